From an optimization exercise on the open Yosys and OpenROAD flow, aimed at small area and a short achievable clock period; shortcuts taken in it are not production practice. At most, simulation tests tie the RTL to the original design; equivalence was not proved. Order is by start time. A run may have started before the one above it ended, and the first run may already hold edits. The series may have gaps, and a smaller design here may also do less where the tests do not look. Function not checked in runs 2 to 4, 9, 15, 16 and 27 to 32: the RTL went through the layout flow alone. Power and IR drop assume default switching activity.

==> design/flow/design.v <==
module adder_1 #(parameter DSIZE = 64)
            (
                in_a,
                in_b,
                in_c,
                in_d,
                sum,
                clk, 
                rst_n
            );
input   [DSIZE-1:0]     in_a;
input   [DSIZE-1:0]     in_b;
input   [DSIZE-1:0]     in_c;
input   [DSIZE-1:0]     in_d;
output  [DSIZE-1:0]     sum ;
input                   clk;
input                   rst_n;
wire   [DSIZE-1:0]      sum_ab;
wire   [DSIZE-1:0]      sum_cd;
wire   [DSIZE-1:0]      sum_abcd;
reg    [DSIZE-1:0]      sum_ab_l;
reg    [DSIZE-1:0]      sum_cd_l;
reg    [DSIZE-1:0]      sum_abcd_l;
assign sum_ab[DSIZE-1:0]    = in_a + in_b;
assign sum_cd[DSIZE-1:0]    = in_c + in_d;
assign sum_abcd[DSIZE-1:0]  = sum_ab_l + sum_cd_l;
always @(posedge clk or negedge rst_n)
begin
    if(~rst_n)
    begin
        sum_ab_l    <= 0;
        sum_cd_l    <= 0;
        sum_abcd_l  <= 0;
    end
    else
    begin
        sum_ab_l    <= sum_ab;
        sum_cd_l    <= sum_cd;
        sum_abcd_l  <= sum_abcd;
    end
end
assign sum = sum_abcd_l;
endmodule
==> design/flow/run.sh <==
#!/bin/bash
# synth_recipe.tcl (not shown) runs the flow's synth.tcl, then flattens the netlist and writes it again
# the make line also repeats each setting of config.mk as NAME=value (left out here)
make -C /OpenROAD-flow-scripts/flow DESIGN_CONFIG=/design/flow/config.mk WORK_HOME=/design/flow/orfs CLKGATE_MAP_FILE= SYNTH_SCRIPT=/design/flow/synth_recipe.tcl finish
==> design/flow/config.mk <==
export PLATFORM = sky130hd
export DESIGN_NAME = adder_1
export DESIGN_NICKNAME = adder_1
export VERILOG_FILES = /design/flow/design.v
export SDC_FILE = /design/flow/constraint.sdc
export NUM_CORES = 4
export LEC_CHECK = 0
export CAP_MARGIN = 20
export CORE_MARGIN = 2
export CORE_UTILIZATION = 40
export SLEW_MARGIN = 20
==> design/flow/constraint.sdc <==
create_clock -name core_clock -period 4.0 [get_ports {clk}]
set_input_delay 0.8000 -clock core_clock [delete_from_list [all_inputs] [get_ports {clk}]]
set_output_delay 0.8000 -clock core_clock [all_outputs]
set_load 0.01 [all_outputs]
==> results of run 1 <==
layout by cell type, fill, tap and decap left out, types with 21 or more instances in the layout:
master and count:
a21o_1 94, clkdlybuf4s50_1 320, nand2_1 138, xor2_1 73, a21oi_1 225, buf_4 67
nand3_1 40, o21ai_0 81, inv_1 56, o21a_1 25, dfrtp_1 192, ha_1 189
nand4_1 71, o21bai_1 51, nor2_1 110, xnor2_1 113, a31oi_1 21, o21ai_1 28
metal layers:
layer / share of wire (%) / wire, µm / up-vias
li1: - / - / 7365
met1: 51 / 27000 / 7127
met2: 43 / 22700 / 525
met3: 5.3 / 2840 / 38
met4: 1.4 / 722 / 0
met5: 0 / 0 / -
how the worst max path moves through the flow:
stage	startpoint	end	slack (ps)
2_1_floorplan	in_c[0]	sum_cd_l[46]	560
3_3_place_gp	in_c[0]	sum_cd_l[58]	-150
3_5_place_dp	in_a[0]	sum_ab_l[50]	-180
4_1_cts	in_a[0]	sum_ab_l[50]	240
5_1_grt	in_b[0]	sum_ab_l[50]	50
6_report	in_a[0]	sum_ab_l[50]	230
what timing repair did:
item / in CTS / in global routing
setup endpoints to repair: 0 / 1
endpoints found under the hold margin: 0 / 0
buffers inserted: 0 / 0
gates resized for setup: 0 / 1
logic make-up after synthesis:
family	count (synthesis)	synth area share [%]
adder cells (fa/ha/maj)	192	15.2
buffers and inverters	141	3.33
XOR/XNOR	186	10.2
AND/OR/NAND/NOR	471	14.3
flip-flops	192	30.0
AO/OA/AOI/OAI	654	27.0
cell type report:
class                           instances  area, µm²
Sequential cell                       192       4800
Multi-Input combinational cell       1503      10700
Clock inverter                         13        158
Timing Repair Buffer                  389       3740
Antenna cell                            1       2.50
Tap cell                              525        657
Clock buffer                           19        443
Inverter                               56        210
Fill cell                            3788      19000
power groups by stage:
stage	registers (µW)	logic, µW	clock network, µW
after floorplan	2950	3290	0
after global placement	2940	5480	0
after detailed placement	2940	5500	0
after CTS	2910	5520	1780
after global routing	2960	6100	1850
final	2920	5560	1730
metrics by stage:
step / worst slack (ps) / total power, µW / instances / cell area (µm²) / utilization, %
CTS: 244 / 10200 / 2697 / 20700 / 52.2
detailed placement: -180 / 8440 / 2665 / 20100 / 50.6
global placement: -152 / 8430 / 2665 / 20100 / 50.6
finish: 233 / 10200 / 2698 / 20700 / 52.2
global route: 47.5 / 10900 / 2698 / 20700 / 52.2
floorplan: 564 / 6250 / 1836 / 16000 / -
flip-flops by register name, indices dropped and copies added, names as in the netlist:
signal / cells
sum_ab_l: 64
sum_cd_l: 64
sum_abcd_l: 64
==> results.yml, run 1 <==
synthesis:
  syn_area_mm2: 0.0160
  synth_warnings: 1
  synth_area_leader_cell: "dfrtp_1"
  post_synth_most_frequent_cells: "225 x a21oi_1, 192 x dfrtp_1, 189 x ha_1"
  synth_cell_type_count: 83
  post_synth_main_area_contributors: "dfrtp_1 30%, ha_1 15%, a21oi_1 7.0%"
  number_of_flops_mapped_to_enable_cells_by_yosys: 0
  ys_dominant_reg_cell: "dfrtp_1"
  post_synth_arst_share_pct: 100
  synthesized_instance_count: 1836
  post_synth.cell_area_avg_um2: 8.72
  ys_seq_area_share_pct: 30.0
  synth_largest_type_area_fraction_pct: 30.0
  synth_seq_cells: 192
  post-synth-top-count-cell: "a21oi_1"
detailed_routing:
  wirelength_um: 53300
  drc_errors: 0
  drt_first_pass_iters: 5
  num_vias: 15100
  drt-initial-drc-count: 943
  route.antenna.remaining_nets: 0
  route.detailed.vias_per_inst: 5.58
  routedWlPerCell_um: 19.7
setup_path:
  critical_path.top_delay_family: "compound AO/OA/AOI/OAI gates"
  critical_path_cell_count: 14
  timing.reg2reg.setup_slack_ps: 580
  r2r_end: "sum_abcd_l[62]"
  worst_setup_path_class: "input pin to flip-flop"
  timing.critical_path.mode_cell: "a31oi_1"
  cp_max_fo: 3
  r2r.worst_path.cells: 12
  timing.critical_path.buf_inv: 2
  cp_slowest_stage_delay_ps: 400
  timing.critical_path.cells: "clkdlybuf4s50_1 -> ha_1 -> fa_1 -> a211oi_1 -> o21ai_1 -> a31oi_1 -> buf_4 -> a31oi_1 -> o211ai_1 -> a31oi_1 -> o21ai_1 -> a21oi_1 -> nor3b_1 -> xnor2_1"
  crit_path_start_kind: "input pin"
  worst_r2r_startpoint: "sum_ab_l[0]"
  crit_required_ps: 4350
  type_of_destination_of_the_critical_path: "flip-flop"
  worst-endpoint-arrival_ps: 4120
  critical-path-slowest-cell: "clkdlybuf4s50_1"
sta:
  timing_worst_slew_pin_value_ps: 601
  rsz0062_at_grt: "no"
  worst_clock_skew_ps: 18.6
  whs_ps: 277
  hold_viol: 0
  finalSetupTns_ps: 0
  final_critical_period_ps: 3770
  final_min_period_over_clock_period_pct: 94.2
  worst_rel_slew_slack_pct: 59.4
  timing_max_transition_violations_final: 0
  finalSetupViolCount: 0
  fmax_mhz: 265
global_route:
  global_route.overflow_total: 0
  gr-usage-met1_pct: 39.0
  wire_length_of_the_first_global_routing_pass_um: 82400
  grt_usage_pct: 25.5
  number_of_global_route_vias_before_repair: 14800
  top_usage_layer: "met1"
  grt_max_degree: 103
  use_met3_pct: 3.28
  grt_antenna_before_repair: 1
  met2_use_gr_pct: 38.2
clocking:
  clockRootBuffer: "clkbuf_16"
  clock_sink_count: 192
  max-clock-path-buffers: 2
  worst_setup_hold_path_clk_slew_ps: 70
  cts_hold_repair.buffers: 0
  clk_latency_ps: 450
  numCtsBuffers: 17
  clock_tree_from_tritoncts: "done"
  htree_levels: 4
place:
  port_buffers: 321
  dpl.hpwl_um: 45200
  place.gp.congestion: 0.940
die:
  fp.dieW_um: 204
  design.die.area_mm2: 0.0416
  floorplan.rows: 73
  die_h_um: 204
  fp.coreArea_mm2: 0.0396
  initial_utilization_pct: 40.4
  total_i_o_pin_count: 322
power:
  swShare_pct: 40.3
  irDropWorstVdd_uv: 340
  power.share.clock_pct: 17.0
  design_internal_power_uw: 6090
  static-leakage-power_uw: 0.00901
  power.density_cell_area_mw_per_mm2: 493
  pwr-share-comb_pct: 54.4
  total_switching_power_uw: 4110
  share_of_power_burned_in_registers_pct: 28.6
finish:
  final_layout_size_suffix_gt1_share_pct: 6.58
  area_delta_synth_final_pct: 29.2
  design.final.nets: 2609
worst_hold_path:
  worst_hold_path_type: "input pin to asynchronous set/reset pin"
outcome:
  status: "no timing/DRC/antenna violations"
job:
  max_cap_viol_count: 0
==> inputs of run 2 (changes only) <==
==> design/flow/design.v (replaced) <==
module adder_1 #(parameter DSIZE = 64)
            (
                in_a,
                in_b,
                in_c,
                in_d,
                sum,
                clk,
                rst_n
            );
input   [DSIZE-1:0]     in_a;
input   [DSIZE-1:0]     in_b;
input   [DSIZE-1:0]     in_c;
input   [DSIZE-1:0]     in_d;
output  [DSIZE-1:0]     sum ;
input                   clk;
input                   rst_n;
wire   [DSIZE-1:0]      s1 = in_a ^ in_b ^ in_c;
wire   [DSIZE-1:0]      c1 = (in_a & in_b) | (in_a & in_c) | (in_b & in_c);
wire   [DSIZE-1:0]      c1s = {c1[DSIZE-2:0], 1'b0};
wire   [DSIZE-1:0]      s2 = s1 ^ c1s ^ in_d;
wire   [DSIZE-1:0]      c2 = (s1 & c1s) | (s1 & in_d) | (c1s & in_d);
reg    [DSIZE-1:0]      sv_l;
reg    [DSIZE-1:1]      cv_l;
reg    [DSIZE-1:0]      sum_l;
always @(posedge clk or negedge rst_n)
begin
    if(~rst_n)
    begin
        sv_l    <= 0;
        cv_l    <= 0;
        sum_l   <= 0;
    end
    else
    begin
        sv_l    <= s2;
        cv_l    <= c2[DSIZE-2:0];
        sum_l   <= sv_l + {cv_l, 1'b0};
    end
end
assign sum = sum_l;
endmodule
==> run 2 against run 1 <==
  * Critical path type is now flip-flop to flip-flop
  * Combinational power fell by 23%
  * Register-to-register slack better by 260 ps
  * Wire length fell by 52%
  * Via count shrank 50%
  * Synthesized cell count down 55%
  * Fmax up 19%
  * First-iteration DRC count fell by 55%
  * Die area decreased by 31%
  * Cell area fell by 27%
  * Power decreased by 15%
  * Sequential power down 6%
  * Worst setup slack improved by 610 ps
==> results.yml, run 2 <==
synthesis:
  synth_seq_cells: 191
  synthesized_instance_count: 828
  post_synth.cell_area_avg_um2: 13.2
  synth_largest_type_area_fraction_pct: 43.7
  number_of_flops_mapped_to_enable_cells_by_yosys: 0
  post_synth_arst_share_pct: 100
  synth_warnings: 1
  ys_dominant_reg_cell: "dfrtp_1"
  ys_seq_area_share_pct: 43.7
  post_synth_and_or_nand_nor_area_fraction_pct: 6.27
  combinational_family_with_the_most_area_after_synthesis: "adder cells"
  syn_area_mm2: 0.0109
  synthMuxAreaShare_pct: 0
  synth_area_leader_cell: "dfrtp_1"
  post_synth_main_area_contributors: "dfrtp_1 44%, fa_1 23%, ha_1 7.2%"
  post_synth_most_frequent_cells: "191 x dfrtp_1, 126 x fa_1, 63 x a21oi_1, 63 x ha_1, 49 x a21o_1"
  post_synthesis_adder_cell_area_fraction_pct: 30.3
  parity_gate_share_of_the_synthesized_area_counting_xor_and_xnor_cells_pct: 5.29
  post-synth-top-count-cell: "dfrtp_1"
  synth_compound_area_share_pct: 13.1
  synth_cell_type_count: 59
die:
  die_h_um: 169
  fp.coreArea_mm2: 0.0269
  fp.dieW_um: 169
  initial_utilization_pct: 40.7
  floorplan.rows: 60
  total_i_o_pin_count: 322
  design.die.area_mm2: 0.0287
clocking:
  clk_latency_ps: 430
  clockRootBuffer: "clkbuf_16"
  cts_hold_repair.buffers: 0
  worst_setup_hold_path_clk_slew_ps: 70
  clock_tree_from_tritoncts: "done"
  numCtsBuffers: 17
  htree_levels: 4
  cts.repair.resized: 0
  clock_sink_count: 191
  cts.repair_timing.setup_buffer_count: 0
  max-clock-path-buffers: 2
finish:
  design.final.nets: 1597
  final_cell_count_no_fill: 1505
  layout.cells.most_common: "clkdlybuf4s50_1"
  area_delta_synth_final_pct: 38.2
  fillCellCount: 2297
  postLayoutCoreUtil_pct: 56.2
  reg.largest.list: "sum_l (64), sv_l (64), cv_l (63)"
  mostFrequentLayoutCells: "320 x clkdlybuf4s50_1, 191 x dfrtp_1, 126 x fa_1"
  final_layout_size_suffix_gt1_share_pct: 4.90
setup_path:
  crit_required_ps: 4300
  setup.worst_path.start: "sv_l[1]"
  r2r_end: "sum_l[41]"
  crit_end: "sum_l[41]"
  critical-path-slowest-cell: "fa_1"
  timing.critical_path.buf_inv: 0
  cp_max_fo: 3
  crit_path_start_kind: "flip-flop"
  critical_path_cell_count: 12
  cp_slowest_stage_delay_ps: 400
  worst_setup_path_class: "flip-flop to flip-flop"
  type_of_destination_of_the_critical_path: "flip-flop"
  worst-endpoint-arrival_ps: 3460
  critical_path.top_delay_family: "compound AO/OA/AOI/OAI gates"
  r2r.worst_path.cells: 12
  timing.critical_path.cells: "ha_1 -> fa_1 -> a21o_1 -> a221oi_2 -> nor3_2 -> o21ba_2 -> o21bai_4 -> nand3_1 -> nor3_1 -> o21a_1 -> o22ai_1 -> xor2_1"
  timing.reg2reg.setup_slack_ps: 840
  worst_r2r_startpoint: "sv_l[1]"
detailed_routing:
  route.detailed.vias_per_inst: 5.00
  drt_first_pass_iters: 5
  wirelength_um: 25600
  routedWlPerCell_um: 17.0
  drc_errors: 0
  route.antenna.remaining_nets: 0
  num_vias: 7520
  drt-initial-drc-count: 422
power:
  irDropWorstVdd_uv: 326
  design_internal_power_uw: 5510
  static-leakage-power_uw: 0.00643
  total_switching_power_uw: 3180
  pwr-share-comb_pct: 49.0
  share_of_power_burned_in_registers_pct: 31.5
  swShare_pct: 36.6
  power.share.clock_pct: 19.5
  power.density_cell_area_mw_per_mm2: 575
place:
  placedCellCount: 1472
  dpl.hpwl_um: 21400
  place.gp.congestion: 0.845
  port_buffers: 321
  detailedPlace.worstSlack_ps: 838
global_route:
  grt_max_degree: 101
  number_of_global_route_vias_before_repair: 8090
  grt_antenna_before_repair: 2
  grt_usage_pct: 18.5
  wire_length_of_the_first_global_routing_pass_um: 41200
  global_route.overflow_total: 0
sta:
  worst_rel_slew_slack_pct: 44.6
  finalSetupTns_ps: 0
  finalSetupViolCount: 0
  rsz0062_at_grt: "no"
  timing_worst_slew_pin_value_ps: 831
  hold_viol: 0
  fmax_mhz: 317
  timing_max_transition_violations_final: 0
  final_min_period_over_clock_period_pct: 79.0
  final_critical_period_ps: 3160
  final_critical_path_setup_slack_ps: 841
  worst_clock_skew_ps: 11.4
worst_hold_path:
  worst_hold_path_type: "flip-flop to flip-flop"
outcome:
  status: "no timing/DRC/antenna violations"
job:
  max_cap_viol_count: 0
[run 2: cell count changes after synthesis, moves of 39 or more]
| cell | delta |
|---|---|
| a21o_1 | -45 |
| a21oi_1 | -162 |
| clkbuf_1 | -68 |
| fa_1 | +123 |
| ha_1 | -126 |
| inv_1 | -41 |
| nand2_1 | -100 |
| nand4_1 | -55 |
| nor2_1 | -78 |
| o21ai_0 | -57 |
| o21bai_1 | -39 |
| xnor2_1 | -70 |
| xor2_1 | -50 |
[run 2: how the worst min path moves through the flow]
| stage | endpoint | slack, ps | cells past startpoint | from |
|---|---|---|---|---|
| after global routing | sum_l[0] | 370 | 0 | sv_l[0] |
| after floorplan | sum_l[0] | 330 | 0 | sv_l[0] |
| final | sum_l[0] | 360 | 0 | sv_l[0] |
| after detailed placement | sum_l[0] | 340 | 0 | sv_l[0] |
| after CTS | sum_l[0] | 360 | 0 | sv_l[0] |
| after global placement | sum_l[0] | 340 | 0 | sv_l[0] |
[run 2: stage by stage]
step | hold slack, ps | power [µW] | cell area, µm²
2_1_floorplan | 331 | 5260 | 10900
3_3_place_gp | 335 | 7040 | 14500
3_5_place_dp | 336 | 7050 | 14500
4_1_cts | 363 | 8800 | 15100
5_1_grt | 372 | 9320 | 15100
6_report | 357 | 8690 | 15100
[run 2: area by class of cell]
class,instances,area (µm²),share of cell area [%]
Sequential cell,191,4780,31.6
Clock buffer,19,453,3.00
Tap cell,341,427,2.82
Clock inverter,13,143,0.944
Multi-Input combinational cell,600,6000,39.7
Antenna cell,1,2.50,0.0166
Inverter,15,56.3,0.373
Timing Repair Buffer,325,3250,21.5
[run 2: routing by layer]
metal	part of all wire (%)	wire (µm)	vias up	track usage [%]
met3	5.8	1490	24	4.41
met5	0.062	16	-	0
met1	44	11300	3729	25.4
met4	1.6	399	2	4.83
met2	49	12400	236	29.9
li1	-	-	3529	-
[run 2: kinds of logic after synthesis]
group | after synthesis
buffers and inverters | 37
adder cells (fa/ha/maj) | 189
XOR/XNOR | 66
AND/OR/NAND/NOR | 137
AO/OA/AOI/OAI | 208
flip-flops | 191
[run 2: power groups by stage]
stage	clock [µW]	combinational [µW]	sequential (µW)
CTS	1750	4300	2750
global placement	0	4270	2770
floorplan	0	2340	2920
finish	1700	4260	2740
global route	1830	4690	2800
detailed placement	0	4270	2780
==> inputs of run 3 (changes only) <==
--- a/design/flow/design.v
+++ b/design/flow/design.v
@@ -1,3 +1,407 @@
+module pfx_nnp (input gi, input pi, input gj, input pj, output go, output po);
+assign go = ((~gi) | ((~pi) & (~gj)));
+assign po = ((~pi) & (~pj));
+endmodule
+module pfx_nnp_g (input gi, input pi, input gj, output go);
+assign go = ((~gi) | ((~pi) & (~gj)));
+endmodule
+module pfx_npp_g (input gi, input pi, input gj, output go);
+assign go = ((~gi) | ((~pi) & (gj)));
+endmodule
+module pfx_pnn_g (input gi, input pi, input gj, output go);
+assign go = ~((gi) | ((pi) & (~gj)));
+endmodule
+module pfx_ppn (input gi, input pi, input gj, input pj, output go, output po);
+assign go = ~((gi) | ((pi) & (gj)));
+assign po = ~((pi) & (pj));
+endmodule
+module pfx_ppn_g (input gi, input pi, input gj, output go);
+assign go = ~((gi) | ((pi) & (gj)));
+endmodule
+module cpa (input [63:0] x, input [63:0] y, output [63:0] s);
+wire [63:0] g0 = x & y;
+wire [63:0] p0 = x ^ y;
+wire g1_1, g1_2, p1_2, g1_3, p1_3, g1_4, p1_4, g1_5, p1_5, g1_6, p1_6, g1_7, p1_7, g1_8, p1_8, g1_9, p1_9, g1_10, p1_10, g1_11, p1_11, g1_12, p1_12, g1_13, p1_13, g1_14, p1_14, g1_15, p1_15, g1_16, p1_16, g1_17, p1_17, g1_18, p1_18, g1_19, p1_19, g1_20, p1_20, g1_21, p1_21, g1_22, p1_22, g1_23, p1_23, g1_24, p1_24, g1_25, p1_25, g1_26, p1_26, g1_27, p1_27, g1_28, p1_28, g1_29, p1_29, g1_30, p1_30, g1_31, p1_31, g1_32, p1_32, g1_33, p1_33, g1_34, p1_34, g1_35, p1_35, g1_36, p1_36, g1_37, p1_37, g1_38, p1_38, g1_39, p1_39, g1_40, p1_40, g1_41, p1_41, g1_42, p1_42, g1_43, p1_43, g1_44, p1_44, g1_45, p1_45, g1_46, p1_46, g1_47, p1_47, g1_48, p1_48, g1_49, p1_49, g1_50, p1_50, g1_51, p1_51, g1_52, p1_52, g1_53, p1_53, g1_54, p1_54, g1_55, p1_55, g1_56, p1_56, g1_57, p1_57, g1_58, p1_58, g1_59, p1_59, g1_60, p1_60, g1_61, p1_61, g1_62, p1_62, g2_2, g2_3, g2_4, p2_4, g2_5, p2_5, g2_6, p2_6, g2_7, p2_7, g2_8, p2_8, g2_9, p2_9, g2_10, p2_10, g2_11, p2_11, g2_12, p2_12, g2_13, p2_13, g2_14, p2_14, g2_15, p2_15, g2_16, p2_16, g2_17, p2_17, g2_18, p2_18, g2_19, p2_19, g2_20, p2_20, g2_21, p2_21, g2_22, p2_22, g2_23, p2_23, g2_24, p2_24, g2_25, p2_25, g2_26, p2_26, g2_27, p2_27, g2_28, p2_28, g2_29, p2_29, g2_30, p2_30, g2_31, p2_31, g2_32, p2_32, g2_33, p2_33, g2_34, p2_34, g2_35, p2_35, g2_36, p2_36, g2_37, p2_37, g2_38, p2_38, g2_39, p2_39, g2_40, p2_40, g2_41, p2_41, g2_42, p2_42, g2_43, p2_43, g2_44, p2_44, g2_45, p2_45, g2_46, p2_46, g2_47, p2_47, g2_48, p2_48, g2_49, p2_49, g2_50, p2_50, g2_51, p2_51, g2_52, p2_52, g2_53, p2_53, g2_54, p2_54, g2_55, p2_55, g2_56, p2_56, g2_57, p2_57, g2_58, p2_58, g2_59, p2_59, g2_60, p2_60, g2_61, p2_61, g2_62, p2_62, g3_4, g3_5, g3_6, g3_7, g3_8, p3_8, g3_9, p3_9, g3_10, p3_10, g3_11, p3_11, g3_12, p3_12, g3_13, p3_13, g3_14, p3_14, g3_15, p3_15, g3_16, p3_16, g3_17, p3_17, g3_18, p3_18, g3_19, p3_19, g3_20, p3_20, g3_21, p3_21, g3_22, p3_22, g3_23, p3_23, g3_24, p3_24, g3_25, p3_25, g3_26, p3_26, g3_27, p3_27, g3_28, p3_28, g3_29, p3_29, g3_30, p3_30, g3_31, p3_31, g3_32, p3_32, g3_33, p3_33, g3_34, p3_34, g3_35, p3_35, g3_36, p3_36, g3_37, p3_37, g3_38, p3_38, g3_39, p3_39, g3_40, p3_40, g3_41, p3_41, g3_42, p3_42, g3_43, p3_43, g3_44, p3_44, g3_45, p3_45, g3_46, p3_46, g3_47, p3_47, g3_48, p3_48, g3_49, p3_49, g3_50, p3_50, g3_51, p3_51, g3_52, p3_52, g3_53, p3_53, g3_54, p3_54, g3_55, p3_55, g3_56, p3_56, g3_57, p3_57, g3_58, p3_58, g3_59, p3_59, g3_60, p3_60, g3_61, p3_61, g3_62, p3_62, g4_8, g4_9, g4_10, g4_11, g4_12, g4_13, g4_14, g4_15, g4_16, p4_16, g4_17, p4_17, g4_18, p4_18, g4_19, p4_19, g4_20, p4_20, g4_21, p4_21, g4_22, p4_22, g4_23, p4_23, g4_24, p4_24, g4_25, p4_25, g4_26, p4_26, g4_27, p4_27, g4_28, p4_28, g4_29, p4_29, g4_30, p4_30, g4_31, p4_31, g4_32, p4_32, g4_33, p4_33, g4_34, p4_34, g4_35, p4_35, g4_36, p4_36, g4_37, p4_37, g4_38, p4_38, g4_39, p4_39, g4_40, p4_40, g4_41, p4_41, g4_42, p4_42, g4_43, p4_43, g4_44, p4_44, g4_45, p4_45, g4_46, p4_46, g4_47, p4_47, g4_48, p4_48, g4_49, p4_49, g4_50, p4_50, g4_51, p4_51, g4_52, p4_52, g4_53, p4_53, g4_54, p4_54, g4_55, p4_55, g4_56, p4_56, g4_57, p4_57, g4_58, p4_58, g4_59, p4_59, g4_60, p4_60, g4_61, p4_61, g4_62, p4_62, g5_16, g5_17, g5_18, g5_19, g5_20, g5_21, g5_22, g5_23, g5_24, g5_25, g5_26, g5_27, g5_28, g5_29, g5_30, g5_31, g5_32, p5_32, g5_33, p5_33, g5_34, p5_34, g5_35, p5_35, g5_36, p5_36, g5_37, p5_37, g5_38, p5_38, g5_39, p5_39, g5_40, p5_40, g5_41, p5_41, g5_42, p5_42, g5_43, p5_43, g5_44, p5_44, g5_45, p5_45, g5_46, p5_46, g5_47, p5_47, g5_48, p5_48, g5_49, p5_49, g5_50, p5_50, g5_51, p5_51, g5_52, p5_52, g5_53, p5_53, g5_54, p5_54, g5_55, p5_55, g5_56, p5_56, g5_57, p5_57, g5_58, p5_58, g5_59, p5_59, g5_60, p5_60, g5_61, p5_61, g5_62, p5_62, g6_32, g6_33, g6_34, g6_35, g6_36, g6_37, g6_38, g6_39, g6_40, g6_41, g6_42, g6_43, g6_44, g6_45, g6_46, g6_47, g6_48, g6_49, g6_50, g6_51, g6_52, g6_53, g6_54, g6_55, g6_56, g6_57, g6_58, g6_59, g6_60, g6_61, g6_62;
+pfx_ppn_g u_1_1 (.gi(g0[1]), .pi(p0[1]), .gj(g0[0]), .go(g1_1));
+pfx_ppn u_1_2 (.gi(g0[2]), .pi(p0[2]), .gj(g0[1]), .pj(p0[1]), .po(p1_2), .go(g1_2));
+pfx_ppn u_1_3 (.gi(g0[3]), .pi(p0[3]), .gj(g0[2]), .pj(p0[2]), .po(p1_3), .go(g1_3));
+pfx_ppn u_1_4 (.gi(g0[4]), .pi(p0[4]), .gj(g0[3]), .pj(p0[3]), .po(p1_4), .go(g1_4));
+pfx_ppn u_1_5 (.gi(g0[5]), .pi(p0[5]), .gj(g0[4]), .pj(p0[4]), .po(p1_5), .go(g1_5));
+pfx_ppn u_1_6 (.gi(g0[6]), .pi(p0[6]), .gj(g0[5]), .pj(p0[5]), .po(p1_6), .go(g1_6));
+pfx_ppn u_1_7 (.gi(g0[7]), .pi(p0[7]), .gj(g0[6]), .pj(p0[6]), .po(p1_7), .go(g1_7));
+pfx_ppn u_1_8 (.gi(g0[8]), .pi(p0[8]), .gj(g0[7]), .pj(p0[7]), .po(p1_8), .go(g1_8));
+pfx_ppn u_1_9 (.gi(g0[9]), .pi(p0[9]), .gj(g0[8]), .pj(p0[8]), .po(p1_9), .go(g1_9));
+pfx_ppn u_1_10 (.gi(g0[10]), .pi(p0[10]), .gj(g0[9]), .pj(p0[9]), .po(p1_10), .go(g1_10));
+pfx_ppn u_1_11 (.gi(g0[11]), .pi(p0[11]), .gj(g0[10]), .pj(p0[10]), .po(p1_11), .go(g1_11));
+pfx_ppn u_1_12 (.gi(g0[12]), .pi(p0[12]), .gj(g0[11]), .pj(p0[11]), .po(p1_12), .go(g1_12));
+pfx_ppn u_1_13 (.gi(g0[13]), .pi(p0[13]), .gj(g0[12]), .pj(p0[12]), .po(p1_13), .go(g1_13));
+pfx_ppn u_1_14 (.gi(g0[14]), .pi(p0[14]), .gj(g0[13]), .pj(p0[13]), .po(p1_14), .go(g1_14));
+pfx_ppn u_1_15 (.gi(g0[15]), .pi(p0[15]), .gj(g0[14]), .pj(p0[14]), .po(p1_15), .go(g1_15));
+pfx_ppn u_1_16 (.gi(g0[16]), .pi(p0[16]), .gj(g0[15]), .pj(p0[15]), .po(p1_16), .go(g1_16));
+pfx_ppn u_1_17 (.gi(g0[17]), .pi(p0[17]), .gj(g0[16]), .pj(p0[16]), .po(p1_17), .go(g1_17));
+pfx_ppn u_1_18 (.gi(g0[18]), .pi(p0[18]), .gj(g0[17]), .pj(p0[17]), .po(p1_18), .go(g1_18));
+pfx_ppn u_1_19 (.gi(g0[19]), .pi(p0[19]), .gj(g0[18]), .pj(p0[18]), .po(p1_19), .go(g1_19));
+pfx_ppn u_1_20 (.gi(g0[20]), .pi(p0[20]), .gj(g0[19]), .pj(p0[19]), .po(p1_20), .go(g1_20));
+pfx_ppn u_1_21 (.gi(g0[21]), .pi(p0[21]), .gj(g0[20]), .pj(p0[20]), .po(p1_21), .go(g1_21));
+pfx_ppn u_1_22 (.gi(g0[22]), .pi(p0[22]), .gj(g0[21]), .pj(p0[21]), .po(p1_22), .go(g1_22));
+pfx_ppn u_1_23 (.gi(g0[23]), .pi(p0[23]), .gj(g0[22]), .pj(p0[22]), .po(p1_23), .go(g1_23));
+pfx_ppn u_1_24 (.gi(g0[24]), .pi(p0[24]), .gj(g0[23]), .pj(p0[23]), .po(p1_24), .go(g1_24));
+pfx_ppn u_1_25 (.gi(g0[25]), .pi(p0[25]), .gj(g0[24]), .pj(p0[24]), .po(p1_25), .go(g1_25));
+pfx_ppn u_1_26 (.gi(g0[26]), .pi(p0[26]), .gj(g0[25]), .pj(p0[25]), .po(p1_26), .go(g1_26));
+pfx_ppn u_1_27 (.gi(g0[27]), .pi(p0[27]), .gj(g0[26]), .pj(p0[26]), .po(p1_27), .go(g1_27));
+pfx_ppn u_1_28 (.gi(g0[28]), .pi(p0[28]), .gj(g0[27]), .pj(p0[27]), .po(p1_28), .go(g1_28));
+pfx_ppn u_1_29 (.gi(g0[29]), .pi(p0[29]), .gj(g0[28]), .pj(p0[28]), .po(p1_29), .go(g1_29));
+pfx_ppn u_1_30 (.gi(g0[30]), .pi(p0[30]), .gj(g0[29]), .pj(p0[29]), .po(p1_30), .go(g1_30));
+pfx_ppn u_1_31 (.gi(g0[31]), .pi(p0[31]), .gj(g0[30]), .pj(p0[30]), .po(p1_31), .go(g1_31));
+pfx_ppn u_1_32 (.gi(g0[32]), .pi(p0[32]), .gj(g0[31]), .pj(p0[31]), .po(p1_32), .go(g1_32));
+pfx_ppn u_1_33 (.gi(g0[33]), .pi(p0[33]), .gj(g0[32]), .pj(p0[32]), .po(p1_33), .go(g1_33));
+pfx_ppn u_1_34 (.gi(g0[34]), .pi(p0[34]), .gj(g0[33]), .pj(p0[33]), .po(p1_34), .go(g1_34));
+pfx_ppn u_1_35 (.gi(g0[35]), .pi(p0[35]), .gj(g0[34]), .pj(p0[34]), .po(p1_35), .go(g1_35));
+pfx_ppn u_1_36 (.gi(g0[36]), .pi(p0[36]), .gj(g0[35]), .pj(p0[35]), .po(p1_36), .go(g1_36));
+pfx_ppn u_1_37 (.gi(g0[37]), .pi(p0[37]), .gj(g0[36]), .pj(p0[36]), .po(p1_37), .go(g1_37));
+pfx_ppn u_1_38 (.gi(g0[38]), .pi(p0[38]), .gj(g0[37]), .pj(p0[37]), .po(p1_38), .go(g1_38));
+pfx_ppn u_1_39 (.gi(g0[39]), .pi(p0[39]), .gj(g0[38]), .pj(p0[38]), .po(p1_39), .go(g1_39));
+pfx_ppn u_1_40 (.gi(g0[40]), .pi(p0[40]), .gj(g0[39]), .pj(p0[39]), .po(p1_40), .go(g1_40));
+pfx_ppn u_1_41 (.gi(g0[41]), .pi(p0[41]), .gj(g0[40]), .pj(p0[40]), .po(p1_41), .go(g1_41));
+pfx_ppn u_1_42 (.gi(g0[42]), .pi(p0[42]), .gj(g0[41]), .pj(p0[41]), .po(p1_42), .go(g1_42));
+pfx_ppn u_1_43 (.gi(g0[43]), .pi(p0[43]), .gj(g0[42]), .pj(p0[42]), .po(p1_43), .go(g1_43));
+pfx_ppn u_1_44 (.gi(g0[44]), .pi(p0[44]), .gj(g0[43]), .pj(p0[43]), .po(p1_44), .go(g1_44));
+pfx_ppn u_1_45 (.gi(g0[45]), .pi(p0[45]), .gj(g0[44]), .pj(p0[44]), .po(p1_45), .go(g1_45));
+pfx_ppn u_1_46 (.gi(g0[46]), .pi(p0[46]), .gj(g0[45]), .pj(p0[45]), .po(p1_46), .go(g1_46));
+pfx_ppn u_1_47 (.gi(g0[47]), .pi(p0[47]), .gj(g0[46]), .pj(p0[46]), .po(p1_47), .go(g1_47));
+pfx_ppn u_1_48 (.gi(g0[48]), .pi(p0[48]), .gj(g0[47]), .pj(p0[47]), .po(p1_48), .go(g1_48));
+pfx_ppn u_1_49 (.gi(g0[49]), .pi(p0[49]), .gj(g0[48]), .pj(p0[48]), .po(p1_49), .go(g1_49));
+pfx_ppn u_1_50 (.gi(g0[50]), .pi(p0[50]), .gj(g0[49]), .pj(p0[49]), .po(p1_50), .go(g1_50));
+pfx_ppn u_1_51 (.gi(g0[51]), .pi(p0[51]), .gj(g0[50]), .pj(p0[50]), .po(p1_51), .go(g1_51));
+pfx_ppn u_1_52 (.gi(g0[52]), .pi(p0[52]), .gj(g0[51]), .pj(p0[51]), .po(p1_52), .go(g1_52));
+pfx_ppn u_1_53 (.gi(g0[53]), .pi(p0[53]), .gj(g0[52]), .pj(p0[52]), .po(p1_53), .go(g1_53));
+pfx_ppn u_1_54 (.gi(g0[54]), .pi(p0[54]), .gj(g0[53]), .pj(p0[53]), .po(p1_54), .go(g1_54));
+pfx_ppn u_1_55 (.gi(g0[55]), .pi(p0[55]), .gj(g0[54]), .pj(p0[54]), .po(p1_55), .go(g1_55));
+pfx_ppn u_1_56 (.gi(g0[56]), .pi(p0[56]), .gj(g0[55]), .pj(p0[55]), .po(p1_56), .go(g1_56));
+pfx_ppn u_1_57 (.gi(g0[57]), .pi(p0[57]), .gj(g0[56]), .pj(p0[56]), .po(p1_57), .go(g1_57));
+pfx_ppn u_1_58 (.gi(g0[58]), .pi(p0[58]), .gj(g0[57]), .pj(p0[57]), .po(p1_58), .go(g1_58));
+pfx_ppn u_1_59 (.gi(g0[59]), .pi(p0[59]), .gj(g0[58]), .pj(p0[58]), .po(p1_59), .go(g1_59));
+pfx_ppn u_1_60 (.gi(g0[60]), .pi(p0[60]), .gj(g0[59]), .pj(p0[59]), .po(p1_60), .go(g1_60));
+pfx_ppn u_1_61 (.gi(g0[61]), .pi(p0[61]), .gj(g0[60]), .pj(p0[60]), .po(p1_61), .go(g1_61));
+pfx_ppn u_1_62 (.gi(g0[62]), .pi(p0[62]), .gj(g0[61]), .pj(p0[61]), .po(p1_62), .go(g1_62));
+pfx_npp_g u_2_2 (.gi(g1_2), .pi(p1_2), .gj(g0[0]), .go(g2_2));
+pfx_nnp_g u_2_3 (.gi(g1_3), .pi(p1_3), .gj(g1_1), .go(g2_3));
+pfx_nnp u_2_4 (.gi(g1_4), .pi(p1_4), .gj(g1_2), .pj(p1_2), .po(p2_4), .go(g2_4));
+pfx_nnp u_2_5 (.gi(g1_5), .pi(p1_5), .gj(g1_3), .pj(p1_3), .po(p2_5), .go(g2_5));
+pfx_nnp u_2_6 (.gi(g1_6), .pi(p1_6), .gj(g1_4), .pj(p1_4), .po(p2_6), .go(g2_6));
+pfx_nnp u_2_7 (.gi(g1_7), .pi(p1_7), .gj(g1_5), .pj(p1_5), .po(p2_7), .go(g2_7));
+pfx_nnp u_2_8 (.gi(g1_8), .pi(p1_8), .gj(g1_6), .pj(p1_6), .po(p2_8), .go(g2_8));
+pfx_nnp u_2_9 (.gi(g1_9), .pi(p1_9), .gj(g1_7), .pj(p1_7), .po(p2_9), .go(g2_9));
+pfx_nnp u_2_10 (.gi(g1_10), .pi(p1_10), .gj(g1_8), .pj(p1_8), .po(p2_10), .go(g2_10));
+pfx_nnp u_2_11 (.gi(g1_11), .pi(p1_11), .gj(g1_9), .pj(p1_9), .po(p2_11), .go(g2_11));
+pfx_nnp u_2_12 (.gi(g1_12), .pi(p1_12), .gj(g1_10), .pj(p1_10), .po(p2_12), .go(g2_12));
+pfx_nnp u_2_13 (.gi(g1_13), .pi(p1_13), .gj(g1_11), .pj(p1_11), .po(p2_13), .go(g2_13));
+pfx_nnp u_2_14 (.gi(g1_14), .pi(p1_14), .gj(g1_12), .pj(p1_12), .po(p2_14), .go(g2_14));
+pfx_nnp u_2_15 (.gi(g1_15), .pi(p1_15), .gj(g1_13), .pj(p1_13), .po(p2_15), .go(g2_15));
+pfx_nnp u_2_16 (.gi(g1_16), .pi(p1_16), .gj(g1_14), .pj(p1_14), .po(p2_16), .go(g2_16));
+pfx_nnp u_2_17 (.gi(g1_17), .pi(p1_17), .gj(g1_15), .pj(p1_15), .po(p2_17), .go(g2_17));
+pfx_nnp u_2_18 (.gi(g1_18), .pi(p1_18), .gj(g1_16), .pj(p1_16), .po(p2_18), .go(g2_18));
+pfx_nnp u_2_19 (.gi(g1_19), .pi(p1_19), .gj(g1_17), .pj(p1_17), .po(p2_19), .go(g2_19));
+pfx_nnp u_2_20 (.gi(g1_20), .pi(p1_20), .gj(g1_18), .pj(p1_18), .po(p2_20), .go(g2_20));
+pfx_nnp u_2_21 (.gi(g1_21), .pi(p1_21), .gj(g1_19), .pj(p1_19), .po(p2_21), .go(g2_21));
+pfx_nnp u_2_22 (.gi(g1_22), .pi(p1_22), .gj(g1_20), .pj(p1_20), .po(p2_22), .go(g2_22));
+pfx_nnp u_2_23 (.gi(g1_23), .pi(p1_23), .gj(g1_21), .pj(p1_21), .po(p2_23), .go(g2_23));
+pfx_nnp u_2_24 (.gi(g1_24), .pi(p1_24), .gj(g1_22), .pj(p1_22), .po(p2_24), .go(g2_24));
+pfx_nnp u_2_25 (.gi(g1_25), .pi(p1_25), .gj(g1_23), .pj(p1_23), .po(p2_25), .go(g2_25));
+pfx_nnp u_2_26 (.gi(g1_26), .pi(p1_26), .gj(g1_24), .pj(p1_24), .po(p2_26), .go(g2_26));
+pfx_nnp u_2_27 (.gi(g1_27), .pi(p1_27), .gj(g1_25), .pj(p1_25), .po(p2_27), .go(g2_27));
+pfx_nnp u_2_28 (.gi(g1_28), .pi(p1_28), .gj(g1_26), .pj(p1_26), .po(p2_28), .go(g2_28));
+pfx_nnp u_2_29 (.gi(g1_29), .pi(p1_29), .gj(g1_27), .pj(p1_27), .po(p2_29), .go(g2_29));
+pfx_nnp u_2_30 (.gi(g1_30), .pi(p1_30), .gj(g1_28), .pj(p1_28), .po(p2_30), .go(g2_30));
+pfx_nnp u_2_31 (.gi(g1_31), .pi(p1_31), .gj(g1_29), .pj(p1_29), .po(p2_31), .go(g2_31));
+pfx_nnp u_2_32 (.gi(g1_32), .pi(p1_32), .gj(g1_30), .pj(p1_30), .po(p2_32), .go(g2_32));
+pfx_nnp u_2_33 (.gi(g1_33), .pi(p1_33), .gj(g1_31), .pj(p1_31), .po(p2_33), .go(g2_33));
+pfx_nnp u_2_34 (.gi(g1_34), .pi(p1_34), .gj(g1_32), .pj(p1_32), .po(p2_34), .go(g2_34));
+pfx_nnp u_2_35 (.gi(g1_35), .pi(p1_35), .gj(g1_33), .pj(p1_33), .po(p2_35), .go(g2_35));
+pfx_nnp u_2_36 (.gi(g1_36), .pi(p1_36), .gj(g1_34), .pj(p1_34), .po(p2_36), .go(g2_36));
+pfx_nnp u_2_37 (.gi(g1_37), .pi(p1_37), .gj(g1_35), .pj(p1_35), .po(p2_37), .go(g2_37));
+pfx_nnp u_2_38 (.gi(g1_38), .pi(p1_38), .gj(g1_36), .pj(p1_36), .po(p2_38), .go(g2_38));
+pfx_nnp u_2_39 (.gi(g1_39), .pi(p1_39), .gj(g1_37), .pj(p1_37), .po(p2_39), .go(g2_39));
+pfx_nnp u_2_40 (.gi(g1_40), .pi(p1_40), .gj(g1_38), .pj(p1_38), .po(p2_40), .go(g2_40));
+pfx_nnp u_2_41 (.gi(g1_41), .pi(p1_41), .gj(g1_39), .pj(p1_39), .po(p2_41), .go(g2_41));
+pfx_nnp u_2_42 (.gi(g1_42), .pi(p1_42), .gj(g1_40), .pj(p1_40), .po(p2_42), .go(g2_42));
+pfx_nnp u_2_43 (.gi(g1_43), .pi(p1_43), .gj(g1_41), .pj(p1_41), .po(p2_43), .go(g2_43));
+pfx_nnp u_2_44 (.gi(g1_44), .pi(p1_44), .gj(g1_42), .pj(p1_42), .po(p2_44), .go(g2_44));
+pfx_nnp u_2_45 (.gi(g1_45), .pi(p1_45), .gj(g1_43), .pj(p1_43), .po(p2_45), .go(g2_45));
+pfx_nnp u_2_46 (.gi(g1_46), .pi(p1_46), .gj(g1_44), .pj(p1_44), .po(p2_46), .go(g2_46));
+pfx_nnp u_2_47 (.gi(g1_47), .pi(p1_47), .gj(g1_45), .pj(p1_45), .po(p2_47), .go(g2_47));
+pfx_nnp u_2_48 (.gi(g1_48), .pi(p1_48), .gj(g1_46), .pj(p1_46), .po(p2_48), .go(g2_48));
+pfx_nnp u_2_49 (.gi(g1_49), .pi(p1_49), .gj(g1_47), .pj(p1_47), .po(p2_49), .go(g2_49));
+pfx_nnp u_2_50 (.gi(g1_50), .pi(p1_50), .gj(g1_48), .pj(p1_48), .po(p2_50), .go(g2_50));
+pfx_nnp u_2_51 (.gi(g1_51), .pi(p1_51), .gj(g1_49), .pj(p1_49), .po(p2_51), .go(g2_51));
+pfx_nnp u_2_52 (.gi(g1_52), .pi(p1_52), .gj(g1_50), .pj(p1_50), .po(p2_52), .go(g2_52));
+pfx_nnp u_2_53 (.gi(g1_53), .pi(p1_53), .gj(g1_51), .pj(p1_51), .po(p2_53), .go(g2_53));
+pfx_nnp u_2_54 (.gi(g1_54), .pi(p1_54), .gj(g1_52), .pj(p1_52), .po(p2_54), .go(g2_54));
+pfx_nnp u_2_55 (.gi(g1_55), .pi(p1_55), .gj(g1_53), .pj(p1_53), .po(p2_55), .go(g2_55));
+pfx_nnp u_2_56 (.gi(g1_56), .pi(p1_56), .gj(g1_54), .pj(p1_54), .po(p2_56), .go(g2_56));
+pfx_nnp u_2_57 (.gi(g1_57), .pi(p1_57), .gj(g1_55), .pj(p1_55), .po(p2_57), .go(g2_57));
+pfx_nnp u_2_58 (.gi(g1_58), .pi(p1_58), .gj(g1_56), .pj(p1_56), .po(p2_58), .go(g2_58));
+pfx_nnp u_2_59 (.gi(g1_59), .pi(p1_59), .gj(g1_57), .pj(p1_57), .po(p2_59), .go(g2_59));
+pfx_nnp u_2_60 (.gi(g1_60), .pi(p1_60), .gj(g1_58), .pj(p1_58), .po(p2_60), .go(g2_60));
+pfx_nnp u_2_61 (.gi(g1_61), .pi(p1_61), .gj(g1_59), .pj(p1_59), .po(p2_61), .go(g2_61));
+pfx_nnp u_2_62 (.gi(g1_62), .pi(p1_62), .gj(g1_60), .pj(p1_60), .po(p2_62), .go(g2_62));
+pfx_ppn_g u_3_4 (.gi(g2_4), .pi(p2_4), .gj(g0[0]), .go(g3_4));
+pfx_pnn_g u_3_5 (.gi(g2_5), .pi(p2_5), .gj(g1_1), .go(g3_5));
+pfx_ppn_g u_3_6 (.gi(g2_6), .pi(p2_6), .gj(g2_2), .go(g3_6));
+pfx_ppn_g u_3_7 (.gi(g2_7), .pi(p2_7), .gj(g2_3), .go(g3_7));
+pfx_ppn u_3_8 (.gi(g2_8), .pi(p2_8), .gj(g2_4), .pj(p2_4), .po(p3_8), .go(g3_8));
+pfx_ppn u_3_9 (.gi(g2_9), .pi(p2_9), .gj(g2_5), .pj(p2_5), .po(p3_9), .go(g3_9));
+pfx_ppn u_3_10 (.gi(g2_10), .pi(p2_10), .gj(g2_6), .pj(p2_6), .po(p3_10), .go(g3_10));
+pfx_ppn u_3_11 (.gi(g2_11), .pi(p2_11), .gj(g2_7), .pj(p2_7), .po(p3_11), .go(g3_11));
+pfx_ppn u_3_12 (.gi(g2_12), .pi(p2_12), .gj(g2_8), .pj(p2_8), .po(p3_12), .go(g3_12));
+pfx_ppn u_3_13 (.gi(g2_13), .pi(p2_13), .gj(g2_9), .pj(p2_9), .po(p3_13), .go(g3_13));
+pfx_ppn u_3_14 (.gi(g2_14), .pi(p2_14), .gj(g2_10), .pj(p2_10), .po(p3_14), .go(g3_14));
+pfx_ppn u_3_15 (.gi(g2_15), .pi(p2_15), .gj(g2_11), .pj(p2_11), .po(p3_15), .go(g3_15));
+pfx_ppn u_3_16 (.gi(g2_16), .pi(p2_16), .gj(g2_12), .pj(p2_12), .po(p3_16), .go(g3_16));
+pfx_ppn u_3_17 (.gi(g2_17), .pi(p2_17), .gj(g2_13), .pj(p2_13), .po(p3_17), .go(g3_17));
+pfx_ppn u_3_18 (.gi(g2_18), .pi(p2_18), .gj(g2_14), .pj(p2_14), .po(p3_18), .go(g3_18));
+pfx_ppn u_3_19 (.gi(g2_19), .pi(p2_19), .gj(g2_15), .pj(p2_15), .po(p3_19), .go(g3_19));
+pfx_ppn u_3_20 (.gi(g2_20), .pi(p2_20), .gj(g2_16), .pj(p2_16), .po(p3_20), .go(g3_20));
+pfx_ppn u_3_21 (.gi(g2_21), .pi(p2_21), .gj(g2_17), .pj(p2_17), .po(p3_21), .go(g3_21));
+pfx_ppn u_3_22 (.gi(g2_22), .pi(p2_22), .gj(g2_18), .pj(p2_18), .po(p3_22), .go(g3_22));
+pfx_ppn u_3_23 (.gi(g2_23), .pi(p2_23), .gj(g2_19), .pj(p2_19), .po(p3_23), .go(g3_23));
+pfx_ppn u_3_24 (.gi(g2_24), .pi(p2_24), .gj(g2_20), .pj(p2_20), .po(p3_24), .go(g3_24));
+pfx_ppn u_3_25 (.gi(g2_25), .pi(p2_25), .gj(g2_21), .pj(p2_21), .po(p3_25), .go(g3_25));
+pfx_ppn u_3_26 (.gi(g2_26), .pi(p2_26), .gj(g2_22), .pj(p2_22), .po(p3_26), .go(g3_26));
+pfx_ppn u_3_27 (.gi(g2_27), .pi(p2_27), .gj(g2_23), .pj(p2_23), .po(p3_27), .go(g3_27));
+pfx_ppn u_3_28 (.gi(g2_28), .pi(p2_28), .gj(g2_24), .pj(p2_24), .po(p3_28), .go(g3_28));
+pfx_ppn u_3_29 (.gi(g2_29), .pi(p2_29), .gj(g2_25), .pj(p2_25), .po(p3_29), .go(g3_29));
+pfx_ppn u_3_30 (.gi(g2_30), .pi(p2_30), .gj(g2_26), .pj(p2_26), .po(p3_30), .go(g3_30));
+pfx_ppn u_3_31 (.gi(g2_31), .pi(p2_31), .gj(g2_27), .pj(p2_27), .po(p3_31), .go(g3_31));
+pfx_ppn u_3_32 (.gi(g2_32), .pi(p2_32), .gj(g2_28), .pj(p2_28), .po(p3_32), .go(g3_32));
+pfx_ppn u_3_33 (.gi(g2_33), .pi(p2_33), .gj(g2_29), .pj(p2_29), .po(p3_33), .go(g3_33));
+pfx_ppn u_3_34 (.gi(g2_34), .pi(p2_34), .gj(g2_30), .pj(p2_30), .po(p3_34), .go(g3_34));
+pfx_ppn u_3_35 (.gi(g2_35), .pi(p2_35), .gj(g2_31), .pj(p2_31), .po(p3_35), .go(g3_35));
+pfx_ppn u_3_36 (.gi(g2_36), .pi(p2_36), .gj(g2_32), .pj(p2_32), .po(p3_36), .go(g3_36));
+pfx_ppn u_3_37 (.gi(g2_37), .pi(p2_37), .gj(g2_33), .pj(p2_33), .po(p3_37), .go(g3_37));
+pfx_ppn u_3_38 (.gi(g2_38), .pi(p2_38), .gj(g2_34), .pj(p2_34), .po(p3_38), .go(g3_38));
+pfx_ppn u_3_39 (.gi(g2_39), .pi(p2_39), .gj(g2_35), .pj(p2_35), .po(p3_39), .go(g3_39));
+pfx_ppn u_3_40 (.gi(g2_40), .pi(p2_40), .gj(g2_36), .pj(p2_36), .po(p3_40), .go(g3_40));
+pfx_ppn u_3_41 (.gi(g2_41), .pi(p2_41), .gj(g2_37), .pj(p2_37), .po(p3_41), .go(g3_41));
+pfx_ppn u_3_42 (.gi(g2_42), .pi(p2_42), .gj(g2_38), .pj(p2_38), .po(p3_42), .go(g3_42));
+pfx_ppn u_3_43 (.gi(g2_43), .pi(p2_43), .gj(g2_39), .pj(p2_39), .po(p3_43), .go(g3_43));
+pfx_ppn u_3_44 (.gi(g2_44), .pi(p2_44), .gj(g2_40), .pj(p2_40), .po(p3_44), .go(g3_44));
+pfx_ppn u_3_45 (.gi(g2_45), .pi(p2_45), .gj(g2_41), .pj(p2_41), .po(p3_45), .go(g3_45));
+pfx_ppn u_3_46 (.gi(g2_46), .pi(p2_46), .gj(g2_42), .pj(p2_42), .po(p3_46), .go(g3_46));
+pfx_ppn u_3_47 (.gi(g2_47), .pi(p2_47), .gj(g2_43), .pj(p2_43), .po(p3_47), .go(g3_47));
+pfx_ppn u_3_48 (.gi(g2_48), .pi(p2_48), .gj(g2_44), .pj(p2_44), .po(p3_48), .go(g3_48));
+pfx_ppn u_3_49 (.gi(g2_49), .pi(p2_49), .gj(g2_45), .pj(p2_45), .po(p3_49), .go(g3_49));
+pfx_ppn u_3_50 (.gi(g2_50), .pi(p2_50), .gj(g2_46), .pj(p2_46), .po(p3_50), .go(g3_50));
+pfx_ppn u_3_51 (.gi(g2_51), .pi(p2_51), .gj(g2_47), .pj(p2_47), .po(p3_51), .go(g3_51));
+pfx_ppn u_3_52 (.gi(g2_52), .pi(p2_52), .gj(g2_48), .pj(p2_48), .po(p3_52), .go(g3_52));
+pfx_ppn u_3_53 (.gi(g2_53), .pi(p2_53), .gj(g2_49), .pj(p2_49), .po(p3_53), .go(g3_53));
+pfx_ppn u_3_54 (.gi(g2_54), .pi(p2_54), .gj(g2_50), .pj(p2_50), .po(p3_54), .go(g3_54));
+pfx_ppn u_3_55 (.gi(g2_55), .pi(p2_55), .gj(g2_51), .pj(p2_51), .po(p3_55), .go(g3_55));
+pfx_ppn u_3_56 (.gi(g2_56), .pi(p2_56), .gj(g2_52), .pj(p2_52), .po(p3_56), .go(g3_56));
+pfx_ppn u_3_57 (.gi(g2_57), .pi(p2_57), .gj(g2_53), .pj(p2_53), .po(p3_57), .go(g3_57));
+pfx_ppn u_3_58 (.gi(g2_58), .pi(p2_58), .gj(g2_54), .pj(p2_54), .po(p3_58), .go(g3_58));
+pfx_ppn u_3_59 (.gi(g2_59), .pi(p2_59), .gj(g2_55), .pj(p2_55), .po(p3_59), .go(g3_59));
+pfx_ppn u_3_60 (.gi(g2_60), .pi(p2_60), .gj(g2_56), .pj(p2_56), .po(p3_60), .go(g3_60));
+pfx_ppn u_3_61 (.gi(g2_61), .pi(p2_61), .gj(g2_57), .pj(p2_57), .po(p3_61), .go(g3_61));
+pfx_ppn u_3_62 (.gi(g2_62), .pi(p2_62), .gj(g2_58), .pj(p2_58), .po(p3_62), .go(g3_62));
+pfx_npp_g u_4_8 (.gi(g3_8), .pi(p3_8), .gj(g0[0]), .go(g4_8));
+pfx_nnp_g u_4_9 (.gi(g3_9), .pi(p3_9), .gj(g1_1), .go(g4_9));
+pfx_npp_g u_4_10 (.gi(g3_10), .pi(p3_10), .gj(g2_2), .go(g4_10));
+pfx_npp_g u_4_11 (.gi(g3_11), .pi(p3_11), .gj(g2_3), .go(g4_11));
+pfx_nnp_g u_4_12 (.gi(g3_12), .pi(p3_12), .gj(g3_4), .go(g4_12));
+pfx_nnp_g u_4_13 (.gi(g3_13), .pi(p3_13), .gj(g3_5), .go(g4_13));
+pfx_nnp_g u_4_14 (.gi(g3_14), .pi(p3_14), .gj(g3_6), .go(g4_14));
+pfx_nnp_g u_4_15 (.gi(g3_15), .pi(p3_15), .gj(g3_7), .go(g4_15));
+pfx_nnp u_4_16 (.gi(g3_16), .pi(p3_16), .gj(g3_8), .pj(p3_8), .po(p4_16), .go(g4_16));
+pfx_nnp u_4_17 (.gi(g3_17), .pi(p3_17), .gj(g3_9), .pj(p3_9), .po(p4_17), .go(g4_17));
+pfx_nnp u_4_18 (.gi(g3_18), .pi(p3_18), .gj(g3_10), .pj(p3_10), .po(p4_18), .go(g4_18));
+pfx_nnp u_4_19 (.gi(g3_19), .pi(p3_19), .gj(g3_11), .pj(p3_11), .po(p4_19), .go(g4_19));
+pfx_nnp u_4_20 (.gi(g3_20), .pi(p3_20), .gj(g3_12), .pj(p3_12), .po(p4_20), .go(g4_20));
+pfx_nnp u_4_21 (.gi(g3_21), .pi(p3_21), .gj(g3_13), .pj(p3_13), .po(p4_21), .go(g4_21));
+pfx_nnp u_4_22 (.gi(g3_22), .pi(p3_22), .gj(g3_14), .pj(p3_14), .po(p4_22), .go(g4_22));
+pfx_nnp u_4_23 (.gi(g3_23), .pi(p3_23), .gj(g3_15), .pj(p3_15), .po(p4_23), .go(g4_23));
+pfx_nnp u_4_24 (.gi(g3_24), .pi(p3_24), .gj(g3_16), .pj(p3_16), .po(p4_24), .go(g4_24));
+pfx_nnp u_4_25 (.gi(g3_25), .pi(p3_25), .gj(g3_17), .pj(p3_17), .po(p4_25), .go(g4_25));
+pfx_nnp u_4_26 (.gi(g3_26), .pi(p3_26), .gj(g3_18), .pj(p3_18), .po(p4_26), .go(g4_26));
+pfx_nnp u_4_27 (.gi(g3_27), .pi(p3_27), .gj(g3_19), .pj(p3_19), .po(p4_27), .go(g4_27));
+pfx_nnp u_4_28 (.gi(g3_28), .pi(p3_28), .gj(g3_20), .pj(p3_20), .po(p4_28), .go(g4_28));
+pfx_nnp u_4_29 (.gi(g3_29), .pi(p3_29), .gj(g3_21), .pj(p3_21), .po(p4_29), .go(g4_29));
+pfx_nnp u_4_30 (.gi(g3_30), .pi(p3_30), .gj(g3_22), .pj(p3_22), .po(p4_30), .go(g4_30));
+pfx_nnp u_4_31 (.gi(g3_31), .pi(p3_31), .gj(g3_23), .pj(p3_23), .po(p4_31), .go(g4_31));
+pfx_nnp u_4_32 (.gi(g3_32), .pi(p3_32), .gj(g3_24), .pj(p3_24), .po(p4_32), .go(g4_32));
+pfx_nnp u_4_33 (.gi(g3_33), .pi(p3_33), .gj(g3_25), .pj(p3_25), .po(p4_33), .go(g4_33));
+pfx_nnp u_4_34 (.gi(g3_34), .pi(p3_34), .gj(g3_26), .pj(p3_26), .po(p4_34), .go(g4_34));
+pfx_nnp u_4_35 (.gi(g3_35), .pi(p3_35), .gj(g3_27), .pj(p3_27), .po(p4_35), .go(g4_35));
+pfx_nnp u_4_36 (.gi(g3_36), .pi(p3_36), .gj(g3_28), .pj(p3_28), .po(p4_36), .go(g4_36));
+pfx_nnp u_4_37 (.gi(g3_37), .pi(p3_37), .gj(g3_29), .pj(p3_29), .po(p4_37), .go(g4_37));
+pfx_nnp u_4_38 (.gi(g3_38), .pi(p3_38), .gj(g3_30), .pj(p3_30), .po(p4_38), .go(g4_38));
+pfx_nnp u_4_39 (.gi(g3_39), .pi(p3_39), .gj(g3_31), .pj(p3_31), .po(p4_39), .go(g4_39));
+pfx_nnp u_4_40 (.gi(g3_40), .pi(p3_40), .gj(g3_32), .pj(p3_32), .po(p4_40), .go(g4_40));
+pfx_nnp u_4_41 (.gi(g3_41), .pi(p3_41), .gj(g3_33), .pj(p3_33), .po(p4_41), .go(g4_41));
+pfx_nnp u_4_42 (.gi(g3_42), .pi(p3_42), .gj(g3_34), .pj(p3_34), .po(p4_42), .go(g4_42));
+pfx_nnp u_4_43 (.gi(g3_43), .pi(p3_43), .gj(g3_35), .pj(p3_35), .po(p4_43), .go(g4_43));
+pfx_nnp u_4_44 (.gi(g3_44), .pi(p3_44), .gj(g3_36), .pj(p3_36), .po(p4_44), .go(g4_44));
+pfx_nnp u_4_45 (.gi(g3_45), .pi(p3_45), .gj(g3_37), .pj(p3_37), .po(p4_45), .go(g4_45));
+pfx_nnp u_4_46 (.gi(g3_46), .pi(p3_46), .gj(g3_38), .pj(p3_38), .po(p4_46), .go(g4_46));
+pfx_nnp u_4_47 (.gi(g3_47), .pi(p3_47), .gj(g3_39), .pj(p3_39), .po(p4_47), .go(g4_47));
+pfx_nnp u_4_48 (.gi(g3_48), .pi(p3_48), .gj(g3_40), .pj(p3_40), .po(p4_48), .go(g4_48));
+pfx_nnp u_4_49 (.gi(g3_49), .pi(p3_49), .gj(g3_41), .pj(p3_41), .po(p4_49), .go(g4_49));
+pfx_nnp u_4_50 (.gi(g3_50), .pi(p3_50), .gj(g3_42), .pj(p3_42), .po(p4_50), .go(g4_50));
+pfx_nnp u_4_51 (.gi(g3_51), .pi(p3_51), .gj(g3_43), .pj(p3_43), .po(p4_51), .go(g4_51));
+pfx_nnp u_4_52 (.gi(g3_52), .pi(p3_52), .gj(g3_44), .pj(p3_44), .po(p4_52), .go(g4_52));
+pfx_nnp u_4_53 (.gi(g3_53), .pi(p3_53), .gj(g3_45), .pj(p3_45), .po(p4_53), .go(g4_53));
+pfx_nnp u_4_54 (.gi(g3_54), .pi(p3_54), .gj(g3_46), .pj(p3_46), .po(p4_54), .go(g4_54));
+pfx_nnp u_4_55 (.gi(g3_55), .pi(p3_55), .gj(g3_47), .pj(p3_47), .po(p4_55), .go(g4_55));
+pfx_nnp u_4_56 (.gi(g3_56), .pi(p3_56), .gj(g3_48), .pj(p3_48), .po(p4_56), .go(g4_56));
+pfx_nnp u_4_57 (.gi(g3_57), .pi(p3_57), .gj(g3_49), .pj(p3_49), .po(p4_57), .go(g4_57));
+pfx_nnp u_4_58 (.gi(g3_58), .pi(p3_58), .gj(g3_50), .pj(p3_50), .po(p4_58), .go(g4_58));
+pfx_nnp u_4_59 (.gi(g3_59), .pi(p3_59), .gj(g3_51), .pj(p3_51), .po(p4_59), .go(g4_59));
+pfx_nnp u_4_60 (.gi(g3_60), .pi(p3_60), .gj(g3_52), .pj(p3_52), .po(p4_60), .go(g4_60));
+pfx_nnp u_4_61 (.gi(g3_61), .pi(p3_61), .gj(g3_53), .pj(p3_53), .po(p4_61), .go(g4_61));
+pfx_nnp u_4_62 (.gi(g3_62), .pi(p3_62), .gj(g3_54), .pj(p3_54), .po(p4_62), .go(g4_62));
+pfx_ppn_g u_5_16 (.gi(g4_16), .pi(p4_16), .gj(g0[0]), .go(g5_16));
+pfx_pnn_g u_5_17 (.gi(g4_17), .pi(p4_17), .gj(g1_1), .go(g5_17));
+pfx_ppn_g u_5_18 (.gi(g4_18), .pi(p4_18), .gj(g2_2), .go(g5_18));
+pfx_ppn_g u_5_19 (.gi(g4_19), .pi(p4_19), .gj(g2_3), .go(g5_19));
+pfx_pnn_g u_5_20 (.gi(g4_20), .pi(p4_20), .gj(g3_4), .go(g5_20));
+pfx_pnn_g u_5_21 (.gi(g4_21), .pi(p4_21), .gj(g3_5), .go(g5_21));
+pfx_pnn_g u_5_22 (.gi(g4_22), .pi(p4_22), .gj(g3_6), .go(g5_22));
+pfx_pnn_g u_5_23 (.gi(g4_23), .pi(p4_23), .gj(g3_7), .go(g5_23));
+pfx_ppn_g u_5_24 (.gi(g4_24), .pi(p4_24), .gj(g4_8), .go(g5_24));
+pfx_ppn_g u_5_25 (.gi(g4_25), .pi(p4_25), .gj(g4_9), .go(g5_25));
+pfx_ppn_g u_5_26 (.gi(g4_26), .pi(p4_26), .gj(g4_10), .go(g5_26));
+pfx_ppn_g u_5_27 (.gi(g4_27), .pi(p4_27), .gj(g4_11), .go(g5_27));
+pfx_ppn_g u_5_28 (.gi(g4_28), .pi(p4_28), .gj(g4_12), .go(g5_28));
+pfx_ppn_g u_5_29 (.gi(g4_29), .pi(p4_29), .gj(g4_13), .go(g5_29));
+pfx_ppn_g u_5_30 (.gi(g4_30), .pi(p4_30), .gj(g4_14), .go(g5_30));
+pfx_ppn_g u_5_31 (.gi(g4_31), .pi(p4_31), .gj(g4_15), .go(g5_31));
+pfx_ppn u_5_32 (.gi(g4_32), .pi(p4_32), .gj(g4_16), .pj(p4_16), .po(p5_32), .go(g5_32));
+pfx_ppn u_5_33 (.gi(g4_33), .pi(p4_33), .gj(g4_17), .pj(p4_17), .po(p5_33), .go(g5_33));
+pfx_ppn u_5_34 (.gi(g4_34), .pi(p4_34), .gj(g4_18), .pj(p4_18), .po(p5_34), .go(g5_34));
+pfx_ppn u_5_35 (.gi(g4_35), .pi(p4_35), .gj(g4_19), .pj(p4_19), .po(p5_35), .go(g5_35));
+pfx_ppn u_5_36 (.gi(g4_36), .pi(p4_36), .gj(g4_20), .pj(p4_20), .po(p5_36), .go(g5_36));
+pfx_ppn u_5_37 (.gi(g4_37), .pi(p4_37), .gj(g4_21), .pj(p4_21), .po(p5_37), .go(g5_37));
+pfx_ppn u_5_38 (.gi(g4_38), .pi(p4_38), .gj(g4_22), .pj(p4_22), .po(p5_38), .go(g5_38));
+pfx_ppn u_5_39 (.gi(g4_39), .pi(p4_39), .gj(g4_23), .pj(p4_23), .po(p5_39), .go(g5_39));
+pfx_ppn u_5_40 (.gi(g4_40), .pi(p4_40), .gj(g4_24), .pj(p4_24), .po(p5_40), .go(g5_40));
+pfx_ppn u_5_41 (.gi(g4_41), .pi(p4_41), .gj(g4_25), .pj(p4_25), .po(p5_41), .go(g5_41));
+pfx_ppn u_5_42 (.gi(g4_42), .pi(p4_42), .gj(g4_26), .pj(p4_26), .po(p5_42), .go(g5_42));
+pfx_ppn u_5_43 (.gi(g4_43), .pi(p4_43), .gj(g4_27), .pj(p4_27), .po(p5_43), .go(g5_43));
+pfx_ppn u_5_44 (.gi(g4_44), .pi(p4_44), .gj(g4_28), .pj(p4_28), .po(p5_44), .go(g5_44));
+pfx_ppn u_5_45 (.gi(g4_45), .pi(p4_45), .gj(g4_29), .pj(p4_29), .po(p5_45), .go(g5_45));
+pfx_ppn u_5_46 (.gi(g4_46), .pi(p4_46), .gj(g4_30), .pj(p4_30), .po(p5_46), .go(g5_46));
+pfx_ppn u_5_47 (.gi(g4_47), .pi(p4_47), .gj(g4_31), .pj(p4_31), .po(p5_47), .go(g5_47));
+pfx_ppn u_5_48 (.gi(g4_48), .pi(p4_48), .gj(g4_32), .pj(p4_32), .po(p5_48), .go(g5_48));
+pfx_ppn u_5_49 (.gi(g4_49), .pi(p4_49), .gj(g4_33), .pj(p4_33), .po(p5_49), .go(g5_49));
+pfx_ppn u_5_50 (.gi(g4_50), .pi(p4_50), .gj(g4_34), .pj(p4_34), .po(p5_50), .go(g5_50));
+pfx_ppn u_5_51 (.gi(g4_51), .pi(p4_51), .gj(g4_35), .pj(p4_35), .po(p5_51), .go(g5_51));
+pfx_ppn u_5_52 (.gi(g4_52), .pi(p4_52), .gj(g4_36), .pj(p4_36), .po(p5_52), .go(g5_52));
+pfx_ppn u_5_53 (.gi(g4_53), .pi(p4_53), .gj(g4_37), .pj(p4_37), .po(p5_53), .go(g5_53));
+pfx_ppn u_5_54 (.gi(g4_54), .pi(p4_54), .gj(g4_38), .pj(p4_38), .po(p5_54), .go(g5_54));
+pfx_ppn u_5_55 (.gi(g4_55), .pi(p4_55), .gj(g4_39), .pj(p4_39), .po(p5_55), .go(g5_55));
+pfx_ppn u_5_56 (.gi(g4_56), .pi(p4_56), .gj(g4_40), .pj(p4_40), .po(p5_56), .go(g5_56));
+pfx_ppn u_5_57 (.gi(g4_57), .pi(p4_57), .gj(g4_41), .pj(p4_41), .po(p5_57), .go(g5_57));
+pfx_ppn u_5_58 (.gi(g4_58), .pi(p4_58), .gj(g4_42), .pj(p4_42), .po(p5_58), .go(g5_58));
+pfx_ppn u_5_59 (.gi(g4_59), .pi(p4_59), .gj(g4_43), .pj(p4_43), .po(p5_59), .go(g5_59));
+pfx_ppn u_5_60 (.gi(g4_60), .pi(p4_60), .gj(g4_44), .pj(p4_44), .po(p5_60), .go(g5_60));
+pfx_ppn u_5_61 (.gi(g4_61), .pi(p4_61), .gj(g4_45), .pj(p4_45), .po(p5_61), .go(g5_61));
+pfx_ppn u_5_62 (.gi(g4_62), .pi(p4_62), .gj(g4_46), .pj(p4_46), .po(p5_62), .go(g5_62));
+pfx_npp_g u_6_32 (.gi(g5_32), .pi(p5_32), .gj(g0[0]), .go(g6_32));
+pfx_nnp_g u_6_33 (.gi(g5_33), .pi(p5_33), .gj(g1_1), .go(g6_33));
+pfx_npp_g u_6_34 (.gi(g5_34), .pi(p5_34), .gj(g2_2), .go(g6_34));
+pfx_npp_g u_6_35 (.gi(g5_35), .pi(p5_35), .gj(g2_3), .go(g6_35));
+pfx_nnp_g u_6_36 (.gi(g5_36), .pi(p5_36), .gj(g3_4), .go(g6_36));
+pfx_nnp_g u_6_37 (.gi(g5_37), .pi(p5_37), .gj(g3_5), .go(g6_37));
+pfx_nnp_g u_6_38 (.gi(g5_38), .pi(p5_38), .gj(g3_6), .go(g6_38));
+pfx_nnp_g u_6_39 (.gi(g5_39), .pi(p5_39), .gj(g3_7), .go(g6_39));
+pfx_npp_g u_6_40 (.gi(g5_40), .pi(p5_40), .gj(g4_8), .go(g6_40));
+pfx_npp_g u_6_41 (.gi(g5_41), .pi(p5_41), .gj(g4_9), .go(g6_41));
+pfx_npp_g u_6_42 (.gi(g5_42), .pi(p5_42), .gj(g4_10), .go(g6_42));
+pfx_npp_g u_6_43 (.gi(g5_43), .pi(p5_43), .gj(g4_11), .go(g6_43));
+pfx_npp_g u_6_44 (.gi(g5_44), .pi(p5_44), .gj(g4_12), .go(g6_44));
+pfx_npp_g u_6_45 (.gi(g5_45), .pi(p5_45), .gj(g4_13), .go(g6_45));
+pfx_npp_g u_6_46 (.gi(g5_46), .pi(p5_46), .gj(g4_14), .go(g6_46));
+pfx_npp_g u_6_47 (.gi(g5_47), .pi(p5_47), .gj(g4_15), .go(g6_47));
+pfx_nnp_g u_6_48 (.gi(g5_48), .pi(p5_48), .gj(g5_16), .go(g6_48));
+pfx_nnp_g u_6_49 (.gi(g5_49), .pi(p5_49), .gj(g5_17), .go(g6_49));
+pfx_nnp_g u_6_50 (.gi(g5_50), .pi(p5_50), .gj(g5_18), .go(g6_50));
+pfx_nnp_g u_6_51 (.gi(g5_51), .pi(p5_51), .gj(g5_19), .go(g6_51));
+pfx_nnp_g u_6_52 (.gi(g5_52), .pi(p5_52), .gj(g5_20), .go(g6_52));
+pfx_nnp_g u_6_53 (.gi(g5_53), .pi(p5_53), .gj(g5_21), .go(g6_53));
+pfx_nnp_g u_6_54 (.gi(g5_54), .pi(p5_54), .gj(g5_22), .go(g6_54));
+pfx_nnp_g u_6_55 (.gi(g5_55), .pi(p5_55), .gj(g5_23), .go(g6_55));
+pfx_nnp_g u_6_56 (.gi(g5_56), .pi(p5_56), .gj(g5_24), .go(g6_56));
+pfx_nnp_g u_6_57 (.gi(g5_57), .pi(p5_57), .gj(g5_25), .go(g6_57));
+pfx_nnp_g u_6_58 (.gi(g5_58), .pi(p5_58), .gj(g5_26), .go(g6_58));
+pfx_nnp_g u_6_59 (.gi(g5_59), .pi(p5_59), .gj(g5_27), .go(g6_59));
+pfx_nnp_g u_6_60 (.gi(g5_60), .pi(p5_60), .gj(g5_28), .go(g6_60));
+pfx_nnp_g u_6_61 (.gi(g5_61), .pi(p5_61), .gj(g5_29), .go(g6_61));
+pfx_nnp_g u_6_62 (.gi(g5_62), .pi(p5_62), .gj(g5_30), .go(g6_62));
+assign s[0] = p0[0];
+assign s[1] = p0[1] ^ g0[0];
+assign s[2] = ~(p0[2] ^ g1_1);
+assign s[3] = p0[3] ^ g2_2;
+assign s[4] = p0[4] ^ g2_3;
+assign s[5] = ~(p0[5] ^ g3_4);
+assign s[6] = ~(p0[6] ^ g3_5);
+assign s[7] = ~(p0[7] ^ g3_6);
+assign s[8] = ~(p0[8] ^ g3_7);
+assign s[9] = p0[9] ^ g4_8;
+assign s[10] = p0[10] ^ g4_9;
+assign s[11] = p0[11] ^ g4_10;
+assign s[12] = p0[12] ^ g4_11;
+assign s[13] = p0[13] ^ g4_12;
+assign s[14] = p0[14] ^ g4_13;
+assign s[15] = p0[15] ^ g4_14;
+assign s[16] = p0[16] ^ g4_15;
+assign s[17] = ~(p0[17] ^ g5_16);
+assign s[18] = ~(p0[18] ^ g5_17);
+assign s[19] = ~(p0[19] ^ g5_18);
+assign s[20] = ~(p0[20] ^ g5_19);
+assign s[21] = ~(p0[21] ^ g5_20);
+assign s[22] = ~(p0[22] ^ g5_21);
+assign s[23] = ~(p0[23] ^ g5_22);
+assign s[24] = ~(p0[24] ^ g5_23);
+assign s[25] = ~(p0[25] ^ g5_24);
+assign s[26] = ~(p0[26] ^ g5_25);
+assign s[27] = ~(p0[27] ^ g5_26);
+assign s[28] = ~(p0[28] ^ g5_27);
+assign s[29] = ~(p0[29] ^ g5_28);
+assign s[30] = ~(p0[30] ^ g5_29);
+assign s[31] = ~(p0[31] ^ g5_30);
+assign s[32] = ~(p0[32] ^ g5_31);
+assign s[33] = p0[33] ^ g6_32;
+assign s[34] = p0[34] ^ g6_33;
+assign s[35] = p0[35] ^ g6_34;
+assign s[36] = p0[36] ^ g6_35;
+assign s[37] = p0[37] ^ g6_36;
+assign s[38] = p0[38] ^ g6_37;
+assign s[39] = p0[39] ^ g6_38;
+assign s[40] = p0[40] ^ g6_39;
+assign s[41] = p0[41] ^ g6_40;
+assign s[42] = p0[42] ^ g6_41;
+assign s[43] = p0[43] ^ g6_42;
+assign s[44] = p0[44] ^ g6_43;
+assign s[45] = p0[45] ^ g6_44;
+assign s[46] = p0[46] ^ g6_45;
+assign s[47] = p0[47] ^ g6_46;
+assign s[48] = p0[48] ^ g6_47;
+assign s[49] = p0[49] ^ g6_48;
+assign s[50] = p0[50] ^ g6_49;
+assign s[51] = p0[51] ^ g6_50;
+assign s[52] = p0[52] ^ g6_51;
+assign s[53] = p0[53] ^ g6_52;
+assign s[54] = p0[54] ^ g6_53;
+assign s[55] = p0[55] ^ g6_54;
+assign s[56] = p0[56] ^ g6_55;
+assign s[57] = p0[57] ^ g6_56;
+assign s[58] = p0[58] ^ g6_57;
+assign s[59] = p0[59] ^ g6_58;
+assign s[60] = p0[60] ^ g6_59;
+assign s[61] = p0[61] ^ g6_60;
+assign s[62] = p0[62] ^ g6_61;
+assign s[63] = p0[63] ^ g6_62;
+endmodule
 module adder_1 #(parameter DSIZE = 64)
             (
                 in_a,
@@ -23,6 +427,8 @@
 reg    [DSIZE-1:0]      sv_l;
 reg    [DSIZE-1:1]      cv_l;
 reg    [DSIZE-1:0]      sum_l;
+wire   [DSIZE-1:0]      sum_n;
+cpa u_cpa (.x(sv_l), .y({cv_l, 1'b0}), .s(sum_n));
 always @(posedge clk or negedge rst_n)
 begin
     if(~rst_n)
@@ -35,7 +441,7 @@
     begin
         sv_l    <= s2;
         cv_l    <= c2[DSIZE-2:0];
-        sum_l   <= sv_l + {cv_l, 1'b0};
+        sum_l   <= sum_n;
     end
 end
 assign sum = sum_l;
==> design/flow/flow/run.sh (new file) <==
#!/bin/bash
export BUFFER_PORTS_ARGS="-buffer_cell sky130_fd_sc_hd__buf_1"
bash standard.sh > standard.log 2>&1
==> design/flow/standard.sh (new file) <==
#!/bin/bash
# synth_recipe.tcl (not shown) runs the flow's synth.tcl, then flattens the netlist and writes it again
# the make line also repeats each setting of config.mk as NAME=value (left out here)
make -C /OpenROAD-flow-scripts/flow DESIGN_CONFIG=/design/flow/config.mk WORK_HOME=/design/flow/orfs CLKGATE_MAP_FILE= SYNTH_SCRIPT=/design/flow/synth_recipe.tcl "${@:-finish}"
--- a/design/flow/config.mk
+++ b/design/flow/config.mk
@@ -8,4 +8,7 @@
 export CAP_MARGIN = 20
 export CORE_MARGIN = 2
 export CORE_UTILIZATION = 40
+export SETUP_SLACK_MARGIN = 2.1
 export SLEW_MARGIN = 20
+export SYNTH_HIERARCHICAL = 1
+export SYNTH_MINIMUM_KEEP_SIZE = 0
removed: design/flow/run.sh
==> run 3 against run 2 <==
  * Still clean on timing, DRC and antenna
  * Non-clock buffer count grew 76
  * Combinational power grew 77%
  * Critical path depth down 4
  * Cell area is 19% higher
  * Critical endpoint is now sum_l[52]
==> results.yml, run 3 <==
outcome:
  status: "no timing/DRC/antenna violations"
worst_hold_path:
  worst_hold_path_type: "input pin to asynchronous set/reset pin"
synthesis:
  post_synth.cell_area_avg_um2: 11.6
  synth_area_leader_cell: "dfrtp_1"
  synth_warnings: 7
  post_synth_arst_share_pct: 100
  syn_area_mm2: 0.0120
  synth_cell_type_count: 15
  post_synth_most_frequent_cells: "191 x dfrtp_1, 168 x a21oi_2, 147 x nand2_1"
  number_of_flops_mapped_to_enable_cells_by_yosys: 0
  ys_seq_area_share_pct: 39.9
  ys_dominant_reg_cell: "dfrtp_1"
  synth_seq_cells: 191
  synth_largest_type_area_fraction_pct: 39.9
  synthesized_instance_count: 1037
  post_synth_main_area_contributors: "dfrtp_1 40%, fa_1 21%, a21oi_2 12%"
  post-synth-top-count-cell: "dfrtp_1"
setup_path:
  cp_slowest_stage_delay_ps: 410
  crit_path_start_kind: "flip-flop"
  timing.critical_path.cells: "ha_4 -> nand2_4 -> nor2_4 -> nand2_2 -> nor2_2 -> a21oi_4 -> o21ai_2 -> xor2_1"
  type_of_destination_of_the_critical_path: "flip-flop"
  cp_max_fo: 4
  worst_setup_path_class: "flip-flop to flip-flop"
  worst-endpoint-arrival_ps: 2420
  r2r.worst_path.cells: 8
  crit_required_ps: 4360
  critical-path-slowest-cell: "dfrtp_1"
finish:
  postLayoutCoreUtil_pct: 60.7
  layout.cells.most_common: "buf_1"
  mostFrequentLayoutCells: "319 x buf_1, 191 x dfrtp_1, 125 x fa_1"
  reg.largest.list: "sum_l (64), sv_l (64), cv_l (63)"
  fillCellCount: 2385
  area_delta_synth_final_pct: 49.5
  design.final.nets: 1903
  antenna-diode-count: 0
  final_layout_size_suffix_gt1_share_pct: 43.5
place:
  detailedPlace.worstSlack_ps: 1410
  port_buffers: 321
  dpl.hpwl_um: 29800
  place.gp.congestion: 0.936
clocking:
  htree_levels: 4
  worst_setup_hold_path_clk_slew_ps: 80
  clk_latency_ps: 450
  max-clock-path-buffers: 2
  cts_hold_repair.buffers: 0
  clock_tree_from_tritoncts: "done"
  numCtsBuffers: 17
  clock_sink_count: 191
  clockRootBuffer: "clkbuf_16"
die:
  design.die.area_mm2: 0.0314
  fp.dieW_um: 177
  fp.coreArea_mm2: 0.0296
  die_h_um: 177
  total_i_o_pin_count: 322
  initial_utilization_pct: 40.6
  floorplan.rows: 63
detailed_routing:
  route.detailed.vias_per_inst: 5.15
  route.antenna.remaining_nets: 0
  drt_first_pass_iters: 5
  wirelength_um: 38100
  routedWlPerCell_um: 20.5
  drc_errors: 0
  drt-initial-drc-count: 531
  num_vias: 9563
global_route:
  global_route.overflow_total: 0
  wire_length_of_the_first_global_routing_pass_um: 57800
  grt_usage_pct: 24.6
  grt_antenna_before_repair: 0
  number_of_global_route_vias_before_repair: 10200
  grt_max_degree: 63
power:
  pwr-share-comb_pct: 62.1
  total_switching_power_uw: 5670
  swShare_pct: 46.8
  power.density_cell_area_mw_per_mm2: 676
  static-leakage-power_uw: 0.00652
  power.share.clock_pct: 13.7
  irDropWorstVdd_uv: 375
  share_of_power_burned_in_registers_pct: 24.2
  total_design_power_uw: 12100
  design_internal_power_uw: 6450
sta:
  timing_worst_slew_pin_value_ps: 810
  final_critical_period_ps: 2070
  timing_max_transition_violations_final: 0
  hold_viol: 0
  finalSetupTns_ps: 0
  fmax_mhz: 484
  finalSetupViolCount: 0
  rsz0062_at_grt: "yes"
  final_critical_path_setup_slack_ps: 1930
  final_min_period_over_clock_period_pct: 51.6
  worst_clock_skew_ps: 13.8
  worst_rel_slew_slack_pct: 46.0
job:
  max_cap_viol_count: 0
[run 3: cell count changes after synthesis, moves of 49 or more]
cell,previous run,this run
a21o_1,49,0
a21oi_1,63,0
a21oi_2,0,168
nand2_1,38,147
nor2_1,32,106
o21ai_1,4,132
[run 3: through the flow]
stage               instances  cell area [µm²]  hold WS (ps)
finish                   1858            17900           476
global route             1858            17900           532
CTS                      1839            17100           496
detailed placement       1750            13700           494
global placement         1750            13700           501
floorplan                1037            12000           504
[run 3: cells by family after synthesis]
kind of cell	synth area share, %
buffers and inverters	0.720
XOR/XNOR	5.06
AND/OR/NAND/NOR	7.92
adder cells (fa/ha/maj)	27.5
AO/OA/AOI/OAI	18.9
flip-flops	39.9
other	0.0313
[run 3: cell type report]
class	count	area [µm²]	share of cell area, %
multi-input cells	824	10100	56.5
flip-flops and latches	191	4780	26.7
repair buffers	401	1890	10.6
well taps	390	488	2.72
clock buffers	18	439	2.45
clock inverters	13	124	0.691
inverters	21	78.8	0.440
[run 3: routing by layer]
| metal | share of wire [%] | vias up | track usage (%) |
|---|---|---|---|
| met3 | 5.4 | 41 | 3.37 |
| met5 | 0 | - | 0 |
| met4 | 1.5 | 0 | 5.51 |
| li1 | - | 4356 | - |
| met2 | 49 | 333 | 40.4 |
| met1 | 44 | 4833 | 34.9 |
[run 3: worst max-delay path, delay by kind of cell, from the launching register on]
kind	cells	cell delay, ps
AOI/OAI and AO/OA	2	320
xor gates and xnor gates	1	190
adders and majority gates	1	340
DFF	1	410
and+or+nand+nor	4	700
[run 3: final timing paths]
check | start | endpoint | slack (ps)
min in group core_clock | sv_l[0] | sum_l[0] | 500
worst min-delay path | rst_n | sv_l[0] | 480
worst max register to register | cv_l[12] | sum_l[52] | 1930
worst max-delay path | cv_l[12] | sum_l[52] | 1930
worst min register to register | sv_l[0] | sum_l[0] | 500
max in group asynchronous | rst_n | sv_l[57] | 2720
[run 3: power by group through the flow]
stage / registers, µW / logic [µW] / clock network [µW]
after global routing: 2990 / 8010 / 1770
final: 2930 / 7530 / 1660
after detailed placement: 2840 / 4730 / 0
after CTS: 2920 / 6790 / 1700
after global placement: 2850 / 4770 / 0
after floorplan: 2920 / 2920 / 0
[run 3: Yosys stat by module (local to each module, per instance)]
| module | copies in the design | flops+latches | cells inside |
|---|---|---|---|
| pfx_ppn | 147 | 0 | 2 |
| adder_1 | 1 | 191 | 321 |
| pfx_npp_g | 15 | 0 | 2 |
| pfx_pnn_g | 6 | 0 | 2 |
| pfx_nnp | 106 | 0 | 2 |
| pfx_nnp_g | 26 | 0 | 1 |
| cpa | 1 | 0 | 127 |
| pfx_ppn_g | 15 | 0 | 1 |
[run 3: repair_timing]
| action | CTS | global route |
|---|---|---|
| resized for setup | 489 | 126 |
| pin swaps | 108 | 66 |
| setup buffers | 58 | 19 |
| setup endpoints to repair | 52 | 50 |
==> run 4: too many edits to list; what changed since run 3 <==
design/flow/design.v: 448 -> 319 lines; modules unchanged: 7
  cpa: edited, 384 -> 255 lines, shown in part
==> module cpa as of run 4, first 3 of 255 lines <==
module cpa (input [63:0] x, input [63:0] y, output [63:0] s);
wire [63:0] g0 = x & y;
wire [63:0] p0 = x ^ y;
==> run 4 against run 3 <==
  * Largest cell class unchanged
  * Cell area decreased by 16%
  * Core utilization shrank 2.6 points
  * Clock-buffer cell count rose by 2
  * Non-clock buffer count down 32
==> results.yml, run 4 <==
place:
  dpl.hpwl_um: 20400
  place.gp.congestion: 0.896
  detailedPlace.worstSlack_ps: 1600
  port_buffers: 321
sta:
  timing_max_transition_violations_final: 0
  fmax_mhz: 477
  hold_viol: 0
  worst_clock_skew_ps: 10.9
  rsz0062_at_grt: "yes"
  final_critical_path_setup_slack_ps: 1900
  final_critical_period_ps: 2100
  final_min_period_over_clock_period_pct: 52.4
  finalSetupTns_ps: 0
  worst_rel_slew_slack_pct: 41.9
  finalSetupViolCount: 0
  timing_worst_slew_pin_value_ps: 871
synthesis:
  post-synth-top-count-cell: "dfrtp_1"
  number_of_flops_mapped_to_enable_cells_by_yosys: 0
  post_synth_most_frequent_cells: "191 x dfrtp_1, 125 x fa_1, 114 x a21oi_2"
  ys_dominant_reg_cell: "dfrtp_1"
  synth_cell_type_count: 14
  synthesized_instance_count: 779
  synth_largest_type_area_fraction_pct: 45.0
  post_synth_main_area_contributors: "dfrtp_1 45%, fa_1 24%, a21oi_2 9.4%"
  post_synth_arst_share_pct: 100
  syn_area_mm2: 0.0106
  synth_warnings: 7
  ys_seq_area_share_pct: 45.0
  synth_area_leader_cell: "dfrtp_1"
  post_synth.cell_area_avg_um2: 13.6
  synth_seq_cells: 191
die:
  design.die.area_mm2: 0.0279
  initial_utilization_pct: 40.8
  die_h_um: 167
  total_i_o_pin_count: 322
  floorplan.rows: 59
  fp.dieW_um: 167
  fp.coreArea_mm2: 0.0261
power:
  design_internal_power_uw: 5820
  pwr-share-comb_pct: 53.0
  total_switching_power_uw: 3910
  static-leakage-power_uw: 0.00572
  share_of_power_burned_in_registers_pct: 29.4
  power.density_cell_area_mw_per_mm2: 644
  irDropWorstVdd_uv: 302
  power.share.clock_pct: 17.6
  swShare_pct: 40.2
finish:
  mostFrequentLayoutCells: "320 x buf_1, 191 x dfrtp_1, 125 x fa_1"
  final_layout_size_suffix_gt1_share_pct: 34.8
  layout.cells.most_common: "buf_1"
  reg.largest.list: "sum_l (64), sv_l (64), cv_l (63)"
  area_delta_synth_final_pct: 42.3
  design.final.nets: 1613
clocking:
  max-clock-path-buffers: 2
  clockRootBuffer: "clkbuf_16"
  clock_sink_count: 191
  clock_tree_from_tritoncts: "done"
  numCtsBuffers: 17
  worst_setup_hold_path_clk_slew_ps: 70
  htree_levels: 4
  clk_latency_ps: 440
detailed_routing:
  route.detailed.vias_per_inst: 4.79
  drt_first_pass_iters: 4
  drc_errors: 0
  routedWlPerCell_um: 17.0
  drt-initial-drc-count: 249
  num_vias: 7253
  route.antenna.remaining_nets: 0
  wirelength_um: 25800
setup_path:
  cp_max_fo: 4
  type_of_destination_of_the_critical_path: "flip-flop"
  worst_setup_path_class: "flip-flop to flip-flop"
  crit_path_start_kind: "flip-flop"
  crit_required_ps: 4320
  worst-endpoint-arrival_ps: 2410
  timing.reg2reg.setup_slack_ps: 1900
global_route:
  grt_antenna_before_repair: 0
  wire_length_of_the_first_global_routing_pass_um: 42300
  grt_usage_pct: 19.5
  number_of_global_route_vias_before_repair: 8236
  grt_max_degree: 59
  global_route.overflow_total: 0
worst_hold_path:
  worst_hold_path_type: "input pin to asynchronous set/reset pin"
outcome:
  status: "no timing/DRC/antenna violations"
job:
  max_cap_viol_count: 0
-- run 4: changes by cell type after synthesis, moves of 9 or more --
cell | before | now
nand2_1 | 147 | 72
xnor2_1 | 22 | 42
xor2_1 | 42 | 22
a21oi_2 | 168 | 114
nor2_1 | 106 | 52
o21ai_2 | 15 | 6
o21ai_1 | 132 | 66
-- run 4: cells by family (layout without fill, tap and decap cells) --
| logic type | Yosys count | after routing | synth area share (%) |
|---|---|---|---|
| flip-flops | 191 | 191 | 45.0 |
| adder cells (fa/ha/maj) | 189 | 189 | 31.1 |
| AO/OA/AOI/OAI | 186 | 186 | 13.0 |
| AND/OR/NAND/NOR | 124 | 124 | 4.38 |
| XOR/XNOR | 66 | 66 | 5.70 |
| buffers and inverters | 22 | 422 | 0.813 |
| other | 1 | 2 | 0.0353 |
-- run 4: metrics by stage --
stage               util (%)  power, µW  hold WS, ps  area [µm²]  instances
floorplan                  -       5260          504       10800        779
global placement        48.0       6430          449       12500       1438
detailed placement      48.0       6440          466       12500       1438
CTS                     57.0       9530          484       14800       1504
global route            58.0      10400          500       15100       1514
finish                  58.0       9730          477       15100       1515
-- run 4: area by class of cell --
type / instances / area (µm²)
fill: 2139 / 10900
inverter: 21 / 78.8
multi-input combinational: 566 / 7560
clock buffer: 20 / 467
antenna: 1 / 2.50
timing repair buffer: 369 / 1680
tap: 335 / 419
sequential: 191 / 4780
clock inverter: 12 / 131
-- run 4: power groups by stage --
stage          registers [µW]  logic (µW)  clock network, µW
3_3_place_gp             2820        3610                  0
6_report                 2860        5160               1710
2_1_floorplan            2930        2320                  0
5_1_grt                  2910        5610               1840
3_5_place_dp             2820        3630                  0
4_1_cts                  2860        4910               1760
-- run 4: Yosys stat by module (local to each module, per instance) --
| module | cells | copies in the design | area, µm² |
|---|---|---|---|
| pfx_ppn_g | 1 | 27 | 8.76 |
| pfx_nnp | 2 | 52 | 8.76 |
| adder_1 | 321 | 1 | 7340 |
| cpa | 127 | 1 | 1360 |
| pfx_pnn_g | 2 | 15 | 12.5 |
| pfx_npp_g | 2 | 6 | 12.5 |
| pfx_ppn | 2 | 72 | 12.5 |
| pfx_nnp_g | 1 | 14 | 5.00 |
-- run 4: worst paths after layout --
check,end,depth (start not counted),from
setup / recovery,sum_l[63],9,sv_l[5]
hold / removal,sum_l[0],1,rst_n
setup reg to reg,sum_l[63],9,sv_l[5]
hold reg to reg,sum_l[0],1,sv_l[0]
max in group asynchronous,sum_l[30],2,rst_n
min in group core_clock,sum_l[0],1,sv_l[0]
-- run 4: layer usage --
metal	track usage (%)	wire length, µm	vias to the layer above
met1	25.4	10900	3657
met3	5.01	1420	17
li1	-	-	3376
met2	33.4	13200	203
met5	0	0	-
met4	3.60	288	0
-- run 4: worst max-delay path, cell delays in order, from the launching register on --
cell,delay (ps)
dfrtp_1,400
ha_4,270
a21oi_4,230
o21ai_4,110
a21oi_4,210
o21ai_4,110
a21oi_2,190
o21ai_2,100
a21oi_2,130
xnor3_1,220
-- run 4: what timing repair did --
action	in CTS	in global routing
hold buffers	0	0
resized for setup	280	41
buffers inserted	34	10
pin swaps	73	39
setup endpoints to repair	48	50
==> inputs of run 5 (changes only) <==
--- a/design/flow/design.v
+++ b/design/flow/design.v
@@ -18,9 +18,7 @@
 module pfx_ppn_g (input gi, input pi, input gj, output go);
 assign go = ~((gi) | ((pi) & (gj)));
 endmodule
-module cpa (input [63:0] x, input [63:0] y, output [63:0] s);
-wire [63:0] g0 = x & y;
-wire [63:0] p0 = x ^ y;
+module cpa (input [63:0] p0, input [63:0] g0, output [63:0] s);
 wire g1_1, g1_3, p1_3, g1_5, p1_5, g1_7, p1_7, g1_9, p1_9, g1_11, p1_11, g1_13, p1_13, g1_15, p1_15, g1_17, p1_17, g1_19, p1_19, g1_21, p1_21, g1_23, p1_23, g1_25, p1_25, g1_27, p1_27, g1_29, p1_29, g1_31, p1_31, g1_33, p1_33, g1_35, p1_35, g1_37, p1_37, g1_39, p1_39, g1_41, p1_41, g1_43, p1_43, g1_45, p1_45, g1_47, p1_47, g1_49, p1_49, g1_51, p1_51, g1_53, p1_53, g1_55, p1_55, g1_57, p1_57, g1_59, p1_59, g1_61, p1_61, g2_3, g2_5, p2_5, g2_7, p2_7, g2_9, p2_9, g2_11, p2_11, g2_13, p2_13, g2_15, p2_15, g2_17, p2_17, g2_19, p2_19, g2_21, p2_21, g2_23, p2_23, g2_25, p2_25, g2_27, p2_27, g2_29, p2_29, g2_31, p2_31, g2_33, p2_33, g2_35, p2_35, g2_37, p2_37, g2_39, p2_39, g2_41, p2_41, g2_43, p2_43, g2_45, p2_45, g2_47, p2_47, g2_49, p2_49, g2_51, p2_51, g2_53, p2_53, g2_55, p2_55, g2_57, p2_57, g2_59, p2_59, g2_61, p2_61, g3_5, g3_7, g3_9, p3_9, g3_11, p3_11, g3_13, p3_13, g3_15, p3_15, g3_17, p3_17, g3_19, p3_19, g3_21, p3_21, g3_23, p3_23, g3_25, p3_25, g3_27, p3_27, g3_29, p3_29, g3_31, p3_31, g3_33, p3_33, g3_35, p3_35, g3_37, p3_37, g3_39, p3_39, g3_41, p3_41, g3_43, p3_43, g3_45, p3_45, g3_47, p3_47, g3_49, p3_49, g3_51, p3_51, g3_53, p3_53, g3_55, p3_55, g3_57, p3_57, g3_59, p3_59, g3_61, p3_61, g4_9, g4_11, g4_13, g4_15, g4_17, p4_17, g4_19, p4_19, g4_21, p4_21, g4_23, p4_23, g4_25, p4_25, g4_27, p4_27, g4_29, p4_29, g4_31, p4_31, g4_33, p4_33, g4_35, p4_35, g4_37, p4_37, g4_39, p4_39, g4_41, p4_41, g4_43, p4_43, g4_45, p4_45, g4_47, p4_47, g4_49, p4_49, g4_51, p4_51, g4_53, p4_53, g4_55, p4_55, g4_57, p4_57, g4_59, p4_59, g4_61, p4_61, g5_17, g5_19, g5_21, g5_23, g5_25, g5_27, g5_29, g5_31, g5_33, p5_33, g5_35, p5_35, g5_37, p5_37, g5_39, p5_39, g5_41, p5_41, g5_43, p5_43, g5_45, p5_45, g5_47, p5_47, g5_49, p5_49, g5_51, p5_51, g5_53, p5_53, g5_55, p5_55, g5_57, p5_57, g5_59, p5_59, g5_61, p5_61, g6_33, g6_35, g6_37, g6_39, g6_41, g6_43, g6_45, g6_47, g6_49, g6_51, g6_53, g6_55, g6_57, g6_59, g6_61, g7_2, g7_4, g7_6, g7_8, g7_10, g7_12, g7_14, g7_16, g7_18, g7_20, g7_22, g7_24, g7_26, g7_28, g7_30, g7_32, g7_34, g7_36, g7_38, g7_40, g7_42, g7_44, g7_46, g7_48, g7_50, g7_52, g7_54, g7_56, g7_58, g7_60, g7_62;
 pfx_ppn_g u_1_1 (.gi(g0[1]), .pi(p0[1]), .gj(g0[0]), .go(g1_1));
 pfx_ppn u_1_3 (.gi(g0[3]), .pi(p0[3]), .gj(g0[2]), .pj(p0[2]), .po(p1_3), .go(g1_3));
@@ -273,6 +271,14 @@
 assign s[62] = p0[62] ^ g6_61;
 assign s[63] = ~(p0[63] ^ g7_62);
 endmodule
+module fa_m (input a, input b, input c, output s, output co);
+assign s = a ^ b ^ c;
+assign co = (a & b) | (a & c) | (b & c);
+endmodule
+module ha_m (input a, input b, output s, output co);
+assign s = a ^ b;
+assign co = a & b;
+endmodule
 module adder_1 #(parameter DSIZE = 64)
             (
                 in_a,
@@ -290,28 +296,220 @@
 output  [DSIZE-1:0]     sum ;
 input                   clk;
 input                   rst_n;
-wire   [DSIZE-1:0]      s1 = in_a ^ in_b ^ in_c;
-wire   [DSIZE-1:0]      c1 = (in_a & in_b) | (in_a & in_c) | (in_b & in_c);
-wire   [DSIZE-1:0]      c1s = {c1[DSIZE-2:0], 1'b0};
-wire   [DSIZE-1:0]      s2 = s1 ^ c1s ^ in_d;
-wire   [DSIZE-1:0]      c2 = (s1 & c1s) | (s1 & in_d) | (c1s & in_d);
-reg    [DSIZE-1:0]      sv_l;
-reg    [DSIZE-1:1]      cv_l;
+wire   [DSIZE-1:0]      s1, c1, s2, c2, pv, gv;
+fa_m u_fa1_0 (.a(in_a[0]), .b(in_b[0]), .c(in_c[0]), .s(s1[0]), .co(c1[0]));
+fa_m u_fa1_1 (.a(in_a[1]), .b(in_b[1]), .c(in_c[1]), .s(s1[1]), .co(c1[1]));
+fa_m u_fa1_2 (.a(in_a[2]), .b(in_b[2]), .c(in_c[2]), .s(s1[2]), .co(c1[2]));
+fa_m u_fa1_3 (.a(in_a[3]), .b(in_b[3]), .c(in_c[3]), .s(s1[3]), .co(c1[3]));
+fa_m u_fa1_4 (.a(in_a[4]), .b(in_b[4]), .c(in_c[4]), .s(s1[4]), .co(c1[4]));
+fa_m u_fa1_5 (.a(in_a[5]), .b(in_b[5]), .c(in_c[5]), .s(s1[5]), .co(c1[5]));
+fa_m u_fa1_6 (.a(in_a[6]), .b(in_b[6]), .c(in_c[6]), .s(s1[6]), .co(c1[6]));
+fa_m u_fa1_7 (.a(in_a[7]), .b(in_b[7]), .c(in_c[7]), .s(s1[7]), .co(c1[7]));
+fa_m u_fa1_8 (.a(in_a[8]), .b(in_b[8]), .c(in_c[8]), .s(s1[8]), .co(c1[8]));
+fa_m u_fa1_9 (.a(in_a[9]), .b(in_b[9]), .c(in_c[9]), .s(s1[9]), .co(c1[9]));
+fa_m u_fa1_10 (.a(in_a[10]), .b(in_b[10]), .c(in_c[10]), .s(s1[10]), .co(c1[10]));
+fa_m u_fa1_11 (.a(in_a[11]), .b(in_b[11]), .c(in_c[11]), .s(s1[11]), .co(c1[11]));
+fa_m u_fa1_12 (.a(in_a[12]), .b(in_b[12]), .c(in_c[12]), .s(s1[12]), .co(c1[12]));
+fa_m u_fa1_13 (.a(in_a[13]), .b(in_b[13]), .c(in_c[13]), .s(s1[13]), .co(c1[13]));
+fa_m u_fa1_14 (.a(in_a[14]), .b(in_b[14]), .c(in_c[14]), .s(s1[14]), .co(c1[14]));
+fa_m u_fa1_15 (.a(in_a[15]), .b(in_b[15]), .c(in_c[15]), .s(s1[15]), .co(c1[15]));
+fa_m u_fa1_16 (.a(in_a[16]), .b(in_b[16]), .c(in_c[16]), .s(s1[16]), .co(c1[16]));
+fa_m u_fa1_17 (.a(in_a[17]), .b(in_b[17]), .c(in_c[17]), .s(s1[17]), .co(c1[17]));
+fa_m u_fa1_18 (.a(in_a[18]), .b(in_b[18]), .c(in_c[18]), .s(s1[18]), .co(c1[18]));
+fa_m u_fa1_19 (.a(in_a[19]), .b(in_b[19]), .c(in_c[19]), .s(s1[19]), .co(c1[19]));
+fa_m u_fa1_20 (.a(in_a[20]), .b(in_b[20]), .c(in_c[20]), .s(s1[20]), .co(c1[20]));
+fa_m u_fa1_21 (.a(in_a[21]), .b(in_b[21]), .c(in_c[21]), .s(s1[21]), .co(c1[21]));
+fa_m u_fa1_22 (.a(in_a[22]), .b(in_b[22]), .c(in_c[22]), .s(s1[22]), .co(c1[22]));
+fa_m u_fa1_23 (.a(in_a[23]), .b(in_b[23]), .c(in_c[23]), .s(s1[23]), .co(c1[23]));
+fa_m u_fa1_24 (.a(in_a[24]), .b(in_b[24]), .c(in_c[24]), .s(s1[24]), .co(c1[24]));
+fa_m u_fa1_25 (.a(in_a[25]), .b(in_b[25]), .c(in_c[25]), .s(s1[25]), .co(c1[25]));
+fa_m u_fa1_26 (.a(in_a[26]), .b(in_b[26]), .c(in_c[26]), .s(s1[26]), .co(c1[26]));
+fa_m u_fa1_27 (.a(in_a[27]), .b(in_b[27]), .c(in_c[27]), .s(s1[27]), .co(c1[27]));
+fa_m u_fa1_28 (.a(in_a[28]), .b(in_b[28]), .c(in_c[28]), .s(s1[28]), .co(c1[28]));
+fa_m u_fa1_29 (.a(in_a[29]), .b(in_b[29]), .c(in_c[29]), .s(s1[29]), .co(c1[29]));
+fa_m u_fa1_30 (.a(in_a[30]), .b(in_b[30]), .c(in_c[30]), .s(s1[30]), .co(c1[30]));
+fa_m u_fa1_31 (.a(in_a[31]), .b(in_b[31]), .c(in_c[31]), .s(s1[31]), .co(c1[31]));
+fa_m u_fa1_32 (.a(in_a[32]), .b(in_b[32]), .c(in_c[32]), .s(s1[32]), .co(c1[32]));
+fa_m u_fa1_33 (.a(in_a[33]), .b(in_b[33]), .c(in_c[33]), .s(s1[33]), .co(c1[33]));
+fa_m u_fa1_34 (.a(in_a[34]), .b(in_b[34]), .c(in_c[34]), .s(s1[34]), .co(c1[34]));
+fa_m u_fa1_35 (.a(in_a[35]), .b(in_b[35]), .c(in_c[35]), .s(s1[35]), .co(c1[35]));
+fa_m u_fa1_36 (.a(in_a[36]), .b(in_b[36]), .c(in_c[36]), .s(s1[36]), .co(c1[36]));
+fa_m u_fa1_37 (.a(in_a[37]), .b(in_b[37]), .c(in_c[37]), .s(s1[37]), .co(c1[37]));
+fa_m u_fa1_38 (.a(in_a[38]), .b(in_b[38]), .c(in_c[38]), .s(s1[38]), .co(c1[38]));
+fa_m u_fa1_39 (.a(in_a[39]), .b(in_b[39]), .c(in_c[39]), .s(s1[39]), .co(c1[39]));
+fa_m u_fa1_40 (.a(in_a[40]), .b(in_b[40]), .c(in_c[40]), .s(s1[40]), .co(c1[40]));
+fa_m u_fa1_41 (.a(in_a[41]), .b(in_b[41]), .c(in_c[41]), .s(s1[41]), .co(c1[41]));
+fa_m u_fa1_42 (.a(in_a[42]), .b(in_b[42]), .c(in_c[42]), .s(s1[42]), .co(c1[42]));
+fa_m u_fa1_43 (.a(in_a[43]), .b(in_b[43]), .c(in_c[43]), .s(s1[43]), .co(c1[43]));
+fa_m u_fa1_44 (.a(in_a[44]), .b(in_b[44]), .c(in_c[44]), .s(s1[44]), .co(c1[44]));
+fa_m u_fa1_45 (.a(in_a[45]), .b(in_b[45]), .c(in_c[45]), .s(s1[45]), .co(c1[45]));
+fa_m u_fa1_46 (.a(in_a[46]), .b(in_b[46]), .c(in_c[46]), .s(s1[46]), .co(c1[46]));
+fa_m u_fa1_47 (.a(in_a[47]), .b(in_b[47]), .c(in_c[47]), .s(s1[47]), .co(c1[47]));
+fa_m u_fa1_48 (.a(in_a[48]), .b(in_b[48]), .c(in_c[48]), .s(s1[48]), .co(c1[48]));
+fa_m u_fa1_49 (.a(in_a[49]), .b(in_b[49]), .c(in_c[49]), .s(s1[49]), .co(c1[49]));
+fa_m u_fa1_50 (.a(in_a[50]), .b(in_b[50]), .c(in_c[50]), .s(s1[50]), .co(c1[50]));
+fa_m u_fa1_51 (.a(in_a[51]), .b(in_b[51]), .c(in_c[51]), .s(s1[51]), .co(c1[51]));
+fa_m u_fa1_52 (.a(in_a[52]), .b(in_b[52]), .c(in_c[52]), .s(s1[52]), .co(c1[52]));
+fa_m u_fa1_53 (.a(in_a[53]), .b(in_b[53]), .c(in_c[53]), .s(s1[53]), .co(c1[53]));
+fa_m u_fa1_54 (.a(in_a[54]), .b(in_b[54]), .c(in_c[54]), .s(s1[54]), .co(c1[54]));
+fa_m u_fa1_55 (.a(in_a[55]), .b(in_b[55]), .c(in_c[55]), .s(s1[55]), .co(c1[55]));
+fa_m u_fa1_56 (.a(in_a[56]), .b(in_b[56]), .c(in_c[56]), .s(s1[56]), .co(c1[56]));
+fa_m u_fa1_57 (.a(in_a[57]), .b(in_b[57]), .c(in_c[57]), .s(s1[57]), .co(c1[57]));
+fa_m u_fa1_58 (.a(in_a[58]), .b(in_b[58]), .c(in_c[58]), .s(s1[58]), .co(c1[58]));
+fa_m u_fa1_59 (.a(in_a[59]), .b(in_b[59]), .c(in_c[59]), .s(s1[59]), .co(c1[59]));
+fa_m u_fa1_60 (.a(in_a[60]), .b(in_b[60]), .c(in_c[60]), .s(s1[60]), .co(c1[60]));
+fa_m u_fa1_61 (.a(in_a[61]), .b(in_b[61]), .c(in_c[61]), .s(s1[61]), .co(c1[61]));
+fa_m u_fa1_62 (.a(in_a[62]), .b(in_b[62]), .c(in_c[62]), .s(s1[62]), .co(c1[62]));
+assign s1[63] = in_a[63] ^ in_b[63] ^ in_c[63];
+assign c1[63] = 1'b0;
+ha_m u_fa2_0 (.a(s1[0]), .b(in_d[0]), .s(s2[0]), .co(c2[0]));
+fa_m u_fa2_1 (.a(s1[1]), .b(c1[0]), .c(in_d[1]), .s(s2[1]), .co(c2[1]));
+fa_m u_fa2_2 (.a(s1[2]), .b(c1[1]), .c(in_d[2]), .s(s2[2]), .co(c2[2]));
+fa_m u_fa2_3 (.a(s1[3]), .b(c1[2]), .c(in_d[3]), .s(s2[3]), .co(c2[3]));
+fa_m u_fa2_4 (.a(s1[4]), .b(c1[3]), .c(in_d[4]), .s(s2[4]), .co(c2[4]));
+fa_m u_fa2_5 (.a(s1[5]), .b(c1[4]), .c(in_d[5]), .s(s2[5]), .co(c2[5]));
+fa_m u_fa2_6 (.a(s1[6]), .b(c1[5]), .c(in_d[6]), .s(s2[6]), .co(c2[6]));
+fa_m u_fa2_7 (.a(s1[7]), .b(c1[6]), .c(in_d[7]), .s(s2[7]), .co(c2[7]));
+fa_m u_fa2_8 (.a(s1[8]), .b(c1[7]), .c(in_d[8]), .s(s2[8]), .co(c2[8]));
+fa_m u_fa2_9 (.a(s1[9]), .b(c1[8]), .c(in_d[9]), .s(s2[9]), .co(c2[9]));
+fa_m u_fa2_10 (.a(s1[10]), .b(c1[9]), .c(in_d[10]), .s(s2[10]), .co(c2[10]));
+fa_m u_fa2_11 (.a(s1[11]), .b(c1[10]), .c(in_d[11]), .s(s2[11]), .co(c2[11]));
+fa_m u_fa2_12 (.a(s1[12]), .b(c1[11]), .c(in_d[12]), .s(s2[12]), .co(c2[12]));
+fa_m u_fa2_13 (.a(s1[13]), .b(c1[12]), .c(in_d[13]), .s(s2[13]), .co(c2[13]));
+fa_m u_fa2_14 (.a(s1[14]), .b(c1[13]), .c(in_d[14]), .s(s2[14]), .co(c2[14]));
+fa_m u_fa2_15 (.a(s1[15]), .b(c1[14]), .c(in_d[15]), .s(s2[15]), .co(c2[15]));
+fa_m u_fa2_16 (.a(s1[16]), .b(c1[15]), .c(in_d[16]), .s(s2[16]), .co(c2[16]));
+fa_m u_fa2_17 (.a(s1[17]), .b(c1[16]), .c(in_d[17]), .s(s2[17]), .co(c2[17]));
+fa_m u_fa2_18 (.a(s1[18]), .b(c1[17]), .c(in_d[18]), .s(s2[18]), .co(c2[18]));
+fa_m u_fa2_19 (.a(s1[19]), .b(c1[18]), .c(in_d[19]), .s(s2[19]), .co(c2[19]));
+fa_m u_fa2_20 (.a(s1[20]), .b(c1[19]), .c(in_d[20]), .s(s2[20]), .co(c2[20]));
+fa_m u_fa2_21 (.a(s1[21]), .b(c1[20]), .c(in_d[21]), .s(s2[21]), .co(c2[21]));
+fa_m u_fa2_22 (.a(s1[22]), .b(c1[21]), .c(in_d[22]), .s(s2[22]), .co(c2[22]));
+fa_m u_fa2_23 (.a(s1[23]), .b(c1[22]), .c(in_d[23]), .s(s2[23]), .co(c2[23]));
+fa_m u_fa2_24 (.a(s1[24]), .b(c1[23]), .c(in_d[24]), .s(s2[24]), .co(c2[24]));
+fa_m u_fa2_25 (.a(s1[25]), .b(c1[24]), .c(in_d[25]), .s(s2[25]), .co(c2[25]));
+fa_m u_fa2_26 (.a(s1[26]), .b(c1[25]), .c(in_d[26]), .s(s2[26]), .co(c2[26]));
+fa_m u_fa2_27 (.a(s1[27]), .b(c1[26]), .c(in_d[27]), .s(s2[27]), .co(c2[27]));
+fa_m u_fa2_28 (.a(s1[28]), .b(c1[27]), .c(in_d[28]), .s(s2[28]), .co(c2[28]));
+fa_m u_fa2_29 (.a(s1[29]), .b(c1[28]), .c(in_d[29]), .s(s2[29]), .co(c2[29]));
+fa_m u_fa2_30 (.a(s1[30]), .b(c1[29]), .c(in_d[30]), .s(s2[30]), .co(c2[30]));
+fa_m u_fa2_31 (.a(s1[31]), .b(c1[30]), .c(in_d[31]), .s(s2[31]), .co(c2[31]));
+fa_m u_fa2_32 (.a(s1[32]), .b(c1[31]), .c(in_d[32]), .s(s2[32]), .co(c2[32]));
+fa_m u_fa2_33 (.a(s1[33]), .b(c1[32]), .c(in_d[33]), .s(s2[33]), .co(c2[33]));
+fa_m u_fa2_34 (.a(s1[34]), .b(c1[33]), .c(in_d[34]), .s(s2[34]), .co(c2[34]));
+fa_m u_fa2_35 (.a(s1[35]), .b(c1[34]), .c(in_d[35]), .s(s2[35]), .co(c2[35]));
+fa_m u_fa2_36 (.a(s1[36]), .b(c1[35]), .c(in_d[36]), .s(s2[36]), .co(c2[36]));
+fa_m u_fa2_37 (.a(s1[37]), .b(c1[36]), .c(in_d[37]), .s(s2[37]), .co(c2[37]));
+fa_m u_fa2_38 (.a(s1[38]), .b(c1[37]), .c(in_d[38]), .s(s2[38]), .co(c2[38]));
+fa_m u_fa2_39 (.a(s1[39]), .b(c1[38]), .c(in_d[39]), .s(s2[39]), .co(c2[39]));
+fa_m u_fa2_40 (.a(s1[40]), .b(c1[39]), .c(in_d[40]), .s(s2[40]), .co(c2[40]));
+fa_m u_fa2_41 (.a(s1[41]), .b(c1[40]), .c(in_d[41]), .s(s2[41]), .co(c2[41]));
+fa_m u_fa2_42 (.a(s1[42]), .b(c1[41]), .c(in_d[42]), .s(s2[42]), .co(c2[42]));
+fa_m u_fa2_43 (.a(s1[43]), .b(c1[42]), .c(in_d[43]), .s(s2[43]), .co(c2[43]));
+fa_m u_fa2_44 (.a(s1[44]), .b(c1[43]), .c(in_d[44]), .s(s2[44]), .co(c2[44]));
+fa_m u_fa2_45 (.a(s1[45]), .b(c1[44]), .c(in_d[45]), .s(s2[45]), .co(c2[45]));
+fa_m u_fa2_46 (.a(s1[46]), .b(c1[45]), .c(in_d[46]), .s(s2[46]), .co(c2[46]));
+fa_m u_fa2_47 (.a(s1[47]), .b(c1[46]), .c(in_d[47]), .s(s2[47]), .co(c2[47]));
+fa_m u_fa2_48 (.a(s1[48]), .b(c1[47]), .c(in_d[48]), .s(s2[48]), .co(c2[48]));
+fa_m u_fa2_49 (.a(s1[49]), .b(c1[48]), .c(in_d[49]), .s(s2[49]), .co(c2[49]));
+fa_m u_fa2_50 (.a(s1[50]), .b(c1[49]), .c(in_d[50]), .s(s2[50]), .co(c2[50]));
+fa_m u_fa2_51 (.a(s1[51]), .b(c1[50]), .c(in_d[51]), .s(s2[51]), .co(c2[51]));
+fa_m u_fa2_52 (.a(s1[52]), .b(c1[51]), .c(in_d[52]), .s(s2[52]), .co(c2[52]));
+fa_m u_fa2_53 (.a(s1[53]), .b(c1[52]), .c(in_d[53]), .s(s2[53]), .co(c2[53]));
+fa_m u_fa2_54 (.a(s1[54]), .b(c1[53]), .c(in_d[54]), .s(s2[54]), .co(c2[54]));
+fa_m u_fa2_55 (.a(s1[55]), .b(c1[54]), .c(in_d[55]), .s(s2[55]), .co(c2[55]));
+fa_m u_fa2_56 (.a(s1[56]), .b(c1[55]), .c(in_d[56]), .s(s2[56]), .co(c2[56]));
+fa_m u_fa2_57 (.a(s1[57]), .b(c1[56]), .c(in_d[57]), .s(s2[57]), .co(c2[57]));
+fa_m u_fa2_58 (.a(s1[58]), .b(c1[57]), .c(in_d[58]), .s(s2[58]), .co(c2[58]));
+fa_m u_fa2_59 (.a(s1[59]), .b(c1[58]), .c(in_d[59]), .s(s2[59]), .co(c2[59]));
+fa_m u_fa2_60 (.a(s1[60]), .b(c1[59]), .c(in_d[60]), .s(s2[60]), .co(c2[60]));
+fa_m u_fa2_61 (.a(s1[61]), .b(c1[60]), .c(in_d[61]), .s(s2[61]), .co(c2[61]));
+fa_m u_fa2_62 (.a(s1[62]), .b(c1[61]), .c(in_d[62]), .s(s2[62]), .co(c2[62]));
+assign s2[63] = s1[63] ^ c1[62] ^ in_d[63];
+assign c2[63] = 1'b0;
+assign pv[0] = s2[0];
+assign gv[0] = 1'b0;
+ha_m u_ha3_1 (.a(s2[1]), .b(c2[0]), .s(pv[1]), .co(gv[1]));
+ha_m u_ha3_2 (.a(s2[2]), .b(c2[1]), .s(pv[2]), .co(gv[2]));
+ha_m u_ha3_3 (.a(s2[3]), .b(c2[2]), .s(pv[3]), .co(gv[3]));
+ha_m u_ha3_4 (.a(s2[4]), .b(c2[3]), .s(pv[4]), .co(gv[4]));
+ha_m u_ha3_5 (.a(s2[5]), .b(c2[4]), .s(pv[5]), .co(gv[5]));
+ha_m u_ha3_6 (.a(s2[6]), .b(c2[5]), .s(pv[6]), .co(gv[6]));
+ha_m u_ha3_7 (.a(s2[7]), .b(c2[6]), .s(pv[7]), .co(gv[7]));
+ha_m u_ha3_8 (.a(s2[8]), .b(c2[7]), .s(pv[8]), .co(gv[8]));
+ha_m u_ha3_9 (.a(s2[9]), .b(c2[8]), .s(pv[9]), .co(gv[9]));
+ha_m u_ha3_10 (.a(s2[10]), .b(c2[9]), .s(pv[10]), .co(gv[10]));
+ha_m u_ha3_11 (.a(s2[11]), .b(c2[10]), .s(pv[11]), .co(gv[11]));
+ha_m u_ha3_12 (.a(s2[12]), .b(c2[11]), .s(pv[12]), .co(gv[12]));
+ha_m u_ha3_13 (.a(s2[13]), .b(c2[12]), .s(pv[13]), .co(gv[13]));
+ha_m u_ha3_14 (.a(s2[14]), .b(c2[13]), .s(pv[14]), .co(gv[14]));
+ha_m u_ha3_15 (.a(s2[15]), .b(c2[14]), .s(pv[15]), .co(gv[15]));
+ha_m u_ha3_16 (.a(s2[16]), .b(c2[15]), .s(pv[16]), .co(gv[16]));
+ha_m u_ha3_17 (.a(s2[17]), .b(c2[16]), .s(pv[17]), .co(gv[17]));
+ha_m u_ha3_18 (.a(s2[18]), .b(c2[17]), .s(pv[18]), .co(gv[18]));
+ha_m u_ha3_19 (.a(s2[19]), .b(c2[18]), .s(pv[19]), .co(gv[19]));
+ha_m u_ha3_20 (.a(s2[20]), .b(c2[19]), .s(pv[20]), .co(gv[20]));
+ha_m u_ha3_21 (.a(s2[21]), .b(c2[20]), .s(pv[21]), .co(gv[21]));
+ha_m u_ha3_22 (.a(s2[22]), .b(c2[21]), .s(pv[22]), .co(gv[22]));
+ha_m u_ha3_23 (.a(s2[23]), .b(c2[22]), .s(pv[23]), .co(gv[23]));
+ha_m u_ha3_24 (.a(s2[24]), .b(c2[23]), .s(pv[24]), .co(gv[24]));
+ha_m u_ha3_25 (.a(s2[25]), .b(c2[24]), .s(pv[25]), .co(gv[25]));
+ha_m u_ha3_26 (.a(s2[26]), .b(c2[25]), .s(pv[26]), .co(gv[26]));
+ha_m u_ha3_27 (.a(s2[27]), .b(c2[26]), .s(pv[27]), .co(gv[27]));
+ha_m u_ha3_28 (.a(s2[28]), .b(c2[27]), .s(pv[28]), .co(gv[28]));
+ha_m u_ha3_29 (.a(s2[29]), .b(c2[28]), .s(pv[29]), .co(gv[29]));
+ha_m u_ha3_30 (.a(s2[30]), .b(c2[29]), .s(pv[30]), .co(gv[30]));
+ha_m u_ha3_31 (.a(s2[31]), .b(c2[30]), .s(pv[31]), .co(gv[31]));
+ha_m u_ha3_32 (.a(s2[32]), .b(c2[31]), .s(pv[32]), .co(gv[32]));
+ha_m u_ha3_33 (.a(s2[33]), .b(c2[32]), .s(pv[33]), .co(gv[33]));
+ha_m u_ha3_34 (.a(s2[34]), .b(c2[33]), .s(pv[34]), .co(gv[34]));
+ha_m u_ha3_35 (.a(s2[35]), .b(c2[34]), .s(pv[35]), .co(gv[35]));
+ha_m u_ha3_36 (.a(s2[36]), .b(c2[35]), .s(pv[36]), .co(gv[36]));
+ha_m u_ha3_37 (.a(s2[37]), .b(c2[36]), .s(pv[37]), .co(gv[37]));
+ha_m u_ha3_38 (.a(s2[38]), .b(c2[37]), .s(pv[38]), .co(gv[38]));
+ha_m u_ha3_39 (.a(s2[39]), .b(c2[38]), .s(pv[39]), .co(gv[39]));
+ha_m u_ha3_40 (.a(s2[40]), .b(c2[39]), .s(pv[40]), .co(gv[40]));
+ha_m u_ha3_41 (.a(s2[41]), .b(c2[40]), .s(pv[41]), .co(gv[41]));
+ha_m u_ha3_42 (.a(s2[42]), .b(c2[41]), .s(pv[42]), .co(gv[42]));
+ha_m u_ha3_43 (.a(s2[43]), .b(c2[42]), .s(pv[43]), .co(gv[43]));
+ha_m u_ha3_44 (.a(s2[44]), .b(c2[43]), .s(pv[44]), .co(gv[44]));
+ha_m u_ha3_45 (.a(s2[45]), .b(c2[44]), .s(pv[45]), .co(gv[45]));
+ha_m u_ha3_46 (.a(s2[46]), .b(c2[45]), .s(pv[46]), .co(gv[46]));
+ha_m u_ha3_47 (.a(s2[47]), .b(c2[46]), .s(pv[47]), .co(gv[47]));
+ha_m u_ha3_48 (.a(s2[48]), .b(c2[47]), .s(pv[48]), .co(gv[48]));
+ha_m u_ha3_49 (.a(s2[49]), .b(c2[48]), .s(pv[49]), .co(gv[49]));
+ha_m u_ha3_50 (.a(s2[50]), .b(c2[49]), .s(pv[50]), .co(gv[50]));
+ha_m u_ha3_51 (.a(s2[51]), .b(c2[50]), .s(pv[51]), .co(gv[51]));
+ha_m u_ha3_52 (.a(s2[52]), .b(c2[51]), .s(pv[52]), .co(gv[52]));
+ha_m u_ha3_53 (.a(s2[53]), .b(c2[52]), .s(pv[53]), .co(gv[53]));
+ha_m u_ha3_54 (.a(s2[54]), .b(c2[53]), .s(pv[54]), .co(gv[54]));
+ha_m u_ha3_55 (.a(s2[55]), .b(c2[54]), .s(pv[55]), .co(gv[55]));
+ha_m u_ha3_56 (.a(s2[56]), .b(c2[55]), .s(pv[56]), .co(gv[56]));
+ha_m u_ha3_57 (.a(s2[57]), .b(c2[56]), .s(pv[57]), .co(gv[57]));
+ha_m u_ha3_58 (.a(s2[58]), .b(c2[57]), .s(pv[58]), .co(gv[58]));
+ha_m u_ha3_59 (.a(s2[59]), .b(c2[58]), .s(pv[59]), .co(gv[59]));
+ha_m u_ha3_60 (.a(s2[60]), .b(c2[59]), .s(pv[60]), .co(gv[60]));
+ha_m u_ha3_61 (.a(s2[61]), .b(c2[60]), .s(pv[61]), .co(gv[61]));
+ha_m u_ha3_62 (.a(s2[62]), .b(c2[61]), .s(pv[62]), .co(gv[62]));
+assign pv[63] = s2[63] ^ c2[62];
+assign gv[63] = 1'b0;
+reg    [DSIZE-1:0]      pv_l;
+reg    [DSIZE-2:1]      gv_l;
 reg    [DSIZE-1:0]      sum_l;
 wire   [DSIZE-1:0]      sum_n;
-cpa u_cpa (.x(sv_l), .y({cv_l, 1'b0}), .s(sum_n));
+cpa u_cpa (.p0(pv_l), .g0({1'b0, gv_l, 1'b0}), .s(sum_n));
 always @(posedge clk or negedge rst_n)
 begin
     if(~rst_n)
     begin
-        sv_l    <= 0;
-        cv_l    <= 0;
+        pv_l    <= 0;
+        gv_l    <= 0;
         sum_l   <= 0;
     end
     else
     begin
-        sv_l    <= s2;
-        cv_l    <= c2[DSIZE-2:0];
+        pv_l    <= pv;
+        gv_l    <= gv[DSIZE-2:1];
         sum_l   <= sum_n;
     end
 end
--- a/design/flow/config.mk
+++ b/design/flow/config.mk
@@ -7,8 +7,9 @@
 export LEC_CHECK = 0
 export CAP_MARGIN = 20
 export CORE_MARGIN = 2
-export CORE_UTILIZATION = 40
-export SETUP_SLACK_MARGIN = 2.1
+export CORE_UTILIZATION = 70
+export PLACE_DENSITY = 0.8
+export SETUP_SLACK_MARGIN = 2.2
 export SLEW_MARGIN = 20
 export SYNTH_HIERARCHICAL = 1
 export SYNTH_MINIMUM_KEEP_SIZE = 0
==> run 5 against run 4 <==
  * The run now fails in global routing (5_1_grt)
  * Area after synthesis shrank 0.33%
  * Synthesized cell count down 0.13%
==> results.yml, run 5 <==
synthesis:
  syn_area_mm2: 0.0106
  synth_largest_type_area_fraction_pct: 44.9
  post_synth_arst_share_pct: 100
  post_synth_most_frequent_cells: "190 x dfrtp_1, 125 x fa_1, 114 x a21oi_2"
  synthesized_instance_count: 778
  synth_seq_cells: 190
  post_synth.cell_area_avg_um2: 13.6
  synthMuxAreaShare_pct: 0
  combinational_family_with_the_most_area_after_synthesis: "adder cells"
  post-synth-top-count-cell: "dfrtp_1"
  synth_cell_type_count: 15
  post_synth_and_or_nand_nor_area_fraction_pct: 4.40
  synth_compound_area_share_pct: 13.0
  ys_dominant_reg_cell: "dfrtp_1"
  parity_gate_share_of_the_synthesized_area_counting_xor_and_xnor_cells_pct: 5.74
  synth_warnings: 7
  ys_seq_area_share_pct: 44.9
  number_of_flops_mapped_to_enable_cells_by_yosys: 0
  post_synth_main_area_contributors: "dfrtp_1 45%, fa_1 24%, a21oi_2 9.4%"
  post_synthesis_adder_cell_area_fraction_pct: 31.1
  synth_area_leader_cell: "dfrtp_1"
clocking:
  max-clock-path-buffers: 2
  htree_levels: 4
  numCtsBuffers: 17
  clockRootBuffer: "clkbuf_16"
  clock_sink_count: 190
sta:
  timing.grt.repair.worst_endpoint: "sum_l[57]$_DFF_PN0_/D"
  worst_endpoint_kind: "register input"
die:
  die_h_um: 127
  fp.dieW_um: 127
  initial_utilization_pct: 72.3
  floorplan.rows: 44
  total_i_o_pin_count: 322
place:
  place.gp.congestion: 0.859
  dpl.hpwl_um: 21300
  port_buffers: 321
outcome:
  flow.first_error: "[ERROR DPL-0038] Utilization greater than 100%, impossible to legalize"
  outcome.stop_stage: "global routing (5_1_grt)"
  status: "did not finish"
global_route:
  grt_max_degree: 72
## run 5: cell count changes after synthesis
cell / before / now
xnor2_1: 42 / 44
xnor2_2: 0 / 1
xnor3_1: 2 / 1
ha_1: 64 / 63
dfrtp_1: 191 / 190
xor2_1: 22 / 21
## run 5: through the flow
step                hold WS (ps)  area, µm²  worst slack [ps]  std cells  total power, µW
floorplan                    416      10700              1830        779             5210
global placement             338      12200              1670       1287             6210
detailed placement           338      12200              1570       1287             6420
CTS                          363      13500              2050       1334             8630
## run 5: power groups by stage
stage	registers [µW]	clock network, µW	logic, µW
4_1_cts	3260	1720	3640
3_5_place_dp	3260	0	3160
3_3_place_gp	3220	0	2990
2_1_floorplan	3300	0	1900
## run 5: worst min-delay path by stage
| stage | endpoint | depth (start not counted) | from |
|---|---|---|---|
| global placement | sum_l[0] | 0 | pv_l[0] |
| floorplan | sum_l[63] | 1 | pv_l[63] |
| detailed placement | sum_l[0] | 0 | pv_l[0] |
| CTS | sum_l[0] | 0 | pv_l[0] |
## run 5: cells by family after synthesis
family | Yosys count
buffers and inverters | 22
other | 1
XOR/XNOR | 67
flip-flops | 190
adder cells (fa/ha/maj) | 188
AO/OA/AOI/OAI | 186
AND/OR/NAND/NOR | 124
## run 5: per-module statistics from Yosys, one instance, submodules excluded, a selection
module | area, µm² | copies in the design | cells
adder_1 | 4810 | 1 | 195
cpa | 559 | 1 | 64
fa_m | 20.0 | 125 | 1
pfx_npp_g | 12.5 | 6 | 2
pfx_pnn_g | 12.5 | 15 | 2
pfx_ppn | 12.5 | 72 | 2
ha_m | 12.5 | 63 | 1
pfx_nnp | 8.76 | 52 | 2
pfx_nnp_g | 5.00 | 14 | 1
## run 5: what timing repair did
item                       in CTS
hold buffers                    0
pin swaps                     104
resized for setup             108
setup buffers                  16
setup endpoints to repair     114
==> inputs of run 6 (changes only) <==
--- a/design/flow/config.mk
+++ b/design/flow/config.mk
@@ -7,8 +7,7 @@
 export LEC_CHECK = 0
 export CAP_MARGIN = 20
 export CORE_MARGIN = 2
-export CORE_UTILIZATION = 70
-export PLACE_DENSITY = 0.8
+export CORE_UTILIZATION = 40
 export SETUP_SLACK_MARGIN = 2.2
 export SLEW_MARGIN = 20
 export SYNTH_HIERARCHICAL = 1
==> run 6 against run 5 <==
  * The run now finishes clean
  * Synthesized cell count did not move
  * Area after synthesis did not move
==> results.yml, run 6 <==
synthesis:
  post_synth.cell_area_avg_um2: 13.6
  synthesized_instance_count: 778
  synth_area_leader_cell: "dfrtp_1"
  synth_warnings: 7
  synth_largest_type_area_fraction_pct: 44.9
  synth_seq_cells: 190
  ys_dominant_reg_cell: "dfrtp_1"
  synth_cell_type_count: 15
  post-synth-top-count-cell: "dfrtp_1"
  post_synth_arst_share_pct: 100
  syn_area_mm2: 0.0106
  number_of_flops_mapped_to_enable_cells_by_yosys: 0
  post_synth_most_frequent_cells: "190 x dfrtp_1, 125 x fa_1, 114 x a21oi_2"
  ys_seq_area_share_pct: 44.9
  post_synth_main_area_contributors: "dfrtp_1 45%, fa_1 24%, a21oi_2 9.4%"
finish:
  finish.instance_area_mm2: 0.0143
  antenna-diode-count: 0
  mostFrequentLayoutCells: "302 x buf_1, 186 x dfrtp_1, 114 x fa_1"
  final_layout_size_suffix_gt1_share_pct: 31.2
  design.final.nets: 1604
  reg.largest.list: "pv_l (64), sum_l (64), gv_l (62)"
  area_delta_synth_final_pct: 35.2
  layout.cells.most_common: "buf_1"
setup_path:
  crit_required_ps: 4320
  worst_setup_path_class: "input pin to flip-flop"
  worst-endpoint-arrival_ps: 2250
  crit_path_start_kind: "input pin"
  type_of_destination_of_the_critical_path: "flip-flop"
  r2r.worst_path.cells: 8
  cp_max_fo: 1
detailed_routing:
  route.antenna.remaining_nets: 0
  num_vias: 7111
  routedWlPerCell_um: 16.5
  route.detailed.vias_per_inst: 4.72
  drc_errors: 0
  wirelength_um: 24800
  drt-initial-drc-count: 247
  drt_first_pass_iters: 4
die:
  total_i_o_pin_count: 322
  fp.coreArea_mm2: 0.0261
  fp.dieW_um: 167
  floorplan.rows: 59
  initial_utilization_pct: 40.6
  die_h_um: 167
  design.die.area_mm2: 0.0278
global_route:
  grt_antenna_before_repair: 0
  grt_max_degree: 75
  number_of_global_route_vias_before_repair: 7900
  global_route.overflow_total: 0
  wire_length_of_the_first_global_routing_pass_um: 39700
  grt_usage_pct: 18.5
sta:
  timing_worst_slew_pin_value_ps: 670
  finalSetupTns_ps: 0
  rsz0062_at_grt: "yes"
  worst_rel_slew_slack_pct: 55.4
  worst_clock_skew_ps: 10.5
  timing_max_transition_violations_final: 0
  hold_viol: 0
  fmax_mhz: 518
  final_critical_period_ps: 1930
  finalSetupViolCount: 0
  final_min_period_over_clock_period_pct: 48.3
clocking:
  clockRootBuffer: "clkbuf_16"
  htree_levels: 4
  clock_sink_count: 190
  clock_tree_from_tritoncts: "done"
  worst_setup_hold_path_clk_slew_ps: 70
  clk_latency_ps: 430
  numCtsBuffers: 17
  max-clock-path-buffers: 2
  cts_hold_repair.buffers: 0
power:
  pwr-share-comb_pct: 44.3
  power.density_cell_area_mw_per_mm2: 634
  design_internal_power_uw: 5490
  share_of_power_burned_in_registers_pct: 35.7
  power.share.clock_pct: 19.9
  total_switching_power_uw: 3590
  static-leakage-power_uw: 0.00549
  swShare_pct: 39.5
  irDropWorstVdd_uv: 364
place:
  place.gp.congestion: 0.824
  port_buffers: 321
  place_area_mm2: 0.0124
  dpl.hpwl_um: 19900
job:
  max_cap_viol_count: 0
worst_hold_path:
  worst_hold_path_type: "flip-flop to flip-flop"
  worst_hold_path.num_cells: 0
outcome:
  status: "no timing/DRC/antenna violations"
[run 6: per-stage QoR]
stage	power (µW)	std cells	utilization, %	hold slack [ps]	setup WS (ps)
2_1_floorplan	5210	779	-	416	1830
3_3_place_gp	6350	1436	47.4	332	1640
3_5_place_dp	6400	1436	47.4	354	1650
4_1_cts	8890	1495	53.1	370	2130
5_1_grt	9730	1506	54.9	375	2040
6_report	9070	1506	54.9	362	2070
[run 6: final timing paths]
check / from / end / slack (ps)
setup / recovery: in_a[36] / pv_l[36] / 2070
hold / removal: pv_l[0] / sum_l[0] / 360
setup reg to reg: pv_l[21] / sum_l[59] / 2120
hold reg to reg: pv_l[0] / sum_l[0] / 360
max in group asynchronous: rst_n / pv_l[34] / 2730
min in group asynchronous: rst_n / sum_l[0] / 430
[run 6: critical path, cell delays in order]
cell,delay [ps]
buf_1,90
fa_1,530
fa_1,610
ha_4,220
[run 6: timing repair]
item / in CTS / in global routing
gates resized for setup: 133 / 87
setup buffers: 27 / 11
pin swaps: 102 / 58
setup endpoints to repair: 103 / 118
[run 6: layout make-up]
cell class              count  area (µm²)
fillers                  2221       11700
clock buffers              19         443
repair buffers            361        1620
well taps                 335         419
clock inverters            13         184
flip-flops and latches    190        4760
multi-input cells         567        6810
inverters                  21        81.3
[run 6: cells by family (layout without fill, tap and decap cells)]
group | after synthesis | count (layout) | synth area share [%]
adder cells (fa/ha/maj) | 188 | 188 | 31.1
AND/OR/NAND/NOR | 124 | 124 | 4.40
other | 1 | 2 | 0.0354
AO/OA/AOI/OAI | 186 | 186 | 13.0
buffers and inverters | 22 | 414 | 0.815
flip-flops | 190 | 190 | 44.9
XOR/XNOR | 67 | 67 | 5.74
[run 6: power groups by stage]
| stage | Combinational, µW | Clock, µW | Sequential [µW] |
|---|---|---|---|
| final | 4020 | 1810 | 3240 |
| after global routing | 4450 | 1950 | 3330 |
| after CTS | 3780 | 1870 | 3230 |
| after detailed placement | 3160 | 0 | 3240 |
| after global placement | 3110 | 0 | 3240 |
| after floorplan | 1900 | 0 | 3300 |
[run 6: modules after synthesis (local to each module, per instance), a selection]
| module | cells inside | area [µm²] |
|---|---|---|
| adder_1 | 195 | 4810 |
| fa_m | 1 | 20.0 |
| pfx_npp_g | 2 | 12.5 |
| pfx_ppn | 2 | 12.5 |
| ha_m | 1 | 12.5 |
| pfx_pnn_g | 2 | 12.5 |
| pfx_ppn_g | 1 | 8.76 |
| pfx_nnp | 2 | 8.76 |
| pfx_nnp_g | 1 | 5.00 |
[run 6: per-layer routing]
layer  up-vias  share of wire, %  global-route usage, %
li1       3357                 -                      -
met1      3514                42                   23.7
met2       219                51                   31.8
met3        21               5.4                   3.94
met4         0               1.6                   5.17
met5         -                 0                      0
==> inputs of run 7 (changes only) <==
--- a/design/flow/config.mk
+++ b/design/flow/config.mk
@@ -7,8 +7,9 @@
 export LEC_CHECK = 0
 export CAP_MARGIN = 20
 export CORE_MARGIN = 2
-export CORE_UTILIZATION = 40
-export SETUP_SLACK_MARGIN = 2.2
+export CORE_UTILIZATION = 50
+export PLACE_DENSITY = 0.7
+export SETUP_SLACK_MARGIN = 2.3
 export SLEW_MARGIN = 20
 export SYNTH_HIERARCHICAL = 1
 export SYNTH_MINIMUM_KEEP_SIZE = 0
==> run 7 against run 6 <==
  * Still clean on timing, DRC and antenna
  * First-iteration DRC count down 4.0%
  * Wire length grew 9.0%
  * Clock-buffer cell count grew 1
  * Critical path type unchanged
  * Largest cell class unchanged
==> results.yml, run 7 <==
clocking:
  numCtsBuffers: 17
  cts_hold_repair.buffers: 0
  clock_tree_from_tritoncts: "done"
  htree_levels: 4
  clk_latency_ps: 420
  clockRootBuffer: "clkbuf_16"
  clock_sink_count: 190
  max-clock-path-buffers: 2
  worst_setup_hold_path_clk_slew_ps: 70
sta:
  fmax_mhz: 508
  rsz0062_at_grt: "yes"
  final_min_period_over_clock_period_pct: 49.2
  finalSetupTns_ps: 0
  final_critical_period_ps: 1970
  timing_worst_slew_pin_value_ps: 534
  hold_viol: 0
  worst_rel_slew_slack_pct: 64.4
  worst_clock_skew_ps: 11.6
  timing_max_transition_violations_final: 0
  finalSetupViolCount: 0
setup_path:
  worst-endpoint-arrival_ps: 2280
  worst_setup_path_class: "input pin to flip-flop"
  timing.reg2reg.setup_slack_ps: 2100
  type_of_destination_of_the_critical_path: "flip-flop"
  timing.critical_path.cells: "buf_6 -> fa_2 -> fa_2 -> ha_4"
  crit_path_start_kind: "input pin"
  critical-path-slowest-cell: "fa_2"
  cp_max_fo: 1
  crit_required_ps: 4310
  cp_slowest_stage_delay_ps: 630
  timing.critical_path.mode_cell: "fa_2"
synthesis:
  number_of_flops_mapped_to_enable_cells_by_yosys: 0
  post_synth_most_frequent_cells: "190 x dfrtp_1, 125 x fa_1, 114 x a21oi_2"
  ys_dominant_reg_cell: "dfrtp_1"
  synth_largest_type_area_fraction_pct: 44.9
  synth_cell_type_count: 15
  post-synth-top-count-cell: "dfrtp_1"
  post_synth_arst_share_pct: 100
  post_synth_main_area_contributors: "dfrtp_1 45%, fa_1 24%, a21oi_2 9.4%"
  syn_area_mm2: 0.0106
  synth_warnings: 7
  synth_area_leader_cell: "dfrtp_1"
  synth_seq_cells: 190
  synthesized_instance_count: 778
  post_synth.cell_area_avg_um2: 13.6
  ys_seq_area_share_pct: 44.9
finish:
  final_layout_size_suffix_gt1_share_pct: 49.2
  multiInputGateArea_mm2: 0.00736
  area_delta_synth_final_pct: 46.7
  mostFrequentLayoutCells: "189 x buf_1, 175 x dfrtp_1, 105 x fa_1"
  antenna-diode-count: 0
  fillCellCount: 1345
  reg.largest.list: "pv_l (64), sum_l (64), gv_l (62)"
  finish.instance_area_mm2: 0.0155
  design.final.nets: 1630
  seq_area_mm2: 0.00477
  layout.cells.most_common: "buf_1"
detailed_routing:
  drt_first_pass_iters: 4
  drt-initial-drc-count: 237
  routedWlPerCell_um: 18.4
  route.detailed.vias_per_inst: 5.10
  wirelength_um: 27000
  route.antenna.remaining_nets: 0
  drc_errors: 0
  num_vias: 7503
power:
  design_internal_power_uw: 5810
  pwr-share-comb_pct: 49.4
  power.share.clock_pct: 16.4
  power.density_cell_area_mw_per_mm2: 626
  share_of_power_burned_in_registers_pct: 34.2
  static-leakage-power_uw: 0.00616
  irDropWorstVdd_uv: 307
  swShare_pct: 40.3
  total_switching_power_uw: 3920
global_route:
  grt_usage_pct: 23.2
  grt_max_degree: 191
  number_of_global_route_vias_before_repair: 8074
  global_route.overflow_total: 0
  wire_length_of_the_first_global_routing_pass_um: 39000
  grt_antenna_before_repair: 0
die:
  die_h_um: 150
  initial_utilization_pct: 50.7
  design.die.area_mm2: 0.0224
  fp.dieW_um: 150
  total_i_o_pin_count: 322
  fp.coreArea_mm2: 0.0209
  floorplan.rows: 53
place:
  dpl.hpwl_um: 19800
  place.gp.congestion: 0.819
  port_buffers: 321
  place_area_mm2: 0.0123
worst_hold_path:
  worst_hold_path_type: "flip-flop to flip-flop"
outcome:
  status: "no timing/DRC/antenna violations"
job:
  max_cap_viol_count: 0
## run 7: cell types whose count changed in the layout (fill, tap and decap cells not counted), moves of 12 or more
| cell | change |
|---|---|
| buf_6 | +81 |
| buf_1 | -113 |
| nor2_4 | +13 |
| ha_1 | -20 |
| nand2_1 | -20 |
| clkbuf_2 | +42 |
| buf_4 | +13 |
| ha_2 | +12 |
## run 7: cell type report
type                       instances  area share, %
tap                              275           2.21
clock buffer                      20           2.88
inverter                          21          0.507
clock inverter                    11          0.677
sequential                       190           30.7
timing repair buffer             387           15.6
multi-input combinational        567           47.4
## run 7: metal layers
metal | GRT usage, % | wire length [µm] | up-vias
li1 | - | - | 3416
met1 | 28.7 | 10400 | 3790
met2 | 42.0 | 14600 | 250
met3 | 4.09 | 1400 | 47
met4 | 6.14 | 595 | 0
met5 | 0 | 0 | -
## run 7: stage by stage
stage | hold slack, ps | worst slack, ps | util [%] | cells | total power (µW)
6_report | 357 | 2030 | 74.4 | 1471 | 9730
5_1_grt | 366 | 2040 | 74.4 | 1471 | 10300
4_1_cts | 361 | 2080 | 67.9 | 1438 | 8920
3_5_place_dp | 348 | 1590 | 58.7 | 1375 | 6400
3_3_place_gp | 332 | 1610 | 58.7 | 1375 | 6310
2_1_floorplan | 416 | 1830 | - | 779 | 5220
## run 7: worst max-delay path, delay by kind of cell
family	cells	cell delay (ps)
adder cells (fa/ha/maj)	3	1380
buffers and inverters	1	100
## run 7: logic make-up (layout without fill, tap and decap cells)
group                      Yosys count  after routing  share of synthesized area, %
DFF                                190            190                          44.9
adders and majority gates          188            188                          31.1
AOI/OAI and AO/OA                  186            186                          13.0
and+or+nand+nor                    124            124                          4.40
xor gates and xnor gates            67             67                          5.74
buffers and inverters               22            439                         0.815
other                                1              2                        0.0354
## run 7: per-module statistics from Yosys (local to each module, per instance), excerpt
| module | cells | copies in the design | cell area (µm²) |
|---|---|---|---|
| pfx_ppn | 2 | 72 | 12.5 |
| pfx_pnn_g | 2 | 15 | 12.5 |
| pfx_npp_g | 2 | 6 | 12.5 |
| pfx_ppn_g | 1 | 27 | 8.76 |
| pfx_nnp_g | 1 | 14 | 5.00 |
| adder_1 | 195 | 1 | 4810 |
| cpa | 64 | 1 | 559 |
| ha_m | 1 | 63 | 12.5 |
| fa_m | 1 | 125 | 20.0 |
## run 7: final timing paths
kind,start,to,cells after the start
min reg2reg,pv_l[0],sum_l[0],0
max,in_b[36],pv_l[36],4
min in group asynchronous,rst_n,pv_l[0],2
min,pv_l[0],sum_l[0],0
max reg2reg,pv_l[7],sum_l[63],8
max in group asynchronous,rst_n,pv_l[28],3
## run 7: power groups by stage
stage          combinational (µW)  sequential [µW]  clock, µW
3_5_place_dp                 3160             3240          0
4_1_cts                      4020             3260       1630
3_3_place_gp                 3060             3250          0
6_report                     4800             3330       1590
5_1_grt                      5210             3400       1730
2_1_floorplan                1910             3310          0
## run 7: repair_timing
action	CTS	global route
pin swaps	117	125
endpoints found under the setup margin	230	239
setup buffers	32	32
gates resized for setup	264	289
==> inputs of run 8 (changes only) <==
==> design/flow/flow/run.sh (replaced) <==
#!/bin/bash
export BUFFER_PORTS_ARGS="-buffer_cell sky130_fd_sc_hd__buf_1"
bash standard.sh ABC_LOAD_IN_FF=3 finish > standard.log 2>&1
--- a/design/flow/config.mk
+++ b/design/flow/config.mk
@@ -7,9 +7,8 @@
 export LEC_CHECK = 0
 export CAP_MARGIN = 20
 export CORE_MARGIN = 2
-export CORE_UTILIZATION = 50
-export PLACE_DENSITY = 0.7
-export SETUP_SLACK_MARGIN = 2.3
+export CORE_UTILIZATION = 40
+export SETUP_SLACK_MARGIN = 2.2
 export SLEW_MARGIN = 20
 export SYNTH_HIERARCHICAL = 1
 export SYNTH_MINIMUM_KEEP_SIZE = 0
==> run 8 against run 7 <==
  * Highest routed layer unchanged
  * Largest cell class unchanged
  * Clock-buffer cell count grew 2
  * Cell count rose by 1.6%
  * Worst setup slack improved by 47 ps
  * Clock skew up 1.1 ps
  * Largest power group unchanged
  * Area after synthesis fell by 4.3%
  * Via count is 3.8% lower
  * Combinational power down 19%
  * Power shrank 10%
==> results.yml, run 8 <==
setup_path:
  cp_max_fo: 1
  setup.worst_path.start: "in_a[33]"
  worst-endpoint-arrival_ps: 2230
  r2r_end: "sum_l[55]"
  timing.reg2reg.setup_slack_ps: 2140
  worst_setup_path_class: "input pin to flip-flop"
  r2r.worst_path.cells: 9
  timing.critical_path.cells: "clkbuf_2 -> fa_2 -> fa_1 -> ha_1"
  cp_slowest_stage_delay_ps: 530
  worst_r2r_startpoint: "pv_l[3]"
  type_of_destination_of_the_critical_path: "flip-flop"
  crit_path_start_kind: "input pin"
  critical-path-slowest-cell: "fa_1"
  crit_required_ps: 4310
sta:
  rsz0062_at_grt: "yes"
  hold_viol: 0
  timing_worst_slew_pin_value_ps: 1120
  worst_clock_skew_ps: 12.7
  whs_ps: 351
  final_min_period_over_clock_period_pct: 48.0
  finalSetupTns_ps: 0
  worst_rel_slew_slack_pct: 25.4
  final_critical_period_ps: 1920
  timing_max_transition_violations_final: 0
  fmax_mhz: 520
  finalSetupViolCount: 0
outcome:
  status: "no timing/DRC/antenna violations"
die:
  fp.dieW_um: 163
  floorplan.rows: 58
  design.die.area_mm2: 0.0266
  total_i_o_pin_count: 322
  fp.coreArea_mm2: 0.0250
  initial_utilization_pct: 40.5
  die_h_um: 163
worst_hold_path:
  worst_hold_path.num_cells: 0
  timing.hold.worst.start: "pv_l[0]"
  worst_hold_path_type: "flip-flop to flip-flop"
  min_delay_worst_endpoint: "sum_l[0]"
global_route:
  grt_max_degree: 191
  gr-usage-met1_pct: 25.1
  grt_antenna_before_repair: 0
  met2_use_gr_pct: 32.9
  number_of_global_route_vias_before_repair: 7740
  wire_length_of_the_first_global_routing_pass_um: 38900
  global_route.overflow_total: 0
  use_met3_pct: 4.90
  grt_usage_pct: 19.4
  top_usage_layer: "met2"
clocking:
  worst_setup_hold_path_clk_slew_ps: 70
  clock_sink_count: 190
  clock_tree_from_tritoncts: "done"
  htree_levels: 4
  max-clock-path-buffers: 2
  clk_latency_ps: 430
  numCtsBuffers: 17
  clockRootBuffer: "clkbuf_16"
power:
  irDropWorstVdd_uv: 279
  power.density_cell_area_mw_per_mm2: 622
  static-leakage-power_uw: 0.00543
detailed_routing:
  num_vias: 7215
  route.detailed.vias_per_inst: 4.83
  route.antenna.remaining_nets: 0
  drt_first_pass_iters: 4
  wirelength_um: 24900
  drt-initial-drc-count: 275
  drc_errors: 0
  routedWlPerCell_um: 16.7
job:
  max_cap_viol_count: 0
finish:
  reg.largest.list: "pv_l (64), sum_l (64), gv_l (62)"
  multiInputGateArea_mm2: 0.00665
  final_layout_size_suffix_gt1_share_pct: 28.7
  fillCellCount: 2092
  area_delta_synth_final_pct: 38.6
  design.final.nets: 1599
  antenna-diode-count: 0
  final_cell_count_no_fill: 1495
  layout.cells.most_common: "buf_1"
  finish.instance_area_mm2: 0.0141
  seq_area_mm2: 0.00476
  mostFrequentLayoutCells: "293 x buf_1, 187 x dfrtp_1, 108 x fa_1"
place:
  place_area_mm2: 0.0119
  port_buffers: 321
  placedCellCount: 1430
  place.gp.congestion: 0.876
  dpl.hpwl_um: 20100
synthesis:
  synth_seq_cells: 190
  post_synth_arst_share_pct: 100
  post_synth.cell_area_avg_um2: 13.0
  post-synth-top-count-cell: "dfrtp_1"
  ys_dominant_reg_cell: "dfrtp_1"
  synthesized_instance_count: 778
  post_synth_most_frequent_cells: "190 x dfrtp_1, 125 x fa_1, 114 x a21oi_1"
  synth_largest_type_area_fraction_pct: 46.9
  synth_area_leader_cell: "dfrtp_1"
  ys_seq_area_share_pct: 46.9
  syn_area_mm2: 0.0101
  number_of_flops_mapped_to_enable_cells_by_yosys: 0
  post_synth_main_area_contributors: "dfrtp_1 47%, fa_1 25%, ha_1 7.8%"
  synth_warnings: 7
  synth_cell_type_count: 14
## run 8: metal layers
layer	share of wire, %	routed length [µm]	vias to the layer above
li1	-	-	3347
met1	41	10300	3634
met2	51	12700	214
met3	6.3	1580	20
met4	1.2	303	0
met5	0	0	-
## run 8: area by class of cell
| class | instances | area share, % |
|---|---|---|
| tap | 330 | 2.94 |
| inverter | 21 | 0.579 |
| sequential | 190 | 33.8 |
| clock inverter | 9 | 0.783 |
| timing repair buffer | 356 | 11.2 |
| multi-input combinational | 567 | 47.3 |
| clock buffer | 22 | 3.37 |
## run 8: power breakdown
group          total [µW]  internal (µW)  switching (µW)
sequential           3180           2680             495
clock                1670            968             702
combinational        3900           1660            2230
total                8740           5310            3430
## run 8: stage by stage
stage	worst slack [ps]	util [%]	power [µW]
detailed placement	1580	47.5	6030
global placement	1580	47.5	5990
finish	2080	56.1	8740
global route	2040	56.1	9410
floorplan	1830	-	4850
CTS	2080	53.6	8420
## run 8: how the worst max path moves through the flow
stage                            to  slack (ps)  cells past startpoint
final                      pv_l[33]        2080                      4
after global routing      sum_l[63]        2040                      8
after CTS                  pv_l[33]        2080                      4
after detailed placement   pv_l[33]        1580                      4
after global placement     pv_l[33]        1580                      4
after floorplan            pv_l[11]        1830                      3
## run 8: logic make-up after synthesis
family	Yosys count	synth area share (%)
AO/OA/AOI/OAI	186	9.18
other	1	0.0370
AND/OR/NAND/NOR	124	4.59
buffers and inverters	22	0.852
XOR/XNOR	67	6.00
adder cells (fa/ha/maj)	188	32.5
flip-flops	190	46.9
## run 8: timing repair
item / CTS / global route
buffers inserted: 26 / 8
resized for setup: 166 / 151
pin swaps: 102 / 87
endpoints found under the setup margin: 116 / 123
hold buffers: 0 / 0
## run 8: per-module statistics from Yosys, one instance, submodules excluded
| module | area [µm²] | cells | flops+latches | times used |
|---|---|---|---|---|
| cpa | 559 | 64 | 0 | 1 |
| adder_1 | 4810 | 195 | 190 | 1 |
| pfx_pnn_g | 8.76 | 2 | 0 | 15 |
| ha_m | 12.5 | 1 | 0 | 63 |
| fa_m | 20.0 | 1 | 0 | 125 |
| pfx_nnp_g | 5.00 | 1 | 0 | 14 |
| pfx_npp_g | 8.76 | 2 | 0 | 6 |
| pfx_nnp | 8.76 | 2 | 0 | 52 |
| pfx_ppn_g | 5.00 | 1 | 0 | 27 |
| pfx_ppn | 8.76 | 2 | 0 | 72 |
## run 8: critical path, delay by kind of cell
kind / cells / cell delay, ps
fa+ha+maj: 3 / 1320
buf+inv: 1 / 110
==> inputs of run 9 (changes only) <==
--- a/design/flow/design.v
+++ b/design/flow/design.v
@@ -275,6 +275,13 @@
 assign s = a ^ b ^ c;
 assign co = (a & b) | (a & c) | (b & c);
 endmodule
+module c42_m (input a, input b, input c, input d, input ci, output s, output cy, output co);
+wire x1 = a ^ b;
+wire x = x1 ^ c ^ d;
+assign co = x1 ? c : a;
+assign s = x ^ ci;
+assign cy = x ? ci : d;
+endmodule
 module ha_m (input a, input b, output s, output co);
 assign s = a ^ b;
 assign co = a & b;
@@ -297,136 +304,71 @@
 input                   clk;
 input                   rst_n;
 wire   [DSIZE-1:0]      s1, c1, s2, c2, pv, gv;
-fa_m u_fa1_0 (.a(in_a[0]), .b(in_b[0]), .c(in_c[0]), .s(s1[0]), .co(c1[0]));
-fa_m u_fa1_1 (.a(in_a[1]), .b(in_b[1]), .c(in_c[1]), .s(s1[1]), .co(c1[1]));
-fa_m u_fa1_2 (.a(in_a[2]), .b(in_b[2]), .c(in_c[2]), .s(s1[2]), .co(c1[2]));
-fa_m u_fa1_3 (.a(in_a[3]), .b(in_b[3]), .c(in_c[3]), .s(s1[3]), .co(c1[3]));
-fa_m u_fa1_4 (.a(in_a[4]), .b(in_b[4]), .c(in_c[4]), .s(s1[4]), .co(c1[4]));
-fa_m u_fa1_5 (.a(in_a[5]), .b(in_b[5]), .c(in_c[5]), .s(s1[5]), .co(c1[5]));
-fa_m u_fa1_6 (.a(in_a[6]), .b(in_b[6]), .c(in_c[6]), .s(s1[6]), .co(c1[6]));
-fa_m u_fa1_7 (.a(in_a[7]), .b(in_b[7]), .c(in_c[7]), .s(s1[7]), .co(c1[7]));
-fa_m u_fa1_8 (.a(in_a[8]), .b(in_b[8]), .c(in_c[8]), .s(s1[8]), .co(c1[8]));
-fa_m u_fa1_9 (.a(in_a[9]), .b(in_b[9]), .c(in_c[9]), .s(s1[9]), .co(c1[9]));
-fa_m u_fa1_10 (.a(in_a[10]), .b(in_b[10]), .c(in_c[10]), .s(s1[10]), .co(c1[10]));
-fa_m u_fa1_11 (.a(in_a[11]), .b(in_b[11]), .c(in_c[11]), .s(s1[11]), .co(c1[11]));
-fa_m u_fa1_12 (.a(in_a[12]), .b(in_b[12]), .c(in_c[12]), .s(s1[12]), .co(c1[12]));
-fa_m u_fa1_13 (.a(in_a[13]), .b(in_b[13]), .c(in_c[13]), .s(s1[13]), .co(c1[13]));
-fa_m u_fa1_14 (.a(in_a[14]), .b(in_b[14]), .c(in_c[14]), .s(s1[14]), .co(c1[14]));
-fa_m u_fa1_15 (.a(in_a[15]), .b(in_b[15]), .c(in_c[15]), .s(s1[15]), .co(c1[15]));
-fa_m u_fa1_16 (.a(in_a[16]), .b(in_b[16]), .c(in_c[16]), .s(s1[16]), .co(c1[16]));
-fa_m u_fa1_17 (.a(in_a[17]), .b(in_b[17]), .c(in_c[17]), .s(s1[17]), .co(c1[17]));
-fa_m u_fa1_18 (.a(in_a[18]), .b(in_b[18]), .c(in_c[18]), .s(s1[18]), .co(c1[18]));
-fa_m u_fa1_19 (.a(in_a[19]), .b(in_b[19]), .c(in_c[19]), .s(s1[19]), .co(c1[19]));
-fa_m u_fa1_20 (.a(in_a[20]), .b(in_b[20]), .c(in_c[20]), .s(s1[20]), .co(c1[20]));
-fa_m u_fa1_21 (.a(in_a[21]), .b(in_b[21]), .c(in_c[21]), .s(s1[21]), .co(c1[21]));
-fa_m u_fa1_22 (.a(in_a[22]), .b(in_b[22]), .c(in_c[22]), .s(s1[22]), .co(c1[22]));
-fa_m u_fa1_23 (.a(in_a[23]), .b(in_b[23]), .c(in_c[23]), .s(s1[23]), .co(c1[23]));
-fa_m u_fa1_24 (.a(in_a[24]), .b(in_b[24]), .c(in_c[24]), .s(s1[24]), .co(c1[24]));
-fa_m u_fa1_25 (.a(in_a[25]), .b(in_b[25]), .c(in_c[25]), .s(s1[25]), .co(c1[25]));
-fa_m u_fa1_26 (.a(in_a[26]), .b(in_b[26]), .c(in_c[26]), .s(s1[26]), .co(c1[26]));
-fa_m u_fa1_27 (.a(in_a[27]), .b(in_b[27]), .c(in_c[27]), .s(s1[27]), .co(c1[27]));
-fa_m u_fa1_28 (.a(in_a[28]), .b(in_b[28]), .c(in_c[28]), .s(s1[28]), .co(c1[28]));
-fa_m u_fa1_29 (.a(in_a[29]), .b(in_b[29]), .c(in_c[29]), .s(s1[29]), .co(c1[29]));
-fa_m u_fa1_30 (.a(in_a[30]), .b(in_b[30]), .c(in_c[30]), .s(s1[30]), .co(c1[30]));
-fa_m u_fa1_31 (.a(in_a[31]), .b(in_b[31]), .c(in_c[31]), .s(s1[31]), .co(c1[31]));
-fa_m u_fa1_32 (.a(in_a[32]), .b(in_b[32]), .c(in_c[32]), .s(s1[32]), .co(c1[32]));
-fa_m u_fa1_33 (.a(in_a[33]), .b(in_b[33]), .c(in_c[33]), .s(s1[33]), .co(c1[33]));
-fa_m u_fa1_34 (.a(in_a[34]), .b(in_b[34]), .c(in_c[34]), .s(s1[34]), .co(c1[34]));
-fa_m u_fa1_35 (.a(in_a[35]), .b(in_b[35]), .c(in_c[35]), .s(s1[35]), .co(c1[35]));
-fa_m u_fa1_36 (.a(in_a[36]), .b(in_b[36]), .c(in_c[36]), .s(s1[36]), .co(c1[36]));
-fa_m u_fa1_37 (.a(in_a[37]), .b(in_b[37]), .c(in_c[37]), .s(s1[37]), .co(c1[37]));
-fa_m u_fa1_38 (.a(in_a[38]), .b(in_b[38]), .c(in_c[38]), .s(s1[38]), .co(c1[38]));
-fa_m u_fa1_39 (.a(in_a[39]), .b(in_b[39]), .c(in_c[39]), .s(s1[39]), .co(c1[39]));
-fa_m u_fa1_40 (.a(in_a[40]), .b(in_b[40]), .c(in_c[40]), .s(s1[40]), .co(c1[40]));
-fa_m u_fa1_41 (.a(in_a[41]), .b(in_b[41]), .c(in_c[41]), .s(s1[41]), .co(c1[41]));
-fa_m u_fa1_42 (.a(in_a[42]), .b(in_b[42]), .c(in_c[42]), .s(s1[42]), .co(c1[42]));
-fa_m u_fa1_43 (.a(in_a[43]), .b(in_b[43]), .c(in_c[43]), .s(s1[43]), .co(c1[43]));
-fa_m u_fa1_44 (.a(in_a[44]), .b(in_b[44]), .c(in_c[44]), .s(s1[44]), .co(c1[44]));
-fa_m u_fa1_45 (.a(in_a[45]), .b(in_b[45]), .c(in_c[45]), .s(s1[45]), .co(c1[45]));
-fa_m u_fa1_46 (.a(in_a[46]), .b(in_b[46]), .c(in_c[46]), .s(s1[46]), .co(c1[46]));
-fa_m u_fa1_47 (.a(in_a[47]), .b(in_b[47]), .c(in_c[47]), .s(s1[47]), .co(c1[47]));
-fa_m u_fa1_48 (.a(in_a[48]), .b(in_b[48]), .c(in_c[48]), .s(s1[48]), .co(c1[48]));
-fa_m u_fa1_49 (.a(in_a[49]), .b(in_b[49]), .c(in_c[49]), .s(s1[49]), .co(c1[49]));
-fa_m u_fa1_50 (.a(in_a[50]), .b(in_b[50]), .c(in_c[50]), .s(s1[50]), .co(c1[50]));
-fa_m u_fa1_51 (.a(in_a[51]), .b(in_b[51]), .c(in_c[51]), .s(s1[51]), .co(c1[51]));
-fa_m u_fa1_52 (.a(in_a[52]), .b(in_b[52]), .c(in_c[52]), .s(s1[52]), .co(c1[52]));
-fa_m u_fa1_53 (.a(in_a[53]), .b(in_b[53]), .c(in_c[53]), .s(s1[53]), .co(c1[53]));
-fa_m u_fa1_54 (.a(in_a[54]), .b(in_b[54]), .c(in_c[54]), .s(s1[54]), .co(c1[54]));
-fa_m u_fa1_55 (.a(in_a[55]), .b(in_b[55]), .c(in_c[55]), .s(s1[55]), .co(c1[55]));
-fa_m u_fa1_56 (.a(in_a[56]), .b(in_b[56]), .c(in_c[56]), .s(s1[56]), .co(c1[56]));
-fa_m u_fa1_57 (.a(in_a[57]), .b(in_b[57]), .c(in_c[57]), .s(s1[57]), .co(c1[57]));
-fa_m u_fa1_58 (.a(in_a[58]), .b(in_b[58]), .c(in_c[58]), .s(s1[58]), .co(c1[58]));
-fa_m u_fa1_59 (.a(in_a[59]), .b(in_b[59]), .c(in_c[59]), .s(s1[59]), .co(c1[59]));
-fa_m u_fa1_60 (.a(in_a[60]), .b(in_b[60]), .c(in_c[60]), .s(s1[60]), .co(c1[60]));
-fa_m u_fa1_61 (.a(in_a[61]), .b(in_b[61]), .c(in_c[61]), .s(s1[61]), .co(c1[61]));
-fa_m u_fa1_62 (.a(in_a[62]), .b(in_b[62]), .c(in_c[62]), .s(s1[62]), .co(c1[62]));
-assign s1[63] = in_a[63] ^ in_b[63] ^ in_c[63];
-assign c1[63] = 1'b0;
-ha_m u_fa2_0 (.a(s1[0]), .b(in_d[0]), .s(s2[0]), .co(c2[0]));
-fa_m u_fa2_1 (.a(s1[1]), .b(c1[0]), .c(in_d[1]), .s(s2[1]), .co(c2[1]));
-fa_m u_fa2_2 (.a(s1[2]), .b(c1[1]), .c(in_d[2]), .s(s2[2]), .co(c2[2]));
-fa_m u_fa2_3 (.a(s1[3]), .b(c1[2]), .c(in_d[3]), .s(s2[3]), .co(c2[3]));
-fa_m u_fa2_4 (.a(s1[4]), .b(c1[3]), .c(in_d[4]), .s(s2[4]), .co(c2[4]));
-fa_m u_fa2_5 (.a(s1[5]), .b(c1[4]), .c(in_d[5]), .s(s2[5]), .co(c2[5]));
-fa_m u_fa2_6 (.a(s1[6]), .b(c1[5]), .c(in_d[6]), .s(s2[6]), .co(c2[6]));
-fa_m u_fa2_7 (.a(s1[7]), .b(c1[6]), .c(in_d[7]), .s(s2[7]), .co(c2[7]));
-fa_m u_fa2_8 (.a(s1[8]), .b(c1[7]), .c(in_d[8]), .s(s2[8]), .co(c2[8]));
-fa_m u_fa2_9 (.a(s1[9]), .b(c1[8]), .c(in_d[9]), .s(s2[9]), .co(c2[9]));
-fa_m u_fa2_10 (.a(s1[10]), .b(c1[9]), .c(in_d[10]), .s(s2[10]), .co(c2[10]));
-fa_m u_fa2_11 (.a(s1[11]), .b(c1[10]), .c(in_d[11]), .s(s2[11]), .co(c2[11]));
-fa_m u_fa2_12 (.a(s1[12]), .b(c1[11]), .c(in_d[12]), .s(s2[12]), .co(c2[12]));
-fa_m u_fa2_13 (.a(s1[13]), .b(c1[12]), .c(in_d[13]), .s(s2[13]), .co(c2[13]));
-fa_m u_fa2_14 (.a(s1[14]), .b(c1[13]), .c(in_d[14]), .s(s2[14]), .co(c2[14]));
-fa_m u_fa2_15 (.a(s1[15]), .b(c1[14]), .c(in_d[15]), .s(s2[15]), .co(c2[15]));
-fa_m u_fa2_16 (.a(s1[16]), .b(c1[15]), .c(in_d[16]), .s(s2[16]), .co(c2[16]));
-fa_m u_fa2_17 (.a(s1[17]), .b(c1[16]), .c(in_d[17]), .s(s2[17]), .co(c2[17]));
-fa_m u_fa2_18 (.a(s1[18]), .b(c1[17]), .c(in_d[18]), .s(s2[18]), .co(c2[18]));
-fa_m u_fa2_19 (.a(s1[19]), .b(c1[18]), .c(in_d[19]), .s(s2[19]), .co(c2[19]));
-fa_m u_fa2_20 (.a(s1[20]), .b(c1[19]), .c(in_d[20]), .s(s2[20]), .co(c2[20]));
-fa_m u_fa2_21 (.a(s1[21]), .b(c1[20]), .c(in_d[21]), .s(s2[21]), .co(c2[21]));
-fa_m u_fa2_22 (.a(s1[22]), .b(c1[21]), .c(in_d[22]), .s(s2[22]), .co(c2[22]));
-fa_m u_fa2_23 (.a(s1[23]), .b(c1[22]), .c(in_d[23]), .s(s2[23]), .co(c2[23]));
-fa_m u_fa2_24 (.a(s1[24]), .b(c1[23]), .c(in_d[24]), .s(s2[24]), .co(c2[24]));
-fa_m u_fa2_25 (.a(s1[25]), .b(c1[24]), .c(in_d[25]), .s(s2[25]), .co(c2[25]));
-fa_m u_fa2_26 (.a(s1[26]), .b(c1[25]), .c(in_d[26]), .s(s2[26]), .co(c2[26]));
-fa_m u_fa2_27 (.a(s1[27]), .b(c1[26]), .c(in_d[27]), .s(s2[27]), .co(c2[27]));
-fa_m u_fa2_28 (.a(s1[28]), .b(c1[27]), .c(in_d[28]), .s(s2[28]), .co(c2[28]));
-fa_m u_fa2_29 (.a(s1[29]), .b(c1[28]), .c(in_d[29]), .s(s2[29]), .co(c2[29]));
-fa_m u_fa2_30 (.a(s1[30]), .b(c1[29]), .c(in_d[30]), .s(s2[30]), .co(c2[30]));
-fa_m u_fa2_31 (.a(s1[31]), .b(c1[30]), .c(in_d[31]), .s(s2[31]), .co(c2[31]));
-fa_m u_fa2_32 (.a(s1[32]), .b(c1[31]), .c(in_d[32]), .s(s2[32]), .co(c2[32]));
-fa_m u_fa2_33 (.a(s1[33]), .b(c1[32]), .c(in_d[33]), .s(s2[33]), .co(c2[33]));
-fa_m u_fa2_34 (.a(s1[34]), .b(c1[33]), .c(in_d[34]), .s(s2[34]), .co(c2[34]));
-fa_m u_fa2_35 (.a(s1[35]), .b(c1[34]), .c(in_d[35]), .s(s2[35]), .co(c2[35]));
-fa_m u_fa2_36 (.a(s1[36]), .b(c1[35]), .c(in_d[36]), .s(s2[36]), .co(c2[36]));
-fa_m u_fa2_37 (.a(s1[37]), .b(c1[36]), .c(in_d[37]), .s(s2[37]), .co(c2[37]));
-fa_m u_fa2_38 (.a(s1[38]), .b(c1[37]), .c(in_d[38]), .s(s2[38]), .co(c2[38]));
-fa_m u_fa2_39 (.a(s1[39]), .b(c1[38]), .c(in_d[39]), .s(s2[39]), .co(c2[39]));
-fa_m u_fa2_40 (.a(s1[40]), .b(c1[39]), .c(in_d[40]), .s(s2[40]), .co(c2[40]));
-fa_m u_fa2_41 (.a(s1[41]), .b(c1[40]), .c(in_d[41]), .s(s2[41]), .co(c2[41]));
-fa_m u_fa2_42 (.a(s1[42]), .b(c1[41]), .c(in_d[42]), .s(s2[42]), .co(c2[42]));
-fa_m u_fa2_43 (.a(s1[43]), .b(c1[42]), .c(in_d[43]), .s(s2[43]), .co(c2[43]));
-fa_m u_fa2_44 (.a(s1[44]), .b(c1[43]), .c(in_d[44]), .s(s2[44]), .co(c2[44]));
-fa_m u_fa2_45 (.a(s1[45]), .b(c1[44]), .c(in_d[45]), .s(s2[45]), .co(c2[45]));
-fa_m u_fa2_46 (.a(s1[46]), .b(c1[45]), .c(in_d[46]), .s(s2[46]), .co(c2[46]));
-fa_m u_fa2_47 (.a(s1[47]), .b(c1[46]), .c(in_d[47]), .s(s2[47]), .co(c2[47]));
-fa_m u_fa2_48 (.a(s1[48]), .b(c1[47]), .c(in_d[48]), .s(s2[48]), .co(c2[48]));
-fa_m u_fa2_49 (.a(s1[49]), .b(c1[48]), .c(in_d[49]), .s(s2[49]), .co(c2[49]));
-fa_m u_fa2_50 (.a(s1[50]), .b(c1[49]), .c(in_d[50]), .s(s2[50]), .co(c2[50]));
-fa_m u_fa2_51 (.a(s1[51]), .b(c1[50]), .c(in_d[51]), .s(s2[51]), .co(c2[51]));
-fa_m u_fa2_52 (.a(s1[52]), .b(c1[51]), .c(in_d[52]), .s(s2[52]), .co(c2[52]));
-fa_m u_fa2_53 (.a(s1[53]), .b(c1[52]), .c(in_d[53]), .s(s2[53]), .co(c2[53]));
-fa_m u_fa2_54 (.a(s1[54]), .b(c1[53]), .c(in_d[54]), .s(s2[54]), .co(c2[54]));
-fa_m u_fa2_55 (.a(s1[55]), .b(c1[54]), .c(in_d[55]), .s(s2[55]), .co(c2[55]));
-fa_m u_fa2_56 (.a(s1[56]), .b(c1[55]), .c(in_d[56]), .s(s2[56]), .co(c2[56]));
-fa_m u_fa2_57 (.a(s1[57]), .b(c1[56]), .c(in_d[57]), .s(s2[57]), .co(c2[57]));
-fa_m u_fa2_58 (.a(s1[58]), .b(c1[57]), .c(in_d[58]), .s(s2[58]), .co(c2[58]));
-fa_m u_fa2_59 (.a(s1[59]), .b(c1[58]), .c(in_d[59]), .s(s2[59]), .co(c2[59]));
-fa_m u_fa2_60 (.a(s1[60]), .b(c1[59]), .c(in_d[60]), .s(s2[60]), .co(c2[60]));
-fa_m u_fa2_61 (.a(s1[61]), .b(c1[60]), .c(in_d[61]), .s(s2[61]), .co(c2[61]));
-fa_m u_fa2_62 (.a(s1[62]), .b(c1[61]), .c(in_d[62]), .s(s2[62]), .co(c2[62]));
-assign s2[63] = s1[63] ^ c1[62] ^ in_d[63];
-assign c2[63] = 1'b0;
+c42_m u_c42_0 (.a(in_a[0]), .b(in_b[0]), .c(in_c[0]), .d(in_d[0]), .ci(1'b0), .s(s2[0]), .cy(c2[0]), .co(c1[0]));
+c42_m u_c42_1 (.a(in_a[1]), .b(in_b[1]), .c(in_c[1]), .d(in_d[1]), .ci(c1[0]), .s(s2[1]), .cy(c2[1]), .co(c1[1]));
+c42_m u_c42_2 (.a(in_a[2]), .b(in_b[2]), .c(in_c[2]), .d(in_d[2]), .ci(c1[1]), .s(s2[2]), .cy(c2[2]), .co(c1[2]));
+c42_m u_c42_3 (.a(in_a[3]), .b(in_b[3]), .c(in_c[3]), .d(in_d[3]), .ci(c1[2]), .s(s2[3]), .cy(c2[3]), .co(c1[3]));
+c42_m u_c42_4 (.a(in_a[4]), .b(in_b[4]), .c(in_c[4]), .d(in_d[4]), .ci(c1[3]), .s(s2[4]), .cy(c2[4]), .co(c1[4]));
+c42_m u_c42_5 (.a(in_a[5]), .b(in_b[5]), .c(in_c[5]), .d(in_d[5]), .ci(c1[4]), .s(s2[5]), .cy(c2[5]), .co(c1[5]));
+c42_m u_c42_6 (.a(in_a[6]), .b(in_b[6]), .c(in_c[6]), .d(in_d[6]), .ci(c1[5]), .s(s2[6]), .cy(c2[6]), .co(c1[6]));
+c42_m u_c42_7 (.a(in_a[7]), .b(in_b[7]), .c(in_c[7]), .d(in_d[7]), .ci(c1[6]), .s(s2[7]), .cy(c2[7]), .co(c1[7]));
+c42_m u_c42_8 (.a(in_a[8]), .b(in_b[8]), .c(in_c[8]), .d(in_d[8]), .ci(c1[7]), .s(s2[8]), .cy(c2[8]), .co(c1[8]));
+c42_m u_c42_9 (.a(in_a[9]), .b(in_b[9]), .c(in_c[9]), .d(in_d[9]), .ci(c1[8]), .s(s2[9]), .cy(c2[9]), .co(c1[9]));
+c42_m u_c42_10 (.a(in_a[10]), .b(in_b[10]), .c(in_c[10]), .d(in_d[10]), .ci(c1[9]), .s(s2[10]), .cy(c2[10]), .co(c1[10]));
+c42_m u_c42_11 (.a(in_a[11]), .b(in_b[11]), .c(in_c[11]), .d(in_d[11]), .ci(c1[10]), .s(s2[11]), .cy(c2[11]), .co(c1[11]));
+c42_m u_c42_12 (.a(in_a[12]), .b(in_b[12]), .c(in_c[12]), .d(in_d[12]), .ci(c1[11]), .s(s2[12]), .cy(c2[12]), .co(c1[12]));
+c42_m u_c42_13 (.a(in_a[13]), .b(in_b[13]), .c(in_c[13]), .d(in_d[13]), .ci(c1[12]), .s(s2[13]), .cy(c2[13]), .co(c1[13]));
+c42_m u_c42_14 (.a(in_a[14]), .b(in_b[14]), .c(in_c[14]), .d(in_d[14]), .ci(c1[13]), .s(s2[14]), .cy(c2[14]), .co(c1[14]));
+c42_m u_c42_15 (.a(in_a[15]), .b(in_b[15]), .c(in_c[15]), .d(in_d[15]), .ci(c1[14]), .s(s2[15]), .cy(c2[15]), .co(c1[15]));
+c42_m u_c42_16 (.a(in_a[16]), .b(in_b[16]), .c(in_c[16]), .d(in_d[16]), .ci(c1[15]), .s(s2[16]), .cy(c2[16]), .co(c1[16]));
+c42_m u_c42_17 (.a(in_a[17]), .b(in_b[17]), .c(in_c[17]), .d(in_d[17]), .ci(c1[16]), .s(s2[17]), .cy(c2[17]), .co(c1[17]));
+c42_m u_c42_18 (.a(in_a[18]), .b(in_b[18]), .c(in_c[18]), .d(in_d[18]), .ci(c1[17]), .s(s2[18]), .cy(c2[18]), .co(c1[18]));
+c42_m u_c42_19 (.a(in_a[19]), .b(in_b[19]), .c(in_c[19]), .d(in_d[19]), .ci(c1[18]), .s(s2[19]), .cy(c2[19]), .co(c1[19]));
+c42_m u_c42_20 (.a(in_a[20]), .b(in_b[20]), .c(in_c[20]), .d(in_d[20]), .ci(c1[19]), .s(s2[20]), .cy(c2[20]), .co(c1[20]));
+c42_m u_c42_21 (.a(in_a[21]), .b(in_b[21]), .c(in_c[21]), .d(in_d[21]), .ci(c1[20]), .s(s2[21]), .cy(c2[21]), .co(c1[21]));
+c42_m u_c42_22 (.a(in_a[22]), .b(in_b[22]), .c(in_c[22]), .d(in_d[22]), .ci(c1[21]), .s(s2[22]), .cy(c2[22]), .co(c1[22]));
+c42_m u_c42_23 (.a(in_a[23]), .b(in_b[23]), .c(in_c[23]), .d(in_d[23]), .ci(c1[22]), .s(s2[23]), .cy(c2[23]), .co(c1[23]));
+c42_m u_c42_24 (.a(in_a[24]), .b(in_b[24]), .c(in_c[24]), .d(in_d[24]), .ci(c1[23]), .s(s2[24]), .cy(c2[24]), .co(c1[24]));
+c42_m u_c42_25 (.a(in_a[25]), .b(in_b[25]), .c(in_c[25]), .d(in_d[25]), .ci(c1[24]), .s(s2[25]), .cy(c2[25]), .co(c1[25]));
+c42_m u_c42_26 (.a(in_a[26]), .b(in_b[26]), .c(in_c[26]), .d(in_d[26]), .ci(c1[25]), .s(s2[26]), .cy(c2[26]), .co(c1[26]));
+c42_m u_c42_27 (.a(in_a[27]), .b(in_b[27]), .c(in_c[27]), .d(in_d[27]), .ci(c1[26]), .s(s2[27]), .cy(c2[27]), .co(c1[27]));
+c42_m u_c42_28 (.a(in_a[28]), .b(in_b[28]), .c(in_c[28]), .d(in_d[28]), .ci(c1[27]), .s(s2[28]), .cy(c2[28]), .co(c1[28]));
+c42_m u_c42_29 (.a(in_a[29]), .b(in_b[29]), .c(in_c[29]), .d(in_d[29]), .ci(c1[28]), .s(s2[29]), .cy(c2[29]), .co(c1[29]));
+c42_m u_c42_30 (.a(in_a[30]), .b(in_b[30]), .c(in_c[30]), .d(in_d[30]), .ci(c1[29]), .s(s2[30]), .cy(c2[30]), .co(c1[30]));
+c42_m u_c42_31 (.a(in_a[31]), .b(in_b[31]), .c(in_c[31]), .d(in_d[31]), .ci(c1[30]), .s(s2[31]), .cy(c2[31]), .co(c1[31]));
+c42_m u_c42_32 (.a(in_a[32]), .b(in_b[32]), .c(in_c[32]), .d(in_d[32]), .ci(c1[31]), .s(s2[32]), .cy(c2[32]), .co(c1[32]));
+c42_m u_c42_33 (.a(in_a[33]), .b(in_b[33]), .c(in_c[33]), .d(in_d[33]), .ci(c1[32]), .s(s2[33]), .cy(c2[33]), .co(c1[33]));
+c42_m u_c42_34 (.a(in_a[34]), .b(in_b[34]), .c(in_c[34]), .d(in_d[34]), .ci(c1[33]), .s(s2[34]), .cy(c2[34]), .co(c1[34]));
+c42_m u_c42_35 (.a(in_a[35]), .b(in_b[35]), .c(in_c[35]), .d(in_d[35]), .ci(c1[34]), .s(s2[35]), .cy(c2[35]), .co(c1[35]));
+c42_m u_c42_36 (.a(in_a[36]), .b(in_b[36]), .c(in_c[36]), .d(in_d[36]), .ci(c1[35]), .s(s2[36]), .cy(c2[36]), .co(c1[36]));
+c42_m u_c42_37 (.a(in_a[37]), .b(in_b[37]), .c(in_c[37]), .d(in_d[37]), .ci(c1[36]), .s(s2[37]), .cy(c2[37]), .co(c1[37]));
+c42_m u_c42_38 (.a(in_a[38]), .b(in_b[38]), .c(in_c[38]), .d(in_d[38]), .ci(c1[37]), .s(s2[38]), .cy(c2[38]), .co(c1[38]));
+c42_m u_c42_39 (.a(in_a[39]), .b(in_b[39]), .c(in_c[39]), .d(in_d[39]), .ci(c1[38]), .s(s2[39]), .cy(c2[39]), .co(c1[39]));
+c42_m u_c42_40 (.a(in_a[40]), .b(in_b[40]), .c(in_c[40]), .d(in_d[40]), .ci(c1[39]), .s(s2[40]), .cy(c2[40]), .co(c1[40]));
+c42_m u_c42_41 (.a(in_a[41]), .b(in_b[41]), .c(in_c[41]), .d(in_d[41]), .ci(c1[40]), .s(s2[41]), .cy(c2[41]), .co(c1[41]));
+c42_m u_c42_42 (.a(in_a[42]), .b(in_b[42]), .c(in_c[42]), .d(in_d[42]), .ci(c1[41]), .s(s2[42]), .cy(c2[42]), .co(c1[42]));
+c42_m u_c42_43 (.a(in_a[43]), .b(in_b[43]), .c(in_c[43]), .d(in_d[43]), .ci(c1[42]), .s(s2[43]), .cy(c2[43]), .co(c1[43]));
+c42_m u_c42_44 (.a(in_a[44]), .b(in_b[44]), .c(in_c[44]), .d(in_d[44]), .ci(c1[43]), .s(s2[44]), .cy(c2[44]), .co(c1[44]));
+c42_m u_c42_45 (.a(in_a[45]), .b(in_b[45]), .c(in_c[45]), .d(in_d[45]), .ci(c1[44]), .s(s2[45]), .cy(c2[45]), .co(c1[45]));
+c42_m u_c42_46 (.a(in_a[46]), .b(in_b[46]), .c(in_c[46]), .d(in_d[46]), .ci(c1[45]), .s(s2[46]), .cy(c2[46]), .co(c1[46]));
+c42_m u_c42_47 (.a(in_a[47]), .b(in_b[47]), .c(in_c[47]), .d(in_d[47]), .ci(c1[46]), .s(s2[47]), .cy(c2[47]), .co(c1[47]));
+c42_m u_c42_48 (.a(in_a[48]), .b(in_b[48]), .c(in_c[48]), .d(in_d[48]), .ci(c1[47]), .s(s2[48]), .cy(c2[48]), .co(c1[48]));
+c42_m u_c42_49 (.a(in_a[49]), .b(in_b[49]), .c(in_c[49]), .d(in_d[49]), .ci(c1[48]), .s(s2[49]), .cy(c2[49]), .co(c1[49]));
+c42_m u_c42_50 (.a(in_a[50]), .b(in_b[50]), .c(in_c[50]), .d(in_d[50]), .ci(c1[49]), .s(s2[50]), .cy(c2[50]), .co(c1[50]));
+c42_m u_c42_51 (.a(in_a[51]), .b(in_b[51]), .c(in_c[51]), .d(in_d[51]), .ci(c1[50]), .s(s2[51]), .cy(c2[51]), .co(c1[51]));
+c42_m u_c42_52 (.a(in_a[52]), .b(in_b[52]), .c(in_c[52]), .d(in_d[52]), .ci(c1[51]), .s(s2[52]), .cy(c2[52]), .co(c1[52]));
+c42_m u_c42_53 (.a(in_a[53]), .b(in_b[53]), .c(in_c[53]), .d(in_d[53]), .ci(c1[52]), .s(s2[53]), .cy(c2[53]), .co(c1[53]));
+c42_m u_c42_54 (.a(in_a[54]), .b(in_b[54]), .c(in_c[54]), .d(in_d[54]), .ci(c1[53]), .s(s2[54]), .cy(c2[54]), .co(c1[54]));
+c42_m u_c42_55 (.a(in_a[55]), .b(in_b[55]), .c(in_c[55]), .d(in_d[55]), .ci(c1[54]), .s(s2[55]), .cy(c2[55]), .co(c1[55]));
+c42_m u_c42_56 (.a(in_a[56]), .b(in_b[56]), .c(in_c[56]), .d(in_d[56]), .ci(c1[55]), .s(s2[56]), .cy(c2[56]), .co(c1[56]));
+c42_m u_c42_57 (.a(in_a[57]), .b(in_b[57]), .c(in_c[57]), .d(in_d[57]), .ci(c1[56]), .s(s2[57]), .cy(c2[57]), .co(c1[57]));
+c42_m u_c42_58 (.a(in_a[58]), .b(in_b[58]), .c(in_c[58]), .d(in_d[58]), .ci(c1[57]), .s(s2[58]), .cy(c2[58]), .co(c1[58]));
+c42_m u_c42_59 (.a(in_a[59]), .b(in_b[59]), .c(in_c[59]), .d(in_d[59]), .ci(c1[58]), .s(s2[59]), .cy(c2[59]), .co(c1[59]));
+c42_m u_c42_60 (.a(in_a[60]), .b(in_b[60]), .c(in_c[60]), .d(in_d[60]), .ci(c1[59]), .s(s2[60]), .cy(c2[60]), .co(c1[60]));
+c42_m u_c42_61 (.a(in_a[61]), .b(in_b[61]), .c(in_c[61]), .d(in_d[61]), .ci(c1[60]), .s(s2[61]), .cy(c2[61]), .co(c1[61]));
+c42_m u_c42_62 (.a(in_a[62]), .b(in_b[62]), .c(in_c[62]), .d(in_d[62]), .ci(c1[61]), .s(s2[62]), .cy(c2[62]), .co(c1[62]));
+c42_m u_c42_63 (.a(in_a[63]), .b(in_b[63]), .c(in_c[63]), .d(in_d[63]), .ci(c1[62]), .s(s2[63]), .cy(c2[63]), .co(c1[63]));
+assign s1 = 0;
 assign pv[0] = s2[0];
 assign gv[0] = 1'b0;
 ha_m u_ha3_1 (.a(s2[1]), .b(c2[0]), .s(pv[1]), .co(gv[1]));
==> design/flow/flow/run.sh (replaced) <==
#!/bin/bash
export BUFFER_PORTS_ARGS="-buffer_cell sky130_fd_sc_hd__buf_1"
bash standard.sh ADDER_MAP_FILE= ABC_LOAD_IN_FF=3 finish > standard.log 2>&1
--- a/design/flow/config.mk
+++ b/design/flow/config.mk
@@ -8,7 +8,7 @@
 export CAP_MARGIN = 20
 export CORE_MARGIN = 2
 export CORE_UTILIZATION = 40
-export SETUP_SLACK_MARGIN = 2.2
+export SETUP_SLACK_MARGIN = 2.3
 export SLEW_MARGIN = 20
 export SYNTH_HIERARCHICAL = 1
 export SYNTH_MINIMUM_KEEP_SIZE = 0
==> run 9 against run 8 <==
  * Non-clock buffer count rose by 14
  * Highest routed layer unchanged
  * Combinational power grew 27%
  * Cell count grew 30%
  * Power increased by 12%
  * Sequential share of layout area is 4.1 points lower
  * Cell area rose by 14%
==> results.yml, run 9 <==
detailed_routing:
  num_vias: 9301
  drt_first_pass_iters: 6
  route.antenna.remaining_nets: 0
  route.detailed.vias_per_inst: 4.78
  drc_errors: 0
  routedWlPerCell_um: 14.9
  drt-initial-drc-count: 441
  wirelength_um: 29000
setup_path:
  worst_setup_path_class: "flip-flop to flip-flop"
  crit_required_ps: 4350
  critical_path_cell_count: 9
  crit_path_start_kind: "flip-flop"
  timing.critical_path.cells: "a21oi_4 -> o21ai_4 -> a21oi_4 -> buf_6 -> o21ai_4 -> a21oi_4 -> o21ai_4 -> a21oi_2 -> xnor2_1"
  critical_path.top_delay_family: "compound AO/OA/AOI/OAI gates"
  cp_slowest_stage_delay_ps: 430
  type_of_destination_of_the_critical_path: "flip-flop"
  critical-path-slowest-cell: "dfrtp_1"
  timing.critical_path.buf_inv: 1
  worst-endpoint-arrival_ps: 2250
  r2r.worst_path.cells: 9
  cp_max_fo: 3
power:
  total_switching_power_uw: 3930
  irDropWorstVdd_uv: 318
  pwr-share-comb_pct: 50.3
  swShare_pct: 40.1
  design_internal_power_uw: 5880
  power.density_cell_area_mw_per_mm2: 613
  power.share.clock_pct: 15.8
  share_of_power_burned_in_registers_pct: 33.9
  static-leakage-power_uw: 0.00673
sta:
  worst_rel_slew_slack_pct: 66.4
  rsz0062_at_grt: "yes"
  fmax_mhz: 527
  timing_max_transition_violations_final: 0
  final_min_period_over_clock_period_pct: 47.4
  final_critical_period_ps: 1900
  worst_clock_skew_ps: 9.06
  whs_ps: 249
  finalSetupTns_ps: 0
  finalSetupViolCount: 0
  timing_worst_slew_pin_value_ps: 504
  hold_viol: 0
clocking:
  clk_latency_ps: 430
  clock_tree_from_tritoncts: "done"
  numCtsBuffers: 17
  clock_sink_count: 190
  max-clock-path-buffers: 2
  worst_setup_hold_path_clk_slew_ps: 70
  clockRootBuffer: "clkbuf_16"
  htree_levels: 4
die:
  design.die.area_mm2: 0.0309
  fp.coreArea_mm2: 0.0289
  fp.dieW_um: 176
  die_h_um: 176
  floorplan.rows: 62
  total_i_o_pin_count: 322
  initial_utilization_pct: 40.9
global_route:
  global_route.overflow_total: 0
  grt_max_degree: 95
  grt_usage_pct: 18.6
  grt_antenna_before_repair: 0
  number_of_global_route_vias_before_repair: 9131
  wire_length_of_the_first_global_routing_pass_um: 45100
worst_hold_path:
  worst_hold_path_type: "input pin to asynchronous set/reset pin"
finish:
  mostFrequentLayoutCells: "256 x buf_1, 184 x dfrtp_1, 148 x xor2_1"
  design.final.nets: 1805
  reg.largest.list: "pv_l (64), sum_l (64), gv_l (62)"
  final_layout_size_suffix_gt1_share_pct: 31.5
  antenna-diode-count: 0
  fillCellCount: 2536
  area_delta_synth_final_pct: 35.9
  layout.cells.most_common: "buf_1"
job:
  max_cap_viol_count: 0
synthesis:
  synthesized_instance_count: 1155
  post_synth.cell_area_avg_um2: 10.2
  syn_area_mm2: 0.0118
  synth_warnings: 7
place:
  port_buffers: 321
  place.gp.congestion: 0.854
  dpl.hpwl_um: 23100
outcome:
  status: "no timing/DRC/antenna violations"
-- run 9: metal layers --
layer / track usage [%] / share of wire [%]
met2: 31.6 / 49
met4: 4.72 / 1.7
met5: 0 / 0
met1: 24.1 / 43
met3: 4.24 / 5.9
-- run 9: layout make-up --
class                      count  area, µm²  area share (%)
multi-input combinational    947       8240            51.4
sequential                   190       4760            29.7
timing repair buffer         370       1910            11.9
tap                          384        480            3.00
clock buffer                  23        478            2.98
inverter                      21       83.8           0.523
clock inverter                 9       62.6           0.391
-- run 9: power groups by stage --
stage	clock [µW]	sequential, µW	combinational (µW)
2_1_floorplan	0	3250	2170
3_3_place_gp	0	3190	3430
3_5_place_dp	0	3190	3440
4_1_cts	1600	3260	4370
5_1_grt	1680	3420	5340
6_report	1550	3330	4940
-- run 9: worst paths after layout --
kind	start	end	slack (ps)
worst max-delay path	pv_l[5]	sum_l[63]	2100
worst min-delay path	rst_n	sum_l[13]	250
worst max register to register	pv_l[5]	sum_l[63]	2100
worst min register to register	pv_l[0]	sum_l[0]	360
max in group asynchronous	rst_n	pv_l[21]	3000
min in group core_clock	pv_l[0]	sum_l[0]	360
-- run 9: repair_timing --
item                       4_1_cts  5_1_grt
pin swaps                       29       54
hold buffers                     0        0
gates cloned                     0        0
gates resized for setup        240      169
buffers inserted                30       17
setup endpoints to repair      115      114
-- run 9: worst reg2reg max path: stages, from the launching register on --
cell     delay (ps)
dfrtp_1         430
a21oi_4         240
o21ai_4         120
a21oi_4         210
buf_6           140
o21ai_4          70
a21oi_4         240
o21ai_4         100
a21oi_2         160
xnor2_1         120
-- run 9: stage by stage --
| step | cells | total power (µW) | area, µm² | setup slack (ps) | util (%) |
|---|---|---|---|---|---|
| 2_1_floorplan | 1159 | 5410 | 11900 | 2280 | - |
| 3_3_place_gp | 1865 | 6620 | 13600 | 1580 | 47.3 |
| 3_5_place_dp | 1865 | 6630 | 13600 | 1560 | 47.3 |
| 4_1_cts | 1927 | 9230 | 15300 | 2150 | 53.0 |
| 5_1_grt | 1944 | 10400 | 16000 | 2050 | 55.5 |
| 6_report | 1944 | 9820 | 16000 | 2100 | 55.5 |
==> inputs of run 10 (changes only) <==
==> design/flow/design.v: back to that of run 5 <==
==> design/flow/flow/run.sh (replaced) <==
#!/bin/bash
export BUFFER_PORTS_ARGS="-buffer_cell sky130_fd_sc_hd__buf_1"
bash standard.sh ABC_LOAD_IN_FF=3 finish > standard.log 2>&1
--- a/design/flow/config.mk
+++ b/design/flow/config.mk
@@ -8,7 +8,7 @@
 export CAP_MARGIN = 20
 export CORE_MARGIN = 2
 export CORE_UTILIZATION = 40
-export SETUP_SLACK_MARGIN = 2.3
+export SETUP_SLACK_MARGIN = 2.1
 export SLEW_MARGIN = 20
 export SYNTH_HIERARCHICAL = 1
 export SYNTH_MINIMUM_KEEP_SIZE = 0
==> run 10 against run 9 <==
  * Worst setup slack worse by 46 ps
  * Wire length down 15%
  * Clock power rose by 6%
  * Clock-buffer cell count is 6 lower
  * Non-clock buffer count is 23 lower
  * Power shrank 13%
  * Area after synthesis shrank 14%
  * Flip-flop and latch count unchanged
==> results.yml, run 10 <==
sta:
  finalSetupTns_ps: 0
  finalSetupViolCount: 0
  hold_viol: 0
  final_critical_path_setup_slack_ps: 2060
  worst_clock_skew_ps: 10.3
  timing_worst_slew_pin_value_ps: 911
  final_min_period_over_clock_period_pct: 48.6
  worst_rel_slew_slack_pct: 39.2
  timing_max_transition_violations_final: 0
  final_critical_period_ps: 1940
  fmax_mhz: 515
  rsz0062_at_grt: "yes"
power:
  design_internal_power_uw: 5130
  swShare_pct: 39.9
  irDropWorstVdd_uv: 258
  pwr-share-comb_pct: 43.4
  total_switching_power_uw: 3410
  static-leakage-power_uw: 0.00529
  power.share.clock_pct: 19.2
  power.density_cell_area_mw_per_mm2: 626
  share_of_power_burned_in_registers_pct: 37.4
setup_path:
  crit_path_start_kind: "flip-flop"
  worst_setup_path_class: "flip-flop to flip-flop"
  type_of_destination_of_the_critical_path: "flip-flop"
  worst-endpoint-arrival_ps: 2290
  cp_max_fo: 3
  crit_required_ps: 4350
  timing.reg2reg.setup_slack_ps: 2060
job:
  max_cap_viol_count: 0
detailed_routing:
  drt_first_pass_iters: 4
  route.detailed.vias_per_inst: 4.83
  route.antenna.remaining_nets: 0
  drt-initial-drc-count: 213
  num_vias: 7173
  routedWlPerCell_um: 16.7
  drc_errors: 0
  wirelength_um: 24700
synthesis:
  synth_largest_type_area_fraction_pct: 46.9
  synthesized_instance_count: 778
  synth_warnings: 7
  ys_seq_area_share_pct: 46.9
  synth_cell_type_count: 14
  post-synth-top-count-cell: "dfrtp_1"
  post_synth_most_frequent_cells: "190 x dfrtp_1, 125 x fa_1, 114 x a21oi_1"
  synth_seq_cells: 190
  number_of_flops_mapped_to_enable_cells_by_yosys: 0
  syn_area_mm2: 0.0101
  ys_dominant_reg_cell: "dfrtp_1"
  synth_area_leader_cell: "dfrtp_1"
  post_synth_arst_share_pct: 100
  post_synth.cell_area_avg_um2: 13.0
  post_synth_main_area_contributors: "dfrtp_1 47%, fa_1 25%, ha_1 7.8%"
finish:
  reg.largest.list: "pv_l (64), sum_l (64), gv_l (62)"
  area_delta_synth_final_pct: 34.6
  finish.instance_area_mm2: 0.0136
  multiInputGateArea_mm2: 0.00636
  mostFrequentLayoutCells: "314 x buf_1, 186 x dfrtp_1, 118 x fa_1"
  seq_area_mm2: 0.00476
  fillCellCount: 2197
  layout.cells.most_common: "buf_1"
  final_layout_size_suffix_gt1_share_pct: 23.7
  antenna-diode-count: 0
  design.final.nets: 1590
clocking:
  cts_hold_repair.buffers: 0
  clk_latency_ps: 430
  htree_levels: 4
  clockRootBuffer: "clkbuf_16"
  clock_sink_count: 190
  numCtsBuffers: 17
  worst_setup_hold_path_clk_slew_ps: 70
  clock_tree_from_tritoncts: "done"
  max-clock-path-buffers: 2
place:
  dpl.hpwl_um: 20100
  detailedPlace.worstSlack_ps: 1430
  place.gp.congestion: 0.864
  port_buffers: 321
  place_area_mm2: 0.0119
die:
  floorplan.rows: 58
  fp.dieW_um: 163
  initial_utilization_pct: 40.5
  fp.coreArea_mm2: 0.0250
  total_i_o_pin_count: 322
  design.die.area_mm2: 0.0266
  die_h_um: 163
global_route:
  wire_length_of_the_first_global_routing_pass_um: 37800
  grt_max_degree: 65
  grt_antenna_before_repair: 0
  grt_usage_pct: 18.8
  number_of_global_route_vias_before_repair: 7609
  global_route.overflow_total: 0
worst_hold_path:
  worst_hold_path_type: "flip-flop to flip-flop"
outcome:
  status: "no timing/DRC/antenna violations"
[run 10: what timing repair did]
action	4_1_cts	5_1_grt
pin swaps	9	61
setup endpoints to repair	48	58
resized for setup	55	185
buffers inserted	12	11
cloned	0	0
[run 10: kinds of logic after synthesis]
kind of cell / count (synthesis) / share of synthesized area [%]
AOI/OAI and AO/OA: 186 / 9.18
adders and majority gates: 188 / 32.5
buffers and inverters: 22 / 0.852
xor gates and xnor gates: 67 / 6.00
DFF: 190 / 46.9
other: 1 / 0.0370
and+or+nand+nor: 124 / 4.59
[run 10: per-stage QoR]
stage / instances / hold WS [ps] / total power (µW) / util, %
6_report: 1486 / 363 / 8540 / 54.5
5_1_grt: 1486 / 378 / 9160 / 54.5
4_1_cts: 1475 / 364 / 7980 / 51.1
3_5_place_dp: 1432 / 347 / 6040 / 47.5
3_3_place_gp: 1432 / 332 / 6000 / 47.5
2_1_floorplan: 779 / 416 / 4850 / -
[run 10: area by class of cell]
type / instances / area share, %
flip-flops and latches: 190 / 34.9
clock inverters: 14 / 1.05
well taps: 330 / 3.03
clock buffers: 17 / 3.12
repair buffers: 347 / 10.7
inverters: 21 / 0.596
multi-input cells: 567 / 46.6
[run 10: per-module statistics from Yosys, one instance, submodules excluded, excerpt]
module	area (µm²)	flops+latches
adder_1	4810	190
cpa	559	0
fa_m	20.0	0
pfx_nnp_g	5.00	0
pfx_npp_g	8.76	0
pfx_pnn_g	8.76	0
pfx_ppn_g	5.00	0
[run 10: routing by layer]
| layer | share of wire (%) | wire [µm] | up-vias | track usage, % |
|---|---|---|---|---|
| li1 | - | - | 3325 | - |
| met1 | 42 | 10400 | 3590 | 24.8 |
| met3 | 6.6 | 1640 | 22 | 4.60 |
| met4 | 1.4 | 335 | 0 | 4.30 |
| met5 | 0 | 0 | - | 0 |
| met2 | 50 | 12400 | 236 | 31.5 |
[run 10: final timing paths]
check / from / to / cells past startpoint
setup / recovery: pv_l[3] / sum_l[23] / 10
hold / removal: pv_l[0] / sum_l[0] / 0
setup reg to reg: pv_l[3] / sum_l[23] / 10
min in group asynchronous: rst_n / pv_l[0] / 1
max in group asynchronous: rst_n / gv_l[50] / 2
hold reg to reg: pv_l[0] / sum_l[0] / 0
[run 10: critical path, stage by stage (launching register included)]
cell     delay, ps
dfrtp_2        440
a21oi_4        240
o21ai_4        120
a21oi_4        230
buf_6          140
inv_4           30
a21oi_4        180
buf_6          140
inv_2           40
a21oi_2        160
xnor2_1        140
[run 10: power groups by stage]
stage	clock (µW)	combinational (µW)	sequential [µW]
after CTS	1680	3180	3110
after detailed placement	0	2910	3130
after global placement	0	2880	3120
after floorplan	0	1630	3220
after global routing	1770	4110	3280
final	1640	3710	3200
==> inputs of run 11 (changes only) <==
--- a/design/flow/config.mk
+++ b/design/flow/config.mk
@@ -8,7 +8,7 @@
 export CAP_MARGIN = 20
 export CORE_MARGIN = 2
 export CORE_UTILIZATION = 40
-export SETUP_SLACK_MARGIN = 2.1
+export SETUP_SLACK_MARGIN = 1.8
 export SLEW_MARGIN = 20
 export SYNTH_HIERARCHICAL = 1
 export SYNTH_MINIMUM_KEEP_SIZE = 0
==> run 11 against run 10 <==
  * Still clean on timing, DRC and antenna
  * Cell area decreased by 8.8%
  * Sequential share of layout area increased by 3.3 points
  * Sequential power fell by 3%
  * Core utilization is 4.8 points lower
  * Clock-buffer cell count up 5
  * Worst hold slack worse by 12 ps
  * Wire length fell by 5.2%
  * Area after synthesis stayed put
  * Combinational power fell by about 20%
  * Critical endpoint is now sum_l[41]
==> results.yml, run 11 <==
outcome:
  status: "no timing/DRC/antenna violations"
power:
  swShare_pct: 38.4
  power.share.clock_pct: 20.0
  static-leakage-power_uw: 0.00509
  total_switching_power_uw: 2920
  irDropWorstVdd_uv: 236
  design_internal_power_uw: 4670
  share_of_power_burned_in_registers_pct: 40.8
  power.density_cell_area_mw_per_mm2: 610
  pwr-share-comb_pct: 39.2
finish:
  layout.cells.most_common: "buf_1"
  final_cell_count_no_fill: 1467
  mostFrequentLayoutCells: "320 x buf_1, 190 x dfrtp_1, 124 x fa_1"
  final_layout_size_suffix_gt1_share_pct: 5.10
  antenna-diode-count: 0
  design.final.nets: 1571
  area_delta_synth_final_pct: 22.7
  fillCellCount: 2307
  reg.largest.list: "pv_l (64), sum_l (64), gv_l (62)"
synthesis:
  post_synth_main_area_contributors: "dfrtp_1 47%, fa_1 25%, ha_1 7.8%"
  post_synth.cell_area_avg_um2: 13.0
  post-synth-top-count-cell: "dfrtp_1"
  synth_seq_cells: 190
  synth_area_leader_cell: "dfrtp_1"
  ys_seq_area_share_pct: 46.9
  post_synth_most_frequent_cells: "190 x dfrtp_1, 125 x fa_1, 114 x a21oi_1"
  synthesized_instance_count: 778
  synth_largest_type_area_fraction_pct: 46.9
  number_of_flops_mapped_to_enable_cells_by_yosys: 0
  synth_cell_type_count: 14
  ys_dominant_reg_cell: "dfrtp_1"
  synth_warnings: 7
  syn_area_mm2: 0.0101
  post_synth_arst_share_pct: 100
die:
  floorplan.rows: 58
  fp.dieW_um: 163
  fp.coreArea_mm2: 0.0250
  design.die.area_mm2: 0.0266
  total_i_o_pin_count: 322
  initial_utilization_pct: 40.5
  die_h_um: 163
place:
  placedCellCount: 1430
  port_buffers: 321
  dpl.hpwl_um: 19800
  place.gp.congestion: 0.838
global_route:
  grt_usage_pct: 18.5
  grt_max_degree: 191
  wire_length_of_the_first_global_routing_pass_um: 37100
  grt_antenna_before_repair: 0
  global_route.overflow_total: 0
  number_of_global_route_vias_before_repair: 7537
worst_hold_path:
  timing.hold.worst.start: "pv_l[0]"
  worst_hold_path.num_cells: 0
  worst_hold_path_type: "flip-flop to flip-flop"
clocking:
  clk_latency_ps: 420
  worst_setup_hold_path_clk_slew_ps: 70
  max-clock-path-buffers: 2
  numCtsBuffers: 17
  cts_hold_repair.buffers: 0
  htree_levels: 4
  clock_tree_from_tritoncts: "done"
  clockRootBuffer: "clkbuf_16"
  clock_sink_count: 190
job:
  max_cap_viol_count: 0
detailed_routing:
  routedWlPerCell_um: 16.0
  wirelength_um: 23500
  drc_errors: 0
  drt-initial-drc-count: 315
  num_vias: 6927
  route.antenna.remaining_nets: 0
  drt_first_pass_iters: 5
  route.detailed.vias_per_inst: 4.72
sta:
  final_min_period_over_clock_period_pct: 53.1
  timing_worst_slew_pin_value_ps: 1020
  worst_clock_skew_ps: 10.5
  finalSetupTns_ps: 0
  worst_rel_slew_slack_pct: 32.1
  final_critical_period_ps: 2120
  finalSetupViolCount: 0
  rsz0062_at_grt: "yes"
  fmax_mhz: 471
  timing_max_transition_violations_final: 0
  hold_viol: 0
setup_path:
  setup.worst_path.start: "pv_l[26]"
  critical-path-slowest-cell: "o21ai_1"
  crit_path_start_kind: "flip-flop"
  cp_slowest_stage_delay_ps: 440
  worst-endpoint-arrival_ps: 2420
  cp_max_fo: 3
  type_of_destination_of_the_critical_path: "flip-flop"
  crit_required_ps: 4300
  r2r.worst_path.cells: 8
  timing.critical_path.cells: "nand2_1 -> nor2_1 -> nand2_1 -> nor2_1 -> nand2_1 -> o21ai_1 -> a21oi_1 -> xnor2_1"
  worst_r2r_startpoint: "pv_l[26]"
  worst_setup_path_class: "flip-flop to flip-flop"
  timing.critical_path.mode_cell: "nand2_1"
[run 11: layout make-up]
type                       instances  area [µm²]  area share, %
multi-input combinational        567        5400           43.4
sequential                       190        4750           38.2
timing repair buffer             328        1270           10.2
clock buffer                      22         464           3.73
tap                              330         413           3.32
inverter                          21        78.8          0.634
clock inverter                     9        62.6          0.503
[run 11: critical path: cells and delay by family, from the launching register on]
family | cells | cell delay, ps
flops | 1 | 380
simple gates | 5 | 860
compound gates | 2 | 600
xor+xnor | 1 | 170
[run 11: kinds of logic (layout without fill, tap and decap cells)]
logic type | count (synthesis) | after routing | synth area share, %
buf+inv | 22 | 380 | 0.852
flops | 190 | 190 | 46.9
xor+xnor | 67 | 67 | 6.00
other cells | 1 | 2 | 0.0370
fa+ha+maj | 188 | 188 | 32.5
compound gates | 186 | 186 | 9.18
simple gates | 124 | 124 | 4.59
[run 11: power by group through the flow]
stage          clock (µW)  combinational, µW  sequential, µW
2_1_floorplan           0               1630            3210
3_3_place_gp            0               2860            3140
3_5_place_dp            0               2890            3130
4_1_cts              1580               2960            3110
5_1_grt              1650               3370            3190
6_report             1520               2970            3100
[run 11: stage by stage]
stage	power, µW	area (µm²)	utilization [%]	worst slack (ps)	hold WS, ps
floorplan	4850	10100	-	1790	416
global placement	6000	11800	47.1	1520	336
detailed placement	6030	11800	47.1	1390	336
CTS	7640	12400	49.3	1780	354
global route	8210	12400	49.7	1740	369
finish	7590	12400	49.7	1880	351
[run 11: timing repair]
action / CTS / global route
endpoints found under the setup margin: 27 / 21
resized for setup: 8 / 14
pin swaps: 0 / 2
buffers inserted: 2 / 4
[run 11: worst paths after layout]
| path | to | slack, ps |
|---|---|---|
| max in group asynchronous | pv_l[46] | 2670 |
| max | sum_l[41] | 1880 |
| min in group asynchronous | sum_l[9] | 560 |
| min reg2reg | sum_l[0] | 350 |
| max reg2reg | sum_l[41] | 1880 |
| min | sum_l[0] | 350 |
[run 11: per-module statistics from Yosys, one instance, submodules excluded, a selection]
| module | times used | area (µm²) | flops+latches | cells |
|---|---|---|---|---|
| pfx_nnp | 52 | 8.76 | 0 | 2 |
| pfx_ppn | 72 | 8.76 | 0 | 2 |
| pfx_ppn_g | 27 | 5.00 | 0 | 1 |
| fa_m | 125 | 20.0 | 0 | 1 |
| adder_1 | 1 | 4810 | 190 | 195 |
| ha_m | 63 | 12.5 | 0 | 1 |
| pfx_npp_g | 6 | 8.76 | 0 | 2 |
[run 11: routing by layer]
layer | track usage [%] | up-vias | wire, µm
li1 | - | 3280 | -
met1 | 23.6 | 3435 | 10100
met2 | 32.1 | 196 | 11900
met3 | 4.32 | 16 | 1230
met4 | 4.02 | 0 | 233
met5 | 0 | - | 0
==> inputs of run 12 (changes only) <==
--- a/design/flow/config.mk
+++ b/design/flow/config.mk
@@ -8,7 +8,7 @@
 export CAP_MARGIN = 20
 export CORE_MARGIN = 2
 export CORE_UTILIZATION = 40
-export SETUP_SLACK_MARGIN = 1.8
+export SETUP_SLACK_MARGIN = 1.9
 export SLEW_MARGIN = 20
 export SYNTH_HIERARCHICAL = 1
 export SYNTH_MINIMUM_KEEP_SIZE = 0
==> run 12 against run 11 <==
  * Worst setup slack better by 60 ps
  * Die area stayed put
  * Power is 3.1% higher
  * Clock-buffer cell count is 1 higher
  * Area after synthesis stayed put
  * Clock skew is 1.7 ps lower
  * Sequential power hardly changed
  * Critical endpoint is now sum_l[57]
  * Largest power group unchanged
  * Highest routed layer unchanged
==> results.yml, run 12 <==
outcome:
  status: "no timing/DRC/antenna violations"
synthesis:
  number_of_flops_mapped_to_enable_cells_by_yosys: 0
  post_synthesis_adder_cell_area_fraction_pct: 32.5
  combinational_family_with_the_most_area_after_synthesis: "adder cells"
  synth_cell_type_count: 14
  synth_area_leader_cell: "dfrtp_1"
  post_synth_arst_share_pct: 100
  post_synth.cell_area_avg_um2: 13.0
  ys_dominant_reg_cell: "dfrtp_1"
  synth_seq_cells: 190
  post_synth_most_frequent_cells: "190 x dfrtp_1, 125 x fa_1, 114 x a21oi_1"
  synth_compound_area_share_pct: 9.18
  syn_area_mm2: 0.0101
  synthMuxAreaShare_pct: 0
  synthesized_instance_count: 778
  parity_gate_share_of_the_synthesized_area_counting_xor_and_xnor_cells_pct: 6.00
  post-synth-top-count-cell: "dfrtp_1"
  synth_warnings: 7
  post_synth_and_or_nand_nor_area_fraction_pct: 4.59
  ys_seq_area_share_pct: 46.9
  synth_largest_type_area_fraction_pct: 46.9
  post_synth_main_area_contributors: "dfrtp_1 47%, fa_1 25%, ha_1 7.8%"
clocking:
  htree_levels: 4
  numCtsBuffers: 17
  clock_tree_from_tritoncts: "done"
  max-clock-path-buffers: 2
  clk_latency_ps: 420
  clockRootBuffer: "clkbuf_16"
  clock_sink_count: 190
  cts_hold_repair.buffers: 0
  worst_setup_hold_path_clk_slew_ps: 60
die:
  fp.coreArea_mm2: 0.0250
  die_h_um: 163
  total_i_o_pin_count: 322
  initial_utilization_pct: 40.5
  design.die.area_mm2: 0.0266
  fp.dieW_um: 163
  floorplan.rows: 58
power:
  pwr-share-comb_pct: 39.0
  static-leakage-power_uw: 0.00514
  irDropWorstVdd_uv: 258
  power.density_cell_area_mw_per_mm2: 619
  share_of_power_burned_in_registers_pct: 39.5
  design_internal_power_uw: 4860
  total_design_power_uw: 7830
  swShare_pct: 37.9
  total_switching_power_uw: 2970
  power.share.clock_pct: 21.5
sta:
  rsz0062_at_grt: "yes"
  finalSetupViolCount: 0
  timing_worst_slew_pin_value_ps: 650
  fmax_mhz: 485
  timing_max_transition_violations_final: 0
  worst_clock_skew_ps: 8.75
  worst_rel_slew_slack_pct: 56.7
  final_min_period_over_clock_period_pct: 51.6
  final_critical_period_ps: 2060
  finalSetupTns_ps: 0
  hold_viol: 0
job:
  max_cap_viol_count: 0
global_route:
  grt_usage_pct: 18.7
  number_of_global_route_vias_before_repair: 7515
  global_route.overflow_total: 0
  grt_max_degree: 95
  wire_length_of_the_first_global_routing_pass_um: 37800
  grt_antenna_before_repair: 0
finish:
  fillCellCount: 2330
  reg.largest.list: "pv_l (64), sum_l (64), gv_l (62)"
  mostFrequentLayoutCells: "320 x buf_1, 190 x dfrtp_1, 124 x fa_1"
  final_layout_size_suffix_gt1_share_pct: 7.21
  seq_area_mm2: 0.00475
  design.final.nets: 1571
  area_delta_synth_final_pct: 24.7
  antenna-diode-count: 0
  layout.cells.most_common: "buf_1"
  multiInputGateArea_mm2: 0.00553
  final_cell_count_no_fill: 1468
setup_path:
  worst_r2r_startpoint: "pv_l[15]"
  type_of_destination_of_the_critical_path: "flip-flop"
  crit_required_ps: 4350
  worst-endpoint-arrival_ps: 2410
  worst_setup_path_class: "flip-flop to flip-flop"
  setup.worst_path.start: "pv_l[15]"
  crit_path_start_kind: "flip-flop"
  timing.reg2reg.setup_slack_ps: 1940
  cp_max_fo: 3
detailed_routing:
  num_vias: 6948
  drt-initial-drc-count: 245
  drc_errors: 0
  route.antenna.remaining_nets: 0
  routedWlPerCell_um: 16.1
  route.detailed.vias_per_inst: 4.73
  wirelength_um: 23600
  drt_first_pass_iters: 4
place:
  placedCellCount: 1432
  place.gp.congestion: 0.868
  port_buffers: 321
  dpl.hpwl_um: 20200
worst_hold_path:
  timing.hold.worst.start: "pv_l[0]"
  worst_hold_path_type: "flip-flop to flip-flop"
==> run 12: cell counts after synthesis <==
Identical to the previous run, type by type.
==> run 12: final cells by class <==
cell class | count | area share (%)
Clock inverter | 9 | 0.861
Multi-Input combinational cell | 567 | 43.7
Inverter | 21 | 0.623
Tap cell | 330 | 3.27
Clock buffer | 23 | 3.86
Sequential cell | 190 | 37.6
Timing Repair Buffer | 328 | 10.1
==> run 12: what timing repair did <==
action,4_1_cts,5_1_grt
pin swaps,0,4
buffers inserted,0,4
gates cloned,0,0
resized for setup,18,34
endpoints found under the setup margin,33,26
==> run 12: per-module statistics from Yosys, one instance, submodules excluded <==
module,copies in the design,flip-flops and latches
adder_1,1,190
cpa,1,0
fa_m,125,0
ha_m,63,0
pfx_nnp,52,0
pfx_nnp_g,14,0
pfx_npp_g,6,0
pfx_pnn_g,15,0
pfx_ppn,72,0
pfx_ppn_g,27,0
==> run 12: power groups by stage <==
stage | sequential, µW | clock [µW] | combinational (µW)
2_1_floorplan | 3210 | 0 | 1610
3_3_place_gp | 3110 | 0 | 2880
3_5_place_dp | 3110 | 0 | 2900
4_1_cts | 3090 | 1730 | 2980
5_1_grt | 3190 | 1830 | 3460
6_report | 3090 | 1690 | 3050
==> run 12: final timing paths <==
path | cells past startpoint | end
worst max-delay path | 8 | sum_l[57]
worst min-delay path | 0 | sum_l[0]
worst max register to register | 8 | sum_l[57]
worst min register to register | 0 | sum_l[0]
max in group asynchronous | 2 | pv_l[58]
min in group asynchronous | 1 | sum_l[0]
==> run 12: layer usage <==
| layer | vias up | global-route usage (%) | share of wire [%] |
|---|---|---|---|
| li1 | 3283 | - | - |
| met1 | 3438 | 25.3 | 43 |
| met2 | 211 | 31.0 | 50 |
| met3 | 16 | 4.34 | 6.4 |
| met4 | 0 | 4.22 | 1.0 |
| met5 | - | 0 | 0 |
==> run 12: kinds of logic after synthesis <==
| kind of cell | after synthesis |
|---|---|
| buffers and inverters | 22 |
| xor gates and xnor gates | 67 |
| DFF | 190 |
| other | 1 |
| and+or+nand+nor | 124 |
| adders and majority gates | 188 |
| AOI/OAI and AO/OA | 186 |
==> run 12: worst max-delay path, stage by stage, from the launching register on <==
cell and delay [ps]:
dfrtp_1 410, a21oi_1 240, o21ai_1 130, a21oi_1 300, o21ai_1 160, a21oi_2 250
o21ai_1 170, a21oi_1 200, xnor2_1 130
==> run 12: metrics by stage <==
step	hold slack, ps	utilization, %	setup slack (ps)	area (µm²)
after floorplan	416	-	1830	10100
after global placement	335	47.1	1370	11800
after detailed placement	337	47.1	1280	11800
after CTS	353	49.8	1890	12500
after global routing	366	50.5	1810	12600
final	349	50.5	1940	12600
==> inputs of run 13 (changes only) <==
--- a/design/flow/config.mk
+++ b/design/flow/config.mk
@@ -8,7 +8,7 @@
 export CAP_MARGIN = 20
 export CORE_MARGIN = 2
 export CORE_UTILIZATION = 40
-export SETUP_SLACK_MARGIN = 1.9
+export SETUP_SLACK_MARGIN = 2.0
 export SLEW_MARGIN = 20
 export SYNTH_HIERARCHICAL = 1
 export SYNTH_MINIMUM_KEEP_SIZE = 0
==> run 13 against run 12 <==
  * Via count increased by 2.5%
  * Sequential power is 1% higher
  * Worst hold slack gained 14 ps
  * Core utilization is 1.1 points higher
  * Sequential share of layout area down 0.82 points
  * Synthesized cell count unchanged
  * Clock-buffer cell count fell by 6
  * Cell count grew 0.68%
  * Cell area increased by 2.3%
  * Clock power shrank 3%
  * Combinational power increased by 6%
  * Critical path type is now input pin to flip-flop
  * Largest power group is now combinational cells
  * Highest routed layer unchanged
==> results.yml, run 13 <==
outcome:
  status: "no timing/DRC/antenna violations"
synthesis:
  post_synth.cell_area_avg_um2: 13.0
  ys_dominant_reg_cell: "dfrtp_1"
  number_of_flops_mapped_to_enable_cells_by_yosys: 0
  synth_area_leader_cell: "dfrtp_1"
  synthesized_instance_count: 778
  post_synth_main_area_contributors: "dfrtp_1 47%, fa_1 25%, ha_1 7.8%"
  synth_cell_type_count: 14
  ys_seq_area_share_pct: 46.9
  post-synth-top-count-cell: "dfrtp_1"
  synth_largest_type_area_fraction_pct: 46.9
  syn_area_mm2: 0.0101
  post_synth_most_frequent_cells: "190 x dfrtp_1, 125 x fa_1, 114 x a21oi_1"
  synth_warnings: 7
  synth_seq_cells: 190
  post_synth_arst_share_pct: 100
sta:
  timing_max_transition_violations_final: 0
  finalSetupViolCount: 0
  final_critical_period_ps: 1980
  hold_viol: 0
  worst_rel_slew_slack_pct: 38.6
  timing_worst_slew_pin_value_ps: 921
  finalSetupTns_ps: 0
  fmax_mhz: 506
  final_min_period_over_clock_period_pct: 49.4
  rsz0062_at_grt: "yes"
  worst_clock_skew_ps: 11.1
setup_path:
  critical-path-slowest-cell: "fa_2"
  critical_path_cell_count: 4
  crit_required_ps: 4310
  r2r_end: "sum_l[47]"
  crit_path_start_kind: "input pin"
  timing.critical_path.cells: "buf_1 -> fa_1 -> fa_2 -> ha_1"
  cp_slowest_stage_delay_ps: 610
  worst-endpoint-arrival_ps: 2280
  r2r.worst_path.cells: 9
  timing.critical_path.buf_inv: 1
  crit_end: "pv_l[33]"
  critical_path.top_delay_family: "adder cells"
  type_of_destination_of_the_critical_path: "flip-flop"
  setup.worst_path.start: "in_a[33]"
  cp_max_fo: 1
  worst_setup_path_class: "input pin to flip-flop"
  timing.reg2reg.setup_slack_ps: 2050
  worst_r2r_startpoint: "pv_l[4]"
die:
  total_i_o_pin_count: 322
  fp.dieW_um: 163
  design.die.area_mm2: 0.0266
  floorplan.rows: 58
  initial_utilization_pct: 40.5
  die_h_um: 163
  fp.coreArea_mm2: 0.0250
detailed_routing:
  route.antenna.remaining_nets: 0
  drt-initial-drc-count: 281
  wirelength_um: 24000
  routedWlPerCell_um: 16.2
  route.detailed.vias_per_inst: 4.82
  drc_errors: 0
  num_vias: 7124
  drt_first_pass_iters: 5
clocking:
  htree_levels: 4
  clock_tree_from_tritoncts: "done"
  clk_latency_ps: 430
  numCtsBuffers: 17
  worst_setup_hold_path_clk_slew_ps: 70
  clock_sink_count: 190
  clockRootBuffer: "clkbuf_16"
  max-clock-path-buffers: 2
finish:
  area_delta_synth_final_pct: 27.5
  reg.largest.list: "pv_l (64), sum_l (64), gv_l (62)"
  layout.cells.most_common: "buf_1"
  fillCellCount: 2239
  design.final.nets: 1582
  antenna-diode-count: 0
  final_layout_size_suffix_gt1_share_pct: 14.4
  finish.instance_area_mm2: 0.0129
  final_cell_count_no_fill: 1478
  mostFrequentLayoutCells: "320 x buf_1, 189 x dfrtp_1, 122 x fa_1"
global_route:
  grt_usage_pct: 18.6
  number_of_global_route_vias_before_repair: 7510
  wire_length_of_the_first_global_routing_pass_um: 37500
  grt_antenna_before_repair: 0
  grt_max_degree: 65
  global_route.overflow_total: 0
place:
  port_buffers: 321
  place.gp.congestion: 0.864
  place_area_mm2: 0.0119
  placedCellCount: 1432
  dpl.hpwl_um: 20100
power:
  static-leakage-power_uw: 0.00516
  power.density_cell_area_mw_per_mm2: 618
  total_design_power_uw: 8000
  irDropWorstVdd_uv: 254
worst_hold_path:
  worst_hold_path_type: "flip-flop to flip-flop"
job:
  max_cap_viol_count: 0
## run 13: timing repair
action,4_1_cts,5_1_grt
pin swaps,3,7
hold buffers,0,0
resized for setup,22,65
setup buffers,7,8
setup endpoints to repair,35,32
## run 13: kinds of logic after synthesis
logic type / count (synthesis) / share of synthesized area (%)
xor gates and xnor gates: 67 / 6.00
DFF: 190 / 46.9
and+or+nand+nor: 124 / 4.59
other: 1 / 0.0370
buffers and inverters: 22 / 0.852
AOI/OAI and AO/OA: 186 / 9.18
adders and majority gates: 188 / 32.5
## run 13: Yosys stat by module (local to each module, per instance)
module | cell area, µm² | flip-flops and latches | cells | copies in the design
adder_1 | 4810 | 190 | 195 | 1
cpa | 559 | 0 | 64 | 1
fa_m | 20.0 | 0 | 1 | 125
ha_m | 12.5 | 0 | 1 | 63
pfx_nnp | 8.76 | 0 | 2 | 52
pfx_npp_g | 8.76 | 0 | 2 | 6
pfx_pnn_g | 8.76 | 0 | 2 | 15
pfx_ppn | 8.76 | 0 | 2 | 72
pfx_nnp_g | 5.00 | 0 | 1 | 14
pfx_ppn_g | 5.00 | 0 | 1 | 27
## run 13: worst min-delay path by stage
stage / start / to / slack (ps) / cells past startpoint
after floorplan: pv_l[63] / sum_l[63] / 420 / 1
after global placement: pv_l[0] / sum_l[0] / 330 / 0
after detailed placement: pv_l[0] / sum_l[0] / 350 / 0
after CTS: pv_l[0] / sum_l[0] / 360 / 0
after global routing: pv_l[0] / sum_l[0] / 380 / 0
final: pv_l[0] / sum_l[0] / 360 / 0
## run 13: power breakdown
part	internal, µW	leakage (µW)	switching (µW)	total [µW]
Sequential	2680	0.00229	450	3130
Combinational	1310	0.00259	1920	3230
Clock	917	0.000279	720	1640
Total	4910	0.00516	3090	8000
## run 13: metal layers
| layer | track usage [%] | up-vias | routed length (µm) |
|---|---|---|---|
| met5 | 0 | - | 0 |
| met4 | 3.94 | 0 | 261 |
| met3 | 4.60 | 17 | 1800 |
| met2 | 31.2 | 250 | 11800 |
| met1 | 24.7 | 3546 | 10100 |
| li1 | - | 3311 | - |
## run 13: final cells by class
class,instances,area [µm²],share of cell area [%]
multi-input cells,567,5750,44.4
well taps,330,413,3.19
clock buffers,17,425,3.29
inverters,21,78.8,0.610
flip-flops and latches,190,4760,36.8
repair buffers,339,1370,10.6
clock inverters,14,144,1.11
## run 13: metrics by stage
step | worst slack (ps) | util (%) | hold slack [ps]
6_report | 2020 | 51.7 | 364
3_5_place_dp | 1430 | 47.5 | 347
2_1_floorplan | 1830 | - | 416
5_1_grt | 1920 | 51.7 | 378
3_3_place_gp | 1470 | 47.5 | 332
4_1_cts | 1900 | 50.4 | 364
==> inputs of run 14 (changes only) <==
--- a/design/flow/config.mk
+++ b/design/flow/config.mk
@@ -8,6 +8,7 @@
 export CAP_MARGIN = 20
 export CORE_MARGIN = 2
 export CORE_UTILIZATION = 40
+export CTS_BUF_LIST = sky130_fd_sc_hd__clkbuf_4 sky130_fd_sc_hd__clkbuf_8
 export SETUP_SLACK_MARGIN = 2.0
 export SLEW_MARGIN = 20
 export SYNTH_HIERARCHICAL = 1
==> run 14 against run 13 <==
  * First-iteration DRC count decreased by 13%
  * Core utilization is 0.46 points lower
  * Highest routed layer unchanged
  * Global-route usage is 0.061 points lower
  * Largest cell class unchanged
  * Non-clock buffer count rose by 1
  * Critical endpoint unchanged
  * Worst setup slack lost 9.0 ps
==> results.yml, run 14 <==
finish:
  fillCellCount: 2267
  final_cell_count_no_fill: 1479
  design.final.nets: 1583
  reg.largest.list: "pv_l (64), sum_l (64), gv_l (62)"
  layout.cells.most_common: "buf_1"
  mostFrequentLayoutCells: "320 x buf_1, 189 x dfrtp_1, 122 x fa_1"
  antenna-diode-count: 0
  area_delta_synth_final_pct: 26.4
  final_layout_size_suffix_gt1_share_pct: 15.6
place:
  placedCellCount: 1432
  dpl.hpwl_um: 20100
  place.gp.congestion: 0.864
  port_buffers: 321
clocking:
  worst_setup_hold_path_clk_slew_ps: 100
  clock_tree_from_tritoncts: "done"
  htree_levels: 4
  max-clock-path-buffers: 2
  clk_latency_ps: 470
  clock_sink_count: 190
  cts_hold_repair.buffers: 0
  clockRootBuffer: "clkbuf_8"
  numCtsBuffers: 17
synthesis:
  number_of_flops_mapped_to_enable_cells_by_yosys: 0
  post_synth_main_area_contributors: "dfrtp_1 47%, fa_1 25%, ha_1 7.8%"
  post_synth.cell_area_avg_um2: 13.0
  synth_largest_type_area_fraction_pct: 46.9
  syn_area_mm2: 0.0101
  post_synth_arst_share_pct: 100
  ys_seq_area_share_pct: 46.9
  synth_area_leader_cell: "dfrtp_1"
  post-synth-top-count-cell: "dfrtp_1"
  synth_cell_type_count: 14
  post_synth_most_frequent_cells: "190 x dfrtp_1, 125 x fa_1, 114 x a21oi_1"
  synth_warnings: 7
  ys_dominant_reg_cell: "dfrtp_1"
  synthesized_instance_count: 778
  synth_seq_cells: 190
detailed_routing:
  drt-initial-drc-count: 244
  route.antenna.remaining_nets: 0
  route.detailed.vias_per_inst: 4.79
  drc_errors: 0
  num_vias: 7087
  drt_first_pass_iters: 4
  routedWlPerCell_um: 16.2
  wirelength_um: 23900
setup_path:
  timing.critical_path.buf_inv: 1
  critical_path.top_delay_family: "adder cells"
  worst_setup_path_class: "input pin to flip-flop"
  timing.critical_path.cells: "buf_1 -> fa_1 -> fa_2 -> ha_1"
  cp_slowest_stage_delay_ps: 650
  worst-endpoint-arrival_ps: 2330
  crit_path_start_kind: "input pin"
  critical-path-slowest-cell: "fa_2"
  cp_max_fo: 1
  type_of_destination_of_the_critical_path: "flip-flop"
  crit_required_ps: 4340
power:
  share_of_power_burned_in_registers_pct: 41.1
  power.density_cell_area_mw_per_mm2: 595
  static-leakage-power_uw: 0.00508
  pwr-share-comb_pct: 42.9
  irDropWorstVdd_uv: 273
  design_internal_power_uw: 4560
  swShare_pct: 40.2
  power.share.clock_pct: 16.1
  total_switching_power_uw: 3070
global_route:
  wire_length_of_the_first_global_routing_pass_um: 37400
  grt_usage_pct: 18.5
  global_route.overflow_total: 0
  grt_max_degree: 65
  grt_antenna_before_repair: 0
  number_of_global_route_vias_before_repair: 7518
sta:
  final_min_period_over_clock_period_pct: 49.7
  worst_clock_skew_ps: 17.1
  timing_max_transition_violations_final: 0
  rsz0062_at_grt: "yes"
  finalSetupTns_ps: 0
  worst_rel_slew_slack_pct: 39.4
  whs_ps: 370
  finalSetupViolCount: 0
  final_critical_period_ps: 1990
  hold_viol: 0
  fmax_mhz: 503
  timing_worst_slew_pin_value_ps: 909
worst_hold_path:
  worst_hold_path_type: "flip-flop to flip-flop"
die:
  design.die.area_mm2: 0.0266
  floorplan.rows: 58
  fp.coreArea_mm2: 0.0250
  fp.dieW_um: 163
  initial_utilization_pct: 40.5
  die_h_um: 163
  total_i_o_pin_count: 322
job:
  max_cap_viol_count: 0
outcome:
  status: "no timing/DRC/antenna violations"
[run 14: cell counts after synthesis]
No cell type changed its count.
[run 14: kinds of logic after synthesis]
group                    share of synthesized area [%]
adder cells (fa/ha/maj)                           32.5
buffers and inverters                            0.852
AO/OA/AOI/OAI                                     9.18
AND/OR/NAND/NOR                                   4.59
other                                           0.0370
XOR/XNOR                                          6.00
flip-flops                                        46.9
[run 14: worst paths after layout]
check	start	endpoint	slack, ps	cells after the start
worst max-delay path	in_a[33]	pv_l[33]	2010	4
worst min-delay path	pv_l[0]	sum_l[0]	370	0
worst max register to register	pv_l[11]	sum_l[39]	2060	8
worst min register to register	pv_l[0]	sum_l[0]	370	0
max in group asynchronous	rst_n	gv_l[50]	2680	2
min in group asynchronous	rst_n	pv_l[0]	440	1
[run 14: power by group through the flow]
stage	Combinational [µW]	Clock (µW)	Sequential, µW
floorplan	1630	0	3220
global placement	2880	0	3120
detailed placement	2910	0	3130
CTS	3080	1260	3100
global route	3680	1350	3220
finish	3270	1220	3130
[run 14: final cells by class]
cell class	instances	area, µm²	share of cell area (%)
clock buffers	17	234	1.83
clock inverters	14	144	1.12
inverters	21	78.8	0.615
multi-input cells	567	5810	45.4
flip-flops and latches	190	4760	37.1
well taps	330	413	3.22
repair buffers	340	1380	10.7
[run 14: metrics by stage]
stage | utilization (%) | worst slack [ps] | instance area [µm²] | total power, µW
2_1_floorplan | - | 1830 | 10200 | 4850
3_3_place_gp | 47.5 | 1470 | 11900 | 6000
3_5_place_dp | 47.5 | 1430 | 11900 | 6040
4_1_cts | 49.8 | 1960 | 12500 | 7440
5_1_grt | 51.2 | 1930 | 12800 | 8250
6_report | 51.2 | 2010 | 12800 | 7620
[run 14: layer usage]
| metal | GRT usage (%) | share of wire (%) | vias up |
|---|---|---|---|
| met4 | 4.79 | 1.4 | 0 |
| met5 | 0 | 0 | - |
| li1 | - | - | 3307 |
| met3 | 4.27 | 7.3 | 18 |
| met2 | 30.9 | 49 | 245 |
| met1 | 24.6 | 42 | 3517 |
[run 14: Yosys stat by module, one instance, submodules excluded]
module     flops+latches  copies in the design  cells
pfx_nnp_g              0                    14      1
pfx_pnn_g              0                    15      2
fa_m                   0                   125      1
ha_m                   0                    63      1
adder_1              190                     1    195
pfx_ppn                0                    72      2
pfx_ppn_g              0                    27      1
pfx_npp_g              0                     6      2
pfx_nnp                0                    52      2
cpa                    0                     1     64
[run 14: repair_timing]
action,in CTS,in global routing
setup endpoints to repair,35,32
pin swaps,2,8
buffers inserted,9,7
resized for setup,27,77
==> run 15: too many edits to list; what changed since run 14 <==
design/flow/design.v: 517 -> 514 lines; modules unchanged: 8
  cpa: edited, 253 -> 252 lines, not shown
  adder_1: edited, 236 -> 234 lines
==> module adder_1, changes in run 15 <==
@@ -15,7 +15,9 @@
 output  [DSIZE-1:0]     sum ;
 input                   clk;
 input                   rst_n;
-wire   [DSIZE-1:0]      s1, c1, s2, c2, pv, gv;
+wire   [DSIZE-1:0]      s1, s2, pv;
+wire   [DSIZE-2:0]      c1, c2;
+wire   [DSIZE-2:1]      gv;
 fa_m u_fa1_0 (.a(in_a[0]), .b(in_b[0]), .c(in_c[0]), .s(s1[0]), .co(c1[0]));
 fa_m u_fa1_1 (.a(in_a[1]), .b(in_b[1]), .c(in_c[1]), .s(s1[1]), .co(c1[1]));
 fa_m u_fa1_2 (.a(in_a[2]), .b(in_b[2]), .c(in_c[2]), .s(s1[2]), .co(c1[2]));
@@ -80,7 +82,6 @@
 fa_m u_fa1_61 (.a(in_a[61]), .b(in_b[61]), .c(in_c[61]), .s(s1[61]), .co(c1[61]));
 fa_m u_fa1_62 (.a(in_a[62]), .b(in_b[62]), .c(in_c[62]), .s(s1[62]), .co(c1[62]));
 assign s1[63] = in_a[63] ^ in_b[63] ^ in_c[63];
-assign c1[63] = 1'b0;
 ha_m u_fa2_0 (.a(s1[0]), .b(in_d[0]), .s(s2[0]), .co(c2[0]));
 fa_m u_fa2_1 (.a(s1[1]), .b(c1[0]), .c(in_d[1]), .s(s2[1]), .co(c2[1]));
 fa_m u_fa2_2 (.a(s1[2]), .b(c1[1]), .c(in_d[2]), .s(s2[2]), .co(c2[2]));
@@ -145,9 +146,7 @@
 fa_m u_fa2_61 (.a(s1[61]), .b(c1[60]), .c(in_d[61]), .s(s2[61]), .co(c2[61]));
 fa_m u_fa2_62 (.a(s1[62]), .b(c1[61]), .c(in_d[62]), .s(s2[62]), .co(c2[62]));
 assign s2[63] = s1[63] ^ c1[62] ^ in_d[63];
-assign c2[63] = 1'b0;
 assign pv[0] = s2[0];
-assign gv[0] = 1'b0;
 ha_m u_ha3_1 (.a(s2[1]), .b(c2[0]), .s(pv[1]), .co(gv[1]));
 ha_m u_ha3_2 (.a(s2[2]), .b(c2[1]), .s(pv[2]), .co(gv[2]));
 ha_m u_ha3_3 (.a(s2[3]), .b(c2[2]), .s(pv[3]), .co(gv[3]));
@@ -211,12 +210,11 @@
 ha_m u_ha3_61 (.a(s2[61]), .b(c2[60]), .s(pv[61]), .co(gv[61]));
 ha_m u_ha3_62 (.a(s2[62]), .b(c2[61]), .s(pv[62]), .co(gv[62]));
 assign pv[63] = s2[63] ^ c2[62];
-assign gv[63] = 1'b0;
 reg    [DSIZE-1:0]      pv_l;
 reg    [DSIZE-2:1]      gv_l;
 reg    [DSIZE-1:0]      sum_l;
 wire   [DSIZE-1:0]      sum_n;
-cpa u_cpa (.p0(pv_l), .g0({1'b0, gv_l, 1'b0}), .s(sum_n));
+cpa u_cpa (.p(pv_l), .g(gv_l), .s(sum_n));
 always @(posedge clk or negedge rst_n)
 begin
     if(~rst_n)
@@ -228,7 +226,7 @@
     else
     begin
         pv_l    <= pv;
-        gv_l    <= gv[DSIZE-2:1];
+        gv_l    <= gv;
         sum_l   <= sum_n;
     end
 end
==> run 15 against run 14 <==
  * Cell area decreased by 0.34%
  * Flip-flop and latch count did not move
  * Clock-buffer cell count unchanged
  * Register-to-register slack barely moved
  * Power is essentially flat
  * Combinational power about the same
  * Die area hardly changed
  * Sequential power about the same
  * Critical path type unchanged
  * Still clean on timing, DRC and antenna
  * Synthesized cell count down 0.26%
  * Area after synthesis about the same
  * Critical path depth unchanged
==> results.yml, run 15 <==
worst_hold_path:
  worst_hold_path_type: "flip-flop to flip-flop"
  timing.hold.worst.start: "pv_l[1]"
setup_path:
  critical-path-slowest-cell: "fa_1"
  timing.critical_path.buf_inv: 1
  type_of_destination_of_the_critical_path: "flip-flop"
  worst_setup_path_class: "input pin to flip-flop"
  setup.worst_path.start: "in_a[33]"
  cp_slowest_stage_delay_ps: 590
  crit_required_ps: 4350
  timing.critical_path.mode_cell: "fa_1"
  cp_max_fo: 1
  worst_r2r_startpoint: "pv_l[16]"
  crit_path_start_kind: "input pin"
  worst-endpoint-arrival_ps: 2310
  timing.critical_path.cells: "buf_1 -> fa_1 -> fa_1 -> ha_1"
  critical_path.top_delay_family: "adder cells"
global_route:
  top_usage_layer: "met2"
  global_route.overflow_total: 0
  wire_length_of_the_first_global_routing_pass_um: 37900
  grt_antenna_before_repair: 0
  met2_use_gr_pct: 32.2
  use_met3_pct: 3.66
  grt_usage_pct: 18.9
  grt_max_degree: 70
  number_of_global_route_vias_before_repair: 7599
  gr-usage-met1_pct: 25.3
detailed_routing:
  num_vias: 7013
  drt-initial-drc-count: 304
  drc_errors: 0
  wirelength_um: 24100
  route.antenna.remaining_nets: 0
  drt_first_pass_iters: 4
  route.detailed.vias_per_inst: 4.77
  routedWlPerCell_um: 16.4
place:
  dpl.hpwl_um: 20200
  port_buffers: 321
  place.gp.congestion: 0.900
die:
  floorplan.rows: 58
  fp.coreArea_mm2: 0.0250
  initial_utilization_pct: 40.5
  design.die.area_mm2: 0.0266
  fp.dieW_um: 163
  total_i_o_pin_count: 322
  die_h_um: 163
sta:
  fmax_mhz: 510
  hold_viol: 0
  final_min_period_over_clock_period_pct: 49.0
  final_critical_period_ps: 1960
  timing_max_transition_violations_final: 0
  finalSetupViolCount: 0
  finalSetupTns_ps: 0
  timing_worst_slew_pin_value_ps: 869
  rsz0062_at_grt: "yes"
  worst_rel_slew_slack_pct: 42.1
  worst_clock_skew_ps: 14.1
synthesis:
  post_synth_most_frequent_cells: "190 x dfrtp_1, 125 x fa_1, 113 x a21oi_1"
  synth_warnings: 7
  post-synth-top-count-cell: "dfrtp_1"
  ys_seq_area_share_pct: 46.9
  synth_cell_type_count: 13
  synth_seq_cells: 190
  ys_dominant_reg_cell: "dfrtp_1"
  syn_area_mm2: 0.0101
  synthesized_instance_count: 776
  number_of_flops_mapped_to_enable_cells_by_yosys: 0
  synth_area_leader_cell: "dfrtp_1"
  synth_largest_type_area_fraction_pct: 46.9
  post_synth_main_area_contributors: "dfrtp_1 47%, fa_1 25%, ha_1 7.8%"
  post_synth.cell_area_avg_um2: 13.1
  post_synth_arst_share_pct: 100
clocking:
  worst_setup_hold_path_clk_slew_ps: 100
  clock_sink_count: 190
  clk_latency_ps: 460
  clockRootBuffer: "clkbuf_8"
  htree_levels: 4
  max-clock-path-buffers: 2
  clock_tree_from_tritoncts: "done"
  numCtsBuffers: 17
finish:
  final_layout_size_suffix_gt1_share_pct: 15.3
  design.final.nets: 1573
  area_delta_synth_final_pct: 26.1
  mostFrequentLayoutCells: "320 x buf_1, 189 x dfrtp_1, 124 x fa_1"
  seq_area_mm2: 0.00476
  reg.largest.list: "pv_l (64), sum_l (64), gv_l (62)"
  fillCellCount: 2276
  antenna-diode-count: 0
  layout.cells.most_common: "buf_1"
  multiInputGateArea_mm2: 0.00581
power:
  total_design_power_uw: 7620
  static-leakage-power_uw: 0.00505
  irDropWorstVdd_uv: 209
  pwr-share-comb_pct: 42.7
  swShare_pct: 41.2
  power.density_cell_area_mw_per_mm2: 597
  design_internal_power_uw: 4480
  share_of_power_burned_in_registers_pct: 41.0
  power.share.clock_pct: 16.3
  total_switching_power_uw: 3140
outcome:
  status: "no timing/DRC/antenna violations"
job:
  max_cap_viol_count: 0
==> run 15: cell count changes after synthesis <==
cell     change
a21oi_1      -1
buf_4        +1
conb_1       -1
xnor2_1      -1
==> run 15: cell type report <==
type,instances,share of cell area [%]
inverter,21,0.617
sequential,190,37.2
clock inverter,15,1.15
tap,330,3.23
timing repair buffer,334,10.4
clock buffer,17,1.83
multi-input combinational,563,45.5
==> run 15: path summary, 6_finish.rpt <==
| check | slack, ps | endpoint | cells past startpoint |
|---|---|---|---|
| max reg2reg | 2060 | sum_l[52] | 9 |
| max in group asynchronous | 2670 | gv_l[30] | 2 |
| min reg2reg | 360 | sum_l[1] | 0 |
| max | 2040 | pv_l[34] | 4 |
| min in group asynchronous | 470 | sum_l[1] | 1 |
| min | 360 | sum_l[1] | 0 |
==> run 15: timing repair <==
| item | 4_1_cts | 5_1_grt |
|---|---|---|
| cloned | 0 | 0 |
| setup endpoints to repair | 39 | 32 |
| hold buffers | 0 | 0 |
| gates resized for setup | 37 | 71 |
| pin swaps | 1 | 7 |
| setup buffers | 5 | 6 |
==> run 15: layer usage <==
layer | vias up | wire length [µm]
li1 | 3290 | -
met1 | 3474 | 10300
met2 | 240 | 12200
met3 | 9 | 1420
met4 | 0 | 169
met5 | - | 0
==> run 15: cells by family (layout without fill, tap and decap cells) <==
family                   after synthesis  after routing  share of synthesized area (%)
XOR/XNOR                              66             66                           5.92
AO/OA/AOI/OAI                        185            185                           9.14
flip-flops                           190            190                           46.9
buffers and inverters                 23            387                          0.926
AND/OR/NAND/NOR                      124            124                           4.59
adder cells (fa/ha/maj)              188            188                           32.5
==> run 15: worst register-to-register path: stages (launching register included) <==
cell and delay (ps):
dfrtp_1 410, nand2_1 150, nor2_2 220, nand2_1 150, o21ai_1 250, a21oi_2 70
buf_4 140, o21ai_2 210, a21oi_1 110, xnor2_1 130
==> run 15: power groups by stage <==
stage	registers (µW)	logic (µW)	clock network (µW)
after floorplan	3210	1630	0
after global placement	3140	2870	0
after detailed placement	3130	2900	0
after CTS	3100	3100	1290
after global routing	3220	3650	1360
final	3120	3250	1240
==> run 15: stage by stage <==
stage	cell area (µm²)	util, %	instances	setup slack, ps	hold slack (ps)
after floorplan	10200	-	776	1830	417
after global placement	11900	47.4	1427	1540	333
after detailed placement	11900	47.4	1427	1430	336
after CTS	12500	49.8	1464	1920	360
after global routing	12800	51.0	1470	1930	375
final	12800	51.0	1470	2040	355
==> run 15: Yosys stat by module (local to each module, per instance), a selection <==
module / area, µm² / cells / copies in the design
pfx_npp_g: 8.76 / 2 / 6
cpa: 558 / 64 / 1
pfx_nnp: 8.76 / 2 / 52
pfx_ppn: 8.76 / 2 / 72
adder_1: 4810 / 194 / 1
pfx_ppn_g: 5.00 / 1 / 26
==> inputs of run 16 (changes only) <==
--- a/design/flow/config.mk
+++ b/design/flow/config.mk
@@ -9,6 +9,7 @@
 export CORE_MARGIN = 2
 export CORE_UTILIZATION = 40
 export CTS_BUF_LIST = sky130_fd_sc_hd__clkbuf_4 sky130_fd_sc_hd__clkbuf_8
+export PLACE_DENSITY = 0.5
 export SETUP_SLACK_MARGIN = 2.0
 export SLEW_MARGIN = 20
 export SYNTH_HIERARCHICAL = 1
==> run 16 against run 15 <==
  * Area after synthesis stayed put
  * Largest power group unchanged
  * Critical endpoint is now sum_l[54]
  * Clock power increased by 6%
  * Still clean on timing, DRC and antenna
  * Clock-buffer cell count up 2
  * Largest cell class unchanged
==> results.yml, run 16 <==
finish:
  postLayoutCoreUtil_pct: 51.0
  seq_area_mm2: 0.00476
  fillCellCount: 2343
  reg.largest.list: "pv_l (64), sum_l (64), gv_l (62)"
  final_layout_size_suffix_gt1_share_pct: 14.7
  area_delta_synth_final_pct: 26.1
  final_cell_count_no_fill: 1468
  multiInputGateArea_mm2: 0.00579
  antenna-diode-count: 0
  design.final.nets: 1573
  mostFrequentLayoutCells: "320 x buf_1, 189 x dfrtp_1, 124 x fa_1"
  finish.instance_area_mm2: 0.0128
  layout.cells.most_common: "buf_1"
detailed_routing:
  routedWlPerCell_um: 15.9
  drc_errors: 0
  wirelength_um: 23300
  drt_first_pass_iters: 4
  drt-initial-drc-count: 250
  num_vias: 6909
  route.detailed.vias_per_inst: 4.71
  route.antenna.remaining_nets: 0
setup_path:
  cp_max_fo: 3
  r2r_end: "sum_l[54]"
  crit_path_start_kind: "flip-flop"
  r2r.worst_path.cells: 8
  worst_r2r_startpoint: "pv_l[34]"
  timing.critical_path.cells: "nand2_1 -> nor2_1 -> nand2_1 -> o21ai_1 -> a21oi_1 -> o21ai_2 -> a21oi_1 -> xnor2_1"
  cp_slowest_stage_delay_ps: 440
  crit_required_ps: 4350
  worst-endpoint-arrival_ps: 2290
  critical_path_cell_count: 8
  crit_end: "sum_l[54]"
  timing.critical_path.buf_inv: 0
  critical_path.top_delay_family: "compound AO/OA/AOI/OAI gates"
  critical-path-slowest-cell: "dfrtp_1"
  setup.worst_path.start: "pv_l[34]"
  timing.reg2reg.setup_slack_ps: 2070
  type_of_destination_of_the_critical_path: "flip-flop"
  worst_setup_path_class: "flip-flop to flip-flop"
place:
  port_buffers: 321
  dpl.hpwl_um: 19700
  place_area_mm2: 0.0119
  placedCellCount: 1427
  place.gp.congestion: 0.842
outcome:
  status: "no timing/DRC/antenna violations"
die:
  floorplan.rows: 58
  total_i_o_pin_count: 322
  fp.coreArea_mm2: 0.0250
  design.die.area_mm2: 0.0266
  die_h_um: 163
  fp.dieW_um: 163
  initial_utilization_pct: 40.5
power:
  power.share.clock_pct: 17.2
  pwr-share-comb_pct: 41.5
  irDropWorstVdd_uv: 263
  total_design_power_uw: 7610
  static-leakage-power_uw: 0.00506
  design_internal_power_uw: 4590
  power.density_cell_area_mw_per_mm2: 596
  swShare_pct: 39.7
  share_of_power_burned_in_registers_pct: 41.2
  total_switching_power_uw: 3020
clocking:
  clock_tree_from_tritoncts: "done"
  htree_levels: 4
  numCtsBuffers: 17
  max-clock-path-buffers: 2
  clock_sink_count: 190
  clockRootBuffer: "clkbuf_8"
  worst_setup_hold_path_clk_slew_ps: 90
  clk_latency_ps: 470
job:
  max_cap_viol_count: 0
sta:
  finalSetupViolCount: 0
  final_min_period_over_clock_period_pct: 48.3
  finalSetupTns_ps: 0
  worst_clock_skew_ps: 15.0
  final_critical_period_ps: 1930
  fmax_mhz: 518
  worst_rel_slew_slack_pct: 54.7
  rsz0062_at_grt: "yes"
  timing_max_transition_violations_final: 0
  timing_worst_slew_pin_value_ps: 679
  hold_viol: 0
global_route:
  grt_usage_pct: 18.3
  number_of_global_route_vias_before_repair: 7255
  grt_antenna_before_repair: 0
  grt_max_degree: 82
  wire_length_of_the_first_global_routing_pass_um: 36800
  global_route.overflow_total: 0
synthesis:
  ys_dominant_reg_cell: "dfrtp_1"
  ys_seq_area_share_pct: 46.9
  post_synth_arst_share_pct: 100
  post-synth-top-count-cell: "dfrtp_1"
  synth_warnings: 7
  synth_seq_cells: 190
  synthesized_instance_count: 776
  synth_largest_type_area_fraction_pct: 46.9
  synth_cell_type_count: 13
  syn_area_mm2: 0.0101
  synth_area_leader_cell: "dfrtp_1"
  post_synth_main_area_contributors: "dfrtp_1 47%, fa_1 25%, ha_1 7.8%"
  post_synth_most_frequent_cells: "190 x dfrtp_1, 125 x fa_1, 113 x a21oi_1"
  post_synth.cell_area_avg_um2: 13.1
  number_of_flops_mapped_to_enable_cells_by_yosys: 0
worst_hold_path:
  worst_hold_path_type: "flip-flop to flip-flop"
## run 16: changes by cell type in the layout (fill, tap and decap cells not counted)
cell,change
a21oi_4,+1
clkbuf_4,+2
inv_6,-3
clkinvlp_4,+2
a21oi_2,-6
o21ai_1,-4
nor2_1,+4
clkinv_2,-3
a21oi_1,+5
nor2_2,-4
o21ai_4,-2
bufinv_16,+2
o21ai_2,+6
inv_8,-2
## run 16: cell families after synthesis
logic type,Yosys count,synth area share [%]
adder cells (fa/ha/maj),188,32.5
AND/OR/NAND/NOR,124,4.59
buffers and inverters,23,0.926
AO/OA/AOI/OAI,185,9.14
flip-flops,190,46.9
XOR/XNOR,66,5.92
## run 16: final cells by class
class,instances,area share (%)
Tap cell,330,3.23
Inverter,21,0.617
Clock buffer,19,1.95
Sequential cell,190,37.2
Multi-Input combinational cell,563,45.3
Timing Repair Buffer,334,10.4
Clock inverter,11,1.23
## run 16: power by group through the flow
| stage | logic (µW) | registers, µW | clock network, µW |
|---|---|---|---|
| floorplan | 1630 | 3210 | 0 |
| global route | 3570 | 3230 | 1440 |
| finish | 3160 | 3140 | 1310 |
| global placement | 2840 | 3150 | 0 |
| CTS | 3030 | 3120 | 1360 |
| detailed placement | 2870 | 3150 | 0 |
## run 16: routing by layer
metal | global-route usage [%] | part of all wire (%) | up-vias
li1 | - | - | 3286
met1 | 24.5 | 43 | 3405
met2 | 31.3 | 51 | 209
met3 | 3.43 | 5.2 | 9
met4 | 3.74 | 0.66 | 0
met5 | 0 | 0 | -
## run 16: Yosys stat by module (local to each module, per instance)
module / times used / area, µm²
pfx_npp_g: 6 / 8.76
pfx_nnp: 52 / 8.76
fa_m: 125 / 20.0
ha_m: 63 / 12.5
cpa: 1 / 558
pfx_pnn_g: 15 / 8.76
pfx_ppn: 72 / 8.76
pfx_ppn_g: 26 / 5.00
pfx_nnp_g: 14 / 5.00
adder_1: 1 / 4810
## run 16: through the flow
step / hold slack (ps) / setup slack [ps]
2_1_floorplan: 417 / 1830
3_3_place_gp: 334 / 1430
3_5_place_dp: 340 / 1410
4_1_cts: 364 / 2000
5_1_grt: 378 / 1970
6_report: 358 / 2070
## run 16: repair_timing
item                       4_1_cts  5_1_grt
setup buffers                    2        9
hold buffers                     0        0
gates resized for setup         34       68
setup endpoints to repair       40       27
pin swaps                        1        9
## run 16: how the worst min path moves through the flow
stage,slack (ps),start,end,depth (start not counted)
detailed placement,340,pv_l[0],sum_l[0],0
finish,360,pv_l[0],sum_l[0],0
CTS,360,pv_l[0],sum_l[0],0
global route,380,pv_l[1],sum_l[1],0
floorplan,420,pv_l[63],sum_l[63],1
global placement,330,pv_l[0],sum_l[0],0
==> inputs of run 17 (changes only) <==
--- a/design/flow/design.v
+++ b/design/flow/design.v
@@ -295,7 +295,8 @@
 output  [DSIZE-1:0]     sum ;
 input                   clk;
 input                   rst_n;
-wire   [DSIZE-1:0]      s1, s2, pv;
+wire   [DSIZE-2:0]      s1, s2;
+wire   [DSIZE-1:0]      pv;
 wire   [DSIZE-2:0]      c1, c2;
 wire   [DSIZE-2:1]      gv;
 fa_m u_fa1_0 (.a(in_a[0]), .b(in_b[0]), .c(in_c[0]), .s(s1[0]), .co(c1[0]));
@@ -361,135 +362,133 @@
 fa_m u_fa1_60 (.a(in_a[60]), .b(in_b[60]), .c(in_c[60]), .s(s1[60]), .co(c1[60]));
 fa_m u_fa1_61 (.a(in_a[61]), .b(in_b[61]), .c(in_c[61]), .s(s1[61]), .co(c1[61]));
 fa_m u_fa1_62 (.a(in_a[62]), .b(in_b[62]), .c(in_c[62]), .s(s1[62]), .co(c1[62]));
-assign s1[63] = in_a[63] ^ in_b[63] ^ in_c[63];
 ha_m u_fa2_0 (.a(s1[0]), .b(in_d[0]), .s(s2[0]), .co(c2[0]));
-fa_m u_fa2_1 (.a(s1[1]), .b(c1[0]), .c(in_d[1]), .s(s2[1]), .co(c2[1]));
-fa_m u_fa2_2 (.a(s1[2]), .b(c1[1]), .c(in_d[2]), .s(s2[2]), .co(c2[2]));
-fa_m u_fa2_3 (.a(s1[3]), .b(c1[2]), .c(in_d[3]), .s(s2[3]), .co(c2[3]));
-fa_m u_fa2_4 (.a(s1[4]), .b(c1[3]), .c(in_d[4]), .s(s2[4]), .co(c2[4]));
-fa_m u_fa2_5 (.a(s1[5]), .b(c1[4]), .c(in_d[5]), .s(s2[5]), .co(c2[5]));
-fa_m u_fa2_6 (.a(s1[6]), .b(c1[5]), .c(in_d[6]), .s(s2[6]), .co(c2[6]));
-fa_m u_fa2_7 (.a(s1[7]), .b(c1[6]), .c(in_d[7]), .s(s2[7]), .co(c2[7]));
-fa_m u_fa2_8 (.a(s1[8]), .b(c1[7]), .c(in_d[8]), .s(s2[8]), .co(c2[8]));
-fa_m u_fa2_9 (.a(s1[9]), .b(c1[8]), .c(in_d[9]), .s(s2[9]), .co(c2[9]));
-fa_m u_fa2_10 (.a(s1[10]), .b(c1[9]), .c(in_d[10]), .s(s2[10]), .co(c2[10]));
-fa_m u_fa2_11 (.a(s1[11]), .b(c1[10]), .c(in_d[11]), .s(s2[11]), .co(c2[11]));
-fa_m u_fa2_12 (.a(s1[12]), .b(c1[11]), .c(in_d[12]), .s(s2[12]), .co(c2[12]));
-fa_m u_fa2_13 (.a(s1[13]), .b(c1[12]), .c(in_d[13]), .s(s2[13]), .co(c2[13]));
-fa_m u_fa2_14 (.a(s1[14]), .b(c1[13]), .c(in_d[14]), .s(s2[14]), .co(c2[14]));
-fa_m u_fa2_15 (.a(s1[15]), .b(c1[14]), .c(in_d[15]), .s(s2[15]), .co(c2[15]));
-fa_m u_fa2_16 (.a(s1[16]), .b(c1[15]), .c(in_d[16]), .s(s2[16]), .co(c2[16]));
-fa_m u_fa2_17 (.a(s1[17]), .b(c1[16]), .c(in_d[17]), .s(s2[17]), .co(c2[17]));
-fa_m u_fa2_18 (.a(s1[18]), .b(c1[17]), .c(in_d[18]), .s(s2[18]), .co(c2[18]));
-fa_m u_fa2_19 (.a(s1[19]), .b(c1[18]), .c(in_d[19]), .s(s2[19]), .co(c2[19]));
-fa_m u_fa2_20 (.a(s1[20]), .b(c1[19]), .c(in_d[20]), .s(s2[20]), .co(c2[20]));
-fa_m u_fa2_21 (.a(s1[21]), .b(c1[20]), .c(in_d[21]), .s(s2[21]), .co(c2[21]));
-fa_m u_fa2_22 (.a(s1[22]), .b(c1[21]), .c(in_d[22]), .s(s2[22]), .co(c2[22]));
-fa_m u_fa2_23 (.a(s1[23]), .b(c1[22]), .c(in_d[23]), .s(s2[23]), .co(c2[23]));
-fa_m u_fa2_24 (.a(s1[24]), .b(c1[23]), .c(in_d[24]), .s(s2[24]), .co(c2[24]));
-fa_m u_fa2_25 (.a(s1[25]), .b(c1[24]), .c(in_d[25]), .s(s2[25]), .co(c2[25]));
-fa_m u_fa2_26 (.a(s1[26]), .b(c1[25]), .c(in_d[26]), .s(s2[26]), .co(c2[26]));
-fa_m u_fa2_27 (.a(s1[27]), .b(c1[26]), .c(in_d[27]), .s(s2[27]), .co(c2[27]));
-fa_m u_fa2_28 (.a(s1[28]), .b(c1[27]), .c(in_d[28]), .s(s2[28]), .co(c2[28]));
-fa_m u_fa2_29 (.a(s1[29]), .b(c1[28]), .c(in_d[29]), .s(s2[29]), .co(c2[29]));
-fa_m u_fa2_30 (.a(s1[30]), .b(c1[29]), .c(in_d[30]), .s(s2[30]), .co(c2[30]));
-fa_m u_fa2_31 (.a(s1[31]), .b(c1[30]), .c(in_d[31]), .s(s2[31]), .co(c2[31]));
-fa_m u_fa2_32 (.a(s1[32]), .b(c1[31]), .c(in_d[32]), .s(s2[32]), .co(c2[32]));
-fa_m u_fa2_33 (.a(s1[33]), .b(c1[32]), .c(in_d[33]), .s(s2[33]), .co(c2[33]));
-fa_m u_fa2_34 (.a(s1[34]), .b(c1[33]), .c(in_d[34]), .s(s2[34]), .co(c2[34]));
-fa_m u_fa2_35 (.a(s1[35]), .b(c1[34]), .c(in_d[35]), .s(s2[35]), .co(c2[35]));
-fa_m u_fa2_36 (.a(s1[36]), .b(c1[35]), .c(in_d[36]), .s(s2[36]), .co(c2[36]));
-fa_m u_fa2_37 (.a(s1[37]), .b(c1[36]), .c(in_d[37]), .s(s2[37]), .co(c2[37]));
-fa_m u_fa2_38 (.a(s1[38]), .b(c1[37]), .c(in_d[38]), .s(s2[38]), .co(c2[38]));
-fa_m u_fa2_39 (.a(s1[39]), .b(c1[38]), .c(in_d[39]), .s(s2[39]), .co(c2[39]));
-fa_m u_fa2_40 (.a(s1[40]), .b(c1[39]), .c(in_d[40]), .s(s2[40]), .co(c2[40]));
-fa_m u_fa2_41 (.a(s1[41]), .b(c1[40]), .c(in_d[41]), .s(s2[41]), .co(c2[41]));
-fa_m u_fa2_42 (.a(s1[42]), .b(c1[41]), .c(in_d[42]), .s(s2[42]), .co(c2[42]));
-fa_m u_fa2_43 (.a(s1[43]), .b(c1[42]), .c(in_d[43]), .s(s2[43]), .co(c2[43]));
-fa_m u_fa2_44 (.a(s1[44]), .b(c1[43]), .c(in_d[44]), .s(s2[44]), .co(c2[44]));
-fa_m u_fa2_45 (.a(s1[45]), .b(c1[44]), .c(in_d[45]), .s(s2[45]), .co(c2[45]));
-fa_m u_fa2_46 (.a(s1[46]), .b(c1[45]), .c(in_d[46]), .s(s2[46]), .co(c2[46]));
-fa_m u_fa2_47 (.a(s1[47]), .b(c1[46]), .c(in_d[47]), .s(s2[47]), .co(c2[47]));
-fa_m u_fa2_48 (.a(s1[48]), .b(c1[47]), .c(in_d[48]), .s(s2[48]), .co(c2[48]));
-fa_m u_fa2_49 (.a(s1[49]), .b(c1[48]), .c(in_d[49]), .s(s2[49]), .co(c2[49]));
-fa_m u_fa2_50 (.a(s1[50]), .b(c1[49]), .c(in_d[50]), .s(s2[50]), .co(c2[50]));
-fa_m u_fa2_51 (.a(s1[51]), .b(c1[50]), .c(in_d[51]), .s(s2[51]), .co(c2[51]));
-fa_m u_fa2_52 (.a(s1[52]), .b(c1[51]), .c(in_d[52]), .s(s2[52]), .co(c2[52]));
-fa_m u_fa2_53 (.a(s1[53]), .b(c1[52]), .c(in_d[53]), .s(s2[53]), .co(c2[53]));
-fa_m u_fa2_54 (.a(s1[54]), .b(c1[53]), .c(in_d[54]), .s(s2[54]), .co(c2[54]));
-fa_m u_fa2_55 (.a(s1[55]), .b(c1[54]), .c(in_d[55]), .s(s2[55]), .co(c2[55]));
-fa_m u_fa2_56 (.a(s1[56]), .b(c1[55]), .c(in_d[56]), .s(s2[56]), .co(c2[56]));
-fa_m u_fa2_57 (.a(s1[57]), .b(c1[56]), .c(in_d[57]), .s(s2[57]), .co(c2[57]));
-fa_m u_fa2_58 (.a(s1[58]), .b(c1[57]), .c(in_d[58]), .s(s2[58]), .co(c2[58]));
-fa_m u_fa2_59 (.a(s1[59]), .b(c1[58]), .c(in_d[59]), .s(s2[59]), .co(c2[59]));
-fa_m u_fa2_60 (.a(s1[60]), .b(c1[59]), .c(in_d[60]), .s(s2[60]), .co(c2[60]));
-fa_m u_fa2_61 (.a(s1[61]), .b(c1[60]), .c(in_d[61]), .s(s2[61]), .co(c2[61]));
-fa_m u_fa2_62 (.a(s1[62]), .b(c1[61]), .c(in_d[62]), .s(s2[62]), .co(c2[62]));
-assign s2[63] = s1[63] ^ c1[62] ^ in_d[63];
+fa_m u_fa2_1 (.a(in_d[1]), .b(c1[0]), .c(s1[1]), .s(s2[1]), .co(c2[1]));
+fa_m u_fa2_2 (.a(in_d[2]), .b(c1[1]), .c(s1[2]), .s(s2[2]), .co(c2[2]));
+fa_m u_fa2_3 (.a(in_d[3]), .b(c1[2]), .c(s1[3]), .s(s2[3]), .co(c2[3]));
+fa_m u_fa2_4 (.a(in_d[4]), .b(c1[3]), .c(s1[4]), .s(s2[4]), .co(c2[4]));
+fa_m u_fa2_5 (.a(in_d[5]), .b(c1[4]), .c(s1[5]), .s(s2[5]), .co(c2[5]));
+fa_m u_fa2_6 (.a(in_d[6]), .b(c1[5]), .c(s1[6]), .s(s2[6]), .co(c2[6]));
+fa_m u_fa2_7 (.a(in_d[7]), .b(c1[6]), .c(s1[7]), .s(s2[7]), .co(c2[7]));
+fa_m u_fa2_8 (.a(in_d[8]), .b(c1[7]), .c(s1[8]), .s(s2[8]), .co(c2[8]));
+fa_m u_fa2_9 (.a(in_d[9]), .b(c1[8]), .c(s1[9]), .s(s2[9]), .co(c2[9]));
+fa_m u_fa2_10 (.a(in_d[10]), .b(c1[9]), .c(s1[10]), .s(s2[10]), .co(c2[10]));
+fa_m u_fa2_11 (.a(in_d[11]), .b(c1[10]), .c(s1[11]), .s(s2[11]), .co(c2[11]));
+fa_m u_fa2_12 (.a(in_d[12]), .b(c1[11]), .c(s1[12]), .s(s2[12]), .co(c2[12]));
+fa_m u_fa2_13 (.a(in_d[13]), .b(c1[12]), .c(s1[13]), .s(s2[13]), .co(c2[13]));
+fa_m u_fa2_14 (.a(in_d[14]), .b(c1[13]), .c(s1[14]), .s(s2[14]), .co(c2[14]));
+fa_m u_fa2_15 (.a(in_d[15]), .b(c1[14]), .c(s1[15]), .s(s2[15]), .co(c2[15]));
+fa_m u_fa2_16 (.a(in_d[16]), .b(c1[15]), .c(s1[16]), .s(s2[16]), .co(c2[16]));
+fa_m u_fa2_17 (.a(in_d[17]), .b(c1[16]), .c(s1[17]), .s(s2[17]), .co(c2[17]));
+fa_m u_fa2_18 (.a(in_d[18]), .b(c1[17]), .c(s1[18]), .s(s2[18]), .co(c2[18]));
+fa_m u_fa2_19 (.a(in_d[19]), .b(c1[18]), .c(s1[19]), .s(s2[19]), .co(c2[19]));
+fa_m u_fa2_20 (.a(in_d[20]), .b(c1[19]), .c(s1[20]), .s(s2[20]), .co(c2[20]));
+fa_m u_fa2_21 (.a(in_d[21]), .b(c1[20]), .c(s1[21]), .s(s2[21]), .co(c2[21]));
+fa_m u_fa2_22 (.a(in_d[22]), .b(c1[21]), .c(s1[22]), .s(s2[22]), .co(c2[22]));
+fa_m u_fa2_23 (.a(in_d[23]), .b(c1[22]), .c(s1[23]), .s(s2[23]), .co(c2[23]));
+fa_m u_fa2_24 (.a(in_d[24]), .b(c1[23]), .c(s1[24]), .s(s2[24]), .co(c2[24]));
+fa_m u_fa2_25 (.a(in_d[25]), .b(c1[24]), .c(s1[25]), .s(s2[25]), .co(c2[25]));
+fa_m u_fa2_26 (.a(in_d[26]), .b(c1[25]), .c(s1[26]), .s(s2[26]), .co(c2[26]));
+fa_m u_fa2_27 (.a(in_d[27]), .b(c1[26]), .c(s1[27]), .s(s2[27]), .co(c2[27]));
+fa_m u_fa2_28 (.a(in_d[28]), .b(c1[27]), .c(s1[28]), .s(s2[28]), .co(c2[28]));
+fa_m u_fa2_29 (.a(in_d[29]), .b(c1[28]), .c(s1[29]), .s(s2[29]), .co(c2[29]));
+fa_m u_fa2_30 (.a(in_d[30]), .b(c1[29]), .c(s1[30]), .s(s2[30]), .co(c2[30]));
+fa_m u_fa2_31 (.a(in_d[31]), .b(c1[30]), .c(s1[31]), .s(s2[31]), .co(c2[31]));
+fa_m u_fa2_32 (.a(in_d[32]), .b(c1[31]), .c(s1[32]), .s(s2[32]), .co(c2[32]));
+fa_m u_fa2_33 (.a(in_d[33]), .b(c1[32]), .c(s1[33]), .s(s2[33]), .co(c2[33]));
+fa_m u_fa2_34 (.a(in_d[34]), .b(c1[33]), .c(s1[34]), .s(s2[34]), .co(c2[34]));
+fa_m u_fa2_35 (.a(in_d[35]), .b(c1[34]), .c(s1[35]), .s(s2[35]), .co(c2[35]));
+fa_m u_fa2_36 (.a(in_d[36]), .b(c1[35]), .c(s1[36]), .s(s2[36]), .co(c2[36]));
+fa_m u_fa2_37 (.a(in_d[37]), .b(c1[36]), .c(s1[37]), .s(s2[37]), .co(c2[37]));
+fa_m u_fa2_38 (.a(in_d[38]), .b(c1[37]), .c(s1[38]), .s(s2[38]), .co(c2[38]));
+fa_m u_fa2_39 (.a(in_d[39]), .b(c1[38]), .c(s1[39]), .s(s2[39]), .co(c2[39]));
+fa_m u_fa2_40 (.a(in_d[40]), .b(c1[39]), .c(s1[40]), .s(s2[40]), .co(c2[40]));
+fa_m u_fa2_41 (.a(in_d[41]), .b(c1[40]), .c(s1[41]), .s(s2[41]), .co(c2[41]));
+fa_m u_fa2_42 (.a(in_d[42]), .b(c1[41]), .c(s1[42]), .s(s2[42]), .co(c2[42]));
+fa_m u_fa2_43 (.a(in_d[43]), .b(c1[42]), .c(s1[43]), .s(s2[43]), .co(c2[43]));
+fa_m u_fa2_44 (.a(in_d[44]), .b(c1[43]), .c(s1[44]), .s(s2[44]), .co(c2[44]));
+fa_m u_fa2_45 (.a(in_d[45]), .b(c1[44]), .c(s1[45]), .s(s2[45]), .co(c2[45]));
+fa_m u_fa2_46 (.a(in_d[46]), .b(c1[45]), .c(s1[46]), .s(s2[46]), .co(c2[46]));
+fa_m u_fa2_47 (.a(in_d[47]), .b(c1[46]), .c(s1[47]), .s(s2[47]), .co(c2[47]));
+fa_m u_fa2_48 (.a(in_d[48]), .b(c1[47]), .c(s1[48]), .s(s2[48]), .co(c2[48]));
+fa_m u_fa2_49 (.a(in_d[49]), .b(c1[48]), .c(s1[49]), .s(s2[49]), .co(c2[49]));
+fa_m u_fa2_50 (.a(in_d[50]), .b(c1[49]), .c(s1[50]), .s(s2[50]), .co(c2[50]));
+fa_m u_fa2_51 (.a(in_d[51]), .b(c1[50]), .c(s1[51]), .s(s2[51]), .co(c2[51]));
+fa_m u_fa2_52 (.a(in_d[52]), .b(c1[51]), .c(s1[52]), .s(s2[52]), .co(c2[52]));
+fa_m u_fa2_53 (.a(in_d[53]), .b(c1[52]), .c(s1[53]), .s(s2[53]), .co(c2[53]));
+fa_m u_fa2_54 (.a(in_d[54]), .b(c1[53]), .c(s1[54]), .s(s2[54]), .co(c2[54]));
+fa_m u_fa2_55 (.a(in_d[55]), .b(c1[54]), .c(s1[55]), .s(s2[55]), .co(c2[55]));
+fa_m u_fa2_56 (.a(in_d[56]), .b(c1[55]), .c(s1[56]), .s(s2[56]), .co(c2[56]));
+fa_m u_fa2_57 (.a(in_d[57]), .b(c1[56]), .c(s1[57]), .s(s2[57]), .co(c2[57]));
+fa_m u_fa2_58 (.a(in_d[58]), .b(c1[57]), .c(s1[58]), .s(s2[58]), .co(c2[58]));
+fa_m u_fa2_59 (.a(in_d[59]), .b(c1[58]), .c(s1[59]), .s(s2[59]), .co(c2[59]));
+fa_m u_fa2_60 (.a(in_d[60]), .b(c1[59]), .c(s1[60]), .s(s2[60]), .co(c2[60]));
+fa_m u_fa2_61 (.a(in_d[61]), .b(c1[60]), .c(s1[61]), .s(s2[61]), .co(c2[61]));
+fa_m u_fa2_62 (.a(in_d[62]), .b(c1[61]), .c(s1[62]), .s(s2[62]), .co(c2[62]));
 assign pv[0] = s2[0];
-ha_m u_ha3_1 (.a(s2[1]), .b(c2[0]), .s(pv[1]), .co(gv[1]));
-ha_m u_ha3_2 (.a(s2[2]), .b(c2[1]), .s(pv[2]), .co(gv[2]));
-ha_m u_ha3_3 (.a(s2[3]), .b(c2[2]), .s(pv[3]), .co(gv[3]));
-ha_m u_ha3_4 (.a(s2[4]), .b(c2[3]), .s(pv[4]), .co(gv[4]));
-ha_m u_ha3_5 (.a(s2[5]), .b(c2[4]), .s(pv[5]), .co(gv[5]));
-ha_m u_ha3_6 (.a(s2[6]), .b(c2[5]), .s(pv[6]), .co(gv[6]));
-ha_m u_ha3_7 (.a(s2[7]), .b(c2[6]), .s(pv[7]), .co(gv[7]));
-ha_m u_ha3_8 (.a(s2[8]), .b(c2[7]), .s(pv[8]), .co(gv[8]));
-ha_m u_ha3_9 (.a(s2[9]), .b(c2[8]), .s(pv[9]), .co(gv[9]));
-ha_m u_ha3_10 (.a(s2[10]), .b(c2[9]), .s(pv[10]), .co(gv[10]));
-ha_m u_ha3_11 (.a(s2[11]), .b(c2[10]), .s(pv[11]), .co(gv[11]));
-ha_m u_ha3_12 (.a(s2[12]), .b(c2[11]), .s(pv[12]), .co(gv[12]));
-ha_m u_ha3_13 (.a(s2[13]), .b(c2[12]), .s(pv[13]), .co(gv[13]));
-ha_m u_ha3_14 (.a(s2[14]), .b(c2[13]), .s(pv[14]), .co(gv[14]));
-ha_m u_ha3_15 (.a(s2[15]), .b(c2[14]), .s(pv[15]), .co(gv[15]));
-ha_m u_ha3_16 (.a(s2[16]), .b(c2[15]), .s(pv[16]), .co(gv[16]));
-ha_m u_ha3_17 (.a(s2[17]), .b(c2[16]), .s(pv[17]), .co(gv[17]));
-ha_m u_ha3_18 (.a(s2[18]), .b(c2[17]), .s(pv[18]), .co(gv[18]));
-ha_m u_ha3_19 (.a(s2[19]), .b(c2[18]), .s(pv[19]), .co(gv[19]));
-ha_m u_ha3_20 (.a(s2[20]), .b(c2[19]), .s(pv[20]), .co(gv[20]));
-ha_m u_ha3_21 (.a(s2[21]), .b(c2[20]), .s(pv[21]), .co(gv[21]));
-ha_m u_ha3_22 (.a(s2[22]), .b(c2[21]), .s(pv[22]), .co(gv[22]));
-ha_m u_ha3_23 (.a(s2[23]), .b(c2[22]), .s(pv[23]), .co(gv[23]));
-ha_m u_ha3_24 (.a(s2[24]), .b(c2[23]), .s(pv[24]), .co(gv[24]));
-ha_m u_ha3_25 (.a(s2[25]), .b(c2[24]), .s(pv[25]), .co(gv[25]));
-ha_m u_ha3_26 (.a(s2[26]), .b(c2[25]), .s(pv[26]), .co(gv[26]));
-ha_m u_ha3_27 (.a(s2[27]), .b(c2[26]), .s(pv[27]), .co(gv[27]));
-ha_m u_ha3_28 (.a(s2[28]), .b(c2[27]), .s(pv[28]), .co(gv[28]));
-ha_m u_ha3_29 (.a(s2[29]), .b(c2[28]), .s(pv[29]), .co(gv[29]));
-ha_m u_ha3_30 (.a(s2[30]), .b(c2[29]), .s(pv[30]), .co(gv[30]));
-ha_m u_ha3_31 (.a(s2[31]), .b(c2[30]), .s(pv[31]), .co(gv[31]));
-ha_m u_ha3_32 (.a(s2[32]), .b(c2[31]), .s(pv[32]), .co(gv[32]));
-ha_m u_ha3_33 (.a(s2[33]), .b(c2[32]), .s(pv[33]), .co(gv[33]));
-ha_m u_ha3_34 (.a(s2[34]), .b(c2[33]), .s(pv[34]), .co(gv[34]));
-ha_m u_ha3_35 (.a(s2[35]), .b(c2[34]), .s(pv[35]), .co(gv[35]));
-ha_m u_ha3_36 (.a(s2[36]), .b(c2[35]), .s(pv[36]), .co(gv[36]));
-ha_m u_ha3_37 (.a(s2[37]), .b(c2[36]), .s(pv[37]), .co(gv[37]));
-ha_m u_ha3_38 (.a(s2[38]), .b(c2[37]), .s(pv[38]), .co(gv[38]));
-ha_m u_ha3_39 (.a(s2[39]), .b(c2[38]), .s(pv[39]), .co(gv[39]));
-ha_m u_ha3_40 (.a(s2[40]), .b(c2[39]), .s(pv[40]), .co(gv[40]));
-ha_m u_ha3_41 (.a(s2[41]), .b(c2[40]), .s(pv[41]), .co(gv[41]));
-ha_m u_ha3_42 (.a(s2[42]), .b(c2[41]), .s(pv[42]), .co(gv[42]));
-ha_m u_ha3_43 (.a(s2[43]), .b(c2[42]), .s(pv[43]), .co(gv[43]));
-ha_m u_ha3_44 (.a(s2[44]), .b(c2[43]), .s(pv[44]), .co(gv[44]));
-ha_m u_ha3_45 (.a(s2[45]), .b(c2[44]), .s(pv[45]), .co(gv[45]));
-ha_m u_ha3_46 (.a(s2[46]), .b(c2[45]), .s(pv[46]), .co(gv[46]));
-ha_m u_ha3_47 (.a(s2[47]), .b(c2[46]), .s(pv[47]), .co(gv[47]));
-ha_m u_ha3_48 (.a(s2[48]), .b(c2[47]), .s(pv[48]), .co(gv[48]));
-ha_m u_ha3_49 (.a(s2[49]), .b(c2[48]), .s(pv[49]), .co(gv[49]));
-ha_m u_ha3_50 (.a(s2[50]), .b(c2[49]), .s(pv[50]), .co(gv[50]));
-ha_m u_ha3_51 (.a(s2[51]), .b(c2[50]), .s(pv[51]), .co(gv[51]));
-ha_m u_ha3_52 (.a(s2[52]), .b(c2[51]), .s(pv[52]), .co(gv[52]));
-ha_m u_ha3_53 (.a(s2[53]), .b(c2[52]), .s(pv[53]), .co(gv[53]));
-ha_m u_ha3_54 (.a(s2[54]), .b(c2[53]), .s(pv[54]), .co(gv[54]));
-ha_m u_ha3_55 (.a(s2[55]), .b(c2[54]), .s(pv[55]), .co(gv[55]));
-ha_m u_ha3_56 (.a(s2[56]), .b(c2[55]), .s(pv[56]), .co(gv[56]));
-ha_m u_ha3_57 (.a(s2[57]), .b(c2[56]), .s(pv[57]), .co(gv[57]));
-ha_m u_ha3_58 (.a(s2[58]), .b(c2[57]), .s(pv[58]), .co(gv[58]));
-ha_m u_ha3_59 (.a(s2[59]), .b(c2[58]), .s(pv[59]), .co(gv[59]));
-ha_m u_ha3_60 (.a(s2[60]), .b(c2[59]), .s(pv[60]), .co(gv[60]));
-ha_m u_ha3_61 (.a(s2[61]), .b(c2[60]), .s(pv[61]), .co(gv[61]));
-ha_m u_ha3_62 (.a(s2[62]), .b(c2[61]), .s(pv[62]), .co(gv[62]));
-assign pv[63] = s2[63] ^ c2[62];
+ha_m u_ha3_1 (.a(c2[0]), .b(s2[1]), .s(pv[1]), .co(gv[1]));
+ha_m u_ha3_2 (.a(c2[1]), .b(s2[2]), .s(pv[2]), .co(gv[2]));
+ha_m u_ha3_3 (.a(c2[2]), .b(s2[3]), .s(pv[3]), .co(gv[3]));
+ha_m u_ha3_4 (.a(c2[3]), .b(s2[4]), .s(pv[4]), .co(gv[4]));
+ha_m u_ha3_5 (.a(c2[4]), .b(s2[5]), .s(pv[5]), .co(gv[5]));
+ha_m u_ha3_6 (.a(c2[5]), .b(s2[6]), .s(pv[6]), .co(gv[6]));
+ha_m u_ha3_7 (.a(c2[6]), .b(s2[7]), .s(pv[7]), .co(gv[7]));
+ha_m u_ha3_8 (.a(c2[7]), .b(s2[8]), .s(pv[8]), .co(gv[8]));
+ha_m u_ha3_9 (.a(c2[8]), .b(s2[9]), .s(pv[9]), .co(gv[9]));
+ha_m u_ha3_10 (.a(c2[9]), .b(s2[10]), .s(pv[10]), .co(gv[10]));
+ha_m u_ha3_11 (.a(c2[10]), .b(s2[11]), .s(pv[11]), .co(gv[11]));
+ha_m u_ha3_12 (.a(c2[11]), .b(s2[12]), .s(pv[12]), .co(gv[12]));
+ha_m u_ha3_13 (.a(c2[12]), .b(s2[13]), .s(pv[13]), .co(gv[13]));
+ha_m u_ha3_14 (.a(c2[13]), .b(s2[14]), .s(pv[14]), .co(gv[14]));
+ha_m u_ha3_15 (.a(c2[14]), .b(s2[15]), .s(pv[15]), .co(gv[15]));
+ha_m u_ha3_16 (.a(c2[15]), .b(s2[16]), .s(pv[16]), .co(gv[16]));
+ha_m u_ha3_17 (.a(c2[16]), .b(s2[17]), .s(pv[17]), .co(gv[17]));
+ha_m u_ha3_18 (.a(c2[17]), .b(s2[18]), .s(pv[18]), .co(gv[18]));
+ha_m u_ha3_19 (.a(c2[18]), .b(s2[19]), .s(pv[19]), .co(gv[19]));
+ha_m u_ha3_20 (.a(c2[19]), .b(s2[20]), .s(pv[20]), .co(gv[20]));
+ha_m u_ha3_21 (.a(c2[20]), .b(s2[21]), .s(pv[21]), .co(gv[21]));
+ha_m u_ha3_22 (.a(c2[21]), .b(s2[22]), .s(pv[22]), .co(gv[22]));
+ha_m u_ha3_23 (.a(c2[22]), .b(s2[23]), .s(pv[23]), .co(gv[23]));
+ha_m u_ha3_24 (.a(c2[23]), .b(s2[24]), .s(pv[24]), .co(gv[24]));
+ha_m u_ha3_25 (.a(c2[24]), .b(s2[25]), .s(pv[25]), .co(gv[25]));
+ha_m u_ha3_26 (.a(c2[25]), .b(s2[26]), .s(pv[26]), .co(gv[26]));
+ha_m u_ha3_27 (.a(c2[26]), .b(s2[27]), .s(pv[27]), .co(gv[27]));
+ha_m u_ha3_28 (.a(c2[27]), .b(s2[28]), .s(pv[28]), .co(gv[28]));
+ha_m u_ha3_29 (.a(c2[28]), .b(s2[29]), .s(pv[29]), .co(gv[29]));
+ha_m u_ha3_30 (.a(c2[29]), .b(s2[30]), .s(pv[30]), .co(gv[30]));
+ha_m u_ha3_31 (.a(c2[30]), .b(s2[31]), .s(pv[31]), .co(gv[31]));
+ha_m u_ha3_32 (.a(c2[31]), .b(s2[32]), .s(pv[32]), .co(gv[32]));
+ha_m u_ha3_33 (.a(c2[32]), .b(s2[33]), .s(pv[33]), .co(gv[33]));
+ha_m u_ha3_34 (.a(c2[33]), .b(s2[34]), .s(pv[34]), .co(gv[34]));
+ha_m u_ha3_35 (.a(c2[34]), .b(s2[35]), .s(pv[35]), .co(gv[35]));
+ha_m u_ha3_36 (.a(c2[35]), .b(s2[36]), .s(pv[36]), .co(gv[36]));
+ha_m u_ha3_37 (.a(c2[36]), .b(s2[37]), .s(pv[37]), .co(gv[37]));
+ha_m u_ha3_38 (.a(c2[37]), .b(s2[38]), .s(pv[38]), .co(gv[38]));
+ha_m u_ha3_39 (.a(c2[38]), .b(s2[39]), .s(pv[39]), .co(gv[39]));
+ha_m u_ha3_40 (.a(c2[39]), .b(s2[40]), .s(pv[40]), .co(gv[40]));
+ha_m u_ha3_41 (.a(c2[40]), .b(s2[41]), .s(pv[41]), .co(gv[41]));
+ha_m u_ha3_42 (.a(c2[41]), .b(s2[42]), .s(pv[42]), .co(gv[42]));
+ha_m u_ha3_43 (.a(c2[42]), .b(s2[43]), .s(pv[43]), .co(gv[43]));
+ha_m u_ha3_44 (.a(c2[43]), .b(s2[44]), .s(pv[44]), .co(gv[44]));
+ha_m u_ha3_45 (.a(c2[44]), .b(s2[45]), .s(pv[45]), .co(gv[45]));
+ha_m u_ha3_46 (.a(c2[45]), .b(s2[46]), .s(pv[46]), .co(gv[46]));
+ha_m u_ha3_47 (.a(c2[46]), .b(s2[47]), .s(pv[47]), .co(gv[47]));
+ha_m u_ha3_48 (.a(c2[47]), .b(s2[48]), .s(pv[48]), .co(gv[48]));
+ha_m u_ha3_49 (.a(c2[48]), .b(s2[49]), .s(pv[49]), .co(gv[49]));
+ha_m u_ha3_50 (.a(c2[49]), .b(s2[50]), .s(pv[50]), .co(gv[50]));
+ha_m u_ha3_51 (.a(c2[50]), .b(s2[51]), .s(pv[51]), .co(gv[51]));
+ha_m u_ha3_52 (.a(c2[51]), .b(s2[52]), .s(pv[52]), .co(gv[52]));
+ha_m u_ha3_53 (.a(c2[52]), .b(s2[53]), .s(pv[53]), .co(gv[53]));
+ha_m u_ha3_54 (.a(c2[53]), .b(s2[54]), .s(pv[54]), .co(gv[54]));
+ha_m u_ha3_55 (.a(c2[54]), .b(s2[55]), .s(pv[55]), .co(gv[55]));
+ha_m u_ha3_56 (.a(c2[55]), .b(s2[56]), .s(pv[56]), .co(gv[56]));
+ha_m u_ha3_57 (.a(c2[56]), .b(s2[57]), .s(pv[57]), .co(gv[57]));
+ha_m u_ha3_58 (.a(c2[57]), .b(s2[58]), .s(pv[58]), .co(gv[58]));
+ha_m u_ha3_59 (.a(c2[58]), .b(s2[59]), .s(pv[59]), .co(gv[59]));
+ha_m u_ha3_60 (.a(c2[59]), .b(s2[60]), .s(pv[60]), .co(gv[60]));
+ha_m u_ha3_61 (.a(c2[60]), .b(s2[61]), .s(pv[61]), .co(gv[61]));
+ha_m u_ha3_62 (.a(c2[61]), .b(s2[62]), .s(pv[62]), .co(gv[62]));
+assign pv[63] = (in_a[63] ^ in_b[63] ^ in_c[63] ^ in_d[63]) ^ c1[62] ^ c2[62];
 reg    [DSIZE-1:0]      pv_l;
 reg    [DSIZE-2:1]      gv_l;
 reg    [DSIZE-1:0]      sum_l;
--- a/design/flow/config.mk
+++ b/design/flow/config.mk
@@ -9,8 +9,7 @@
 export CORE_MARGIN = 2
 export CORE_UTILIZATION = 40
 export CTS_BUF_LIST = sky130_fd_sc_hd__clkbuf_4 sky130_fd_sc_hd__clkbuf_8
-export PLACE_DENSITY = 0.5
-export SETUP_SLACK_MARGIN = 2.0
+export SETUP_SLACK_MARGIN = 2.1
 export SLEW_MARGIN = 20
 export SYNTH_HIERARCHICAL = 1
 export SYNTH_MINIMUM_KEEP_SIZE = 0
==> run 17 against run 16 <==
  * Worst hold slack lost 1.4 ps
  * Clock-buffer cell count decreased by 2
  * Clock skew rose by 2.9 ps
  * Area after synthesis unchanged
  * Critical path type is now input pin to flip-flop
  * Largest cell class unchanged
  * Highest routed layer unchanged
==> results.yml, run 17 <==
outcome:
  status: "no timing/DRC/antenna violations"
place:
  port_buffers: 321
  place.gp.congestion: 0.862
  detailedPlace.worstSlack_ps: 1410
  dpl.hpwl_um: 20300
sta:
  final_min_period_over_clock_period_pct: 47.7
  timing_worst_slew_pin_value_ps: 1130
  finalSetupTns_ps: 0
  finalSetupViolCount: 0
  final_critical_path_setup_slack_ps: 2090
  timing_max_transition_violations_final: 0
  rsz0062_at_grt: "yes"
  worst_rel_slew_slack_pct: 24.6
  fmax_mhz: 524
  final_critical_period_ps: 1910
  worst_clock_skew_ps: 17.9
  hold_viol: 0
detailed_routing:
  routedWlPerCell_um: 16.5
  num_vias: 7093
  route.layer.met1.wl_um: 10000
  drt_first_pass_iters: 4
  met2WireLength_um: 12500
  drc_errors: 0
  dr_wl_met3_um: 1960
  drt-initial-drc-count: 286
  wirelength_um: 24600
  route.detailed.vias_per_inst: 4.76
  top_layer_used: "met4"
  route.antenna.remaining_nets: 0
power:
  total_switching_power_uw: 3290
  power.density_cell_area_mw_per_mm2: 597
  total_design_power_uw: 7960
  static-leakage-power_uw: 0.00514
  design_internal_power_uw: 4670
  power.share.clock_pct: 14.5
  irDropWorstVdd_uv: 259
  pwr-share-comb_pct: 45.4
  swShare_pct: 41.3
  share_of_power_burned_in_registers_pct: 40.1
synthesis:
  synth_cell_type_count: 13
  ys_seq_area_share_pct: 46.9
  synthesized_instance_count: 776
  post_synth_main_area_contributors: "dfrtp_1 47%, fa_1 25%, ha_1 7.8%"
  synth_area_leader_cell: "dfrtp_1"
  synth_warnings: 7
  syn_area_mm2: 0.0101
  post-synth-top-count-cell: "dfrtp_1"
  post_synth.cell_area_avg_um2: 13.1
  synth_seq_cells: 190
  post_synth_arst_share_pct: 100
  number_of_flops_mapped_to_enable_cells_by_yosys: 0
  synth_largest_type_area_fraction_pct: 46.9
  post_synth_most_frequent_cells: "190 x dfrtp_1, 125 x fa_1, 113 x a21oi_1"
  ys_dominant_reg_cell: "dfrtp_1"
clocking:
  clk_latency_ps: 460
  clock_sink_count: 190
  max-clock-path-buffers: 2
  clockRootBuffer: "clkbuf_8"
  htree_levels: 4
  clock_tree_from_tritoncts: "done"
  numCtsBuffers: 17
  worst_setup_hold_path_clk_slew_ps: 90
finish:
  mostFrequentLayoutCells: "317 x buf_1, 187 x dfrtp_1, 125 x fa_1"
  reg.largest.list: "pv_l (64), sum_l (64), gv_l (62)"
  final_layout_size_suffix_gt1_share_pct: 25.5
  design.final.nets: 1593
  fillCellCount: 2246
  area_delta_synth_final_pct: 31.7
  seq_area_mm2: 0.00476
  layout.cells.most_common: "buf_1"
  multiInputGateArea_mm2: 0.00626
die:
  design.die.area_mm2: 0.0266
  fp.coreArea_mm2: 0.0250
  floorplan.rows: 58
  total_i_o_pin_count: 322
  initial_utilization_pct: 40.5
  die_h_um: 163
  fp.dieW_um: 163
global_route:
  grt_max_degree: 191
  wire_length_of_the_first_global_routing_pass_um: 37700
  number_of_global_route_vias_before_repair: 7543
  grt_antenna_before_repair: 1
  global_route.overflow_total: 0
  grt_usage_pct: 18.8
setup_path:
  r2r.worst_path.cells: 9
  r2r_end: "sum_l[26]"
  crit_path_start_kind: "input pin"
  worst-endpoint-arrival_ps: 2260
  worst_setup_path_class: "input pin to flip-flop"
  cp_max_fo: 1
  crit_required_ps: 4350
  timing.reg2reg.setup_slack_ps: 2120
  type_of_destination_of_the_critical_path: "flip-flop"
  worst_r2r_startpoint: "pv_l[4]"
worst_hold_path:
  min_delay_worst_endpoint: "sum_l[1]"
  worst_hold_path.num_cells: 0
  timing.hold.worst.start: "pv_l[1]"
  worst_hold_path_type: "flip-flop to flip-flop"
job:
  max_cap_viol_count: 0
[run 17: cell counts after synthesis]
Identical to the previous run, type by type.
[run 17: cell type report]
type	count	share of cell area, %
multi-input cells	563	46.9
flip-flops and latches	190	35.7
repair buffers	354	11.0
well taps	330	3.09
clock buffers	17	1.75
clock inverters	14	0.900
inverters	21	0.591
diodes	1	0.0188
[run 17: Yosys stat by module, one instance, submodules excluded]
module / flip-flops and latches / cells inside / copies in the design
pfx_nnp: 0 / 2 / 52
cpa: 0 / 64 / 1
ha_m: 0 / 1 / 63
pfx_ppn: 0 / 2 / 72
pfx_pnn_g: 0 / 2 / 15
pfx_nnp_g: 0 / 1 / 14
fa_m: 0 / 1 / 125
pfx_npp_g: 0 / 2 / 6
adder_1: 190 / 194 / 1
pfx_ppn_g: 0 / 1 / 26
[run 17: worst max path at each step]
stage	start	to	slack [ps]	depth (start not counted)
floorplan	in_a[62]	pv_l[63]	1850	4
global placement	gv_l[1]	sum_l[58]	1440	8
detailed placement	gv_l[1]	sum_l[58]	1410	8
CTS	pv_l[20]	sum_l[58]	2040	8
global route	pv_l[26]	sum_l[60]	2030	8
finish	in_a[32]	pv_l[33]	2090	4
[run 17: repair_timing]
action / 4_1_cts / 5_1_grt
pin swaps: 7 / 34
buffers inserted: 15 / 17
gates resized for setup: 63 / 150
hold buffers: 0 / 0
setup endpoints to repair: 47 / 39
[run 17: routing by layer]
| layer | up-vias | GRT usage (%) |
|---|---|---|
| met4 | 0 | 2.90 |
| met5 | - | 0 |
| met1 | 3512 | 24.3 |
| li1 | 3324 | - |
| met2 | 246 | 32.2 |
| met3 | 11 | 5.49 |
[run 17: logic make-up after synthesis]
family,Yosys count,synth area share (%)
adder cells (fa/ha/maj),188,32.5
AO/OA/AOI/OAI,185,9.14
buffers and inverters,23,0.926
XOR/XNOR,66,5.92
AND/OR/NAND/NOR,124,4.59
flip-flops,190,46.9
[run 17: power by group through the flow]
stage               combinational (µW)  sequential [µW]  clock, µW
floorplan                         1630             3210          0
global placement                  2870             3120          0
detailed placement                2900             3130          0
CTS                               3200             3120       1190
global route                      4020             3280       1280
finish                            3620             3190       1160
[run 17: through the flow]
stage | cells | hold WS (ps) | instance area (µm²) | utilization, %
after floorplan | 776 | 417 | 10300 | -
after CTS | 1472 | 359 | 12700 | 50.5
after global placement | 1426 | 334 | 11900 | 47.6
after global routing | 1489 | 365 | 13300 | 53.3
final | 1490 | 357 | 13300 | 53.3
after detailed placement | 1426 | 337 | 11900 | 47.6
[run 17: worst max-delay path, stage by stage]
cell,delay (ps)
buf_1,90
fa_1,540
fa_1,560
ha_2,270
==> inputs of run 18 (changes only) <==
--- a/design/flow/config.mk
+++ b/design/flow/config.mk
@@ -9,7 +9,9 @@
 export CORE_MARGIN = 2
 export CORE_UTILIZATION = 40
 export CTS_BUF_LIST = sky130_fd_sc_hd__clkbuf_4 sky130_fd_sc_hd__clkbuf_8
-export SETUP_SLACK_MARGIN = 2.1
+export CTS_CLUSTER_DIAMETER = 150
+export CTS_CLUSTER_SIZE = 40
+export SETUP_SLACK_MARGIN = 2.0
 export SLEW_MARGIN = 20
 export SYNTH_HIERARCHICAL = 1
 export SYNTH_MINIMUM_KEEP_SIZE = 0
==> run 18 against run 17 <==
  * Still clean on timing, DRC and antenna
  * Core utilization down 2.1 points
  * Worst hold slack better by 4.4 ps
  * Die area unchanged
  * Area after synthesis unchanged
  * Register-to-register slack worse by 40 ps
  * Cell area down 3.9%
  * First-iteration DRC count up 1.0%
  * Critical path depth unchanged
  * Cell count down 1.1%
  * Clock-buffer cell count up 1
  * Critical endpoint unchanged
  * Largest cell class unchanged
  * Largest power group unchanged
==> results.yml, run 18 <==
outcome:
  status: "no timing/DRC/antenna violations"
detailed_routing:
  route.detailed.vias_per_inst: 4.79
  drt_first_pass_iters: 4
  wirelength_um: 23700
  drt-initial-drc-count: 289
  drc_errors: 0
  num_vias: 7054
  routedWlPerCell_um: 16.1
  route.antenna.remaining_nets: 0
finish:
  area_delta_synth_final_pct: 26.6
  reg.largest.list: "pv_l (64), sum_l (64), gv_l (62)"
  multiInputGateArea_mm2: 0.00585
  design.final.nets: 1577
  fillCellCount: 2311
  seq_area_mm2: 0.00476
  final_layout_size_suffix_gt1_share_pct: 18.0
  mostFrequentLayoutCells: "320 x buf_1, 189 x dfrtp_1, 125 x fa_1"
  antenna-diode-count: 0
  layout.cells.most_common: "buf_1"
  finish.instance_area_mm2: 0.0128
  final_cell_count_no_fill: 1474
synthesis:
  syn_area_mm2: 0.0101
  synth_seq_cells: 190
  synth_cell_type_count: 13
  post_synth_and_or_nand_nor_area_fraction_pct: 4.59
  synthMuxAreaShare_pct: 0
  synth_warnings: 7
  ys_seq_area_share_pct: 46.9
  post-synth-top-count-cell: "dfrtp_1"
  post_synth.cell_area_avg_um2: 13.1
  synth_area_leader_cell: "dfrtp_1"
  parity_gate_share_of_the_synthesized_area_counting_xor_and_xnor_cells_pct: 5.92
  synth_largest_type_area_fraction_pct: 46.9
  post_synth_most_frequent_cells: "190 x dfrtp_1, 125 x fa_1, 113 x a21oi_1"
  post_synth_arst_share_pct: 100
  ys_dominant_reg_cell: "dfrtp_1"
  synth_compound_area_share_pct: 9.14
  post_synth_main_area_contributors: "dfrtp_1 47%, fa_1 25%, ha_1 7.8%"
  number_of_flops_mapped_to_enable_cells_by_yosys: 0
  combinational_family_with_the_most_area_after_synthesis: "adder cells"
  synthesized_instance_count: 776
  post_synthesis_adder_cell_area_fraction_pct: 32.5
power:
  total_design_power_uw: 7580
  power.density_cell_area_mw_per_mm2: 591
  swShare_pct: 40.5
  irDropWorstVdd_uv: 206
  pwr-share-comb_pct: 42.7
  share_of_power_burned_in_registers_pct: 41.3
  static-leakage-power_uw: 0.00501
  power.share.clock_pct: 16.0
  total_switching_power_uw: 3070
  design_internal_power_uw: 4510
sta:
  final_min_period_over_clock_period_pct: 48.6
  rsz0062_at_grt: "yes"
  fmax_mhz: 514
  worst_clock_skew_ps: 13.5
  timing_max_transition_violations_final: 0
  timing_worst_slew_pin_value_ps: 1030
  finalSetupTns_ps: 0
  final_critical_period_ps: 1950
  hold_viol: 0
  finalSetupViolCount: 0
  worst_rel_slew_slack_pct: 31.1
worst_hold_path:
  timing.hold.worst.start: "pv_l[1]"
  worst_hold_path_type: "flip-flop to flip-flop"
  worst_hold_path.num_cells: 0
  min_delay_worst_endpoint: "sum_l[1]"
global_route:
  number_of_global_route_vias_before_repair: 7497
  grt_usage_pct: 18.6
  grt_max_degree: 191
  wire_length_of_the_first_global_routing_pass_um: 37300
  global_route.overflow_total: 0
  grt_antenna_before_repair: 0
setup_path:
  worst_setup_path_class: "input pin to flip-flop"
  crit_required_ps: 4360
  worst_r2r_startpoint: "pv_l[4]"
  crit_path_start_kind: "input pin"
  r2r.worst_path.cells: 8
  timing.reg2reg.setup_slack_ps: 2080
  worst-endpoint-arrival_ps: 2300
  r2r_end: "sum_l[62]"
  type_of_destination_of_the_critical_path: "flip-flop"
  cp_max_fo: 1
die:
  initial_utilization_pct: 40.5
  die_h_um: 163
  fp.coreArea_mm2: 0.0250
  total_i_o_pin_count: 322
  design.die.area_mm2: 0.0266
  fp.dieW_um: 163
  floorplan.rows: 58
place:
  place_area_mm2: 0.0119
  dpl.hpwl_um: 20100
  placedCellCount: 1426
  place.gp.congestion: 0.857
  port_buffers: 321
clocking:
  numCtsBuffers: 17
  htree_levels: 4
  clock_sink_count: 190
  max-clock-path-buffers: 2
  clockRootBuffer: "clkbuf_8"
  clock_tree_from_tritoncts: "done"
  worst_setup_hold_path_clk_slew_ps: 100
  clk_latency_ps: 460
job:
  max_cap_viol_count: 0
[run 18: cell count changes in the layout (fill, tap and decap cells not counted), moves of 4 or more]
cell,previous run,this run
a21oi_1,48,71
a21oi_2,52,36
a21oi_4,13,6
buf_4,32,16
nand2_1,50,71
nand2_2,21,1
nor2_1,17,27
nor2_2,13,25
nor2_4,22,0
o21ai_1,33,48
o21ai_2,28,17
o21ai_4,11,7
[run 18: worst max path at each step]
stage                  start   endpoint  slack (ps)
global placement     gv_l[1]  sum_l[58]        1540
global route        pv_l[20]  sum_l[56]        1950
finish              in_a[32]   pv_l[33]        2050
floorplan           in_a[62]   pv_l[63]        1850
CTS                  pv_l[2]  sum_l[56]        1910
detailed placement   gv_l[1]  sum_l[58]        1440
[run 18: per-module statistics from Yosys, one instance, submodules excluded]
module     flops+latches  times used  cells inside
cpa                    0           1            64
adder_1              190           1           194
pfx_nnp                0          52             2
pfx_ppn                0          72             2
ha_m                   0          63             1
pfx_pnn_g              0          15             2
fa_m                   0         125             1
pfx_ppn_g              0          26             1
pfx_nnp_g              0          14             1
pfx_npp_g              0           6             2
[run 18: power groups by stage]
stage          sequential, µW  combinational, µW  clock [µW]
3_5_place_dp             3140               2890           0
3_3_place_gp             3130               2870           0
2_1_floorplan            3210               1630           0
6_report                 3130               3240        1210
5_1_grt                  3230               3650        1340
4_1_cts                  3110               3030        1260
[run 18: logic make-up after synthesis]
group                    Yosys count
flip-flops                       190
adder cells (fa/ha/maj)          188
AND/OR/NAND/NOR                  124
AO/OA/AOI/OAI                    185
buffers and inverters             23
XOR/XNOR                          66
[run 18: cell type report]
type | instances | area share [%]
clock buffer | 18 | 1.93
clock inverter | 14 | 1.04
tap | 330 | 3.22
multi-input combinational | 563 | 45.6
timing repair buffer | 338 | 10.5
inverter | 21 | 0.615
sequential | 190 | 37.1
[run 18: timing repair]
item	4_1_cts	5_1_grt
setup buffers	5	11
resized for setup	24	81
setup endpoints to repair	38	32
cloned	0	0
pin swaps	1	4
hold buffers	0	0
[run 18: stage by stage]
step                      setup slack [ps]  utilization [%]  hold WS (ps)
after floorplan                       1850                -           417
after global placement                1540             47.6           331
after detailed placement              1440             47.6           337
after CTS                             1910             49.7           361
after global routing                  1950             51.2           373
final                                 2050             51.2           361
[run 18: critical path, stage by stage]
cell	delay [ps]
buf_1	110
fa_1	560
fa_1	570
ha_2	260
[run 18: per-layer routing]
layer  track usage, %  vias to the layer above  routed length [µm]  part of all wire, %
met5                0                        -                   0                    0
met4             4.71                        0                 212                 0.89
met3             4.16                       17                1480                  6.2
met2             31.7                      227               12000                   51
met1             24.1                     3508               10100                   42
li1                 -                     3302                   -                    -
==> inputs of run 19 (changes only) <==
--- a/design/flow/config.mk
+++ b/design/flow/config.mk
@@ -9,9 +9,7 @@
 export CORE_MARGIN = 2
 export CORE_UTILIZATION = 40
 export CTS_BUF_LIST = sky130_fd_sc_hd__clkbuf_4 sky130_fd_sc_hd__clkbuf_8
-export CTS_CLUSTER_DIAMETER = 150
-export CTS_CLUSTER_SIZE = 40
-export SETUP_SLACK_MARGIN = 2.0
+export SETUP_SLACK_MARGIN = 2.05
 export SLEW_MARGIN = 20
 export SYNTH_HIERARCHICAL = 1
 export SYNTH_MINIMUM_KEEP_SIZE = 0
==> run 19 against run 18 <==
  * Sequential power hardly changed
  * Combinational power is 3% higher
  * Flip-flop and latch count stayed put
  * Still clean on timing, DRC and antenna
  * Wire length is 0.81% higher
  * Clock-buffer cell count stayed put
  * Cell count is 0.34% higher
  * Clock skew hardly changed
  * Cell area is 0.99% higher
==> results.yml, run 19 <==
power:
  irDropWorstVdd_uv: 215
  power.density_cell_area_mw_per_mm2: 594
  static-leakage-power_uw: 0.00505
job:
  max_cap_viol_count: 0
setup_path:
  crit_required_ps: 4360
  worst_r2r_startpoint: "pv_l[6]"
  worst_setup_path_class: "input pin to flip-flop"
  r2r.worst_path.cells: 9
  worst-endpoint-arrival_ps: 2310
  type_of_destination_of_the_critical_path: "flip-flop"
  timing.reg2reg.setup_slack_ps: 2060
  cp_max_fo: 1
  crit_path_start_kind: "input pin"
  r2r_end: "sum_l[48]"
die:
  die_h_um: 163
  design.die.area_mm2: 0.0266
  fp.dieW_um: 163
  fp.coreArea_mm2: 0.0250
  total_i_o_pin_count: 322
  initial_utilization_pct: 40.5
  floorplan.rows: 58
sta:
  final_critical_period_ps: 1950
  finalSetupViolCount: 0
  worst_rel_slew_slack_pct: 31.1
  timing_max_transition_violations_final: 0
  rsz0062_at_grt: "yes"
  worst_clock_skew_ps: 13.1
  timing_worst_slew_pin_value_ps: 1030
  finalSetupTns_ps: 0
  hold_viol: 0
  fmax_mhz: 512
  final_min_period_over_clock_period_pct: 48.8
  whs_ps: 361
  final_critical_path_setup_slack_ps: 2050
global_route:
  global_route.overflow_total: 0
  grt_usage_pct: 18.6
  number_of_global_route_vias_before_repair: 7501
  grt_max_degree: 191
  grt_antenna_before_repair: 0
  wire_length_of_the_first_global_routing_pass_um: 37400
detailed_routing:
  drc_errors: 0
  met2WireLength_um: 12100
  num_vias: 7069
  route.layer.met1.wl_um: 10200
  route.detailed.vias_per_inst: 4.78
  dr_wl_met3_um: 1420
  drt-initial-drc-count: 279
  top_layer_used: "met4"
  route.antenna.remaining_nets: 0
  drt_first_pass_iters: 4
  wirelength_um: 23900
  routedWlPerCell_um: 16.2
place:
  place.gp.congestion: 0.857
  port_buffers: 321
  place_area_mm2: 0.0119
  dpl.hpwl_um: 20100
  detailedPlace.worstSlack_ps: 1440
worst_hold_path:
  min_delay_worst_endpoint: "sum_l[1]"
  worst_hold_path_type: "flip-flop to flip-flop"
  worst_hold_path.num_cells: 0
  timing.hold.worst.start: "pv_l[1]"
synthesis:
  synthesized_instance_count: 776
  synth_warnings: 7
  synth_seq_cells: 190
  post_synth_arst_share_pct: 100
  ys_dominant_reg_cell: "dfrtp_1"
  post_synth_most_frequent_cells: "190 x dfrtp_1, 125 x fa_1, 113 x a21oi_1"
  post_synth_main_area_contributors: "dfrtp_1 47%, fa_1 25%, ha_1 7.8%"
  synth_cell_type_count: 13
  synth_largest_type_area_fraction_pct: 46.9
  synth_area_leader_cell: "dfrtp_1"
  post_synth.cell_area_avg_um2: 13.1
  post-synth-top-count-cell: "dfrtp_1"
  syn_area_mm2: 0.0101
  ys_seq_area_share_pct: 46.9
  number_of_flops_mapped_to_enable_cells_by_yosys: 0
clocking:
  clockRootBuffer: "clkbuf_8"
  clock_sink_count: 190
  clock_tree_from_tritoncts: "done"
  numCtsBuffers: 17
  max-clock-path-buffers: 2
  worst_setup_hold_path_clk_slew_ps: 100
  htree_levels: 4
  clk_latency_ps: 460
finish:
  antenna-diode-count: 0
  reg.largest.list: "pv_l (64), sum_l (64), gv_l (62)"
  layout.cells.most_common: "buf_1"
  final_layout_size_suffix_gt1_share_pct: 19.5
  mostFrequentLayoutCells: "320 x buf_1, 188 x dfrtp_1, 125 x fa_1"
  area_delta_synth_final_pct: 27.9
  design.final.nets: 1582
  finish.instance_area_mm2: 0.0130
outcome:
  status: "no timing/DRC/antenna violations"
==> run 19: repair_timing <==
| item | in CTS | in global routing |
|---|---|---|
| pin swaps | 2 | 11 |
| endpoints found under the setup margin | 42 | 38 |
| resized for setup | 35 | 91 |
| buffers inserted | 8 | 13 |
| hold buffers | 0 | 0 |
==> run 19: worst max path at each step <==
stage	cells after the start	from	slack (ps)	end
2_1_floorplan	4	in_a[62]	1850	pv_l[63]
3_3_place_gp	8	gv_l[1]	1540	sum_l[58]
4_1_cts	8	pv_l[12]	1950	sum_l[58]
6_report	4	in_a[32]	2050	pv_l[33]
3_5_place_dp	8	gv_l[1]	1440	sum_l[58]
5_1_grt	8	pv_l[14]	1990	sum_l[38]
==> run 19: cell families (layout without fill, tap and decap cells) <==
logic type | after synthesis | after routing | share of synthesized area [%]
AOI/OAI and AO/OA | 185 | 185 | 9.14
xor gates and xnor gates | 66 | 66 | 5.92
adders and majority gates | 188 | 188 | 32.5
buffers and inverters | 23 | 396 | 0.926
DFF | 190 | 190 | 46.9
and+or+nand+nor | 124 | 124 | 4.59
==> run 19: final cells by class <==
type | instances | area (µm²)
well taps | 330 | 413
clock inverters | 14 | 134
clock buffers | 18 | 248
inverters | 21 | 78.8
repair buffers | 343 | 1390
flip-flops and latches | 190 | 4760
multi-input cells | 563 | 5940
fillers | 2293 | 12100
==> run 19: critical path: stages <==
cell	delay, ps
buf_1	110
fa_1	570
fa_1	570
ha_2	260
==> run 19: modules after synthesis (local to each module, per instance) <==
module | area [µm²] | cells inside
adder_1 | 4810 | 194
cpa | 558 | 64
fa_m | 20.0 | 1
ha_m | 12.5 | 1
pfx_nnp | 8.76 | 2
pfx_npp_g | 8.76 | 2
pfx_pnn_g | 8.76 | 2
pfx_ppn | 8.76 | 2
pfx_nnp_g | 5.00 | 1
pfx_ppn_g | 5.00 | 1
==> run 19: layer usage <==
| layer | track usage [%] | vias up |
|---|---|---|
| met5 | 0 | - |
| met4 | 3.98 | 0 |
| met3 | 4.77 | 14 |
| met2 | 31.7 | 216 |
| met1 | 24.2 | 3533 |
| li1 | - | 3306 |
==> run 19: report_power, final <==
group / switching [µW] / internal (µW) / leakage [µW] / total (µW)
Combinational: 1970 / 1370 / 0.00257 / 3350
Clock: 691 / 521 / 0.000190 / 1210
Sequential: 463 / 2670 / 0.00229 / 3140
==> run 19: through the flow <==
stage / cells / total power [µW] / util, %
floorplan: 776 / 4840 / -
global placement: 1426 / 6000 / 47.6
detailed placement: 1426 / 6030 / 47.6
CTS: 1466 / 7460 / 50.0
global route: 1479 / 8320 / 51.7
finish: 1479 / 7700 / 51.7
==> inputs of run 20 (changes only) <==
--- a/design/flow/config.mk
+++ b/design/flow/config.mk
@@ -9,7 +9,7 @@
 export CORE_MARGIN = 2
 export CORE_UTILIZATION = 40
 export CTS_BUF_LIST = sky130_fd_sc_hd__clkbuf_4 sky130_fd_sc_hd__clkbuf_8
-export SETUP_SLACK_MARGIN = 2.05
+export SETUP_SLACK_MARGIN = 2.0
 export SLEW_MARGIN = 20
 export SYNTH_HIERARCHICAL = 1
 export SYNTH_MINIMUM_KEEP_SIZE = 0
==> run 20 against run 19 <==
  * Critical path depth unchanged
  * Sequential power about the same
  * Clock power about the same
  * Cell area down 0.99%
  * Power down 1.5%
  * Area after synthesis unchanged
  * Worst setup slack better by 6.4 ps
  * Largest power group unchanged
  * Critical path type unchanged
  * Synthesized cell count unchanged
  * Clock-buffer cell count unchanged
  * Core utilization down 0.51 points
==> results.yml, run 20 <==
outcome:
  status: "no timing/DRC/antenna violations"
sta:
  timing_max_transition_violations_final: 0
  final_critical_path_setup_slack_ps: 2050
  worst_clock_skew_ps: 13.5
  rsz0062_at_grt: "yes"
  final_critical_period_ps: 1950
  hold_viol: 0
  finalSetupViolCount: 0
  finalSetupTns_ps: 0
  timing_worst_slew_pin_value_ps: 1030
  fmax_mhz: 514
  worst_rel_slew_slack_pct: 31.1
  final_min_period_over_clock_period_pct: 48.6
  whs_ps: 361
die:
  die_h_um: 163
  total_i_o_pin_count: 322
  fp.coreArea_mm2: 0.0250
  design.die.area_mm2: 0.0266
  floorplan.rows: 58
  fp.dieW_um: 163
  initial_utilization_pct: 40.5
finish:
  area_delta_synth_final_pct: 26.6
  multiInputGateArea_mm2: 0.00585
  layout.cells.most_common: "buf_1"
  reg.largest.list: "pv_l (64), sum_l (64), gv_l (62)"
  final_layout_size_suffix_gt1_share_pct: 18.0
  fillCellCount: 2311
  seq_area_mm2: 0.00476
  postLayoutCoreUtil_pct: 51.2
  antenna-diode-count: 0
  design.final.nets: 1577
  mostFrequentLayoutCells: "320 x buf_1, 189 x dfrtp_1, 125 x fa_1"
synthesis:
  post_synth_arst_share_pct: 100
  synth_largest_type_area_fraction_pct: 46.9
  ys_dominant_reg_cell: "dfrtp_1"
  ys_seq_area_share_pct: 46.9
  synth_warnings: 7
  post_synth_main_area_contributors: "dfrtp_1 47%, fa_1 25%, ha_1 7.8%"
  synthesized_instance_count: 776
  post-synth-top-count-cell: "dfrtp_1"
  post_synth_most_frequent_cells: "190 x dfrtp_1, 125 x fa_1, 113 x a21oi_1"
  syn_area_mm2: 0.0101
  synth_seq_cells: 190
  post_synth.cell_area_avg_um2: 13.1
  synth_area_leader_cell: "dfrtp_1"
  number_of_flops_mapped_to_enable_cells_by_yosys: 0
  synth_cell_type_count: 13
place:
  place.gp.congestion: 0.857
  detailedPlace.worstSlack_ps: 1440
  dpl.hpwl_um: 20100
  port_buffers: 321
detailed_routing:
  route.antenna.remaining_nets: 0
  drt_first_pass_iters: 4
  routedWlPerCell_um: 16.1
  drt-initial-drc-count: 289
  drc_errors: 0
  route.detailed.vias_per_inst: 4.79
  wirelength_um: 23700
  num_vias: 7054
clocking:
  clock_tree_from_tritoncts: "done"
  clk_latency_ps: 460
  worst_setup_hold_path_clk_slew_ps: 100
  max-clock-path-buffers: 2
  htree_levels: 4
  clock_sink_count: 190
  numCtsBuffers: 17
  clockRootBuffer: "clkbuf_8"
  cts_hold_repair.buffers: 0
global_route:
  grt_usage_pct: 18.6
  grt_max_degree: 191
  number_of_global_route_vias_before_repair: 7497
  global_route.overflow_total: 0
  grt_antenna_before_repair: 0
  wire_length_of_the_first_global_routing_pass_um: 37300
setup_path:
  worst_setup_path_class: "input pin to flip-flop"
  timing.reg2reg.setup_slack_ps: 2080
  crit_required_ps: 4360
  worst_r2r_startpoint: "pv_l[4]"
  worst-endpoint-arrival_ps: 2300
  r2r.worst_path.cells: 8
  r2r_end: "sum_l[62]"
  type_of_destination_of_the_critical_path: "flip-flop"
  crit_path_start_kind: "input pin"
  cp_max_fo: 1
power:
  power.density_cell_area_mw_per_mm2: 591
  irDropWorstVdd_uv: 206
  static-leakage-power_uw: 0.00501
worst_hold_path:
  worst_hold_path.num_cells: 0
  min_delay_worst_endpoint: "sum_l[1]"
  timing.hold.worst.start: "pv_l[1]"
  worst_hold_path_type: "flip-flop to flip-flop"
job:
  max_cap_viol_count: 0
## run 20: cell counts after synthesis
No cell type changed its count.
## run 20: routing by layer
layer  vias up  wire length [µm]  GRT usage (%)
met5         -                 0              0
met4         0               212           4.71
met3        17              1480           4.16
met2       227             12000           31.7
met1      3508             10100           24.1
li1       3302                 -              -
## run 20: how the worst max path moves through the flow
| stage | slack [ps] | startpoint | endpoint | cells past startpoint |
|---|---|---|---|---|
| finish | 2050 | in_a[32] | pv_l[33] | 4 |
| global placement | 1540 | gv_l[1] | sum_l[58] | 8 |
| detailed placement | 1440 | gv_l[1] | sum_l[58] | 8 |
| CTS | 1910 | pv_l[2] | sum_l[56] | 8 |
| floorplan | 1850 | in_a[62] | pv_l[63] | 4 |
| global route | 1950 | pv_l[20] | sum_l[56] | 8 |
## run 20: report_power, final
part | internal (µW) | total [µW] | switching, µW
Sequential | 2670 | 3130 | 459
Combinational | 1320 | 3240 | 1920
Clock | 521 | 1210 | 691
Total | 4510 | 7580 | 3070
## run 20: stage by stage
step	cell area, µm²	std cells	total power, µW
floorplan	10300	776	4840
global placement	11900	1426	6000
detailed placement	11900	1426	6030
CTS	12400	1463	7400
global route	12800	1474	8210
finish	12800	1474	7580
## run 20: worst max-delay path, cell delays in order
cell and delay (ps):
buf_1 110, fa_1 560, fa_1 570, ha_2 260
## run 20: modules after synthesis (local to each module, per instance), a selection
module,cells,cell area [µm²]
pfx_ppn,2,8.76
cpa,64,558
fa_m,1,20.0
pfx_nnp,2,8.76
pfx_pnn_g,2,8.76
pfx_npp_g,2,8.76
pfx_nnp_g,1,5.00
ha_m,1,12.5
pfx_ppn_g,1,5.00
## run 20: layout make-up
cell class	count	share of cell area, %
repair buffers	338	10.5
flip-flops and latches	190	37.1
clock buffers	18	1.93
multi-input cells	563	45.6
well taps	330	3.22
clock inverters	14	1.04
inverters	21	0.615
## run 20: logic make-up after synthesis
| group | count (synthesis) | share of synthesized area [%] |
|---|---|---|
| xor+xnor | 66 | 5.92 |
| buf+inv | 23 | 0.926 |
| fa+ha+maj | 188 | 32.5 |
| simple gates | 124 | 4.59 |
| compound gates | 185 | 9.14 |
| flops | 190 | 46.9 |
## run 20: repair_timing
action / 4_1_cts / 5_1_grt
buffers inserted: 5 / 11
resized for setup: 24 / 81
endpoints found under the setup margin: 38 / 32
pin swaps: 1 / 4
gates cloned: 0 / 0
==> inputs of run 21 (changes only) <==
--- a/design/flow/config.mk
+++ b/design/flow/config.mk
@@ -9,7 +9,7 @@
 export CORE_MARGIN = 2
 export CORE_UTILIZATION = 40
 export CTS_BUF_LIST = sky130_fd_sc_hd__clkbuf_4 sky130_fd_sc_hd__clkbuf_8
-export SETUP_SLACK_MARGIN = 2.0
+export SETUP_SLACK_MARGIN = 1.95
 export SLEW_MARGIN = 20
 export SYNTH_HIERARCHICAL = 1
 export SYNTH_MINIMUM_KEEP_SIZE = 0
==> run 21 against run 20 <==
  * First-iteration DRC count is 19% lower
  * Power is 3.8% lower
  * Flip-flop and latch count stayed put
  * Cell count is 0.41% lower
  * Clock skew is 1.2 ps lower
  * Worst setup slack worse by 74 ps
  * Critical path type is now flip-flop to flip-flop
==> results.yml, run 21 <==
finish:
  postLayoutCoreUtil_pct: 49.7
  reg.largest.list: "pv_l (64), sum_l (64), gv_l (62)"
  mostFrequentLayoutCells: "320 x buf_1, 190 x dfrtp_1, 125 x fa_1"
  final_layout_size_suffix_gt1_share_pct: 8.35
  antenna-diode-count: 0
  layout.cells.most_common: "buf_1"
  multiInputGateArea_mm2: 0.00552
  fillCellCount: 2331
  finish.instance_area_mm2: 0.0124
  design.final.nets: 1571
  seq_area_mm2: 0.00475
  area_delta_synth_final_pct: 22.7
sta:
  worst_clock_skew_ps: 12.3
  timing_max_transition_violations_final: 0
  rsz0062_at_grt: "yes"
  worst_rel_slew_slack_pct: 67.5
  fmax_mhz: 495
  finalSetupTns_ps: 0
  final_min_period_over_clock_period_pct: 50.5
  timing_worst_slew_pin_value_ps: 487
  hold_viol: 0
  final_critical_period_ps: 2020
  finalSetupViolCount: 0
clocking:
  clockRootBuffer: "clkbuf_8"
  cts_hold_repair.buffers: 0
  worst_setup_hold_path_clk_slew_ps: 100
  numCtsBuffers: 17
  htree_levels: 4
  max-clock-path-buffers: 2
  clock_tree_from_tritoncts: "done"
  clock_sink_count: 190
  clk_latency_ps: 470
power:
  irDropWorstVdd_uv: 215
  static-leakage-power_uw: 0.00506
  pwr-share-comb_pct: 41.8
  swShare_pct: 40.7
  total_switching_power_uw: 2970
  power.density_cell_area_mw_per_mm2: 587
  share_of_power_burned_in_registers_pct: 42.7
  power.share.clock_pct: 15.5
  design_internal_power_uw: 4330
detailed_routing:
  num_vias: 6959
  drc_errors: 0
  route.detailed.vias_per_inst: 4.74
  wirelength_um: 24100
  drt_first_pass_iters: 4
  drt-initial-drc-count: 233
  route.antenna.remaining_nets: 0
  routedWlPerCell_um: 16.4
place:
  place_area_mm2: 0.0118
  port_buffers: 321
  dpl.hpwl_um: 20700
  place.gp.congestion: 0.882
synthesis:
  synthesized_instance_count: 776
  synth_largest_type_area_fraction_pct: 46.9
  post-synth-top-count-cell: "dfrtp_1"
  ys_seq_area_share_pct: 46.9
  synth_cell_type_count: 13
  number_of_flops_mapped_to_enable_cells_by_yosys: 0
  post_synth_most_frequent_cells: "190 x dfrtp_1, 125 x fa_1, 113 x a21oi_1"
  syn_area_mm2: 0.0101
  post_synth.cell_area_avg_um2: 13.1
  ys_dominant_reg_cell: "dfrtp_1"
  synth_area_leader_cell: "dfrtp_1"
  post_synth_main_area_contributors: "dfrtp_1 47%, fa_1 25%, ha_1 7.8%"
  post_synth_arst_share_pct: 100
  synth_seq_cells: 190
  synth_warnings: 7
die:
  design.die.area_mm2: 0.0266
  die_h_um: 163
  fp.coreArea_mm2: 0.0250
  initial_utilization_pct: 40.5
  total_i_o_pin_count: 322
  floorplan.rows: 58
  fp.dieW_um: 163
global_route:
  global_route.overflow_total: 0
  grt_antenna_before_repair: 0
  grt_max_degree: 96
  wire_length_of_the_first_global_routing_pass_um: 37800
  number_of_global_route_vias_before_repair: 7432
  grt_usage_pct: 19.0
outcome:
  status: "no timing/DRC/antenna violations"
job:
  max_cap_viol_count: 0
setup_path:
  crit_path_start_kind: "flip-flop"
  crit_required_ps: 4390
  worst_setup_path_class: "flip-flop to flip-flop"
  worst-endpoint-arrival_ps: 2410
  type_of_destination_of_the_critical_path: "flip-flop"
  cp_max_fo: 6
worst_hold_path:
  worst_hold_path_type: "input pin to asynchronous set/reset pin"
run 21: power groups by stage:
stage | combinational, µW | sequential [µW] | clock, µW
after floorplan | 1590 | 3210 | 0
after global placement | 2840 | 3140 | 0
after detailed placement | 2870 | 3130 | 0
after CTS | 3000 | 3110 | 1180
after global routing | 3450 | 3200 | 1260
final | 3050 | 3110 | 1130
run 21: critical path, cell delays in order (launching register included):
cell     delay [ps]
dfrtp_1         430
a21oi_2         260
o21ai_4         150
a21oi_4         260
inv_1            90
a21oi_2         250
o21ai_1         170
a21oi_1         190
xnor2_1         130
run 21: modules after synthesis, one instance, submodules excluded:
module | times used | cell area, µm²
fa_m | 125 | 20.0
ha_m | 63 | 12.5
adder_1 | 1 | 4810
pfx_ppn | 72 | 8.76
pfx_ppn_g | 26 | 5.00
pfx_npp_g | 6 | 8.76
pfx_pnn_g | 15 | 8.76
pfx_nnp | 52 | 8.76
cpa | 1 | 558
pfx_nnp_g | 14 | 5.00
run 21: worst paths after layout:
kind,from,end,slack [ps],depth (start not counted)
max,pv_l[4],sum_l[58],1980,8
min,rst_n,sum_l[4],230,1
max reg2reg,pv_l[4],sum_l[58],1980,8
min reg2reg,pv_l[0],sum_l[0],360,0
max in group asynchronous,rst_n,gv_l[61],2980,2
min in group core_clock,pv_l[0],sum_l[0],360,0
run 21: logic make-up (layout without fill, tap and decap cells):
group                      after synthesis  after routing  synth area share, %
xor gates and xnor gates                66             66                 5.92
DFF                                    190            190                 46.9
AOI/OAI and AO/OA                      185            185                 9.14
buffers and inverters                   23            385                0.926
adders and majority gates              188            188                 32.5
and+or+nand+nor                        124            124                 4.59
run 21: final cells by class:
class	count	area share [%]
clock inverter	14	0.886
sequential	190	38.2
timing repair buffer	332	10.6
tap	330	3.32
inverter	21	0.634
multi-input combinational	563	44.4
clock buffer	18	1.94
run 21: through the flow:
stage / power (µW) / hold slack (ps) / cells / setup WS, ps
after floorplan: 4810 / 417 / 776 / 1850
after global placement: 5990 / 334 / 1427 / 1510
after detailed placement: 6000 / 343 / 1427 / 1470
after CTS: 7290 / 201 / 1462 / 1920
after global routing: 7910 / 215 / 1468 / 1880
final: 7290 / 233 / 1468 / 1980
run 21: what timing repair did:
action                                  4_1_cts  5_1_grt
resized for setup                            26       31
endpoints found under the setup margin       33       25
pin swaps                                     1        2
buffers inserted                              3        6
run 21: per-layer routing:
| metal | part of all wire [%] | vias up | global-route usage, % |
|---|---|---|---|
| met1 | 43 | 3439 | 25.2 |
| met4 | 1.3 | 0 | 4.83 |
| li1 | - | 3279 | - |
| met2 | 49 | 222 | 31.7 |
| met3 | 6.7 | 19 | 4.44 |
| met5 | 0 | - | 0 |
==> inputs of run 22 (changes only) <==
--- a/design/flow/config.mk
+++ b/design/flow/config.mk
@@ -7,9 +7,9 @@
 export LEC_CHECK = 0
 export CAP_MARGIN = 20
 export CORE_MARGIN = 2
-export CORE_UTILIZATION = 40
+export CORE_UTILIZATION = 50
 export CTS_BUF_LIST = sky130_fd_sc_hd__clkbuf_4 sky130_fd_sc_hd__clkbuf_8
-export SETUP_SLACK_MARGIN = 1.95
+export SETUP_SLACK_MARGIN = 2.0
 export SLEW_MARGIN = 20
 export SYNTH_HIERARCHICAL = 1
 export SYNTH_MINIMUM_KEEP_SIZE = 0
==> run 22 against run 21 <==
  * Worst hold slack improved by 73 ps
  * Via count increased by 1.4%
  * Area after synthesis unchanged
  * Fmax increased by 2.4%
  * Clock skew increased by 0.50 ps
  * Worst setup slack improved by 47 ps
  * Global-route usage increased by 3.7 points
  * Sequential power about the same
==> results.yml, run 22 <==
finish:
  postLayoutCoreUtil_pct: 62.9
  area_delta_synth_final_pct: 24.5
  mostFrequentLayoutCells: "320 x buf_1, 190 x dfrtp_1, 125 x fa_1"
  final_layout_size_suffix_gt1_share_pct: 15.0
  layout.cells.most_common: "buf_1"
  final_cell_count_no_fill: 1411
  antenna-diode-count: 0
  design.final.nets: 1574
  reg.largest.list: "pv_l (64), sum_l (64), gv_l (62)"
synthesis:
  post_synth_most_frequent_cells: "190 x dfrtp_1, 125 x fa_1, 113 x a21oi_1"
  ys_dominant_reg_cell: "dfrtp_1"
  synth_cell_type_count: 13
  ys_seq_area_share_pct: 46.9
  post_synth.cell_area_avg_um2: 13.1
  synth_largest_type_area_fraction_pct: 46.9
  synth_warnings: 7
  post_synth_main_area_contributors: "dfrtp_1 47%, fa_1 25%, ha_1 7.8%"
  syn_area_mm2: 0.0101
  post_synth_arst_share_pct: 100
  synth_seq_cells: 190
  synthesized_instance_count: 776
  post-synth-top-count-cell: "dfrtp_1"
  synth_area_leader_cell: "dfrtp_1"
  number_of_flops_mapped_to_enable_cells_by_yosys: 0
global_route:
  wire_length_of_the_first_global_routing_pass_um: 37400
  global_route.overflow_total: 0
  grt_max_degree: 101
  number_of_global_route_vias_before_repair: 7589
  grt_usage_pct: 22.7
  grt_antenna_before_repair: 0
die:
  fp.dieW_um: 146
  fp.coreArea_mm2: 0.0200
  total_i_o_pin_count: 322
  initial_utilization_pct: 50.5
  die_h_um: 146
  design.die.area_mm2: 0.0214
  floorplan.rows: 52
sta:
  rsz0062_at_grt: "yes"
  fmax_mhz: 507
  finalSetupTns_ps: 0
  worst_clock_skew_ps: 12.8
  hold_viol: 0
  final_min_period_over_clock_period_pct: 49.3
  whs_ps: 305
  timing_worst_slew_pin_value_ps: 691
  final_critical_period_ps: 1970
  finalSetupViolCount: 0
  worst_rel_slew_slack_pct: 53.9
  timing_max_transition_violations_final: 0
detailed_routing:
  route.antenna.remaining_nets: 0
  wirelength_um: 23000
  drt-initial-drc-count: 287
  num_vias: 7058
  drt_first_pass_iters: 4
  drc_errors: 0
  route.detailed.vias_per_inst: 5.00
  routedWlPerCell_um: 16.3
clocking:
  clock_sink_count: 190
  clk_latency_ps: 470
  clock_tree_from_tritoncts: "done"
  htree_levels: 4
  cts_hold_repair.buffers: 0
  numCtsBuffers: 17
  max-clock-path-buffers: 2
  worst_setup_hold_path_clk_slew_ps: 100
  clockRootBuffer: "clkbuf_8"
setup_path:
  type_of_destination_of_the_critical_path: "flip-flop"
  crit_path_start_kind: "flip-flop"
  worst-endpoint-arrival_ps: 2360
  crit_required_ps: 4380
  cp_max_fo: 6
  worst_setup_path_class: "flip-flop to flip-flop"
place:
  placedCellCount: 1367
  dpl.hpwl_um: 19500
  port_buffers: 321
  place.gp.congestion: 0.905
power:
  irDropWorstVdd_uv: 266
  static-leakage-power_uw: 0.00499
  power.density_cell_area_mw_per_mm2: 594
job:
  max_cap_viol_count: 0
outcome:
  status: "no timing/DRC/antenna violations"
worst_hold_path:
  worst_hold_path_type: "input pin to asynchronous set/reset pin"
[run 22: cell counts after synthesis]
No cell type changed its count.
[run 22: through the flow]
stage / power, µW / cell area [µm²] / setup WS [ps]
6_report: 7480 / 12600 / 2030
5_1_grt: 8090 / 12600 / 1890
4_1_cts: 7370 / 12300 / 1890
3_5_place_dp: 6020 / 11800 / 1450
3_3_place_gp: 5990 / 11800 / 1480
2_1_floorplan: 4840 / 10300 / 1850
[run 22: where the power goes]
part,switching [µW],internal (µW),total [µW]
Clock,705,523,1230
Combinational,1870,1270,3140
Sequential,448,2670,3120
Total,3020,4460,7480
[run 22: cell type report]
class	instances	area, µm²
Sequential cell	190	4750
Clock buffer	18	241
Tap cell	270	338
Clock inverter	14	151
Inverter	21	78.8
Multi-Input combinational cell	563	5720
Fill cell	1697	7430
Timing Repair Buffer	335	1330
[run 22: per-layer routing]
| metal | part of all wire, % | GRT usage (%) | vias up |
|---|---|---|---|
| li1 | - | - | 3293 |
| met3 | 6.1 | 4.13 | 25 |
| met4 | 1.4 | 6.12 | 0 |
| met5 | 0 | 0 | - |
| met2 | 50 | 38.2 | 219 |
| met1 | 42 | 30.9 | 3521 |
[run 22: repair_timing]
action	4_1_cts	5_1_grt
endpoints found under the setup margin	39	32
gates resized for setup	19	50
pin swaps	0	5
gates cloned	0	0
setup buffers	4	8
[run 22: Yosys stat by module (local to each module, per instance)]
module / copies in the design / cells inside / area, µm² / flip-flops and latches
adder_1: 1 / 194 / 4810 / 190
cpa: 1 / 64 / 558 / 0
fa_m: 125 / 1 / 20.0 / 0
ha_m: 63 / 1 / 12.5 / 0
pfx_nnp: 52 / 2 / 8.76 / 0
pfx_npp_g: 6 / 2 / 8.76 / 0
pfx_pnn_g: 15 / 2 / 8.76 / 0
pfx_ppn: 72 / 2 / 8.76 / 0
pfx_nnp_g: 14 / 1 / 5.00 / 0
pfx_ppn_g: 26 / 1 / 5.00 / 0
[run 22: kinds of logic after synthesis]
family,synth area share (%)
buf+inv,0.926
simple gates,4.59
flops,46.9
compound gates,9.14
fa+ha+maj,32.5
xor+xnor,5.92
[run 22: critical path: stages, from the launching register on]
cell     delay, ps
dfrtp_1        430
a21oi_4        260
o21ai_4        140
a21oi_4        250
inv_1          110
a21oi_4        200
o21ai_1        160
a21oi_1        190
xnor2_1        140
[run 22: worst paths after layout]
path                       depth (start not counted)        end  slack [ps]     from
max reg2reg                                        8  sum_l[58]        2030  gv_l[1]
max in group asynchronous                          2  sum_l[54]        2610    rst_n
min in group core_clock                            0   sum_l[1]         360  pv_l[1]
min reg2reg                                        0   sum_l[1]         360  pv_l[1]
max                                                8  sum_l[58]        2030  gv_l[1]
min                                                1  sum_l[14]         310    rst_n
==> inputs of run 23 (changes only) <==
==> design/flow/flow/run.sh (replaced) <==
#!/bin/bash
export BUFFER_PORTS_ARGS="-buffer_cell sky130_fd_sc_hd__buf_1"
bash standard.sh ABC_LOAD_IN_FF=3 RECOVER_POWER=100 finish > standard.log 2>&1
--- a/design/flow/config.mk
+++ b/design/flow/config.mk
@@ -7,7 +7,7 @@
 export LEC_CHECK = 0
 export CAP_MARGIN = 20
 export CORE_MARGIN = 2
-export CORE_UTILIZATION = 50
+export CORE_UTILIZATION = 40
 export CTS_BUF_LIST = sky130_fd_sc_hd__clkbuf_4 sky130_fd_sc_hd__clkbuf_8
 export SETUP_SLACK_MARGIN = 2.0
 export SLEW_MARGIN = 20
==> run 23 against run 22 <==
  * Combinational power down 4%
  * Worst setup slack worse by 840 ps
  * Cell count increased by 4.5%
  * Critical path depth did not move
  * Sequential share of layout area is 0.41 points higher
  * First-iteration DRC count down 3.1%
  * Highest routed layer unchanged
  * Still clean
  * Area after synthesis unchanged
  * Synthesized cell count is the same
==> results.yml, run 23 <==
outcome:
  status: "no timing/DRC/antenna violations"
global_route:
  wire_length_of_the_first_global_routing_pass_um: 37300
  grt_antenna_before_repair: 0
  global_route.overflow_total: 0
  grt_max_degree: 191
  number_of_global_route_vias_before_repair: 7497
  grt_usage_pct: 18.6
clocking:
  cts_hold_repair.buffers: 0
  clockRootBuffer: "clkbuf_8"
  clock_tree_from_tritoncts: "done"
  numCtsBuffers: 17
  max-clock-path-buffers: 2
  clk_latency_ps: 470
  worst_setup_hold_path_clk_slew_ps: 100
  htree_levels: 4
  clock_sink_count: 190
setup_path:
  timing.critical_path.buf_inv: 2
  critical_path.top_delay_family: "compound AO/OA/AOI/OAI gates"
  critical-path-slowest-cell: "o21ai_0"
  crit_required_ps: 4360
  worst_setup_path_class: "flip-flop to flip-flop"
  timing.critical_path.mode_cell: "o21ai_0"
  r2r.worst_path.cells: 8
  cp_max_fo: 5
  crit_path_start_kind: "flip-flop"
  critical_path_cell_count: 8
  cp_slowest_stage_delay_ps: 650
  timing.critical_path.cells: "a21oi_1 -> o21ai_0 -> inv_1 -> o21ai_0 -> inv_1 -> o21ai_0 -> a21oi_1 -> xnor2_1"
  worst-endpoint-arrival_ps: 3170
  type_of_destination_of_the_critical_path: "flip-flop"
sta:
  final_critical_path_setup_slack_ps: 1190
  timing_worst_slew_pin_value_ps: 1030
  final_min_period_over_clock_period_pct: 70.2
  hold_viol: 0
  rsz0062_at_grt: "yes"
  timing_max_transition_violations_final: 0
  finalSetupTns_ps: 0
  worst_rel_slew_slack_pct: 31.1
  finalSetupViolCount: 0
  fmax_mhz: 356
  worst_clock_skew_ps: 12.7
  final_critical_period_ps: 2810
die:
  floorplan.rows: 58
  fp.coreArea_mm2: 0.0250
  total_i_o_pin_count: 322
  design.die.area_mm2: 0.0266
  die_h_um: 163
  fp.dieW_um: 163
  initial_utilization_pct: 40.5
synthesis:
  post_synth_arst_share_pct: 100
  synth_largest_type_area_fraction_pct: 46.9
  post_synth_most_frequent_cells: "190 x dfrtp_1, 125 x fa_1, 113 x a21oi_1"
  synth_area_leader_cell: "dfrtp_1"
  post_synth.cell_area_avg_um2: 13.1
  synth_warnings: 7
  ys_seq_area_share_pct: 46.9
  post_synth_main_area_contributors: "dfrtp_1 47%, fa_1 25%, ha_1 7.8%"
  synth_cell_type_count: 13
  number_of_flops_mapped_to_enable_cells_by_yosys: 0
  ys_dominant_reg_cell: "dfrtp_1"
  post-synth-top-count-cell: "dfrtp_1"
  syn_area_mm2: 0.0101
  synthesized_instance_count: 776
  synth_seq_cells: 190
power:
  swShare_pct: 40.3
  design_internal_power_uw: 4390
  power.density_cell_area_mw_per_mm2: 590
  static-leakage-power_uw: 0.00505
  irDropWorstVdd_uv: 204
  total_switching_power_uw: 2970
  pwr-share-comb_pct: 41.1
  share_of_power_burned_in_registers_pct: 42.5
  total_design_power_uw: 7370
  power.share.clock_pct: 16.4
place:
  detailedPlace.worstSlack_ps: 1440
  place.gp.congestion: 0.857
  dpl.hpwl_um: 20100
  port_buffers: 321
  place_area_mm2: 0.0119
detailed_routing:
  drc_errors: 0
  route.antenna.remaining_nets: 0
  drt-initial-drc-count: 278
  wirelength_um: 23700
  routedWlPerCell_um: 16.1
  num_vias: 7019
  route.detailed.vias_per_inst: 4.76
  drt_first_pass_iters: 4
finish:
  antenna-diode-count: 0
  mostFrequentLayoutCells: "320 x buf_1, 189 x dfrtp_1, 125 x fa_1"
  reg.largest.list: "pv_l (64), sum_l (64), gv_l (62)"
  layout.cells.most_common: "buf_1"
  final_layout_size_suffix_gt1_share_pct: 9.70
  multiInputGateArea_mm2: 0.00553
  seq_area_mm2: 0.00476
  design.final.nets: 1577
  finish.instance_area_mm2: 0.0125
  area_delta_synth_final_pct: 23.1
  fillCellCount: 2381
worst_hold_path:
  worst_hold_path_type: "flip-flop to flip-flop"
  worst_hold_path.num_cells: 0
job:
  max_cap_viol_count: 0
run 23: cell count changes in the layout (fill, tap and decap cells not counted), moves of 3 or more:
cell / delta
ha_2: -62
buf_4: -8
a21oi_2: +3
o21ai_4: -3
nor2_2: +10
ha_1: +62
o21ai_1: -13
nor2_1: -10
o21ai_0: +18
clkbuf_1: +8
a21oi_4: -3
run 23: worst paths after layout:
check                      slack [ps]        end     from
min in group asynchronous         520   sum_l[0]    rst_n
max                              1190  sum_l[46]  gv_l[1]
max reg2reg                      1190  sum_l[46]  gv_l[1]
max in group asynchronous        2660   pv_l[17]    rst_n
min                               360   sum_l[1]  pv_l[1]
min reg2reg                       360   sum_l[1]  pv_l[1]
run 23: per-layer routing:
layer | part of all wire [%] | GRT usage, % | up-vias
li1 | - | - | 3295
met1 | 42 | 24.1 | 3491
met2 | 50 | 31.7 | 218
met3 | 6.3 | 4.16 | 15
met4 | 0.83 | 4.71 | 0
met5 | 0 | 0 | -
run 23: worst register-to-register path, cell delays in order, from the launching register on:
cell and delay, ps:
dfrtp_1 370, a21oi_1 170, o21ai_0 560, inv_1 90, o21ai_0 650, inv_1 70, o21ai_0 480, a21oi_1 160
xnor2_1 160
run 23: what timing repair did:
item | CTS | global route
buffers inserted | 5 | 11
gates resized for setup | 24 | 81
pin swaps | 1 | 4
hold endpoints to repair | 0 | 0
endpoints found under the setup margin | 38 | 32
run 23: cells by family (layout without fill, tap and decap cells):
group	after synthesis	after routing	share of synthesized area [%]
flops	190	190	46.9
fa+ha+maj	188	188	32.5
compound gates	185	185	9.14
simple gates	124	124	4.59
xor+xnor	66	66	5.92
buf+inv	23	391	0.926
run 23: power groups by stage:
stage,clock [µW],combinational [µW],sequential (µW)
finish,1210,3030,3130
floorplan,0,1630,3210
global placement,0,2870,3130
CTS,1260,3030,3110
global route,1340,3430,3220
detailed placement,0,2890,3140
run 23: through the flow:
step,cells,hold slack (ps),utilization [%]
finish,1474,358,49.8
global route,1474,373,49.8
CTS,1463,361,49.7
detailed placement,1426,337,47.6
global placement,1426,331,47.6
floorplan,776,417,-
run 23: Yosys stat by module (local to each module, per instance):
| module | cells inside | times used | flip-flops and latches | cell area, µm² |
|---|---|---|---|---|
| pfx_ppn_g | 1 | 26 | 0 | 5.00 |
| adder_1 | 194 | 1 | 190 | 4810 |
| ha_m | 1 | 63 | 0 | 12.5 |
| fa_m | 1 | 125 | 0 | 20.0 |
| pfx_nnp_g | 1 | 14 | 0 | 5.00 |
| pfx_ppn | 2 | 72 | 0 | 8.76 |
| pfx_pnn_g | 2 | 15 | 0 | 8.76 |
| cpa | 64 | 1 | 0 | 558 |
| pfx_nnp | 2 | 52 | 0 | 8.76 |
| pfx_npp_g | 2 | 6 | 0 | 8.76 |
run 23: final cells by class:
| cell class | count | share of cell area [%] |
|---|---|---|
| inverters | 21 | 0.632 |
| clock inverters | 14 | 1.07 |
| repair buffers | 338 | 10.6 |
| multi-input cells | 563 | 44.3 |
| well taps | 330 | 3.31 |
| flip-flops and latches | 190 | 38.1 |
| clock buffers | 18 | 1.99 |
==> inputs of run 24 (changes only) <==
==> design/flow/flow/run.sh (replaced) <==
#!/bin/bash
export BUFFER_PORTS_ARGS="-buffer_cell sky130_fd_sc_hd__buf_1"
bash standard.sh ABC_LOAD_IN_FF=3 finish > standard.log 2>&1
--- a/design/flow/config.mk
+++ b/design/flow/config.mk
@@ -7,7 +7,7 @@
 export LEC_CHECK = 0
 export CAP_MARGIN = 20
 export CORE_MARGIN = 2
-export CORE_UTILIZATION = 40
+export CORE_UTILIZATION = 33
 export CTS_BUF_LIST = sky130_fd_sc_hd__clkbuf_4 sky130_fd_sc_hd__clkbuf_8
 export SETUP_SLACK_MARGIN = 2.0
 export SLEW_MARGIN = 20
==> run 24 against run 23 <==
  * Still clean
  * Global-route usage fell by 1.7 points
  * Via count increased by 0.34%
  * Clock skew up 5.8 ps
  * Register-to-register slack gained 790 ps
==> results.yml, run 24 <==
clocking:
  worst_setup_hold_path_clk_slew_ps: 90
  max-clock-path-buffers: 2
  clockRootBuffer: "clkbuf_8"
  htree_levels: 4
  numCtsBuffers: 17
  clk_latency_ps: 480
  cts_hold_repair.buffers: 0
  clock_tree_from_tritoncts: "done"
  clock_sink_count: 190
sta:
  worst_rel_slew_slack_pct: 36.4
  hold_viol: 0
  final_critical_period_ps: 2020
  whs_ps: 361
  timing_worst_slew_pin_value_ps: 953
  finalSetupViolCount: 0
  fmax_mhz: 495
  finalSetupTns_ps: 0
  final_min_period_over_clock_period_pct: 50.5
  worst_clock_skew_ps: 18.6
  rsz0062_at_grt: "yes"
  timing_max_transition_violations_final: 0
global_route:
  gr-usage-met1_pct: 21.6
  met2_use_gr_pct: 29.2
  top_usage_layer: "met2"
  grt_antenna_before_repair: 0
  grt_usage_pct: 16.9
  wire_length_of_the_first_global_routing_pass_um: 39500
  global_route.overflow_total: 0
  grt_max_degree: 65
  number_of_global_route_vias_before_repair: 7557
  use_met3_pct: 3.56
die:
  design.die.area_mm2: 0.0321
  die_h_um: 179
  fp.dieW_um: 179
  total_i_o_pin_count: 322
  fp.coreArea_mm2: 0.0304
  initial_utilization_pct: 33.3
  floorplan.rows: 64
finish:
  final_cell_count_no_fill: 1540
  mostFrequentLayoutCells: "320 x buf_1, 189 x dfrtp_1, 125 x fa_1"
  layout.cells.most_common: "buf_1"
  postLayoutCoreUtil_pct: 42.5
  area_delta_synth_final_pct: 27.7
  fillCellCount: 2919
  reg.largest.list: "pv_l (64), sum_l (64), gv_l (62)"
  final_layout_size_suffix_gt1_share_pct: 17.3
  design.final.nets: 1578
  antenna-diode-count: 0
synthesis:
  post-synth-top-count-cell: "dfrtp_1"
  syn_area_mm2: 0.0101
  synth_cell_type_count: 13
  ys_seq_area_share_pct: 46.9
  post_synth_most_frequent_cells: "190 x dfrtp_1, 125 x fa_1, 113 x a21oi_1"
  synth_seq_cells: 190
  synth_warnings: 7
  synthesized_instance_count: 776
  synth_largest_type_area_fraction_pct: 46.9
  number_of_flops_mapped_to_enable_cells_by_yosys: 0
  synth_area_leader_cell: "dfrtp_1"
  post_synth_main_area_contributors: "dfrtp_1 47%, fa_1 25%, ha_1 7.8%"
  ys_dominant_reg_cell: "dfrtp_1"
  post_synth.cell_area_avg_um2: 13.1
  post_synth_arst_share_pct: 100
detailed_routing:
  wirelength_um: 26400
  route.antenna.remaining_nets: 0
  drt_first_pass_iters: 4
  drc_errors: 0
  num_vias: 7043
  drt-initial-drc-count: 258
  routedWlPerCell_um: 17.2
  route.detailed.vias_per_inst: 4.57
setup_path:
  timing.critical_path.cells: "nand2_1 -> nor2_2 -> nand2_1 -> nor2_1 -> nand2_1 -> o21ai_2 -> a21oi_1 -> xnor2_1"
  timing.critical_path.buf_inv: 0
  cp_max_fo: 3
  setup.worst_path.start: "pv_l[36]"
  timing.reg2reg.setup_slack_ps: 1980
  worst_r2r_startpoint: "pv_l[36]"
  type_of_destination_of_the_critical_path: "flip-flop"
  critical_path.top_delay_family: "simple AND/OR/NAND/NOR gates"
  timing.critical_path.mode_cell: "nand2_1"
  crit_path_start_kind: "flip-flop"
  crit_required_ps: 4360
  cp_slowest_stage_delay_ps: 420
  critical-path-slowest-cell: "dfrtp_1"
  worst_setup_path_class: "flip-flop to flip-flop"
  worst-endpoint-arrival_ps: 2380
power:
  static-leakage-power_uw: 0.00504
  irDropWorstVdd_uv: 211
  power.density_cell_area_mw_per_mm2: 599
place:
  place.gp.congestion: 0.885
  placedCellCount: 1495
  port_buffers: 321
  dpl.hpwl_um: 22300
job:
  max_cap_viol_count: 0
worst_hold_path:
  worst_hold_path_type: "flip-flop to flip-flop"
  timing.hold.worst.start: "pv_l[0]"
outcome:
  status: "no timing/DRC/antenna violations"
-- run 24: cell types whose count changed in the layout (fill, tap and decap cells not counted), moves of 8 or more --
cell / change
a21oi_1: -8
buf_4: +11
clkbuf_1: -8
ha_1: -62
ha_2: +62
o21ai_0: -18
o21ai_2: +8
-- run 24: final timing paths --
| check | end | depth (start not counted) |
|---|---|---|
| hold reg to reg | sum_l[0] | 0 |
| hold / removal | sum_l[0] | 0 |
| setup / recovery | sum_l[40] | 8 |
| setup reg to reg | sum_l[40] | 8 |
| max in group asynchronous | sum_l[63] | 2 |
| min in group asynchronous | gv_l[36] | 1 |
-- run 24: modules after synthesis (local to each module, per instance) --
module | flip-flops and latches | cells inside | cell area (µm²)
ha_m | 0 | 1 | 12.5
pfx_nnp_g | 0 | 1 | 5.00
pfx_pnn_g | 0 | 2 | 8.76
pfx_npp_g | 0 | 2 | 8.76
pfx_ppn_g | 0 | 1 | 5.00
pfx_ppn | 0 | 2 | 8.76
cpa | 0 | 64 | 558
fa_m | 0 | 1 | 20.0
adder_1 | 190 | 194 | 4810
pfx_nnp | 0 | 2 | 8.76
-- run 24: what timing repair did --
| action | CTS | global route |
|---|---|---|
| resized for setup | 33 | 65 |
| pin swaps | 1 | 5 |
| setup buffers | 3 | 11 |
| setup endpoints to repair | 40 | 33 |
-- run 24: cell type report --
| type | count | area, µm² | area share (%) |
|---|---|---|---|
| inverters | 21 | 78.8 | 0.609 |
| clock inverters | 13 | 165 | 1.28 |
| flip-flops and latches | 190 | 4760 | 36.8 |
| clock buffers | 18 | 241 | 1.87 |
| well taps | 396 | 495 | 3.83 |
| repair buffers | 339 | 1370 | 10.6 |
| multi-input cells | 563 | 5830 | 45.1 |
-- run 24: per-stage QoR --
stage	worst slack, ps	power, µW	cell area, µm²
after CTS	1920	7590	12600
after global routing	1940	8370	12900
after floorplan	1850	4840	10300
after global placement	1580	6070	12000
after detailed placement	1520	6110	12000
final	1980	7750	12900
-- run 24: logic make-up after synthesis --
| family | share of synthesized area, % |
|---|---|
| compound gates | 9.14 |
| xor+xnor | 5.92 |
| fa+ha+maj | 32.5 |
| buf+inv | 0.926 |
| flops | 46.9 |
| simple gates | 4.59 |
-- run 24: worst register-to-register path, stage by stage (launching register included) --
cell,delay (ps)
dfrtp_1,420
nand2_1,190
nor2_2,240
nand2_1,170
nor2_1,260
nand2_1,110
o21ai_2,250
a21oi_1,130
xnor2_1,140
-- run 24: power by group --
part | total [µW] | switching [µW] | internal [µW] | leakage (µW)
combinational | 3290 | 1970 | 1320 | 0.00254
clock | 1310 | 683 | 626 | 0.000207
sequential | 3150 | 474 | 2670 | 0.00229
total | 7750 | 3130 | 4620 | 0.00504
-- run 24: layer usage --
| metal | wire, µm | vias up |
|---|---|---|
| met1 | 10900 | 3490 |
| met4 | 296 | 0 |
| met3 | 1900 | 19 |
| met5 | 0 | - |
| met2 | 13300 | 239 |
| li1 | - | 3295 |
==> inputs of run 25 (changes only) <==
==> design/flow/flow/run.sh (replaced) <==
#!/bin/bash
export BUFFER_PORTS_ARGS="-buffer_cell sky130_fd_sc_hd__buf_1"
bash standard.sh ABC_LOAD_IN_FF=3 IO_CONSTRAINTS=$PWD/flow/io.tcl finish > standard.log 2>&1
==> design/flow/flow/io.tcl (new file) <==
# pin order: operand bits grouped by bit, sums in bit order
set_io_pin_constraint -region left:* -group -order -pin_names {in_a[0] in_b[0] in_c[0] in_d[0] in_a[1] in_b[1] in_c[1] in_d[1] in_a[2] in_b[2] in_c[2] in_d[2] in_a[3] in_b[3] in_c[3] in_d[3] in_a[4] in_b[4] in_c[4] in_d[4] in_a[5] in_b[5] in_c[5] in_d[5] in_a[6] in_b[6] in_c[6] in_d[6] in_a[7] in_b[7] in_c[7] in_d[7] in_a[8] in_b[8] in_c[8] in_d[8] in_a[9] in_b[9] in_c[9] in_d[9] in_a[10] in_b[10] in_c[10] in_d[10] in_a[11] in_b[11] in_c[11] in_d[11] in_a[12] in_b[12] in_c[12] in_d[12] in_a[13] in_b[13] in_c[13] in_d[13] in_a[14] in_b[14] in_c[14] in_d[14] in_a[15] in_b[15] in_c[15] in_d[15] in_a[16] in_b[16] in_c[16] in_d[16] in_a[17] in_b[17] in_c[17] in_d[17] in_a[18] in_b[18] in_c[18] in_d[18] in_a[19] in_b[19] in_c[19] in_d[19] in_a[20] in_b[20] in_c[20] in_d[20]}
set_io_pin_constraint -region top:* -group -order -pin_names {in_a[21] in_b[21] in_c[21] in_d[21] in_a[22] in_b[22] in_c[22] in_d[22] in_a[23] in_b[23] in_c[23] in_d[23] in_a[24] in_b[24] in_c[24] in_d[24] in_a[25] in_b[25] in_c[25] in_d[25] in_a[26] in_b[26] in_c[26] in_d[26] in_a[27] in_b[27] in_c[27] in_d[27] in_a[28] in_b[28] in_c[28] in_d[28] in_a[29] in_b[29] in_c[29] in_d[29] in_a[30] in_b[30] in_c[30] in_d[30] in_a[31] in_b[31] in_c[31] in_d[31] in_a[32] in_b[32] in_c[32] in_d[32] in_a[33] in_b[33] in_c[33] in_d[33] in_a[34] in_b[34] in_c[34] in_d[34] in_a[35] in_b[35] in_c[35] in_d[35] in_a[36] in_b[36] in_c[36] in_d[36] in_a[37] in_b[37] in_c[37] in_d[37] in_a[38] in_b[38] in_c[38] in_d[38] in_a[39] in_b[39] in_c[39] in_d[39] in_a[40] in_b[40] in_c[40] in_d[40] in_a[41] in_b[41] in_c[41] in_d[41] in_a[42] in_b[42] in_c[42] in_d[42]}
set_io_pin_constraint -region right:* -group -order -pin_names {in_a[63] in_b[63] in_c[63] in_d[63] in_a[62] in_b[62] in_c[62] in_d[62] in_a[61] in_b[61] in_c[61] in_d[61] in_a[60] in_b[60] in_c[60] in_d[60] in_a[59] in_b[59] in_c[59] in_d[59] in_a[58] in_b[58] in_c[58] in_d[58] in_a[57] in_b[57] in_c[57] in_d[57] in_a[56] in_b[56] in_c[56] in_d[56] in_a[55] in_b[55] in_c[55] in_d[55] in_a[54] in_b[54] in_c[54] in_d[54] in_a[53] in_b[53] in_c[53] in_d[53] in_a[52] in_b[52] in_c[52] in_d[52] in_a[51] in_b[51] in_c[51] in_d[51] in_a[50] in_b[50] in_c[50] in_d[50] in_a[49] in_b[49] in_c[49] in_d[49] in_a[48] in_b[48] in_c[48] in_d[48] in_a[47] in_b[47] in_c[47] in_d[47] in_a[46] in_b[46] in_c[46] in_d[46] in_a[45] in_b[45] in_c[45] in_d[45] in_a[44] in_b[44] in_c[44] in_d[44] in_a[43] in_b[43] in_c[43] in_d[43]}
set_io_pin_constraint -region bottom:* -group -order -pin_names {sum[0] sum[1] sum[2] sum[3] sum[4] sum[5] sum[6] sum[7] sum[8] sum[9] sum[10] sum[11] sum[12] sum[13] sum[14] sum[15] sum[16] sum[17] sum[18] sum[19] sum[20] sum[21] sum[22] sum[23] sum[24] sum[25] sum[26] sum[27] sum[28] sum[29] sum[30] sum[31] sum[32] sum[33] sum[34] sum[35] sum[36] sum[37] sum[38] sum[39] sum[40] sum[41] sum[42] sum[43] sum[44] sum[45] sum[46] sum[47] sum[48] sum[49] sum[50] sum[51] sum[52] sum[53] sum[54] sum[55] sum[56] sum[57] sum[58] sum[59] sum[60] sum[61] sum[62] sum[63]}
--- a/design/flow/config.mk
+++ b/design/flow/config.mk
@@ -7,7 +7,7 @@
 export LEC_CHECK = 0
 export CAP_MARGIN = 20
 export CORE_MARGIN = 2
-export CORE_UTILIZATION = 33
+export CORE_UTILIZATION = 40
 export CTS_BUF_LIST = sky130_fd_sc_hd__clkbuf_4 sky130_fd_sc_hd__clkbuf_8
 export SETUP_SLACK_MARGIN = 2.0
 export SLEW_MARGIN = 20
==> run 25 against run 24 <==
  * Still clean on timing, DRC and antenna
  * Register-to-register slack gained 20 ps
  * Flip-flop and latch count did not move
  * Global-route usage is 5.0 points higher
  * Core utilization increased by 9.4 points
  * Combinational power rose by 11%
  * Critical path depth did not move
  * Cell area up 0.49%
  * Sequential share of layout area barely moved
  * Critical path type unchanged
  * Critical endpoint is now sum_l[56]
==> results.yml, run 25 <==
sta:
  final_min_period_over_clock_period_pct: 50.2
  finalSetupTns_ps: 0
  finalSetupViolCount: 0
  rsz0062_at_grt: "yes"
  final_critical_period_ps: 2010
  timing_worst_slew_pin_value_ps: 515
  fmax_mhz: 498
  worst_clock_skew_ps: 13.3
  worst_rel_slew_slack_pct: 65.7
  timing_max_transition_violations_final: 0
  hold_viol: 0
global_route:
  grt_usage_pct: 21.9
  global_route.overflow_total: 0
  number_of_global_route_vias_before_repair: 7415
  grt_max_degree: 191
  grt_antenna_before_repair: 0
  wire_length_of_the_first_global_routing_pass_um: 42700
clocking:
  cts_hold_repair.buffers: 0
  worst_setup_hold_path_clk_slew_ps: 110
  max-clock-path-buffers: 2
  clockRootBuffer: "clkbuf_8"
  clock_tree_from_tritoncts: "done"
  clk_latency_ps: 460
  htree_levels: 4
  numCtsBuffers: 17
  clock_sink_count: 190
synthesis:
  syn_area_mm2: 0.0101
  synth_seq_cells: 190
  post_synth_main_area_contributors: "dfrtp_1 47%, fa_1 25%, ha_1 7.8%"
  synth_warnings: 7
  synth_largest_type_area_fraction_pct: 46.9
  post_synth_most_frequent_cells: "190 x dfrtp_1, 125 x fa_1, 113 x a21oi_1"
  ys_seq_area_share_pct: 46.9
  post_synth_arst_share_pct: 100
  post-synth-top-count-cell: "dfrtp_1"
  number_of_flops_mapped_to_enable_cells_by_yosys: 0
  post_synth.cell_area_avg_um2: 13.1
  synth_area_leader_cell: "dfrtp_1"
  synthesized_instance_count: 776
  ys_dominant_reg_cell: "dfrtp_1"
  synth_cell_type_count: 13
setup_path:
  type_of_destination_of_the_critical_path: "flip-flop"
  worst-endpoint-arrival_ps: 2380
  crit_path_start_kind: "flip-flop"
  timing.critical_path.mode_cell: "nand2_1"
  cp_max_fo: 3
  timing.critical_path.cells: "nand2_1 -> nor2_1 -> nand2_1 -> nor2_1 -> nand2_1 -> o21ai_4 -> a21oi_1 -> xnor2_1"
  crit_required_ps: 4370
  critical_path.top_delay_family: "simple AND/OR/NAND/NOR gates"
  cp_slowest_stage_delay_ps: 460
  critical-path-slowest-cell: "dfrtp_1"
  timing.critical_path.buf_inv: 0
  worst_setup_path_class: "flip-flop to flip-flop"
place:
  place.gp.congestion: 0.923
  dpl.hpwl_um: 24200
  port_buffers: 321
  placedCellCount: 1426
detailed_routing:
  drt-initial-drc-count: 284
  route.antenna.remaining_nets: 0
  drc_errors: 0
  route.detailed.vias_per_inst: 4.87
  routedWlPerCell_um: 19.5
  drt_first_pass_iters: 4
  num_vias: 7169
  wirelength_um: 28600
outcome:
  status: "no timing/DRC/antenna violations"
die:
  design.die.area_mm2: 0.0266
  die_h_um: 163
  fp.dieW_um: 163
  floorplan.rows: 58
  fp.coreArea_mm2: 0.0250
  total_i_o_pin_count: 322
  initial_utilization_pct: 40.5
finish:
  antenna-diode-count: 0
  area_delta_synth_final_pct: 28.4
  postLayoutCoreUtil_pct: 51.9
  final_cell_count_no_fill: 1471
  mostFrequentLayoutCells: "320 x buf_1, 175 x dfrtp_1, 125 x fa_1"
  layout.cells.most_common: "buf_1"
  reg.largest.list: "pv_l (64), sum_l (64), gv_l (62)"
  final_layout_size_suffix_gt1_share_pct: 21.0
  design.final.nets: 1574
worst_hold_path:
  worst_hold_path_type: "flip-flop to flip-flop"
power:
  irDropWorstVdd_uv: 256
  power.density_cell_area_mw_per_mm2: 630
  static-leakage-power_uw: 0.00504
job:
  max_cap_viol_count: 0
-- run 25: metal layers --
layer	part of all wire (%)	track usage, %	vias to the layer above
met4	3.4	7.64	0
met5	0	0	-
met3	5.2	3.48	33
met2	51	37.8	258
met1	40	28.0	3585
li1	-	-	3293
-- run 25: power by group --
| part | total (µW) | internal [µW] | leakage [µW] | switching [µW] |
|---|---|---|---|---|
| Clock | 1260 | 533 | 0.000194 | 727 |
| Combinational | 3650 | 1370 | 0.00257 | 2270 |
| Sequential | 3280 | 2690 | 0.00228 | 596 |
| Total | 8190 | 4590 | 0.00504 | 3600 |
-- run 25: cells by family after synthesis --
logic type / after synthesis / share of synthesized area [%]
flip-flops: 190 / 46.9
adder cells (fa/ha/maj): 188 / 32.5
AO/OA/AOI/OAI: 185 / 9.14
AND/OR/NAND/NOR: 124 / 4.59
XOR/XNOR: 66 / 5.92
buffers and inverters: 23 / 0.926
-- run 25: area by class of cell --
type	count	area [µm²]
Sequential cell	190	4770
Timing Repair Buffer	335	1350
Clock buffer	18	248
Fill cell	2288	12000
Clock inverter	14	155
Multi-Input combinational cell	563	5990
Tap cell	330	413
Inverter	21	78.8
-- run 25: Yosys stat by module (local to each module, per instance), excerpt --
| module | times used | cells | flip-flops and latches | area, µm² |
|---|---|---|---|---|
| adder_1 | 1 | 194 | 190 | 4810 |
| cpa | 1 | 64 | 0 | 558 |
| pfx_nnp | 52 | 2 | 0 | 8.76 |
| pfx_nnp_g | 14 | 1 | 0 | 5.00 |
| pfx_pnn_g | 15 | 2 | 0 | 8.76 |
| pfx_ppn_g | 26 | 1 | 0 | 5.00 |
-- run 25: final timing paths --
check | cells past startpoint | slack (ps) | from | endpoint
min in group asynchronous | 2 | 370 | rst_n | gv_l[42]
worst max register to register | 8 | 1990 | pv_l[45] | sum_l[56]
worst min register to register | 0 | 360 | pv_l[1] | sum_l[1]
worst max-delay path | 8 | 1990 | pv_l[45] | sum_l[56]
max in group asynchronous | 3 | 2750 | rst_n | sum_l[1]
worst min-delay path | 0 | 360 | pv_l[1] | sum_l[1]
-- run 25: repair_timing --
action / CTS / global route
endpoints found under the setup margin: 42 / 35
buffers inserted: 5 / 7
resized for setup: 56 / 92
pin swaps: 7 / 13
-- run 25: through the flow --
stage          hold WS (ps)  power, µW  instance area, µm²  worst slack [ps]
2_1_floorplan           417       4840               10300              1850
3_3_place_gp            339       6490               11900              1450
3_5_place_dp            342       6440               11900              1440
4_1_cts                 364       7990               12600              1920
5_1_grt                 366       8700               13000              1940
6_report                360       8190               13000              1990
==> inputs of run 26 (changes only) <==
==> design/flow/flow/run.sh (replaced) <==
#!/bin/bash
export BUFFER_PORTS_ARGS="-buffer_cell sky130_fd_sc_hd__buf_1"
bash standard.sh ABC_LOAD_IN_FF=3 finish > standard.log 2>&1
--- a/design/flow/config.mk
+++ b/design/flow/config.mk
@@ -9,6 +9,7 @@
 export CORE_MARGIN = 2
 export CORE_UTILIZATION = 40
 export CTS_BUF_LIST = sky130_fd_sc_hd__clkbuf_4 sky130_fd_sc_hd__clkbuf_8
+export PLACE_DENSITY = 0.65
 export SETUP_SLACK_MARGIN = 2.0
 export SLEW_MARGIN = 20
 export SYNTH_HIERARCHICAL = 1
removed: design/flow/flow/io.tcl
==> run 26 against run 25 <==
  * Still clean on timing, DRC and antenna
  * First-iteration DRC count shrank 19%
  * Area after synthesis is the same
  * Clock-buffer cell count grew 4
  * Global-route usage shrank 2.9 points
  * Sequential share of layout area grew 0.34 points
  * Critical path type unchanged
  * Largest cell class unchanged
  * Highest routed layer unchanged
==> results.yml, run 26 <==
clocking:
  clock_sink_count: 190
  cts_hold_repair.buffers: 0
  max-clock-path-buffers: 2
  htree_levels: 4
  worst_setup_hold_path_clk_slew_ps: 90
  clockRootBuffer: "clkbuf_8"
  numCtsBuffers: 17
  clock_tree_from_tritoncts: "done"
  clk_latency_ps: 460
setup_path:
  timing.critical_path.cells: "nand2_1 -> nor2_2 -> nand2_1 -> nor2_2 -> a21oi_2 -> o21ai_1 -> a21oi_1 -> xnor2_1"
  setup.worst_path.start: "pv_l[16]"
  worst-endpoint-arrival_ps: 2310
  r2r_end: "sum_l[60]"
  type_of_destination_of_the_critical_path: "flip-flop"
  worst_setup_path_class: "flip-flop to flip-flop"
  timing.reg2reg.setup_slack_ps: 2030
  cp_max_fo: 3
  timing.critical_path.buf_inv: 0
  cp_slowest_stage_delay_ps: 420
  crit_required_ps: 4340
  critical-path-slowest-cell: "dfrtp_1"
  r2r.worst_path.cells: 8
  crit_path_start_kind: "flip-flop"
  critical_path.top_delay_family: "simple AND/OR/NAND/NOR gates"
  worst_r2r_startpoint: "pv_l[16]"
die:
  design.die.area_mm2: 0.0266
  fp.coreArea_mm2: 0.0250
  initial_utilization_pct: 40.5
  total_i_o_pin_count: 322
  die_h_um: 163
  floorplan.rows: 58
  fp.dieW_um: 163
global_route:
  number_of_global_route_vias_before_repair: 7648
  grt_max_degree: 69
  global_route.overflow_total: 0
  grt_antenna_before_repair: 0
  wire_length_of_the_first_global_routing_pass_um: 38000
  grt_usage_pct: 18.9
finish:
  area_delta_synth_final_pct: 26.7
  reg.largest.list: "pv_l (64), sum_l (64), gv_l (62)"
  fillCellCount: 2271
  multiInputGateArea_mm2: 0.00588
  final_layout_size_suffix_gt1_share_pct: 17.8
  design.final.nets: 1577
  postLayoutCoreUtil_pct: 51.3
  mostFrequentLayoutCells: "320 x buf_1, 189 x dfrtp_1, 125 x fa_1"
  layout.cells.most_common: "buf_1"
  seq_area_mm2: 0.00476
  finish.instance_area_mm2: 0.0128
  antenna-diode-count: 0
sta:
  hold_viol: 0
  final_critical_period_ps: 1970
  worst_clock_skew_ps: 13.5
  worst_rel_slew_slack_pct: 44.9
  final_min_period_over_clock_period_pct: 49.3
  fmax_mhz: 507
  whs_ps: 358
  finalSetupViolCount: 0
  finalSetupTns_ps: 0
  timing_max_transition_violations_final: 0
  rsz0062_at_grt: "yes"
  timing_worst_slew_pin_value_ps: 826
detailed_routing:
  drc_errors: 0
  wirelength_um: 24100
  route.detailed.vias_per_inst: 4.76
  route.antenna.remaining_nets: 0
  routedWlPerCell_um: 16.4
  drt-initial-drc-count: 231
  num_vias: 7015
  drt_first_pass_iters: 4
synthesis:
  synth_cell_type_count: 13
  synth_seq_cells: 190
  synth_warnings: 7
  post_synth_arst_share_pct: 100
  post_synth_main_area_contributors: "dfrtp_1 47%, fa_1 25%, ha_1 7.8%"
  post_synth.cell_area_avg_um2: 13.1
  ys_seq_area_share_pct: 46.9
  syn_area_mm2: 0.0101
  synth_area_leader_cell: "dfrtp_1"
  ys_dominant_reg_cell: "dfrtp_1"
  number_of_flops_mapped_to_enable_cells_by_yosys: 0
  post_synth_most_frequent_cells: "190 x dfrtp_1, 125 x fa_1, 113 x a21oi_1"
  post-synth-top-count-cell: "dfrtp_1"
  synth_largest_type_area_fraction_pct: 46.9
  synthesized_instance_count: 776
worst_hold_path:
  timing.hold.worst.start: "pv_l[1]"
  min_delay_worst_endpoint: "sum_l[1]"
  worst_hold_path_type: "flip-flop to flip-flop"
  worst_hold_path.num_cells: 0
place:
  dpl.hpwl_um: 20500
  place.gp.congestion: 0.884
  place_area_mm2: 0.0119
  port_buffers: 321
power:
  power.density_cell_area_mw_per_mm2: 586
  irDropWorstVdd_uv: 249
  static-leakage-power_uw: 0.00501
outcome:
  status: "no timing/DRC/antenna violations"
job:
  max_cap_viol_count: 0
[run 26: report_power, final]
part	switching [µW]	internal, µW	total (µW)
Sequential	458	2670	3130
Combinational	1950	1320	3270
Clock	641	480	1120
[run 26: cell type report]
class	count	area share [%]
Multi-Input combinational cell	563	45.8
Sequential cell	190	37.1
Timing Repair Buffer	338	10.6
Tap cell	330	3.22
Clock buffer	22	2.21
Inverter	21	0.614
Clock inverter	9	0.507
[run 26: modules after synthesis, one instance, submodules excluded, excerpt]
module | cells | area (µm²) | flops+latches | copies in the design
ha_m | 1 | 12.5 | 0 | 63
pfx_ppn_g | 1 | 5.00 | 0 | 26
fa_m | 1 | 20.0 | 0 | 125
cpa | 64 | 558 | 0 | 1
pfx_npp_g | 2 | 8.76 | 0 | 6
pfx_nnp_g | 1 | 5.00 | 0 | 14
[run 26: repair_timing]
item / CTS / global route
gates resized for setup: 37 / 73
pin swaps: 2 / 11
buffers inserted: 5 / 9
endpoints found under the setup margin: 42 / 30
[run 26: worst max path at each step]
stage,end,slack (ps),depth (start not counted)
after floorplan,pv_l[63],1850,4
after CTS,sum_l[58],1990,8
after detailed placement,sum_l[58],1310,8
after global routing,sum_l[60],1940,8
final,sum_l[60],2030,8
after global placement,sum_l[58],1340,8
[run 26: per-stage QoR]
stage,worst slack (ps),total power [µW],instances
after global placement,1340,6000,1428
final,2030,7520,1473
after detailed placement,1310,6050,1428
after CTS,1990,7360,1464
after global routing,1940,8140,1473
after floorplan,1850,4840,776
[run 26: cell families (layout without fill, tap and decap cells)]
group                    Yosys count  in the layout  synth area share (%)
buffers and inverters             23            390                 0.926
XOR/XNOR                          66             66                  5.92
AND/OR/NAND/NOR                  124            124                  4.59
flip-flops                       190            190                  46.9
adder cells (fa/ha/maj)          188            188                  32.5
AO/OA/AOI/OAI                    185            185                  9.14
[run 26: worst register-to-register path, stage by stage, from the launching register on]
cell and delay [ps]:
dfrtp_1 420, nand2_1 160, nor2_2 250, nand2_1 150
nor2_2 230, a21oi_2 120, o21ai_1 260, a21oi_1 120
xnor2_1 140
[run 26: layer usage]
metal | global-route usage (%) | wire [µm] | vias to the layer above
li1 | - | - | 3292
met3 | 4.22 | 1530 | 28
met5 | 0 | 0 | -
met2 | 31.8 | 11900 | 240
met4 | 5.75 | 455 | 0
met1 | 24.7 | 10300 | 3455
==> inputs of run 27 (changes only) <==
--- a/design/flow/design.v
+++ b/design/flow/design.v
@@ -278,6 +278,12 @@
 assign s = a ^ b;
 assign co = a & b;
 endmodule
+module xor_m (input a, input b, output y);
+assign y = a ^ b;
+endmodule
+module and_m (input a, input b, output y);
+assign y = a & b;
+endmodule
 module adder_1 #(parameter DSIZE = 64)
             (
                 in_a,
@@ -426,68 +432,130 @@
 fa_m u_fa2_61 (.a(in_d[61]), .b(c1[60]), .c(s1[61]), .s(s2[61]), .co(c2[61]));
 fa_m u_fa2_62 (.a(in_d[62]), .b(c1[61]), .c(s1[62]), .s(s2[62]), .co(c2[62]));
 assign pv[0] = s2[0];
-ha_m u_ha3_1 (.a(c2[0]), .b(s2[1]), .s(pv[1]), .co(gv[1]));
-ha_m u_ha3_2 (.a(c2[1]), .b(s2[2]), .s(pv[2]), .co(gv[2]));
-ha_m u_ha3_3 (.a(c2[2]), .b(s2[3]), .s(pv[3]), .co(gv[3]));
-ha_m u_ha3_4 (.a(c2[3]), .b(s2[4]), .s(pv[4]), .co(gv[4]));
-ha_m u_ha3_5 (.a(c2[4]), .b(s2[5]), .s(pv[5]), .co(gv[5]));
-ha_m u_ha3_6 (.a(c2[5]), .b(s2[6]), .s(pv[6]), .co(gv[6]));
-ha_m u_ha3_7 (.a(c2[6]), .b(s2[7]), .s(pv[7]), .co(gv[7]));
-ha_m u_ha3_8 (.a(c2[7]), .b(s2[8]), .s(pv[8]), .co(gv[8]));
-ha_m u_ha3_9 (.a(c2[8]), .b(s2[9]), .s(pv[9]), .co(gv[9]));
-ha_m u_ha3_10 (.a(c2[9]), .b(s2[10]), .s(pv[10]), .co(gv[10]));
-ha_m u_ha3_11 (.a(c2[10]), .b(s2[11]), .s(pv[11]), .co(gv[11]));
-ha_m u_ha3_12 (.a(c2[11]), .b(s2[12]), .s(pv[12]), .co(gv[12]));
-ha_m u_ha3_13 (.a(c2[12]), .b(s2[13]), .s(pv[13]), .co(gv[13]));
-ha_m u_ha3_14 (.a(c2[13]), .b(s2[14]), .s(pv[14]), .co(gv[14]));
-ha_m u_ha3_15 (.a(c2[14]), .b(s2[15]), .s(pv[15]), .co(gv[15]));
-ha_m u_ha3_16 (.a(c2[15]), .b(s2[16]), .s(pv[16]), .co(gv[16]));
-ha_m u_ha3_17 (.a(c2[16]), .b(s2[17]), .s(pv[17]), .co(gv[17]));
-ha_m u_ha3_18 (.a(c2[17]), .b(s2[18]), .s(pv[18]), .co(gv[18]));
-ha_m u_ha3_19 (.a(c2[18]), .b(s2[19]), .s(pv[19]), .co(gv[19]));
-ha_m u_ha3_20 (.a(c2[19]), .b(s2[20]), .s(pv[20]), .co(gv[20]));
-ha_m u_ha3_21 (.a(c2[20]), .b(s2[21]), .s(pv[21]), .co(gv[21]));
-ha_m u_ha3_22 (.a(c2[21]), .b(s2[22]), .s(pv[22]), .co(gv[22]));
-ha_m u_ha3_23 (.a(c2[22]), .b(s2[23]), .s(pv[23]), .co(gv[23]));
-ha_m u_ha3_24 (.a(c2[23]), .b(s2[24]), .s(pv[24]), .co(gv[24]));
-ha_m u_ha3_25 (.a(c2[24]), .b(s2[25]), .s(pv[25]), .co(gv[25]));
-ha_m u_ha3_26 (.a(c2[25]), .b(s2[26]), .s(pv[26]), .co(gv[26]));
-ha_m u_ha3_27 (.a(c2[26]), .b(s2[27]), .s(pv[27]), .co(gv[27]));
-ha_m u_ha3_28 (.a(c2[27]), .b(s2[28]), .s(pv[28]), .co(gv[28]));
-ha_m u_ha3_29 (.a(c2[28]), .b(s2[29]), .s(pv[29]), .co(gv[29]));
-ha_m u_ha3_30 (.a(c2[29]), .b(s2[30]), .s(pv[30]), .co(gv[30]));
-ha_m u_ha3_31 (.a(c2[30]), .b(s2[31]), .s(pv[31]), .co(gv[31]));
-ha_m u_ha3_32 (.a(c2[31]), .b(s2[32]), .s(pv[32]), .co(gv[32]));
-ha_m u_ha3_33 (.a(c2[32]), .b(s2[33]), .s(pv[33]), .co(gv[33]));
-ha_m u_ha3_34 (.a(c2[33]), .b(s2[34]), .s(pv[34]), .co(gv[34]));
-ha_m u_ha3_35 (.a(c2[34]), .b(s2[35]), .s(pv[35]), .co(gv[35]));
-ha_m u_ha3_36 (.a(c2[35]), .b(s2[36]), .s(pv[36]), .co(gv[36]));
-ha_m u_ha3_37 (.a(c2[36]), .b(s2[37]), .s(pv[37]), .co(gv[37]));
-ha_m u_ha3_38 (.a(c2[37]), .b(s2[38]), .s(pv[38]), .co(gv[38]));
-ha_m u_ha3_39 (.a(c2[38]), .b(s2[39]), .s(pv[39]), .co(gv[39]));
-ha_m u_ha3_40 (.a(c2[39]), .b(s2[40]), .s(pv[40]), .co(gv[40]));
-ha_m u_ha3_41 (.a(c2[40]), .b(s2[41]), .s(pv[41]), .co(gv[41]));
-ha_m u_ha3_42 (.a(c2[41]), .b(s2[42]), .s(pv[42]), .co(gv[42]));
-ha_m u_ha3_43 (.a(c2[42]), .b(s2[43]), .s(pv[43]), .co(gv[43]));
-ha_m u_ha3_44 (.a(c2[43]), .b(s2[44]), .s(pv[44]), .co(gv[44]));
-ha_m u_ha3_45 (.a(c2[44]), .b(s2[45]), .s(pv[45]), .co(gv[45]));
-ha_m u_ha3_46 (.a(c2[45]), .b(s2[46]), .s(pv[46]), .co(gv[46]));
-ha_m u_ha3_47 (.a(c2[46]), .b(s2[47]), .s(pv[47]), .co(gv[47]));
-ha_m u_ha3_48 (.a(c2[47]), .b(s2[48]), .s(pv[48]), .co(gv[48]));
-ha_m u_ha3_49 (.a(c2[48]), .b(s2[49]), .s(pv[49]), .co(gv[49]));
-ha_m u_ha3_50 (.a(c2[49]), .b(s2[50]), .s(pv[50]), .co(gv[50]));
-ha_m u_ha3_51 (.a(c2[50]), .b(s2[51]), .s(pv[51]), .co(gv[51]));
-ha_m u_ha3_52 (.a(c2[51]), .b(s2[52]), .s(pv[52]), .co(gv[52]));
-ha_m u_ha3_53 (.a(c2[52]), .b(s2[53]), .s(pv[53]), .co(gv[53]));
-ha_m u_ha3_54 (.a(c2[53]), .b(s2[54]), .s(pv[54]), .co(gv[54]));
-ha_m u_ha3_55 (.a(c2[54]), .b(s2[55]), .s(pv[55]), .co(gv[55]));
-ha_m u_ha3_56 (.a(c2[55]), .b(s2[56]), .s(pv[56]), .co(gv[56]));
-ha_m u_ha3_57 (.a(c2[56]), .b(s2[57]), .s(pv[57]), .co(gv[57]));
-ha_m u_ha3_58 (.a(c2[57]), .b(s2[58]), .s(pv[58]), .co(gv[58]));
-ha_m u_ha3_59 (.a(c2[58]), .b(s2[59]), .s(pv[59]), .co(gv[59]));
-ha_m u_ha3_60 (.a(c2[59]), .b(s2[60]), .s(pv[60]), .co(gv[60]));
-ha_m u_ha3_61 (.a(c2[60]), .b(s2[61]), .s(pv[61]), .co(gv[61]));
-ha_m u_ha3_62 (.a(c2[61]), .b(s2[62]), .s(pv[62]), .co(gv[62]));
+xor_m u_px_1 (.a(c2[0]), .b(s2[1]), .y(pv[1]));
+and_m u_ga_1 (.a(c2[0]), .b(s2[1]), .y(gv[1]));
+xor_m u_px_2 (.a(c2[1]), .b(s2[2]), .y(pv[2]));
+and_m u_ga_2 (.a(c2[1]), .b(s2[2]), .y(gv[2]));
+xor_m u_px_3 (.a(c2[2]), .b(s2[3]), .y(pv[3]));
+and_m u_ga_3 (.a(c2[2]), .b(s2[3]), .y(gv[3]));
+xor_m u_px_4 (.a(c2[3]), .b(s2[4]), .y(pv[4]));
+and_m u_ga_4 (.a(c2[3]), .b(s2[4]), .y(gv[4]));
+xor_m u_px_5 (.a(c2[4]), .b(s2[5]), .y(pv[5]));
+and_m u_ga_5 (.a(c2[4]), .b(s2[5]), .y(gv[5]));
+xor_m u_px_6 (.a(c2[5]), .b(s2[6]), .y(pv[6]));
+and_m u_ga_6 (.a(c2[5]), .b(s2[6]), .y(gv[6]));
+xor_m u_px_7 (.a(c2[6]), .b(s2[7]), .y(pv[7]));
+and_m u_ga_7 (.a(c2[6]), .b(s2[7]), .y(gv[7]));
+xor_m u_px_8 (.a(c2[7]), .b(s2[8]), .y(pv[8]));
+and_m u_ga_8 (.a(c2[7]), .b(s2[8]), .y(gv[8]));
+xor_m u_px_9 (.a(c2[8]), .b(s2[9]), .y(pv[9]));
+and_m u_ga_9 (.a(c2[8]), .b(s2[9]), .y(gv[9]));
+xor_m u_px_10 (.a(c2[9]), .b(s2[10]), .y(pv[10]));
+and_m u_ga_10 (.a(c2[9]), .b(s2[10]), .y(gv[10]));
+xor_m u_px_11 (.a(c2[10]), .b(s2[11]), .y(pv[11]));
+and_m u_ga_11 (.a(c2[10]), .b(s2[11]), .y(gv[11]));
+xor_m u_px_12 (.a(c2[11]), .b(s2[12]), .y(pv[12]));
+and_m u_ga_12 (.a(c2[11]), .b(s2[12]), .y(gv[12]));
+xor_m u_px_13 (.a(c2[12]), .b(s2[13]), .y(pv[13]));
+and_m u_ga_13 (.a(c2[12]), .b(s2[13]), .y(gv[13]));
+xor_m u_px_14 (.a(c2[13]), .b(s2[14]), .y(pv[14]));
+and_m u_ga_14 (.a(c2[13]), .b(s2[14]), .y(gv[14]));
+xor_m u_px_15 (.a(c2[14]), .b(s2[15]), .y(pv[15]));
+and_m u_ga_15 (.a(c2[14]), .b(s2[15]), .y(gv[15]));
+xor_m u_px_16 (.a(c2[15]), .b(s2[16]), .y(pv[16]));
+and_m u_ga_16 (.a(c2[15]), .b(s2[16]), .y(gv[16]));
+xor_m u_px_17 (.a(c2[16]), .b(s2[17]), .y(pv[17]));
+and_m u_ga_17 (.a(c2[16]), .b(s2[17]), .y(gv[17]));
+xor_m u_px_18 (.a(c2[17]), .b(s2[18]), .y(pv[18]));
+and_m u_ga_18 (.a(c2[17]), .b(s2[18]), .y(gv[18]));
+xor_m u_px_19 (.a(c2[18]), .b(s2[19]), .y(pv[19]));
+and_m u_ga_19 (.a(c2[18]), .b(s2[19]), .y(gv[19]));
+xor_m u_px_20 (.a(c2[19]), .b(s2[20]), .y(pv[20]));
+and_m u_ga_20 (.a(c2[19]), .b(s2[20]), .y(gv[20]));
+xor_m u_px_21 (.a(c2[20]), .b(s2[21]), .y(pv[21]));
+and_m u_ga_21 (.a(c2[20]), .b(s2[21]), .y(gv[21]));
+xor_m u_px_22 (.a(c2[21]), .b(s2[22]), .y(pv[22]));
+and_m u_ga_22 (.a(c2[21]), .b(s2[22]), .y(gv[22]));
+xor_m u_px_23 (.a(c2[22]), .b(s2[23]), .y(pv[23]));
+and_m u_ga_23 (.a(c2[22]), .b(s2[23]), .y(gv[23]));
+xor_m u_px_24 (.a(c2[23]), .b(s2[24]), .y(pv[24]));
+and_m u_ga_24 (.a(c2[23]), .b(s2[24]), .y(gv[24]));
+xor_m u_px_25 (.a(c2[24]), .b(s2[25]), .y(pv[25]));
+and_m u_ga_25 (.a(c2[24]), .b(s2[25]), .y(gv[25]));
+xor_m u_px_26 (.a(c2[25]), .b(s2[26]), .y(pv[26]));
+and_m u_ga_26 (.a(c2[25]), .b(s2[26]), .y(gv[26]));
+xor_m u_px_27 (.a(c2[26]), .b(s2[27]), .y(pv[27]));
+and_m u_ga_27 (.a(c2[26]), .b(s2[27]), .y(gv[27]));
+xor_m u_px_28 (.a(c2[27]), .b(s2[28]), .y(pv[28]));
+and_m u_ga_28 (.a(c2[27]), .b(s2[28]), .y(gv[28]));
+xor_m u_px_29 (.a(c2[28]), .b(s2[29]), .y(pv[29]));
+and_m u_ga_29 (.a(c2[28]), .b(s2[29]), .y(gv[29]));
+xor_m u_px_30 (.a(c2[29]), .b(s2[30]), .y(pv[30]));
+and_m u_ga_30 (.a(c2[29]), .b(s2[30]), .y(gv[30]));
+xor_m u_px_31 (.a(c2[30]), .b(s2[31]), .y(pv[31]));
+and_m u_ga_31 (.a(c2[30]), .b(s2[31]), .y(gv[31]));
+xor_m u_px_32 (.a(c2[31]), .b(s2[32]), .y(pv[32]));
+and_m u_ga_32 (.a(c2[31]), .b(s2[32]), .y(gv[32]));
+xor_m u_px_33 (.a(c2[32]), .b(s2[33]), .y(pv[33]));
+and_m u_ga_33 (.a(c2[32]), .b(s2[33]), .y(gv[33]));
+xor_m u_px_34 (.a(c2[33]), .b(s2[34]), .y(pv[34]));
+and_m u_ga_34 (.a(c2[33]), .b(s2[34]), .y(gv[34]));
+xor_m u_px_35 (.a(c2[34]), .b(s2[35]), .y(pv[35]));
+and_m u_ga_35 (.a(c2[34]), .b(s2[35]), .y(gv[35]));
+xor_m u_px_36 (.a(c2[35]), .b(s2[36]), .y(pv[36]));
+and_m u_ga_36 (.a(c2[35]), .b(s2[36]), .y(gv[36]));
+xor_m u_px_37 (.a(c2[36]), .b(s2[37]), .y(pv[37]));
+and_m u_ga_37 (.a(c2[36]), .b(s2[37]), .y(gv[37]));
+xor_m u_px_38 (.a(c2[37]), .b(s2[38]), .y(pv[38]));
+and_m u_ga_38 (.a(c2[37]), .b(s2[38]), .y(gv[38]));
+xor_m u_px_39 (.a(c2[38]), .b(s2[39]), .y(pv[39]));
+and_m u_ga_39 (.a(c2[38]), .b(s2[39]), .y(gv[39]));
+xor_m u_px_40 (.a(c2[39]), .b(s2[40]), .y(pv[40]));
+and_m u_ga_40 (.a(c2[39]), .b(s2[40]), .y(gv[40]));
+xor_m u_px_41 (.a(c2[40]), .b(s2[41]), .y(pv[41]));
+and_m u_ga_41 (.a(c2[40]), .b(s2[41]), .y(gv[41]));
+xor_m u_px_42 (.a(c2[41]), .b(s2[42]), .y(pv[42]));
+and_m u_ga_42 (.a(c2[41]), .b(s2[42]), .y(gv[42]));
+xor_m u_px_43 (.a(c2[42]), .b(s2[43]), .y(pv[43]));
+and_m u_ga_43 (.a(c2[42]), .b(s2[43]), .y(gv[43]));
+xor_m u_px_44 (.a(c2[43]), .b(s2[44]), .y(pv[44]));
+and_m u_ga_44 (.a(c2[43]), .b(s2[44]), .y(gv[44]));
+xor_m u_px_45 (.a(c2[44]), .b(s2[45]), .y(pv[45]));
+and_m u_ga_45 (.a(c2[44]), .b(s2[45]), .y(gv[45]));
+xor_m u_px_46 (.a(c2[45]), .b(s2[46]), .y(pv[46]));
+and_m u_ga_46 (.a(c2[45]), .b(s2[46]), .y(gv[46]));
+xor_m u_px_47 (.a(c2[46]), .b(s2[47]), .y(pv[47]));
+and_m u_ga_47 (.a(c2[46]), .b(s2[47]), .y(gv[47]));
+xor_m u_px_48 (.a(c2[47]), .b(s2[48]), .y(pv[48]));
+and_m u_ga_48 (.a(c2[47]), .b(s2[48]), .y(gv[48]));
+xor_m u_px_49 (.a(c2[48]), .b(s2[49]), .y(pv[49]));
+and_m u_ga_49 (.a(c2[48]), .b(s2[49]), .y(gv[49]));
+xor_m u_px_50 (.a(c2[49]), .b(s2[50]), .y(pv[50]));
+and_m u_ga_50 (.a(c2[49]), .b(s2[50]), .y(gv[50]));
+xor_m u_px_51 (.a(c2[50]), .b(s2[51]), .y(pv[51]));
+and_m u_ga_51 (.a(c2[50]), .b(s2[51]), .y(gv[51]));
+xor_m u_px_52 (.a(c2[51]), .b(s2[52]), .y(pv[52]));
+and_m u_ga_52 (.a(c2[51]), .b(s2[52]), .y(gv[52]));
+xor_m u_px_53 (.a(c2[52]), .b(s2[53]), .y(pv[53]));
+and_m u_ga_53 (.a(c2[52]), .b(s2[53]), .y(gv[53]));
+xor_m u_px_54 (.a(c2[53]), .b(s2[54]), .y(pv[54]));
+and_m u_ga_54 (.a(c2[53]), .b(s2[54]), .y(gv[54]));
+xor_m u_px_55 (.a(c2[54]), .b(s2[55]), .y(pv[55]));
+and_m u_ga_55 (.a(c2[54]), .b(s2[55]), .y(gv[55]));
+xor_m u_px_56 (.a(c2[55]), .b(s2[56]), .y(pv[56]));
+and_m u_ga_56 (.a(c2[55]), .b(s2[56]), .y(gv[56]));
+xor_m u_px_57 (.a(c2[56]), .b(s2[57]), .y(pv[57]));
+and_m u_ga_57 (.a(c2[56]), .b(s2[57]), .y(gv[57]));
+xor_m u_px_58 (.a(c2[57]), .b(s2[58]), .y(pv[58]));
+and_m u_ga_58 (.a(c2[57]), .b(s2[58]), .y(gv[58]));
+xor_m u_px_59 (.a(c2[58]), .b(s2[59]), .y(pv[59]));
+and_m u_ga_59 (.a(c2[58]), .b(s2[59]), .y(gv[59]));
+xor_m u_px_60 (.a(c2[59]), .b(s2[60]), .y(pv[60]));
+and_m u_ga_60 (.a(c2[59]), .b(s2[60]), .y(gv[60]));
+xor_m u_px_61 (.a(c2[60]), .b(s2[61]), .y(pv[61]));
+and_m u_ga_61 (.a(c2[60]), .b(s2[61]), .y(gv[61]));
+xor_m u_px_62 (.a(c2[61]), .b(s2[62]), .y(pv[62]));
+and_m u_ga_62 (.a(c2[61]), .b(s2[62]), .y(gv[62]));
 assign pv[63] = (in_a[63] ^ in_b[63] ^ in_c[63] ^ in_d[63]) ^ c1[62] ^ c2[62];
 reg    [DSIZE-1:0]      pv_l;
 reg    [DSIZE-2:1]      gv_l;
--- a/design/flow/config.mk
+++ b/design/flow/config.mk
@@ -9,7 +9,6 @@
 export CORE_MARGIN = 2
 export CORE_UTILIZATION = 40
 export CTS_BUF_LIST = sky130_fd_sc_hd__clkbuf_4 sky130_fd_sc_hd__clkbuf_8
-export PLACE_DENSITY = 0.65
 export SETUP_SLACK_MARGIN = 2.0
 export SLEW_MARGIN = 20
 export SYNTH_HIERARCHICAL = 1
==> run 27 against run 26 <==
  * Still clean
  * Fmax is 1.2% higher
  * Power is 2.3% higher
  * Sequential power hardly changed
  * Synthesized cell count is 8.0% higher
  * Critical endpoint is now sum_l[63]
  * Highest routed layer unchanged
==> results.yml, run 27 <==
synthesis:
  post_synth_arst_share_pct: 100
  synth_seq_cells: 190
  synth_largest_type_area_fraction_pct: 46.2
  synth_area_leader_cell: "dfrtp_1"
  synthesized_instance_count: 838
  ys_seq_area_share_pct: 46.2
  post_synth_most_frequent_cells: "190 x dfrtp_1, 125 x fa_1, 113 x a21oi_1"
  synth_cell_type_count: 14
  ys_dominant_reg_cell: "dfrtp_1"
  post_synth.cell_area_avg_um2: 12.3
  post-synth-top-count-cell: "dfrtp_1"
  syn_area_mm2: 0.0103
  synth_warnings: 7
  number_of_flops_mapped_to_enable_cells_by_yosys: 0
  post_synth_main_area_contributors: "dfrtp_1 46%, fa_1 24%, xor2_1 7.1%"
die:
  total_i_o_pin_count: 322
  fp.coreArea_mm2: 0.0252
  floorplan.rows: 58
  design.die.area_mm2: 0.0270
  initial_utilization_pct: 40.8
  fp.dieW_um: 164
  die_h_um: 164
clocking:
  max-clock-path-buffers: 2
  clock_sink_count: 190
  clock_tree_from_tritoncts: "done"
  worst_setup_hold_path_clk_slew_ps: 90
  htree_levels: 4
  numCtsBuffers: 17
  cts_hold_repair.buffers: 0
  clockRootBuffer: "clkbuf_8"
  clk_latency_ps: 470
detailed_routing:
  drt-initial-drc-count: 251
  num_vias: 7200
  drt_first_pass_iters: 5
  routedWlPerCell_um: 16.1
  route.detailed.vias_per_inst: 4.69
  route.antenna.remaining_nets: 0
  drc_errors: 0
  wirelength_um: 24700
setup_path:
  r2r.worst_path.cells: 8
  r2r_end: "sum_l[63]"
  cp_slowest_stage_delay_ps: 410
  type_of_destination_of_the_critical_path: "flip-flop"
  crit_path_start_kind: "flip-flop"
  setup.worst_path.start: "pv_l[10]"
  crit_end: "sum_l[63]"
  worst_setup_path_class: "flip-flop to flip-flop"
  worst_r2r_startpoint: "pv_l[10]"
  crit_required_ps: 4350
  timing.critical_path.cells: "a21oi_1 -> o21ai_1 -> a21oi_2 -> buf_4 -> o21ai_4 -> a21oi_2 -> o21ai_1 -> xor2_1"
  worst-endpoint-arrival_ps: 2290
  critical-path-slowest-cell: "dfrtp_1"
  cp_max_fo: 4
  timing.reg2reg.setup_slack_ps: 2050
power:
  irDropWorstVdd_uv: 220
  power.density_cell_area_mw_per_mm2: 602
  static-leakage-power_uw: 0.00505
finish:
  design.final.nets: 1575
  seq_area_mm2: 0.00476
  antenna-diode-count: 0
  reg.largest.list: "pv_l (64), sum_l (64), gv_l (62)"
  area_delta_synth_final_pct: 24.3
  fillCellCount: 2347
  multiInputGateArea_mm2: 0.00580
  mostFrequentLayoutCells: "320 x buf_1, 189 x dfrtp_1, 124 x fa_1"
  final_layout_size_suffix_gt1_share_pct: 10.5
  layout.cells.most_common: "buf_1"
  final_cell_count_no_fill: 1534
place:
  port_buffers: 321
  dpl.hpwl_um: 20700
  placedCellCount: 1488
  place.gp.congestion: 0.858
sta:
  final_min_period_over_clock_period_pct: 48.7
  final_critical_period_ps: 1950
  timing_max_transition_violations_final: 0
  fmax_mhz: 513
  worst_clock_skew_ps: 17.1
  hold_viol: 0
  rsz0062_at_grt: "yes"
  finalSetupViolCount: 0
  worst_rel_slew_slack_pct: 64.6
  finalSetupTns_ps: 0
  timing_worst_slew_pin_value_ps: 531
global_route:
  grt_max_degree: 191
  number_of_global_route_vias_before_repair: 7605
  wire_length_of_the_first_global_routing_pass_um: 38100
  global_route.overflow_total: 0
  grt_usage_pct: 18.8
  grt_antenna_before_repair: 0
outcome:
  status: "no timing/DRC/antenna violations"
worst_hold_path:
  worst_hold_path_type: "input pin to asynchronous set/reset pin"
job:
  max_cap_viol_count: 0
==> run 27: changes by cell type after synthesis <==
cell / before / now
and2_1: 0 / 62
xor2_1: 21 / 83
ha_1: 63 / 1
==> run 27: cell families after synthesis <==
| logic type | after synthesis | synth area share (%) |
|---|---|---|
| xor gates and xnor gates | 128 | 11.1 |
| DFF | 190 | 46.2 |
| AOI/OAI and AO/OA | 185 | 9.00 |
| adders and majority gates | 126 | 24.5 |
| buffers and inverters | 23 | 0.912 |
| and+or+nand+nor | 186 | 8.30 |
==> run 27: what timing repair did <==
| item | in CTS | in global routing |
|---|---|---|
| pin swaps | 2 | 8 |
| endpoints found under the setup margin | 37 | 30 |
| buffers inserted | 6 | 7 |
| hold endpoints to repair | 0 | 0 |
| resized for setup | 28 | 61 |
==> run 27: report_power, final <==
part	internal (µW)	leakage, µW	total, µW	switching, µW
Sequential	2670	0.00229	3120	451
Clock	553	0.000190	1200	652
Combinational	1370	0.00257	3370	1990
Total	4600	0.00505	7690	3100
==> run 27: final cells by class <==
type | count | area share [%]
Inverter | 21 | 0.617
Clock buffer | 23 | 2.28
Tap cell | 330 | 3.23
Clock inverter | 9 | 0.666
Sequential cell | 190 | 37.2
Timing Repair Buffer | 336 | 10.6
Multi-Input combinational cell | 625 | 45.4
==> run 27: through the flow <==
stage          hold slack [ps]  instance area [µm²]  utilization, %  total power (µW)  setup slack (ps)
6_report                   341                12800            50.8              7690              2050
5_1_grt                    356                12800            50.8              8270              1930
4_1_cts                    360                12500            49.5              7540              2000
3_5_place_dp               339                11900            47.3              6170              1490
3_3_place_gp               334                11900            47.3              6150              1560
2_1_floorplan              417                10300               -              5010              1890
==> run 27: metal layers <==
layer  up-vias  wire length (µm)  track usage, %  part of all wire, %
met1      3549             10600            24.8                   43
met5         -                 0               0                    0
met2       216             12400            31.9                   50
met4         0               214            4.19                 0.87
met3        14              1550            4.17                  6.3
li1       3421                 -               -                    -
==> run 27: Yosys stat by module, one instance, submodules excluded, excerpt <==
module / times used / cell area [µm²] / flops+latches
pfx_pnn_g: 15 / 8.76 / 0
pfx_npp_g: 6 / 8.76 / 0
pfx_nnp_g: 14 / 5.00 / 0
pfx_ppn: 72 / 8.76 / 0
pfx_ppn_g: 26 / 5.00 / 0
pfx_nnp: 52 / 8.76 / 0
and_m: 62 / 6.26 / 0
adder_1: 1 / 4810 / 190
xor_m: 62 / 8.76 / 0
fa_m: 125 / 20.0 / 0
==> run 27: critical path: cells and delay by family, from the launching register on <==
kind | cells | cell delay, ps
AOI/OAI and AO/OA | 6 | 1090
xor gates and xnor gates | 1 | 180
buffers and inverters | 1 | 150
DFF | 1 | 410
==> run 27: how the worst min path moves through the flow <==
stage	slack (ps)	endpoint	from	depth (start not counted)
final	340	pv_l[5]	rst_n	2
after global routing	360	pv_l[5]	rst_n	2
after CTS	360	sum_l[0]	pv_l[0]	0
after detailed placement	340	sum_l[0]	pv_l[0]	0
after global placement	330	sum_l[0]	pv_l[0]	0
after floorplan	420	sum_l[63]	pv_l[63]	1
==> inputs of run 28 (changes only) <==
--- a/design/flow/config.mk
+++ b/design/flow/config.mk
@@ -9,7 +9,7 @@
 export CORE_MARGIN = 2
 export CORE_UTILIZATION = 40
 export CTS_BUF_LIST = sky130_fd_sc_hd__clkbuf_4 sky130_fd_sc_hd__clkbuf_8
-export SETUP_SLACK_MARGIN = 2.0
+export SETUP_SLACK_MARGIN = 2.05
 export SLEW_MARGIN = 20
 export SYNTH_HIERARCHICAL = 1
 export SYNTH_MINIMUM_KEEP_SIZE = 0
==> run 28 against run 27 <==
  * Power is 3.2% higher
  * Clock power hardly changed
  * Clock-buffer cell count stayed put
  * Area after synthesis stayed put
  * Flip-flop and latch count stayed put
  * Die area stayed put
  * Critical path depth is 1 higher
  * Via count is 1.0% higher
==> results.yml, run 28 <==
outcome:
  status: "no timing/DRC/antenna violations"
die:
  fp.coreArea_mm2: 0.0252
  die_h_um: 164
  fp.dieW_um: 164
  initial_utilization_pct: 40.8
  floorplan.rows: 58
  total_i_o_pin_count: 322
  design.die.area_mm2: 0.0270
setup_path:
  timing.critical_path.buf_inv: 2
  r2r_end: "sum_l[50]"
  cp_max_fo: 5
  worst_r2r_startpoint: "pv_l[2]"
  worst-endpoint-arrival_ps: 2300
  r2r.worst_path.cells: 9
  timing.reg2reg.setup_slack_ps: 2080
  timing.critical_path.cells: "a21oi_4 -> buf_4 -> o21ai_4 -> a21oi_4 -> o21ai_4 -> inv_1 -> o21ai_4 -> a21oi_1 -> xnor2_1"
  type_of_destination_of_the_critical_path: "flip-flop"
  timing.critical_path.mode_cell: "o21ai_4"
  critical-path-slowest-cell: "dfrtp_1"
  critical_path.top_delay_family: "compound AO/OA/AOI/OAI gates"
  worst_setup_path_class: "flip-flop to flip-flop"
  cp_slowest_stage_delay_ps: 420
  crit_path_start_kind: "flip-flop"
  crit_required_ps: 4380
global_route:
  grt_max_degree: 191
  grt_antenna_before_repair: 0
  wire_length_of_the_first_global_routing_pass_um: 38200
  grt_usage_pct: 18.9
  number_of_global_route_vias_before_repair: 7643
  global_route.overflow_total: 0
synthesis:
  post-synth-top-count-cell: "dfrtp_1"
  ys_dominant_reg_cell: "dfrtp_1"
  post_synth_main_area_contributors: "dfrtp_1 46%, fa_1 24%, xor2_1 7.1%"
  syn_area_mm2: 0.0103
  synthesized_instance_count: 838
  post_synth_most_frequent_cells: "190 x dfrtp_1, 125 x fa_1, 113 x a21oi_1"
  post_synth.cell_area_avg_um2: 12.3
  synth_warnings: 7
  synth_largest_type_area_fraction_pct: 46.2
  synth_seq_cells: 190
  number_of_flops_mapped_to_enable_cells_by_yosys: 0
  ys_seq_area_share_pct: 46.2
  synth_cell_type_count: 14
  synth_area_leader_cell: "dfrtp_1"
  post_synth_arst_share_pct: 100
sta:
  final_min_period_over_clock_period_pct: 47.9
  worst_rel_slew_slack_pct: 64.5
  final_critical_path_setup_slack_ps: 2080
  rsz0062_at_grt: "yes"
  timing_max_transition_violations_final: 0
  fmax_mhz: 522
  finalSetupTns_ps: 0
  timing_worst_slew_pin_value_ps: 533
  final_critical_period_ps: 1920
  worst_clock_skew_ps: 18.1
  hold_viol: 0
  finalSetupViolCount: 0
place:
  detailedPlace.worstSlack_ps: 1490
  place.gp.congestion: 0.858
  dpl.hpwl_um: 20700
  port_buffers: 321
finish:
  design.final.nets: 1581
  layout.cells.most_common: "buf_1"
  area_delta_synth_final_pct: 27.4
  antenna-diode-count: 0
  final_layout_size_suffix_gt1_share_pct: 15.4
  mostFrequentLayoutCells: "319 x buf_1, 188 x dfrtp_1, 124 x fa_1"
  reg.largest.list: "pv_l (64), sum_l (64), gv_l (62)"
  fillCellCount: 2305
power:
  irDropWorstVdd_uv: 226
  power.density_cell_area_mw_per_mm2: 606
  share_of_power_burned_in_registers_pct: 39.8
  pwr-share-comb_pct: 45.1
  power.share.clock_pct: 15.2
  design_internal_power_uw: 4690
  swShare_pct: 40.9
  static-leakage-power_uw: 0.00512
  total_switching_power_uw: 3250
clocking:
  clock_tree_from_tritoncts: "done"
  clockRootBuffer: "clkbuf_8"
  numCtsBuffers: 17
  clk_latency_ps: 470
  htree_levels: 4
  clock_sink_count: 190
  worst_setup_hold_path_clk_slew_ps: 100
  max-clock-path-buffers: 2
detailed_routing:
  dr_wl_met3_um: 1500
  drt_first_pass_iters: 4
  route.layer.met1.wl_um: 10600
  met2WireLength_um: 12600
  routedWlPerCell_um: 16.2
  num_vias: 7273
  top_layer_used: "met4"
  wirelength_um: 25000
  route.detailed.vias_per_inst: 4.72
  route.antenna.remaining_nets: 0
  drc_errors: 0
  drt-initial-drc-count: 246
job:
  max_cap_viol_count: 0
worst_hold_path:
  worst_hold_path_type: "input pin to asynchronous set/reset pin"
-- run 28: cell families after synthesis --
logic type      Yosys count  synth area share, %
flops                   190                 46.2
simple gates            186                 8.30
compound gates          185                 9.00
xor+xnor                128                 11.1
fa+ha+maj               126                 24.5
buf+inv                  23                0.912
-- run 28: metrics by stage --
stage          instance area, µm²  hold slack (ps)  instances  util (%)  power, µW
2_1_floorplan               10300              417        838         -       5010
3_3_place_gp                11900              334       1488      47.3       6150
3_5_place_dp                11900              339       1488      47.3       6170
4_1_cts                     12500              360       1526      49.7       7570
5_1_grt                     13100              356       1540      52.0       8520
6_report                    13100              348       1540      52.0       7940
-- run 28: worst max path at each step --
stage	from	to	slack (ps)	depth (start not counted)
after floorplan	in_a[62]	pv_l[63]	1890	4
after global placement	pv_l[3]	sum_l[50]	1560	8
after detailed placement	gv_l[1]	sum_l[34]	1490	8
after CTS	pv_l[5]	sum_l[48]	1980	8
after global routing	pv_l[8]	sum_l[40]	2010	8
final	pv_l[2]	sum_l[50]	2080	9
-- run 28: power groups by stage --
stage,logic [µW],clock network [µW],registers (µW)
2_1_floorplan,1800,0,3210
3_3_place_gp,3020,0,3130
3_5_place_dp,3040,0,3130
4_1_cts,3220,1250,3110
5_1_grt,3950,1330,3240
6_report,3580,1200,3160
-- run 28: worst reg2reg max path: cells and delay by family, from the launching register on --
family                    cells  cell delay (ps)
AOI/OAI and AO/OA             6              960
buffers and inverters         2              250
xor gates and xnor gates      1              190
DFF                           1              420
-- run 28: per-layer routing --
layer | vias up | global-route usage [%]
met3 | 14 | 4.17
met4 | 0 | 4.19
li1 | 3432 | -
met1 | 3606 | 24.8
met2 | 221 | 32.1
met5 | - | 0
-- run 28: area by class of cell --
class / count / area [µm²] / area share, %
Tap cell: 330 / 413 / 3.15
Timing Repair Buffer: 342 / 1400 / 10.7
Sequential cell: 190 / 4760 / 36.3
Inverter: 21 / 78.8 / 0.602
Multi-Input combinational cell: 625 / 6080 / 46.4
Clock inverter: 9 / 85.1 / 0.649
Clock buffer: 23 / 292 / 2.23
-- run 28: modules after synthesis (local to each module, per instance), a selection --
module,cells,flip-flops and latches
and_m,1,0
pfx_pnn_g,2,0
ha_m,1,0
adder_1,194,190
fa_m,1,0
cpa,64,0
pfx_ppn,2,0
pfx_npp_g,2,0
pfx_nnp,2,0
-- run 28: what timing repair did --
| action | 4_1_cts | 5_1_grt |
|---|---|---|
| pin swaps | 2 | 15 |
| buffers inserted | 6 | 13 |
| endpoints found under the setup margin | 39 | 38 |
| hold buffers | 0 | 0 |
| gates resized for setup | 38 | 124 |
==> inputs of run 29 (changes only) <==
--- a/design/flow/config.mk
+++ b/design/flow/config.mk
@@ -9,7 +9,8 @@
 export CORE_MARGIN = 2
 export CORE_UTILIZATION = 40
 export CTS_BUF_LIST = sky130_fd_sc_hd__clkbuf_4 sky130_fd_sc_hd__clkbuf_8
-export SETUP_SLACK_MARGIN = 2.05
+export GPL_ROUTABILITY_DRIVEN = 0
+export SETUP_SLACK_MARGIN = 2.0
 export SLEW_MARGIN = 20
 export SYNTH_HIERARCHICAL = 1
 export SYNTH_MINIMUM_KEEP_SIZE = 0
==> run 29 against run 28 <==
  * Via count grew 0.54%
  * Worst setup slack got worse by 61 ps
  * Combinational power fell by 5%
  * Fmax fell by 3.1%
  * Critical path depth shrank 1
  * Clock-buffer cell count shrank 5
  * Clock skew decreased by 0.60 ps
  * Largest power group unchanged
  * Worst hold slack better by 12 ps
  * Register-to-register slack worse by 60 ps
  * Cell area shrank 2.3%
  * Area after synthesis is the same
  * Global-route usage fell by 0.14 points
  * Still clean on timing, DRC and antenna
==> results.yml, run 29 <==
setup_path:
  timing.critical_path.cells: "nand2_1 -> nor2_1 -> nand2_1 -> nor2_1 -> nand2_1 -> o21ai_4 -> a21oi_1 -> xnor2_1"
  timing.critical_path.buf_inv: 0
  crit_path_start_kind: "flip-flop"
  crit_required_ps: 4380
  worst-endpoint-arrival_ps: 2350
  critical_path.top_delay_family: "simple AND/OR/NAND/NOR gates"
  type_of_destination_of_the_critical_path: "flip-flop"
  critical-path-slowest-cell: "dfrtp_1"
  worst_setup_path_class: "flip-flop to flip-flop"
  cp_slowest_stage_delay_ps: 420
  cp_max_fo: 3
  timing.critical_path.mode_cell: "nand2_1"
global_route:
  grt_antenna_before_repair: 0
  global_route.overflow_total: 0
  number_of_global_route_vias_before_repair: 7620
  wire_length_of_the_first_global_routing_pass_um: 38000
  grt_max_degree: 95
  grt_usage_pct: 18.7
place:
  port_buffers: 321
  detailedPlace.worstSlack_ps: 1540
  placedCellCount: 1490
  place_area_mm2: 0.0119
  dpl.hpwl_um: 20700
power:
  pwr-share-comb_pct: 44.1
  swShare_pct: 40.9
  power.density_cell_area_mw_per_mm2: 604
  design_internal_power_uw: 4570
  static-leakage-power_uw: 0.00506
  power.share.clock_pct: 15.6
  irDropWorstVdd_uv: 214
  share_of_power_burned_in_registers_pct: 40.3
  total_switching_power_uw: 3160
die:
  fp.coreArea_mm2: 0.0252
  design.die.area_mm2: 0.0270
  total_i_o_pin_count: 322
  floorplan.rows: 58
  die_h_um: 164
  initial_utilization_pct: 40.8
  fp.dieW_um: 164
detailed_routing:
  drt_first_pass_iters: 5
  route.detailed.vias_per_inst: 4.76
  route.antenna.remaining_nets: 0
  num_vias: 7312
  routedWlPerCell_um: 16.0
  drt-initial-drc-count: 275
  drc_errors: 0
  wirelength_um: 24500
sta:
  hold_viol: 0
  fmax_mhz: 506
  worst_clock_skew_ps: 17.5
  finalSetupViolCount: 0
  final_min_period_over_clock_period_pct: 49.4
  final_critical_path_setup_slack_ps: 2020
  worst_rel_slew_slack_pct: 50.1
  timing_max_transition_violations_final: 0
  final_critical_period_ps: 1980
  rsz0062_at_grt: "yes"
  finalSetupTns_ps: 0
  timing_worst_slew_pin_value_ps: 748
synthesis:
  synth_seq_cells: 190
  synth_warnings: 7
  post_synth.cell_area_avg_um2: 12.3
  synthesized_instance_count: 838
  post_synth_main_area_contributors: "dfrtp_1 46%, fa_1 24%, xor2_1 7.1%"
  number_of_flops_mapped_to_enable_cells_by_yosys: 0
  ys_seq_area_share_pct: 46.2
  synth_largest_type_area_fraction_pct: 46.2
  ys_dominant_reg_cell: "dfrtp_1"
  post_synth_arst_share_pct: 100
  syn_area_mm2: 0.0103
  post_synth_most_frequent_cells: "190 x dfrtp_1, 125 x fa_1, 113 x a21oi_1"
  synth_cell_type_count: 14
  synth_area_leader_cell: "dfrtp_1"
  post-synth-top-count-cell: "dfrtp_1"
clocking:
  htree_levels: 4
  clock_tree_from_tritoncts: "done"
  max-clock-path-buffers: 2
  worst_setup_hold_path_clk_slew_ps: 90
  clk_latency_ps: 470
  clock_sink_count: 190
  clockRootBuffer: "clkbuf_8"
  numCtsBuffers: 17
  cts_hold_repair.buffers: 0
finish:
  design.final.nets: 1577
  antenna-diode-count: 0
  finish.instance_area_mm2: 0.0128
  reg.largest.list: "pv_l (64), sum_l (64), gv_l (62)"
  area_delta_synth_final_pct: 24.4
  layout.cells.most_common: "buf_1"
  final_cell_count_no_fill: 1536
  mostFrequentLayoutCells: "320 x buf_1, 189 x dfrtp_1, 124 x fa_1"
  final_layout_size_suffix_gt1_share_pct: 10.7
  postLayoutCoreUtil_pct: 50.8
outcome:
  status: "no timing/DRC/antenna violations"
worst_hold_path:
  worst_hold_path_type: "flip-flop to flip-flop"
job:
  max_cap_viol_count: 0
run 29: path summary, 6_finish.rpt:
| path | cells after the start | slack [ps] | startpoint | to |
|---|---|---|---|---|
| max | 8 | 2020 | pv_l[34] | sum_l[40] |
| max reg2reg | 8 | 2020 | pv_l[34] | sum_l[40] |
| min reg2reg | 0 | 360 | pv_l[0] | sum_l[0] |
| min | 0 | 360 | pv_l[0] | sum_l[0] |
| min in group asynchronous | 1 | 400 | rst_n | gv_l[4] |
| max in group asynchronous | 2 | 2640 | rst_n | pv_l[58] |
run 29: worst reg2reg max path, cell delays in order, from the launching register on:
cell and delay (ps):
dfrtp_1 420, nand2_1 150, nor2_1 240, nand2_1 140, nor2_1 280, nand2_1 160
o21ai_4 210, a21oi_1 110, xnor2_1 200
run 29: cell type report:
| class | instances | area (µm²) |
|---|---|---|
| flip-flops and latches | 190 | 4760 |
| clock buffers | 18 | 241 |
| fillers | 2343 | 12400 |
| repair buffers | 338 | 1350 |
| clock inverters | 14 | 131 |
| well taps | 330 | 413 |
| inverters | 21 | 78.8 |
| multi-input cells | 625 | 5830 |
run 29: repair_timing:
| action | 4_1_cts | 5_1_grt |
|---|---|---|
| buffers inserted | 5 | 9 |
| endpoints found under the setup margin | 35 | 30 |
| pin swaps | 1 | 11 |
| resized for setup | 25 | 68 |
run 29: routing by layer:
metal  share of wire (%)  global-route usage, %  up-vias
met5                   0                      0        -
li1                    -                      -     3415
met2                  50                   31.8      236
met3                 6.5                   4.57       21
met1                  42                   24.4     3640
met4                 1.3                   4.07        0
run 29: power groups by stage:
stage,sequential (µW),clock [µW],combinational [µW]
floorplan,3210,0,1800
global placement,3130,0,3010
detailed placement,3130,0,3040
CTS,3100,1250,3180
global route,3210,1320,3790
finish,3110,1200,3410
run 29: metrics by stage:
step / power [µW] / hold slack (ps)
floorplan: 5010 / 417
global placement: 6140 / 333
detailed placement: 6170 / 342
CTS: 7520 / 363
global route: 8310 / 372
finish: 7730 / 360
run 29: logic make-up after synthesis:
group / after synthesis / synth area share, %
xor gates and xnor gates: 128 / 11.1
buffers and inverters: 23 / 0.912
adders and majority gates: 126 / 24.5
DFF: 190 / 46.2
and+or+nand+nor: 186 / 8.30
AOI/OAI and AO/OA: 185 / 9.00
run 29: Yosys stat by module (local to each module, per instance), excerpt:
module / area [µm²] / copies in the design / flops+latches
adder_1: 4810 / 1 / 190
and_m: 6.26 / 62 / 0
cpa: 558 / 1 / 0
fa_m: 20.0 / 125 / 0
ha_m: 12.5 / 1 / 0
pfx_nnp: 8.76 / 52 / 0
pfx_pnn_g: 8.76 / 15 / 0
pfx_ppn: 8.76 / 72 / 0
pfx_ppn_g: 5.00 / 26 / 0
xor_m: 8.76 / 62 / 0
==> inputs of run 30 (changes only) <==
--- a/design/flow/config.mk
+++ b/design/flow/config.mk
@@ -6,10 +6,11 @@
 export NUM_CORES = 4
 export LEC_CHECK = 0
 export CAP_MARGIN = 20
+export CELL_PAD_IN_SITES_DETAIL_PLACEMENT = 0
+export CELL_PAD_IN_SITES_GLOBAL_PLACEMENT = 0
 export CORE_MARGIN = 2
 export CORE_UTILIZATION = 40
 export CTS_BUF_LIST = sky130_fd_sc_hd__clkbuf_4 sky130_fd_sc_hd__clkbuf_8
-export GPL_ROUTABILITY_DRIVEN = 0
 export SETUP_SLACK_MARGIN = 2.0
 export SLEW_MARGIN = 20
 export SYNTH_HIERARCHICAL = 1
==> run 30 against run 29 <==
  * Worst hold slack got worse by 20 ps
  * Combinational power shrank 1%
  * Flip-flop and latch count unchanged
  * Clock power is essentially flat
  * Non-clock buffer count decreased by 2
==> results.yml, run 30 <==
power:
  design_internal_power_uw: 4600
  pwr-share-comb_pct: 43.7
  share_of_power_burned_in_registers_pct: 40.6
  total_switching_power_uw: 3100
  static-leakage-power_uw: 0.00505
  power.share.clock_pct: 15.7
  power.density_cell_area_mw_per_mm2: 602
  swShare_pct: 40.2
  irDropWorstVdd_uv: 220
  total_design_power_uw: 7690
sta:
  rsz0062_at_grt: "yes"
  finalSetupTns_ps: 0
  final_critical_path_setup_slack_ps: 2050
  final_critical_period_ps: 1950
  final_min_period_over_clock_period_pct: 48.7
  timing_max_transition_violations_final: 0
  hold_viol: 0
  timing_worst_slew_pin_value_ps: 531
  worst_clock_skew_ps: 17.1
  finalSetupViolCount: 0
  worst_rel_slew_slack_pct: 64.6
  fmax_mhz: 513
detailed_routing:
  drt_first_pass_iters: 5
  routedWlPerCell_um: 16.1
  drt-initial-drc-count: 251
  drc_errors: 0
  route.detailed.vias_per_inst: 4.69
  wirelength_um: 24700
  num_vias: 7200
  route.antenna.remaining_nets: 0
clocking:
  numCtsBuffers: 17
  clockRootBuffer: "clkbuf_8"
  htree_levels: 4
  clock_sink_count: 190
  clk_latency_ps: 470
  worst_setup_hold_path_clk_slew_ps: 90
  clock_tree_from_tritoncts: "done"
  cts_hold_repair.buffers: 0
  max-clock-path-buffers: 2
setup_path:
  worst-endpoint-arrival_ps: 2290
  worst_setup_path_class: "flip-flop to flip-flop"
  cp_max_fo: 4
  crit_required_ps: 4350
  crit_path_start_kind: "flip-flop"
  type_of_destination_of_the_critical_path: "flip-flop"
global_route:
  grt_max_degree: 191
  grt_usage_pct: 18.8
  number_of_global_route_vias_before_repair: 7605
  grt_antenna_before_repair: 0
  wire_length_of_the_first_global_routing_pass_um: 38100
  global_route.overflow_total: 0
place:
  port_buffers: 321
  place_area_mm2: 0.0119
  place.gp.congestion: 0.858
  detailedPlace.worstSlack_ps: 1490
  dpl.hpwl_um: 20700
synthesis:
  ys_seq_area_share_pct: 46.2
  synth_area_leader_cell: "dfrtp_1"
  post_synth_main_area_contributors: "dfrtp_1 46%, fa_1 24%, xor2_1 7.1%"
  post_synth.cell_area_avg_um2: 12.3
  synth_cell_type_count: 14
  post-synth-top-count-cell: "dfrtp_1"
  synthesized_instance_count: 838
  synth_largest_type_area_fraction_pct: 46.2
  post_synth_most_frequent_cells: "190 x dfrtp_1, 125 x fa_1, 113 x a21oi_1"
  ys_dominant_reg_cell: "dfrtp_1"
  number_of_flops_mapped_to_enable_cells_by_yosys: 0
  post_synth_arst_share_pct: 100
  synth_seq_cells: 190
  synth_warnings: 7
  syn_area_mm2: 0.0103
finish:
  antenna-diode-count: 0
  design.final.nets: 1575
  fillCellCount: 2347
  area_delta_synth_final_pct: 24.3
  reg.largest.list: "pv_l (64), sum_l (64), gv_l (62)"
  seq_area_mm2: 0.00476
  finish.instance_area_mm2: 0.0128
  multiInputGateArea_mm2: 0.00580
  postLayoutCoreUtil_pct: 50.8
  layout.cells.most_common: "buf_1"
  final_layout_size_suffix_gt1_share_pct: 10.5
  mostFrequentLayoutCells: "320 x buf_1, 189 x dfrtp_1, 124 x fa_1"
die:
  floorplan.rows: 58
  initial_utilization_pct: 40.8
  fp.dieW_um: 164
  design.die.area_mm2: 0.0270
  die_h_um: 164
  total_i_o_pin_count: 322
  fp.coreArea_mm2: 0.0252
worst_hold_path:
  worst_hold_path_type: "input pin to asynchronous set/reset pin"
outcome:
  status: "no timing/DRC/antenna violations"
job:
  max_cap_viol_count: 0
-- run 30: cell count changes in the layout (fill, tap and decap cells not counted), sizes merged --
cell      change
clkbuf        +5
clkinv        -1
inv           -5
buf           -2
clkinvlp      +1
-- run 30: worst max-delay path: stages, from the launching register on --
cell and delay, ps:
dfrtp_1 410, a21oi_1 230, o21ai_1 180, a21oi_2 240, buf_4 150, o21ai_4 80
a21oi_2 210, o21ai_1 150, xor2_1 180
-- run 30: path summary, 6_finish.rpt --
check / start / endpoint / slack [ps] / depth (start not counted)
setup reg to reg: pv_l[10] / sum_l[63] / 2050 / 8
hold reg to reg: pv_l[0] / sum_l[0] / 350 / 0
hold / removal: rst_n / pv_l[5] / 340 / 2
max in group asynchronous: rst_n / pv_l[30] / 2770 / 3
setup / recovery: pv_l[10] / sum_l[63] / 2050 / 8
min in group core_clock: pv_l[0] / sum_l[0] / 350 / 0
-- run 30: through the flow --
stage,std cells,hold WS (ps)
2_1_floorplan,838,417
3_3_place_gp,1488,334
3_5_place_dp,1488,339
4_1_cts,1526,360
5_1_grt,1534,356
6_report,1534,341
-- run 30: what timing repair did --
| item | in CTS | in global routing |
|---|---|---|
| setup endpoints to repair | 37 | 30 |
| resized for setup | 28 | 61 |
| setup buffers | 6 | 7 |
| pin swaps | 2 | 8 |
-- run 30: cell families (layout without fill, tap and decap cells) --
group	count (synthesis)	after routing	share of synthesized area, %
simple gates	186	186	8.30
xor+xnor	128	128	11.1
flops	190	190	46.2
buf+inv	23	389	0.912
fa+ha+maj	126	126	24.5
compound gates	185	185	9.00
-- run 30: per-module statistics from Yosys (local to each module, per instance) --
module     cell area, µm²  flip-flops and latches  cells  times used
pfx_nnp_g            5.00                       0      1          14
pfx_ppn              8.76                       0      2          72
pfx_npp_g            8.76                       0      2           6
xor_m                8.76                       0      1          62
ha_m                 12.5                       0      1           1
pfx_ppn_g            5.00                       0      1          26
cpa                   558                       0     64           1
fa_m                 20.0                       0      1         125
pfx_pnn_g            8.76                       0      2          15
adder_1              4810                     190    194           1
and_m                6.26                       0      1          62
pfx_nnp              8.76                       0      2          52
-- run 30: area by class of cell --
| class | count | area share, % |
|---|---|---|
| clock buffer | 23 | 2.28 |
| inverter | 21 | 0.617 |
| multi-input combinational | 625 | 45.4 |
| tap | 330 | 3.23 |
| sequential | 190 | 37.2 |
| clock inverter | 9 | 0.666 |
| timing repair buffer | 336 | 10.6 |
-- run 30: routing by layer --
metal / global-route usage [%] / share of wire, % / up-vias
met4: 4.19 / 0.87 / 0
li1: - / - / 3421
met5: 0 / 0 / -
met2: 31.9 / 50 / 216
met1: 24.8 / 43 / 3549
met3: 4.17 / 6.3 / 14
-- run 30: power by group through the flow --
stage,Clock [µW],Sequential [µW],Combinational (µW)
final,1200,3120,3370
after detailed placement,0,3130,3040
after global routing,1330,3210,3730
after global placement,0,3130,3020
after CTS,1250,3110,3190
after floorplan,0,3210,1800
==> inputs of run 31 (changes only) <==
--- a/design/flow/design.v
+++ b/design/flow/design.v
@@ -19,7 +19,7 @@
 assign go = ~((gi) | ((pi) & (gj)));
 endmodule
 module cpa (input [63:0] p, input [62:1] g, output [63:0] s);
-wire g1_1, g1_3, p1_3, g1_5, p1_5, g1_7, p1_7, g1_9, p1_9, g1_11, p1_11, g1_13, p1_13, g1_15, p1_15, g1_17, p1_17, g1_19, p1_19, g1_21, p1_21, g1_23, p1_23, g1_25, p1_25, g1_27, p1_27, g1_29, p1_29, g1_31, p1_31, g1_33, p1_33, g1_35, p1_35, g1_37, p1_37, g1_39, p1_39, g1_41, p1_41, g1_43, p1_43, g1_45, p1_45, g1_47, p1_47, g1_49, p1_49, g1_51, p1_51, g1_53, p1_53, g1_55, p1_55, g1_57, p1_57, g1_59, p1_59, g1_61, p1_61, g2_3, g2_5, p2_5, g2_7, p2_7, g2_9, p2_9, g2_11, p2_11, g2_13, p2_13, g2_15, p2_15, g2_17, p2_17, g2_19, p2_19, g2_21, p2_21, g2_23, p2_23, g2_25, p2_25, g2_27, p2_27, g2_29, p2_29, g2_31, p2_31, g2_33, p2_33, g2_35, p2_35, g2_37, p2_37, g2_39, p2_39, g2_41, p2_41, g2_43, p2_43, g2_45, p2_45, g2_47, p2_47, g2_49, p2_49, g2_51, p2_51, g2_53, p2_53, g2_55, p2_55, g2_57, p2_57, g2_59, p2_59, g2_61, p2_61, g3_5, g3_7, g3_9, p3_9, g3_11, p3_11, g3_13, p3_13, g3_15, p3_15, g3_17, p3_17, g3_19, p3_19, g3_21, p3_21, g3_23, p3_23, g3_25, p3_25, g3_27, p3_27, g3_29, p3_29, g3_31, p3_31, g3_33, p3_33, g3_35, p3_35, g3_37, p3_37, g3_39, p3_39, g3_41, p3_41, g3_43, p3_43, g3_45, p3_45, g3_47, p3_47, g3_49, p3_49, g3_51, p3_51, g3_53, p3_53, g3_55, p3_55, g3_57, p3_57, g3_59, p3_59, g3_61, p3_61, g4_9, g4_11, g4_13, g4_15, g4_17, p4_17, g4_19, p4_19, g4_21, p4_21, g4_23, p4_23, g4_25, p4_25, g4_27, p4_27, g4_29, p4_29, g4_31, p4_31, g4_33, p4_33, g4_35, p4_35, g4_37, p4_37, g4_39, p4_39, g4_41, p4_41, g4_43, p4_43, g4_45, p4_45, g4_47, p4_47, g4_49, p4_49, g4_51, p4_51, g4_53, p4_53, g4_55, p4_55, g4_57, p4_57, g4_59, p4_59, g4_61, p4_61, g5_17, g5_19, g5_21, g5_23, g5_25, g5_27, g5_29, g5_31, g5_33, p5_33, g5_35, p5_35, g5_37, p5_37, g5_39, p5_39, g5_41, p5_41, g5_43, p5_43, g5_45, p5_45, g5_47, p5_47, g5_49, p5_49, g5_51, p5_51, g5_53, p5_53, g5_55, p5_55, g5_57, p5_57, g5_59, p5_59, g5_61, p5_61, g6_33, g6_35, g6_37, g6_39, g6_41, g6_43, g6_45, g6_47, g6_49, g6_51, g6_53, g6_55, g6_57, g6_59, g6_61, g7_2, g7_4, g7_6, g7_8, g7_10, g7_12, g7_14, g7_16, g7_18, g7_20, g7_22, g7_24, g7_26, g7_28, g7_30, g7_32, g7_34, g7_36, g7_38, g7_40, g7_42, g7_44, g7_46, g7_48, g7_50, g7_52, g7_54, g7_56, g7_58, g7_60;
+wire g1_1, g1_3, p1_3, g1_5, p1_5, g1_7, p1_7, g1_9, p1_9, g1_11, p1_11, g1_13, p1_13, g1_15, p1_15, g1_17, p1_17, g1_19, p1_19, g1_21, p1_21, g1_23, p1_23, g1_25, p1_25, g1_27, p1_27, g1_29, p1_29, g1_31, p1_31, g1_33, p1_33, g1_35, p1_35, g1_37, p1_37, g1_39, p1_39, g1_41, p1_41, g1_43, p1_43, g1_45, p1_45, g1_47, p1_47, g1_49, p1_49, g1_51, p1_51, g1_53, p1_53, g1_55, p1_55, g1_57, p1_57, g1_59, p1_59, g1_61, p1_61, g2_3, g2_5, p2_5, g2_7, p2_7, g2_9, p2_9, g2_11, p2_11, g2_13, p2_13, g2_15, p2_15, g2_17, p2_17, g2_19, p2_19, g2_21, p2_21, g2_23, p2_23, g2_25, p2_25, g2_27, p2_27, g2_29, p2_29, g2_31, p2_31, g2_33, p2_33, g2_35, p2_35, g2_37, p2_37, g2_39, p2_39, g2_41, p2_41, g2_43, p2_43, g2_45, p2_45, g2_47, p2_47, g2_49, p2_49, g2_51, p2_51, g2_53, p2_53, g2_55, p2_55, g2_57, p2_57, g2_59, p2_59, g2_61, p2_61, g3_5, g3_7, g3_9, p3_9, g3_11, p3_11, g3_13, p3_13, g3_15, p3_15, g3_17, p3_17, g3_19, p3_19, g3_21, p3_21, g3_23, p3_23, g3_25, p3_25, g3_27, p3_27, g3_29, p3_29, g3_31, p3_31, g3_33, p3_33, g3_35, p3_35, g3_37, p3_37, g3_39, p3_39, g3_41, p3_41, g3_43, p3_43, g3_45, p3_45, g3_47, p3_47, g3_49, p3_49, g3_51, p3_51, g3_53, p3_53, g3_55, p3_55, g3_57, p3_57, g3_59, p3_59, g3_61, p3_61, g4_9, g4_11, g4_13, g4_15, g4_17, p4_17, g4_19, p4_19, g4_21, p4_21, g4_23, p4_23, g4_25, p4_25, g4_27, p4_27, g4_29, p4_29, g4_31, p4_31, g4_33, p4_33, g4_35, p4_35, g4_37, p4_37, g4_39, p4_39, g4_41, p4_41, g4_43, p4_43, g4_45, p4_45, g4_47, p4_47, g4_49, p4_49, g4_51, p4_51, g4_53, p4_53, g4_55, p4_55, g4_57, p4_57, g4_59, p4_59, g4_61, p4_61, g5_17, g5_19, g5_21, g5_23, g5_25, g5_27, g5_29, g5_31, g5_33, p5_33, g5_35, p5_35, g5_37, p5_37, g5_39, p5_39, g5_41, p5_41, g5_43, p5_43, g5_45, p5_45, g5_47, p5_47, g5_49, p5_49, g5_51, p5_51, g5_53, p5_53, g5_55, p5_55, g5_57, p5_57, g5_59, p5_59, g5_61, p5_61, g6_33, g6_35, g6_37, g6_39, g6_41, g6_43, g6_45, g6_47, g6_49, g6_51, g6_53, g6_55, g6_57, g6_59, g6_61, t0_4, t1_4, t0_6, t1_6, t0_8, t1_8, t0_10, t1_10, t0_12, t1_12, t0_14, t1_14, t0_16, t1_16, t0_18, t1_18, t0_20, t1_20, t0_22, t1_22, t0_24, t1_24, t0_26, t1_26, t0_28, t1_28, t0_30, t1_30, t0_32, t1_32, t0_34, t1_34, t0_36, t1_36, t0_38, t1_38, t0_40, t1_40, t0_42, t1_42, t0_44, t1_44, t0_46, t1_46, t0_48, t1_48, t0_50, t1_50, t0_52, t1_52, t0_54, t1_54, t0_56, t1_56, t0_58, t1_58, t0_60, t1_60, t0_62, t1_62;
 pfx_ppn_g u_1_1 (.gi(g[2]), .pi(p[2]), .gj(g[1]), .go(g1_1));
 pfx_ppn u_1_3 (.gi(g[4]), .pi(p[4]), .gj(g[3]), .pj(p[3]), .po(p1_3), .go(g1_3));
 pfx_ppn u_1_5 (.gi(g[6]), .pi(p[6]), .gj(g[5]), .pj(p[5]), .po(p1_5), .go(g1_5));
@@ -175,99 +175,129 @@
 pfx_nnp_g u_6_57 (.gi(g5_57), .pi(p5_57), .gj(g5_25), .go(g6_57));
 pfx_nnp_g u_6_59 (.gi(g5_59), .pi(p5_59), .gj(g5_27), .go(g6_59));
 pfx_nnp_g u_6_61 (.gi(g5_61), .pi(p5_61), .gj(g5_29), .go(g6_61));
-pfx_pnn_g u_7_2 (.gi(g[3]), .pi(p[3]), .gj(g1_1), .go(g7_2));
-pfx_ppn_g u_7_4 (.gi(g[5]), .pi(p[5]), .gj(g2_3), .go(g7_4));
-pfx_pnn_g u_7_6 (.gi(g[7]), .pi(p[7]), .gj(g3_5), .go(g7_6));
-pfx_pnn_g u_7_8 (.gi(g[9]), .pi(p[9]), .gj(g3_7), .go(g7_8));
-pfx_ppn_g u_7_10 (.gi(g[11]), .pi(p[11]), .gj(g4_9), .go(g7_10));
-pfx_ppn_g u_7_12 (.gi(g[13]), .pi(p[13]), .gj(g4_11), .go(g7_12));
-pfx_ppn_g u_7_14 (.gi(g[15]), .pi(p[15]), .gj(g4_13), .go(g7_14));
-pfx_ppn_g u_7_16 (.gi(g[17]), .pi(p[17]), .gj(g4_15), .go(g7_16));
-pfx_pnn_g u_7_18 (.gi(g[19]), .pi(p[19]), .gj(g5_17), .go(g7_18));
-pfx_pnn_g u_7_20 (.gi(g[21]), .pi(p[21]), .gj(g5_19), .go(g7_20));
-pfx_pnn_g u_7_22 (.gi(g[23]), .pi(p[23]), .gj(g5_21), .go(g7_22));
-pfx_pnn_g u_7_24 (.gi(g[25]), .pi(p[25]), .gj(g5_23), .go(g7_24));
-pfx_pnn_g u_7_26 (.gi(g[27]), .pi(p[27]), .gj(g5_25), .go(g7_26));
-pfx_pnn_g u_7_28 (.gi(g[29]), .pi(p[29]), .gj(g5_27), .go(g7_28));
-pfx_pnn_g u_7_30 (.gi(g[31]), .pi(p[31]), .gj(g5_29), .go(g7_30));
-pfx_pnn_g u_7_32 (.gi(g[33]), .pi(p[33]), .gj(g5_31), .go(g7_32));
-pfx_ppn_g u_7_34 (.gi(g[35]), .pi(p[35]), .gj(g6_33), .go(g7_34));
-pfx_ppn_g u_7_36 (.gi(g[37]), .pi(p[37]), .gj(g6_35), .go(g7_36));
-pfx_ppn_g u_7_38 (.gi(g[39]), .pi(p[39]), .gj(g6_37), .go(g7_38));
-pfx_ppn_g u_7_40 (.gi(g[41]), .pi(p[41]), .gj(g6_39), .go(g7_40));
-pfx_ppn_g u_7_42 (.gi(g[43]), .pi(p[43]), .gj(g6_41), .go(g7_42));
-pfx_ppn_g u_7_44 (.gi(g[45]), .pi(p[45]), .gj(g6_43), .go(g7_44));
-pfx_ppn_g u_7_46 (.gi(g[47]), .pi(p[47]), .gj(g6_45), .go(g7_46));
-pfx_ppn_g u_7_48 (.gi(g[49]), .pi(p[49]), .gj(g6_47), .go(g7_48));
-pfx_ppn_g u_7_50 (.gi(g[51]), .pi(p[51]), .gj(g6_49), .go(g7_50));
-pfx_ppn_g u_7_52 (.gi(g[53]), .pi(p[53]), .gj(g6_51), .go(g7_52));
-pfx_ppn_g u_7_54 (.gi(g[55]), .pi(p[55]), .gj(g6_53), .go(g7_54));
-pfx_ppn_g u_7_56 (.gi(g[57]), .pi(p[57]), .gj(g6_55), .go(g7_56));
-pfx_ppn_g u_7_58 (.gi(g[59]), .pi(p[59]), .gj(g6_57), .go(g7_58));
-pfx_ppn_g u_7_60 (.gi(g[61]), .pi(p[61]), .gj(g6_59), .go(g7_60));
 assign s[0] = p[0];
 assign s[1] = p[1];
 assign s[2] = p[2] ^ g[1];
 assign s[3] = ~(p[3] ^ g1_1);
-assign s[4] = ~(p[4] ^ g7_2);
+xnor_m u_t0_4 (.a(p[4]), .b(g[3]), .y(t0_4));
+xnor_or_m u_t1_4 (.a(p[4]), .b(g[3]), .c(p[3]), .y(t1_4));
+muxi_m u_sel_4 (.s(g1_1), .a1(t0_4), .a0(t1_4), .y(s[4]));
 assign s[5] = p[5] ^ g2_3;
-assign s[6] = ~(p[6] ^ g7_4);
+xnor_m u_t0_6 (.a(p[6]), .b(g[5]), .y(t0_6));
+xnor_or_m u_t1_6 (.a(p[6]), .b(g[5]), .c(p[5]), .y(t1_6));
+muxi_m u_sel_6 (.s(g2_3), .a1(t1_6), .a0(t0_6), .y(s[6]));
 assign s[7] = ~(p[7] ^ g3_5);
-assign s[8] = ~(p[8] ^ g7_6);
+xnor_m u_t0_8 (.a(p[8]), .b(g[7]), .y(t0_8));
+xnor_or_m u_t1_8 (.a(p[8]), .b(g[7]), .c(p[7]), .y(t1_8));
+muxi_m u_sel_8 (.s(g3_5), .a1(t0_8), .a0(t1_8), .y(s[8]));
 assign s[9] = ~(p[9] ^ g3_7);
-assign s[10] = ~(p[10] ^ g7_8);
+xnor_m u_t0_10 (.a(p[10]), .b(g[9]), .y(t0_10));
+xnor_or_m u_t1_10 (.a(p[10]), .b(g[9]), .c(p[9]), .y(t1_10));
+muxi_m u_sel_10 (.s(g3_7), .a1(t0_10), .a0(t1_10), .y(s[10]));
 assign s[11] = p[11] ^ g4_9;
-assign s[12] = ~(p[12] ^ g7_10);
+xnor_m u_t0_12 (.a(p[12]), .b(g[11]), .y(t0_12));
+xnor_or_m u_t1_12 (.a(p[12]), .b(g[11]), .c(p[11]), .y(t1_12));
+muxi_m u_sel_12 (.s(g4_9), .a1(t1_12), .a0(t0_12), .y(s[12]));
 assign s[13] = p[13] ^ g4_11;
-assign s[14] = ~(p[14] ^ g7_12);
+xnor_m u_t0_14 (.a(p[14]), .b(g[13]), .y(t0_14));
+xnor_or_m u_t1_14 (.a(p[14]), .b(g[13]), .c(p[13]), .y(t1_14));
+muxi_m u_sel_14 (.s(g4_11), .a1(t1_14), .a0(t0_14), .y(s[14]));
 assign s[15] = p[15] ^ g4_13;
-assign s[16] = ~(p[16] ^ g7_14);
+xnor_m u_t0_16 (.a(p[16]), .b(g[15]), .y(t0_16));
+xnor_or_m u_t1_16 (.a(p[16]), .b(g[15]), .c(p[15]), .y(t1_16));
+muxi_m u_sel_16 (.s(g4_13), .a1(t1_16), .a0(t0_16), .y(s[16]));
 assign s[17] = p[17] ^ g4_15;
-assign s[18] = ~(p[18] ^ g7_16);
+xnor_m u_t0_18 (.a(p[18]), .b(g[17]), .y(t0_18));
+xnor_or_m u_t1_18 (.a(p[18]), .b(g[17]), .c(p[17]), .y(t1_18));
+muxi_m u_sel_18 (.s(g4_15), .a1(t1_18), .a0(t0_18), .y(s[18]));
 assign s[19] = ~(p[19] ^ g5_17);
-assign s[20] = ~(p[20] ^ g7_18);
+xnor_m u_t0_20 (.a(p[20]), .b(g[19]), .y(t0_20));
+xnor_or_m u_t1_20 (.a(p[20]), .b(g[19]), .c(p[19]), .y(t1_20));
+muxi_m u_sel_20 (.s(g5_17), .a1(t0_20), .a0(t1_20), .y(s[20]));
 assign s[21] = ~(p[21] ^ g5_19);
-assign s[22] = ~(p[22] ^ g7_20);
+xnor_m u_t0_22 (.a(p[22]), .b(g[21]), .y(t0_22));
+xnor_or_m u_t1_22 (.a(p[22]), .b(g[21]), .c(p[21]), .y(t1_22));
+muxi_m u_sel_22 (.s(g5_19), .a1(t0_22), .a0(t1_22), .y(s[22]));
 assign s[23] = ~(p[23] ^ g5_21);
-assign s[24] = ~(p[24] ^ g7_22);
+xnor_m u_t0_24 (.a(p[24]), .b(g[23]), .y(t0_24));
+xnor_or_m u_t1_24 (.a(p[24]), .b(g[23]), .c(p[23]), .y(t1_24));
+muxi_m u_sel_24 (.s(g5_21), .a1(t0_24), .a0(t1_24), .y(s[24]));
 assign s[25] = ~(p[25] ^ g5_23);
-assign s[26] = ~(p[26] ^ g7_24);
+xnor_m u_t0_26 (.a(p[26]), .b(g[25]), .y(t0_26));
+xnor_or_m u_t1_26 (.a(p[26]), .b(g[25]), .c(p[25]), .y(t1_26));
+muxi_m u_sel_26 (.s(g5_23), .a1(t0_26), .a0(t1_26), .y(s[26]));
 assign s[27] = ~(p[27] ^ g5_25);
-assign s[28] = ~(p[28] ^ g7_26);
+xnor_m u_t0_28 (.a(p[28]), .b(g[27]), .y(t0_28));
+xnor_or_m u_t1_28 (.a(p[28]), .b(g[27]), .c(p[27]), .y(t1_28));
+muxi_m u_sel_28 (.s(g5_25), .a1(t0_28), .a0(t1_28), .y(s[28]));
 assign s[29] = ~(p[29] ^ g5_27);
-assign s[30] = ~(p[30] ^ g7_28);
+xnor_m u_t0_30 (.a(p[30]), .b(g[29]), .y(t0_30));
+xnor_or_m u_t1_30 (.a(p[30]), .b(g[29]), .c(p[29]), .y(t1_30));
+muxi_m u_sel_30 (.s(g5_27), .a1(t0_30), .a0(t1_30), .y(s[30]));
 assign s[31] = ~(p[31] ^ g5_29);
-assign s[32] = ~(p[32] ^ g7_30);
+xnor_m u_t0_32 (.a(p[32]), .b(g[31]), .y(t0_32));
+xnor_or_m u_t1_32 (.a(p[32]), .b(g[31]), .c(p[31]), .y(t1_32));
+muxi_m u_sel_32 (.s(g5_29), .a1(t0_32), .a0(t1_32), .y(s[32]));
 assign s[33] = ~(p[33] ^ g5_31);
-assign s[34] = ~(p[34] ^ g7_32);
+xnor_m u_t0_34 (.a(p[34]), .b(g[33]), .y(t0_34));
+xnor_or_m u_t1_34 (.a(p[34]), .b(g[33]), .c(p[33]), .y(t1_34));
+muxi_m u_sel_34 (.s(g5_31), .a1(t0_34), .a0(t1_34), .y(s[34]));
 assign s[35] = p[35] ^ g6_33;
-assign s[36] = ~(p[36] ^ g7_34);
+xnor_m u_t0_36 (.a(p[36]), .b(g[35]), .y(t0_36));
+xnor_or_m u_t1_36 (.a(p[36]), .b(g[35]), .c(p[35]), .y(t1_36));
+muxi_m u_sel_36 (.s(g6_33), .a1(t1_36), .a0(t0_36), .y(s[36]));
 assign s[37] = p[37] ^ g6_35;
-assign s[38] = ~(p[38] ^ g7_36);
+xnor_m u_t0_38 (.a(p[38]), .b(g[37]), .y(t0_38));
+xnor_or_m u_t1_38 (.a(p[38]), .b(g[37]), .c(p[37]), .y(t1_38));
+muxi_m u_sel_38 (.s(g6_35), .a1(t1_38), .a0(t0_38), .y(s[38]));
 assign s[39] = p[39] ^ g6_37;
-assign s[40] = ~(p[40] ^ g7_38);
+xnor_m u_t0_40 (.a(p[40]), .b(g[39]), .y(t0_40));
+xnor_or_m u_t1_40 (.a(p[40]), .b(g[39]), .c(p[39]), .y(t1_40));
+muxi_m u_sel_40 (.s(g6_37), .a1(t1_40), .a0(t0_40), .y(s[40]));
 assign s[41] = p[41] ^ g6_39;
-assign s[42] = ~(p[42] ^ g7_40);
+xnor_m u_t0_42 (.a(p[42]), .b(g[41]), .y(t0_42));
+xnor_or_m u_t1_42 (.a(p[42]), .b(g[41]), .c(p[41]), .y(t1_42));
+muxi_m u_sel_42 (.s(g6_39), .a1(t1_42), .a0(t0_42), .y(s[42]));
 assign s[43] = p[43] ^ g6_41;
-assign s[44] = ~(p[44] ^ g7_42);
+xnor_m u_t0_44 (.a(p[44]), .b(g[43]), .y(t0_44));
+xnor_or_m u_t1_44 (.a(p[44]), .b(g[43]), .c(p[43]), .y(t1_44));
+muxi_m u_sel_44 (.s(g6_41), .a1(t1_44), .a0(t0_44), .y(s[44]));
 assign s[45] = p[45] ^ g6_43;
-assign s[46] = ~(p[46] ^ g7_44);
+xnor_m u_t0_46 (.a(p[46]), .b(g[45]), .y(t0_46));
+xnor_or_m u_t1_46 (.a(p[46]), .b(g[45]), .c(p[45]), .y(t1_46));
+muxi_m u_sel_46 (.s(g6_43), .a1(t1_46), .a0(t0_46), .y(s[46]));
 assign s[47] = p[47] ^ g6_45;
-assign s[48] = ~(p[48] ^ g7_46);
+xnor_m u_t0_48 (.a(p[48]), .b(g[47]), .y(t0_48));
+xnor_or_m u_t1_48 (.a(p[48]), .b(g[47]), .c(p[47]), .y(t1_48));
+muxi_m u_sel_48 (.s(g6_45), .a1(t1_48), .a0(t0_48), .y(s[48]));
 assign s[49] = p[49] ^ g6_47;
-assign s[50] = ~(p[50] ^ g7_48);
+xnor_m u_t0_50 (.a(p[50]), .b(g[49]), .y(t0_50));
+xnor_or_m u_t1_50 (.a(p[50]), .b(g[49]), .c(p[49]), .y(t1_50));
+muxi_m u_sel_50 (.s(g6_47), .a1(t1_50), .a0(t0_50), .y(s[50]));
 assign s[51] = p[51] ^ g6_49;
-assign s[52] = ~(p[52] ^ g7_50);
+xnor_m u_t0_52 (.a(p[52]), .b(g[51]), .y(t0_52));
+xnor_or_m u_t1_52 (.a(p[52]), .b(g[51]), .c(p[51]), .y(t1_52));
+muxi_m u_sel_52 (.s(g6_49), .a1(t1_52), .a0(t0_52), .y(s[52]));
 assign s[53] = p[53] ^ g6_51;
-assign s[54] = ~(p[54] ^ g7_52);
+xnor_m u_t0_54 (.a(p[54]), .b(g[53]), .y(t0_54));
+xnor_or_m u_t1_54 (.a(p[54]), .b(g[53]), .c(p[53]), .y(t1_54));
+muxi_m u_sel_54 (.s(g6_51), .a1(t1_54), .a0(t0_54), .y(s[54]));
 assign s[55] = p[55] ^ g6_53;
-assign s[56] = ~(p[56] ^ g7_54);
+xnor_m u_t0_56 (.a(p[56]), .b(g[55]), .y(t0_56));
+xnor_or_m u_t1_56 (.a(p[56]), .b(g[55]), .c(p[55]), .y(t1_56));
+muxi_m u_sel_56 (.s(g6_53), .a1(t1_56), .a0(t0_56), .y(s[56]));
 assign s[57] = p[57] ^ g6_55;
-assign s[58] = ~(p[58] ^ g7_56);
+xnor_m u_t0_58 (.a(p[58]), .b(g[57]), .y(t0_58));
+xnor_or_m u_t1_58 (.a(p[58]), .b(g[57]), .c(p[57]), .y(t1_58));
+muxi_m u_sel_58 (.s(g6_55), .a1(t1_58), .a0(t0_58), .y(s[58]));
 assign s[59] = p[59] ^ g6_57;
-assign s[60] = ~(p[60] ^ g7_58);
+xnor_m u_t0_60 (.a(p[60]), .b(g[59]), .y(t0_60));
+xnor_or_m u_t1_60 (.a(p[60]), .b(g[59]), .c(p[59]), .y(t1_60));
+muxi_m u_sel_60 (.s(g6_57), .a1(t1_60), .a0(t0_60), .y(s[60]));
 assign s[61] = p[61] ^ g6_59;
-assign s[62] = ~(p[62] ^ g7_60);
+xnor_m u_t0_62 (.a(p[62]), .b(g[61]), .y(t0_62));
+xnor_or_m u_t1_62 (.a(p[62]), .b(g[61]), .c(p[61]), .y(t1_62));
+muxi_m u_sel_62 (.s(g6_59), .a1(t1_62), .a0(t0_62), .y(s[62]));
 assign s[63] = p[63] ^ g6_61;
 endmodule
 module fa_m (input a, input b, input c, output s, output co);
@@ -284,6 +314,15 @@
 module and_m (input a, input b, output y);
 assign y = a & b;
 endmodule
+module xnor_m (input a, input b, output y);
+assign y = ~(a ^ b);
+endmodule
+module xnor_or_m (input a, input b, input c, output y);
+assign y = ~(a ^ (b | c));
+endmodule
+module muxi_m (input s, input a1, input a0, output y);
+assign y = ~(s ? a1 : a0);
+endmodule
 module adder_1 #(parameter DSIZE = 64)
             (
                 in_a,
==> design/flow/config.mk (replaced) <==
export PLATFORM = sky130hd
export DESIGN_NAME = adder_1
export DESIGN_NICKNAME = adder_1
export VERILOG_FILES = /design/flow/design.v
export SDC_FILE = /design/flow/constraint.sdc
export NUM_CORES = 4
export LEC_CHECK = 0
export CAP_MARGIN = 20
export CORE_MARGIN = 2
export CORE_UTILIZATION = 40
export CTS_BUF_LIST = sky130_fd_sc_hd__clkbuf_4 sky130_fd_sc_hd__clkbuf_8
export SETUP_SLACK_MARGIN = 2.1
export SLEW_MARGIN = 20
export SYNTH_HIERARCHICAL = 1
export SYNTH_MINIMUM_KEEP_SIZE = 0
==> run 31 against run 30 <==
  * Critical endpoint is now sum_l[48]
  * Sequential power up 3%
  * Worst setup slack improved by 92 ps
  * Clock skew is 1.4 ps higher
  * Cell count grew 4.0%
  * Die area grew 4.6%
  * Critical path type unchanged
  * Area after synthesis up 4.7%
  * Wire length rose by 1.1%
==> results.yml, run 31 <==
setup_path:
  type_of_destination_of_the_critical_path: "flip-flop"
  timing.critical_path.buf_inv: 0
  timing.critical_path.cells: "nand2_1 -> nor2_2 -> nand2_1 -> nor2_2 -> nand2_1 -> o21ai_4 -> mux2i_1"
  crit_required_ps: 4380
  critical_path_cell_count: 7
  worst-endpoint-arrival_ps: 2230
  timing.critical_path.mode_cell: "nand2_1"
  critical_path.top_delay_family: "simple AND/OR/NAND/NOR gates"
  worst_setup_path_class: "flip-flop to flip-flop"
  cp_max_fo: 4
  critical-path-slowest-cell: "dfrtp_2"
  r2r.worst_path.cells: 7
  crit_path_start_kind: "flip-flop"
  cp_slowest_stage_delay_ps: 420
clocking:
  clk_latency_ps: 460
  clock_tree_from_tritoncts: "done"
  clockRootBuffer: "clkbuf_8"
  clock_sink_count: 190
  cts_hold_repair.buffers: 0
  numCtsBuffers: 17
  max-clock-path-buffers: 2
  worst_setup_hold_path_clk_slew_ps: 110
  htree_levels: 4
sta:
  fmax_mhz: 539
  timing_max_transition_violations_final: 0
  final_critical_period_ps: 1860
  worst_clock_skew_ps: 18.5
  hold_viol: 0
  worst_rel_slew_slack_pct: 63.8
  final_min_period_over_clock_period_pct: 46.4
  finalSetupViolCount: 0
  timing_worst_slew_pin_value_ps: 543
  finalSetupTns_ps: 0
  rsz0062_at_grt: "yes"
finish:
  fillCellCount: 2444
  layout.cells.most_common: "buf_1"
  postLayoutCoreUtil_pct: 50.4
  mostFrequentLayoutCells: "319 x buf_1, 183 x dfrtp_1, 124 x fa_1"
  design.final.nets: 1626
  antenna-diode-count: 0
  final_layout_size_suffix_gt1_share_pct: 13.1
  area_delta_synth_final_pct: 25.1
  reg.largest.list: "pv_l (64), sum_l (64), gv_l (62)"
  finish.instance_area_mm2: 0.0135
place:
  port_buffers: 321
  place_area_mm2: 0.0124
  dpl.hpwl_um: 20700
  place.gp.congestion: 0.857
synthesis:
  post-synth-top-count-cell: "dfrtp_1"
  synthesized_instance_count: 887
  post_synth.cell_area_avg_um2: 12.1
  synth_seq_cells: 190
  syn_area_mm2: 0.0108
  post_synth_most_frequent_cells: "190 x dfrtp_1, 125 x fa_1, 113 x xor2_1"
  synth_area_leader_cell: "dfrtp_1"
  synth_warnings: 7
  post_synth_arst_share_pct: 100
  synth_largest_type_area_fraction_pct: 44.2
  synth_cell_type_count: 15
  ys_dominant_reg_cell: "dfrtp_1"
  post_synth_main_area_contributors: "dfrtp_1 44%, fa_1 23%, xor2_1 9.2%"
  number_of_flops_mapped_to_enable_cells_by_yosys: 0
  ys_seq_area_share_pct: 44.2
power:
  total_design_power_uw: 8280
  irDropWorstVdd_uv: 248
  static-leakage-power_uw: 0.00532
  power.density_cell_area_mw_per_mm2: 614
global_route:
  grt_antenna_before_repair: 0
  global_route.overflow_total: 0
  number_of_global_route_vias_before_repair: 8030
  grt_max_degree: 191
  wire_length_of_the_first_global_routing_pass_um: 39900
  grt_usage_pct: 18.3
detailed_routing:
  wirelength_um: 25000
  drt_first_pass_iters: 4
  routedWlPerCell_um: 15.7
  num_vias: 7512
  drt-initial-drc-count: 286
  drc_errors: 0
  route.antenna.remaining_nets: 0
  route.detailed.vias_per_inst: 4.71
worst_hold_path:
  worst_hold_path_type: "flip-flop to flip-flop"
  worst_hold_path.num_cells: 0
job:
  max_cap_viol_count: 0
die:
  fp.dieW_um: 168
  initial_utilization_pct: 40.3
  fp.coreArea_mm2: 0.0267
  design.die.area_mm2: 0.0283
  total_i_o_pin_count: 322
  die_h_um: 168
  floorplan.rows: 60
outcome:
  status: "no timing/DRC/antenna violations"
-- run 31: changes by cell type after synthesis --
cell / before / now
inv_1: 21 / 10
xor2_1: 83 / 113
nor2_1: 52 / 82
a21oi_1: 113 / 83
mux2i_1: 0 / 30
-- run 31: layout make-up --
| cell class | instances | area, µm² | share of cell area, % |
|---|---|---|---|
| Clock buffer | 18 | 248 | 1.84 |
| Clock inverter | 14 | 158 | 1.17 |
| Inverter | 10 | 37.5 | 0.279 |
| Multi-Input combinational cell | 685 | 6470 | 48.0 |
| Sequential cell | 190 | 4760 | 35.4 |
| Tap cell | 341 | 427 | 3.17 |
| Timing Repair Buffer | 338 | 1370 | 10.2 |
-- run 31: final timing paths --
path                       startpoint         to  slack [ps]
setup / recovery             pv_l[16]  sum_l[48]        2140
hold / removal                pv_l[1]   sum_l[1]         360
setup reg to reg             pv_l[16]  sum_l[48]        2140
hold reg to reg               pv_l[1]   sum_l[1]         360
max in group asynchronous       rst_n   pv_l[28]        2740
min in group asynchronous       rst_n  sum_l[37]         400
-- run 31: report_power, final --
group	leakage, µW	internal [µW]	switching, µW
clock	0.000191	584	711
sequential	0.00228	2680	542
combinational	0.00285	1600	2160
total	0.00532	4870	3410
-- run 31: modules after synthesis, one instance, submodules excluded, a selection --
| module | flip-flops and latches | cells | area, µm² | times used |
|---|---|---|---|---|
| adder_1 | 190 | 194 | 4810 | 1 |
| fa_m | 0 | 1 | 20.0 | 125 |
| xnor_or_m | 0 | 2 | 12.5 | 30 |
| muxi_m | 0 | 1 | 10.0 | 30 |
| pfx_npp_g | 0 | 2 | 8.76 | 6 |
| xnor_m | 0 | 1 | 8.76 | 30 |
| pfx_ppn | 0 | 2 | 8.76 | 72 |
| xor_m | 0 | 1 | 8.76 | 62 |
| pfx_pnn_g | 0 | 2 | 8.76 | 4 |
| and_m | 0 | 1 | 6.26 | 62 |
| pfx_ppn_g | 0 | 1 | 5.00 | 7 |
-- run 31: per-stage QoR --
step / std cells / worst slack (ps) / hold WS [ps]
after floorplan: 887 / 1890 / 417
final: 1596 / 2140 / 355
after CTS: 1587 / 2090 / 358
after global placement: 1548 / 1580 / 333
after global routing: 1596 / 2020 / 368
after detailed placement: 1548 / 1510 / 335
-- run 31: routing by layer --
layer / share of wire, % / wire, µm / GRT usage (%)
met2: 49 / 12200 / 31.0
met4: 1.4 / 344 / 4.57
met3: 5.7 / 1430 / 3.81
met5: 0 / 0 / 0
met1: 44 / 11000 / 24.2
-- run 31: cells by family after synthesis --
family,Yosys count,synth area share (%)
buffers and inverters,12,0.488
muxes,30,2.79
and+or+nand+nor,216,8.97
adders and majority gates,126,23.4
DFF,190,44.2
AOI/OAI and AO/OA,155,7.20
xor gates and xnor gates,158,13.0
-- run 31: worst register-to-register path, stage by stage (launching register included) --
cell     delay, ps
dfrtp_2        420
nand2_1        150
nor2_2         220
nand2_1        160
nor2_2         230
nand2_1        130
o21ai_4        250
mux2i_1        210
-- run 31: timing repair --
| action | CTS | global route |
|---|---|---|
| cloned | 0 | 0 |
| pin swaps | 2 | 4 |
| endpoints found under the setup margin | 43 | 41 |
| buffers inserted | 7 | 8 |
| gates resized for setup | 53 | 77 |
==> inputs of run 32 (changes only) <==
--- a/design/flow/config.mk
+++ b/design/flow/config.mk
@@ -9,7 +9,7 @@
 export CORE_MARGIN = 2
 export CORE_UTILIZATION = 40
 export CTS_BUF_LIST = sky130_fd_sc_hd__clkbuf_4 sky130_fd_sc_hd__clkbuf_8
-export SETUP_SLACK_MARGIN = 2.1
+export SETUP_SLACK_MARGIN = 2.0
 export SLEW_MARGIN = 20
 export SYNTH_HIERARCHICAL = 1
 export SYNTH_MINIMUM_KEEP_SIZE = 0
==> run 32 against run 31 <==
  * Cell area shrank 1.7%
  * Worst setup slack got worse by 95 ps
  * Wire length is 1.5% higher
  * Sequential share of layout area grew 0.57 points
  * Fmax is 4.9% lower
  * Critical path depth did not move
  * Cell count shrank 0.31%
  * Non-clock buffer count down 5
  * Sequential power about the same
==> results.yml, run 32 <==
outcome:
  status: "no timing/DRC/antenna violations"
finish:
  mostFrequentLayoutCells: "320 x buf_1, 188 x dfrtp_1, 124 x fa_1"
  layout.cells.most_common: "buf_1"
  area_delta_synth_final_pct: 22.9
  antenna-diode-count: 0
  design.final.nets: 1621
  final_layout_size_suffix_gt1_share_pct: 8.80
  reg.largest.list: "pv_l (64), sum_l (64), gv_l (62)"
  fillCellCount: 2525
  finish.instance_area_mm2: 0.0132
clocking:
  clockRootBuffer: "clkbuf_8"
  clock_sink_count: 190
  cts_hold_repair.buffers: 0
  clock_tree_from_tritoncts: "done"
  htree_levels: 4
  clk_latency_ps: 470
  worst_setup_hold_path_clk_slew_ps: 100
  numCtsBuffers: 17
  max-clock-path-buffers: 2
job:
  max_cap_viol_count: 0
setup_path:
  setup.worst_path.start: "pv_l[4]"
  worst_setup_path_class: "flip-flop to flip-flop"
  timing.reg2reg.setup_slack_ps: 2050
  r2r_end: "sum_l[60]"
  worst-endpoint-arrival_ps: 2350
  crit_required_ps: 4400
  cp_max_fo: 4
  crit_end: "sum_l[60]"
  worst_r2r_startpoint: "pv_l[4]"
  crit_path_start_kind: "flip-flop"
  type_of_destination_of_the_critical_path: "flip-flop"
  r2r.worst_path.cells: 7
synthesis:
  number_of_flops_mapped_to_enable_cells_by_yosys: 0
  ys_seq_area_share_pct: 44.2
  post-synth-top-count-cell: "dfrtp_1"
  syn_area_mm2: 0.0108
  synth_largest_type_area_fraction_pct: 44.2
  post_synth_arst_share_pct: 100
  synth_warnings: 7
  synth_seq_cells: 190
  synth_area_leader_cell: "dfrtp_1"
  ys_dominant_reg_cell: "dfrtp_1"
  post_synth_main_area_contributors: "dfrtp_1 44%, fa_1 23%, xor2_1 9.2%"
  synth_cell_type_count: 15
  post_synth_most_frequent_cells: "190 x dfrtp_1, 125 x fa_1, 113 x xor2_1"
  post_synth.cell_area_avg_um2: 12.1
  synthesized_instance_count: 887
sta:
  timing_max_transition_violations_final: 0
  hold_viol: 0
  whs_ps: 273
  final_critical_period_ps: 1950
  rsz0062_at_grt: "yes"
  timing_worst_slew_pin_value_ps: 468
  worst_clock_skew_ps: 13.6
  fmax_mhz: 513
  worst_rel_slew_slack_pct: 68.8
  finalSetupTns_ps: 0
  finalSetupViolCount: 0
  final_min_period_over_clock_period_pct: 48.8
detailed_routing:
  routedWlPerCell_um: 16.0
  wirelength_um: 25400
  drt-initial-drc-count: 355
  route.detailed.vias_per_inst: 4.72
  drc_errors: 0
  route.antenna.remaining_nets: 0
  drt_first_pass_iters: 5
  num_vias: 7506
global_route:
  number_of_global_route_vias_before_repair: 7820
  global_route.overflow_total: 0
  wire_length_of_the_first_global_routing_pass_um: 39500
  grt_usage_pct: 18.4
  grt_antenna_before_repair: 0
  grt_max_degree: 91
place:
  port_buffers: 321
  dpl.hpwl_um: 21300
  place_area_mm2: 0.0124
  place.gp.congestion: 0.883
worst_hold_path:
  worst_hold_path_type: "input pin to asynchronous set/reset pin"
die:
  fp.coreArea_mm2: 0.0267
  design.die.area_mm2: 0.0283
  fp.dieW_um: 168
  total_i_o_pin_count: 322
  initial_utilization_pct: 40.3
  die_h_um: 168
  floorplan.rows: 60
power:
  power.density_cell_area_mw_per_mm2: 618
  static-leakage-power_uw: 0.00529
  irDropWorstVdd_uv: 255
run 32: worst max-delay path, cell delays in order (launching register included):
cell     delay, ps
dfrtp_1        450
nand2_1        160
nor2_2         230
nand2_1        150
o21ai_4        280
a21oi_4        130
o21ai_2        260
mux2i_1        210
run 32: what timing repair did:
item / in CTS / in global routing
gates resized for setup: 28 / 46
pin swaps: 1 / 3
setup buffers: 2 / 8
endpoints found under the setup margin: 40 / 36
run 32: kinds of logic (layout without fill, tap and decap cells):
| family | count (synthesis) | count (layout) | share of synthesized area [%] |
|---|---|---|---|
| flip-flops | 190 | 190 | 44.2 |
| AND/OR/NAND/NOR | 216 | 216 | 8.97 |
| AO/OA/AOI/OAI | 155 | 155 | 7.20 |
| buffers and inverters | 12 | 375 | 0.488 |
| XOR/XNOR | 158 | 158 | 13.0 |
| adder cells (fa/ha/maj) | 126 | 126 | 23.4 |
| multiplexers | 30 | 30 | 2.79 |
run 32: Yosys stat by module (local to each module, per instance), a selection:
module,area [µm²],copies in the design
pfx_nnp_g,5.00,14
pfx_ppn,8.76,72
xnor_or_m,12.5,30
pfx_pnn_g,8.76,4
xnor_m,8.76,30
pfx_ppn_g,5.00,7
ha_m,12.5,1
and_m,6.26,62
xor_m,8.76,62
adder_1,4810,1
cpa,295,1
fa_m,20.0,125
pfx_npp_g,8.76,6
muxi_m,10.0,30
run 32: worst min-delay path by stage:
stage / start / end / slack, ps / depth (start not counted)
3_5_place_dp: pv_l[1] / sum_l[1] / 340 / 0
3_3_place_gp: pv_l[1] / sum_l[1] / 330 / 0
5_1_grt: rst_n / sum_l[1] / 280 / 1
4_1_cts: rst_n / sum_l[1] / 260 / 1
6_report: rst_n / sum_l[1] / 270 / 1
2_1_floorplan: pv_l[63] / sum_l[63] / 420 / 1
run 32: power breakdown:
part	internal (µW)	switching [µW]
logic	1520	2080
clock network	664	687
registers	2680	547
run 32: metal layers:
metal  vias to the layer above  routed length, µm  global-route usage [%]  share of wire (%)
li1                       3561                  -                       -                  -
met1                      3703              11000                    24.2                 43
met4                         0                205                    3.71               0.81
met5                         -                  0                       0                  0
met3                        13               1520                    4.11                6.0
met2                       229              12700                    31.6                 50
run 32: layout make-up:
type	instances	area [µm²]	share of cell area, %
inverter	10	37.5	0.284
timing repair buffer	333	1320	10.0
clock buffer	20	269	2.03
clock inverter	12	158	1.19
tap	341	427	3.22
multi-input combinational	685	6270	47.3
sequential	190	4760	35.9
run 32: stage by stage:
| step | std cells | power (µW) | utilization, % | setup WS (ps) |
|---|---|---|---|---|
| detailed placement | 1549 | 6580 | 46.5 | 1360 |
| finish | 1591 | 8180 | 49.5 | 2050 |
| global placement | 1549 | 6530 | 46.5 | 1510 |
| floorplan | 887 | 5360 | - | 1890 |
| global route | 1591 | 8810 | 49.5 | 1920 |
| CTS | 1583 | 8090 | 48.7 | 1910 |

## re-timing with driven ports
Ports are ideal in the flow. The routed layouts listed here were re-timed in OpenROAD. Step 1: set_driving_cell puts a clkbuf_16 on clk and a buf_2 on each other input, an assumption about the parent block. Step 2 moves the port delays by t, midway between the first and last clock arrival at a register: inputs arrive t later, outputs are due t later. That takes back most of the time a late clock gives input paths. a / b / c = ideal ports / drivers / drivers and shift; a / b = the first two.
run	t, ns	slack for setup (ns)	clock arrival spread, ns	pins driven straight from the clock port
run 1	0.492	0.233 / 0.257 / -0.235	0.019 / 0.018	1
run 2	0.472	0.841 / 0.841 / 0.841	0.012 / 0.011	1
run 3	0.491	1.934 / 1.934 / 1.934	0.014 / 0.014	1
run 4	0.478	1.904 / 1.904 / 1.904	0.011 / 0.011	1
run 6	0.474	2.069 / 2.096 / 1.623	0.010 / 0.011	1
run 7	0.466	2.031 / 2.048 / 1.582	0.012 / 0.012	1
run 8	0.471	2.078 / 2.102 / 1.632	0.013 / 0.013	1
run 9	0.472	2.104 / 2.104 / 1.958	0.009 / 0.009	1
run 10	0.473	2.058 / 2.058 / 1.611	0.010 / 0.011	1
run 11	0.470	1.877 / 1.877 / 1.469	0.011 / 0.011	1
run 12	0.466	1.937 / 1.937 / 1.511	0.009 / 0.009	1
run 13	0.468	2.022 / 2.046 / 1.578	0.012 / 0.012	1
run 14	0.500	2.013 / 2.031 / 1.531	0.017 / 0.018	1
run 15	0.496	2.040 / 2.055 / 1.565	0.014 / 0.014	1
run 16	0.498	2.068 / 2.068 / 1.616	0.015 / 0.015	1
run 17	0.501	2.090 / 2.116 / 1.615	0.018 / 0.018	1
run 18	0.504	2.054 / 2.079 / 1.575	0.014 / 0.014	1
run 19	0.504	2.048 / 2.059 / 1.570	0.014 / 0.013	1
run 20	0.504	2.054 / 2.079 / 1.575	0.014 / 0.014	1
run 21	0.503	1.981 / 1.981 / 1.641	0.012 / 0.012	1
run 22	0.502	2.028 / 2.028 / 1.555	0.013 / 0.013	1
run 23	0.506	1.192 / 1.192 / 1.192	0.012 / 0.013	1
run 24	0.511	1.978 / 1.978 / 1.586	0.019 / 0.018	1
run 25	0.497	1.993 / 1.993 / 1.656	0.013 / 0.014	1
run 26	0.490	2.029 / 2.029 / 1.612	0.014 / 0.015	1
run 27	0.500	2.052 / 2.052 / 1.699	0.017 / 0.017	1
run 28	0.500	2.085 / 2.085 / 1.696	0.019 / 0.019	1
run 29	0.510	2.023 / 2.023 / 1.720	0.018 / 0.017	1
run 30	0.500	2.052 / 2.052 / 1.699	0.017 / 0.017	1
run 31	0.498	2.145 / 2.133 / 1.688	0.018 / 0.019	1
run 32	0.509	2.050 / 2.050 / 1.691	0.014 / 0.014	1
Met with ideal ports but missed after step 2: setup timing in run 1. For run 14, which loses most, drivers alone change the setup slack by +0.018 ns; drivers and shift together by -0.482 ns.
